This is an optimization exercise on Yosys and OpenROAD, whose aim is small area, not a production implementation. At most, simulation tests tie the RTL to the original design; equivalence was not proved. Runs are listed by start time; runs that overlapped did not see each other's results, and the first one shown may already differ from the original design. The series may have gaps, and a smaller design here may also do less where the tests do not look. No functional check of the RTL was part of runs 1, 2 and 7. Power is estimated from default activity; no workload was simulated.

==> flow/design.v <==
`timescale 1ns / 1ps
package opl3_pkg;
	 parameter int CLK_FREQ = 315/88*1e6*4;
	 parameter SAMPLE_FREQ = 315/88*1e6*4/288;
    parameter REG_FILE_ADDRESS_WIDTH = $clog2('hF5);
    parameter REG_FILE_DATA_WIDTH = 8;
    parameter REG_TIMER_WIDTH = 8;
    parameter REG_CONNECTION_SEL_WIDTH = 6;
    parameter REG_MULT_WIDTH = 4;
    parameter REG_FNUM_WIDTH = 10;
    parameter REG_BLOCK_WIDTH = 3;
    parameter REG_WS_WIDTH = 3;
    parameter REG_ENV_WIDTH = 4;
    parameter REG_TL_WIDTH = 6;
    parameter REG_KSL_WIDTH = 2;
    parameter REG_FB_WIDTH = 3;
    parameter SAMPLE_WIDTH = 16;
    parameter DAC_OUTPUT_WIDTH = 24;
    parameter ENV_WIDTH = 9;
    parameter OP_OUT_WIDTH = 13;
    parameter PHASE_ACC_WIDTH = 20;
    parameter AM_VAL_WIDTH = 5;
    parameter ENV_RATE_COUNTER_OVERFLOW_WIDTH = 8;
    parameter CHANNEL_ACCUMULATOR_WIDTH = 19;    
    parameter NUM_BANKS = 2;
    parameter NUM_OPERATORS_PER_BANK = 18;
    parameter NUM_CHANNELS_PER_BANK = 9;
    parameter BANK_NUM_WIDTH = $clog2(NUM_BANKS);
    parameter OP_NUM_WIDTH = $clog2(NUM_OPERATORS_PER_BANK);
    parameter INSTANTIATE_TIMERS = 0;  
    parameter TIMER1_TICK_INTERVAL = 80e-6;   
    parameter TIMER2_TICK_INTERVAL = 320e-6;  
    typedef enum logic [2:0] {
        OP_NORMAL,
        OP_BASS_DRUM,
        OP_HI_HAT,
        OP_TOM_TOM,
        OP_SNARE_DRUM,
        OP_TOP_CYMBAL
    } operator_t;
endpackage
`timescale 1ns / 1ps
`default_nettype none   
module edge_detector #(
    parameter EDGE_LEVEL = 1,  
    parameter CLK_DLY = 0,  
    parameter INITIAL_INPUT_LEVEL = 0
) (
    input wire clk,
    input wire rst,
    input wire clk_en,
    input wire in, 
    output logic edge_detected
);
    logic in_r0;
    logic in_r1;
    always_ff @(posedge clk)
        if (rst) begin
            in_r0 <= INITIAL_INPUT_LEVEL;
            in_r1 <= INITIAL_INPUT_LEVEL;
        end
    	else if (!CLK_DLY)
            in_r0 <= in;
        else if (clk_en) begin
            in_r0 <= in;
            in_r1 <= in_r0;
        end
    always_comb
        if (EDGE_LEVEL)
            if (!CLK_DLY)
                edge_detected = in && !in_r0;
            else
                edge_detected = in_r0 && !in_r1;
        else
            if (!CLK_DLY)
                edge_detected = !in && in_r0;
            else 
                edge_detected = !in_r0 && in_r1;        
endmodule
`default_nettype wire   
`timescale 1ns / 1ps
`default_nettype none   
module clk_div
(
    input wire clk,
    input wire rst, 
    output logic clk_en
);
    localparam int CLK_DIV_COUNT = 288;
    logic [$clog2(CLK_DIV_COUNT)-1:0] counter;
    always_ff @(posedge clk)
        if (rst)
            counter <= 0;
        else if (counter == CLK_DIV_COUNT - 1)
            counter <= 0;
        else
            counter <= counter + 1;
    always_ff @(posedge clk)
        clk_en <= !rst && (counter == CLK_DIV_COUNT - 1);
endmodule
`default_nettype wire   
`timescale 1ns / 1ps
`default_nettype none   
module opl3_exp_lut (
    input wire clk,
    input wire [7:0] in,
    output logic [9:0] out
);
    always_ff @(posedge clk)
        unique case(in)
        8'h0: out <= 0;
        8'h1: out <= 3;
        8'h2: out <= 6;
        8'h3: out <= 8;
        8'h4: out <= 11;
        8'h5: out <= 14;
        8'h6: out <= 17;
        8'h7: out <= 20;
        8'h8: out <= 22;
        8'h9: out <= 25;
        8'ha: out <= 28;
        8'hb: out <= 31;
        8'hc: out <= 34;
        8'hd: out <= 37;
        8'he: out <= 40;
        8'hf: out <= 42;
        8'h10: out <= 45;
        8'h11: out <= 48;
        8'h12: out <= 51;
        8'h13: out <= 54;
        8'h14: out <= 57;
        8'h15: out <= 60;
        8'h16: out <= 63;
        8'h17: out <= 66;
        8'h18: out <= 69;
        8'h19: out <= 72;
        8'h1a: out <= 75;
        8'h1b: out <= 78;
        8'h1c: out <= 81;
        8'h1d: out <= 84;
        8'h1e: out <= 87;
        8'h1f: out <= 90;
        8'h20: out <= 93;
        8'h21: out <= 96;
        8'h22: out <= 99;
        8'h23: out <= 102;
        8'h24: out <= 105;
        8'h25: out <= 108;
        8'h26: out <= 111;
        8'h27: out <= 114;
        8'h28: out <= 117;
        8'h29: out <= 120;
        8'h2a: out <= 123;
        8'h2b: out <= 126;
        8'h2c: out <= 130;
        8'h2d: out <= 133;
        8'h2e: out <= 136;
        8'h2f: out <= 139;
        8'h30: out <= 142;
        8'h31: out <= 145;
        8'h32: out <= 148;
        8'h33: out <= 152;
        8'h34: out <= 155;
        8'h35: out <= 158;
        8'h36: out <= 161;
        8'h37: out <= 164;
        8'h38: out <= 168;
        8'h39: out <= 171;
        8'h3a: out <= 174;
        8'h3b: out <= 177;
        8'h3c: out <= 181;
        8'h3d: out <= 184;
        8'h3e: out <= 187;
        8'h3f: out <= 190;
        8'h40: out <= 194;
        8'h41: out <= 197;
        8'h42: out <= 200;
        8'h43: out <= 204;
        8'h44: out <= 207;
        8'h45: out <= 210;
        8'h46: out <= 214;
        8'h47: out <= 217;
        8'h48: out <= 220;
        8'h49: out <= 224;
        8'h4a: out <= 227;
        8'h4b: out <= 231;
        8'h4c: out <= 234;
        8'h4d: out <= 237;
        8'h4e: out <= 241;
        8'h4f: out <= 244;
        8'h50: out <= 248;
        8'h51: out <= 251;
        8'h52: out <= 255;
        8'h53: out <= 258;
        8'h54: out <= 262;
        8'h55: out <= 265;
        8'h56: out <= 268;
        8'h57: out <= 272;
        8'h58: out <= 276;
        8'h59: out <= 279;
        8'h5a: out <= 283;
        8'h5b: out <= 286;
        8'h5c: out <= 290;
        8'h5d: out <= 293;
        8'h5e: out <= 297;
        8'h5f: out <= 300;
        8'h60: out <= 304;
        8'h61: out <= 308;
        8'h62: out <= 311;
        8'h63: out <= 315;
        8'h64: out <= 318;
        8'h65: out <= 322;
        8'h66: out <= 326;
        8'h67: out <= 329;
        8'h68: out <= 333;
        8'h69: out <= 337;
        8'h6a: out <= 340;
        8'h6b: out <= 344;
        8'h6c: out <= 348;
        8'h6d: out <= 352;
        8'h6e: out <= 355;
        8'h6f: out <= 359;
        8'h70: out <= 363;
        8'h71: out <= 367;
        8'h72: out <= 370;
        8'h73: out <= 374;
        8'h74: out <= 378;
        8'h75: out <= 382;
        8'h76: out <= 385;
        8'h77: out <= 389;
        8'h78: out <= 393;
        8'h79: out <= 397;
        8'h7a: out <= 401;
        8'h7b: out <= 405;
        8'h7c: out <= 409;
        8'h7d: out <= 412;
        8'h7e: out <= 416;
        8'h7f: out <= 420;
        8'h80: out <= 424;
        8'h81: out <= 428;
        8'h82: out <= 432;
        8'h83: out <= 436;
        8'h84: out <= 440;
        8'h85: out <= 444;
        8'h86: out <= 448;
        8'h87: out <= 452;
        8'h88: out <= 456;
        8'h89: out <= 460;
        8'h8a: out <= 464;
        8'h8b: out <= 468;
        8'h8c: out <= 472;
        8'h8d: out <= 476;
        8'h8e: out <= 480;
        8'h8f: out <= 484;
        8'h90: out <= 488;
        8'h91: out <= 492;
        8'h92: out <= 496;
        8'h93: out <= 501;
        8'h94: out <= 505;
        8'h95: out <= 509;
        8'h96: out <= 513;
        8'h97: out <= 517;
        8'h98: out <= 521;
        8'h99: out <= 526;
        8'h9a: out <= 530;
        8'h9b: out <= 534;
        8'h9c: out <= 538;
        8'h9d: out <= 542;
        8'h9e: out <= 547;
        8'h9f: out <= 551;
        8'ha0: out <= 555;
        8'ha1: out <= 560;
        8'ha2: out <= 564;
        8'ha3: out <= 568;
        8'ha4: out <= 572;
        8'ha5: out <= 577;
        8'ha6: out <= 581;
        8'ha7: out <= 585;
        8'ha8: out <= 590;
        8'ha9: out <= 594;
        8'haa: out <= 599;
        8'hab: out <= 603;
        8'hac: out <= 607;
        8'had: out <= 612;
        8'hae: out <= 616;
        8'haf: out <= 621;
        8'hb0: out <= 625;
        8'hb1: out <= 630;
        8'hb2: out <= 634;
        8'hb3: out <= 639;
        8'hb4: out <= 643;
        8'hb5: out <= 648;
        8'hb6: out <= 652;
        8'hb7: out <= 657;
        8'hb8: out <= 661;
        8'hb9: out <= 666;
        8'hba: out <= 670;
        8'hbb: out <= 675;
        8'hbc: out <= 680;
        8'hbd: out <= 684;
        8'hbe: out <= 689;
        8'hbf: out <= 693;
        8'hc0: out <= 698;
        8'hc1: out <= 703;
        8'hc2: out <= 708;
        8'hc3: out <= 712;
        8'hc4: out <= 717;
        8'hc5: out <= 722;
        8'hc6: out <= 726;
        8'hc7: out <= 731;
        8'hc8: out <= 736;
        8'hc9: out <= 741;
        8'hca: out <= 745;
        8'hcb: out <= 750;
        8'hcc: out <= 755;
        8'hcd: out <= 760;
        8'hce: out <= 765;
        8'hcf: out <= 770;
        8'hd0: out <= 774;
        8'hd1: out <= 779;
        8'hd2: out <= 784;
        8'hd3: out <= 789;
        8'hd4: out <= 794;
        8'hd5: out <= 799;
        8'hd6: out <= 804;
        8'hd7: out <= 809;
        8'hd8: out <= 814;
        8'hd9: out <= 819;
        8'hda: out <= 824;
        8'hdb: out <= 829;
        8'hdc: out <= 834;
        8'hdd: out <= 839;
        8'hde: out <= 844;
        8'hdf: out <= 849;
        8'he0: out <= 854;
        8'he1: out <= 859;
        8'he2: out <= 864;
        8'he3: out <= 869;
        8'he4: out <= 874;
        8'he5: out <= 880;
        8'he6: out <= 885;
        8'he7: out <= 890;
        8'he8: out <= 895;
        8'he9: out <= 900;
        8'hea: out <= 906;
        8'heb: out <= 911;
        8'hec: out <= 916;
        8'hed: out <= 921;
        8'hee: out <= 927;
        8'hef: out <= 932;
        8'hf0: out <= 937;
        8'hf1: out <= 942;
        8'hf2: out <= 948;
        8'hf3: out <= 953;
        8'hf4: out <= 959;
        8'hf5: out <= 964;
        8'hf6: out <= 969;
        8'hf7: out <= 975;
        8'hf8: out <= 980;
        8'hf9: out <= 986;
        8'hfa: out <= 991;
        8'hfb: out <= 996;
        8'hfc: out <= 1002;
        8'hfd: out <= 1007;
        8'hfe: out <= 1013;
        8'hff: out <= 1018;
        endcase
endmodule
`default_nettype wire   
`timescale 1ns / 1ps
`default_nettype none   
module opl3_log_sine_lut (
    input wire clk,
    input wire [7:0] theta,
    output logic [11:0] out
);
    always_ff @(posedge clk)
        unique case(theta) 
        8'h0: out <= 2137;
        8'h1: out <= 1731;
        8'h2: out <= 1543;
        8'h3: out <= 1419;
        8'h4: out <= 1326;
        8'h5: out <= 1252;
        8'h6: out <= 1190;
        8'h7: out <= 1137;
        8'h8: out <= 1091;
        8'h9: out <= 1050;
        8'ha: out <= 1013;
        8'hb: out <= 979;
        8'hc: out <= 949;
        8'hd: out <= 920;
        8'he: out <= 894;
        8'hf: out <= 869;
        8'h10: out <= 846;
        8'h11: out <= 825;
        8'h12: out <= 804;
        8'h13: out <= 785;
        8'h14: out <= 767;
        8'h15: out <= 749;
        8'h16: out <= 732;
        8'h17: out <= 717;
        8'h18: out <= 701;
        8'h19: out <= 687;
        8'h1a: out <= 672;
        8'h1b: out <= 659;
        8'h1c: out <= 646;
        8'h1d: out <= 633;
        8'h1e: out <= 621;
        8'h1f: out <= 609;
        8'h20: out <= 598;
        8'h21: out <= 587;
        8'h22: out <= 576;
        8'h23: out <= 566;
        8'h24: out <= 556;
        8'h25: out <= 546;
        8'h26: out <= 536;
        8'h27: out <= 527;
        8'h28: out <= 518;
        8'h29: out <= 509;
        8'h2a: out <= 501;
        8'h2b: out <= 492;
        8'h2c: out <= 484;
        8'h2d: out <= 476;
        8'h2e: out <= 468;
        8'h2f: out <= 461;
        8'h30: out <= 453;
        8'h31: out <= 446;
        8'h32: out <= 439;
        8'h33: out <= 432;
        8'h34: out <= 425;
        8'h35: out <= 418;
        8'h36: out <= 411;
        8'h37: out <= 405;
        8'h38: out <= 399;
        8'h39: out <= 392;
        8'h3a: out <= 386;
        8'h3b: out <= 380;
        8'h3c: out <= 375;
        8'h3d: out <= 369;
        8'h3e: out <= 363;
        8'h3f: out <= 358;
        8'h40: out <= 352;
        8'h41: out <= 347;
        8'h42: out <= 341;
        8'h43: out <= 336;
        8'h44: out <= 331;
        8'h45: out <= 326;
        8'h46: out <= 321;
        8'h47: out <= 316;
        8'h48: out <= 311;
        8'h49: out <= 307;
        8'h4a: out <= 302;
        8'h4b: out <= 297;
        8'h4c: out <= 293;
        8'h4d: out <= 289;
        8'h4e: out <= 284;
        8'h4f: out <= 280;
        8'h50: out <= 276;
        8'h51: out <= 271;
        8'h52: out <= 267;
        8'h53: out <= 263;
        8'h54: out <= 259;
        8'h55: out <= 255;
        8'h56: out <= 251;
        8'h57: out <= 248;
        8'h58: out <= 244;
        8'h59: out <= 240;
        8'h5a: out <= 236;
        8'h5b: out <= 233;
        8'h5c: out <= 229;
        8'h5d: out <= 226;
        8'h5e: out <= 222;
        8'h5f: out <= 219;
        8'h60: out <= 215;
        8'h61: out <= 212;
        8'h62: out <= 209;
        8'h63: out <= 205;
        8'h64: out <= 202;
        8'h65: out <= 199;
        8'h66: out <= 196;
        8'h67: out <= 193;
        8'h68: out <= 190;
        8'h69: out <= 187;
        8'h6a: out <= 184;
        8'h6b: out <= 181;
        8'h6c: out <= 178;
        8'h6d: out <= 175;
        8'h6e: out <= 172;
        8'h6f: out <= 169;
        8'h70: out <= 167;
        8'h71: out <= 164;
        8'h72: out <= 161;
        8'h73: out <= 159;
        8'h74: out <= 156;
        8'h75: out <= 153;
        8'h76: out <= 151;
        8'h77: out <= 148;
        8'h78: out <= 146;
        8'h79: out <= 143;
        8'h7a: out <= 141;
        8'h7b: out <= 138;
        8'h7c: out <= 136;
        8'h7d: out <= 134;
        8'h7e: out <= 131;
        8'h7f: out <= 129;
        8'h80: out <= 127;
        8'h81: out <= 125;
        8'h82: out <= 122;
        8'h83: out <= 120;
        8'h84: out <= 118;
        8'h85: out <= 116;
        8'h86: out <= 114;
        8'h87: out <= 112;
        8'h88: out <= 110;
        8'h89: out <= 108;
        8'h8a: out <= 106;
        8'h8b: out <= 104;
        8'h8c: out <= 102;
        8'h8d: out <= 100;
        8'h8e: out <= 98;
        8'h8f: out <= 96;
        8'h90: out <= 94;
        8'h91: out <= 92;
        8'h92: out <= 91;
        8'h93: out <= 89;
        8'h94: out <= 87;
        8'h95: out <= 85;
        8'h96: out <= 83;
        8'h97: out <= 82;
        8'h98: out <= 80;
        8'h99: out <= 78;
        8'h9a: out <= 77;
        8'h9b: out <= 75;
        8'h9c: out <= 74;
        8'h9d: out <= 72;
        8'h9e: out <= 70;
        8'h9f: out <= 69;
        8'ha0: out <= 67;
        8'ha1: out <= 66;
        8'ha2: out <= 64;
        8'ha3: out <= 63;
        8'ha4: out <= 62;
        8'ha5: out <= 60;
        8'ha6: out <= 59;
        8'ha7: out <= 57;
        8'ha8: out <= 56;
        8'ha9: out <= 55;
        8'haa: out <= 53;
        8'hab: out <= 52;
        8'hac: out <= 51;
        8'had: out <= 49;
        8'hae: out <= 48;
        8'haf: out <= 47;
        8'hb0: out <= 46;
        8'hb1: out <= 45;
        8'hb2: out <= 43;
        8'hb3: out <= 42;
        8'hb4: out <= 41;
        8'hb5: out <= 40;
        8'hb6: out <= 39;
        8'hb7: out <= 38;
        8'hb8: out <= 37;
        8'hb9: out <= 36;
        8'hba: out <= 35;
        8'hbb: out <= 34;
        8'hbc: out <= 33;
        8'hbd: out <= 32;
        8'hbe: out <= 31;
        8'hbf: out <= 30;
        8'hc0: out <= 29;
        8'hc1: out <= 28;
        8'hc2: out <= 27;
        8'hc3: out <= 26;
        8'hc4: out <= 25;
        8'hc5: out <= 24;
        8'hc6: out <= 23;
        8'hc7: out <= 23;
        8'hc8: out <= 22;
        8'hc9: out <= 21;
        8'hca: out <= 20;
        8'hcb: out <= 20;
        8'hcc: out <= 19;
        8'hcd: out <= 18;
        8'hce: out <= 17;
        8'hcf: out <= 17;
        8'hd0: out <= 16;
        8'hd1: out <= 15;
        8'hd2: out <= 15;
        8'hd3: out <= 14;
        8'hd4: out <= 13;
        8'hd5: out <= 13;
        8'hd6: out <= 12;
        8'hd7: out <= 12;
        8'hd8: out <= 11;
        8'hd9: out <= 10;
        8'hda: out <= 10;
        8'hdb: out <= 9;
        8'hdc: out <= 9;
        8'hdd: out <= 8;
        8'hde: out <= 8;
        8'hdf: out <= 7;
        8'he0: out <= 7;
        8'he1: out <= 7;
        8'he2: out <= 6;
        8'he3: out <= 6;
        8'he4: out <= 5;
        8'he5: out <= 5;
        8'he6: out <= 5;
        8'he7: out <= 4;
        8'he8: out <= 4;
        8'he9: out <= 4;
        8'hea: out <= 3;
        8'heb: out <= 3;
        8'hec: out <= 3;
        8'hed: out <= 2;
        8'hee: out <= 2;
        8'hef: out <= 2;
        8'hf0: out <= 2;
        8'hf1: out <= 1;
        8'hf2: out <= 1;
        8'hf3: out <= 1;
        8'hf4: out <= 1;
        8'hf5: out <= 1;
        8'hf6: out <= 1;
        8'hf7: out <= 1;
        8'hf8: out <= 0;
        8'hf9: out <= 0;
        8'hfa: out <= 0;
        8'hfb: out <= 0;
        8'hfc: out <= 0;
        8'hfd: out <= 0;
        8'hfe: out <= 0;
        8'hff: out <= 0;
        endcase
endmodule
`default_nettype wire   
`timescale 1ns / 1ps
`default_nettype none  
import opl3_pkg::*;
module ksl_add_rom # (
    KSL_ADD_WIDTH = 8  
) (
    input wire clk,
    input wire [REG_FNUM_WIDTH-1:0] fnum,
    input wire [REG_BLOCK_WIDTH-1:0] block,
    input wire [REG_KSL_WIDTH-1:0] ksl,
    output logic [KSL_ADD_WIDTH-1:0] ksl_add
);
    logic [6:0] rom_out;
    logic signed [KSL_ADD_WIDTH-1:0] tmp0;
    logic signed [KSL_ADD_WIDTH-1:0] tmp1;
    logic [REG_FNUM_WIDTH-6-1:0] fnum_shifted;
    always_comb fnum_shifted = fnum >> 6;
    always_ff @(posedge clk)
        unique case (fnum_shifted)
        0: rom_out <= 0;
        1: rom_out <= 32;
        2: rom_out <= 40;
        3: rom_out <= 45;
        4: rom_out <= 48;
        5: rom_out <= 51;
        6: rom_out <= 53;
        7: rom_out <= 55;
        8: rom_out <= 56;
        9: rom_out <= 58;
        10: rom_out <= 59;
        11: rom_out <= 60;
        12: rom_out <= 61;
        13: rom_out <= 62;
        14: rom_out <= 63;
        15: rom_out <= 64;
        endcase
    always_comb tmp0 = block - 8;            
    always_comb tmp1 = rom_out + (tmp0 << 3);
    always_ff @(posedge clk)
        unique case (ksl)
        0: ksl_add <= 0;
        1: ksl_add <= tmp1 <= 0 ? 0 : tmp1 << 1;
        2: ksl_add <= tmp1 <= 0 ? 0 : tmp1;
        3: ksl_add <= tmp1 <= 0 ? 0 : tmp1 << 2;
        endcase
endmodule
`default_nettype wire   
`timescale 1ns / 1ps
`default_nettype none  
import opl3_pkg::*;
module tremolo (
    input wire clk,
    input wire rst,
    input wire sample_clk_en,
    input wire [BANK_NUM_WIDTH-1:0] bank_num,
    input wire [OP_NUM_WIDTH-1:0] op_num,            
    input wire dam,  
    output logic [AM_VAL_WIDTH-1:0] am_val
);
    localparam TREMOLO_MAX_COUNT = 13*1024;
    localparam TREMOLO_INDEX_WIDTH = $clog2(TREMOLO_MAX_COUNT);
    logic [TREMOLO_INDEX_WIDTH-1:0] tremolo_index;
    logic [TREMOLO_INDEX_WIDTH-8-1:0] am_val_tmp0;
    logic [TREMOLO_INDEX_WIDTH-8-1:0] am_val_tmp1;
    always_ff @(posedge clk)
        if (rst)
            tremolo_index <= '0;
        else if (sample_clk_en && bank_num == 0 && op_num == 0)
            if (tremolo_index == TREMOLO_MAX_COUNT - 1)
                tremolo_index <= 0;
            else
                tremolo_index <= tremolo_index + 1;
    always_comb am_val_tmp0 = tremolo_index >> 8;
    always_comb 
        if (am_val_tmp0 > 26)
            am_val_tmp1 = 2*26 + ~am_val_tmp0;
        else
            am_val_tmp1 = am_val_tmp0;
    always_ff @(posedge clk)
        if (dam)
            am_val <= am_val_tmp1;
        else
            am_val <= am_val_tmp1 >> 2;
endmodule
`default_nettype wire   
`timescale 1ns / 1ps
`default_nettype none   
import opl3_pkg::*;
module vibrato (
    input wire clk,
    input wire rst,
    input wire sample_clk_en,
    input wire [BANK_NUM_WIDTH-1:0] bank_num,
    input wire [OP_NUM_WIDTH-1:0] op_num,            
    input wire [REG_FNUM_WIDTH-1:0] fnum,
    input wire vib,
    input wire dvb,    
    output logic [REG_FNUM_WIDTH-1:0] vib_val
);
    localparam VIBRATO_INDEX_WIDTH = 13;
    logic [VIBRATO_INDEX_WIDTH-1:0] vibrato_index;
    logic [REG_FNUM_WIDTH-1:0] delta0;
    logic [REG_FNUM_WIDTH-1:0] delta1;
    logic [REG_FNUM_WIDTH-1:0] delta2;
    always_ff @(posedge clk)
        if (rst)
            vibrato_index <= '0;
        else if (sample_clk_en)
            vibrato_index <= vibrato_index + 1;
    always_comb delta0 = fnum >> 7;
    always_comb delta1 = ((vibrato_index >> 10) & 3) == 3 ? delta0 >> 1 : delta0;
    always_comb delta2 = !dvb ? delta1 >> 1 : delta1;
    always_ff @(posedge clk)
        vib_val <= ((vibrato_index >> 10) & 4) != 0 ? ~delta2 : delta2;
endmodule
`default_nettype wire   
`timescale 1ns / 1ps
`default_nettype none  
import opl3_pkg::*;
module env_rate_counter (
    input wire clk,
    input wire rst,
    input wire sample_clk_en,
    input wire [BANK_NUM_WIDTH-1:0] bank_num,
    input wire [OP_NUM_WIDTH-1:0] op_num,                  
    input wire ksr,  
    input wire nts,  
    input wire [REG_FNUM_WIDTH-1:0] fnum,    
    input wire [REG_BLOCK_WIDTH-1:0] block,    
    input wire [REG_ENV_WIDTH-1:0] requested_rate,
    output logic [ENV_RATE_COUNTER_OVERFLOW_WIDTH-1:0] rate_counter_overflow
);
    localparam COUNTER_WIDTH = 15;
    localparam OVERFLOW_TMP_MAX_VALUE = 7<<15;
    logic [ENV_RATE_COUNTER_OVERFLOW_WIDTH-1:0] rate_tmp0;
    logic [ENV_RATE_COUNTER_OVERFLOW_WIDTH-1:0] rate_tmp1;
    logic [ENV_RATE_COUNTER_OVERFLOW_WIDTH-1:0] rate_tmp2;
    logic [ENV_RATE_COUNTER_OVERFLOW_WIDTH-1:0] effective_rate;
    logic [ENV_RATE_COUNTER_OVERFLOW_WIDTH-1:0] rate_value;
    logic [ENV_RATE_COUNTER_OVERFLOW_WIDTH-1:0] requested_rate_shifted;
    logic [1:0] rof;
    logic [COUNTER_WIDTH-1:0] counter_cur;
    always_comb begin
        counter_cur = '0;
        for (int bi = 0; bi < NUM_BANKS; bi++)
            for (int oi = 0; oi < NUM_OPERATORS_PER_BANK; oi++)
                if (bank_num == bi && op_num == oi)
                    counter_cur = counter[bi][oi];
    end
    logic [NUM_BANKS-1:0][NUM_OPERATORS_PER_BANK-1:0][COUNTER_WIDTH-1:0] counter;
    logic [$clog2(OVERFLOW_TMP_MAX_VALUE)-1:0] overflow_tmp;
    logic sample_clk_en_d0;
    always_comb rate_tmp0 = nts ? fnum[8] : fnum[9];
    always_comb rate_tmp1 = rate_tmp0 | (block << 1);
    always_comb rate_tmp2 = ksr ? rate_tmp1 : rate_tmp1 >> 2;
    always_comb requested_rate_shifted = requested_rate << 2;
    always_comb
        if (rate_tmp2 + requested_rate_shifted > 60)
            effective_rate = 60;
        else
            effective_rate = rate_tmp2 + requested_rate_shifted;
    always_comb rate_value = effective_rate >> 2;
    always_comb rof = effective_rate[1:0];
    always_ff @(posedge clk)
        sample_clk_en_d0 <= sample_clk_en;
    genvar gi_rc, gj_rc;
    generate
    for (gi_rc = 0; gi_rc < NUM_BANKS; gi_rc++) begin : rc_bank
        for (gj_rc = 0; gj_rc < NUM_OPERATORS_PER_BANK; gj_rc++) begin : rc_op
            always_ff @(posedge clk)
                if (rst) begin
                    counter[gi_rc][gj_rc] <= '0;
                end
                else if (bank_num == gi_rc && op_num == gj_rc) begin
        if (sample_clk_en_d0 && requested_rate != 0)
                    counter[gi_rc][gj_rc] <= counter_cur + ((4 | rof) << rate_value);
                end
        end
    end
    endgenerate
    always_comb overflow_tmp = counter_cur + ((4 | rof) << rate_value);
    always_comb
        rate_counter_overflow = overflow_tmp >> 15;
endmodule
`default_nettype wire   
`timescale 1ns / 1ps
`default_nettype none  
import opl3_pkg::*;
module envelope_generator #(
    parameter SILENCE = 511
)(
    input wire clk,
    input wire rst,
    input wire sample_clk_en,
    input wire [BANK_NUM_WIDTH-1:0] bank_num,
    input wire [OP_NUM_WIDTH-1:0] op_num,        
    input wire [REG_ENV_WIDTH-1:0] ar,  
    input wire [REG_ENV_WIDTH-1:0] dr,  
    input wire [REG_ENV_WIDTH-1:0] sl,  
    input wire [REG_ENV_WIDTH-1:0] rr,  
    input wire [REG_TL_WIDTH-1:0] tl,   
    input wire ksr,                     
    input wire [REG_KSL_WIDTH-1:0] ksl,  
    input wire egt,                      
    input wire am,                       
    input wire dam,                      
    input wire nts,                      
    input wire [REG_FNUM_WIDTH-1:0] fnum,
    input wire [REG_MULT_WIDTH-1:0] mult,
    input wire [REG_BLOCK_WIDTH-1:0] block,
    input wire key_on_pulse,
    input wire key_off_pulse,
    output logic [ENV_WIDTH-1:0] env
);
    localparam KSL_ADD_WIDTH = 8;
    localparam PIPELINE_DELAY = 2;
    typedef enum logic [3:0] {
        ATTACK    = 4'b0001,
        DECAY     = 4'b0010,
        SUSTAIN   = 4'b0100,
        RELEASE   = 4'b1000
    } state_t;
    logic [NUM_BANKS-1:0][NUM_OPERATORS_PER_BANK-1:0][3:0] state;
    state_t next_state;
    logic [3:0] state_cur;
    logic [ENV_WIDTH-1:0] env_int_cur;
    always_comb begin
        state_cur = '0;
        for (int bi = 0; bi < NUM_BANKS; bi++)
            for (int oi = 0; oi < NUM_OPERATORS_PER_BANK; oi++)
                if (bank_num == bi && op_num == oi)
                    state_cur = state[bi][oi];
    end
    always_comb begin
        env_int_cur = '0;
        for (int bi = 0; bi < NUM_BANKS; bi++)
            for (int oi = 0; oi < NUM_OPERATORS_PER_BANK; oi++)
                if (bank_num == bi && op_num == oi)
                    env_int_cur = env_int[bi][oi];
    end    
    wire [KSL_ADD_WIDTH-1:0] ksl_add;
    logic [NUM_BANKS-1:0][NUM_OPERATORS_PER_BANK-1:0][ENV_WIDTH-1:0] env_int;
    wire [AM_VAL_WIDTH-1:0] am_val;
    logic [REG_ENV_WIDTH-1:0] requested_rate;
    wire [ENV_RATE_COUNTER_OVERFLOW_WIDTH-1:0] rate_counter_overflow;
    logic signed [ENV_WIDTH+1:0] env_tmp;  
    logic [PIPELINE_DELAY-1:0] sample_clk_en_delayed;
    ksl_add_rom ksl_add_rom (
        .*
    );
    genvar gi_st, gj_st;
    generate
    for (gi_st = 0; gi_st < NUM_BANKS; gi_st++) begin : st_bank
        for (gj_st = 0; gj_st < NUM_OPERATORS_PER_BANK; gj_st++) begin : st_op
            always_ff @(posedge clk)
                if (rst) begin
                    state[gi_st][gj_st] <= RELEASE;
                end
                else if (bank_num == gi_st && op_num == gj_st) begin
        if (key_on_pulse)
                    state[gi_st][gj_st] <= ATTACK;
                else if (key_off_pulse)
                    state[gi_st][gj_st] <= RELEASE;
                else if (sample_clk_en)
                    state[gi_st][gj_st] <= next_state;
                end
        end
    end
    endgenerate
    always_comb
        unique case (state_cur)
        ATTACK: next_state = env_int_cur == 0 ? DECAY : ATTACK;
        DECAY: next_state = (env_int_cur >> 4) >= sl ? SUSTAIN : DECAY;
        SUSTAIN: next_state = !egt ? RELEASE : SUSTAIN;
        RELEASE: next_state = RELEASE;
        default: next_state = RELEASE;
        endcase
    always_comb
        unique case (state_cur)
        ATTACK: requested_rate = ar;
        DECAY: requested_rate = dr;
        SUSTAIN: requested_rate = 0;
        RELEASE: requested_rate = rr;
        default: requested_rate = rr;
        endcase
    env_rate_counter env_rate_counter (
        .*
    );
    always_ff @(posedge clk) begin
        sample_clk_en_delayed <= sample_clk_en_delayed << 1;
        sample_clk_en_delayed[0] <= sample_clk_en;
    end        
    genvar gi_ei, gj_ei;
    generate
    for (gi_ei = 0; gi_ei < NUM_BANKS; gi_ei++) begin : ei_bank
        for (gj_ei = 0; gj_ei < NUM_OPERATORS_PER_BANK; gj_ei++) begin : ei_op
            always_ff @(posedge clk)
                if (rst) begin
                    env_int[gi_ei][gj_ei] <= SILENCE;
                end
                else if (bank_num == gi_ei && op_num == gj_ei) begin
        if (sample_clk_en_delayed[PIPELINE_DELAY-1])
                    if (state_cur == ATTACK && rate_counter_overflow != 0 && env_int_cur != 0)
                        env_int[gi_ei][gj_ei] <= env_int_cur - (((env_int_cur*rate_counter_overflow) >> 3) + 1);
                    else if (state_cur == DECAY || state_cur == RELEASE)
                        if (env_int_cur + rate_counter_overflow > SILENCE)
                            env_int[gi_ei][gj_ei] <= SILENCE;
                        else
                            env_int[gi_ei][gj_ei] <= env_int_cur + rate_counter_overflow;     
                end
        end
    end
    endgenerate
    tremolo tremolo (
        .*
    );
    always_comb
        if (am)
            env_tmp = env_int_cur + (tl << 2) + ksl_add + am_val;
        else
            env_tmp = env_int_cur + (tl << 2) + ksl_add;
    always_ff @(posedge clk)
        if (env_tmp < 0)
            env <= 0;
        else if (env_tmp > SILENCE) 
            env <= SILENCE;
        else
            env <= env_tmp;
endmodule
`default_nettype wire   
`timescale 1ns / 1ps
`default_nettype none  
import opl3_pkg::*;
module calc_rhythm_phase (
    input wire clk,
    input wire rst,
    input wire sample_clk_en,
    input wire [BANK_NUM_WIDTH-1:0] bank_num,
    input wire [OP_NUM_WIDTH-1:0] op_num,          
    input wire [NUM_BANKS-1:0][NUM_OPERATORS_PER_BANK-1:0][PHASE_ACC_WIDTH-1:0] phase_acc,
    input wire [2:0] op_type,    
    output logic [PHASE_ACC_WIDTH-1:0] rhythm_phase
);	
    localparam RAND_POLYNOMIAL = 'h800302;  
    localparam RAND_NUM_WIDTH = $clog2(RAND_POLYNOMIAL);
    logic [PHASE_ACC_WIDTH-10-1:0] friend_phase;
    logic [PHASE_ACC_WIDTH-10-1:0] phase_bit;
    logic [PHASE_ACC_WIDTH-10-1:0] upper_current_phase;
    logic [PHASE_ACC_WIDTH-10-1:0] noise_bit;    
    logic [RAND_NUM_WIDTH-1:0] rand_num;
    logic [PHASE_ACC_WIDTH-1:0] phase_acc_cur;
    always_comb begin
        phase_acc_cur = '0;
        for (int bi = 0; bi < NUM_BANKS; bi++)
            for (int oi = 0; oi < NUM_OPERATORS_PER_BANK; oi++)
                if (bank_num == bi && op_num == oi)
                    phase_acc_cur = phase_acc[bi][oi];
    end
    always_comb upper_current_phase = phase_acc_cur >> 10;
    always_comb
        unique case (op_type)
        OP_HI_HAT:     friend_phase = phase_acc[0][17] >> 10;
        OP_TOP_CYMBAL: friend_phase = phase_acc[0][13] >> 10;
        default:       friend_phase = '0;
        endcase
    always_comb
        phase_bit = (((upper_current_phase & 'h88) ^ ((upper_current_phase << 5) & 'h80)) |
         ((friend_phase ^ (friend_phase << 2)) & 'h20)) ? 'h02 : 'h00;
    always_comb
        unique case (op_type)
        OP_HI_HAT:     noise_bit = rand_num[0] << 1;
        OP_SNARE_DRUM: noise_bit = rand_num[0] << 8;
        default:       noise_bit = 0;
        endcase
    always_comb
        unique case (op_type)
        OP_NORMAL:     rhythm_phase = phase_acc_cur;
        OP_BASS_DRUM:  rhythm_phase = phase_acc_cur;
        OP_HI_HAT:     rhythm_phase = ((phase_bit << 8) | ('h34 << (phase_bit ^ noise_bit))) << 10;
        OP_TOM_TOM:    rhythm_phase = phase_acc_cur;
        OP_SNARE_DRUM: rhythm_phase = (('h100 + (upper_current_phase & 'h100)) ^ noise_bit) << 10;
        OP_TOP_CYMBAL: rhythm_phase = ((1 + phase_bit) << 8) << 10;
        default:       rhythm_phase = phase_acc_cur;
        endcase
    always_ff @(posedge clk)
        if (rst)
            rand_num <= 1;
        else if (sample_clk_en && bank_num == 0 && op_num == 0)
            if (rand_num & 1)
                rand_num <= (rand_num ^ RAND_POLYNOMIAL) >> 1;
            else
                rand_num <= rand_num >> 1;  
endmodule
`default_nettype wire   
`timescale 1ns / 1ps
`default_nettype none   
import opl3_pkg::*;
module calc_phase_inc (
    input wire clk,
    input wire rst,
    input wire sample_clk_en,
    input wire [BANK_NUM_WIDTH-1:0] bank_num,
    input wire [OP_NUM_WIDTH-1:0] op_num,                    
    input wire [REG_FNUM_WIDTH-1:0] fnum,
    input wire [REG_MULT_WIDTH-1:0] mult,
    input wire [REG_BLOCK_WIDTH-1:0] block,
    input wire vib,
    input wire dvb,
    input wire [ENV_WIDTH-1:0] env,
    output logic signed [PHASE_ACC_WIDTH-1:0] phase_inc
);   
    logic signed [PHASE_ACC_WIDTH-1:0] pre_mult;
    logic signed [PHASE_ACC_WIDTH-1:0] post_mult;
    wire signed [REG_FNUM_WIDTH-1:0] vib_val;
    always_comb pre_mult = fnum << block;
    always_ff @(posedge clk)
        unique case (mult)
        'h0: post_mult <= pre_mult >> 1;
        'h1: post_mult <= pre_mult;
        'h2: post_mult <= pre_mult*2;
        'h3: post_mult <= pre_mult*3;
        'h4: post_mult <= pre_mult*4;
        'h5: post_mult <= pre_mult*5;
        'h6: post_mult <= pre_mult*6;
        'h7: post_mult <= pre_mult*7;
        'h8: post_mult <= pre_mult*8;
        'h9: post_mult <= pre_mult*9;
        'hA: post_mult <= pre_mult*10;
        'hB: post_mult <= pre_mult*10;
        'hC: post_mult <= pre_mult*12;
        'hD: post_mult <= pre_mult*12;
        'hE: post_mult <= pre_mult*15;
        'hF: post_mult <= pre_mult*15;
        endcase
    always_comb
        if (vib)
            phase_inc = post_mult + vib_val;
        else
            phase_inc = post_mult;
    vibrato vibrato (
		  .vib_val(vib_val),
        .*
    );
endmodule
`default_nettype wire   
`timescale 1ns / 1ps
`default_nettype none  
import opl3_pkg::*;
module phase_generator (
    input wire clk,
    input wire rst,
    input wire sample_clk_en,
    input wire is_new,    
    input wire [BANK_NUM_WIDTH-1:0] bank_num,
    input wire [OP_NUM_WIDTH-1:0] op_num,  
    input wire [PHASE_ACC_WIDTH-1:0] phase_inc,
    input wire [REG_WS_WIDTH-1:0] ws,
    input wire [ENV_WIDTH-1:0] env,
    input wire key_on_pulse,
    input wire [OP_OUT_WIDTH-1:0] modulation,
    input wire [2:0] op_type,    
    output logic signed [OP_OUT_WIDTH-1:0] out
);	
    localparam LOG_SIN_OUT_WIDTH = 12;
    localparam EXP_IN_WIDTH = 8;
    localparam EXP_OUT_WIDTH = 10;
    localparam LOG_SIN_PLUS_GAIN_WIDTH = 13;
    localparam PIPELINE_DELAY = 2;     
    logic [PIPELINE_DELAY-1:0] sample_clk_en_delayed;
    logic [NUM_BANKS-1:0][NUM_OPERATORS_PER_BANK-1:0][PHASE_ACC_WIDTH-1:0] phase_acc;
    logic [NUM_BANKS-1:0][NUM_OPERATORS_PER_BANK-1:0][PHASE_ACC_WIDTH-1:0] final_phase;
    logic [PHASE_ACC_WIDTH-1:0] rhythm_phase;
    logic [NUM_BANKS-1:0][NUM_OPERATORS_PER_BANK-1:0] is_odd_period;
    logic [NUM_BANKS-1:0][NUM_OPERATORS_PER_BANK-1:0] phase_acc_msb_pos_edge_pulse;
    wire [LOG_SIN_OUT_WIDTH-1:0] log_sin_out; 
    logic [LOG_SIN_PLUS_GAIN_WIDTH-1:0] log_sin_plus_gain;     
    wire [EXP_OUT_WIDTH-1:0] exp_out;
    logic [OP_OUT_WIDTH-1:0] tmp_out0;
    logic signed [OP_OUT_WIDTH-1:0] tmp_out1;
    logic signed [OP_OUT_WIDTH-1:0] tmp_out2;    
    logic signed [OP_OUT_WIDTH-1:0] tmp_ws2;
    logic signed [OP_OUT_WIDTH-1:0] tmp_ws4;  
    logic [LOG_SIN_OUT_WIDTH-1:0] tmp_ws7;
    logic [REG_WS_WIDTH-1:0] ws_post_opl;
    logic [PHASE_ACC_WIDTH-1:0] final_phase_cur;
    always_comb begin
        final_phase_cur = '0;
        for (int bi = 0; bi < NUM_BANKS; bi++)
            for (int oi = 0; oi < NUM_OPERATORS_PER_BANK; oi++)
                if (bank_num == bi && op_num == oi)
                    final_phase_cur = final_phase[bi][oi];
    end
    logic [PHASE_ACC_WIDTH-1:0] phase_acc_cur;
    always_comb begin
        phase_acc_cur = '0;
        for (int bi = 0; bi < NUM_BANKS; bi++)
            for (int oi = 0; oi < NUM_OPERATORS_PER_BANK; oi++)
                if (bank_num == bi && op_num == oi)
                    phase_acc_cur = phase_acc[bi][oi];
    end
    logic  is_odd_period_cur;
    always_comb begin
        is_odd_period_cur = '0;
        for (int bi = 0; bi < NUM_BANKS; bi++)
            for (int oi = 0; oi < NUM_OPERATORS_PER_BANK; oi++)
                if (bank_num == bi && op_num == oi)
                    is_odd_period_cur = is_odd_period[bi][oi];
    end
    always_comb ws_post_opl = ws & (is_new ? 'h7 : 'h3);
    always_ff @(posedge clk) begin
        sample_clk_en_delayed <= sample_clk_en_delayed << 1;
        sample_clk_en_delayed[0] <= sample_clk_en;
    end
    calc_rhythm_phase calc_rhythm_phase (
        .*
    );
    genvar gi_pa, gj_pa;
    generate
    for (gi_pa = 0; gi_pa < NUM_BANKS; gi_pa++) begin : pa_bank
        for (gj_pa = 0; gj_pa < NUM_OPERATORS_PER_BANK; gj_pa++) begin : pa_op
            always_ff @(posedge clk)
                if (rst) begin
                    phase_acc[gi_pa][gj_pa] <= '0;
                    final_phase[gi_pa][gj_pa] <= '0;
                end
                else if (bank_num == gi_pa && op_num == gj_pa) begin
        if (sample_clk_en_delayed[PIPELINE_DELAY-1])
                    if (key_on_pulse) begin
                        phase_acc[gi_pa][gj_pa] <= 0;
                        final_phase[gi_pa][gj_pa] <= 0;
                    end
                    else if (ws_post_opl == 4 || ws_post_opl == 5) begin
                        phase_acc[gi_pa][gj_pa] <= phase_acc_cur + (phase_inc << 1);
                        final_phase[gi_pa][gj_pa] <= rhythm_phase + (phase_inc << 1)
                         + (modulation << 10);
                    end    
                    else begin
                        phase_acc[gi_pa][gj_pa] <= phase_acc_cur + phase_inc;
                        final_phase[gi_pa][gj_pa] <= rhythm_phase + phase_inc
                         + (modulation << 10);
                    end    
                end
        end
    end
    endgenerate
    always_comb tmp_ws2 = tmp_out1 < 0 ? ~tmp_out1 : tmp_out1;
    always_comb tmp_ws4 = is_odd_period_cur ? tmp_out1 : 0;
    genvar i, j;
    generate
    for (i = 0; i < NUM_BANKS; i ++) begin : pgname000
        for (j = 0; j < NUM_OPERATORS_PER_BANK; j++) begin : pgname001
            edge_detector #(
                .EDGE_LEVEL(0),
                .CLK_DLY(0)
            ) phase_acc_msb_edge_detect (
                .clk,
                .rst,
                .clk_en(1'b1),
                .in(final_phase_cur[19]),
                .edge_detected(phase_acc_msb_pos_edge_pulse[i][j])
            );   
        always_ff @(posedge clk)
            if (rst)
                is_odd_period[i][j] <= 0;
            else if (phase_acc_msb_pos_edge_pulse[i][j])
                is_odd_period[i][j] <= !is_odd_period[i][j]; 
    end            
	 end
    endgenerate
    opl3_log_sine_lut log_sine_lut_inst (
        .theta(final_phase_cur[18] ? ~final_phase_cur[17:10]
         : final_phase_cur[17:10]),
        .out(log_sin_out),
    	.*
    );
    always_comb
        unique case (final_phase_cur[19:18])
        0: tmp_ws7[11] = 0;
        1: tmp_ws7[11] = 1;
        2: tmp_ws7[11] = 1;
        3: tmp_ws7[11] = 0;
        endcase
    always_comb tmp_ws7[10:0] = final_phase_cur[19] ?
     ~final_phase_cur[17:10] << 3 : final_phase_cur[17:10] << 3;        
    always_comb log_sin_plus_gain = (ws_post_opl == 7 ? tmp_ws7 : log_sin_out) + (env << 3);
    opl3_exp_lut exp_lut_inst (
        .in(~log_sin_plus_gain[7:0]),
        .out(exp_out),
        .*
    );
    always_comb tmp_out0 = (2**10 + exp_out) << 1;
    always_comb
        if (final_phase_cur[19])
            tmp_out1 = ~(tmp_out0 >> log_sin_plus_gain[LOG_SIN_PLUS_GAIN_WIDTH-1:8]);
        else
            tmp_out1 = tmp_out0 >> log_sin_plus_gain[LOG_SIN_PLUS_GAIN_WIDTH-1:8]; 
    always_comb
        unique case (ws_post_opl)
        0: tmp_out2 = tmp_out1;
        1: tmp_out2 = tmp_out1 < 0 ? 0 : tmp_out1;
        2: tmp_out2 = tmp_ws2;
        3: tmp_out2 = final_phase_cur[PHASE_ACC_WIDTH-2] ? 0 : tmp_ws2;
        4: tmp_out2 = tmp_ws4;
        5: tmp_out2 = tmp_ws4 < 0 ? ~tmp_ws4 : tmp_ws4;
        6: tmp_out2 = tmp_out1 > 0 ? 2**(OP_OUT_WIDTH-1) - 1 : -2**(OP_OUT_WIDTH-1);
        7: tmp_out2 = tmp_out1;
        endcase 
    always_ff @(posedge clk)
        unique case (op_type)
        OP_NORMAL:    out <= tmp_out2;
        OP_BASS_DRUM: out <= tmp_out2;
        default:      out <= tmp_out2 << 1;
        endcase      
endmodule
`default_nettype wire   
`timescale 1ns / 1ps
`default_nettype none   
import opl3_pkg::*;
module operator (
    input wire clk,
    input wire rst,
    input wire sample_clk_en,
    input wire is_new,    
    input wire [BANK_NUM_WIDTH-1:0] bank_num,
    input wire [OP_NUM_WIDTH-1:0] op_num,              
    input wire [REG_FNUM_WIDTH-1:0] fnum,
    input wire [REG_MULT_WIDTH-1:0] mult,
    input wire [REG_BLOCK_WIDTH-1:0] block,
    input wire [REG_WS_WIDTH-1:0] ws,
    input wire vib,
    input wire dvb,
    input wire [NUM_BANKS-1:0][NUM_OPERATORS_PER_BANK-1:0] kon,  
    input wire [REG_ENV_WIDTH-1:0] ar,  
    input wire [REG_ENV_WIDTH-1:0] dr,  
    input wire [REG_ENV_WIDTH-1:0] sl,  
    input wire [REG_ENV_WIDTH-1:0] rr,  
    input wire [REG_TL_WIDTH-1:0] tl,   
    input wire ksr,                     
    input wire [REG_KSL_WIDTH-1:0] ksl,  
    input wire egt,                      
    input wire am,                       
    input wire dam,                      
    input wire nts,                      
    input wire bd,
    input wire sd,
    input wire tom,
    input wire tc,
    input wire hh,        
    input wire use_feedback,
    input wire [REG_FB_WIDTH-1:0] fb,
    input wire [OP_OUT_WIDTH-1:0] modulation,
    input wire latch_feedback_pulse,
    input wire [2:0] op_type,
    output logic signed [OP_OUT_WIDTH-1:0] out
);   
    wire [PHASE_ACC_WIDTH-1:0] phase_inc;
    logic key_on_pulse;
    wire [NUM_BANKS-1:0][NUM_OPERATORS_PER_BANK-1:0] key_on_pulse_array;
    logic key_off_pulse;
    wire [NUM_BANKS-1:0][NUM_OPERATORS_PER_BANK-1:0] key_off_pulse_array;
    wire [ENV_WIDTH-1:0] env;
    logic signed [NUM_BANKS-1:0][NUM_OPERATORS_PER_BANK-1:0][2-1:0][OP_OUT_WIDTH-1:0] feedback;
    logic signed [OP_OUT_WIDTH-1:0] feedback_result;
    logic signed [OP_OUT_WIDTH+1+2**REG_FB_WIDTH-1:0] feedback_result_p0;
    wire bd_on_pulse;
    wire sd_on_pulse;
    wire tom_on_pulse;
    wire tc_on_pulse;
    wire hh_on_pulse;
    logic rhythm_kon_pulse;
    logic [1:0][OP_OUT_WIDTH-1:0] feedback_cur;
    always_comb begin
        feedback_cur = '0;
        for (int bi = 0; bi < NUM_BANKS; bi++)
            for (int oi = 0; oi < NUM_OPERATORS_PER_BANK; oi++)
                if (bank_num == bi && op_num == oi)
                    feedback_cur = feedback[bi][oi];
    end
    logic  key_on_pulse_array_cur;
    always_comb begin
        key_on_pulse_array_cur = '0;
        for (int bi = 0; bi < NUM_BANKS; bi++)
            for (int oi = 0; oi < NUM_OPERATORS_PER_BANK; oi++)
                if (bank_num == bi && op_num == oi)
                    key_on_pulse_array_cur = key_on_pulse_array[bi][oi];
    end
    logic  key_off_pulse_array_cur;
    always_comb begin
        key_off_pulse_array_cur = '0;
        for (int bi = 0; bi < NUM_BANKS; bi++)
            for (int oi = 0; oi < NUM_OPERATORS_PER_BANK; oi++)
                if (bank_num == bi && op_num == oi)
                    key_off_pulse_array_cur = key_off_pulse_array[bi][oi];
    end
    genvar i, j;
    generate
        for (i = 0; i < NUM_BANKS; i ++) begin : ooname000
            for (j = 0; j < NUM_OPERATORS_PER_BANK; j++) begin : ooname001
                edge_detector #(
                    .EDGE_LEVEL(1), 
                    .CLK_DLY(1)
                ) key_on_edge_detect (
                    .clk_en(i == bank_num && j == op_num && sample_clk_en),
                    .in(kon[i][j]), 
                    .edge_detected(key_on_pulse_array[i][j]),
                    .*
                );
                edge_detector #(
                    .EDGE_LEVEL(0), 
                    .CLK_DLY(1)
                ) key_off_edge_detect (
                    .clk_en(i == bank_num && j == op_num && sample_clk_en && op_type == OP_NORMAL),
                    .in(kon[i][j]), 
                    .edge_detected(key_off_pulse_array[i][j]),
                    .*
                );                                   
            end            
			end
    endgenerate  
    edge_detector #(
        .EDGE_LEVEL(1), 
        .CLK_DLY(1)
    ) bd_edge_detect (
        .clk_en(op_type == OP_BASS_DRUM && sample_clk_en),
        .in(bd), 
        .edge_detected(bd_on_pulse),
        .*
    );
    edge_detector #(
        .EDGE_LEVEL(1), 
        .CLK_DLY(1)
    ) sd_edge_detect (
        .clk_en(op_type == OP_SNARE_DRUM && sample_clk_en),
        .in(sd), 
        .edge_detected(sd_on_pulse),
        .*
    );
    edge_detector #(
        .EDGE_LEVEL(1), 
        .CLK_DLY(1)
    ) tom_edge_detect (
        .clk_en(op_type == OP_TOM_TOM && sample_clk_en),
        .in(tom), 
        .edge_detected(tom_on_pulse),
        .*
    );       
    edge_detector #(
        .EDGE_LEVEL(1), 
        .CLK_DLY(1)
    ) tc_edge_detect (
        .clk_en(op_type == OP_TOP_CYMBAL && sample_clk_en),
        .in(tc), 
        .edge_detected(tc_on_pulse),
        .*
    );
    edge_detector #(
        .EDGE_LEVEL(1), 
        .CLK_DLY(1)
    ) hh_edge_detect (
        .clk_en(op_type == OP_HI_HAT && sample_clk_en),
        .in(hh), 
        .edge_detected(hh_on_pulse),
        .*
    ); 
    always_comb rhythm_kon_pulse =
     (op_type == OP_BASS_DRUM && bd_on_pulse) ||
     (op_type == OP_SNARE_DRUM && sd_on_pulse) ||
     (op_type == OP_TOM_TOM && tom_on_pulse) ||
     (op_type == OP_TOP_CYMBAL && tc_on_pulse) ||
     (op_type == OP_HI_HAT && hh_on_pulse);
    always_comb key_on_pulse = key_on_pulse_array_cur || rhythm_kon_pulse;
    always_comb key_off_pulse = key_off_pulse_array_cur;
    genvar gi_fb, gj_fb;
    generate
    for (gi_fb = 0; gi_fb < NUM_BANKS; gi_fb++) begin : fb_bank
        for (gj_fb = 0; gj_fb < NUM_OPERATORS_PER_BANK; gj_fb++) begin : fb_op
            always_ff @(posedge clk)
                if (rst) begin
                    feedback[gi_fb][gj_fb] <= '0;
                end
                else if (bank_num == gi_fb && op_num == gj_fb) begin
        if (latch_feedback_pulse) begin
                    feedback[gi_fb][gj_fb][0] <= out;
                    feedback[gi_fb][gj_fb][1] <= feedback[gi_fb][gj_fb][0];
                end
                end
        end
    end
    endgenerate
    always_comb
        if (fb == 0)
            feedback_result_p0 = 0;
        else
            feedback_result_p0 = (($signed(feedback_cur[0]) +
             $signed(feedback_cur[1])) <<< fb);
    always_comb feedback_result = feedback_result_p0 >>> 9;
    calc_phase_inc calc_phase_inc (
	     .phase_inc(phase_inc),
        .*
    ); 
    envelope_generator envelope_generator (
        .*
    );
    phase_generator phase_generator (
        .modulation(use_feedback ? feedback_result : modulation),
        .*
    );
endmodule
`default_nettype wire   
`timescale 1ns / 1ps
`default_nettype none   
import opl3_pkg::*;
module control_operators (
    input wire clk,
    input wire rst,
    input wire sample_clk_en,
    input wire [REG_CONNECTION_SEL_WIDTH-1:0] connection_sel,
    input wire is_new,
    input wire nts,                      
    input wire [NUM_BANKS-1:0][NUM_CHANNELS_PER_BANK-1:0][REG_FNUM_WIDTH-1:0] fnum,
    input wire [NUM_BANKS-1:0][NUM_OPERATORS_PER_BANK-1:0][REG_MULT_WIDTH-1:0] mult,
    input wire [NUM_BANKS-1:0][NUM_CHANNELS_PER_BANK-1:0][REG_BLOCK_WIDTH-1:0] block,
    input wire [NUM_BANKS-1:0][NUM_OPERATORS_PER_BANK-1:0][REG_WS_WIDTH-1:0] ws,
    input wire [NUM_BANKS-1:0][NUM_OPERATORS_PER_BANK-1:0] vib,
    input wire dvb,
    input wire [NUM_BANKS-1:0][NUM_CHANNELS_PER_BANK-1:0] kon,  
    input wire [NUM_BANKS-1:0][NUM_OPERATORS_PER_BANK-1:0][REG_ENV_WIDTH-1:0] ar,  
    input wire [NUM_BANKS-1:0][NUM_OPERATORS_PER_BANK-1:0][REG_ENV_WIDTH-1:0] dr,  
    input wire [NUM_BANKS-1:0][NUM_OPERATORS_PER_BANK-1:0][REG_ENV_WIDTH-1:0] sl,  
    input wire [NUM_BANKS-1:0][NUM_OPERATORS_PER_BANK-1:0][REG_ENV_WIDTH-1:0] rr,  
    input wire [NUM_BANKS-1:0][NUM_OPERATORS_PER_BANK-1:0][REG_TL_WIDTH-1:0] tl,   
    input wire [NUM_BANKS-1:0][NUM_OPERATORS_PER_BANK-1:0] ksr,                     
    input wire [NUM_BANKS-1:0][NUM_OPERATORS_PER_BANK-1:0][REG_KSL_WIDTH-1:0] ksl,  
    input wire [NUM_BANKS-1:0][NUM_OPERATORS_PER_BANK-1:0] egt,                      
    input wire [NUM_BANKS-1:0][NUM_OPERATORS_PER_BANK-1:0] am,                       
    input wire dam,                              
    input wire ryt,
    input wire bd,
    input wire sd,
    input wire tom,
    input wire tc,
    input wire hh,
    input wire [NUM_BANKS-1:0][NUM_CHANNELS_PER_BANK-1:0][REG_FB_WIDTH-1:0] fb,
    input wire [NUM_BANKS-1:0][NUM_CHANNELS_PER_BANK-1:0] cnt,
    output logic signed [NUM_BANKS-1:0][NUM_OPERATORS_PER_BANK-1:0][OP_OUT_WIDTH-1:0] operator_out
);  
    localparam OPERATOR_PIPELINE_DELAY = 7; 
    localparam NUM_OPERATOR_UPDATE_STATES = NUM_BANKS*NUM_OPERATORS_PER_BANK + 1;  
    logic [$clog2(OPERATOR_PIPELINE_DELAY)-1:0] delay_counter;
    logic [$clog2(NUM_OPERATOR_UPDATE_STATES)-1:0] state;
    logic [$clog2(NUM_OPERATOR_UPDATE_STATES)-1:0] next_state;
    logic [$clog2(NUM_BANKS)-1:0] bank_num;
    logic [$clog2(NUM_OPERATORS_PER_BANK)-1:0] op_num;
    logic [NUM_BANKS-1:0][NUM_OPERATORS_PER_BANK-1:0][REG_FNUM_WIDTH-1:0] fnum_tmp;
    logic [NUM_BANKS-1:0][NUM_OPERATORS_PER_BANK-1:0][REG_BLOCK_WIDTH-1:0] block_tmp;
    logic [NUM_BANKS-1:0][NUM_OPERATORS_PER_BANK-1:0] kon_tmp;
    logic [NUM_BANKS-1:0][NUM_OPERATORS_PER_BANK-1:0][REG_FB_WIDTH-1:0] fb_tmp;
    logic [NUM_BANKS-1:0][NUM_OPERATORS_PER_BANK-1:0] use_feedback;
    logic signed [NUM_BANKS-1:0][NUM_OPERATORS_PER_BANK-1:0][OP_OUT_WIDTH-1:0] modulation; 
    wire signed [OP_OUT_WIDTH-1:0] operator_out_tmp;
    logic latch_feedback_pulse;
    logic [NUM_BANKS-1:0][NUM_OPERATORS_PER_BANK-1:0][2:0] op_type_tmp;
    logic [REG_FNUM_WIDTH-1:0] fnum_tmp_cur;
    always_comb begin
        fnum_tmp_cur = '0;
        for (int bi = 0; bi < NUM_BANKS; bi++)
            for (int oi = 0; oi < NUM_OPERATORS_PER_BANK; oi++)
                if (bank_num == bi && op_num == oi)
                    fnum_tmp_cur = fnum_tmp[bi][oi];
    end
    logic [REG_MULT_WIDTH-1:0] mult_cur;
    always_comb begin
        mult_cur = '0;
        for (int bi = 0; bi < NUM_BANKS; bi++)
            for (int oi = 0; oi < NUM_OPERATORS_PER_BANK; oi++)
                if (bank_num == bi && op_num == oi)
                    mult_cur = mult[bi][oi];
    end
    logic [REG_BLOCK_WIDTH-1:0] block_tmp_cur;
    always_comb begin
        block_tmp_cur = '0;
        for (int bi = 0; bi < NUM_BANKS; bi++)
            for (int oi = 0; oi < NUM_OPERATORS_PER_BANK; oi++)
                if (bank_num == bi && op_num == oi)
                    block_tmp_cur = block_tmp[bi][oi];
    end
    logic [REG_WS_WIDTH-1:0] ws_cur;
    always_comb begin
        ws_cur = '0;
        for (int bi = 0; bi < NUM_BANKS; bi++)
            for (int oi = 0; oi < NUM_OPERATORS_PER_BANK; oi++)
                if (bank_num == bi && op_num == oi)
                    ws_cur = ws[bi][oi];
    end
    logic  vib_cur;
    always_comb begin
        vib_cur = '0;
        for (int bi = 0; bi < NUM_BANKS; bi++)
            for (int oi = 0; oi < NUM_OPERATORS_PER_BANK; oi++)
                if (bank_num == bi && op_num == oi)
                    vib_cur = vib[bi][oi];
    end
    logic [REG_ENV_WIDTH-1:0] ar_cur;
    always_comb begin
        ar_cur = '0;
        for (int bi = 0; bi < NUM_BANKS; bi++)
            for (int oi = 0; oi < NUM_OPERATORS_PER_BANK; oi++)
                if (bank_num == bi && op_num == oi)
                    ar_cur = ar[bi][oi];
    end
    logic [REG_ENV_WIDTH-1:0] dr_cur;
    always_comb begin
        dr_cur = '0;
        for (int bi = 0; bi < NUM_BANKS; bi++)
            for (int oi = 0; oi < NUM_OPERATORS_PER_BANK; oi++)
                if (bank_num == bi && op_num == oi)
                    dr_cur = dr[bi][oi];
    end
    logic [REG_ENV_WIDTH-1:0] sl_cur;
    always_comb begin
        sl_cur = '0;
        for (int bi = 0; bi < NUM_BANKS; bi++)
            for (int oi = 0; oi < NUM_OPERATORS_PER_BANK; oi++)
                if (bank_num == bi && op_num == oi)
                    sl_cur = sl[bi][oi];
    end
    logic [REG_ENV_WIDTH-1:0] rr_cur;
    always_comb begin
        rr_cur = '0;
        for (int bi = 0; bi < NUM_BANKS; bi++)
            for (int oi = 0; oi < NUM_OPERATORS_PER_BANK; oi++)
                if (bank_num == bi && op_num == oi)
                    rr_cur = rr[bi][oi];
    end
    logic [REG_TL_WIDTH-1:0] tl_cur;
    always_comb begin
        tl_cur = '0;
        for (int bi = 0; bi < NUM_BANKS; bi++)
            for (int oi = 0; oi < NUM_OPERATORS_PER_BANK; oi++)
                if (bank_num == bi && op_num == oi)
                    tl_cur = tl[bi][oi];
    end
    logic  ksr_cur;
    always_comb begin
        ksr_cur = '0;
        for (int bi = 0; bi < NUM_BANKS; bi++)
            for (int oi = 0; oi < NUM_OPERATORS_PER_BANK; oi++)
                if (bank_num == bi && op_num == oi)
                    ksr_cur = ksr[bi][oi];
    end
    logic [REG_KSL_WIDTH-1:0] ksl_cur;
    always_comb begin
        ksl_cur = '0;
        for (int bi = 0; bi < NUM_BANKS; bi++)
            for (int oi = 0; oi < NUM_OPERATORS_PER_BANK; oi++)
                if (bank_num == bi && op_num == oi)
                    ksl_cur = ksl[bi][oi];
    end
    logic  egt_cur;
    always_comb begin
        egt_cur = '0;
        for (int bi = 0; bi < NUM_BANKS; bi++)
            for (int oi = 0; oi < NUM_OPERATORS_PER_BANK; oi++)
                if (bank_num == bi && op_num == oi)
                    egt_cur = egt[bi][oi];
    end
    logic  am_cur;
    always_comb begin
        am_cur = '0;
        for (int bi = 0; bi < NUM_BANKS; bi++)
            for (int oi = 0; oi < NUM_OPERATORS_PER_BANK; oi++)
                if (bank_num == bi && op_num == oi)
                    am_cur = am[bi][oi];
    end
    logic  use_feedback_cur;
    always_comb begin
        use_feedback_cur = '0;
        for (int bi = 0; bi < NUM_BANKS; bi++)
            for (int oi = 0; oi < NUM_OPERATORS_PER_BANK; oi++)
                if (bank_num == bi && op_num == oi)
                    use_feedback_cur = use_feedback[bi][oi];
    end
    logic [REG_FB_WIDTH-1:0] fb_tmp_cur;
    always_comb begin
        fb_tmp_cur = '0;
        for (int bi = 0; bi < NUM_BANKS; bi++)
            for (int oi = 0; oi < NUM_OPERATORS_PER_BANK; oi++)
                if (bank_num == bi && op_num == oi)
                    fb_tmp_cur = fb_tmp[bi][oi];
    end
    logic [OP_OUT_WIDTH-1:0] modulation_cur;
    always_comb begin
        modulation_cur = '0;
        for (int bi = 0; bi < NUM_BANKS; bi++)
            for (int oi = 0; oi < NUM_OPERATORS_PER_BANK; oi++)
                if (bank_num == bi && op_num == oi)
                    modulation_cur = modulation[bi][oi];
    end
    logic [2:0] op_type_tmp_cur;
    always_comb begin
        op_type_tmp_cur = '0;
        for (int bi = 0; bi < NUM_BANKS; bi++)
            for (int oi = 0; oi < NUM_OPERATORS_PER_BANK; oi++)
                if (bank_num == bi && op_num == oi)
                    op_type_tmp_cur = op_type_tmp[bi][oi];
    end
    always_comb begin
        op_type_tmp = '0;
        fnum_tmp[0][0] = fnum[0][0];
        block_tmp[0][0] = block[0][0];
        kon_tmp[0][0] = kon[0][0];
        fb_tmp[0][0] = fb[0][0];
        use_feedback[0][0] = 1;
        modulation[0][0] = 0;
        fnum_tmp[0][3] = fnum[0][0];
        block_tmp[0][3] = block[0][0];
        kon_tmp[0][3] = kon[0][0];
        fb_tmp[0][3] = 0;
        use_feedback[0][3] = 0;
        modulation[0][3] = cnt[0][0] ? 0 : operator_out[0][0];
        fnum_tmp[0][1] = fnum[0][1];
        block_tmp[0][1] = block[0][1];
        kon_tmp[0][1] = kon[0][1];
        fb_tmp[0][1] = fb[0][1];
        use_feedback[0][1] = 1;
        modulation[0][1] = 0;
        fnum_tmp[0][4] = fnum[0][1];
        block_tmp[0][4] = block[0][1];
        kon_tmp[0][4] = kon[0][1];
        fb_tmp[0][4] = 0;
        use_feedback[0][4] = 0;
        modulation[0][4] = cnt[0][1] ? 0 : operator_out[0][1];
        fnum_tmp[0][2] = fnum[0][2];
        block_tmp[0][2] = block[0][2];
        kon_tmp[0][2] = kon[0][2];
        fb_tmp[0][2] = fb[0][2];
        use_feedback[0][2] = 1;
        modulation[0][2] = 0;
        fnum_tmp[0][5] = fnum[0][2];
        block_tmp[0][5] = block[0][2];
        kon_tmp[0][5] = kon[0][2];
        fb_tmp[0][5] = 0;
        use_feedback[0][5] = 0;
        modulation[0][5] = cnt[0][2] ? 0 : operator_out[0][2];
        fnum_tmp[1][0] = fnum[1][0];
        block_tmp[1][0] = block[1][0];
        kon_tmp[1][0] = kon[1][0];
        fb_tmp[1][0] = fb[1][0];
        use_feedback[1][0] = 1;
        modulation[1][0] = 0;
        fnum_tmp[1][3] = fnum[1][0];
        block_tmp[1][3] = block[1][0];
        kon_tmp[1][3] = kon[1][0];
        fb_tmp[1][3] = 0;
        use_feedback[1][3] = 0;
        modulation[1][3] = cnt[1][0] ? 0 : operator_out[1][0];
        fnum_tmp[1][1] = fnum[1][1];
        block_tmp[1][1] = block[1][1];
        kon_tmp[1][1] = kon[1][1];
        fb_tmp[1][1] = fb[1][1];
        use_feedback[1][1] = 1;
        modulation[1][1] = 0;
        fnum_tmp[1][4] = fnum[1][1];
        block_tmp[1][4] = block[1][1];
        kon_tmp[1][4] = kon[1][1];
        fb_tmp[1][4] = 0;
        use_feedback[1][4] = 0;
        modulation[1][4] = cnt[1][1] ? 0 : operator_out[1][1];
        fnum_tmp[1][2] = fnum[1][2];
        block_tmp[1][2] = block[1][2];
        kon_tmp[1][2] = kon[1][2];
        fb_tmp[1][2] = fb[1][2];
        use_feedback[1][2] = 1;
        modulation[1][2] = 0;
        fnum_tmp[1][5] = fnum[1][2];
        block_tmp[1][5] = block[1][2];
        kon_tmp[1][5] = kon[1][2];
        fb_tmp[1][5] = 0;
        use_feedback[1][5] = 0;
        modulation[1][5] = cnt[1][2] ? 0 : operator_out[1][2];
        fnum_tmp[0][12] = fnum[0][6];
        block_tmp[0][12] = block[0][6];
        kon_tmp[0][12] = kon[0][6];
        fb_tmp[0][12] = fb[0][6];
        op_type_tmp[0][12] = ryt ? OP_BASS_DRUM : OP_NORMAL;
        use_feedback[0][12] = 1;
        modulation[0][12] = 0;
        fnum_tmp[0][15] = fnum[0][6];
        block_tmp[0][15] = block[0][6];
        kon_tmp[0][15] = kon[0][6];
        fb_tmp[0][15] = 0;
        op_type_tmp[0][15] = ryt ? OP_BASS_DRUM : OP_NORMAL;
        use_feedback[0][15] = 0;
        modulation[0][15] = cnt[0][6] ? 0 : operator_out[0][12];
        fnum_tmp[0][13] = fnum[0][7];
        block_tmp[0][13] = block[0][7];
        kon_tmp[0][13] = kon[0][7];
        fb_tmp[0][13] = ryt ? 0 : fb[0][7];
        op_type_tmp[0][13] = ryt ? OP_HI_HAT : OP_NORMAL;
        use_feedback[0][13] = ryt ? 0 : 1;
        modulation[0][13] = 0;
        fnum_tmp[0][16] = fnum[0][7];
        block_tmp[0][16] = block[0][7];
        kon_tmp[0][16] = kon[0][7];
        fb_tmp[0][16] = 0;
        op_type_tmp[0][16] = ryt ? OP_SNARE_DRUM : OP_NORMAL;        
        use_feedback[0][16] = 0;
        modulation[0][16] = cnt[0][7] || ryt ? 0 : operator_out[0][13];
        fnum_tmp[0][14] = fnum[0][8];
        block_tmp[0][14] = block[0][8];
        kon_tmp[0][14] = kon[0][8];
        fb_tmp[0][14] = ryt ? 0 : fb[0][8];
        op_type_tmp[0][14] = ryt ? OP_TOM_TOM : OP_NORMAL;        
        use_feedback[0][14] = ryt ? 0 : 1;
        modulation[0][14] = 0;
        fnum_tmp[0][17] = fnum[0][8];
        block_tmp[0][17] = block[0][8];
        kon_tmp[0][17] = kon[0][8];
        fb_tmp[0][17] = 0;
        op_type_tmp[0][17] = ryt ? OP_TOP_CYMBAL : OP_NORMAL;
        use_feedback[0][17] = 0;
        modulation[0][17] = cnt[0][8] || ryt ? 0 : operator_out[0][14];
        fnum_tmp[1][12] = fnum[1][6];
        block_tmp[1][12] = block[1][6];
        kon_tmp[1][12] = kon[1][6];
        fb_tmp[1][12] = fb[1][6];
        use_feedback[1][12] = 1;
        modulation[1][12] = 0;
        fnum_tmp[1][15] = fnum[1][6];
        block_tmp[1][15] = block[1][6];
        kon_tmp[1][15] = kon[1][6];
        fb_tmp[1][15] = 0;
        use_feedback[1][15] = 0;
        modulation[1][15] = cnt[1][6] ? 0 : operator_out[1][12];
        fnum_tmp[1][13] = fnum[1][7];
        block_tmp[1][13] = block[1][7];
        kon_tmp[1][13] = kon[1][7];
        fb_tmp[1][13] = fb[1][7];
        use_feedback[1][13] = 1;
        modulation[1][13] = 0;
        fnum_tmp[1][16] = fnum[1][7];
        block_tmp[1][16] = block[1][7];
        kon_tmp[1][16] = kon[1][7];
        fb_tmp[1][16] = 0;
        use_feedback[1][16] = 0;
        modulation[1][16] = cnt[1][7] ? 0 : operator_out[1][13];
        fnum_tmp[1][14] = fnum[1][8];
        block_tmp[1][14] = block[1][8];
        kon_tmp[1][14] = kon[1][8];
        fb_tmp[1][14] = fb[1][8];
        use_feedback[1][14] = 1;
        modulation[1][14] = 0;
        fnum_tmp[1][17] = fnum[1][8];
        block_tmp[1][17] = block[1][8];
        kon_tmp[1][17] = kon[1][8];
        fb_tmp[1][17] = 0;  
        use_feedback[1][17] = 0;
        modulation[1][17] = cnt[1][8] ? 0 : operator_out[1][14];
        if (connection_sel[0]) begin
            fnum_tmp[0][6] = fnum[0][0];
            block_tmp[0][6] = block[0][0];
            kon_tmp[0][6] = kon[0][0];
            fb_tmp[0][6] = 0;
            use_feedback[0][6] = 0;
            modulation[0][6] = !cnt[0][0] && cnt[0][3] ? 0 : operator_out[0][3]; 
            fnum_tmp[0][9] = fnum[0][0];
            block_tmp[0][9] = block[0][0];
            kon_tmp[0][9] = kon[0][0];
            fb_tmp[0][9] = 0;
            use_feedback[0][9] = 0;
            modulation[0][9] = cnt[0][0] && cnt[0][3] ? 0 : operator_out[0][6];
        end
        else begin
            fnum_tmp[0][6] = fnum[0][3];
            block_tmp[0][6] = block[0][3];
            kon_tmp[0][6] = kon[0][3];
            fb_tmp[0][6] = fb[0][3];
            use_feedback[0][6] = 1;
            modulation[0][6] = 0;
            fnum_tmp[0][9] = fnum[0][3];
            block_tmp[0][9] = block[0][3];
            kon_tmp[0][9] = kon[0][3];
            fb_tmp[0][9] = 0; 
            use_feedback[0][9] = 0;
            modulation[0][9] = cnt[0][3] ? 0 : operator_out[0][6];
        end
        if (connection_sel[1]) begin
            fnum_tmp[0][7] = fnum[0][1];
            block_tmp[0][7] = block[0][1];
            kon_tmp[0][7] = kon[0][1];
            fb_tmp[0][7] = 0;
            use_feedback[0][7] = 0;
            modulation[0][7] = !cnt[0][1] && cnt[0][4] ? 0 : operator_out[0][4]; 
            fnum_tmp[0][10] = fnum[0][1];
            block_tmp[0][10] = block[0][1];
            kon_tmp[0][10] = kon[0][1];
            fb_tmp[0][10] = 0;
            use_feedback[0][10] = 0;
            modulation[0][10] = cnt[0][1] && cnt[0][4] ? 0 : operator_out[0][7];
        end
        else begin
            fnum_tmp[0][7] = fnum[0][4];
            block_tmp[0][7] = block[0][4];
            kon_tmp[0][7] = kon[0][4];
            fb_tmp[0][7] = fb[0][4];
            use_feedback[0][7] = 1;
            modulation[0][7] = 0;
            fnum_tmp[0][10] = fnum[0][4];
            block_tmp[0][10] = block[0][4];
            kon_tmp[0][10] = kon[0][4];
            fb_tmp[0][10] = 0;
            use_feedback[0][10] = 0;
            modulation[0][10] = cnt[0][4] ? 0 : operator_out[0][7];
        end
        if (connection_sel[2]) begin
            fnum_tmp[0][8] = fnum[0][2];
            block_tmp[0][8] = block[0][2];
            kon_tmp[0][8] = kon[0][2];
            fb_tmp[0][8] = 0;
            use_feedback[0][8] = 0;
            modulation[0][8] = !cnt[0][2] && cnt[0][5] ? 0 : operator_out[0][5];             
            fnum_tmp[0][11] = fnum[0][2];
            block_tmp[0][11] = block[0][2];
            kon_tmp[0][11] = kon[0][2];
            fb_tmp[0][11] = 0;
            use_feedback[0][11] = 0;
            modulation[0][11] = cnt[0][2] && cnt[0][5] ? 0 : operator_out[0][8];
        end
        else begin
            fnum_tmp[0][8] = fnum[0][5];
            block_tmp[0][8] = block[0][5];
            kon_tmp[0][8] = kon[0][5];
            fb_tmp[0][8] = fb[0][5];
            use_feedback[0][8] = 1;
            modulation[0][8] = 0;
            fnum_tmp[0][11] = fnum[0][5];
            block_tmp[0][11] = block[0][5];
            kon_tmp[0][11] = kon[0][5];
            fb_tmp[0][11] = 0;   
            use_feedback[0][11] = 0;
            modulation[0][11] = cnt[0][5] ? 0 : operator_out[0][8];
        end
        if (connection_sel[3]) begin
            fnum_tmp[1][6] = fnum[1][0];
            block_tmp[1][6] = block[1][0];
            kon_tmp[1][6] = kon[1][0];
            fb_tmp[1][6] = 0;
            use_feedback[1][6] = 0;
            modulation[1][6] = !cnt[1][0] && cnt[1][3] ? 0 : operator_out[1][3];            
            fnum_tmp[1][9] = fnum[1][0];
            block_tmp[1][9] = block[1][0];
            kon_tmp[1][9] = kon[1][0];
            fb_tmp[1][9] = 0;
            use_feedback[1][9] = 0;
            modulation[1][9] = cnt[1][0] && cnt[1][3] ? 0 : operator_out[1][6];           
        end
        else begin
            fnum_tmp[1][6] = fnum[1][3];
            block_tmp[1][6] = block[1][3];
            kon_tmp[1][6] = kon[1][3];
            fb_tmp[1][6] = fb[1][3];
            use_feedback[1][6] = 1;
            modulation[1][6] = 0;
            fnum_tmp[1][9] = fnum[1][3];
            block_tmp[1][9] = block[1][3];
            kon_tmp[1][9] = kon[1][3];
            fb_tmp[1][9] = 0; 
            use_feedback[1][9] = 0;
            modulation[1][9] = cnt[1][3] ? 0 : operator_out[1][6];
        end
        if (connection_sel[4]) begin
            fnum_tmp[1][7] = fnum[1][1];
            block_tmp[1][7] = block[1][1];
            kon_tmp[1][7] = kon[1][1];
            fb_tmp[1][7] = 0;
            use_feedback[1][7] = 0;
            modulation[1][7] = !cnt[1][1] && cnt[1][4] ? 0 : operator_out[1][4];            
            fnum_tmp[1][10] = fnum[1][1];
            block_tmp[1][10] = block[1][1];
            kon_tmp[1][10] = kon[1][1];
            fb_tmp[1][10] = 0;
            use_feedback[1][10] = 0;
            modulation[1][10] = cnt[1][1] && cnt[1][4] ? 0 : operator_out[1][7]; 
        end
        else begin
            fnum_tmp[1][7] = fnum[1][4];
            block_tmp[1][7] = block[1][4];
            kon_tmp[1][7] = kon[1][4];
            fb_tmp[1][7] = fb[1][4];
            use_feedback[1][7] = 1;
            modulation[1][7] = 0;
            fnum_tmp[1][10] = fnum[1][4];
            block_tmp[1][10] = block[1][4];
            kon_tmp[1][10] = kon[1][4];
            fb_tmp[1][10] = 0;   
            use_feedback[1][10] = 0;
            modulation[1][10] = cnt[1][4] ? 0 : operator_out[1][7];
        end
        if (connection_sel[5]) begin
            fnum_tmp[1][8] = fnum[1][2];
            block_tmp[1][8] = block[1][2];
            kon_tmp[1][8] = kon[1][2];
            fb_tmp[1][8] = 0;
            use_feedback[1][8] = 0;
            modulation[1][8] = !cnt[1][2] && cnt[1][5] ? 0 : operator_out[1][5];            
            fnum_tmp[1][11] = fnum[1][2];
            block_tmp[1][11] = block[1][2];
            kon_tmp[1][11] = kon[1][2];
            fb_tmp[1][11] = 0;
            use_feedback[1][11] = 0;
            modulation[1][11] = cnt[1][2] && cnt[1][5] ? 0 : operator_out[1][8]; 
        end
        else begin
            fnum_tmp[1][8] = fnum[1][5];
            block_tmp[1][8] = block[1][5];
            kon_tmp[1][8] = kon[1][5];
            fb_tmp[1][8] = fb[1][5];
            use_feedback[1][8] = 1;
            modulation[1][8] = 0;
            fnum_tmp[1][11] = fnum[1][5];
            block_tmp[1][11] = block[1][5];
            kon_tmp[1][11] = kon[1][5];
            fb_tmp[1][11] = 0; 
            use_feedback[1][11] = 0;
            modulation[1][11] = cnt[1][5] ? 0 : operator_out[1][8];
        end
    end               
    always_ff @(posedge clk)
        if (rst)
            state <= 0;
        else
            state <= next_state;
    always_comb
        if (state == 0)
            next_state = sample_clk_en ? 1 : 0;
        else if (delay_counter == OPERATOR_PIPELINE_DELAY - 1)
            if (state == NUM_OPERATOR_UPDATE_STATES - 1)
                next_state = 0;
            else
                next_state = state + 1;
        else
            next_state = state;
    always_ff @(posedge clk)
        if (rst || next_state != state)
            delay_counter <= 0;
        else if (delay_counter == OPERATOR_PIPELINE_DELAY - 1)
            delay_counter <= 0;
        else
            delay_counter <= delay_counter + 1;
    always_comb bank_num = state > NUM_OPERATORS_PER_BANK;
    always_comb 
        if (state == 0)
            op_num = 0;
        else if (state > NUM_OPERATORS_PER_BANK)
            op_num = state - NUM_OPERATORS_PER_BANK - 1;
        else
            op_num = state - 1;
    operator operator (
        .clk,
        .rst,
        .sample_clk_en(state != 0 && delay_counter == 0),
        .is_new,
        .bank_num,
        .op_num,
        .fnum(fnum_tmp_cur),
        .mult(mult_cur),
        .block(block_tmp_cur),
        .ws(ws_cur),
        .vib(vib_cur),
        .dvb,
        .kon(kon_tmp),  
        .ar(ar_cur), 
        .dr(dr_cur),
        .sl(sl_cur), 
        .rr(rr_cur), 
        .tl(tl_cur),  
        .ksr(ksr_cur),                   
        .ksl(ksl_cur), 
        .egt(egt_cur),                    
        .am(am_cur),                    
        .dam,                     
        .nts,  
        .bd,
        .sd,
        .tom,
        .tc,
        .hh,
        .use_feedback(use_feedback_cur),
        .fb(fb_tmp_cur),
        .latch_feedback_pulse,
        .modulation(modulation_cur),
        .op_type(op_type_tmp_cur),   
        .out(operator_out_tmp)
    ); 
    genvar i, j;
    generate
    for (i = 0; i < NUM_BANKS; i++) begin : ccname000
        for (j = 0; j < NUM_OPERATORS_PER_BANK; j++) begin : ccname001
            always_ff @(posedge clk)
                if (rst)
                    operator_out[i][j] <= 0;
                else if (i == bank_num && j == op_num &&
                 delay_counter == OPERATOR_PIPELINE_DELAY - 1)
                    operator_out[i][j] <= operator_out_tmp;
			end
		end
    endgenerate 
    always_comb
        latch_feedback_pulse = delay_counter == OPERATOR_PIPELINE_DELAY - 1;                 
endmodule
`default_nettype wire   
`timescale 1ns / 1ps
`default_nettype none   
import opl3_pkg::*;
module channels (
    input wire clk,
    input wire rst,
    input wire sample_clk_en,
    input wire [REG_CONNECTION_SEL_WIDTH-1:0] connection_sel,
    input wire is_new,
    input wire nts,                      
    input wire [2-1:0][9-1:0][REG_FNUM_WIDTH-1:0] fnum,
    input wire [2-1:0][18-1:0][REG_MULT_WIDTH-1:0] mult,
    input wire [2-1:0][9-1:0][REG_BLOCK_WIDTH-1:0] block,
    input wire [2-1:0][18-1:0][REG_WS_WIDTH-1:0] ws,
    input wire [2-1:0][18-1:0] vib,
    input wire dvb,
    input wire [2-1:0][9-1:0] kon,  
    input wire [2-1:0][18-1:0][REG_ENV_WIDTH-1:0] ar,  
    input wire [2-1:0][18-1:0][REG_ENV_WIDTH-1:0] dr,  
    input wire [2-1:0][18-1:0][REG_ENV_WIDTH-1:0] sl,  
    input wire [2-1:0][18-1:0][REG_ENV_WIDTH-1:0] rr,  
    input wire [2-1:0][18-1:0][REG_TL_WIDTH-1:0] tl,   
    input wire [2-1:0][18-1:0] ksr,                     
    input wire [2-1:0][18-1:0][REG_KSL_WIDTH-1:0] ksl,  
    input wire [2-1:0][18-1:0] egt,                      
    input wire [2-1:0][18-1:0] am,                       
    input wire dam,                              
    input wire ryt,
    input wire bd,
    input wire sd,
    input wire tom,
    input wire tc,
    input wire hh,
    input wire [2-1:0][9-1:0] cha,
    input wire [2-1:0][9-1:0] chb,
    input wire [2-1:0][9-1:0] chc,
    input wire [2-1:0][9-1:0] chd,
    input wire [2-1:0][9-1:0][REG_FB_WIDTH-1:0] fb,
    input wire [2-1:0][9-1:0] cnt,
	 output logic signed [SAMPLE_WIDTH-1:0] channel_a,
    output logic signed [SAMPLE_WIDTH-1:0] channel_b,
    output logic signed [SAMPLE_WIDTH-1:0] channel_c,
    output logic signed [SAMPLE_WIDTH-1:0] channel_d
);      
    logic signed [2-1:0][9-1:0][SAMPLE_WIDTH-1:0] channel_2_op;
    logic signed [2-1:0][3-1:0][SAMPLE_WIDTH-1:0] channel_4_op;
    logic signed [NUM_BANKS-1:0][NUM_OPERATORS_PER_BANK-1:0][OP_OUT_WIDTH-1:0] operator_out;
    logic signed [CHANNEL_ACCUMULATOR_WIDTH-1:0] channel_a_acc_pre_clamp;
    logic signed [2-1:0][9-1:0][CHANNEL_ACCUMULATOR_WIDTH-1:0] channel_a_acc_pre_clamp_p;    
    logic signed [CHANNEL_ACCUMULATOR_WIDTH-1:0] channel_b_acc_pre_clamp;
    logic signed [2-1:0][9-1:0][CHANNEL_ACCUMULATOR_WIDTH-1:0] channel_b_acc_pre_clamp_p;        
    logic signed [CHANNEL_ACCUMULATOR_WIDTH-1:0] channel_c_acc_pre_clamp;
    logic signed [2-1:0][9-1:0][CHANNEL_ACCUMULATOR_WIDTH-1:0] channel_c_acc_pre_clamp_p;        
    logic signed [CHANNEL_ACCUMULATOR_WIDTH-1:0] channel_d_acc_pre_clamp;
    logic signed [2-1:0][9-1:0][CHANNEL_ACCUMULATOR_WIDTH-1:0] channel_d_acc_pre_clamp_p;
    typedef enum {
        IDLE,
        CALC_OUTPUTS
    } state_t;
    state_t state;
    state_t next_state;
    logic [$clog2(9)-1:0] channel;
    logic bank;
    logic signed [CHANNEL_ACCUMULATOR_WIDTH-1:0] channel_a_acc_pre_clamp_p_cur;
    always_comb begin
        channel_a_acc_pre_clamp_p_cur = '0;
        for (int bi = 0; bi < 2; bi++)
            for (int oi = 0; oi < 9; oi++)
                if (bank == bi && channel == oi)
                    channel_a_acc_pre_clamp_p_cur = channel_a_acc_pre_clamp_p[bi][oi];
    end
    logic signed [CHANNEL_ACCUMULATOR_WIDTH-1:0] channel_b_acc_pre_clamp_p_cur;
    always_comb begin
        channel_b_acc_pre_clamp_p_cur = '0;
        for (int bi = 0; bi < 2; bi++)
            for (int oi = 0; oi < 9; oi++)
                if (bank == bi && channel == oi)
                    channel_b_acc_pre_clamp_p_cur = channel_b_acc_pre_clamp_p[bi][oi];
    end
    logic signed [CHANNEL_ACCUMULATOR_WIDTH-1:0] channel_c_acc_pre_clamp_p_cur;
    always_comb begin
        channel_c_acc_pre_clamp_p_cur = '0;
        for (int bi = 0; bi < 2; bi++)
            for (int oi = 0; oi < 9; oi++)
                if (bank == bi && channel == oi)
                    channel_c_acc_pre_clamp_p_cur = channel_c_acc_pre_clamp_p[bi][oi];
    end
    logic signed [CHANNEL_ACCUMULATOR_WIDTH-1:0] channel_d_acc_pre_clamp_p_cur;
    always_comb begin
        channel_d_acc_pre_clamp_p_cur = '0;
        for (int bi = 0; bi < 2; bi++)
            for (int oi = 0; oi < 9; oi++)
                if (bank == bi && channel == oi)
                    channel_d_acc_pre_clamp_p_cur = channel_d_acc_pre_clamp_p[bi][oi];
    end 
    always_ff @(posedge clk)
        if (rst)
            state <= IDLE;
        else
            state <= next_state;
    always_comb
        unique case (state)
        IDLE: next_state = sample_clk_en ? CALC_OUTPUTS : IDLE;
        CALC_OUTPUTS: next_state = bank == 1 && channel == 8 ? IDLE : CALC_OUTPUTS;
        endcase
    always_ff @(posedge clk)
        if (rst || state == IDLE || channel == 8)
            channel <= 0;
        else
            channel <= channel + 1;
    always_ff @(posedge clk)
        if (rst || state == IDLE)
            bank <= 0;
        else if (channel == 8)
            bank <= 1;       
    control_operators control_operators (
        .*
    );    
    genvar i, j;
    generate            
    for (i = 0; i < NUM_BANKS; i++) begin : cname001
        always_comb begin
            channel_2_op[i][0] = cnt[i][0] ? $signed(operator_out[i][0]) + $signed(operator_out[i][3])
             : $signed(operator_out[i][3]);
            channel_2_op[i][1] = cnt[i][1] ? $signed(operator_out[i][1]) + $signed(operator_out[i][4])
             : $signed(operator_out[i][4]);
            channel_2_op[i][2] = cnt[i][2] ? $signed(operator_out[i][2]) + $signed(operator_out[i][5])
             : $signed(operator_out[i][5]);        
            channel_2_op[i][3] = cnt[i][3] ? $signed(operator_out[i][6]) + $signed(operator_out[i][9])
             : $signed(operator_out[i][9]);
            channel_2_op[i][4] = cnt[i][4] ? $signed(operator_out[i][7]) + $signed(operator_out[i][10])
             : $signed(operator_out[i][10]);
            channel_2_op[i][5] = cnt[i][5] ? $signed(operator_out[i][8]) + $signed(operator_out[i][11])
             : $signed(operator_out[i][11]);
            if (ryt && i == 0)               
                channel_2_op[i][6] = cnt[i][6] ? $signed(operator_out[i][15]) : $signed(operator_out[i][12]);
            else
                channel_2_op[i][6] = cnt[i][6] ? $signed(operator_out[i][12]) + $signed(operator_out[i][15])
                 : $signed(operator_out[i][15]);
            channel_2_op[i][7] = cnt[i][7] || (ryt && i == 0) ? $signed(operator_out[i][13]) + $signed(operator_out[i][16])
             : $signed(operator_out[i][16]);   
            channel_2_op[i][8] = cnt[i][8] || (ryt && i == 0)  ? $signed(operator_out[i][14]) + $signed(operator_out[i][17])
             : $signed(operator_out[i][17]);
        end
        wire [1:0] cnt4_sel0 = {cnt[i][0], cnt[i][3]};
        wire [1:0] cnt4_sel1 = {cnt[i][1], cnt[i][4]};
        wire [1:0] cnt4_sel2 = {cnt[i][2], cnt[i][5]};
        always_comb begin
            unique case (cnt4_sel0)
            'b00: channel_4_op[i][0] = $signed(operator_out[i][9]);
            'b01: channel_4_op[i][0] = $signed(operator_out[i][3]) + $signed(operator_out[i][9]);
            'b10: channel_4_op[i][0] = $signed(operator_out[i][0]) + $signed(operator_out[i][9]);
            'b11: channel_4_op[i][0] = $signed(operator_out[i][0]) + $signed(operator_out[i][6]) + $signed(operator_out[i][9]);
            endcase
            unique case (cnt4_sel1)
            'b00: channel_4_op[i][1] = $signed(operator_out[i][10]);
            'b01: channel_4_op[i][1] = $signed(operator_out[i][4]) + $signed(operator_out[i][10]);
            'b10: channel_4_op[i][1] = $signed(operator_out[i][1]) + $signed(operator_out[i][10]);
            'b11: channel_4_op[i][1] = $signed(operator_out[i][1]) + $signed(operator_out[i][7]) + $signed(operator_out[i][10]);
            endcase
            unique case (cnt4_sel2)
            'b00: channel_4_op[i][2] = $signed(operator_out[i][11]);
            'b01: channel_4_op[i][2] = $signed(operator_out[i][5]) + $signed(operator_out[i][11]);
            'b10: channel_4_op[i][2] = $signed(operator_out[i][2]) + $signed(operator_out[i][11]);
            'b11: channel_4_op[i][2] = $signed(operator_out[i][2]) + $signed(operator_out[i][8]) + $signed(operator_out[i][11]);
            endcase 
        end
    end 
    endgenerate        
    generate
    for (i = 0; i < 3; i++) begin : cname011
        always_ff @(posedge clk)
            if (cha[0][i] || !is_new)
                channel_a_acc_pre_clamp_p[0][i] <= connection_sel[i] && is_new ? $signed(channel_4_op[0][i]) : $signed(channel_2_op[0][i]);
            else
                channel_a_acc_pre_clamp_p[0][i] <= 0;
	 end
    for (i = 3; i < 6; i++) begin : cname012
        always_ff @(posedge clk)
            if (cha[0][i] || !is_new)
                channel_a_acc_pre_clamp_p[0][i] <= $signed(channel_2_op[0][i]);
            else
                channel_a_acc_pre_clamp_p[0][i] <= 0;
	 end
    for (i = 6; i < 9; i++) begin : cname013
        always_ff @(posedge clk)
            if (cha[0][i] || !is_new)
                channel_a_acc_pre_clamp_p[0][i] <= $signed(channel_2_op[0][i]);
            else
                channel_a_acc_pre_clamp_p[0][i] <= 0;
		end
    for (i = 0; i < 3; i++) begin : cname014
        always_ff @(posedge clk)
            if (cha[1][i])
                channel_a_acc_pre_clamp_p[1][i] <= connection_sel[i+3] && is_new ? $signed(channel_4_op[1][i]) : $signed(channel_2_op[1][i]);
            else
                channel_a_acc_pre_clamp_p[1][i] <= 0;
	 end
    for (i = 3; i < 6; i++) begin : cname015
        always_ff @(posedge clk)
            if (cha[1][i])
                channel_a_acc_pre_clamp_p[1][i] <= $signed(channel_2_op[1][i]);
            else
                channel_a_acc_pre_clamp_p[1][i] <= 0;
	 end
    for (i = 6; i < 9; i++) begin : cname015a
        always_ff @(posedge clk)
            if (cha[1][i])
                channel_a_acc_pre_clamp_p[1][i] <= $signed(channel_2_op[1][i]);
            else
                channel_a_acc_pre_clamp_p[1][i] <= 0; 
	 end
    endgenerate
    always_ff @(posedge clk)
        if (sample_clk_en || rst)
            channel_a_acc_pre_clamp <= 0;
        else if (state == CALC_OUTPUTS)
            channel_a_acc_pre_clamp <= channel_a_acc_pre_clamp + channel_a_acc_pre_clamp_p_cur;
    generate
        for (i = 0; i < 3; i++) begin : cname016
            always_ff @(posedge clk)
                if (chb[0][i] || !is_new)
                    channel_b_acc_pre_clamp_p[0][i] <= connection_sel[i] && is_new ? $signed(channel_4_op[0][i]) : $signed(channel_2_op[0][i]);
                else
                    channel_b_acc_pre_clamp_p[0][i] <= 0;
		  end
        for (i = 3; i < 6; i++) begin : cname017
            always_ff @(posedge clk)
                if (chb[0][i] || !is_new)
                    channel_b_acc_pre_clamp_p[0][i] <= $signed(channel_2_op[0][i]);
                else
                    channel_b_acc_pre_clamp_p[0][i] <= 0;
		  end
        for (i = 6; i < 9; i++) begin : cname018
            always_ff @(posedge clk)
                if (chb[0][i] || !is_new)
                    channel_b_acc_pre_clamp_p[0][i] <= $signed(channel_2_op[0][i]);
                else
                    channel_b_acc_pre_clamp_p[0][i] <= 0;
		  end
        for (i = 0; i < 3; i++) begin : cname019
            always_ff @(posedge clk)
                if (chb[1][i])
                    channel_b_acc_pre_clamp_p[1][i] <= connection_sel[i+3] && is_new ? $signed(channel_4_op[1][i]) : $signed(channel_2_op[1][i]);
                else
                    channel_b_acc_pre_clamp_p[1][i] <= 0;
		  end
        for (i = 3; i < 6; i++) begin : cname020
            always_ff @(posedge clk)
                if (chb[1][i])
                    channel_b_acc_pre_clamp_p[1][i] <= $signed(channel_2_op[1][i]);
                else
                    channel_b_acc_pre_clamp_p[1][i] <= 0;
		  end
        for (i = 6; i < 9; i++) begin : cname021
            always_ff @(posedge clk)
                if (chb[1][i])
                    channel_b_acc_pre_clamp_p[1][i] <= $signed(channel_2_op[1][i]);
                else
                    channel_b_acc_pre_clamp_p[1][i] <= 0; 
		  end
    endgenerate
    always_ff @(posedge clk)
        if (sample_clk_en || rst)
            channel_b_acc_pre_clamp <= 0;
        else if (state == CALC_OUTPUTS)
            channel_b_acc_pre_clamp <= channel_b_acc_pre_clamp + channel_b_acc_pre_clamp_p_cur;    
    generate
        for (i = 0; i < 3; i++) begin : cname023
            always_ff @(posedge clk)
                if (chc[0][i] || !is_new)
                    channel_c_acc_pre_clamp_p[0][i] <= connection_sel[i] && is_new ? $signed(channel_4_op[0][i]) : $signed(channel_2_op[0][i]);
                else
                    channel_c_acc_pre_clamp_p[0][i] <= 0;
		  end
        for (i = 3; i < 6; i++) begin : cname024
            always_ff @(posedge clk)
                if (chc[0][i] || !is_new)
                    channel_c_acc_pre_clamp_p[0][i] <= $signed(channel_2_op[0][i]);
                else
                    channel_c_acc_pre_clamp_p[0][i] <= 0;
		  end
        for (i = 6; i < 9; i++) begin : cname025
            always_ff @(posedge clk)
                if (chc[0][i] || !is_new)
                    channel_c_acc_pre_clamp_p[0][i] <= $signed(channel_2_op[0][i]);
                else
                    channel_c_acc_pre_clamp_p[0][i] <= 0;
		  end
        for (i = 0; i < 3; i++) begin : cname026
            always_ff @(posedge clk)
                if (chc[1][i])
                    channel_c_acc_pre_clamp_p[1][i] <= connection_sel[i+3] && is_new ? $signed(channel_4_op[1][i]) : $signed(channel_2_op[1][i]);
                else
                    channel_c_acc_pre_clamp_p[1][i] <= 0;
		  end
        for (i = 3; i < 6; i++) begin : cname027
            always_ff @(posedge clk)
                if (chc[1][i])
                    channel_c_acc_pre_clamp_p[1][i] <= $signed(channel_2_op[1][i]);
                else
                    channel_c_acc_pre_clamp_p[1][i] <= 0;
		  end
        for (i = 6; i < 9; i++) begin : cname028
            always_ff @(posedge clk)
                if (chc[1][i])
                    channel_c_acc_pre_clamp_p[1][i] <= $signed(channel_2_op[1][i]);
                else
                    channel_c_acc_pre_clamp_p[1][i] <= 0; 
		  end
    endgenerate
    always_ff @(posedge clk)
        if (sample_clk_en || rst)
            channel_c_acc_pre_clamp <= 0;
        else if (state == CALC_OUTPUTS)
            channel_c_acc_pre_clamp <= channel_c_acc_pre_clamp + channel_c_acc_pre_clamp_p_cur;    
    generate
        for (i = 0; i < 3; i++) begin : cname029
            always_ff @(posedge clk)
                if (chd[0][i] || !is_new)
                    channel_d_acc_pre_clamp_p[0][i] <= connection_sel[i] && is_new ? $signed(channel_4_op[0][i]) : $signed(channel_2_op[0][i]);
                else
                    channel_d_acc_pre_clamp_p[0][i] <= 0;
		  end
        for (i = 3; i < 6; i++) begin : cname030
            always_ff @(posedge clk)
                if (chd[0][i] || !is_new)
                    channel_d_acc_pre_clamp_p[0][i] <= $signed(channel_2_op[0][i]);
                else
                    channel_d_acc_pre_clamp_p[0][i] <= 0;
		end
        for (i = 6; i < 9; i++) begin : cname031
            always_ff @(posedge clk)
                if (chd[0][i] || !is_new)
                    channel_d_acc_pre_clamp_p[0][i] <= $signed(channel_2_op[0][i]);
                else
                    channel_d_acc_pre_clamp_p[0][i] <= 0;
		end
        for (i = 0; i < 3; i++) begin : cname032
            always_ff @(posedge clk)
                if (chd[1][i])
                    channel_d_acc_pre_clamp_p[1][i] <= connection_sel[i+3] && is_new ? $signed(channel_4_op[1][i]) : $signed(channel_2_op[1][i]);
                else
                    channel_d_acc_pre_clamp_p[1][i] <= 0;
		end
        for (i = 3; i < 6; i++) begin : cname033
            always_ff @(posedge clk)
                if (chd[1][i])
                    channel_d_acc_pre_clamp_p[1][i] <= $signed(channel_2_op[1][i]);
                else
                    channel_d_acc_pre_clamp_p[1][i] <= 0;
			end
        for (i = 6; i < 9; i++) begin : cname034
            always_ff @(posedge clk)
                if (chd[1][i])
                    channel_d_acc_pre_clamp_p[1][i] <= $signed(channel_2_op[1][i]);
                else
                    channel_d_acc_pre_clamp_p[1][i] <= 0; 
			end
    endgenerate
    always_ff @(posedge clk)
        if (sample_clk_en || rst)
            channel_d_acc_pre_clamp <= 0;
        else if (state == CALC_OUTPUTS)
            channel_d_acc_pre_clamp <= channel_d_acc_pre_clamp + channel_d_acc_pre_clamp_p_cur;    
    always_ff @(posedge clk)
        if (rst) begin
            channel_a <= 0;
            channel_b <= 0;
            channel_c <= 0;
            channel_d <= 0;
        end
        else if (sample_clk_en) begin
            if (channel_a_acc_pre_clamp > 2**15 - 1)
                channel_a <= 2**15 - 1;
            else if (channel_a_acc_pre_clamp < -2**15)
                channel_a <= -2**15;
            else
                channel_a <= channel_a_acc_pre_clamp;
            if (channel_b_acc_pre_clamp > 2**15 - 1)
                channel_b <= 2**15 - 1;
            else if (channel_b_acc_pre_clamp < -2**15)
                channel_b <= -2**15;
            else
                channel_b <= channel_b_acc_pre_clamp;              
            if (channel_c_acc_pre_clamp > 2**15 - 1)
                channel_c <= 2**15 - 1;
            else if (channel_c_acc_pre_clamp < -2**15)
                channel_c <= -2**15;
            else
                channel_c <= channel_c_acc_pre_clamp;              
            if (channel_d_acc_pre_clamp > 2**15 - 1)
                channel_d <= 2**15 - 1;
            else if (channel_d_acc_pre_clamp < -2**15)
                channel_d <= -2**15;
            else
                channel_d <= channel_d_acc_pre_clamp; 
        end        
endmodule
`default_nettype wire   
`timescale 1ns / 1ps
`default_nettype none   
import opl3_pkg::*;
module register_file_axi #(
    parameter integer C_S_AXI_DATA_WIDTH = 0,
    parameter NUM_AXI_REGISTERS = 128
) (
    input wire clk,
    input wire rst,
    input wire [NUM_AXI_REGISTERS*4-1:0][7:0] slv8_reg,
    input wire sample_clk_en,
    output logic [REG_TIMER_WIDTH-1:0] timer1,
    output logic [REG_TIMER_WIDTH-1:0] timer2,
    output logic irq_rst,
    output logic mt1,
    output logic mt2,
    output logic st1,
    output logic st2,
    output logic [REG_CONNECTION_SEL_WIDTH-1:0] connection_sel,
    output logic is_new,
    output logic nts,                      
    output logic [2-1:0][9-1:0][REG_FNUM_WIDTH-1:0] fnum,
    output logic [2-1:0][18-1:0][REG_MULT_WIDTH-1:0] mult,
    output logic [2-1:0][9-1:0][REG_BLOCK_WIDTH-1:0] block,
    output logic [2-1:0][18-1:0][REG_WS_WIDTH-1:0] ws,
    output logic [2-1:0][18-1:0] vib,
    output logic dvb,
    output logic [2-1:0][9-1:0] kon,  
    output logic [2-1:0][18-1:0][REG_ENV_WIDTH-1:0] ar,  
    output logic [2-1:0][18-1:0][REG_ENV_WIDTH-1:0] dr,  
    output logic [2-1:0][18-1:0][REG_ENV_WIDTH-1:0] sl,  
    output logic [2-1:0][18-1:0][REG_ENV_WIDTH-1:0] rr,  
    output logic [2-1:0][18-1:0][REG_TL_WIDTH-1:0] tl,   
    output logic [2-1:0][18-1:0] ksr,                     
    output logic [2-1:0][18-1:0][REG_KSL_WIDTH-1:0] ksl,  
    output logic [2-1:0][18-1:0] egt,                      
    output logic [2-1:0][18-1:0] am,                       
    output logic dam,                              
    output logic ryt,
    output logic bd,
    output logic sd,
    output logic tom,
    output logic tc,
    output logic hh,
    output logic [2-1:0][9-1:0] cha,
    output logic [2-1:0][9-1:0] chb,
    output logic [2-1:0][9-1:0] chc,
    output logic [2-1:0][9-1:0] chd,
    output logic [2-1:0][9-1:0][REG_FB_WIDTH-1:0] fb,
    output logic [2-1:0][9-1:0] cnt
);  
    localparam BANK2_OFFSET = 256;
    always_ff @(posedge clk)
        if (sample_clk_en || rst) begin
            timer1 <= slv8_reg[2];
            timer2 <= slv8_reg[3];
            irq_rst <= slv8_reg[4][7];
            mt1 <= slv8_reg[4][6];
            mt2 <= slv8_reg[4][5];
            st2 <= slv8_reg[4][1];
            st1 <= slv8_reg[4][0];
            connection_sel <= slv8_reg[BANK2_OFFSET+4][REG_CONNECTION_SEL_WIDTH-1:0];
            is_new <= slv8_reg[BANK2_OFFSET+5][0];
            nts <= slv8_reg[8][6];
            dam <= slv8_reg['hBD][7];
            dvb <= slv8_reg['hBD][6];
            ryt <= slv8_reg['hBD][5];
            bd  <= slv8_reg['hBD][4];
            sd  <= slv8_reg['hBD][3];
            tom <= slv8_reg['hBD][2];
            tc  <= slv8_reg['hBD][1];
            hh  <= slv8_reg['hBD][0];                               
        end
    genvar bank;
    genvar i;
    generate
    for (bank = 0; bank < 2; bank++) begin : rname001
        for (i = 0; i < 6; i++) begin  : rname002
            always_ff @(posedge clk)
                if (sample_clk_en || rst) begin
                    am[bank][i]   <= slv8_reg['h20+i+bank*BANK2_OFFSET][7];
                    vib[bank][i]  <= slv8_reg['h20+i+bank*BANK2_OFFSET][6];
                    egt[bank][i]  <= slv8_reg['h20+i+bank*BANK2_OFFSET][5];
                    ksr[bank][i]  <= slv8_reg['h20+i+bank*BANK2_OFFSET][4];
                    mult[bank][i] <= slv8_reg['h20+i+bank*BANK2_OFFSET][3:0];
                    ksl[bank][i] <= slv8_reg['h40+i+bank*BANK2_OFFSET][7:6];
                    tl[bank][i]  <= slv8_reg['h40+i+bank*BANK2_OFFSET][5:0];
                    ar[bank][i] <= slv8_reg['h60+i+bank*BANK2_OFFSET][7:4];
                    dr[bank][i] <= slv8_reg['h60+i+bank*BANK2_OFFSET][3:0]; 
                    sl[bank][i] <= slv8_reg['h80+i+bank*BANK2_OFFSET][7:4];
                    rr[bank][i] <= slv8_reg['h80+i+bank*BANK2_OFFSET][3:0];
                    ws[bank][i] <= slv8_reg['hE0+i+bank*BANK2_OFFSET][2:0];                   
                end
					end
        for (i = 8; i < 14; i++) begin : rname003
            always_ff @(posedge clk)
                if (sample_clk_en || rst) begin               
                    am[bank][i-2]   <= slv8_reg['h20+i+bank*BANK2_OFFSET][7];
                    vib[bank][i-2]  <= slv8_reg['h20+i+bank*BANK2_OFFSET][6];
                    egt[bank][i-2]  <= slv8_reg['h20+i+bank*BANK2_OFFSET][5];
                    ksr[bank][i-2]  <= slv8_reg['h20+i+bank*BANK2_OFFSET][4];
                    mult[bank][i-2] <= slv8_reg['h20+i+bank*BANK2_OFFSET][3:0];
                    ksl[bank][i-2] <= slv8_reg['h40+i+bank*BANK2_OFFSET][7:6];
                    tl[bank][i-2]  <= slv8_reg['h40+i+bank*BANK2_OFFSET][5:0];
                    ar[bank][i-2] <= slv8_reg['h60+i+bank*BANK2_OFFSET][7:4];
                    dr[bank][i-2] <= slv8_reg['h60+i+bank*BANK2_OFFSET][3:0];
                    sl[bank][i-2] <= slv8_reg['h80+i+bank*BANK2_OFFSET][7:4];
                    rr[bank][i-2] <= slv8_reg['h80+i+bank*BANK2_OFFSET][3:0];                      
                    ws[bank][i-2] <= slv8_reg['hE0+i+bank*BANK2_OFFSET][2:0];                 
                end
					end
        for (i = 16; i < 22; i++) begin : rname004
            always_ff @(posedge clk)
                if (sample_clk_en || rst) begin                        
                    am[bank][i-4]   <= slv8_reg['h20+i+bank*BANK2_OFFSET][7];
                    vib[bank][i-4]  <= slv8_reg['h20+i+bank*BANK2_OFFSET][6];
                    egt[bank][i-4]  <= slv8_reg['h20+i+bank*BANK2_OFFSET][5];
                    ksr[bank][i-4]  <= slv8_reg['h20+i+bank*BANK2_OFFSET][4];
                    mult[bank][i-4] <= slv8_reg['h20+i+bank*BANK2_OFFSET][3:0];
                    ksl[bank][i-4] <= slv8_reg['h40+i+bank*BANK2_OFFSET][7:6];
                    tl[bank][i-4]  <= slv8_reg['h40+i+bank*BANK2_OFFSET][5:0];
                    ar[bank][i-4] <= slv8_reg['h60+i+bank*BANK2_OFFSET][7:4];
                    dr[bank][i-4] <= slv8_reg['h60+i+bank*BANK2_OFFSET][3:0];
                    sl[bank][i-4] <= slv8_reg['h80+i+bank*BANK2_OFFSET][7:4];
                    rr[bank][i-4] <= slv8_reg['h80+i+bank*BANK2_OFFSET][3:0];
                    ws[bank][i-4] <= slv8_reg['hE0+i+bank*BANK2_OFFSET][2:0];                 
                end
					end
        for (i = 0; i < 9; i++) begin : rname005
            always_ff @(posedge clk)
                if (sample_clk_en || rst) begin
                    fnum[bank][i][7:0] <= slv8_reg['hA0+i+bank*BANK2_OFFSET];
                    kon[bank][i]       <= slv8_reg['hB0+i+bank*BANK2_OFFSET][5];
                    block[bank][i]     <= slv8_reg['hB0+i+bank*BANK2_OFFSET][4:2];
                    fnum[bank][i][9:8] <= slv8_reg['hB0+i+bank*BANK2_OFFSET][1:0];
                    chd[bank][i] <= slv8_reg['hC0+i+bank*BANK2_OFFSET][7];
                    chc[bank][i] <= slv8_reg['hC0+i+bank*BANK2_OFFSET][6];
                    chb[bank][i] <= slv8_reg['hC0+i+bank*BANK2_OFFSET][5];
                    cha[bank][i] <= slv8_reg['hC0+i+bank*BANK2_OFFSET][4];
                    fb[bank][i]  <= slv8_reg['hC0+i+bank*BANK2_OFFSET][3:1];
                    cnt[bank][i] <= slv8_reg['hC0+i+bank*BANK2_OFFSET][0];                                
                end
					end
    end                
    endgenerate   
endmodule
`default_nettype wire   
`timescale 1ns / 1ps
`default_nettype none
import opl3_pkg::*;
module opl3 (
    input wire clk,
    input wire rst,
    input wire wr,
    input wire [8:0] addr,
    input wire [7:0] din,
    output logic signed [SAMPLE_WIDTH-1:0] channel_a,
    output logic signed [SAMPLE_WIDTH-1:0] channel_b,
    output logic signed [SAMPLE_WIDTH-1:0] channel_c,
    output logic signed [SAMPLE_WIDTH-1:0] channel_d
);
    logic [511:0][7:0] slv8_reg;
    function automatic [7:0] reg_mask(input integer a);
        integer bank;
        integer off;
        begin
            bank = a / 256;
            off = a % 256;
            reg_mask = 8'h00;
            if (bank == 0 && off == 'h08)
                reg_mask = 8'h40;
            if (bank == 0 && off == 'hBD)
                reg_mask = 8'hFF;
            if (bank == 1 && off == 'h04)
                reg_mask = 8'h3F;
            if (bank == 1 && off == 'h05)
                reg_mask = 8'h01;
            if ((off % 8) < 6 && (off & 'h1F) < 'h16) begin
                if (off >= 'h20 && off < 'h36)
                    reg_mask = 8'hFF;
                if (off >= 'h40 && off < 'h56)
                    reg_mask = 8'hFF;
                if (off >= 'h60 && off < 'h76)
                    reg_mask = 8'hFF;
                if (off >= 'h80 && off < 'h96)
                    reg_mask = 8'hFF;
                if (off >= 'hE0 && off < 'hF6)
                    reg_mask = 8'h07;
            end
            if (off >= 'hA0 && off < 'hA9)
                reg_mask = 8'hFF;
            if (off >= 'hB0 && off < 'hB9)
                reg_mask = 8'h3F;
            if (off >= 'hC0 && off < 'hC9)
                reg_mask = 8'hFF;
        end
    endfunction
    genvar ra, rb;
    generate
    for (ra = 0; ra < 512; ra++) begin : reg_byte
        for (rb = 0; rb < 8; rb++) begin : reg_bit
            if (reg_mask(ra) & (8'h01 << rb)) begin : stored
                always_ff @(posedge clk)
                    if (rst)
                        slv8_reg[ra][rb] <= 1'b0;
                    else if (wr && addr == ra)
                        slv8_reg[ra][rb] <= din[rb];
            end
            else begin : unused
                assign slv8_reg[ra][rb] = 1'b0;
            end
        end
    end
    endgenerate
    logic sample_clk_en;
    logic [REG_TIMER_WIDTH-1:0] timer1;
    logic [REG_TIMER_WIDTH-1:0] timer2;
    logic irq_rst;
    logic mt1;
    logic mt2;
    logic st1;
    logic st2;
    logic [REG_CONNECTION_SEL_WIDTH-1:0] connection_sel;
    logic is_new;
    logic nts;
    logic [1:0][8:0][REG_FNUM_WIDTH-1:0] fnum;
    logic [1:0][17:0][REG_MULT_WIDTH-1:0] mult;
    logic [1:0][8:0][REG_BLOCK_WIDTH-1:0] block;
    logic [1:0][17:0][REG_WS_WIDTH-1:0] ws;
    logic [1:0][17:0] vib;
    logic dvb;
    logic [1:0][8:0] kon;
    logic [1:0][17:0][REG_ENV_WIDTH-1:0] ar;
    logic [1:0][17:0][REG_ENV_WIDTH-1:0] dr;
    logic [1:0][17:0][REG_ENV_WIDTH-1:0] sl;
    logic [1:0][17:0][REG_ENV_WIDTH-1:0] rr;
    logic [1:0][17:0][REG_TL_WIDTH-1:0] tl;
    logic [1:0][17:0] ksr;
    logic [1:0][17:0][REG_KSL_WIDTH-1:0] ksl;
    logic [1:0][17:0] egt;
    logic [1:0][17:0] am;
    logic dam;
    logic ryt;
    logic bd;
    logic sd;
    logic tom;
    logic tc;
    logic hh;
    logic [1:0][8:0] cha;
    logic [1:0][8:0] chb;
    logic [1:0][8:0] chc;
    logic [1:0][8:0] chd;
    logic [1:0][8:0][REG_FB_WIDTH-1:0] fb;
    logic [1:0][8:0] cnt;
    clk_div sample_clk_gen (.clk(clk), .rst(rst), .clk_en(sample_clk_en));
    register_file_axi register_file_axi (.*);
    channels channels (.*);
endmodule
`default_nettype wire
==> flow/run.sh <==
#!/bin/bash
# synth_recipe.tcl (not shown) runs the flow's synth.tcl, then flattens the netlist and writes it again
# the make line also repeats each setting of config.mk as NAME=value (left out here)
make -C /OpenROAD-flow-scripts/flow DESIGN_CONFIG=/design/flow/config.mk WORK_HOME=/design/flow/orfs CLKGATE_MAP_FILE= SYNTH_SCRIPT=/design/flow/synth_recipe.tcl finish
==> flow/config.mk <==
export PLATFORM = sky130hd
export DESIGN_NAME = opl3
export DESIGN_NICKNAME = opl3
export VERILOG_FILES = /design/flow/design.v
export SDC_FILE = /design/flow/constraint.sdc
export NUM_CORES = 8
export LEC_CHECK = 0
export CAP_MARGIN = 20
export CORE_MARGIN = 2
export CORE_UTILIZATION = 35
export SLEW_MARGIN = 20
==> flow/constraint.sdc <==
create_clock -name core_clock -period 30.0 [get_ports {clk}]
set_input_delay 6.0000 -clock core_clock [delete_from_list [all_inputs] [get_ports {clk}]]
set_output_delay 6.0000 -clock core_clock [all_outputs]
set_load 0.01 [all_outputs]
==> flow_metrics.env, run 1 <==
export IMPL_slowest_stage="a32o_2"
export IMPL_max_cap_violations=0
export IMPL_fin_crit_sh_pct=73.5
export IMPL_ys_warn_count=2374
export IMPL_coreArea_mm2=0.999
export IMPL_clock_root_buffer="clkbuf_16"
export IMPL_tns_ps=0
export IMPL_async_flop_share_pct=0
export IMPL_relSlewSlack_pct=5.80
export IMPL_final_cell_area_mm2=0.397
export IMPL_cts_made_buffers=838
export IMPL_critical_path_startpoint="channels.control_operators.state[0]$_SDFF_PP0_"
export IMPL_yosys_top_cells_area="dfxtp_1, edfxtp_1, nand2_1"
export IMPL_cp_required_ps=31000
export IMPL_area_growth_syn_to_layout_pct=13.1
export IMPL_cts_setup_buffers=0
export IMPL_synth_nets=41093
export IMPL_synth_cells=39969
export IMPL_antenna_found_initial=142
export IMPL_numPortBuffers=83
export IMPL_synth_compound_area_share_pct=20.4
export IMPL_yosysMostFrequentCell="nand2_1"
export IMPL_rsz0062_at_grt="false"
export IMPL_synthXorXnorAreaFrac_pct=1.72
export IMPL_ys_top_cells_by_count="nand2_1, dfxtp_1, a21oi_1, nor2_1, clkbuf_1"
export IMPL_yosysTopAreaCell="dfxtp_1"
export IMPL_crit_type="reg2reg"
export IMPL_final_hold_viol_count=0
export IMPL_post_dp_hpwl_mm=1190
export IMPL_synthAdderAreaFrac_pct=4.35
export IMPL_period_needed_ps=22060
export IMPL_r2r_start="channels.control_operators.state[0]$_SDFF_PP0_"
export IMPL_die_height_mm=1.01
export IMPL_finalMaxSlewViolations=0
export IMPL_dieArea_mm2=1.01
export IMPL_grt_pass1_vias=295952
export IMPL_grt_pass1_wl_mm=2340
export IMPL_htreeDepth=6
export IMPL_drive_above_1_share_pct=8.20
export IMPL_synth_area_per_cell_um2=8.78
export IMPL_die_w_mm=1.01
export IMPL_vias=323973
export IMPL_ys_types=124
export IMPL_synth_top_family_by_area="compound AO/OA/AOI/OAI gates"
export IMPL_clock_fmax_mhz=45.3
export IMPL_critPathMaxStageDelay_ps=890
export IMPL_reg2reg_slack_ps=7940
export IMPL_first_iter_violations=51499
export IMPL_wl_per_cell_um=32.1
export IMPL_hp_start="register_file_axi.slv8_reg[1132]$_SDFFE_PP0P_"
export IMPL_start_util_pct=35.1
export IMPL_max_slew_worst_pin_slew_ps=1410
export IMPL_critPathMaxFanout=44
export IMPL_ys_seq_area_share_pct=49.8
export IMPL_drt_wl_total_mm=1710
export IMPL_fin_worst_skew_ps=144
export IMPL_grt_overflow_total=0
export IMPL_clkTransAtPathRegs_ps=70
export IMPL_p_leak_nw=142
export IMPL_min_path_cells=0
export IMPL_clock_path_buffers=5
export IMPL_p_per_area_mw_per_mm2=57.9
export IMPL_grt_max_degree=270
export IMPL_drc=0
export IMPL_grt_usage_pct=32.2
export IMPL_synth_seq_cells=7896
export IMPL_status="no timing/DRC/antenna violations"
export IMPL_clock_sinks=7896
export IMPL_clock_latency_ps=1260
export IMPL_ys_flop_type="dfxtp_1"
export IMPL_worst_setup_path_start_kind="flop"
export IMPL_peakVddDrop_mv=0.0579
export IMPL_crit_top_cell="a21oi_1"
export IMPL_drt_first_pass_iters=14
export IMPL_synth_area_mux_share_pct=2.30
export IMPL_cts_tree="done"
export IMPL_hold_path_endpoint="register_file_axi.sl[44]$_DFFE_PP_"
export IMPL_place_area_mm2=0.369
export IMPL_netlist_area_mm2=0.351
export IMPL_cts_hold_buf=0
export IMPL_routabilityCongestion=1.03
export IMPL_fin_nets=40122
export IMPL_setup_violations_final=0
export IMPL_ant_nets=0
export IMPL_crit_path_end_kind="flop"
export IMPL_hp_class="reg2reg"
export IMPL_cts_resized=0
export IMPL_netlist_area_leader_share_pct=35.5
export IMPL_reg2regPathDepth=65
export IMPL_arrival_ps=23060
export IMPL_viasPerCell=6.10
export IMPL_yosys_area_share_simple_pct=17.4
export IMPL_row_count=367
export IMPL_synth_edf_count=1672
export IMPL_io_pins=84
## worst max-delay path by stage
stage / to / slack [ps] / cells past startpoint
5_1_grt: flop / 7240 / 65
3_5_place_dp: flop / 8470 / 65
4_1_cts: flop / 8310 / 65
3_3_place_gp: flop / 8230 / 65
6_report: flop / 7940 / 65
2_1_floorplan: register_file_axi.am[0]$_DFFE_PP_ / 1090 / 5
## per-stage QoR
stage | util, % | power (mW) | std cells | setup WS, ps | hold WS (ps)
3_5_place_dp | 36.9 | 12.4 | 51433 | 8470 | 391
3_3_place_gp | 36.9 | 12.4 | 51425 | 8230 | 379
6_report | 39.7 | 23.0 | 53104 | 7940 | 334
5_1_grt | 39.7 | 23.5 | 52998 | 7240 | 341
2_1_floorplan | - | 12.0 | 39969 | 1090 | 330
4_1_cts | 39.7 | 23.0 | 52956 | 8310 | 332
## cell usage in the layout, fill, tap and decap left out, types with 454 or more instances in the layout
cell type	synthesis	routed
o21ai_0	2064	2044
nand2_1	7570	7517
ha_1	908	906
nor2b_1	579	557
nand3_1	1190	1170
dfxtp_1	6224	6206
inv_1	559	558
xnor2_1	464	454
clkbuf_16	0	858
a221oi_1	602	599
mux2i_1	661	657
a21oi_1	5462	5434
nand3b_1	591	591
nor2_1	2860	2710
buf_4	14	1165
edfxtp_1	1672	1672
a22oi_1	466	464
## where the power goes
part	switching [mW]	internal [mW]	total, mW	leakage (nW)
logic	0.865	0.280	1.15	60.4
clock network	4.57	6.20	10.8	13.8
registers	0.134	10.9	11.1	67.5
## cells by family (layout without fill, tap and decap cells)
group                      Yosys count  in the layout
xor gates and xnor gates           687            687
other                                0            139
DFF                               7896           7896
and+or+nand+nor                  14070          14070
adders and majority gates         1104           1104
AOI/OAI and AO/OA                11788          11788
muxes                              756            756
buffers and inverters             3668           3380
## worst max-delay path, delay by kind of cell (launching register included)
kind / cells / cell delay [ps]
flip-flops: 1 / 570
AO/OA/AOI/OAI: 33 / 10080
XOR/XNOR: 2 / 320
buffers and inverters: 9 / 3770
multiplexers: 2 / 320
AND/OR/NAND/NOR: 12 / 3390
adder cells (fa/ha/maj): 7 / 3130
## cell type report
| class | instances | area [um2] |
|---|---|---|
| Clock buffer | 1194 | 24300 |
| Antenna cell | 139 | 348 |
| Sequential cell | 7896 | 175000 |
| Fill cell | 98468 | 602000 |
| Inverter | 567 | 2140 |
| Clock inverter | 329 | 3670 |
| Timing Repair Buffer | 1290 | 10400 |
| Multi-Input combinational cell | 28405 | 165000 |
| Tap cell | 13284 | 16600 |
## per-layer routing
layer | track usage (%) | wire length (um)
met3 | 9.14 | 205000
met4 | 21.7 | 138000
met5 | 0.0282 | 335
met2 | 46.9 | 708000
met1 | 41.5 | 656000
==> run 2, diff against run 1 <==
--- a/flow/design.v
+++ b/flow/design.v
@@ -851,15 +851,15 @@
 );
     localparam KSL_ADD_WIDTH = 8;
     localparam PIPELINE_DELAY = 2;
-    typedef enum logic [3:0] {
-        ATTACK    = 4'b0001,
-        DECAY     = 4'b0010,
-        SUSTAIN   = 4'b0100,
-        RELEASE   = 4'b1000
+    typedef enum logic [1:0] {
+        ATTACK    = 2'd0,
+        DECAY     = 2'd1,
+        SUSTAIN   = 2'd2,
+        RELEASE   = 2'd3
     } state_t;
-    logic [NUM_BANKS-1:0][NUM_OPERATORS_PER_BANK-1:0][3:0] state;
+    logic [NUM_BANKS-1:0][NUM_OPERATORS_PER_BANK-1:0][1:0] state;
     state_t next_state;
-    logic [3:0] state_cur;
+    logic [1:0] state_cur;
     logic [ENV_WIDTH-1:0] env_int_cur;
     always_comb begin
         state_cur = '0;
@@ -910,7 +910,6 @@
         DECAY: next_state = (env_int_cur >> 4) >= sl ? SUSTAIN : DECAY;
         SUSTAIN: next_state = !egt ? RELEASE : SUSTAIN;
         RELEASE: next_state = RELEASE;
-        default: next_state = RELEASE;
         endcase
     always_comb
         unique case (state_cur)
@@ -918,7 +917,6 @@
         DECAY: requested_rate = dr;
         SUSTAIN: requested_rate = 0;
         RELEASE: requested_rate = rr;
-        default: requested_rate = rr;
         endcase
     env_rate_counter env_rate_counter (
         .*
@@ -1096,6 +1094,7 @@
     input wire key_on_pulse,
     input wire [OP_OUT_WIDTH-1:0] modulation,
     input wire [2:0] op_type,    
+    input wire op_idle,
     output logic signed [OP_OUT_WIDTH-1:0] out
 );	
     localparam LOG_SIN_OUT_WIDTH = 12;
@@ -1105,10 +1104,13 @@
     localparam PIPELINE_DELAY = 2;     
     logic [PIPELINE_DELAY-1:0] sample_clk_en_delayed;
     logic [NUM_BANKS-1:0][NUM_OPERATORS_PER_BANK-1:0][PHASE_ACC_WIDTH-1:0] phase_acc;
-    logic [NUM_BANKS-1:0][NUM_OPERATORS_PER_BANK-1:0][PHASE_ACC_WIDTH-1:0] final_phase;
+    logic [NUM_BANKS-1:0][NUM_OPERATORS_PER_BANK-1:0] final_phase_msb;
+    logic [PHASE_ACC_WIDTH-1:0] fp_cur;
+    logic [PHASE_ACC_WIDTH-1:0] fp_00;
+    logic slot_early;
     logic [PHASE_ACC_WIDTH-1:0] rhythm_phase;
-    logic [NUM_BANKS-1:0][NUM_OPERATORS_PER_BANK-1:0] is_odd_period;
-    logic [NUM_BANKS-1:0][NUM_OPERATORS_PER_BANK-1:0] phase_acc_msb_pos_edge_pulse;
+    logic is_odd_period;
+    logic final_phase_msb_r0;
     wire [LOG_SIN_OUT_WIDTH-1:0] log_sin_out; 
     logic [LOG_SIN_PLUS_GAIN_WIDTH-1:0] log_sin_plus_gain;     
     wire [EXP_OUT_WIDTH-1:0] exp_out;
@@ -1120,13 +1122,22 @@
     logic [LOG_SIN_OUT_WIDTH-1:0] tmp_ws7;
     logic [REG_WS_WIDTH-1:0] ws_post_opl;
     logic [PHASE_ACC_WIDTH-1:0] final_phase_cur;
+    logic final_phase_msb_cur;
     always_comb begin
-        final_phase_cur = '0;
+        final_phase_msb_cur = '0;
         for (int bi = 0; bi < NUM_BANKS; bi++)
             for (int oi = 0; oi < NUM_OPERATORS_PER_BANK; oi++)
                 if (bank_num == bi && op_num == oi)
-                    final_phase_cur = final_phase[bi][oi];
+                    final_phase_msb_cur = (bi == 0 && oi == 0) ? fp_00[PHASE_ACC_WIDTH-1] : final_phase_msb[bi][oi];
     end
+    always_comb slot_early = sample_clk_en || sample_clk_en_delayed[0] || sample_clk_en_delayed[1];
+    always_comb
+        if (op_idle)
+            final_phase_cur = fp_00;
+        else if (slot_early)
+            final_phase_cur = {final_phase_msb_cur, fp_cur[PHASE_ACC_WIDTH-2:0]};
+        else
+            final_phase_cur = fp_cur;
     logic [PHASE_ACC_WIDTH-1:0] phase_acc_cur;
     always_comb begin
         phase_acc_cur = '0;
@@ -1136,13 +1147,7 @@
                     phase_acc_cur = phase_acc[bi][oi];
     end
     logic  is_odd_period_cur;
-    always_comb begin
-        is_odd_period_cur = '0;
-        for (int bi = 0; bi < NUM_BANKS; bi++)
-            for (int oi = 0; oi < NUM_OPERATORS_PER_BANK; oi++)
-                if (bank_num == bi && op_num == oi)
-                    is_odd_period_cur = is_odd_period[bi][oi];
-    end
+    always_comb is_odd_period_cur = is_odd_period;
     always_comb ws_post_opl = ws & (is_new ? 'h7 : 'h3);
     always_ff @(posedge clk) begin
         sample_clk_en_delayed <= sample_clk_en_delayed << 1;
@@ -1151,6 +1156,21 @@
     calc_rhythm_phase calc_rhythm_phase (
         .*
     );
+    logic [PHASE_ACC_WIDTH-1:0] phase_acc_new;
+    logic [PHASE_ACC_WIDTH-1:0] final_phase_new;
+    always_comb
+        if (key_on_pulse) begin
+            phase_acc_new = 0;
+            final_phase_new = 0;
+        end
+        else if (ws_post_opl == 4 || ws_post_opl == 5) begin
+            phase_acc_new = phase_acc_cur + (phase_inc << 1);
+            final_phase_new = rhythm_phase + (phase_inc << 1) + (modulation << 10);
+        end
+        else begin
+            phase_acc_new = phase_acc_cur + phase_inc;
+            final_phase_new = rhythm_phase + phase_inc + (modulation << 10);
+        end
     genvar gi_pa, gj_pa;
     generate
     for (gi_pa = 0; gi_pa < NUM_BANKS; gi_pa++) begin : pa_bank
@@ -1158,52 +1178,43 @@
             always_ff @(posedge clk)
                 if (rst) begin
                     phase_acc[gi_pa][gj_pa] <= '0;
-                    final_phase[gi_pa][gj_pa] <= '0;
                 end
-                else if (bank_num == gi_pa && op_num == gj_pa) begin
-        if (sample_clk_en_delayed[PIPELINE_DELAY-1])
-                    if (key_on_pulse) begin
-                        phase_acc[gi_pa][gj_pa] <= 0;
-                        final_phase[gi_pa][gj_pa] <= 0;
-                    end
-                    else if (ws_post_opl == 4 || ws_post_opl == 5) begin
-                        phase_acc[gi_pa][gj_pa] <= phase_acc_cur + (phase_inc << 1);
-                        final_phase[gi_pa][gj_pa] <= rhythm_phase + (phase_inc << 1)
-                         + (modulation << 10);
-                    end    
-                    else begin
-                        phase_acc[gi_pa][gj_pa] <= phase_acc_cur + phase_inc;
-                        final_phase[gi_pa][gj_pa] <= rhythm_phase + phase_inc
-                         + (modulation << 10);
-                    end    
+                else if (bank_num == gi_pa && op_num == gj_pa && sample_clk_en_delayed[PIPELINE_DELAY-1]) begin
+                    phase_acc[gi_pa][gj_pa] <= phase_acc_new;
                 end
+            if (gi_pa == 0 && gj_pa == 0) begin : msb00
+                always_ff @(posedge clk)
+                    if (rst)
+                        fp_00 <= '0;
+                    else if (bank_num == 0 && op_num == 0 && sample_clk_en_delayed[PIPELINE_DELAY-1])
+                        fp_00 <= final_phase_new;
+                assign final_phase_msb[gi_pa][gj_pa] = 1'b0;
+            end
+            else begin : msbop
+                always_ff @(posedge clk)
+                    if (rst)
+                        final_phase_msb[gi_pa][gj_pa] <= '0;
+                    else if (bank_num == gi_pa && op_num == gj_pa && sample_clk_en_delayed[PIPELINE_DELAY-1])
+                        final_phase_msb[gi_pa][gj_pa] <= final_phase_new[PHASE_ACC_WIDTH-1];
+            end
         end
     end
     endgenerate
+    always_ff @(posedge clk)
+        if (sample_clk_en_delayed[PIPELINE_DELAY-1])
+            fp_cur <= final_phase_new;
     always_comb tmp_ws2 = tmp_out1 < 0 ? ~tmp_out1 : tmp_out1;
     always_comb tmp_ws4 = is_odd_period_cur ? tmp_out1 : 0;
-    genvar i, j;
-    generate
-    for (i = 0; i < NUM_BANKS; i ++) begin : pgname000
-        for (j = 0; j < NUM_OPERATORS_PER_BANK; j++) begin : pgname001
-            edge_detector #(
-                .EDGE_LEVEL(0),
-                .CLK_DLY(0)
-            ) phase_acc_msb_edge_detect (
-                .clk,
-                .rst,
-                .clk_en(1'b1),
-                .in(final_phase_cur[19]),
-                .edge_detected(phase_acc_msb_pos_edge_pulse[i][j])
-            );   
-        always_ff @(posedge clk)
-            if (rst)
-                is_odd_period[i][j] <= 0;
-            else if (phase_acc_msb_pos_edge_pulse[i][j])
-                is_odd_period[i][j] <= !is_odd_period[i][j]; 
-    end            
-	 end
-    endgenerate
+    always_ff @(posedge clk)
+        if (rst) begin
+            final_phase_msb_r0 <= 0;
+            is_odd_period <= 0;
+        end
+        else begin
+            final_phase_msb_r0 <= final_phase_cur[19];
+            if (!final_phase_cur[19] && final_phase_msb_r0)
+                is_odd_period <= !is_odd_period;
+        end
     opl3_log_sine_lut log_sine_lut_inst (
         .theta(final_phase_cur[18] ? ~final_phase_cur[17:10]
          : final_phase_cur[17:10]),
@@ -1286,8 +1297,9 @@
     input wire use_feedback,
     input wire [REG_FB_WIDTH-1:0] fb,
     input wire [OP_OUT_WIDTH-1:0] modulation,
-    input wire latch_feedback_pulse,
+    input wire [1:0][OP_OUT_WIDTH-1:0] feedback_cur,
     input wire [2:0] op_type,
+    input wire op_idle,
     output logic signed [OP_OUT_WIDTH-1:0] out
 );   
     wire [PHASE_ACC_WIDTH-1:0] phase_inc;
@@ -1296,7 +1308,6 @@
     logic key_off_pulse;
     wire [NUM_BANKS-1:0][NUM_OPERATORS_PER_BANK-1:0] key_off_pulse_array;
     wire [ENV_WIDTH-1:0] env;
-    logic signed [NUM_BANKS-1:0][NUM_OPERATORS_PER_BANK-1:0][2-1:0][OP_OUT_WIDTH-1:0] feedback;
     logic signed [OP_OUT_WIDTH-1:0] feedback_result;
     logic signed [OP_OUT_WIDTH+1+2**REG_FB_WIDTH-1:0] feedback_result_p0;
     wire bd_on_pulse;
@@ -1305,14 +1316,6 @@
     wire tc_on_pulse;
     wire hh_on_pulse;
     logic rhythm_kon_pulse;
-    logic [1:0][OP_OUT_WIDTH-1:0] feedback_cur;
-    always_comb begin
-        feedback_cur = '0;
-        for (int bi = 0; bi < NUM_BANKS; bi++)
-            for (int oi = 0; oi < NUM_OPERATORS_PER_BANK; oi++)
-                if (bank_num == bi && op_num == oi)
-                    feedback_cur = feedback[bi][oi];
-    end
     logic  key_on_pulse_array_cur;
     always_comb begin
         key_on_pulse_array_cur = '0;
@@ -1329,30 +1332,39 @@
                 if (bank_num == bi && op_num == oi)
                     key_off_pulse_array_cur = key_off_pulse_array[bi][oi];
     end
+    logic [NUM_BANKS-1:0][NUM_OPERATORS_PER_BANK-1:0] kon_r0, kon_r1;
+    logic [5:0] koff_r0, koff_r1;
     genvar i, j;
     generate
         for (i = 0; i < NUM_BANKS; i ++) begin : ooname000
             for (j = 0; j < NUM_OPERATORS_PER_BANK; j++) begin : ooname001
-                edge_detector #(
-                    .EDGE_LEVEL(1), 
-                    .CLK_DLY(1)
-                ) key_on_edge_detect (
-                    .clk_en(i == bank_num && j == op_num && sample_clk_en),
-                    .in(kon[i][j]), 
-                    .edge_detected(key_on_pulse_array[i][j]),
-                    .*
-                );
-                edge_detector #(
-                    .EDGE_LEVEL(0), 
-                    .CLK_DLY(1)
-                ) key_off_edge_detect (
-                    .clk_en(i == bank_num && j == op_num && sample_clk_en && op_type == OP_NORMAL),
-                    .in(kon[i][j]), 
-                    .edge_detected(key_off_pulse_array[i][j]),
-                    .*
-                );                                   
-            end            
-			end
+                always_ff @(posedge clk)
+                    if (rst) begin
+                        kon_r0[i][j] <= 0;
+                        kon_r1[i][j] <= 0;
+                    end
+                    else if (i == bank_num && j == op_num && sample_clk_en) begin
+                        kon_r0[i][j] <= kon[i][j];
+                        kon_r1[i][j] <= kon_r0[i][j];
+                    end
+                assign key_on_pulse_array[i][j] = kon_r0[i][j] && !kon_r1[i][j];
+                if (i == 0 && j >= 12) begin : rko
+                    always_ff @(posedge clk)
+                        if (rst) begin
+                            koff_r0[j-12] <= 0;
+                            koff_r1[j-12] <= 0;
+                        end
+                        else if (i == bank_num && j == op_num && sample_clk_en && op_type == OP_NORMAL) begin
+                            koff_r0[j-12] <= kon[i][j];
+                            koff_r1[j-12] <= koff_r0[j-12];
+                        end
+                    assign key_off_pulse_array[i][j] = !koff_r0[j-12] && koff_r1[j-12];
+                end
+                else begin : nko
+                    assign key_off_pulse_array[i][j] = !kon_r0[i][j] && kon_r1[i][j];
+                end
+            end
+        end
     endgenerate  
     edge_detector #(
         .EDGE_LEVEL(1), 
@@ -1407,23 +1419,6 @@
      (op_type == OP_HI_HAT && hh_on_pulse);
     always_comb key_on_pulse = key_on_pulse_array_cur || rhythm_kon_pulse;
     always_comb key_off_pulse = key_off_pulse_array_cur;
-    genvar gi_fb, gj_fb;
-    generate
-    for (gi_fb = 0; gi_fb < NUM_BANKS; gi_fb++) begin : fb_bank
-        for (gj_fb = 0; gj_fb < NUM_OPERATORS_PER_BANK; gj_fb++) begin : fb_op
-            always_ff @(posedge clk)
-                if (rst) begin
-                    feedback[gi_fb][gj_fb] <= '0;
-                end
-                else if (bank_num == gi_fb && op_num == gj_fb) begin
-        if (latch_feedback_pulse) begin
-                    feedback[gi_fb][gj_fb][0] <= out;
-                    feedback[gi_fb][gj_fb][1] <= feedback[gi_fb][gj_fb][0];
-                end
-                end
-        end
-    end
-    endgenerate
     always_comb
         if (fb == 0)
             feedback_result_p0 = 0;
@@ -1992,6 +1987,19 @@
             op_num = state - NUM_OPERATORS_PER_BANK - 1;
         else
             op_num = state - 1;
+    localparam logic [NUM_OPERATORS_PER_BANK-1:0] FB_CAPABLE = 18'b000111000111000111;
+    logic signed [NUM_BANKS-1:0][NUM_OPERATORS_PER_BANK-1:0][OP_OUT_WIDTH-1:0] fb_prev;
+    logic [1:0][OP_OUT_WIDTH-1:0] feedback_cur;
+    always_comb begin
+        feedback_cur = '0;
+        for (int bi = 0; bi < NUM_BANKS; bi++)
+            for (int oi = 0; oi < NUM_OPERATORS_PER_BANK; oi++)
+                if (bank_num == bi && op_num == oi) begin
+                    feedback_cur[0] = operator_out[bi][oi];
+                    if (FB_CAPABLE[oi])
+                        feedback_cur[1] = fb_prev[bi][oi];
+                end
+    end
     operator operator (
         .clk,
         .rst,
@@ -2024,9 +2032,10 @@
         .hh,
         .use_feedback(use_feedback_cur),
         .fb(fb_tmp_cur),
-        .latch_feedback_pulse,
+        .feedback_cur,
         .modulation(modulation_cur),
         .op_type(op_type_tmp_cur),   
+        .op_idle(state == 0),
         .out(operator_out_tmp)
     ); 
     genvar i, j;
@@ -2039,6 +2048,17 @@
                 else if (i == bank_num && j == op_num &&
                  delay_counter == OPERATOR_PIPELINE_DELAY - 1)
                     operator_out[i][j] <= operator_out_tmp;
+            if (FB_CAPABLE[j]) begin : fbp
+                always_ff @(posedge clk)
+                    if (rst)
+                        fb_prev[i][j] <= 0;
+                    else if (i == bank_num && j == op_num &&
+                     delay_counter == OPERATOR_PIPELINE_DELAY - 1)
+                        fb_prev[i][j] <= operator_out[i][j];
+            end
+            else begin : nofbp
+                assign fb_prev[i][j] = '0;
+            end
 			end
 		end
     endgenerate 
@@ -2090,327 +2110,123 @@
     output logic signed [SAMPLE_WIDTH-1:0] channel_c,
     output logic signed [SAMPLE_WIDTH-1:0] channel_d
 );      
-    logic signed [2-1:0][9-1:0][SAMPLE_WIDTH-1:0] channel_2_op;
-    logic signed [2-1:0][3-1:0][SAMPLE_WIDTH-1:0] channel_4_op;
     logic signed [NUM_BANKS-1:0][NUM_OPERATORS_PER_BANK-1:0][OP_OUT_WIDTH-1:0] operator_out;
     logic signed [CHANNEL_ACCUMULATOR_WIDTH-1:0] channel_a_acc_pre_clamp;
-    logic signed [2-1:0][9-1:0][CHANNEL_ACCUMULATOR_WIDTH-1:0] channel_a_acc_pre_clamp_p;    
     logic signed [CHANNEL_ACCUMULATOR_WIDTH-1:0] channel_b_acc_pre_clamp;
-    logic signed [2-1:0][9-1:0][CHANNEL_ACCUMULATOR_WIDTH-1:0] channel_b_acc_pre_clamp_p;        
     logic signed [CHANNEL_ACCUMULATOR_WIDTH-1:0] channel_c_acc_pre_clamp;
-    logic signed [2-1:0][9-1:0][CHANNEL_ACCUMULATOR_WIDTH-1:0] channel_c_acc_pre_clamp_p;        
     logic signed [CHANNEL_ACCUMULATOR_WIDTH-1:0] channel_d_acc_pre_clamp;
-    logic signed [2-1:0][9-1:0][CHANNEL_ACCUMULATOR_WIDTH-1:0] channel_d_acc_pre_clamp_p;
-    typedef enum {
-        IDLE,
-        CALC_OUTPUTS
-    } state_t;
-    state_t state;
-    state_t next_state;
-    logic [$clog2(9)-1:0] channel;
+    logic signed [CHANNEL_ACCUMULATOR_WIDTH-1:0] p_a, p_b, p_c, p_d;
+    logic calc;       
+    logic [3:0] channel;
     logic bank;
-    logic signed [CHANNEL_ACCUMULATOR_WIDTH-1:0] channel_a_acc_pre_clamp_p_cur;
+    logic [3:0] nchannel;
+    logic nbank;
     always_comb begin
-        channel_a_acc_pre_clamp_p_cur = '0;
-        for (int bi = 0; bi < 2; bi++)
-            for (int oi = 0; oi < 9; oi++)
-                if (bank == bi && channel == oi)
-                    channel_a_acc_pre_clamp_p_cur = channel_a_acc_pre_clamp_p[bi][oi];
-    end
-    logic signed [CHANNEL_ACCUMULATOR_WIDTH-1:0] channel_b_acc_pre_clamp_p_cur;
-    always_comb begin
-        channel_b_acc_pre_clamp_p_cur = '0;
-        for (int bi = 0; bi < 2; bi++)
-            for (int oi = 0; oi < 9; oi++)
-                if (bank == bi && channel == oi)
-                    channel_b_acc_pre_clamp_p_cur = channel_b_acc_pre_clamp_p[bi][oi];
-    end
-    logic signed [CHANNEL_ACCUMULATOR_WIDTH-1:0] channel_c_acc_pre_clamp_p_cur;
-    always_comb begin
-        channel_c_acc_pre_clamp_p_cur = '0;
-        for (int bi = 0; bi < 2; bi++)
-            for (int oi = 0; oi < 9; oi++)
-                if (bank == bi && channel == oi)
-                    channel_c_acc_pre_clamp_p_cur = channel_c_acc_pre_clamp_p[bi][oi];
-    end
-    logic signed [CHANNEL_ACCUMULATOR_WIDTH-1:0] channel_d_acc_pre_clamp_p_cur;
-    always_comb begin
-        channel_d_acc_pre_clamp_p_cur = '0;
-        for (int bi = 0; bi < 2; bi++)
-            for (int oi = 0; oi < 9; oi++)
-                if (bank == bi && channel == oi)
-                    channel_d_acc_pre_clamp_p_cur = channel_d_acc_pre_clamp_p[bi][oi];
-    end 
-    always_ff @(posedge clk)
-        if (rst)
-            state <= IDLE;
+        if (rst || !calc || channel == 8)
+            nchannel = 0;
         else
-            state <= next_state;
-    always_comb
-        unique case (state)
-        IDLE: next_state = sample_clk_en ? CALC_OUTPUTS : IDLE;
-        CALC_OUTPUTS: next_state = bank == 1 && channel == 8 ? IDLE : CALC_OUTPUTS;
-        endcase
-    always_ff @(posedge clk)
-        if (rst || state == IDLE || channel == 8)
-            channel <= 0;
+            nchannel = channel + 1;
+        if (rst || !calc)
+            nbank = 0;
+        else if (channel == 8)
+            nbank = 1;
         else
-            channel <= channel + 1;
+            nbank = bank;
+    end
     always_ff @(posedge clk)
-        if (rst || state == IDLE)
-            bank <= 0;
-        else if (channel == 8)
-            bank <= 1;       
+        if (rst)
+            calc <= 0;
+        else if (!calc)
+            calc <= sample_clk_en;
+        else if (bank == 1 && channel == 8)
+            calc <= 0;
+    always_ff @(posedge clk) begin
+        channel <= nchannel;
+        bank <= nbank;
+    end
     control_operators control_operators (
         .*
-    );    
-    genvar i, j;
-    generate            
-    for (i = 0; i < NUM_BANKS; i++) begin : cname001
-        always_comb begin
-            channel_2_op[i][0] = cnt[i][0] ? $signed(operator_out[i][0]) + $signed(operator_out[i][3])
-             : $signed(operator_out[i][3]);
-            channel_2_op[i][1] = cnt[i][1] ? $signed(operator_out[i][1]) + $signed(operator_out[i][4])
-             : $signed(operator_out[i][4]);
-            channel_2_op[i][2] = cnt[i][2] ? $signed(operator_out[i][2]) + $signed(operator_out[i][5])
-             : $signed(operator_out[i][5]);        
-            channel_2_op[i][3] = cnt[i][3] ? $signed(operator_out[i][6]) + $signed(operator_out[i][9])
-             : $signed(operator_out[i][9]);
-            channel_2_op[i][4] = cnt[i][4] ? $signed(operator_out[i][7]) + $signed(operator_out[i][10])
-             : $signed(operator_out[i][10]);
-            channel_2_op[i][5] = cnt[i][5] ? $signed(operator_out[i][8]) + $signed(operator_out[i][11])
-             : $signed(operator_out[i][11]);
-            if (ryt && i == 0)               
-                channel_2_op[i][6] = cnt[i][6] ? $signed(operator_out[i][15]) : $signed(operator_out[i][12]);
-            else
-                channel_2_op[i][6] = cnt[i][6] ? $signed(operator_out[i][12]) + $signed(operator_out[i][15])
-                 : $signed(operator_out[i][15]);
-            channel_2_op[i][7] = cnt[i][7] || (ryt && i == 0) ? $signed(operator_out[i][13]) + $signed(operator_out[i][16])
-             : $signed(operator_out[i][16]);   
-            channel_2_op[i][8] = cnt[i][8] || (ryt && i == 0)  ? $signed(operator_out[i][14]) + $signed(operator_out[i][17])
-             : $signed(operator_out[i][17]);
-        end
-        wire [1:0] cnt4_sel0 = {cnt[i][0], cnt[i][3]};
-        wire [1:0] cnt4_sel1 = {cnt[i][1], cnt[i][4]};
-        wire [1:0] cnt4_sel2 = {cnt[i][2], cnt[i][5]};
-        always_comb begin
-            unique case (cnt4_sel0)
-            'b00: channel_4_op[i][0] = $signed(operator_out[i][9]);
-            'b01: channel_4_op[i][0] = $signed(operator_out[i][3]) + $signed(operator_out[i][9]);
-            'b10: channel_4_op[i][0] = $signed(operator_out[i][0]) + $signed(operator_out[i][9]);
-            'b11: channel_4_op[i][0] = $signed(operator_out[i][0]) + $signed(operator_out[i][6]) + $signed(operator_out[i][9]);
-            endcase
-            unique case (cnt4_sel1)
-            'b00: channel_4_op[i][1] = $signed(operator_out[i][10]);
-            'b01: channel_4_op[i][1] = $signed(operator_out[i][4]) + $signed(operator_out[i][10]);
-            'b10: channel_4_op[i][1] = $signed(operator_out[i][1]) + $signed(operator_out[i][10]);
-            'b11: channel_4_op[i][1] = $signed(operator_out[i][1]) + $signed(operator_out[i][7]) + $signed(operator_out[i][10]);
-            endcase
-            unique case (cnt4_sel2)
-            'b00: channel_4_op[i][2] = $signed(operator_out[i][11]);
-            'b01: channel_4_op[i][2] = $signed(operator_out[i][5]) + $signed(operator_out[i][11]);
-            'b10: channel_4_op[i][2] = $signed(operator_out[i][2]) + $signed(operator_out[i][11]);
-            'b11: channel_4_op[i][2] = $signed(operator_out[i][2]) + $signed(operator_out[i][8]) + $signed(operator_out[i][11]);
-            endcase 
+    );
+    logic [NUM_OPERATORS_PER_BANK-1:0][OP_OUT_WIDTH-1:0] ob;
+    always_comb ob = nbank ? operator_out[1] : operator_out[0];
+    logic [OP_OUT_WIDTH-1:0] op_p, op_q, op_r, op_s;
+    always_comb begin
+        op_p = '0; op_q = '0; op_r = '0; op_s = '0;
+        for (int c = 0; c < 9; c++)
+            if (nchannel == c) begin
+                op_p = ob[c < 3 ? c : c < 6 ? c + 3 : c + 6];
+                op_q = ob[c < 3 ? c + 3 : c < 6 ? c + 6 : c + 9];
+            end
+        for (int c = 0; c < 3; c++)
+            if (nchannel == c) begin
+                op_r = ob[c + 6];
+                op_s = ob[c + 9];
+            end
+    end
+    logic [NUM_CHANNELS_PER_BANK-1:0] cntb, chab, chbb, chcb, chdb;
+    always_comb begin
+        cntb = nbank ? cnt[1] : cnt[0];
+        chab = nbank ? cha[1] : cha[0];
+        chbb = nbank ? chb[1] : chb[0];
+        chcb = nbank ? chc[1] : chc[0];
+        chdb = nbank ? chd[1] : chd[0];
+    end
+    logic cnt_c, cnt_c3, four_op, ryt0;
+    logic use_p, use_q, use_r, use_s;
+    always_comb begin
+        cnt_c = cntb[nchannel];
+        cnt_c3 = '0;
+        four_op = '0;
+        for (int c = 0; c < 3; c++)
+            if (nchannel == c) begin
+                cnt_c3 = cntb[c + 3];
+                four_op = connection_sel[c + 3*nbank] && is_new;
+            end
+        ryt0 = ryt && !nbank && nchannel >= 6;
+        if (four_op) begin
+            use_s = 1;
+            use_r = cnt_c && cnt_c3;
+            use_p = cnt_c;
+            use_q = !cnt_c && cnt_c3;
         end
-    end 
-    endgenerate        
-    generate
-    for (i = 0; i < 3; i++) begin : cname011
-        always_ff @(posedge clk)
-            if (cha[0][i] || !is_new)
-                channel_a_acc_pre_clamp_p[0][i] <= connection_sel[i] && is_new ? $signed(channel_4_op[0][i]) : $signed(channel_2_op[0][i]);
-            else
-                channel_a_acc_pre_clamp_p[0][i] <= 0;
-	 end
-    for (i = 3; i < 6; i++) begin : cname012
-        always_ff @(posedge clk)
-            if (cha[0][i] || !is_new)
-                channel_a_acc_pre_clamp_p[0][i] <= $signed(channel_2_op[0][i]);
-            else
-                channel_a_acc_pre_clamp_p[0][i] <= 0;
-	 end
-    for (i = 6; i < 9; i++) begin : cname013
-        always_ff @(posedge clk)
-            if (cha[0][i] || !is_new)
-                channel_a_acc_pre_clamp_p[0][i] <= $signed(channel_2_op[0][i]);
-            else
-                channel_a_acc_pre_clamp_p[0][i] <= 0;
-		end
-    for (i = 0; i < 3; i++) begin : cname014
-        always_ff @(posedge clk)
-            if (cha[1][i])
-                channel_a_acc_pre_clamp_p[1][i] <= connection_sel[i+3] && is_new ? $signed(channel_4_op[1][i]) : $signed(channel_2_op[1][i]);
-            else
-                channel_a_acc_pre_clamp_p[1][i] <= 0;
-	 end
-    for (i = 3; i < 6; i++) begin : cname015
-        always_ff @(posedge clk)
-            if (cha[1][i])
-                channel_a_acc_pre_clamp_p[1][i] <= $signed(channel_2_op[1][i]);
-            else
-                channel_a_acc_pre_clamp_p[1][i] <= 0;
-	 end
-    for (i = 6; i < 9; i++) begin : cname015a
-        always_ff @(posedge clk)
-            if (cha[1][i])
-                channel_a_acc_pre_clamp_p[1][i] <= $signed(channel_2_op[1][i]);
-            else
-                channel_a_acc_pre_clamp_p[1][i] <= 0; 
-	 end
-    endgenerate
+        else if (ryt0 && nchannel == 6) begin
+            use_s = 0;
+            use_r = 0;
+            use_p = !cnt_c;
+            use_q = cnt_c;
+        end
+        else begin
+            use_s = 0;
+            use_r = 0;
+            use_p = cnt_c || ryt0;
+            use_q = 1;
+        end
+    end
+    logic signed [CHANNEL_ACCUMULATOR_WIDTH-1:0] chan_val;
+    always_comb
+        chan_val = (use_p ? $signed(op_p) : 13'sd0) + (use_q ? $signed(op_q) : 13'sd0)
+         + (use_r ? $signed(op_r) : 13'sd0) + (use_s ? $signed(op_s) : 13'sd0);
+    logic all_out;
+    always_comb all_out = !is_new && !nbank;
+    always_ff @(posedge clk) begin
+        p_a <= chab[nchannel] || all_out ? chan_val : '0;
+        p_b <= chbb[nchannel] || all_out ? chan_val : '0;
+        p_c <= chcb[nchannel] || all_out ? chan_val : '0;
+        p_d <= chdb[nchannel] || all_out ? chan_val : '0;
+    end
     always_ff @(posedge clk)
-        if (sample_clk_en || rst)
+        if (sample_clk_en || rst) begin
             channel_a_acc_pre_clamp <= 0;
-        else if (state == CALC_OUTPUTS)
-            channel_a_acc_pre_clamp <= channel_a_acc_pre_clamp + channel_a_acc_pre_clamp_p_cur;
-    generate
-        for (i = 0; i < 3; i++) begin : cname016
-            always_ff @(posedge clk)
-                if (chb[0][i] || !is_new)
-                    channel_b_acc_pre_clamp_p[0][i] <= connection_sel[i] && is_new ? $signed(channel_4_op[0][i]) : $signed(channel_2_op[0][i]);
-                else
-                    channel_b_acc_pre_clamp_p[0][i] <= 0;
-		  end
-        for (i = 3; i < 6; i++) begin : cname017
-            always_ff @(posedge clk)
-                if (chb[0][i] || !is_new)
-                    channel_b_acc_pre_clamp_p[0][i] <= $signed(channel_2_op[0][i]);
-                else
-                    channel_b_acc_pre_clamp_p[0][i] <= 0;
-		  end
-        for (i = 6; i < 9; i++) begin : cname018
-            always_ff @(posedge clk)
-                if (chb[0][i] || !is_new)
-                    channel_b_acc_pre_clamp_p[0][i] <= $signed(channel_2_op[0][i]);
-                else
-                    channel_b_acc_pre_clamp_p[0][i] <= 0;
-		  end
-        for (i = 0; i < 3; i++) begin : cname019
-            always_ff @(posedge clk)
-                if (chb[1][i])
-                    channel_b_acc_pre_clamp_p[1][i] <= connection_sel[i+3] && is_new ? $signed(channel_4_op[1][i]) : $signed(channel_2_op[1][i]);
-                else
-                    channel_b_acc_pre_clamp_p[1][i] <= 0;
-		  end
-        for (i = 3; i < 6; i++) begin : cname020
-            always_ff @(posedge clk)
-                if (chb[1][i])
-                    channel_b_acc_pre_clamp_p[1][i] <= $signed(channel_2_op[1][i]);
-                else
-                    channel_b_acc_pre_clamp_p[1][i] <= 0;
-		  end
-        for (i = 6; i < 9; i++) begin : cname021
-            always_ff @(posedge clk)
-                if (chb[1][i])
-                    channel_b_acc_pre_clamp_p[1][i] <= $signed(channel_2_op[1][i]);
-                else
-                    channel_b_acc_pre_clamp_p[1][i] <= 0; 
-		  end
-    endgenerate
-    always_ff @(posedge clk)
-        if (sample_clk_en || rst)
             channel_b_acc_pre_clamp <= 0;
-        else if (state == CALC_OUTPUTS)
-            channel_b_acc_pre_clamp <= channel_b_acc_pre_clamp + channel_b_acc_pre_clamp_p_cur;    
-    generate
-        for (i = 0; i < 3; i++) begin : cname023
-            always_ff @(posedge clk)
-                if (chc[0][i] || !is_new)
-                    channel_c_acc_pre_clamp_p[0][i] <= connection_sel[i] && is_new ? $signed(channel_4_op[0][i]) : $signed(channel_2_op[0][i]);
-                else
-                    channel_c_acc_pre_clamp_p[0][i] <= 0;
-		  end
-        for (i = 3; i < 6; i++) begin : cname024
-            always_ff @(posedge clk)
-                if (chc[0][i] || !is_new)
-                    channel_c_acc_pre_clamp_p[0][i] <= $signed(channel_2_op[0][i]);
-                else
-                    channel_c_acc_pre_clamp_p[0][i] <= 0;
-		  end
-        for (i = 6; i < 9; i++) begin : cname025
-            always_ff @(posedge clk)
-                if (chc[0][i] || !is_new)
-                    channel_c_acc_pre_clamp_p[0][i] <= $signed(channel_2_op[0][i]);
-                else
-                    channel_c_acc_pre_clamp_p[0][i] <= 0;
-		  end
-        for (i = 0; i < 3; i++) begin : cname026
-            always_ff @(posedge clk)
-                if (chc[1][i])
-                    channel_c_acc_pre_clamp_p[1][i] <= connection_sel[i+3] && is_new ? $signed(channel_4_op[1][i]) : $signed(channel_2_op[1][i]);
-                else
-                    channel_c_acc_pre_clamp_p[1][i] <= 0;
-		  end
-        for (i = 3; i < 6; i++) begin : cname027
-            always_ff @(posedge clk)
-                if (chc[1][i])
-                    channel_c_acc_pre_clamp_p[1][i] <= $signed(channel_2_op[1][i]);
-                else
-                    channel_c_acc_pre_clamp_p[1][i] <= 0;
-		  end
-        for (i = 6; i < 9; i++) begin : cname028
-            always_ff @(posedge clk)
-                if (chc[1][i])
-                    channel_c_acc_pre_clamp_p[1][i] <= $signed(channel_2_op[1][i]);
-                else
-                    channel_c_acc_pre_clamp_p[1][i] <= 0; 
-		  end
-    endgenerate
-    always_ff @(posedge clk)
-        if (sample_clk_en || rst)
             channel_c_acc_pre_clamp <= 0;
-        else if (state == CALC_OUTPUTS)
-            channel_c_acc_pre_clamp <= channel_c_acc_pre_clamp + channel_c_acc_pre_clamp_p_cur;    
-    generate
-        for (i = 0; i < 3; i++) begin : cname029
-            always_ff @(posedge clk)
-                if (chd[0][i] || !is_new)
-                    channel_d_acc_pre_clamp_p[0][i] <= connection_sel[i] && is_new ? $signed(channel_4_op[0][i]) : $signed(channel_2_op[0][i]);
-                else
-                    channel_d_acc_pre_clamp_p[0][i] <= 0;
-		  end
-        for (i = 3; i < 6; i++) begin : cname030
-            always_ff @(posedge clk)
-                if (chd[0][i] || !is_new)
-                    channel_d_acc_pre_clamp_p[0][i] <= $signed(channel_2_op[0][i]);
-                else
-                    channel_d_acc_pre_clamp_p[0][i] <= 0;
-		end
-        for (i = 6; i < 9; i++) begin : cname031
-            always_ff @(posedge clk)
-                if (chd[0][i] || !is_new)
-                    channel_d_acc_pre_clamp_p[0][i] <= $signed(channel_2_op[0][i]);
-                else
-                    channel_d_acc_pre_clamp_p[0][i] <= 0;
-		end
-        for (i = 0; i < 3; i++) begin : cname032
-            always_ff @(posedge clk)
-                if (chd[1][i])
-                    channel_d_acc_pre_clamp_p[1][i] <= connection_sel[i+3] && is_new ? $signed(channel_4_op[1][i]) : $signed(channel_2_op[1][i]);
-                else
-                    channel_d_acc_pre_clamp_p[1][i] <= 0;
-		end
-        for (i = 3; i < 6; i++) begin : cname033
-            always_ff @(posedge clk)
-                if (chd[1][i])
-                    channel_d_acc_pre_clamp_p[1][i] <= $signed(channel_2_op[1][i]);
-                else
-                    channel_d_acc_pre_clamp_p[1][i] <= 0;
-			end
-        for (i = 6; i < 9; i++) begin : cname034
-            always_ff @(posedge clk)
-                if (chd[1][i])
-                    channel_d_acc_pre_clamp_p[1][i] <= $signed(channel_2_op[1][i]);
-                else
-                    channel_d_acc_pre_clamp_p[1][i] <= 0; 
-			end
-    endgenerate
-    always_ff @(posedge clk)
-        if (sample_clk_en || rst)
             channel_d_acc_pre_clamp <= 0;
-        else if (state == CALC_OUTPUTS)
-            channel_d_acc_pre_clamp <= channel_d_acc_pre_clamp + channel_d_acc_pre_clamp_p_cur;    
+        end
+        else if (calc) begin
+            channel_a_acc_pre_clamp <= channel_a_acc_pre_clamp + p_a;
+            channel_b_acc_pre_clamp <= channel_b_acc_pre_clamp + p_b;
+            channel_c_acc_pre_clamp <= channel_c_acc_pre_clamp + p_c;
+            channel_d_acc_pre_clamp <= channel_d_acc_pre_clamp + p_d;
+        end
     always_ff @(posedge clk)
         if (rst) begin
             channel_a <= 0;
--- a/flow/config.mk
+++ b/flow/config.mk
@@ -5,7 +5,8 @@
 export SDC_FILE = /design/flow/constraint.sdc
 export NUM_CORES = 8
 export LEC_CHECK = 0
+export ABC_AREA = 1
 export CAP_MARGIN = 20
 export CORE_MARGIN = 2
-export CORE_UTILIZATION = 35
+export CORE_UTILIZATION = 60
 export SLEW_MARGIN = 20
==> flow_metrics.env, run 2 <==
export IMPL_hp_class="reg2reg"
export IMPL_critPathMaxStageDelay_ps=560
export IMPL_placed_cells=38594
export IMPL_ys_top_cells_by_count="nand2_1, dfxtp_1, a21oi_1, o21ai_0, inv_1"
export IMPL_drt_first_pass_iters=11
export IMPL_peakVddDrop_mv=0.146
export IMPL_synth_seq_cells=6234
export IMPL_netlist_area_mm2=0.276
export IMPL_stdcell_count=39831
export IMPL_switching_share_pct=24.4
export IMPL_cts_tree="done"
export IMPL_ys_seq_area_share_pct=51.3
export IMPL_layout_commonest_cell="nand2_1"
export IMPL_finalMaxSlewViolations=0
export IMPL_sequentialPowerShare_pct=48.6
export IMPL_crit_path_end_kind="flop"
export IMPL_pwr_share_comb_pct=6.1
export IMPL_row_count=249
export IMPL_yosysMostFrequentCell="nand2_1"
export IMPL_status="no timing/DRC/antenna violations"
export IMPL_synth_edf_count=1682
export IMPL_first_iter_violations=34582
export IMPL_crit_type="reg2reg"
export IMPL_fin_worst_skew_ps=70.9
export IMPL_area_growth_syn_to_layout_pct=9.74
export IMPL_ant_nets=0
export IMPL_die_w_um=682
export IMPL_die_height_um=682
export IMPL_max_slew_worst_pin_slew_ps=1360
export IMPL_internal_power_mw=13.6
export IMPL_clock_latency_ps=1120
export IMPL_period_needed_ps=18610
export IMPL_final_cell_area_mm2=0.303
export IMPL_p_per_area_mw_per_mm2=59.6
export IMPL_crit_top_cell="nand2_1"
export IMPL_place_area_mm2=0.281
export IMPL_yosysTopAreaCell="dfxtp_1"
export IMPL_cts_setup_buffers=0
export IMPL_final_hold_viol_count=0
export IMPL_drc=0
export IMPL_layout_common_cells="nand2_1, dfxtp_1, a21oi_1"
export IMPL_grt_usage_pct=43.2
export IMPL_max_cap_violations=0
export IMPL_grt_pass1_vias=228542
export IMPL_power_mw=18.0
export IMPL_tns_ps=0
export IMPL_wl_per_cell_um=26.2
export IMPL_clkPwrFrac_pct=45.3
export IMPL_worst_setup_path_start_kind="flop"
export IMPL_drt_wl_total_mm=1050
export IMPL_synth_nets=34714
export IMPL_ys_flop_type="dfxtp_1"
export IMPL_p_sw_mw=4.40
export IMPL_vias=249625
export IMPL_drive_above_1_share_pct=6.32
export IMPL_async_flop_share_pct=0
export IMPL_dieArea_mm2=0.466
export IMPL_clock_root_buffer="clkbuf_16"
export IMPL_numPortBuffers=83
export IMPL_clock_fmax_mhz=53.7
export IMPL_ys_warn_count=2390
export IMPL_ys_types=84
export IMPL_start_util_pct=60.1
export IMPL_yosys_top_cells_area="dfxtp_1, edfxtp_1, nand2_1"
export IMPL_rsz0062_at_grt="false"
export IMPL_slowest_stage="o31ai_1"
export IMPL_routabilityCongestion=1.02
export IMPL_io_pins=84
export IMPL_clock_path_buffers=4
export IMPL_netlist_area_leader_share_pct=33.0
export IMPL_grt_pass1_wl_mm=1510
export IMPL_clkTransAtPathRegs_ps=60
export IMPL_grt_overflow_total=0
export IMPL_cp_required_ps=31040
export IMPL_arrival_ps=19660
export IMPL_synth_cells=34131
export IMPL_relSlewSlack_pct=8.19
export IMPL_cts_resized=0
export IMPL_fin_crit_sh_pct=62.0
export IMPL_post_dp_hpwl_mm=683
export IMPL_cts_made_buffers=633
export IMPL_clock_sinks=6234
export IMPL_p_leak_nw=120
export IMPL_antenna_found_initial=59
export IMPL_viasPerCell=6.27
export IMPL_critPathMaxFanout=54
export IMPL_htreeDepth=6
export IMPL_grt_max_degree=264
export IMPL_cts_hold_buf=0
export IMPL_coreArea_mm2=0.459
export IMPL_fin_nets=33672
export IMPL_setup_violations_final=0
export IMPL_synth_area_per_cell_um2=8.09
## run 2: changes by cell type in the layout (fill, tap and decap cells not counted), sizes merged, moves of 632 or more
cell | previous run | this run
inv | 594 | 3591
o21ai | 2161 | 4160
dfxtp | 6224 | 4552
nand2 | 7571 | 6244
a21oi | 5463 | 4152
nand4 | 138 | 841
mux2i | 662 | 30
## run 2: layout make-up
type	instances	area [um2]
antenna	53	133
clock buffer	930	18300
clock inverter	245	3150
fill	38271	156000
inverter	3604	13700
multi-input combinational	21922	112000
sequential	6234	142000
tap	6149	7690
timing repair buffer	694	5830
## run 2: kinds of logic after synthesis
kind of cell | Yosys count | synth area share [%]
compound gates | 9673 | 19.0
buf+inv | 5975 | 8.35
fa+ha+maj | 563 | 2.85
mux | 33 | 0.121
xor+xnor | 287 | 0.910
flops | 6234 | 51.3
simple gates | 11366 | 17.4
## run 2: through the flow
step           hold slack, ps  setup WS [ps]  util (%)
2_1_floorplan             329           1130         -
3_3_place_gp              405          11520      61.2
3_5_place_dp              408          11610      61.2
4_1_cts                   395          11490      65.9
5_1_grt                   400          10200      65.9
6_report                  396          11390      66.0
## run 2: worst max-delay path, delay by kind of cell, from the launching register on
kind	cells	cell delay, ps
buffers and inverters	16	3060
AND/OR/NAND/NOR	41	5990
XOR/XNOR	2	350
adder cells (fa/ha/maj)	9	2770
flip-flops	1	330
AO/OA/AOI/OAI	24	5850
## run 2: path summary, 6_finish.rpt
path	startpoint	end	slack, ps	depth (start not counted)
worst max-delay path	channels.control_operators.state[0]$_SDFF_PP0_	flop	11390	92
worst min register to register	register_file_axi.slv8_reg[1349]$_SDFFE_PP0P_	register_file_axi.fnum[85]$_DFFE_PP_	400	0
worst max register to register	channels.control_operators.state[0]$_SDFF_PP0_	flop	11390	92
worst min-delay path	register_file_axi.slv8_reg[1349]$_SDFFE_PP0P_	register_file_axi.fnum[85]$_DFFE_PP_	400	0
## run 2: per-layer routing
layer  vias to the layer above  part of all wire, %  track usage, %
met5                         -                0.036               0
met4                        32                  8.1            29.5
met3                      3555                   12            9.48
met2                     15554                   43            65.1
met1                    117447                   37            55.6
li1                     113037                    -               -
## run 2: power groups by stage
stage | clock network, mW | registers, mW | logic (mW)
4_1_cts | 8.16 | 8.77 | 1.07
2_1_floorplan | 0 | 9.04 | 0.661
6_report | 8.17 | 8.77 | 1.11
5_1_grt | 8.49 | 8.77 | 1.17
3_3_place_gp | 0 | 8.95 | 1.05
3_5_place_dp | 0 | 8.95 | 1.06
==> run 3, diff against run 2 <==
==> flow/design.v (replaced) <==
`timescale 1ns / 1ps
package opl3_pkg;
	 parameter int CLK_FREQ = 315/88*1e6*4;
	 parameter SAMPLE_FREQ = 315/88*1e6*4/288;
    parameter REG_FILE_ADDRESS_WIDTH = $clog2('hF5);
    parameter REG_FILE_DATA_WIDTH = 8;
    parameter REG_TIMER_WIDTH = 8;
    parameter REG_CONNECTION_SEL_WIDTH = 6;
    parameter REG_MULT_WIDTH = 4;
    parameter REG_FNUM_WIDTH = 10;
    parameter REG_BLOCK_WIDTH = 3;
    parameter REG_WS_WIDTH = 3;
    parameter REG_ENV_WIDTH = 4;
    parameter REG_TL_WIDTH = 6;
    parameter REG_KSL_WIDTH = 2;
    parameter REG_FB_WIDTH = 3;
    parameter SAMPLE_WIDTH = 16;
    parameter DAC_OUTPUT_WIDTH = 24;
    parameter ENV_WIDTH = 9;
    parameter OP_OUT_WIDTH = 13;
    parameter PHASE_ACC_WIDTH = 20;
    parameter AM_VAL_WIDTH = 5;
    parameter ENV_RATE_COUNTER_OVERFLOW_WIDTH = 8;
    parameter CHANNEL_ACCUMULATOR_WIDTH = 19;    
    parameter NUM_BANKS = 2;
    parameter NUM_OPERATORS_PER_BANK = 18;
    parameter NUM_CHANNELS_PER_BANK = 9;
    parameter BANK_NUM_WIDTH = $clog2(NUM_BANKS);
    parameter OP_NUM_WIDTH = $clog2(NUM_OPERATORS_PER_BANK);
    parameter INSTANTIATE_TIMERS = 0;  
    parameter TIMER1_TICK_INTERVAL = 80e-6;   
    parameter TIMER2_TICK_INTERVAL = 320e-6;  
    typedef enum logic [2:0] {
        OP_NORMAL,
        OP_BASS_DRUM,
        OP_HI_HAT,
        OP_TOM_TOM,
        OP_SNARE_DRUM,
        OP_TOP_CYMBAL
    } operator_t;
endpackage
`timescale 1ns / 1ps
`default_nettype none   
module edge_detector #(
    parameter EDGE_LEVEL = 1,  
    parameter CLK_DLY = 0,  
    parameter INITIAL_INPUT_LEVEL = 0
) (
    input wire clk,
    input wire rst,
    input wire clk_en,
    input wire in, 
    output logic edge_detected
);
    logic in_r0;
    logic in_r1;
    always_ff @(posedge clk)
        if (rst) begin
            in_r0 <= INITIAL_INPUT_LEVEL;
            in_r1 <= INITIAL_INPUT_LEVEL;
        end
    	else if (!CLK_DLY)
            in_r0 <= in;
        else if (clk_en) begin
            in_r0 <= in;
            in_r1 <= in_r0;
        end
    always_comb
        if (EDGE_LEVEL)
            if (!CLK_DLY)
                edge_detected = in && !in_r0;
            else
                edge_detected = in_r0 && !in_r1;
        else
            if (!CLK_DLY)
                edge_detected = !in && in_r0;
            else 
                edge_detected = !in_r0 && in_r1;        
endmodule
`default_nettype wire   
`timescale 1ns / 1ps
`default_nettype none   
module clk_div
(
    input wire clk,
    input wire rst, 
    output logic clk_en
);
    localparam int CLK_DIV_COUNT = 288;
    logic [$clog2(CLK_DIV_COUNT)-1:0] counter;
    always_ff @(posedge clk)
        if (rst)
            counter <= 0;
        else if (counter == CLK_DIV_COUNT - 1)
            counter <= 0;
        else
            counter <= counter + 1;
    always_ff @(posedge clk)
        clk_en <= !rst && (counter == CLK_DIV_COUNT - 1);
endmodule
`default_nettype wire   
`timescale 1ns / 1ps
`default_nettype none   
module opl3_exp_lut (
    input wire clk,
    input wire [7:0] in,
    output logic [9:0] out
);
    always_ff @(posedge clk)
        unique case(in)
        8'h0: out <= 0;
        8'h1: out <= 3;
        8'h2: out <= 6;
        8'h3: out <= 8;
        8'h4: out <= 11;
        8'h5: out <= 14;
        8'h6: out <= 17;
        8'h7: out <= 20;
        8'h8: out <= 22;
        8'h9: out <= 25;
        8'ha: out <= 28;
        8'hb: out <= 31;
        8'hc: out <= 34;
        8'hd: out <= 37;
        8'he: out <= 40;
        8'hf: out <= 42;
        8'h10: out <= 45;
        8'h11: out <= 48;
        8'h12: out <= 51;
        8'h13: out <= 54;
        8'h14: out <= 57;
        8'h15: out <= 60;
        8'h16: out <= 63;
        8'h17: out <= 66;
        8'h18: out <= 69;
        8'h19: out <= 72;
        8'h1a: out <= 75;
        8'h1b: out <= 78;
        8'h1c: out <= 81;
        8'h1d: out <= 84;
        8'h1e: out <= 87;
        8'h1f: out <= 90;
        8'h20: out <= 93;
        8'h21: out <= 96;
        8'h22: out <= 99;
        8'h23: out <= 102;
        8'h24: out <= 105;
        8'h25: out <= 108;
        8'h26: out <= 111;
        8'h27: out <= 114;
        8'h28: out <= 117;
        8'h29: out <= 120;
        8'h2a: out <= 123;
        8'h2b: out <= 126;
        8'h2c: out <= 130;
        8'h2d: out <= 133;
        8'h2e: out <= 136;
        8'h2f: out <= 139;
        8'h30: out <= 142;
        8'h31: out <= 145;
        8'h32: out <= 148;
        8'h33: out <= 152;
        8'h34: out <= 155;
        8'h35: out <= 158;
        8'h36: out <= 161;
        8'h37: out <= 164;
        8'h38: out <= 168;
        8'h39: out <= 171;
        8'h3a: out <= 174;
        8'h3b: out <= 177;
        8'h3c: out <= 181;
        8'h3d: out <= 184;
        8'h3e: out <= 187;
        8'h3f: out <= 190;
        8'h40: out <= 194;
        8'h41: out <= 197;
        8'h42: out <= 200;
        8'h43: out <= 204;
        8'h44: out <= 207;
        8'h45: out <= 210;
        8'h46: out <= 214;
        8'h47: out <= 217;
        8'h48: out <= 220;
        8'h49: out <= 224;
        8'h4a: out <= 227;
        8'h4b: out <= 231;
        8'h4c: out <= 234;
        8'h4d: out <= 237;
        8'h4e: out <= 241;
        8'h4f: out <= 244;
        8'h50: out <= 248;
        8'h51: out <= 251;
        8'h52: out <= 255;
        8'h53: out <= 258;
        8'h54: out <= 262;
        8'h55: out <= 265;
        8'h56: out <= 268;
        8'h57: out <= 272;
        8'h58: out <= 276;
        8'h59: out <= 279;
        8'h5a: out <= 283;
        8'h5b: out <= 286;
        8'h5c: out <= 290;
        8'h5d: out <= 293;
        8'h5e: out <= 297;
        8'h5f: out <= 300;
        8'h60: out <= 304;
        8'h61: out <= 308;
        8'h62: out <= 311;
        8'h63: out <= 315;
        8'h64: out <= 318;
        8'h65: out <= 322;
        8'h66: out <= 326;
        8'h67: out <= 329;
        8'h68: out <= 333;
        8'h69: out <= 337;
        8'h6a: out <= 340;
        8'h6b: out <= 344;
        8'h6c: out <= 348;
        8'h6d: out <= 352;
        8'h6e: out <= 355;
        8'h6f: out <= 359;
        8'h70: out <= 363;
        8'h71: out <= 367;
        8'h72: out <= 370;
        8'h73: out <= 374;
        8'h74: out <= 378;
        8'h75: out <= 382;
        8'h76: out <= 385;
        8'h77: out <= 389;
        8'h78: out <= 393;
        8'h79: out <= 397;
        8'h7a: out <= 401;
        8'h7b: out <= 405;
        8'h7c: out <= 409;
        8'h7d: out <= 412;
        8'h7e: out <= 416;
        8'h7f: out <= 420;
        8'h80: out <= 424;
        8'h81: out <= 428;
        8'h82: out <= 432;
        8'h83: out <= 436;
        8'h84: out <= 440;
        8'h85: out <= 444;
        8'h86: out <= 448;
        8'h87: out <= 452;
        8'h88: out <= 456;
        8'h89: out <= 460;
        8'h8a: out <= 464;
        8'h8b: out <= 468;
        8'h8c: out <= 472;
        8'h8d: out <= 476;
        8'h8e: out <= 480;
        8'h8f: out <= 484;
        8'h90: out <= 488;
        8'h91: out <= 492;
        8'h92: out <= 496;
        8'h93: out <= 501;
        8'h94: out <= 505;
        8'h95: out <= 509;
        8'h96: out <= 513;
        8'h97: out <= 517;
        8'h98: out <= 521;
        8'h99: out <= 526;
        8'h9a: out <= 530;
        8'h9b: out <= 534;
        8'h9c: out <= 538;
        8'h9d: out <= 542;
        8'h9e: out <= 547;
        8'h9f: out <= 551;
        8'ha0: out <= 555;
        8'ha1: out <= 560;
        8'ha2: out <= 564;
        8'ha3: out <= 568;
        8'ha4: out <= 572;
        8'ha5: out <= 577;
        8'ha6: out <= 581;
        8'ha7: out <= 585;
        8'ha8: out <= 590;
        8'ha9: out <= 594;
        8'haa: out <= 599;
        8'hab: out <= 603;
        8'hac: out <= 607;
        8'had: out <= 612;
        8'hae: out <= 616;
        8'haf: out <= 621;
        8'hb0: out <= 625;
        8'hb1: out <= 630;
        8'hb2: out <= 634;
        8'hb3: out <= 639;
        8'hb4: out <= 643;
        8'hb5: out <= 648;
        8'hb6: out <= 652;
        8'hb7: out <= 657;
        8'hb8: out <= 661;
        8'hb9: out <= 666;
        8'hba: out <= 670;
        8'hbb: out <= 675;
        8'hbc: out <= 680;
        8'hbd: out <= 684;
        8'hbe: out <= 689;
        8'hbf: out <= 693;
        8'hc0: out <= 698;
        8'hc1: out <= 703;
        8'hc2: out <= 708;
        8'hc3: out <= 712;
        8'hc4: out <= 717;
        8'hc5: out <= 722;
        8'hc6: out <= 726;
        8'hc7: out <= 731;
        8'hc8: out <= 736;
        8'hc9: out <= 741;
        8'hca: out <= 745;
        8'hcb: out <= 750;
        8'hcc: out <= 755;
        8'hcd: out <= 760;
        8'hce: out <= 765;
        8'hcf: out <= 770;
        8'hd0: out <= 774;
        8'hd1: out <= 779;
        8'hd2: out <= 784;
        8'hd3: out <= 789;
        8'hd4: out <= 794;
        8'hd5: out <= 799;
        8'hd6: out <= 804;
        8'hd7: out <= 809;
        8'hd8: out <= 814;
        8'hd9: out <= 819;
        8'hda: out <= 824;
        8'hdb: out <= 829;
        8'hdc: out <= 834;
        8'hdd: out <= 839;
        8'hde: out <= 844;
        8'hdf: out <= 849;
        8'he0: out <= 854;
        8'he1: out <= 859;
        8'he2: out <= 864;
        8'he3: out <= 869;
        8'he4: out <= 874;
        8'he5: out <= 880;
        8'he6: out <= 885;
        8'he7: out <= 890;
        8'he8: out <= 895;
        8'he9: out <= 900;
        8'hea: out <= 906;
        8'heb: out <= 911;
        8'hec: out <= 916;
        8'hed: out <= 921;
        8'hee: out <= 927;
        8'hef: out <= 932;
        8'hf0: out <= 937;
        8'hf1: out <= 942;
        8'hf2: out <= 948;
        8'hf3: out <= 953;
        8'hf4: out <= 959;
        8'hf5: out <= 964;
        8'hf6: out <= 969;
        8'hf7: out <= 975;
        8'hf8: out <= 980;
        8'hf9: out <= 986;
        8'hfa: out <= 991;
        8'hfb: out <= 996;
        8'hfc: out <= 1002;
        8'hfd: out <= 1007;
        8'hfe: out <= 1013;
        8'hff: out <= 1018;
        endcase
endmodule
`default_nettype wire   
`timescale 1ns / 1ps
`default_nettype none   
module opl3_log_sine_lut (
    input wire clk,
    input wire [7:0] theta,
    output logic [11:0] out
);
    always_ff @(posedge clk)
        unique case(theta) 
        8'h0: out <= 2137;
        8'h1: out <= 1731;
        8'h2: out <= 1543;
        8'h3: out <= 1419;
        8'h4: out <= 1326;
        8'h5: out <= 1252;
        8'h6: out <= 1190;
        8'h7: out <= 1137;
        8'h8: out <= 1091;
        8'h9: out <= 1050;
        8'ha: out <= 1013;
        8'hb: out <= 979;
        8'hc: out <= 949;
        8'hd: out <= 920;
        8'he: out <= 894;
        8'hf: out <= 869;
        8'h10: out <= 846;
        8'h11: out <= 825;
        8'h12: out <= 804;
        8'h13: out <= 785;
        8'h14: out <= 767;
        8'h15: out <= 749;
        8'h16: out <= 732;
        8'h17: out <= 717;
        8'h18: out <= 701;
        8'h19: out <= 687;
        8'h1a: out <= 672;
        8'h1b: out <= 659;
        8'h1c: out <= 646;
        8'h1d: out <= 633;
        8'h1e: out <= 621;
        8'h1f: out <= 609;
        8'h20: out <= 598;
        8'h21: out <= 587;
        8'h22: out <= 576;
        8'h23: out <= 566;
        8'h24: out <= 556;
        8'h25: out <= 546;
        8'h26: out <= 536;
        8'h27: out <= 527;
        8'h28: out <= 518;
        8'h29: out <= 509;
        8'h2a: out <= 501;
        8'h2b: out <= 492;
        8'h2c: out <= 484;
        8'h2d: out <= 476;
        8'h2e: out <= 468;
        8'h2f: out <= 461;
        8'h30: out <= 453;
        8'h31: out <= 446;
        8'h32: out <= 439;
        8'h33: out <= 432;
        8'h34: out <= 425;
        8'h35: out <= 418;
        8'h36: out <= 411;
        8'h37: out <= 405;
        8'h38: out <= 399;
        8'h39: out <= 392;
        8'h3a: out <= 386;
        8'h3b: out <= 380;
        8'h3c: out <= 375;
        8'h3d: out <= 369;
        8'h3e: out <= 363;
        8'h3f: out <= 358;
        8'h40: out <= 352;
        8'h41: out <= 347;
        8'h42: out <= 341;
        8'h43: out <= 336;
        8'h44: out <= 331;
        8'h45: out <= 326;
        8'h46: out <= 321;
        8'h47: out <= 316;
        8'h48: out <= 311;
        8'h49: out <= 307;
        8'h4a: out <= 302;
        8'h4b: out <= 297;
        8'h4c: out <= 293;
        8'h4d: out <= 289;
        8'h4e: out <= 284;
        8'h4f: out <= 280;
        8'h50: out <= 276;
        8'h51: out <= 271;
        8'h52: out <= 267;
        8'h53: out <= 263;
        8'h54: out <= 259;
        8'h55: out <= 255;
        8'h56: out <= 251;
        8'h57: out <= 248;
        8'h58: out <= 244;
        8'h59: out <= 240;
        8'h5a: out <= 236;
        8'h5b: out <= 233;
        8'h5c: out <= 229;
        8'h5d: out <= 226;
        8'h5e: out <= 222;
        8'h5f: out <= 219;
        8'h60: out <= 215;
        8'h61: out <= 212;
        8'h62: out <= 209;
        8'h63: out <= 205;
        8'h64: out <= 202;
        8'h65: out <= 199;
        8'h66: out <= 196;
        8'h67: out <= 193;
        8'h68: out <= 190;
        8'h69: out <= 187;
        8'h6a: out <= 184;
        8'h6b: out <= 181;
        8'h6c: out <= 178;
        8'h6d: out <= 175;
        8'h6e: out <= 172;
        8'h6f: out <= 169;
        8'h70: out <= 167;
        8'h71: out <= 164;
        8'h72: out <= 161;
        8'h73: out <= 159;
        8'h74: out <= 156;
        8'h75: out <= 153;
        8'h76: out <= 151;
        8'h77: out <= 148;
        8'h78: out <= 146;
        8'h79: out <= 143;
        8'h7a: out <= 141;
        8'h7b: out <= 138;
        8'h7c: out <= 136;
        8'h7d: out <= 134;
        8'h7e: out <= 131;
        8'h7f: out <= 129;
        8'h80: out <= 127;
        8'h81: out <= 125;
        8'h82: out <= 122;
        8'h83: out <= 120;
        8'h84: out <= 118;
        8'h85: out <= 116;
        8'h86: out <= 114;
        8'h87: out <= 112;
        8'h88: out <= 110;
        8'h89: out <= 108;
        8'h8a: out <= 106;
        8'h8b: out <= 104;
        8'h8c: out <= 102;
        8'h8d: out <= 100;
        8'h8e: out <= 98;
        8'h8f: out <= 96;
        8'h90: out <= 94;
        8'h91: out <= 92;
        8'h92: out <= 91;
        8'h93: out <= 89;
        8'h94: out <= 87;
        8'h95: out <= 85;
        8'h96: out <= 83;
        8'h97: out <= 82;
        8'h98: out <= 80;
        8'h99: out <= 78;
        8'h9a: out <= 77;
        8'h9b: out <= 75;
        8'h9c: out <= 74;
        8'h9d: out <= 72;
        8'h9e: out <= 70;
        8'h9f: out <= 69;
        8'ha0: out <= 67;
        8'ha1: out <= 66;
        8'ha2: out <= 64;
        8'ha3: out <= 63;
        8'ha4: out <= 62;
        8'ha5: out <= 60;
        8'ha6: out <= 59;
        8'ha7: out <= 57;
        8'ha8: out <= 56;
        8'ha9: out <= 55;
        8'haa: out <= 53;
        8'hab: out <= 52;
        8'hac: out <= 51;
        8'had: out <= 49;
        8'hae: out <= 48;
        8'haf: out <= 47;
        8'hb0: out <= 46;
        8'hb1: out <= 45;
        8'hb2: out <= 43;
        8'hb3: out <= 42;
        8'hb4: out <= 41;
        8'hb5: out <= 40;
        8'hb6: out <= 39;
        8'hb7: out <= 38;
        8'hb8: out <= 37;
        8'hb9: out <= 36;
        8'hba: out <= 35;
        8'hbb: out <= 34;
        8'hbc: out <= 33;
        8'hbd: out <= 32;
        8'hbe: out <= 31;
        8'hbf: out <= 30;
        8'hc0: out <= 29;
        8'hc1: out <= 28;
        8'hc2: out <= 27;
        8'hc3: out <= 26;
        8'hc4: out <= 25;
        8'hc5: out <= 24;
        8'hc6: out <= 23;
        8'hc7: out <= 23;
        8'hc8: out <= 22;
        8'hc9: out <= 21;
        8'hca: out <= 20;
        8'hcb: out <= 20;
        8'hcc: out <= 19;
        8'hcd: out <= 18;
        8'hce: out <= 17;
        8'hcf: out <= 17;
        8'hd0: out <= 16;
        8'hd1: out <= 15;
        8'hd2: out <= 15;
        8'hd3: out <= 14;
        8'hd4: out <= 13;
        8'hd5: out <= 13;
        8'hd6: out <= 12;
        8'hd7: out <= 12;
        8'hd8: out <= 11;
        8'hd9: out <= 10;
        8'hda: out <= 10;
        8'hdb: out <= 9;
        8'hdc: out <= 9;
        8'hdd: out <= 8;
        8'hde: out <= 8;
        8'hdf: out <= 7;
        8'he0: out <= 7;
        8'he1: out <= 7;
        8'he2: out <= 6;
        8'he3: out <= 6;
        8'he4: out <= 5;
        8'he5: out <= 5;
        8'he6: out <= 5;
        8'he7: out <= 4;
        8'he8: out <= 4;
        8'he9: out <= 4;
        8'hea: out <= 3;
        8'heb: out <= 3;
        8'hec: out <= 3;
        8'hed: out <= 2;
        8'hee: out <= 2;
        8'hef: out <= 2;
        8'hf0: out <= 2;
        8'hf1: out <= 1;
        8'hf2: out <= 1;
        8'hf3: out <= 1;
        8'hf4: out <= 1;
        8'hf5: out <= 1;
        8'hf6: out <= 1;
        8'hf7: out <= 1;
        8'hf8: out <= 0;
        8'hf9: out <= 0;
        8'hfa: out <= 0;
        8'hfb: out <= 0;
        8'hfc: out <= 0;
        8'hfd: out <= 0;
        8'hfe: out <= 0;
        8'hff: out <= 0;
        endcase
endmodule
`default_nettype wire   
`timescale 1ns / 1ps
`default_nettype none  
import opl3_pkg::*;
module ksl_add_rom # (
    KSL_ADD_WIDTH = 8  
) (
    input wire clk,
    input wire [REG_FNUM_WIDTH-1:0] fnum,
    input wire [REG_BLOCK_WIDTH-1:0] block,
    input wire [REG_KSL_WIDTH-1:0] ksl,
    output logic [KSL_ADD_WIDTH-1:0] ksl_add
);
    logic [6:0] rom_out;
    logic signed [KSL_ADD_WIDTH-1:0] tmp0;
    logic signed [KSL_ADD_WIDTH-1:0] tmp1;
    logic [REG_FNUM_WIDTH-6-1:0] fnum_shifted;
    always_comb fnum_shifted = fnum >> 6;
    always_ff @(posedge clk)
        unique case (fnum_shifted)
        0: rom_out <= 0;
        1: rom_out <= 32;
        2: rom_out <= 40;
        3: rom_out <= 45;
        4: rom_out <= 48;
        5: rom_out <= 51;
        6: rom_out <= 53;
        7: rom_out <= 55;
        8: rom_out <= 56;
        9: rom_out <= 58;
        10: rom_out <= 59;
        11: rom_out <= 60;
        12: rom_out <= 61;
        13: rom_out <= 62;
        14: rom_out <= 63;
        15: rom_out <= 64;
        endcase
    always_comb tmp0 = block - 8;            
    always_comb tmp1 = rom_out + (tmp0 << 3);
    always_ff @(posedge clk)
        unique case (ksl)
        0: ksl_add <= 0;
        1: ksl_add <= tmp1 <= 0 ? 0 : tmp1 << 1;
        2: ksl_add <= tmp1 <= 0 ? 0 : tmp1;
        3: ksl_add <= tmp1 <= 0 ? 0 : tmp1 << 2;
        endcase
endmodule
`default_nettype wire   
`timescale 1ns / 1ps
`default_nettype none  
import opl3_pkg::*;
module tremolo (
    input wire clk,
    input wire rst,
    input wire sample_clk_en,
    input wire [BANK_NUM_WIDTH-1:0] bank_num,
    input wire [OP_NUM_WIDTH-1:0] op_num,            
    input wire dam,  
    output logic [AM_VAL_WIDTH-1:0] am_val
);
    localparam TREMOLO_MAX_COUNT = 13*1024;
    localparam TREMOLO_INDEX_WIDTH = $clog2(TREMOLO_MAX_COUNT);
    logic [TREMOLO_INDEX_WIDTH-1:0] tremolo_index;
    logic [TREMOLO_INDEX_WIDTH-8-1:0] am_val_tmp0;
    logic [TREMOLO_INDEX_WIDTH-8-1:0] am_val_tmp1;
    always_ff @(posedge clk)
        if (rst)
            tremolo_index <= '0;
        else if (sample_clk_en && bank_num == 0 && op_num == 0)
            if (tremolo_index == TREMOLO_MAX_COUNT - 1)
                tremolo_index <= 0;
            else
                tremolo_index <= tremolo_index + 1;
    always_comb am_val_tmp0 = tremolo_index >> 8;
    always_comb 
        if (am_val_tmp0 > 26)
            am_val_tmp1 = 2*26 + ~am_val_tmp0;
        else
            am_val_tmp1 = am_val_tmp0;
    always_ff @(posedge clk)
        if (dam)
            am_val <= am_val_tmp1;
        else
            am_val <= am_val_tmp1 >> 2;
endmodule
`default_nettype wire   
`timescale 1ns / 1ps
`default_nettype none   
import opl3_pkg::*;
module vibrato (
    input wire clk,
    input wire rst,
    input wire sample_clk_en,
    input wire [BANK_NUM_WIDTH-1:0] bank_num,
    input wire [OP_NUM_WIDTH-1:0] op_num,            
    input wire [REG_FNUM_WIDTH-1:0] fnum,
    input wire vib,
    input wire dvb,    
    output logic [REG_FNUM_WIDTH-1:0] vib_val
);
    localparam VIBRATO_INDEX_WIDTH = 13;
    logic [VIBRATO_INDEX_WIDTH-1:0] vibrato_index;
    logic [REG_FNUM_WIDTH-1:0] delta0;
    logic [REG_FNUM_WIDTH-1:0] delta1;
    logic [REG_FNUM_WIDTH-1:0] delta2;
    always_ff @(posedge clk)
        if (rst)
            vibrato_index <= '0;
        else if (sample_clk_en)
            vibrato_index <= vibrato_index + 1;
    always_comb delta0 = fnum >> 7;
    always_comb delta1 = ((vibrato_index >> 10) & 3) == 3 ? delta0 >> 1 : delta0;
    always_comb delta2 = !dvb ? delta1 >> 1 : delta1;
    always_ff @(posedge clk)
        vib_val <= ((vibrato_index >> 10) & 4) != 0 ? ~delta2 : delta2;
endmodule
`default_nettype wire   
`timescale 1ns / 1ps
`default_nettype none  
import opl3_pkg::*;
module calc_rhythm_phase (
    input wire clk,
    input wire rst,
    input wire sample_clk_en,
    input wire [BANK_NUM_WIDTH-1:0] bank_num,
    input wire [OP_NUM_WIDTH-1:0] op_num,          
    input wire [PHASE_ACC_WIDTH-1:0] phase_acc_cur,
    input wire [PHASE_ACC_WIDTH-1:0] phase_acc_0_17,  
    input wire [PHASE_ACC_WIDTH-1:0] phase_acc_0_13,  
    input wire [2:0] op_type,    
    output logic [PHASE_ACC_WIDTH-1:0] rhythm_phase
);	
    localparam RAND_POLYNOMIAL = 'h800302;  
    localparam RAND_NUM_WIDTH = $clog2(RAND_POLYNOMIAL);
    logic [PHASE_ACC_WIDTH-10-1:0] friend_phase;
    logic [PHASE_ACC_WIDTH-10-1:0] phase_bit;
    logic [PHASE_ACC_WIDTH-10-1:0] upper_current_phase;
    logic [PHASE_ACC_WIDTH-10-1:0] noise_bit;    
    logic [RAND_NUM_WIDTH-1:0] rand_num;
    always_comb upper_current_phase = phase_acc_cur >> 10;
    always_comb
        unique case (op_type)
        OP_HI_HAT:     friend_phase = phase_acc_0_17 >> 10;
        OP_TOP_CYMBAL: friend_phase = phase_acc_0_13 >> 10;
        default:       friend_phase = '0;
        endcase
    always_comb
        phase_bit = (((upper_current_phase & 'h88) ^ ((upper_current_phase << 5) & 'h80)) |
         ((friend_phase ^ (friend_phase << 2)) & 'h20)) ? 'h02 : 'h00;
    always_comb
        unique case (op_type)
        OP_HI_HAT:     noise_bit = rand_num[0] << 1;
        OP_SNARE_DRUM: noise_bit = rand_num[0] << 8;
        default:       noise_bit = 0;
        endcase
    always_comb
        unique case (op_type)
        OP_NORMAL:     rhythm_phase = phase_acc_cur;
        OP_BASS_DRUM:  rhythm_phase = phase_acc_cur;
        OP_HI_HAT:     rhythm_phase = ((phase_bit << 8) | ('h34 << (phase_bit ^ noise_bit))) << 10;
        OP_TOM_TOM:    rhythm_phase = phase_acc_cur;
        OP_SNARE_DRUM: rhythm_phase = (('h100 + (upper_current_phase & 'h100)) ^ noise_bit) << 10;
        OP_TOP_CYMBAL: rhythm_phase = ((1 + phase_bit) << 8) << 10;
        default:       rhythm_phase = phase_acc_cur;
        endcase
    always_ff @(posedge clk)
        if (rst)
            rand_num <= 1;
        else if (sample_clk_en && bank_num == 0 && op_num == 0)
            if (rand_num & 1)
                rand_num <= (rand_num ^ RAND_POLYNOMIAL) >> 1;
            else
                rand_num <= rand_num >> 1;  
endmodule
`default_nettype wire   
`timescale 1ns / 1ps
`default_nettype none   
import opl3_pkg::*;
module calc_phase_inc (
    input wire clk,
    input wire rst,
    input wire sample_clk_en,
    input wire [BANK_NUM_WIDTH-1:0] bank_num,
    input wire [OP_NUM_WIDTH-1:0] op_num,                    
    input wire [REG_FNUM_WIDTH-1:0] fnum,
    input wire [REG_MULT_WIDTH-1:0] mult,
    input wire [REG_BLOCK_WIDTH-1:0] block,
    input wire vib,
    input wire dvb,
    input wire [ENV_WIDTH-1:0] env,
    output logic signed [PHASE_ACC_WIDTH-1:0] phase_inc
);   
    logic signed [PHASE_ACC_WIDTH-1:0] post_mult;
    wire signed [REG_FNUM_WIDTH-1:0] vib_val;
    logic [3:0] mm;
    logic [13:0] fnum_mult;
    logic [PHASE_ACC_WIDTH-1:0] shifted;
    always_comb begin
        unique case (mult)
        'h0: mm = 1;
        'hA, 'hB: mm = 10;
        'hC, 'hD: mm = 12;
        'hE, 'hF: mm = 15;
        default: mm = mult;
        endcase
        fnum_mult = fnum * mm;
        shifted = fnum_mult << block;
    end
    always_ff @(posedge clk)
        if (mult == 0)
            post_mult <= shifted >> 1;
        else
            post_mult <= shifted;
    always_comb
        if (vib)
            phase_inc = post_mult + vib_val;
        else
            phase_inc = post_mult;
    vibrato vibrato (
		  .vib_val(vib_val),
        .*
    );
endmodule
`default_nettype wire   
`timescale 1ns / 1ps
`default_nettype none   
import opl3_pkg::*;
module control_operators (
    input wire clk,
    input wire rst,
    input wire sample_clk_en,
    input wire [REG_CONNECTION_SEL_WIDTH-1:0] connection_sel,
    input wire is_new,
    input wire nts,                      
    input wire [NUM_BANKS-1:0][NUM_CHANNELS_PER_BANK-1:0][REG_FNUM_WIDTH-1:0] fnum,
    input wire [NUM_BANKS-1:0][NUM_OPERATORS_PER_BANK-1:0][REG_MULT_WIDTH-1:0] mult,
    input wire [NUM_BANKS-1:0][NUM_CHANNELS_PER_BANK-1:0][REG_BLOCK_WIDTH-1:0] block,
    input wire [NUM_BANKS-1:0][NUM_OPERATORS_PER_BANK-1:0][REG_WS_WIDTH-1:0] ws,
    input wire [NUM_BANKS-1:0][NUM_OPERATORS_PER_BANK-1:0] vib,
    input wire dvb,
    input wire [NUM_BANKS-1:0][NUM_CHANNELS_PER_BANK-1:0] kon,
    input wire [NUM_BANKS-1:0][NUM_OPERATORS_PER_BANK-1:0][REG_ENV_WIDTH-1:0] ar,  
    input wire [NUM_BANKS-1:0][NUM_OPERATORS_PER_BANK-1:0][REG_ENV_WIDTH-1:0] dr,  
    input wire [NUM_BANKS-1:0][NUM_OPERATORS_PER_BANK-1:0][REG_ENV_WIDTH-1:0] sl,  
    input wire [NUM_BANKS-1:0][NUM_OPERATORS_PER_BANK-1:0][REG_ENV_WIDTH-1:0] rr,  
    input wire [NUM_BANKS-1:0][NUM_OPERATORS_PER_BANK-1:0][REG_TL_WIDTH-1:0] tl,   
    input wire [NUM_BANKS-1:0][NUM_OPERATORS_PER_BANK-1:0] ksr,                     
    input wire [NUM_BANKS-1:0][NUM_OPERATORS_PER_BANK-1:0][REG_KSL_WIDTH-1:0] ksl,  
    input wire [NUM_BANKS-1:0][NUM_OPERATORS_PER_BANK-1:0] egt,                      
    input wire [NUM_BANKS-1:0][NUM_OPERATORS_PER_BANK-1:0] am,                       
    input wire dam,                              
    input wire ryt,
    input wire bd,
    input wire sd,
    input wire tom,
    input wire tc,
    input wire hh,
    input wire [NUM_BANKS-1:0][NUM_CHANNELS_PER_BANK-1:0][REG_FB_WIDTH-1:0] fb,
    input wire [NUM_BANKS-1:0][NUM_CHANNELS_PER_BANK-1:0] cnt,
    input wire mix_bank,
    input wire [3:0] mix_channel,
    output logic [OP_OUT_WIDTH-1:0] mix_p,
    output logic [OP_OUT_WIDTH-1:0] mix_q,
    output logic [OP_OUT_WIDTH-1:0] mix_r,
    output logic [OP_OUT_WIDTH-1:0] mix_s
);
    localparam OPERATOR_PIPELINE_DELAY = 7;
    localparam NUM_OPERATOR_UPDATE_STATES = NUM_BANKS*NUM_OPERATORS_PER_BANK + 1;  
    localparam RING = NUM_BANKS*NUM_OPERATORS_PER_BANK;
    localparam SILENCE = 511;
    localparam COUNTER_WIDTH = 15;
    typedef enum logic [1:0] {
        ATTACK    = 2'd0,
        DECAY     = 2'd1,
        SUSTAIN   = 2'd2,
        RELEASE   = 2'd3
    } env_state_t;
    logic [$clog2(OPERATOR_PIPELINE_DELAY)-1:0] delay_counter;
    logic [$clog2(NUM_OPERATOR_UPDATE_STATES)-1:0] state;
    logic [$clog2(NUM_OPERATOR_UPDATE_STATES)-1:0] next_state;
    logic [$clog2(NUM_BANKS)-1:0] bank_num;
    logic [$clog2(NUM_OPERATORS_PER_BANK)-1:0] op_num;
    logic idle;
    logic sce;       
    logic sce_d1;    
    logic sce_d2;    
    logic latch_out;
    always_ff @(posedge clk)
        if (rst)
            state <= 0;
        else
            state <= next_state;
    always_comb
        if (state == 0)
            next_state = sample_clk_en ? 1 : 0;
        else if (delay_counter == OPERATOR_PIPELINE_DELAY - 1)
            if (state == NUM_OPERATOR_UPDATE_STATES - 1)
                next_state = 0;
            else
                next_state = state + 1;
        else
            next_state = state;
    always_ff @(posedge clk)
        if (rst || next_state != state)
            delay_counter <= 0;
        else if (delay_counter == OPERATOR_PIPELINE_DELAY - 1)
            delay_counter <= 0;
        else
            delay_counter <= delay_counter + 1;
    always_comb bank_num = state > NUM_OPERATORS_PER_BANK;
    always_comb
        if (state == 0)
            op_num = 0;
        else if (state > NUM_OPERATORS_PER_BANK)
            op_num = state - NUM_OPERATORS_PER_BANK - 1;
        else
            op_num = state - 1;
    always_comb idle = state == 0;
    logic [RING-1:0] op_sel;
    always_comb
        for (int k = 0; k < RING; k++)
            op_sel[k] = state == k + 1 || (k == 0 && state == 0);
    always_comb sce = state != 0 && delay_counter == 0;
    always_ff @(posedge clk) begin
        sce_d1 <= sce;
        sce_d2 <= sce_d1;
    end
    always_comb latch_out = delay_counter == OPERATOR_PIPELINE_DELAY - 1;
    logic [NUM_BANKS-1:0][NUM_OPERATORS_PER_BANK-1:0][REG_FNUM_WIDTH-1:0] fnum_tmp;
    logic [NUM_BANKS-1:0][NUM_OPERATORS_PER_BANK-1:0][REG_BLOCK_WIDTH-1:0] block_tmp;
    logic [NUM_BANKS-1:0][NUM_OPERATORS_PER_BANK-1:0] kon_tmp;
    logic [NUM_BANKS-1:0][NUM_OPERATORS_PER_BANK-1:0][REG_FB_WIDTH-1:0] fb_tmp;
    logic [NUM_BANKS-1:0][NUM_OPERATORS_PER_BANK-1:0] use_feedback;
    logic [NUM_BANKS-1:0][NUM_OPERATORS_PER_BANK-1:0] mod_zero;   
    logic [NUM_BANKS-1:0][NUM_OPERATORS_PER_BANK-1:0][2:0] op_type_tmp;
    always_comb begin
        for (int b = 0; b < NUM_BANKS; b++) begin
            for (int j = 0; j < NUM_OPERATORS_PER_BANK; j++) begin
                op_type_tmp[b][j] = OP_NORMAL;
                fb_tmp[b][j] = 0;
                use_feedback[b][j] = 0;
                mod_zero[b][j] = 1;
            end
            for (int c = 0; c < 3; c++) begin
                fnum_tmp[b][c] = fnum[b][c];
                block_tmp[b][c] = block[b][c];
                kon_tmp[b][c] = kon[b][c];
                fb_tmp[b][c] = fb[b][c];
                use_feedback[b][c] = 1;
                fnum_tmp[b][c+3] = fnum[b][c];
                block_tmp[b][c+3] = block[b][c];
                kon_tmp[b][c+3] = kon[b][c];
                mod_zero[b][c+3] = cnt[b][c];
                fnum_tmp[b][c+12] = fnum[b][c+6];
                block_tmp[b][c+12] = block[b][c+6];
                kon_tmp[b][c+12] = kon[b][c+6];
                fnum_tmp[b][c+15] = fnum[b][c+6];
                block_tmp[b][c+15] = block[b][c+6];
                kon_tmp[b][c+15] = kon[b][c+6];
                if (connection_sel[3*b+c]) begin
                    fnum_tmp[b][c+6] = fnum[b][c];
                    block_tmp[b][c+6] = block[b][c];
                    kon_tmp[b][c+6] = kon[b][c];
                    mod_zero[b][c+6] = !cnt[b][c] && cnt[b][c+3];
                    fnum_tmp[b][c+9] = fnum[b][c];
                    block_tmp[b][c+9] = block[b][c];
                    kon_tmp[b][c+9] = kon[b][c];
                    mod_zero[b][c+9] = cnt[b][c] && cnt[b][c+3];
                end
                else begin
                    fnum_tmp[b][c+6] = fnum[b][c+3];
                    block_tmp[b][c+6] = block[b][c+3];
                    kon_tmp[b][c+6] = kon[b][c+3];
                    fb_tmp[b][c+6] = fb[b][c+3];
                    use_feedback[b][c+6] = 1;
                    fnum_tmp[b][c+9] = fnum[b][c+3];
                    block_tmp[b][c+9] = block[b][c+3];
                    kon_tmp[b][c+9] = kon[b][c+3];
                    mod_zero[b][c+9] = cnt[b][c+3];
                end
            end
            fb_tmp[b][12] = fb[b][6];
            use_feedback[b][12] = 1;
            mod_zero[b][15] = cnt[b][6];
            if (b == 0) begin
                fb_tmp[b][13] = ryt ? 0 : fb[b][7];
                use_feedback[b][13] = ryt ? 0 : 1;
                fb_tmp[b][14] = ryt ? 0 : fb[b][8];
                use_feedback[b][14] = ryt ? 0 : 1;
                mod_zero[b][16] = cnt[b][7] || ryt;
                mod_zero[b][17] = cnt[b][8] || ryt;
                op_type_tmp[b][12] = ryt ? OP_BASS_DRUM : OP_NORMAL;
                op_type_tmp[b][15] = ryt ? OP_BASS_DRUM : OP_NORMAL;
                op_type_tmp[b][13] = ryt ? OP_HI_HAT : OP_NORMAL;
                op_type_tmp[b][16] = ryt ? OP_SNARE_DRUM : OP_NORMAL;
                op_type_tmp[b][14] = ryt ? OP_TOM_TOM : OP_NORMAL;
                op_type_tmp[b][17] = ryt ? OP_TOP_CYMBAL : OP_NORMAL;
            end
            else begin
                fb_tmp[b][13] = fb[b][7];
                use_feedback[b][13] = 1;
                fb_tmp[b][14] = fb[b][8];
                use_feedback[b][14] = 1;
                mod_zero[b][16] = cnt[b][7];
                mod_zero[b][17] = cnt[b][8];
            end
        end
    end
    logic [REG_FNUM_WIDTH-1:0] fnum_cur;
    logic [REG_MULT_WIDTH-1:0] mult_cur;
    logic [REG_BLOCK_WIDTH-1:0] block_cur;
    logic [REG_WS_WIDTH-1:0] ws_cur;
    logic vib_cur;
    logic [REG_ENV_WIDTH-1:0] ar_cur, dr_cur, sl_cur, rr_cur;
    logic [REG_TL_WIDTH-1:0] tl_cur;
    logic ksr_cur;
    logic [REG_KSL_WIDTH-1:0] ksl_cur;
    logic egt_cur, am_cur, kon_cur, use_feedback_cur, mod_zero_cur;
    logic [REG_FB_WIDTH-1:0] fb_cur;
    logic [2:0] op_type;
    always_comb begin
        fnum_cur = '0; mult_cur = '0; block_cur = '0; ws_cur = '0; vib_cur = '0;
        ar_cur = '0; dr_cur = '0; sl_cur = '0; rr_cur = '0; tl_cur = '0; ksr_cur = '0;
        ksl_cur = '0; egt_cur = '0; am_cur = '0; kon_cur = '0; use_feedback_cur = '0;
        mod_zero_cur = '0; fb_cur = '0; op_type = '0;
        for (int bi = 0; bi < NUM_BANKS; bi++)
            for (int oi = 0; oi < NUM_OPERATORS_PER_BANK; oi++) begin
                fnum_cur = fnum_cur | (fnum_tmp[bi][oi] & {REG_FNUM_WIDTH{op_sel[18*bi+oi]}});
                mult_cur = mult_cur | (mult[bi][oi] & {REG_MULT_WIDTH{op_sel[18*bi+oi]}});
                block_cur = block_cur | (block_tmp[bi][oi] & {REG_BLOCK_WIDTH{op_sel[18*bi+oi]}});
                ws_cur = ws_cur | (ws[bi][oi] & {REG_WS_WIDTH{op_sel[18*bi+oi]}});
                vib_cur = vib_cur | (vib[bi][oi] & {1{op_sel[18*bi+oi]}});
                ar_cur = ar_cur | (ar[bi][oi] & {REG_ENV_WIDTH{op_sel[18*bi+oi]}});
                dr_cur = dr_cur | (dr[bi][oi] & {REG_ENV_WIDTH{op_sel[18*bi+oi]}});
                sl_cur = sl_cur | (sl[bi][oi] & {REG_ENV_WIDTH{op_sel[18*bi+oi]}});
                rr_cur = rr_cur | (rr[bi][oi] & {REG_ENV_WIDTH{op_sel[18*bi+oi]}});
                tl_cur = tl_cur | (tl[bi][oi] & {REG_TL_WIDTH{op_sel[18*bi+oi]}});
                ksr_cur = ksr_cur | (ksr[bi][oi] & {1{op_sel[18*bi+oi]}});
                ksl_cur = ksl_cur | (ksl[bi][oi] & {REG_KSL_WIDTH{op_sel[18*bi+oi]}});
                egt_cur = egt_cur | (egt[bi][oi] & {1{op_sel[18*bi+oi]}});
                am_cur = am_cur | (am[bi][oi] & {1{op_sel[18*bi+oi]}});
                kon_cur = kon_cur | (kon_tmp[bi][oi] & {1{op_sel[18*bi+oi]}});
                use_feedback_cur = use_feedback_cur | (use_feedback[bi][oi] & {1{op_sel[18*bi+oi]}});
                mod_zero_cur = mod_zero_cur | (mod_zero[bi][oi] & {1{op_sel[18*bi+oi]}});
                fb_cur = fb_cur | (fb_tmp[bi][oi] & {REG_FB_WIDTH{op_sel[18*bi+oi]}});
                op_type = op_type | (op_type_tmp[bi][oi] & {3{op_sel[18*bi+oi]}});
            end
    end
    logic [RING-1:0] r_kon0, r_kon1;                         
    logic [RING-1:0][1:0] r_state;                           
    logic [RING-1:0][ENV_WIDTH-1:0] r_env;                   
    logic [RING-1:0][COUNTER_WIDTH-1:0] r_cnt;               
    logic [RING-1:0][PHASE_ACC_WIDTH-1:0] r_phase;           
    logic [RING-1:0] r_fpmsb;                                
    logic [RING-1:0][OP_OUT_WIDTH-1:0] r_out;                
    logic [RING-1:0][OP_OUT_WIDTH-1:0] r_fb;                 
    logic [OP_OUT_WIDTH-1:0] out_00;
    logic [OP_OUT_WIDTH-1:0] fb_prev_00;
    logic [ENV_WIDTH-1:0] env_int_00;
    logic [PHASE_ACC_WIDTH-1:0] fp_00;
    wire bd_on_pulse, sd_on_pulse, tom_on_pulse, tc_on_pulse, hh_on_pulse;
    logic rhythm_kon_pulse;
    edge_detector #(.EDGE_LEVEL(1), .CLK_DLY(1)) bd_edge_detect (
        .clk, .rst, .clk_en(op_type == OP_BASS_DRUM && sce), .in(bd), .edge_detected(bd_on_pulse));
    edge_detector #(.EDGE_LEVEL(1), .CLK_DLY(1)) sd_edge_detect (
        .clk, .rst, .clk_en(op_type == OP_SNARE_DRUM && sce), .in(sd), .edge_detected(sd_on_pulse));
    edge_detector #(.EDGE_LEVEL(1), .CLK_DLY(1)) tom_edge_detect (
        .clk, .rst, .clk_en(op_type == OP_TOM_TOM && sce), .in(tom), .edge_detected(tom_on_pulse));
    edge_detector #(.EDGE_LEVEL(1), .CLK_DLY(1)) tc_edge_detect (
        .clk, .rst, .clk_en(op_type == OP_TOP_CYMBAL && sce), .in(tc), .edge_detected(tc_on_pulse));
    edge_detector #(.EDGE_LEVEL(1), .CLK_DLY(1)) hh_edge_detect (
        .clk, .rst, .clk_en(op_type == OP_HI_HAT && sce), .in(hh), .edge_detected(hh_on_pulse));
    always_comb rhythm_kon_pulse =
     (op_type == OP_BASS_DRUM && bd_on_pulse) ||
     (op_type == OP_SNARE_DRUM && sd_on_pulse) ||
     (op_type == OP_TOM_TOM && tom_on_pulse) ||
     (op_type == OP_TOP_CYMBAL && tc_on_pulse) ||
     (op_type == OP_HI_HAT && hh_on_pulse);
    logic [5:0] koff_r0, koff_r1;
    genvar gk;
    generate
    for (gk = 0; gk < 6; gk++) begin : rko
        always_ff @(posedge clk)
            if (rst) begin
                koff_r0[gk] <= 0;
                koff_r1[gk] <= 0;
            end
            else if (bank_num == 0 && op_num == gk + 12 && sce && op_type == OP_NORMAL) begin
                koff_r0[gk] <= kon_cur;
                koff_r1[gk] <= koff_r0[gk];
            end
    end
    endgenerate
    logic rhythm_op;
    logic koff_rhythm_pulse;
    always_comb begin
        rhythm_op = bank_num == 0 && op_num >= 12;
        koff_rhythm_pulse = 0;
        for (int k = 0; k < 6; k++)
            if (op_num == k + 12)
                koff_rhythm_pulse = !koff_r0[k] && koff_r1[k];
    end
    logic [2:0] key_on_pulse;    
    logic [2:0] key_off_pulse;
    always_comb
        for (int d = 0; d < 3; d++) begin
            key_on_pulse[d] = (r_kon0[d] && !r_kon1[d]) || rhythm_kon_pulse;
            key_off_pulse[d] = rhythm_op ? koff_rhythm_pulse : !r_kon0[d] && r_kon1[d];
        end
    env_state_t env_next_state;
    always_comb
        unique case (r_state[0])
        ATTACK: env_next_state = r_env[0] == 0 ? DECAY : ATTACK;
        DECAY: env_next_state = (r_env[0] >> 4) >= sl_cur ? SUSTAIN : DECAY;
        SUSTAIN: env_next_state = !egt_cur ? RELEASE : SUSTAIN;
        RELEASE: env_next_state = RELEASE;
        endcase
    function automatic [REG_ENV_WIDTH-1:0] req_rate(input [1:0] st);
        unique case (st)
        ATTACK: req_rate = ar_cur;
        DECAY: req_rate = dr_cur;
        SUSTAIN: req_rate = 0;
        RELEASE: req_rate = rr_cur;
        endcase
    endfunction
    logic [ENV_RATE_COUNTER_OVERFLOW_WIDTH-1:0] rate_tmp0;
    logic [ENV_RATE_COUNTER_OVERFLOW_WIDTH-1:0] rate_tmp1;
    logic [ENV_RATE_COUNTER_OVERFLOW_WIDTH-1:0] rate_tmp2;
    always_comb rate_tmp0 = nts ? fnum_cur[8] : fnum_cur[9];
    always_comb rate_tmp1 = rate_tmp0 | (block_cur << 1);
    always_comb rate_tmp2 = ksr_cur ? rate_tmp1 : rate_tmp1 >> 2;
    function automatic [17:0] rate_inc(input [REG_ENV_WIDTH-1:0] requested_rate);
        logic [ENV_RATE_COUNTER_OVERFLOW_WIDTH-1:0] effective_rate;
        logic [ENV_RATE_COUNTER_OVERFLOW_WIDTH-1:0] requested_rate_shifted;
        logic [ENV_RATE_COUNTER_OVERFLOW_WIDTH-1:0] rate_value;
        logic [1:0] rof;
        requested_rate_shifted = requested_rate << 2;
        if (rate_tmp2 + requested_rate_shifted > 60)
            effective_rate = 60;
        else
            effective_rate = rate_tmp2 + requested_rate_shifted;
        rate_value = effective_rate >> 2;
        rof = effective_rate[1:0];
        rate_inc = (4 | rof) << rate_value;
    endfunction
    logic [REG_ENV_WIDTH-1:0] requested_rate_sel;
    logic [17:0] overflow_tmp;
    logic [ENV_RATE_COUNTER_OVERFLOW_WIDTH-1:0] rate_counter_overflow;
    always_comb begin
        requested_rate_sel = req_rate(sce_d1 ? r_state[1] : r_state[2]);
        overflow_tmp = (sce_d1 ? r_cnt[1] : r_cnt[2]) + rate_inc(requested_rate_sel);
        rate_counter_overflow = overflow_tmp >> 15;
    end
    logic [ENV_WIDTH-1:0] env_int_cur;
    logic [ENV_WIDTH-1:0] env_int_new;
    always_comb begin
        env_int_cur = r_env[2];
        env_int_new = env_int_cur;
        if (r_state[2] == ATTACK && rate_counter_overflow != 0 && env_int_cur != 0)
            env_int_new = env_int_cur - (((env_int_cur*rate_counter_overflow) >> 3) + 1);
        else if (r_state[2] == DECAY || r_state[2] == RELEASE)
            if (env_int_cur + rate_counter_overflow > SILENCE)
                env_int_new = SILENCE;
            else
                env_int_new = env_int_cur + rate_counter_overflow;
    end
    logic [ENV_WIDTH-1:0] env_int_slot;
    always_ff @(posedge clk)
        if (sce_d2)
            env_int_slot <= env_int_new;
    logic [ENV_WIDTH-1:0] env_int_dp;
    always_comb env_int_dp = idle ? env_int_00 : env_int_slot;
    wire [7:0] ksl_add;
    wire [AM_VAL_WIDTH-1:0] am_val;
    ksl_add_rom ksl_add_rom (
        .clk,
        .fnum(fnum_cur),
        .block(block_cur),
        .ksl(ksl_cur),
        .ksl_add
    );
    tremolo tremolo (
        .clk,
        .rst,
        .sample_clk_en(sce),
        .bank_num,
        .op_num,
        .dam,
        .am_val
    );
    logic signed [ENV_WIDTH+1:0] env_tmp;  
    logic [ENV_WIDTH-1:0] env;
    always_comb
        if (am_cur)
            env_tmp = env_int_dp + (tl_cur << 2) + ksl_add + am_val;
        else
            env_tmp = env_int_dp + (tl_cur << 2) + ksl_add;
    always_ff @(posedge clk)
        if (env_tmp < 0)
            env <= 0;
        else if (env_tmp > SILENCE)
            env <= SILENCE;
        else
            env <= env_tmp;
    wire [PHASE_ACC_WIDTH-1:0] phase_inc;
    calc_phase_inc calc_phase_inc (
        .clk,
        .rst,
        .sample_clk_en(sce),
        .bank_num,
        .op_num,
        .fnum(fnum_cur),
        .mult(mult_cur),
        .block(block_cur),
        .vib(vib_cur),
        .dvb,
        .env,
        .phase_inc
    );
    logic is_00;
    always_comb is_00 = bank_num == 0 && op_num == 0;
    logic [1:0][OP_OUT_WIDTH-1:0] feedback_cur;
    always_comb begin
        feedback_cur[0] = is_00 ? out_00 : r_out[2];
        feedback_cur[1] = is_00 ? fb_prev_00 : r_fb[2];
    end
    logic signed [OP_OUT_WIDTH-1:0] feedback_result;
    logic signed [OP_OUT_WIDTH+1+2**REG_FB_WIDTH-1:0] feedback_result_p0;
    always_comb
        if (fb_cur == 0)
            feedback_result_p0 = 0;
        else
            feedback_result_p0 = (($signed(feedback_cur[0]) +
             $signed(feedback_cur[1])) <<< fb_cur);
    always_comb feedback_result = feedback_result_p0 >>> 9;
    logic [OP_OUT_WIDTH-1:0] modulation_in;
    logic [OP_OUT_WIDTH-1:0] modulation;
    always_comb modulation_in = mod_zero_cur ? '0 : r_out[23];
    always_comb modulation = use_feedback_cur ? feedback_result : modulation_in;
    localparam LOG_SIN_OUT_WIDTH = 12;
    localparam EXP_OUT_WIDTH = 10;
    localparam LOG_SIN_PLUS_GAIN_WIDTH = 13;
    logic [REG_WS_WIDTH-1:0] ws_post_opl;
    always_comb ws_post_opl = ws_cur & (is_new ? 'h7 : 'h3);
    wire [PHASE_ACC_WIDTH-1:0] rhythm_phase;
    calc_rhythm_phase calc_rhythm_phase (
        .clk,
        .rst,
        .sample_clk_en(sce),
        .bank_num,
        .op_num,
        .phase_acc_cur(r_phase[2]),
        .phase_acc_0_17(r_phase[10]),
        .phase_acc_0_13(r_phase[30]),
        .op_type,
        .rhythm_phase
    );
    logic [PHASE_ACC_WIDTH-1:0] phase_acc_new;
    logic [PHASE_ACC_WIDTH-1:0] final_phase_new;
    always_comb
        if (key_on_pulse[2]) begin
            phase_acc_new = 0;
            final_phase_new = 0;
        end
        else if (ws_post_opl == 4 || ws_post_opl == 5) begin
            phase_acc_new = r_phase[2] + (phase_inc << 1);
            final_phase_new = rhythm_phase + (phase_inc << 1) + (modulation << 10);
        end
        else begin
            phase_acc_new = r_phase[2] + phase_inc;
            final_phase_new = rhythm_phase + phase_inc + (modulation << 10);
        end
    logic [PHASE_ACC_WIDTH-1:0] fp_slot;
    always_ff @(posedge clk)
        if (sce_d2)
            fp_slot <= final_phase_new;
    logic [PHASE_ACC_WIDTH-1:0] final_phase_cur;
    always_comb
        if (idle)
            final_phase_cur = fp_00;
        else if (sce)
            final_phase_cur = {r_fpmsb[0], fp_slot[PHASE_ACC_WIDTH-2:0]};
        else if (sce_d1)
            final_phase_cur = {r_fpmsb[1], fp_slot[PHASE_ACC_WIDTH-2:0]};
        else if (sce_d2)
            final_phase_cur = {r_fpmsb[2], fp_slot[PHASE_ACC_WIDTH-2:0]};
        else
            final_phase_cur = fp_slot;
    logic is_odd_period;
    logic final_phase_msb_r0;
    always_ff @(posedge clk)
        if (rst) begin
            final_phase_msb_r0 <= 0;
            is_odd_period <= 0;
        end
        else begin
            final_phase_msb_r0 <= final_phase_cur[19];
            if (!final_phase_cur[19] && final_phase_msb_r0)
                is_odd_period <= !is_odd_period;
        end
    wire [LOG_SIN_OUT_WIDTH-1:0] log_sin_out;
    logic [LOG_SIN_PLUS_GAIN_WIDTH-1:0] log_sin_plus_gain;
    wire [EXP_OUT_WIDTH-1:0] exp_out;
    logic [OP_OUT_WIDTH-1:0] tmp_out0;
    logic signed [OP_OUT_WIDTH-1:0] tmp_out1;
    logic signed [OP_OUT_WIDTH-1:0] tmp_out2;
    logic signed [OP_OUT_WIDTH-1:0] tmp_ws2;
    logic signed [OP_OUT_WIDTH-1:0] tmp_ws4;
    logic [LOG_SIN_OUT_WIDTH-1:0] tmp_ws7;
    logic signed [OP_OUT_WIDTH-1:0] out;
    always_comb tmp_ws2 = tmp_out1 < 0 ? ~tmp_out1 : tmp_out1;
    always_comb tmp_ws4 = is_odd_period ? tmp_out1 : 0;
    opl3_log_sine_lut log_sine_lut_inst (
        .theta(final_phase_cur[18] ? ~final_phase_cur[17:10]
         : final_phase_cur[17:10]),
        .out(log_sin_out),
        .clk
    );
    always_comb
        unique case (final_phase_cur[19:18])
        0: tmp_ws7[11] = 0;
        1: tmp_ws7[11] = 1;
        2: tmp_ws7[11] = 1;
        3: tmp_ws7[11] = 0;
        endcase
    always_comb tmp_ws7[10:0] = final_phase_cur[19] ?
     ~final_phase_cur[17:10] << 3 : final_phase_cur[17:10] << 3;
    always_comb log_sin_plus_gain = (ws_post_opl == 7 ? tmp_ws7 : log_sin_out) + (env << 3);
    opl3_exp_lut exp_lut_inst (
        .in(~log_sin_plus_gain[7:0]),
        .out(exp_out),
        .clk
    );
    always_comb tmp_out0 = (2**10 + exp_out) << 1;
    always_comb
        if (final_phase_cur[19])
            tmp_out1 = ~(tmp_out0 >> log_sin_plus_gain[LOG_SIN_PLUS_GAIN_WIDTH-1:8]);
        else
            tmp_out1 = tmp_out0 >> log_sin_plus_gain[LOG_SIN_PLUS_GAIN_WIDTH-1:8];
    always_comb
        unique case (ws_post_opl)
        0: tmp_out2 = tmp_out1;
        1: tmp_out2 = tmp_out1 < 0 ? 0 : tmp_out1;
        2: tmp_out2 = tmp_ws2;
        3: tmp_out2 = final_phase_cur[PHASE_ACC_WIDTH-2] ? 0 : tmp_ws2;
        4: tmp_out2 = tmp_ws4;
        5: tmp_out2 = tmp_ws4 < 0 ? ~tmp_ws4 : tmp_ws4;
        6: tmp_out2 = tmp_out1 > 0 ? 2**(OP_OUT_WIDTH-1) - 1 : -2**(OP_OUT_WIDTH-1);
        7: tmp_out2 = tmp_out1;
        endcase
    always_ff @(posedge clk)
        unique case (op_type)
        OP_NORMAL:    out <= tmp_out2;
        OP_BASS_DRUM: out <= tmp_out2;
        default:      out <= tmp_out2 << 1;
        endcase
    logic w1_kon0, w1_kon1;
    logic [1:0] w1_state, w2_state;
    logic [COUNTER_WIDTH-1:0] w2_cnt;
    always_comb begin
        w1_kon0 = r_kon0[0];
        w1_kon1 = r_kon1[0];
        w1_state = r_state[0];
        if (sce) begin
            w1_kon0 = kon_cur;
            w1_kon1 = r_kon0[0];
            if (key_on_pulse[0])
                w1_state = ATTACK;
            else if (key_off_pulse[0])
                w1_state = RELEASE;
            else
                w1_state = env_next_state;
        end
        w2_state = r_state[1];
        w2_cnt = r_cnt[1];
        if (sce_d1) begin
            if (key_on_pulse[1])
                w2_state = ATTACK;
            else if (key_off_pulse[1])
                w2_state = RELEASE;
            if (requested_rate_sel != 0)
                w2_cnt = overflow_tmp[COUNTER_WIDTH-1:0];
        end
    end
    always_ff @(posedge clk) begin
        for (int p = 1; p < RING; p++) begin
            r_kon0[p] <= r_kon0[p-1];
            r_kon1[p] <= r_kon1[p-1];
            r_state[p] <= r_state[p-1];
            r_env[p] <= r_env[p-1];
            r_cnt[p] <= r_cnt[p-1];
            r_phase[p] <= r_phase[p-1];
            r_fpmsb[p] <= r_fpmsb[p-1];
            r_out[p] <= r_out[p-1];
            r_fb[p] <= r_fb[p-1];
        end
        r_kon0[0] <= r_kon0[RING-1];
        r_kon1[0] <= r_kon1[RING-1];
        r_state[0] <= r_state[RING-1];
        r_env[0] <= r_env[RING-1];
        r_cnt[0] <= r_cnt[RING-1];
        r_phase[0] <= r_phase[RING-1];
        r_fpmsb[0] <= r_fpmsb[RING-1];
        r_out[0] <= r_out[RING-1];
        r_fb[0] <= r_fb[RING-1];
        r_kon0[1] <= w1_kon0;
        r_kon1[1] <= w1_kon1;
        r_state[1] <= w1_state;
        if (!rst) begin
            r_state[2] <= w2_state;
            r_cnt[2] <= w2_cnt;
            if (sce_d2) begin
                r_env[3] <= env_int_new;
                r_phase[3] <= phase_acc_new;
                r_fpmsb[3] <= final_phase_new[PHASE_ACC_WIDTH-1];
            end
            if (!idle && latch_out) begin
                r_out[7] <= out;
                r_fb[7] <= r_out[6];
            end
        end
        for (int p = 1; p < RING; p += 12)
            if (rst) begin
                r_kon0[p] <= 0;
                r_kon1[p] <= 0;
                r_state[p] <= RELEASE;
                r_env[p] <= SILENCE;
                r_cnt[p] <= 0;
                r_phase[p] <= 0;
                r_fpmsb[p] <= 0;
                r_out[p] <= 0;
                r_fb[p] <= 0;
            end
    end
    always_ff @(posedge clk)
        if (rst) begin
            out_00 <= 0;
            fb_prev_00 <= 0;
            env_int_00 <= SILENCE;
            fp_00 <= 0;
        end
        else begin
            if (is_00 && latch_out) begin
                out_00 <= out;
                fb_prev_00 <= out_00;
            end
            if (is_00 && sce_d2) begin
                env_int_00 <= env_int_new;
                fp_00 <= final_phase_new;
            end
        end
    function automatic integer rpos(input integer c, input integer b, input integer j);
        rpos = ((c - 1 - 7*(18*b + j)) % RING + RING) % RING;
    endfunction
    logic [17:0] mix_sel;
    always_comb
        for (int c = 0; c < 18; c++)
            mix_sel[c] = {mix_bank, mix_channel} == {c / 9 == 1, 4'(c % 9)};
    always_comb begin
        mix_p = '0; mix_q = '0; mix_r = '0; mix_s = '0;
        for (int b = 0; b < NUM_BANKS; b++)
            for (int c = 0; c < 9; c++) begin
                if (b == 0 && c == 0)
                    mix_p = mix_p | (out_00 & {OP_OUT_WIDTH{mix_sel[9*b+c]}});
                else
                    mix_p = mix_p | (r_out[rpos(9*b+c, b, c < 3 ? c : c < 6 ? c + 3 : c + 6)] & {OP_OUT_WIDTH{mix_sel[9*b+c]}});
                mix_q = mix_q | (r_out[rpos(9*b+c, b, c < 3 ? c + 3 : c < 6 ? c + 6 : c + 9)] & {OP_OUT_WIDTH{mix_sel[9*b+c]}});
                if (c < 3) begin
                    mix_r = mix_r | (r_out[rpos(9*b+c, b, c + 6)] & {OP_OUT_WIDTH{mix_sel[9*b+c]}});
                    mix_s = mix_s | (r_out[rpos(9*b+c, b, c + 9)] & {OP_OUT_WIDTH{mix_sel[9*b+c]}});
                end
            end
    end
endmodule
`default_nettype wire   
`timescale 1ns / 1ps
`default_nettype none   
import opl3_pkg::*;
module channels (
    input wire clk,
    input wire rst,
    input wire sample_clk_en,
    input wire [REG_CONNECTION_SEL_WIDTH-1:0] connection_sel,
    input wire is_new,
    input wire nts,                      
    input wire [2-1:0][9-1:0][REG_FNUM_WIDTH-1:0] fnum,
    input wire [2-1:0][18-1:0][REG_MULT_WIDTH-1:0] mult,
    input wire [2-1:0][9-1:0][REG_BLOCK_WIDTH-1:0] block,
    input wire [2-1:0][18-1:0][REG_WS_WIDTH-1:0] ws,
    input wire [2-1:0][18-1:0] vib,
    input wire dvb,
    input wire [2-1:0][9-1:0] kon,  
    input wire [2-1:0][18-1:0][REG_ENV_WIDTH-1:0] ar,  
    input wire [2-1:0][18-1:0][REG_ENV_WIDTH-1:0] dr,  
    input wire [2-1:0][18-1:0][REG_ENV_WIDTH-1:0] sl,  
    input wire [2-1:0][18-1:0][REG_ENV_WIDTH-1:0] rr,  
    input wire [2-1:0][18-1:0][REG_TL_WIDTH-1:0] tl,   
    input wire [2-1:0][18-1:0] ksr,                     
    input wire [2-1:0][18-1:0][REG_KSL_WIDTH-1:0] ksl,  
    input wire [2-1:0][18-1:0] egt,                      
    input wire [2-1:0][18-1:0] am,                       
    input wire dam,                              
    input wire ryt,
    input wire bd,
    input wire sd,
    input wire tom,
    input wire tc,
    input wire hh,
    input wire [2-1:0][9-1:0] cha,
    input wire [2-1:0][9-1:0] chb,
    input wire [2-1:0][9-1:0] chc,
    input wire [2-1:0][9-1:0] chd,
    input wire [2-1:0][9-1:0][REG_FB_WIDTH-1:0] fb,
    input wire [2-1:0][9-1:0] cnt,
	 output logic signed [SAMPLE_WIDTH-1:0] channel_a,
    output logic signed [SAMPLE_WIDTH-1:0] channel_b,
    output logic signed [SAMPLE_WIDTH-1:0] channel_c,
    output logic signed [SAMPLE_WIDTH-1:0] channel_d
);      
    logic signed [CHANNEL_ACCUMULATOR_WIDTH-1:0] channel_a_acc_pre_clamp;
    logic signed [CHANNEL_ACCUMULATOR_WIDTH-1:0] channel_b_acc_pre_clamp;
    logic signed [CHANNEL_ACCUMULATOR_WIDTH-1:0] channel_c_acc_pre_clamp;
    logic signed [CHANNEL_ACCUMULATOR_WIDTH-1:0] channel_d_acc_pre_clamp;
    logic signed [CHANNEL_ACCUMULATOR_WIDTH-1:0] p_a, p_b, p_c, p_d;
    logic calc;       
    logic [3:0] channel;
    logic bank;
    logic [3:0] nchannel;
    logic nbank;
    always_comb begin
        if (rst || !calc || channel == 8)
            nchannel = 0;
        else
            nchannel = channel + 1;
        if (rst || !calc)
            nbank = 0;
        else if (channel == 8)
            nbank = 1;
        else
            nbank = bank;
    end
    always_ff @(posedge clk)
        if (rst)
            calc <= 0;
        else if (!calc)
            calc <= sample_clk_en;
        else if (bank == 1 && channel == 8)
            calc <= 0;
    always_ff @(posedge clk) begin
        channel <= nchannel;
        bank <= nbank;
    end
    logic [OP_OUT_WIDTH-1:0] op_p, op_q, op_r, op_s;
    control_operators control_operators (
        .mix_bank(nbank),
        .mix_channel(nchannel),
        .mix_p(op_p),
        .mix_q(op_q),
        .mix_r(op_r),
        .mix_s(op_s),
        .*
    );
    logic [NUM_CHANNELS_PER_BANK-1:0] cntb, chab, chbb, chcb, chdb;
    always_comb begin
        cntb = nbank ? cnt[1] : cnt[0];
        chab = nbank ? cha[1] : cha[0];
        chbb = nbank ? chb[1] : chb[0];
        chcb = nbank ? chc[1] : chc[0];
        chdb = nbank ? chd[1] : chd[0];
    end
    logic cnt_c, cnt_c3, four_op, ryt0;
    logic use_p, use_q, use_r, use_s;
    always_comb begin
        cnt_c = cntb[nchannel];
        cnt_c3 = '0;
        four_op = '0;
        for (int c = 0; c < 3; c++)
            if (nchannel == c) begin
                cnt_c3 = cntb[c + 3];
                four_op = connection_sel[c + 3*nbank] && is_new;
            end
        ryt0 = ryt && !nbank && nchannel >= 6;
        if (four_op) begin
            use_s = 1;
            use_r = cnt_c && cnt_c3;
            use_p = cnt_c;
            use_q = !cnt_c && cnt_c3;
        end
        else if (ryt0 && nchannel == 6) begin
            use_s = 0;
            use_r = 0;
            use_p = !cnt_c;
            use_q = cnt_c;
        end
        else begin
            use_s = 0;
            use_r = 0;
            use_p = cnt_c || ryt0;
            use_q = 1;
        end
    end
    logic signed [CHANNEL_ACCUMULATOR_WIDTH-1:0] chan_val;
    always_comb
        chan_val = (use_p ? $signed(op_p) : 13'sd0) + (use_q ? $signed(op_q) : 13'sd0)
         + (use_r ? $signed(op_r) : 13'sd0) + (use_s ? $signed(op_s) : 13'sd0);
    logic all_out;
    always_comb all_out = !is_new && !nbank;
    logic signed [CHANNEL_ACCUMULATOR_WIDTH-1:0] p_val;
    logic [3:0] p_en;
    always_ff @(posedge clk) begin
        p_val <= chan_val;
        p_en <= {chdb[nchannel] || all_out, chcb[nchannel] || all_out,
                 chbb[nchannel] || all_out, chab[nchannel] || all_out};
    end
    always_comb begin
        p_a = p_en[0] ? p_val : '0;
        p_b = p_en[1] ? p_val : '0;
        p_c = p_en[2] ? p_val : '0;
        p_d = p_en[3] ? p_val : '0;
    end
    always_ff @(posedge clk)
        if (sample_clk_en || rst) begin
            channel_a_acc_pre_clamp <= 0;
            channel_b_acc_pre_clamp <= 0;
            channel_c_acc_pre_clamp <= 0;
            channel_d_acc_pre_clamp <= 0;
        end
        else if (calc) begin
            channel_a_acc_pre_clamp <= channel_a_acc_pre_clamp + p_a;
            channel_b_acc_pre_clamp <= channel_b_acc_pre_clamp + p_b;
            channel_c_acc_pre_clamp <= channel_c_acc_pre_clamp + p_c;
            channel_d_acc_pre_clamp <= channel_d_acc_pre_clamp + p_d;
        end
    always_ff @(posedge clk)
        if (rst) begin
            channel_a <= 0;
            channel_b <= 0;
            channel_c <= 0;
            channel_d <= 0;
        end
        else if (sample_clk_en) begin
            if (channel_a_acc_pre_clamp > 2**15 - 1)
                channel_a <= 2**15 - 1;
            else if (channel_a_acc_pre_clamp < -2**15)
                channel_a <= -2**15;
            else
                channel_a <= channel_a_acc_pre_clamp;
            if (channel_b_acc_pre_clamp > 2**15 - 1)
                channel_b <= 2**15 - 1;
            else if (channel_b_acc_pre_clamp < -2**15)
                channel_b <= -2**15;
            else
                channel_b <= channel_b_acc_pre_clamp;              
            if (channel_c_acc_pre_clamp > 2**15 - 1)
                channel_c <= 2**15 - 1;
            else if (channel_c_acc_pre_clamp < -2**15)
                channel_c <= -2**15;
            else
                channel_c <= channel_c_acc_pre_clamp;              
            if (channel_d_acc_pre_clamp > 2**15 - 1)
                channel_d <= 2**15 - 1;
            else if (channel_d_acc_pre_clamp < -2**15)
                channel_d <= -2**15;
            else
                channel_d <= channel_d_acc_pre_clamp; 
        end        
endmodule
`default_nettype wire   
`timescale 1ns / 1ps
`default_nettype none   
import opl3_pkg::*;
module register_file_axi #(
    parameter integer C_S_AXI_DATA_WIDTH = 0,
    parameter NUM_AXI_REGISTERS = 128
) (
    input wire clk,
    input wire rst,
    input wire [NUM_AXI_REGISTERS*4-1:0][7:0] slv8_reg,
    input wire sample_clk_en,
    output logic [REG_TIMER_WIDTH-1:0] timer1,
    output logic [REG_TIMER_WIDTH-1:0] timer2,
    output logic irq_rst,
    output logic mt1,
    output logic mt2,
    output logic st1,
    output logic st2,
    output logic [REG_CONNECTION_SEL_WIDTH-1:0] connection_sel,
    output logic is_new,
    output logic nts,                      
    output logic [2-1:0][9-1:0][REG_FNUM_WIDTH-1:0] fnum,
    output logic [2-1:0][18-1:0][REG_MULT_WIDTH-1:0] mult,
    output logic [2-1:0][9-1:0][REG_BLOCK_WIDTH-1:0] block,
    output logic [2-1:0][18-1:0][REG_WS_WIDTH-1:0] ws,
    output logic [2-1:0][18-1:0] vib,
    output logic dvb,
    output logic [2-1:0][9-1:0] kon,  
    output logic [2-1:0][18-1:0][REG_ENV_WIDTH-1:0] ar,  
    output logic [2-1:0][18-1:0][REG_ENV_WIDTH-1:0] dr,  
    output logic [2-1:0][18-1:0][REG_ENV_WIDTH-1:0] sl,  
    output logic [2-1:0][18-1:0][REG_ENV_WIDTH-1:0] rr,  
    output logic [2-1:0][18-1:0][REG_TL_WIDTH-1:0] tl,   
    output logic [2-1:0][18-1:0] ksr,                     
    output logic [2-1:0][18-1:0][REG_KSL_WIDTH-1:0] ksl,  
    output logic [2-1:0][18-1:0] egt,                      
    output logic [2-1:0][18-1:0] am,                       
    output logic dam,                              
    output logic ryt,
    output logic bd,
    output logic sd,
    output logic tom,
    output logic tc,
    output logic hh,
    output logic [2-1:0][9-1:0] cha,
    output logic [2-1:0][9-1:0] chb,
    output logic [2-1:0][9-1:0] chc,
    output logic [2-1:0][9-1:0] chd,
    output logic [2-1:0][9-1:0][REG_FB_WIDTH-1:0] fb,
    output logic [2-1:0][9-1:0] cnt
);  
    localparam BANK2_OFFSET = 256;
    always_ff @(posedge clk)
        if (sample_clk_en || rst) begin
            timer1 <= slv8_reg[2];
            timer2 <= slv8_reg[3];
            irq_rst <= slv8_reg[4][7];
            mt1 <= slv8_reg[4][6];
            mt2 <= slv8_reg[4][5];
            st2 <= slv8_reg[4][1];
            st1 <= slv8_reg[4][0];
            connection_sel <= slv8_reg[BANK2_OFFSET+4][REG_CONNECTION_SEL_WIDTH-1:0];
            is_new <= slv8_reg[BANK2_OFFSET+5][0];
            nts <= slv8_reg[8][6];
            dam <= slv8_reg['hBD][7];
            dvb <= slv8_reg['hBD][6];
            ryt <= slv8_reg['hBD][5];
            bd  <= slv8_reg['hBD][4];
            sd  <= slv8_reg['hBD][3];
            tom <= slv8_reg['hBD][2];
            tc  <= slv8_reg['hBD][1];
            hh  <= slv8_reg['hBD][0];                               
        end
    genvar bank;
    genvar i;
    generate
    for (bank = 0; bank < 2; bank++) begin : rname001
        for (i = 0; i < 6; i++) begin  : rname002
            always_ff @(posedge clk)
                if (sample_clk_en || rst) begin
                    am[bank][i]   <= slv8_reg['h20+i+bank*BANK2_OFFSET][7];
                    vib[bank][i]  <= slv8_reg['h20+i+bank*BANK2_OFFSET][6];
                    egt[bank][i]  <= slv8_reg['h20+i+bank*BANK2_OFFSET][5];
                    ksr[bank][i]  <= slv8_reg['h20+i+bank*BANK2_OFFSET][4];
                    mult[bank][i] <= slv8_reg['h20+i+bank*BANK2_OFFSET][3:0];
                    ksl[bank][i] <= slv8_reg['h40+i+bank*BANK2_OFFSET][7:6];
                    tl[bank][i]  <= slv8_reg['h40+i+bank*BANK2_OFFSET][5:0];
                    ar[bank][i] <= slv8_reg['h60+i+bank*BANK2_OFFSET][7:4];
                    dr[bank][i] <= slv8_reg['h60+i+bank*BANK2_OFFSET][3:0]; 
                    sl[bank][i] <= slv8_reg['h80+i+bank*BANK2_OFFSET][7:4];
                    rr[bank][i] <= slv8_reg['h80+i+bank*BANK2_OFFSET][3:0];
                    ws[bank][i] <= slv8_reg['hE0+i+bank*BANK2_OFFSET][2:0];                   
                end
					end
        for (i = 8; i < 14; i++) begin : rname003
            always_ff @(posedge clk)
                if (sample_clk_en || rst) begin               
                    am[bank][i-2]   <= slv8_reg['h20+i+bank*BANK2_OFFSET][7];
                    vib[bank][i-2]  <= slv8_reg['h20+i+bank*BANK2_OFFSET][6];
                    egt[bank][i-2]  <= slv8_reg['h20+i+bank*BANK2_OFFSET][5];
                    ksr[bank][i-2]  <= slv8_reg['h20+i+bank*BANK2_OFFSET][4];
                    mult[bank][i-2] <= slv8_reg['h20+i+bank*BANK2_OFFSET][3:0];
                    ksl[bank][i-2] <= slv8_reg['h40+i+bank*BANK2_OFFSET][7:6];
                    tl[bank][i-2]  <= slv8_reg['h40+i+bank*BANK2_OFFSET][5:0];
                    ar[bank][i-2] <= slv8_reg['h60+i+bank*BANK2_OFFSET][7:4];
                    dr[bank][i-2] <= slv8_reg['h60+i+bank*BANK2_OFFSET][3:0];
                    sl[bank][i-2] <= slv8_reg['h80+i+bank*BANK2_OFFSET][7:4];
                    rr[bank][i-2] <= slv8_reg['h80+i+bank*BANK2_OFFSET][3:0];                      
                    ws[bank][i-2] <= slv8_reg['hE0+i+bank*BANK2_OFFSET][2:0];                 
                end
					end
        for (i = 16; i < 22; i++) begin : rname004
            always_ff @(posedge clk)
                if (sample_clk_en || rst) begin                        
                    am[bank][i-4]   <= slv8_reg['h20+i+bank*BANK2_OFFSET][7];
                    vib[bank][i-4]  <= slv8_reg['h20+i+bank*BANK2_OFFSET][6];
                    egt[bank][i-4]  <= slv8_reg['h20+i+bank*BANK2_OFFSET][5];
                    ksr[bank][i-4]  <= slv8_reg['h20+i+bank*BANK2_OFFSET][4];
                    mult[bank][i-4] <= slv8_reg['h20+i+bank*BANK2_OFFSET][3:0];
                    ksl[bank][i-4] <= slv8_reg['h40+i+bank*BANK2_OFFSET][7:6];
                    tl[bank][i-4]  <= slv8_reg['h40+i+bank*BANK2_OFFSET][5:0];
                    ar[bank][i-4] <= slv8_reg['h60+i+bank*BANK2_OFFSET][7:4];
                    dr[bank][i-4] <= slv8_reg['h60+i+bank*BANK2_OFFSET][3:0];
                    sl[bank][i-4] <= slv8_reg['h80+i+bank*BANK2_OFFSET][7:4];
                    rr[bank][i-4] <= slv8_reg['h80+i+bank*BANK2_OFFSET][3:0];
                    ws[bank][i-4] <= slv8_reg['hE0+i+bank*BANK2_OFFSET][2:0];                 
                end
					end
        for (i = 0; i < 9; i++) begin : rname005
            always_ff @(posedge clk)
                if (sample_clk_en || rst) begin
                    fnum[bank][i][7:0] <= slv8_reg['hA0+i+bank*BANK2_OFFSET];
                    kon[bank][i]       <= slv8_reg['hB0+i+bank*BANK2_OFFSET][5];
                    block[bank][i]     <= slv8_reg['hB0+i+bank*BANK2_OFFSET][4:2];
                    fnum[bank][i][9:8] <= slv8_reg['hB0+i+bank*BANK2_OFFSET][1:0];
                    chd[bank][i] <= slv8_reg['hC0+i+bank*BANK2_OFFSET][7];
                    chc[bank][i] <= slv8_reg['hC0+i+bank*BANK2_OFFSET][6];
                    chb[bank][i] <= slv8_reg['hC0+i+bank*BANK2_OFFSET][5];
                    cha[bank][i] <= slv8_reg['hC0+i+bank*BANK2_OFFSET][4];
                    fb[bank][i]  <= slv8_reg['hC0+i+bank*BANK2_OFFSET][3:1];
                    cnt[bank][i] <= slv8_reg['hC0+i+bank*BANK2_OFFSET][0];                                
                end
					end
    end                
    endgenerate   
endmodule
`default_nettype wire   
`timescale 1ns / 1ps
`default_nettype none
import opl3_pkg::*;
module opl3 (
    input wire clk,
    input wire rst,
    input wire wr,
    input wire [8:0] addr,
    input wire [7:0] din,
    output logic signed [SAMPLE_WIDTH-1:0] channel_a,
    output logic signed [SAMPLE_WIDTH-1:0] channel_b,
    output logic signed [SAMPLE_WIDTH-1:0] channel_c,
    output logic signed [SAMPLE_WIDTH-1:0] channel_d
);
    logic [511:0][7:0] slv8_reg;
    function automatic [7:0] reg_mask(input integer a);
        integer bank;
        integer off;
        begin
            bank = a / 256;
            off = a % 256;
            reg_mask = 8'h00;
            if (bank == 0 && off == 'h08)
                reg_mask = 8'h40;
            if (bank == 0 && off == 'hBD)
                reg_mask = 8'hFF;
            if (bank == 1 && off == 'h04)
                reg_mask = 8'h3F;
            if (bank == 1 && off == 'h05)
                reg_mask = 8'h01;
            if ((off % 8) < 6 && (off & 'h1F) < 'h16) begin
                if (off >= 'h20 && off < 'h36)
                    reg_mask = 8'hFF;
                if (off >= 'h40 && off < 'h56)
                    reg_mask = 8'hFF;
                if (off >= 'h60 && off < 'h76)
                    reg_mask = 8'hFF;
                if (off >= 'h80 && off < 'h96)
                    reg_mask = 8'hFF;
                if (off >= 'hE0 && off < 'hF6)
                    reg_mask = 8'h07;
            end
            if (off >= 'hA0 && off < 'hA9)
                reg_mask = 8'hFF;
            if (off >= 'hB0 && off < 'hB9)
                reg_mask = 8'h3F;
            if (off >= 'hC0 && off < 'hC9)
                reg_mask = 8'hFF;
        end
    endfunction
    logic [31:0] wr_grp;
    logic [15:0] wr_idx;
    logic [7:0] wr_data;
    always_comb begin
        wr_grp = '0;
        wr_idx = '0;
        for (int g = 0; g < 32; g++)
            if (addr[8:4] == g)
                wr_grp[g] = wr;
        for (int x = 0; x < 16; x++)
            if (addr[3:0] == x)
                wr_idx[x] = 1'b1;
        wr_data = rst ? 8'h00 : din;
    end
    genvar ra, rb;
    generate
    for (ra = 0; ra < 512; ra++) begin : reg_byte
        wire wr_en = rst || (wr_grp[ra / 16] && wr_idx[ra % 16]);
        for (rb = 0; rb < 8; rb++) begin : reg_bit
            if (reg_mask(ra) & (8'h01 << rb)) begin : stored
                always_ff @(posedge clk)
                    if (wr_en)
                        slv8_reg[ra][rb] <= wr_data[rb];
            end
            else begin : unused
                assign slv8_reg[ra][rb] = 1'b0;
            end
        end
    end
    endgenerate
    logic sample_clk_en;
    logic [REG_TIMER_WIDTH-1:0] timer1;
    logic [REG_TIMER_WIDTH-1:0] timer2;
    logic irq_rst;
    logic mt1;
    logic mt2;
    logic st1;
    logic st2;
    logic [REG_CONNECTION_SEL_WIDTH-1:0] connection_sel;
    logic is_new;
    logic nts;
    logic [1:0][8:0][REG_FNUM_WIDTH-1:0] fnum;
    logic [1:0][17:0][REG_MULT_WIDTH-1:0] mult;
    logic [1:0][8:0][REG_BLOCK_WIDTH-1:0] block;
    logic [1:0][17:0][REG_WS_WIDTH-1:0] ws;
    logic [1:0][17:0] vib;
    logic dvb;
    logic [1:0][8:0] kon;
    logic [1:0][17:0][REG_ENV_WIDTH-1:0] ar;
    logic [1:0][17:0][REG_ENV_WIDTH-1:0] dr;
    logic [1:0][17:0][REG_ENV_WIDTH-1:0] sl;
    logic [1:0][17:0][REG_ENV_WIDTH-1:0] rr;
    logic [1:0][17:0][REG_TL_WIDTH-1:0] tl;
    logic [1:0][17:0] ksr;
    logic [1:0][17:0][REG_KSL_WIDTH-1:0] ksl;
    logic [1:0][17:0] egt;
    logic [1:0][17:0] am;
    logic dam;
    logic ryt;
    logic bd;
    logic sd;
    logic tom;
    logic tc;
    logic hh;
    logic [1:0][8:0] cha;
    logic [1:0][8:0] chb;
    logic [1:0][8:0] chc;
    logic [1:0][8:0] chd;
    logic [1:0][8:0][REG_FB_WIDTH-1:0] fb;
    logic [1:0][8:0] cnt;
    clk_div sample_clk_gen (.clk(clk), .rst(rst), .clk_en(sample_clk_en));
    register_file_axi register_file_axi (.*);
    channels channels (.*);
endmodule
`default_nettype wire
--- a/flow/config.mk
+++ b/flow/config.mk
@@ -8,5 +8,7 @@
 export ABC_AREA = 1
 export CAP_MARGIN = 20
 export CORE_MARGIN = 2
-export CORE_UTILIZATION = 60
+export CORE_UTILIZATION = 50
+export CTS_CLUSTER_DIAMETER = 100
+export CTS_CLUSTER_SIZE = 20
 export SLEW_MARGIN = 20
==> flow_metrics.env, run 3 <==
export IMPL_status="no timing/DRC/antenna violations"
export IMPL_critPathMaxStageDelay_ps=580
export IMPL_routabilityCongestion=0.909
export IMPL_yosysTopAreaCell="edfxtp_1"
export IMPL_synth_cells=15668
export IMPL_yosys_top_cells_area="edfxtp_1, dfxtp_1, nand2_1"
export IMPL_p_leak_nw=87.3
export IMPL_grt_overflow_total=0
export IMPL_coreArea_mm2=0.420
export IMPL_dieArea_mm2=0.427
export IMPL_finalMaxSlewViolations=0
export IMPL_numPortBuffers=83
export IMPL_fin_worst_skew_ps=87.9
export IMPL_regToRegEndpoint="channels.control_operators.env_int_slot[8]$_DFFE_PP_"
export IMPL_worst_slack_ps=16450
export IMPL_final_cell_area_mm2=0.230
export IMPL_drc=0
export IMPL_tns_ps=0
export IMPL_antenna_found_initial=33
export IMPL_cts_made_buffers=366
export IMPL_ys_warn_count=2368
export IMPL_drive_above_1_share_pct=6.41
export IMPL_fin_nets=16473
export IMPL_placed_cells=21285
export IMPL_htreeDepth=5
export IMPL_cts_tree="done"
export IMPL_p_per_area_mw_per_mm2=69.4
export IMPL_crit_path_end_kind="flop"
export IMPL_crit_type="in2reg"
export IMPL_ant_nets=0
export IMPL_worst_setup_path_start_kind="input pin"
export IMPL_fillers=34687
export IMPL_post_dp_hpwl_mm=349
export IMPL_cts_hold_buf=0
export IMPL_die_w_um=654
export IMPL_clock_fmax_mhz=73.8
export IMPL_hp_class="reg2reg"
export IMPL_ys_types=77
export IMPL_io_pins=84
export IMPL_stdcell_count=21761
export IMPL_critPathMaxFanout=24
export IMPL_viasPerCell=5.41
export IMPL_ys_flop_type="edfxtp_1"
export IMPL_ys_seq_area_share_pct=77.2
export IMPL_clkTransAtPathRegs_ps=70
export IMPL_clock_root_buffer="clkbuf_16"
export IMPL_start_util_pct=50.2
export IMPL_peakVddDrop_mv=0.0578
export IMPL_async_flop_share_pct=0
export IMPL_clock_path_buffers=4
export IMPL_synth_seq_cells=6460
export IMPL_ys_top_cells_by_count="edfxtp_1, dfxtp_1, nand2_1, inv_1, nor2_1"
export IMPL_reg2reg_slack_ps=16780
export IMPL_clock_latency_ps=1010
export IMPL_cts_resized=0
export IMPL_grt_usage_pct=24.5
export IMPL_largest_reg_flops=1672
export IMPL_area_growth_syn_to_layout_pct=9.18
export IMPL_die_height_um=654
export IMPL_synth_area_per_cell_um2=13.5
export IMPL_netlist_area_leader_share_pct=47.9
export IMPL_grt_pass1_vias=111351
export IMPL_first_iter_violations=13710
export IMPL_wl_per_cell_um=24.5
export IMPL_arrival_ps=14440
export IMPL_r2r_start="channels.control_operators.state[0]$_SDFF_PP0_"
export IMPL_netlist_area_mm2=0.211
export IMPL_crit_top_cell="inv_1"
export IMPL_grt_pass1_wl_mm=765
export IMPL_hp_start="channels.control_operators.r_phase[266]$_SDFF_PP0_"
export IMPL_synth_edf_count=3363
export IMPL_post_place_ws_ps=15570
export IMPL_max_slew_worst_pin_slew_ps=1300
export IMPL_reg2regPathDepth=65
export IMPL_layout_common_cells="edfxtp_1, dfxtp_1, nand2_1"
export IMPL_fin_crit_sh_pct=45.2
export IMPL_cp_endpoint="channels.p_val[15]$_DFF_P_"
export IMPL_vias=117756
export IMPL_yosysMostFrequentCell="edfxtp_1"
export IMPL_cp_required_ps=30880
export IMPL_clock_sinks=6460
export IMPL_max_cap_violations=0
export IMPL_setup_violations_final=0
export IMPL_critical_path_startpoint="rst"
export IMPL_relSlewSlack_pct=13.3
export IMPL_cts_setup_buffers=0
export IMPL_place_area_mm2=0.220
export IMPL_grt_max_degree=191
export IMPL_rsz0062_at_grt="false"
export IMPL_period_needed_ps=13550
export IMPL_slowest_stage="inv_1"
export IMPL_layout_commonest_cell="edfxtp_1"
export IMPL_drt_wl_total_mm=532
export IMPL_synth_nets=16125
export IMPL_row_count=238
export IMPL_final_hold_viol_count=0
export IMPL_drt_first_pass_iters=6
-- run 3: cell type report --
| type | count | area (um2) | area share, % |
|---|---|---|---|
| timing repair buffer | 445 | 3640 | 1.58 |
| inverter | 1316 | 4960 | 2.15 |
| antenna | 10 | 25.0 | 0.0109 |
| clock buffer | 431 | 9520 | 4.13 |
| multi-input combinational | 7427 | 41600 | 18.1 |
| tap | 5640 | 7060 | 3.06 |
| sequential | 6460 | 163000 | 70.8 |
| clock inverter | 32 | 563 | 0.244 |
-- run 3: worst min-delay path by stage --
stage / to / cells past startpoint
after floorplan: channels.control_operators.r_cnt[0]$_DFF_P_ / 0
after global placement: channels.control_operators.r_env[109]$_DFF_P_ / 0
after detailed placement: channels.control_operators.r_cnt[1]$_DFF_P_ / 0
after CTS: channels.control_operators.r_phase[545]$_DFF_P_ / 0
after global routing: channels.control_operators.r_phase[546]$_DFF_P_ / 0
final: channels.control_operators.r_phase[286]$_DFF_P_ / 0
-- run 3: stage by stage --
stage	total power [mW]	utilization, %	hold WS, ps
after floorplan	10.9	-	310
after global placement	11.2	52.4	310
after detailed placement	11.2	52.4	312
after CTS	16.1	54.8	292
after global routing	16.6	54.8	287
final	16.0	54.8	291
-- run 3: logic make-up (layout without fill, tap and decap cells) --
logic type | after synthesis | count (layout) | synth area share (%)
other cells | 0 | 10 | 0
mux | 64 | 64 | 0.321
flops | 6460 | 6460 | 77.2
xor+xnor | 239 | 239 | 0.992
compound gates | 2430 | 2430 | 6.95
simple gates | 4257 | 4257 | 8.35
fa+ha+maj | 437 | 437 | 2.91
buf+inv | 1781 | 2224 | 3.24
-- run 3: metal layers --
layer	global-route usage [%]	vias to the layer above	part of all wire, %
li1	-	54661	-
met2	39.5	4565	46
met4	8.29	18	3.8
met5	0	-	0.024
met3	3.49	846	7.7
met1	34.4	57666	42
-- run 3: worst max-delay path: cells and delay by family --
kind,cells,cell delay [ps]
AOI/OAI and AO/OA,11,2240
buffers and inverters,12,2610
adders and majority gates,3,1590
and+or+nand+nor,8,1960
-- run 3: power by group --
| part | total, mW | internal, mW | switching [mW] |
|---|---|---|---|
| clock | 4.99 | 2.27 | 2.72 |
| combinational | 1.05 | 0.305 | 0.748 |
| sequential | 9.95 | 9.80 | 0.150 |
==> run 4, diff against run 3 <==
==> flow/flow/run.sh (new file) <==
#!/bin/bash
set -euo pipefail
bash standard.sh \
  CTS_ARGS="-sink_clustering_enable -repair_clock_nets -sink_clustering_size 20 -sink_clustering_max_diameter 100 -dont_use_dummy_load" \
  finish > standard_flow.log 2>&1
==> flow/standard.sh (new file) <==
#!/bin/bash
# synth_recipe.tcl (not shown) runs the flow's synth.tcl, then flattens the netlist and writes it again
# the make line also repeats each setting of config.mk as NAME=value (left out here)
make -C /OpenROAD-flow-scripts/flow DESIGN_CONFIG=/design/flow/config.mk WORK_HOME=/design/flow/orfs CLKGATE_MAP_FILE= SYNTH_SCRIPT=/design/flow/synth_recipe.tcl "${@:-finish}"
removed: flow/run.sh
==> flow_metrics.env, run 4 <==
export IMPL_status="no timing/DRC/antenna violations"
export IMPL_utilization_pct=54.6
export IMPL_antenna_found_initial=30
export IMPL_row_count=238
export IMPL_yosysTopAreaCell="edfxtp_1"
export IMPL_netlist_area_leader_share_pct=47.9
export IMPL_crit_type="in2reg"
export IMPL_drt_first_pass_iters=6
export IMPL_seq_area_mm2=0.163
export IMPL_route_met3_wl_mm=40.6
export IMPL_hp_start="channels.control_operators.r_phase[365]$_DFF_P_"
export IMPL_period_needed_ps=13570
export IMPL_p_per_area_mw_per_mm2=68.8
export IMPL_drc=0
export IMPL_finalMaxSlewViolations=0
export IMPL_arrival_ps=14420
export IMPL_coreArea_mm2=0.420
export IMPL_start_util_pct=50.2
export IMPL_synth_seq_cells=6460
export IMPL_fin_crit_sh_pct=45.2
export IMPL_worst_slack_ps=16430
export IMPL_multi_input_area_mm2=0.0416
export IMPL_critPathMaxFanout=24
export IMPL_clock_latency_ps=1000
export IMPL_die_w_um=654
export IMPL_synth_edf_count=3363
export IMPL_synth_nets=16125
export IMPL_crit_top_cell="inv_1"
export IMPL_viasPerCell=5.42
export IMPL_grt_pass1_vias=111033
export IMPL_fin_nets=16473
export IMPL_max_slew_worst_pin_slew_ps=1300
export IMPL_grt_max_degree=191
export IMPL_slowest_stage="inv_1"
export IMPL_yosysMostFrequentCell="edfxtp_1"
export IMPL_largest_reg_flops=1672
export IMPL_async_flop_share_pct=0
export IMPL_setup_violations_final=0
export IMPL_ys_seq_area_share_pct=77.2
export IMPL_stdcell_count=21667
export IMPL_final_hold_viol_count=0
export IMPL_ant_nets=0
export IMPL_crit_path_end_kind="flop"
export IMPL_cts_tree="done"
export IMPL_layout_commonest_cell="edfxtp_1"
export IMPL_ys_warn_count=2368
export IMPL_power_mw=15.8
export IMPL_drive_above_1_share_pct=6.21
export IMPL_first_iter_violations=14017
export IMPL_top_layer_used="met5"
export IMPL_placed_cells=21285
export IMPL_met2_length_mm=246
export IMPL_numPortBuffers=83
export IMPL_grt_pass1_wl_mm=764
export IMPL_area_growth_syn_to_layout_pct=8.74
export IMPL_layout_common_cells="edfxtp_1, dfxtp_1, nand2_1"
export IMPL_ys_flop_type="edfxtp_1"
export IMPL_max_cap_violations=0
export IMPL_fin_worst_skew_ps=116
export IMPL_dieArea_mm2=0.427
export IMPL_whs_ps=272
export IMPL_routabilityCongestion=0.909
export IMPL_netlist_area_mm2=0.211
export IMPL_clkTransAtPathRegs_ps=70
export IMPL_drt_wl_total_mm=532
export IMPL_critPathMaxStageDelay_ps=580
export IMPL_worst_setup_path_start_kind="input pin"
export IMPL_clock_fmax_mhz=73.7
export IMPL_tns_ps=0
export IMPL_die_height_um=654
export IMPL_relSlewSlack_pct=12.8
export IMPL_cts_setup_buffers=0
export IMPL_post_dp_hpwl_mm=349
export IMPL_final_cell_area_mm2=0.229
export IMPL_r2r_start="channels.control_operators.state[0]$_SDFF_PP0_"
export IMPL_vias=117527
export IMPL_post_place_ws_ps=15570
export IMPL_wl_met1_mm=226
export IMPL_ys_top_cells_by_count="edfxtp_1, dfxtp_1, nand2_1, inv_1, nor2_1"
export IMPL_cts_hold_buf=0
export IMPL_synth_cells=15668
export IMPL_ys_types=77
export IMPL_grt_overflow_total=0
export IMPL_yosys_top_cells_area="edfxtp_1, dfxtp_1, nand2_1"
export IMPL_htreeDepth=5
export IMPL_critical_path_startpoint="rst"
export IMPL_cts_made_buffers=366
export IMPL_cts_resized=0
export IMPL_place_area_mm2=0.220
export IMPL_clock_sinks=6460
export IMPL_wl_per_cell_um=24.6
export IMPL_p_leak_nw=86.9
export IMPL_grt_usage_pct=24.5
export IMPL_clock_root_buffer="clkbuf_16"
export IMPL_cp_required_ps=30840
export IMPL_synth_area_per_cell_um2=13.5
export IMPL_io_pins=84
export IMPL_fillers=34722
export IMPL_rsz0062_at_grt="false"
export IMPL_peakVddDrop_mv=0.0575
export IMPL_clock_path_buffers=4
export IMPL_hp_class="reg2reg"
run 4: cell counts after synthesis:
No cell type changed its count.
run 4: report_power, final:
group / switching [mW] / total, mW / internal [mW]
Sequential: 0.150 / 9.95 / 9.80
Clock: 2.62 / 4.78 / 2.16
Combinational: 0.748 / 1.05 / 0.305
run 4: logic make-up after synthesis:
| family | share of synthesized area, % |
|---|---|
| adders and majority gates | 2.91 |
| buffers and inverters | 3.24 |
| AOI/OAI and AO/OA | 6.95 |
| and+or+nand+nor | 8.35 |
| muxes | 0.321 |
| xor gates and xnor gates | 0.992 |
| DFF | 77.2 |
run 4: worst max-delay path: cells and delay by family:
| family | cells | cell delay, ps |
|---|---|---|
| buffers and inverters | 12 | 2580 |
| AND/OR/NAND/NOR | 8 | 1970 |
| adder cells (fa/ha/maj) | 3 | 1580 |
| AO/OA/AOI/OAI | 11 | 2240 |
run 4: path summary, 6_finish.rpt:
kind                                                           to  slack [ps]  cells past startpoint
max reg2reg  channels.control_operators.env_int_slot[8]$_DFFE_PP_       16750                     65
min reg2reg       channels.control_operators.r_phase[385]$_DFF_P_         270                      0
max                                    channels.p_val[15]$_DFF_P_       16430                     34
min               channels.control_operators.r_phase[385]$_DFF_P_         270                      0
run 4: layout make-up:
class                   count  area share (%)
clock buffers             366            3.99
inverters                1316            2.16
diodes                     13          0.0142
repair buffers            445            1.59
well taps                5640            3.08
flip-flops and latches   6460            71.0
multi-input cells        7427            18.1
run 4: metal layers:
metal | vias up | track usage, %
met5 | - | 0
met4 | 14 | 7.96
met3 | 834 | 3.49
met2 | 4576 | 39.6
met1 | 57532 | 34.4
li1 | 54571 | -
==> run 5, diff against run 4 <==
--- a/flow/design.v
+++ b/flow/design.v
@@ -962,10 +962,6 @@
         sce_d2 <= sce_d1;
     end
     always_comb latch_out = delay_counter == OPERATOR_PIPELINE_DELAY - 1;
-    logic [NUM_BANKS-1:0][NUM_OPERATORS_PER_BANK-1:0][REG_FNUM_WIDTH-1:0] fnum_tmp;
-    logic [NUM_BANKS-1:0][NUM_OPERATORS_PER_BANK-1:0][REG_BLOCK_WIDTH-1:0] block_tmp;
-    logic [NUM_BANKS-1:0][NUM_OPERATORS_PER_BANK-1:0] kon_tmp;
-    logic [NUM_BANKS-1:0][NUM_OPERATORS_PER_BANK-1:0][REG_FB_WIDTH-1:0] fb_tmp;
     logic [NUM_BANKS-1:0][NUM_OPERATORS_PER_BANK-1:0] use_feedback;
     logic [NUM_BANKS-1:0][NUM_OPERATORS_PER_BANK-1:0] mod_zero;   
     logic [NUM_BANKS-1:0][NUM_OPERATORS_PER_BANK-1:0][2:0] op_type_tmp;
@@ -973,55 +969,25 @@
         for (int b = 0; b < NUM_BANKS; b++) begin
             for (int j = 0; j < NUM_OPERATORS_PER_BANK; j++) begin
                 op_type_tmp[b][j] = OP_NORMAL;
-                fb_tmp[b][j] = 0;
                 use_feedback[b][j] = 0;
                 mod_zero[b][j] = 1;
             end
             for (int c = 0; c < 3; c++) begin
-                fnum_tmp[b][c] = fnum[b][c];
-                block_tmp[b][c] = block[b][c];
-                kon_tmp[b][c] = kon[b][c];
-                fb_tmp[b][c] = fb[b][c];
                 use_feedback[b][c] = 1;
-                fnum_tmp[b][c+3] = fnum[b][c];
-                block_tmp[b][c+3] = block[b][c];
-                kon_tmp[b][c+3] = kon[b][c];
                 mod_zero[b][c+3] = cnt[b][c];
-                fnum_tmp[b][c+12] = fnum[b][c+6];
-                block_tmp[b][c+12] = block[b][c+6];
-                kon_tmp[b][c+12] = kon[b][c+6];
-                fnum_tmp[b][c+15] = fnum[b][c+6];
-                block_tmp[b][c+15] = block[b][c+6];
-                kon_tmp[b][c+15] = kon[b][c+6];
                 if (connection_sel[3*b+c]) begin
-                    fnum_tmp[b][c+6] = fnum[b][c];
-                    block_tmp[b][c+6] = block[b][c];
-                    kon_tmp[b][c+6] = kon[b][c];
                     mod_zero[b][c+6] = !cnt[b][c] && cnt[b][c+3];
-                    fnum_tmp[b][c+9] = fnum[b][c];
-                    block_tmp[b][c+9] = block[b][c];
-                    kon_tmp[b][c+9] = kon[b][c];
                     mod_zero[b][c+9] = cnt[b][c] && cnt[b][c+3];
                 end
                 else begin
-                    fnum_tmp[b][c+6] = fnum[b][c+3];
-                    block_tmp[b][c+6] = block[b][c+3];
-                    kon_tmp[b][c+6] = kon[b][c+3];
-                    fb_tmp[b][c+6] = fb[b][c+3];
                     use_feedback[b][c+6] = 1;
-                    fnum_tmp[b][c+9] = fnum[b][c+3];
-                    block_tmp[b][c+9] = block[b][c+3];
-                    kon_tmp[b][c+9] = kon[b][c+3];
                     mod_zero[b][c+9] = cnt[b][c+3];
                 end
             end
-            fb_tmp[b][12] = fb[b][6];
             use_feedback[b][12] = 1;
             mod_zero[b][15] = cnt[b][6];
             if (b == 0) begin
-                fb_tmp[b][13] = ryt ? 0 : fb[b][7];
                 use_feedback[b][13] = ryt ? 0 : 1;
-                fb_tmp[b][14] = ryt ? 0 : fb[b][8];
                 use_feedback[b][14] = ryt ? 0 : 1;
                 mod_zero[b][16] = cnt[b][7] || ryt;
                 mod_zero[b][17] = cnt[b][8] || ryt;
@@ -1033,9 +999,7 @@
                 op_type_tmp[b][17] = ryt ? OP_TOP_CYMBAL : OP_NORMAL;
             end
             else begin
-                fb_tmp[b][13] = fb[b][7];
                 use_feedback[b][13] = 1;
-                fb_tmp[b][14] = fb[b][8];
                 use_feedback[b][14] = 1;
                 mod_zero[b][16] = cnt[b][7];
                 mod_zero[b][17] = cnt[b][8];
@@ -1054,16 +1018,33 @@
     logic egt_cur, am_cur, kon_cur, use_feedback_cur, mod_zero_cur;
     logic [REG_FB_WIDTH-1:0] fb_cur;
     logic [2:0] op_type;
+    logic [2*NUM_CHANNELS_PER_BANK-1:0] chan_sel;
+    always_comb
+        for (int b = 0; b < NUM_BANKS; b++)
+            for (int c = 0; c < 3; c++) begin
+                chan_sel[9*b+c] = op_sel[18*b+c] || op_sel[18*b+c+3] ||
+                 (connection_sel[3*b+c] && (op_sel[18*b+c+6] || op_sel[18*b+c+9]));
+                chan_sel[9*b+c+3] = !connection_sel[3*b+c] && (op_sel[18*b+c+6] || op_sel[18*b+c+9]);
+                chan_sel[9*b+c+6] = op_sel[18*b+c+12] || op_sel[18*b+c+15];
+            end
     always_comb begin
-        fnum_cur = '0; mult_cur = '0; block_cur = '0; ws_cur = '0; vib_cur = '0;
+        fnum_cur = '0; block_cur = '0; kon_cur = '0; fb_cur = '0;
+        for (int b = 0; b < NUM_BANKS; b++)
+            for (int c = 0; c < NUM_CHANNELS_PER_BANK; c++) begin
+                fnum_cur = fnum_cur | (fnum[b][c] & {REG_FNUM_WIDTH{chan_sel[9*b+c]}});
+                block_cur = block_cur | (block[b][c] & {REG_BLOCK_WIDTH{chan_sel[9*b+c]}});
+                kon_cur = kon_cur | (kon[b][c] & chan_sel[9*b+c]);
+                fb_cur = fb_cur | (fb[b][c] & {REG_FB_WIDTH{chan_sel[9*b+c]}});
+            end
+    end
+    always_comb begin
+        mult_cur = '0; ws_cur = '0; vib_cur = '0;
         ar_cur = '0; dr_cur = '0; sl_cur = '0; rr_cur = '0; tl_cur = '0; ksr_cur = '0;
-        ksl_cur = '0; egt_cur = '0; am_cur = '0; kon_cur = '0; use_feedback_cur = '0;
-        mod_zero_cur = '0; fb_cur = '0; op_type = '0;
+        ksl_cur = '0; egt_cur = '0; am_cur = '0; use_feedback_cur = '0;
+        mod_zero_cur = '0; op_type = '0;
         for (int bi = 0; bi < NUM_BANKS; bi++)
             for (int oi = 0; oi < NUM_OPERATORS_PER_BANK; oi++) begin
-                fnum_cur = fnum_cur | (fnum_tmp[bi][oi] & {REG_FNUM_WIDTH{op_sel[18*bi+oi]}});
                 mult_cur = mult_cur | (mult[bi][oi] & {REG_MULT_WIDTH{op_sel[18*bi+oi]}});
-                block_cur = block_cur | (block_tmp[bi][oi] & {REG_BLOCK_WIDTH{op_sel[18*bi+oi]}});
                 ws_cur = ws_cur | (ws[bi][oi] & {REG_WS_WIDTH{op_sel[18*bi+oi]}});
                 vib_cur = vib_cur | (vib[bi][oi] & {1{op_sel[18*bi+oi]}});
                 ar_cur = ar_cur | (ar[bi][oi] & {REG_ENV_WIDTH{op_sel[18*bi+oi]}});
@@ -1075,10 +1056,8 @@
                 ksl_cur = ksl_cur | (ksl[bi][oi] & {REG_KSL_WIDTH{op_sel[18*bi+oi]}});
                 egt_cur = egt_cur | (egt[bi][oi] & {1{op_sel[18*bi+oi]}});
                 am_cur = am_cur | (am[bi][oi] & {1{op_sel[18*bi+oi]}});
-                kon_cur = kon_cur | (kon_tmp[bi][oi] & {1{op_sel[18*bi+oi]}});
                 use_feedback_cur = use_feedback_cur | (use_feedback[bi][oi] & {1{op_sel[18*bi+oi]}});
                 mod_zero_cur = mod_zero_cur | (mod_zero[bi][oi] & {1{op_sel[18*bi+oi]}});
-                fb_cur = fb_cur | (fb_tmp[bi][oi] & {REG_FB_WIDTH{op_sel[18*bi+oi]}});
                 op_type = op_type | (op_type_tmp[bi][oi] & {3{op_sel[18*bi+oi]}});
             end
     end
@@ -1089,7 +1068,6 @@
     logic [RING-1:0][PHASE_ACC_WIDTH-1:0] r_phase;           
     logic [RING-1:0] r_fpmsb;                                
     logic [RING-1:0][OP_OUT_WIDTH-1:0] r_out;                
-    logic [RING-1:0][OP_OUT_WIDTH-1:0] r_fb;                 
     logic [OP_OUT_WIDTH-1:0] out_00;
     logic [OP_OUT_WIDTH-1:0] fb_prev_00;
     logic [ENV_WIDTH-1:0] env_int_00;
@@ -1258,7 +1236,7 @@
     logic [1:0][OP_OUT_WIDTH-1:0] feedback_cur;
     always_comb begin
         feedback_cur[0] = is_00 ? out_00 : r_out[2];
-        feedback_cur[1] = is_00 ? fb_prev_00 : r_fb[2];
+        feedback_cur[1] = is_00 ? fb_prev_00 : fb_queue[0];
     end
     logic signed [OP_OUT_WIDTH-1:0] feedback_result;
     logic signed [OP_OUT_WIDTH+1+2**REG_FB_WIDTH-1:0] feedback_result_p0;
@@ -1428,7 +1406,6 @@
             r_phase[p] <= r_phase[p-1];
             r_fpmsb[p] <= r_fpmsb[p-1];
             r_out[p] <= r_out[p-1];
-            r_fb[p] <= r_fb[p-1];
         end
         r_kon0[0] <= r_kon0[RING-1];
         r_kon1[0] <= r_kon1[RING-1];
@@ -1438,7 +1415,6 @@
         r_phase[0] <= r_phase[RING-1];
         r_fpmsb[0] <= r_fpmsb[RING-1];
         r_out[0] <= r_out[RING-1];
-        r_fb[0] <= r_fb[RING-1];
         r_kon0[1] <= w1_kon0;
         r_kon1[1] <= w1_kon1;
         r_state[1] <= w1_state;
@@ -1452,7 +1428,6 @@
             end
             if (!idle && latch_out) begin
                 r_out[7] <= out;
-                r_fb[7] <= r_out[6];
             end
         end
         for (int p = 1; p < RING; p += 12)
@@ -1465,9 +1440,19 @@
                 r_phase[p] <= 0;
                 r_fpmsb[p] <= 0;
                 r_out[p] <= 0;
-                r_fb[p] <= 0;
             end
     end
+    localparam FB_OPS = 17;
+    logic [FB_OPS-1:0][OP_OUT_WIDTH-1:0] fb_queue;
+    logic fb_shift;
+    always_comb fb_shift = !idle && latch_out && !is_00 &&
+     (op_num < 3 || (op_num >= 6 && op_num < 9) || (op_num >= 12 && op_num < 15));
+    always_ff @(posedge clk)
+        for (int i = 0; i < FB_OPS; i++)
+            if (rst && (i == FB_OPS-1 || i == FB_OPS/2))
+                fb_queue[i] <= '0;
+            else if (rst || fb_shift)
+                fb_queue[i] <= i == FB_OPS-1 ? r_out[6] : fb_queue[i+1];
     always_ff @(posedge clk)
         if (rst) begin
             out_00 <= 0;
==> flow/flow/run.sh (replaced) <==
#!/bin/bash
# Layout flow: the standard synthesis, then the combinational logic is
# re-mapped with Yosys's default ABC script (which gives less cell area than
# the ORFS speed/area scripts); every flip-flop instance, its name and cell
# type, is kept as the standard synthesis made it. Then the standard
# layout from floorplan to finish, with clock tree synthesis told to add no
# dummy loads. Each tool's output goes to a log file of its own here.
set -euo pipefail
WORK=$(pwd)
R=$WORK/orfs/results/$FLOW_PLATFORM/opl3/base
LIB=$FLOW_HOME/platforms/$FLOW_PLATFORM/lib/sky130_fd_sc_hd__tt_025C_1v80.lib
YOSYS=$(command -v yosys || echo "$FLOW_HOME/../tools/install/yosys/bin/yosys")

bash standard.sh synth > synth.log 2>&1

DONT_USE=$(grep -o 'sky130_fd_sc_hd__lpflow\w*\|sky130_fd_sc_hd__probe\w*' \
  "$FLOW_HOME/platforms/$FLOW_PLATFORM/config.mk" | sort -u | sed 's/^/-dont_use /' | tr '\n' ' ')
mkdir -p reopt
cp "$R/1_2_yosys.v" reopt/standard_1_2_yosys.v
cat > reopt/reopt.ys <<EOT
read_liberty -ignore_miss_func $LIB
read_verilog $WORK/reopt/standard_1_2_yosys.v
hierarchy -top $FLOW_TOP
blackbox sky130_fd_sc_hd__dfxtp_1 sky130_fd_sc_hd__edfxtp_1 sky130_fd_sc_hd__conb_1
flatten
opt_clean
techmap
opt -fast
abc -liberty $LIB $DONT_USE
opt_clean -purge
splitnets
opt_clean -purge
hilomap -singleton -hicell sky130_fd_sc_hd__conb_1 HI -locell sky130_fd_sc_hd__conb_1 LO
insbuf -buf sky130_fd_sc_hd__buf_4 A X
opt_clean -purge
stat -liberty $LIB
write_verilog -noattr -nohex -nodec $WORK/reopt/1_2_yosys.v
EOT
"$YOSYS" -l reopt/reopt.log -q reopt/reopt.ys > reopt/yosys_stdout.log 2>&1
# the re-mapped netlist replaces the standard one; make then rebuilds
# 1_synth.odb from it and runs the rest of the flow
cp reopt/1_2_yosys.v "$R/1_2_yosys.v"
touch "$R/1_2_yosys.v"

bash standard.sh \
  CTS_ARGS="-sink_clustering_enable -repair_clock_nets -sink_clustering_size 20 -sink_clustering_max_diameter 100 -dont_use_dummy_load" \
  finish > layout.log 2>&1
==> flow_metrics.env, run 5 <==
export IMPL_status="no timing/DRC/antenna violations"
export IMPL_cts_hold_buf=0
export IMPL_grt_overflow_total=0
export IMPL_crit_path_end_kind="flop"
export IMPL_hp_start="channels.control_operators.r_out[411]$_DFF_P_"
export IMPL_drc=0
export IMPL_cts_resized=0
export IMPL_p_per_area_mw_per_mm2=69.4
export IMPL_worst_setup_path_start_kind="input pin"
export IMPL_final_hold_viol_count=0
export IMPL_setup_violations_final=0
export IMPL_arrival_ps=14780
export IMPL_drt_first_pass_iters=14
export IMPL_cp_required_ps=30840
export IMPL_critical_path_startpoint="rst"
export IMPL_r2r_start="channels.control_operators.state[3]$_SDFF_PP0_"
export IMPL_drive_above_1_share_pct=7.05
export IMPL_utilization_pct=55.4
export IMPL_p_leak_nw=75.9
export IMPL_coreArea_mm2=0.393
export IMPL_first_iter_violations=14879
export IMPL_stdcell_count=18448
export IMPL_rsz0062_at_grt="false"
export IMPL_finalMaxSlewViolations=0
export IMPL_cts_setup_buffers=0
export IMPL_clock_latency_ps=1030
export IMPL_netlist_area_mm2=0.198
export IMPL_start_util_pct=50.3
export IMPL_htreeDepth=5
export IMPL_largest_reg_flops=1672
export IMPL_clock_root_buffer="clkbuf_16"
export IMPL_io_pins=84
export IMPL_area_growth_syn_to_layout_pct=10.1
export IMPL_die_w_um=633
export IMPL_vias=110082
export IMPL_peakVddDrop_mv=0.0567
export IMPL_fin_crit_sh_pct=46.5
export IMPL_ant_nets=0
export IMPL_critPathMaxFanout=47
export IMPL_crit_type="in2reg"
export IMPL_clock_fmax_mhz=71.7
export IMPL_seq_area_mm2=0.160
export IMPL_tns_ps=0
export IMPL_drt_wl_total_mm=545
export IMPL_viasPerCell=5.97
export IMPL_row_count=230
export IMPL_grt_pass1_wl_mm=772
export IMPL_slowest_stage="a21oi_1"
export IMPL_final_cell_area_mm2=0.218
export IMPL_fin_nets=13237
export IMPL_max_slew_worst_pin_slew_ps=1230
export IMPL_antenna_found_initial=28
export IMPL_multi_input_area_mm2=0.0376
export IMPL_placed_cells=18080
export IMPL_die_height_um=633
export IMPL_routabilityCongestion=0.912
export IMPL_grt_usage_pct=26.8
export IMPL_relSlewSlack_pct=17.1
export IMPL_ys_warn_count=2368
export IMPL_fillers=30897
export IMPL_cts_made_buffers=352
export IMPL_grt_max_degree=202
export IMPL_dieArea_mm2=0.400
export IMPL_clock_path_buffers=4
export IMPL_fin_worst_skew_ps=145
export IMPL_layout_commonest_cell="edfxtp_1"
export IMPL_hp_class="reg2reg"
export IMPL_power_mw=15.1
export IMPL_critPathMaxStageDelay_ps=500
export IMPL_synth_area_per_cell_um2=15.9
export IMPL_clock_sinks=6213
export IMPL_max_cap_violations=0
export IMPL_crit_top_cell="maj3_1"
export IMPL_clkTransAtPathRegs_ps=80
export IMPL_synth_cells=12415
export IMPL_place_area_mm2=0.209
export IMPL_period_needed_ps=13940
export IMPL_wl_per_cell_um=29.6
export IMPL_synth_nets=12435
export IMPL_cts_tree="done"
export IMPL_layout_common_cells="edfxtp_1, dfxtp_1, nand2_1"
export IMPL_grt_pass1_vias=105864
export IMPL_numPortBuffers=83
export IMPL_post_dp_hpwl_mm=353
==> run 5: through the flow <==
step | hold WS [ps] | setup WS [ps]
2_1_floorplan | 310 | 9480
3_3_place_gp | 310 | 14870
3_5_place_dp | 312 | 15180
4_1_cts | 276 | 16140
5_1_grt | 282 | 15190
6_report | 270 | 16060
==> run 5: final timing paths <==
check	slack [ps]	endpoint	depth (start not counted)
worst max register to register	16060	channels.control_operators.r_env[35]$_DFF_P_	37
worst min register to register	270	channels.control_operators.r_out[424]$_DFF_P_	0
worst min-delay path	270	channels.control_operators.r_out[424]$_DFF_P_	0
worst max-delay path	16060	channels.p_val[16]$_DFF_P_	37
==> run 5: critical path: cells and delay by family <==
family	cells	cell delay, ps
buf+inv	8	1580
xor+xnor	1	230
fa+ha+maj	7	2510
compound gates	13	2450
simple gates	8	1860
==> run 5: where the power goes <==
part | internal, mW | switching [mW] | total [mW]
sequential | 9.45 | 0.143 | 9.60
clock | 2.08 | 2.53 | 4.61
combinational | 0.266 | 0.639 | 0.905
==> run 5: cell type report <==
cell class	count	share of cell area [%]
antenna	13	0.0149
tap	5220	3.00
clock buffer	352	4.05
inverter	120	0.222
timing repair buffer	513	1.92
multi-input combinational	6017	17.3
sequential	6213	73.5
==> run 5: routing by layer <==
metal	vias to the layer above	routed length, um	GRT usage (%)
li1	48403	-	-
met1	55303	220000	36.7
met2	5346	254000	43.3
met3	1024	45600	3.91
met4	6	25100	10.7
met5	-	39	0
==> run 6, diff against run 5 <==
--- a/flow/flow/run.sh
+++ b/flow/flow/run.sh
@@ -21,7 +21,7 @@
 read_liberty -ignore_miss_func $LIB
 read_verilog $WORK/reopt/standard_1_2_yosys.v
 hierarchy -top $FLOW_TOP
-blackbox sky130_fd_sc_hd__dfxtp_1 sky130_fd_sc_hd__edfxtp_1 sky130_fd_sc_hd__conb_1
+blackbox sky130_fd_sc_hd__*df* sky130_fd_sc_hd__*dl*
 flatten
 opt_clean
 techmap
==> flow_metrics.env, run 6 <==
export IMPL_max_cap_violations=0
export IMPL_drc=0
export IMPL_synth_cells=12415
export IMPL_wl_per_cell_um=29.6
export IMPL_relSlewSlack_pct=17.1
export IMPL_antenna_found_initial=28
export IMPL_numPortBuffers=83
export IMPL_power_mw=15.1
export IMPL_vias=110082
export IMPL_stdcell_count=18448
export IMPL_layout_commonest_cell="edfxtp_1"
export IMPL_fin_worst_skew_ps=145
export IMPL_routabilityCongestion=0.912
export IMPL_post_dp_hpwl_mm=353
export IMPL_rsz0062_at_grt="false"
export IMPL_drt_first_pass_iters=14
export IMPL_viasPerCell=5.97
export IMPL_period_needed_ps=13940
export IMPL_critPathMaxFanout=47
export IMPL_largest_reg_flops=1672
export IMPL_cts_hold_buf=0
export IMPL_critPathMaxStageDelay_ps=500
export IMPL_cp_required_ps=30840
export IMPL_slowest_stage="a21oi_1"
export IMPL_fin_crit_sh_pct=46.5
export IMPL_grt_pass1_vias=105864
export IMPL_status="no timing/DRC/antenna violations"
export IMPL_drt_wl_total_mm=545
export IMPL_netlist_area_mm2=0.198
export IMPL_p_per_area_mw_per_mm2=69.4
export IMPL_setup_violations_final=0
export IMPL_hp_class="reg2reg"
export IMPL_peakVddDrop_mv=0.0567
export IMPL_clock_path_buffers=4
export IMPL_final_hold_viol_count=0
export IMPL_dieArea_mm2=0.400
export IMPL_coreArea_mm2=0.393
export IMPL_die_height_um=633
export IMPL_finalMaxSlewViolations=0
export IMPL_placed_cells=18080
export IMPL_clkTransAtPathRegs_ps=80
export IMPL_arrival_ps=14780
export IMPL_synth_area_per_cell_um2=15.9
export IMPL_clock_sinks=6213
export IMPL_place_area_mm2=0.209
export IMPL_crit_path_end_kind="flop"
export IMPL_synth_nets=12435
export IMPL_die_w_um=633
export IMPL_clock_latency_ps=1030
export IMPL_grt_max_degree=202
export IMPL_cts_setup_buffers=0
export IMPL_layout_common_cells="edfxtp_1, dfxtp_1, nand2_1"
export IMPL_area_growth_syn_to_layout_pct=10.1
export IMPL_first_iter_violations=14879
export IMPL_path_delay_family="adder cells"
export IMPL_crit_top_cell="maj3_1"
export IMPL_max_slew_worst_pin_slew_ps=1230
export IMPL_start_util_pct=50.3
export IMPL_drive_above_1_share_pct=7.05
export IMPL_fin_nets=13237
export IMPL_grt_usage_pct=26.8
export IMPL_ant_nets=0
export IMPL_worst_setup_path_start_kind="input pin"
export IMPL_crit_buf_inv=8
export IMPL_row_count=230
export IMPL_grt_overflow_total=0
export IMPL_cts_resized=0
export IMPL_grt_pass1_wl_mm=772
export IMPL_cts_made_buffers=352
export IMPL_crit_type="in2reg"
export IMPL_cts_tree="done"
export IMPL_ys_warn_count=2368
export IMPL_final_cell_area_mm2=0.218
export IMPL_htreeDepth=5
export IMPL_tns_ps=0
export IMPL_clock_root_buffer="clkbuf_16"
export IMPL_p_leak_nw=75.9
export IMPL_clock_fmax_mhz=71.7
export IMPL_io_pins=84
run 6: cell counts in the layout (fill, tap and decap cells not counted):
No cell type changed its count.
run 6: area by class of cell:
type                            count  area, um2
Tap cell                         5220       6530
Multi-Input combinational cell   6017      37600
Inverter                          120        484
Timing Repair Buffer              513       4170
Antenna cell                       13       32.5
Clock buffer                      352       8810
Fill cell                       30897     175000
Sequential cell                  6213     160000
run 6: metrics by stage:
step | hold WS [ps] | setup slack [ps] | util [%]
after CTS | 276 | 16140 | 55.4
after global routing | 282 | 15190 | 55.4
after global placement | 310 | 14870 | 53.1
after floorplan | 310 | 9480 | -
final | 270 | 16060 | 55.4
after detailed placement | 312 | 15180 | 53.1
run 6: worst reg2reg max path: cells and delay by family (launching register included):
family,cells,cell delay (ps)
AO/OA/AOI/OAI,19,5490
AND/OR/NAND/NOR,7,2700
adder cells (fa/ha/maj),5,2090
buffers and inverters,3,1250
flip-flops,1,1020
XOR/XNOR,2,970
multiplexers,1,310
run 6: report_power, final:
group	switching [mW]	internal, mW	total (mW)
combinational	0.639	0.266	0.905
sequential	0.143	9.45	9.60
clock	2.53	2.08	4.61
total	3.31	11.8	15.1
run 6: final timing paths:
path | start | endpoint | slack, ps | cells past startpoint
worst min-delay path | channels.control_operators.r_out[411]$_DFF_P_ | channels.control_operators.r_out[424]$_DFF_P_ | 270 | 0
worst max register to register | channels.control_operators.state[3]$_SDFF_PP0_ | channels.control_operators.r_env[35]$_DFF_P_ | 16060 | 37
worst min register to register | channels.control_operators.r_out[411]$_DFF_P_ | channels.control_operators.r_out[424]$_DFF_P_ | 270 | 0
worst max-delay path | rst | channels.p_val[16]$_DFF_P_ | 16060 | 37
run 6: per-layer routing:
layer | track usage [%] | routed length (um) | part of all wire [%]
met4 | 10.7 | 25100 | 4.6
met1 | 36.7 | 220000 | 40
met3 | 3.91 | 45600 | 8.4
met2 | 43.3 | 254000 | 47
met5 | 0 | 39 | 0.0072
==> run 7, diff against run 6 <==
--- a/flow/design.v
+++ b/flow/design.v
@@ -865,25 +865,14 @@
     input wire clk,
     input wire rst,
     input wire sample_clk_en,
+    input wire [511:0][7:0] slv8_reg,       
     input wire [REG_CONNECTION_SEL_WIDTH-1:0] connection_sel,
     input wire is_new,
     input wire nts,                      
     input wire [NUM_BANKS-1:0][NUM_CHANNELS_PER_BANK-1:0][REG_FNUM_WIDTH-1:0] fnum,
-    input wire [NUM_BANKS-1:0][NUM_OPERATORS_PER_BANK-1:0][REG_MULT_WIDTH-1:0] mult,
     input wire [NUM_BANKS-1:0][NUM_CHANNELS_PER_BANK-1:0][REG_BLOCK_WIDTH-1:0] block,
-    input wire [NUM_BANKS-1:0][NUM_OPERATORS_PER_BANK-1:0][REG_WS_WIDTH-1:0] ws,
-    input wire [NUM_BANKS-1:0][NUM_OPERATORS_PER_BANK-1:0] vib,
     input wire dvb,
     input wire [NUM_BANKS-1:0][NUM_CHANNELS_PER_BANK-1:0] kon,
-    input wire [NUM_BANKS-1:0][NUM_OPERATORS_PER_BANK-1:0][REG_ENV_WIDTH-1:0] ar,  
-    input wire [NUM_BANKS-1:0][NUM_OPERATORS_PER_BANK-1:0][REG_ENV_WIDTH-1:0] dr,  
-    input wire [NUM_BANKS-1:0][NUM_OPERATORS_PER_BANK-1:0][REG_ENV_WIDTH-1:0] sl,  
-    input wire [NUM_BANKS-1:0][NUM_OPERATORS_PER_BANK-1:0][REG_ENV_WIDTH-1:0] rr,  
-    input wire [NUM_BANKS-1:0][NUM_OPERATORS_PER_BANK-1:0][REG_TL_WIDTH-1:0] tl,   
-    input wire [NUM_BANKS-1:0][NUM_OPERATORS_PER_BANK-1:0] ksr,                     
-    input wire [NUM_BANKS-1:0][NUM_OPERATORS_PER_BANK-1:0][REG_KSL_WIDTH-1:0] ksl,  
-    input wire [NUM_BANKS-1:0][NUM_OPERATORS_PER_BANK-1:0] egt,                      
-    input wire [NUM_BANKS-1:0][NUM_OPERATORS_PER_BANK-1:0] am,                       
     input wire dam,                              
     input wire ryt,
     input wire bd,
@@ -1038,29 +1027,69 @@
             end
     end
     always_comb begin
-        mult_cur = '0; ws_cur = '0; vib_cur = '0;
-        ar_cur = '0; dr_cur = '0; sl_cur = '0; rr_cur = '0; tl_cur = '0; ksr_cur = '0;
-        ksl_cur = '0; egt_cur = '0; am_cur = '0; use_feedback_cur = '0;
-        mod_zero_cur = '0; op_type = '0;
+        use_feedback_cur = '0; mod_zero_cur = '0; op_type = '0;
         for (int bi = 0; bi < NUM_BANKS; bi++)
             for (int oi = 0; oi < NUM_OPERATORS_PER_BANK; oi++) begin
-                mult_cur = mult_cur | (mult[bi][oi] & {REG_MULT_WIDTH{op_sel[18*bi+oi]}});
-                ws_cur = ws_cur | (ws[bi][oi] & {REG_WS_WIDTH{op_sel[18*bi+oi]}});
-                vib_cur = vib_cur | (vib[bi][oi] & {1{op_sel[18*bi+oi]}});
-                ar_cur = ar_cur | (ar[bi][oi] & {REG_ENV_WIDTH{op_sel[18*bi+oi]}});
-                dr_cur = dr_cur | (dr[bi][oi] & {REG_ENV_WIDTH{op_sel[18*bi+oi]}});
-                sl_cur = sl_cur | (sl[bi][oi] & {REG_ENV_WIDTH{op_sel[18*bi+oi]}});
-                rr_cur = rr_cur | (rr[bi][oi] & {REG_ENV_WIDTH{op_sel[18*bi+oi]}});
-                tl_cur = tl_cur | (tl[bi][oi] & {REG_TL_WIDTH{op_sel[18*bi+oi]}});
-                ksr_cur = ksr_cur | (ksr[bi][oi] & {1{op_sel[18*bi+oi]}});
-                ksl_cur = ksl_cur | (ksl[bi][oi] & {REG_KSL_WIDTH{op_sel[18*bi+oi]}});
-                egt_cur = egt_cur | (egt[bi][oi] & {1{op_sel[18*bi+oi]}});
-                am_cur = am_cur | (am[bi][oi] & {1{op_sel[18*bi+oi]}});
-                use_feedback_cur = use_feedback_cur | (use_feedback[bi][oi] & {1{op_sel[18*bi+oi]}});
-                mod_zero_cur = mod_zero_cur | (mod_zero[bi][oi] & {1{op_sel[18*bi+oi]}});
+                use_feedback_cur = use_feedback_cur | (use_feedback[bi][oi] & op_sel[18*bi+oi]);
+                mod_zero_cur = mod_zero_cur | (mod_zero[bi][oi] & op_sel[18*bi+oi]);
                 op_type = op_type | (op_type_tmp[bi][oi] & {3{op_sel[18*bi+oi]}});
             end
     end
+    localparam PARAM_WIDTH = 35;
+    logic [RING-1:0][PARAM_WIDTH-1:0] r_par;
+    function automatic integer op_reg_offset(input integer j);
+        op_reg_offset = j < 6 ? j : j < 12 ? j + 2 : j + 4;
+    endfunction
+    function automatic [PARAM_WIDTH-1:0] op_params(input integer k);
+        integer a;
+        a = 256*(k / NUM_OPERATORS_PER_BANK) + op_reg_offset(k % NUM_OPERATORS_PER_BANK);
+        op_params = {slv8_reg['h20+a], slv8_reg['h40+a], slv8_reg['h60+a],
+                     slv8_reg['h80+a], slv8_reg['hE0+a][REG_WS_WIDTH-1:0]};
+    endfunction
+    always_ff @(posedge clk)
+        for (int k = 0; k < RING; k++)
+            if (sample_clk_en || rst)
+                r_par[((-7*k) % RING + RING) % RING] <= op_params(k);
+            else
+                r_par[((-7*k) % RING + RING) % RING] <= r_par[((-1 - 7*k) % RING + RING) % RING];
+    function automatic [REG_MULT_WIDTH-1:0] p_mult(input [PARAM_WIDTH-1:0] p); p_mult = p[30:27]; endfunction
+    function automatic p_am(input [PARAM_WIDTH-1:0] p); p_am = p[34]; endfunction
+    function automatic p_vib(input [PARAM_WIDTH-1:0] p); p_vib = p[33]; endfunction
+    function automatic p_egt(input [PARAM_WIDTH-1:0] p); p_egt = p[32]; endfunction
+    function automatic p_ksr(input [PARAM_WIDTH-1:0] p); p_ksr = p[31]; endfunction
+    function automatic [REG_KSL_WIDTH-1:0] p_ksl(input [PARAM_WIDTH-1:0] p); p_ksl = p[26:25]; endfunction
+    function automatic [REG_TL_WIDTH-1:0] p_tl(input [PARAM_WIDTH-1:0] p); p_tl = p[24:19]; endfunction
+    function automatic [REG_ENV_WIDTH-1:0] p_ar(input [PARAM_WIDTH-1:0] p); p_ar = p[18:15]; endfunction
+    function automatic [REG_ENV_WIDTH-1:0] p_dr(input [PARAM_WIDTH-1:0] p); p_dr = p[14:11]; endfunction
+    function automatic [REG_ENV_WIDTH-1:0] p_sl(input [PARAM_WIDTH-1:0] p); p_sl = p[10:7]; endfunction
+    function automatic [REG_ENV_WIDTH-1:0] p_rr(input [PARAM_WIDTH-1:0] p); p_rr = p[6:3]; endfunction
+    function automatic [REG_WS_WIDTH-1:0] p_ws(input [PARAM_WIDTH-1:0] p); p_ws = p[2:0]; endfunction
+    logic [REG_TL_WIDTH-1:0] tl_00;
+    logic [REG_KSL_WIDTH-1:0] ksl_00;
+    logic am_00;
+    logic [REG_WS_WIDTH-1:0] ws_00;
+    always_ff @(posedge clk)
+        if (sample_clk_en || rst) begin
+            tl_00 <= p_tl(op_params(0));
+            ksl_00 <= p_ksl(op_params(0));
+            am_00 <= p_am(op_params(0));
+            ws_00 <= p_ws(op_params(0));
+        end
+    always_comb begin
+        sl_cur = p_sl(r_par[0]);
+        egt_cur = p_egt(r_par[0]);
+        ar_cur = sce_d1 ? p_ar(r_par[1]) : p_ar(r_par[2]);
+        dr_cur = sce_d1 ? p_dr(r_par[1]) : p_dr(r_par[2]);
+        rr_cur = sce_d1 ? p_rr(r_par[1]) : p_rr(r_par[2]);
+        ksr_cur = sce_d1 ? p_ksr(r_par[1]) : p_ksr(r_par[2]);
+        mult_cur = p_mult(r_par[1]);
+        vib_cur = p_vib(r_par[2]);
+        ksl_cur = idle ? ksl_00 : delay_counter == 2 ? p_ksl(r_par[2]) : p_ksl(r_par[3]);
+        tl_cur = idle ? tl_00 : delay_counter == 3 ? p_tl(r_par[3]) : p_tl(r_par[4]);
+        am_cur = idle ? am_00 : delay_counter == 3 ? p_am(r_par[3]) : p_am(r_par[4]);
+        ws_cur = idle ? ws_00 : delay_counter == 2 ? p_ws(r_par[2]) :
+         delay_counter == 4 ? p_ws(r_par[4]) : p_ws(r_par[5]);
+    end
     logic [RING-1:0] r_kon0, r_kon1;                         
     logic [RING-1:0][1:0] r_state;                           
     logic [RING-1:0][ENV_WIDTH-1:0] r_env;                   
@@ -1471,7 +1500,7 @@
             end
         end
     function automatic integer rpos(input integer c, input integer b, input integer j);
-        rpos = ((c - 1 - 7*(18*b + j)) % RING + RING) % RING;
+        rpos = ((4*c - 1 - 7*(18*b + j)) % RING + RING) % RING;
     endfunction
     logic [17:0] mix_sel;
     always_comb
@@ -1501,25 +1530,14 @@
     input wire clk,
     input wire rst,
     input wire sample_clk_en,
+    input wire [511:0][7:0] slv8_reg,
     input wire [REG_CONNECTION_SEL_WIDTH-1:0] connection_sel,
     input wire is_new,
     input wire nts,                      
     input wire [2-1:0][9-1:0][REG_FNUM_WIDTH-1:0] fnum,
-    input wire [2-1:0][18-1:0][REG_MULT_WIDTH-1:0] mult,
     input wire [2-1:0][9-1:0][REG_BLOCK_WIDTH-1:0] block,
-    input wire [2-1:0][18-1:0][REG_WS_WIDTH-1:0] ws,
-    input wire [2-1:0][18-1:0] vib,
     input wire dvb,
     input wire [2-1:0][9-1:0] kon,  
-    input wire [2-1:0][18-1:0][REG_ENV_WIDTH-1:0] ar,  
-    input wire [2-1:0][18-1:0][REG_ENV_WIDTH-1:0] dr,  
-    input wire [2-1:0][18-1:0][REG_ENV_WIDTH-1:0] sl,  
-    input wire [2-1:0][18-1:0][REG_ENV_WIDTH-1:0] rr,  
-    input wire [2-1:0][18-1:0][REG_TL_WIDTH-1:0] tl,   
-    input wire [2-1:0][18-1:0] ksr,                     
-    input wire [2-1:0][18-1:0][REG_KSL_WIDTH-1:0] ksl,  
-    input wire [2-1:0][18-1:0] egt,                      
-    input wire [2-1:0][18-1:0] am,                       
     input wire dam,                              
     input wire ryt,
     input wire bd,
@@ -1542,34 +1560,30 @@
     logic signed [CHANNEL_ACCUMULATOR_WIDTH-1:0] channel_b_acc_pre_clamp;
     logic signed [CHANNEL_ACCUMULATOR_WIDTH-1:0] channel_c_acc_pre_clamp;
     logic signed [CHANNEL_ACCUMULATOR_WIDTH-1:0] channel_d_acc_pre_clamp;
-    logic signed [CHANNEL_ACCUMULATOR_WIDTH-1:0] p_a, p_b, p_c, p_d;
-    logic calc;       
-    logic [3:0] channel;
-    logic bank;
+    localparam MIX_CYCLES = 4*2*NUM_CHANNELS_PER_BANK;
+    logic mix_active;
+    logic [6:0] mix_cnt;         
+    logic mix_take;
+    logic [4:0] mix_idx;         
     logic [3:0] nchannel;
     logic nbank;
-    always_comb begin
-        if (rst || !calc || channel == 8)
-            nchannel = 0;
-        else
-            nchannel = channel + 1;
-        if (rst || !calc)
-            nbank = 0;
-        else if (channel == 8)
-            nbank = 1;
-        else
-            nbank = bank;
-    end
     always_ff @(posedge clk)
         if (rst)
-            calc <= 0;
-        else if (!calc)
-            calc <= sample_clk_en;
-        else if (bank == 1 && channel == 8)
-            calc <= 0;
-    always_ff @(posedge clk) begin
-        channel <= nchannel;
-        bank <= nbank;
+            mix_active <= 0;
+        else if (sample_clk_en)
+            mix_active <= 1;
+        else if (mix_cnt == MIX_CYCLES - 1)
+            mix_active <= 0;
+    always_ff @(posedge clk)
+        if (sample_clk_en || !mix_active)
+            mix_cnt <= 0;
+        else
+            mix_cnt <= mix_cnt + 1;
+    always_comb begin
+        mix_take = sample_clk_en || (mix_active && mix_cnt[1:0] == 3 && mix_cnt != MIX_CYCLES - 1);
+        mix_idx = sample_clk_en ? 5'd0 : 5'(mix_cnt[6:2] + 1);
+        nbank = mix_idx >= NUM_CHANNELS_PER_BANK;
+        nchannel = nbank ? 4'(mix_idx - NUM_CHANNELS_PER_BANK) : 4'(mix_idx);
     end
     logic [OP_OUT_WIDTH-1:0] op_p, op_q, op_r, op_s;
     control_operators control_operators (
@@ -1628,31 +1642,32 @@
     always_comb all_out = !is_new && !nbank;
     logic signed [CHANNEL_ACCUMULATOR_WIDTH-1:0] p_val;
     logic [3:0] p_en;
+    always_ff @(posedge clk)
+        if (mix_take) begin
+            p_val <= chan_val;
+            p_en <= {chdb[nchannel] || all_out, chcb[nchannel] || all_out,
+                     chbb[nchannel] || all_out, chab[nchannel] || all_out};
+        end
+    logic signed [3:0][CHANNEL_ACCUMULATOR_WIDTH-1:0] acc;
+    logic signed [CHANNEL_ACCUMULATOR_WIDTH-1:0] acc_in;
+    logic signed [CHANNEL_ACCUMULATOR_WIDTH-1:0] addend;
+    always_comb begin
+        addend = mix_active && p_en[mix_cnt[1:0]] ? p_val : '0;
+        acc_in = (mix_active && mix_cnt < 4 ? '0 : acc[3]) + addend;
+    end
     always_ff @(posedge clk) begin
-        p_val <= chan_val;
-        p_en <= {chdb[nchannel] || all_out, chcb[nchannel] || all_out,
-                 chbb[nchannel] || all_out, chab[nchannel] || all_out};
+        acc[0] <= rst ? '0 : acc_in;
+        acc[1] <= acc[0];
+        acc[2] <= acc[1];
+        acc[3] <= acc[2];
     end
     always_comb begin
-        p_a = p_en[0] ? p_val : '0;
-        p_b = p_en[1] ? p_val : '0;
-        p_c = p_en[2] ? p_val : '0;
-        p_d = p_en[3] ? p_val : '0;
+        channel_a_acc_pre_clamp = acc[2];
+        channel_b_acc_pre_clamp = acc[1];
+        channel_c_acc_pre_clamp = acc[0];
+        channel_d_acc_pre_clamp = acc[3];
     end
     always_ff @(posedge clk)
-        if (sample_clk_en || rst) begin
-            channel_a_acc_pre_clamp <= 0;
-            channel_b_acc_pre_clamp <= 0;
-            channel_c_acc_pre_clamp <= 0;
-            channel_d_acc_pre_clamp <= 0;
-        end
-        else if (calc) begin
-            channel_a_acc_pre_clamp <= channel_a_acc_pre_clamp + p_a;
-            channel_b_acc_pre_clamp <= channel_b_acc_pre_clamp + p_b;
-            channel_c_acc_pre_clamp <= channel_c_acc_pre_clamp + p_c;
-            channel_d_acc_pre_clamp <= channel_d_acc_pre_clamp + p_d;
-        end
-    always_ff @(posedge clk)
         if (rst) begin
             channel_a <= 0;
             channel_b <= 0;
@@ -1709,21 +1724,9 @@
     output logic is_new,
     output logic nts,                      
     output logic [2-1:0][9-1:0][REG_FNUM_WIDTH-1:0] fnum,
-    output logic [2-1:0][18-1:0][REG_MULT_WIDTH-1:0] mult,
     output logic [2-1:0][9-1:0][REG_BLOCK_WIDTH-1:0] block,
-    output logic [2-1:0][18-1:0][REG_WS_WIDTH-1:0] ws,
-    output logic [2-1:0][18-1:0] vib,
     output logic dvb,
     output logic [2-1:0][9-1:0] kon,  
-    output logic [2-1:0][18-1:0][REG_ENV_WIDTH-1:0] ar,  
-    output logic [2-1:0][18-1:0][REG_ENV_WIDTH-1:0] dr,  
-    output logic [2-1:0][18-1:0][REG_ENV_WIDTH-1:0] sl,  
-    output logic [2-1:0][18-1:0][REG_ENV_WIDTH-1:0] rr,  
-    output logic [2-1:0][18-1:0][REG_TL_WIDTH-1:0] tl,   
-    output logic [2-1:0][18-1:0] ksr,                     
-    output logic [2-1:0][18-1:0][REG_KSL_WIDTH-1:0] ksl,  
-    output logic [2-1:0][18-1:0] egt,                      
-    output logic [2-1:0][18-1:0] am,                       
     output logic dam,                              
     output logic ryt,
     output logic bd,
@@ -1764,57 +1767,6 @@
     genvar i;
     generate
     for (bank = 0; bank < 2; bank++) begin : rname001
-        for (i = 0; i < 6; i++) begin  : rname002
-            always_ff @(posedge clk)
-                if (sample_clk_en || rst) begin
-                    am[bank][i]   <= slv8_reg['h20+i+bank*BANK2_OFFSET][7];
-                    vib[bank][i]  <= slv8_reg['h20+i+bank*BANK2_OFFSET][6];
-                    egt[bank][i]  <= slv8_reg['h20+i+bank*BANK2_OFFSET][5];
-                    ksr[bank][i]  <= slv8_reg['h20+i+bank*BANK2_OFFSET][4];
-                    mult[bank][i] <= slv8_reg['h20+i+bank*BANK2_OFFSET][3:0];
-                    ksl[bank][i] <= slv8_reg['h40+i+bank*BANK2_OFFSET][7:6];
-                    tl[bank][i]  <= slv8_reg['h40+i+bank*BANK2_OFFSET][5:0];
-                    ar[bank][i] <= slv8_reg['h60+i+bank*BANK2_OFFSET][7:4];
-                    dr[bank][i] <= slv8_reg['h60+i+bank*BANK2_OFFSET][3:0]; 
-                    sl[bank][i] <= slv8_reg['h80+i+bank*BANK2_OFFSET][7:4];
-                    rr[bank][i] <= slv8_reg['h80+i+bank*BANK2_OFFSET][3:0];
-                    ws[bank][i] <= slv8_reg['hE0+i+bank*BANK2_OFFSET][2:0];                   
-                end
-					end
-        for (i = 8; i < 14; i++) begin : rname003
-            always_ff @(posedge clk)
-                if (sample_clk_en || rst) begin               
-                    am[bank][i-2]   <= slv8_reg['h20+i+bank*BANK2_OFFSET][7];
-                    vib[bank][i-2]  <= slv8_reg['h20+i+bank*BANK2_OFFSET][6];
-                    egt[bank][i-2]  <= slv8_reg['h20+i+bank*BANK2_OFFSET][5];
-                    ksr[bank][i-2]  <= slv8_reg['h20+i+bank*BANK2_OFFSET][4];
-                    mult[bank][i-2] <= slv8_reg['h20+i+bank*BANK2_OFFSET][3:0];
-                    ksl[bank][i-2] <= slv8_reg['h40+i+bank*BANK2_OFFSET][7:6];
-                    tl[bank][i-2]  <= slv8_reg['h40+i+bank*BANK2_OFFSET][5:0];
-                    ar[bank][i-2] <= slv8_reg['h60+i+bank*BANK2_OFFSET][7:4];
-                    dr[bank][i-2] <= slv8_reg['h60+i+bank*BANK2_OFFSET][3:0];
-                    sl[bank][i-2] <= slv8_reg['h80+i+bank*BANK2_OFFSET][7:4];
-                    rr[bank][i-2] <= slv8_reg['h80+i+bank*BANK2_OFFSET][3:0];                      
-                    ws[bank][i-2] <= slv8_reg['hE0+i+bank*BANK2_OFFSET][2:0];                 
-                end
-					end
-        for (i = 16; i < 22; i++) begin : rname004
-            always_ff @(posedge clk)
-                if (sample_clk_en || rst) begin                        
-                    am[bank][i-4]   <= slv8_reg['h20+i+bank*BANK2_OFFSET][7];
-                    vib[bank][i-4]  <= slv8_reg['h20+i+bank*BANK2_OFFSET][6];
-                    egt[bank][i-4]  <= slv8_reg['h20+i+bank*BANK2_OFFSET][5];
-                    ksr[bank][i-4]  <= slv8_reg['h20+i+bank*BANK2_OFFSET][4];
-                    mult[bank][i-4] <= slv8_reg['h20+i+bank*BANK2_OFFSET][3:0];
-                    ksl[bank][i-4] <= slv8_reg['h40+i+bank*BANK2_OFFSET][7:6];
-                    tl[bank][i-4]  <= slv8_reg['h40+i+bank*BANK2_OFFSET][5:0];
-                    ar[bank][i-4] <= slv8_reg['h60+i+bank*BANK2_OFFSET][7:4];
-                    dr[bank][i-4] <= slv8_reg['h60+i+bank*BANK2_OFFSET][3:0];
-                    sl[bank][i-4] <= slv8_reg['h80+i+bank*BANK2_OFFSET][7:4];
-                    rr[bank][i-4] <= slv8_reg['h80+i+bank*BANK2_OFFSET][3:0];
-                    ws[bank][i-4] <= slv8_reg['hE0+i+bank*BANK2_OFFSET][2:0];                 
-                end
-					end
         for (i = 0; i < 9; i++) begin : rname005
             always_ff @(posedge clk)
                 if (sample_clk_en || rst) begin
@@ -1926,21 +1878,9 @@
     logic is_new;
     logic nts;
     logic [1:0][8:0][REG_FNUM_WIDTH-1:0] fnum;
-    logic [1:0][17:0][REG_MULT_WIDTH-1:0] mult;
     logic [1:0][8:0][REG_BLOCK_WIDTH-1:0] block;
-    logic [1:0][17:0][REG_WS_WIDTH-1:0] ws;
-    logic [1:0][17:0] vib;
     logic dvb;
     logic [1:0][8:0] kon;
-    logic [1:0][17:0][REG_ENV_WIDTH-1:0] ar;
-    logic [1:0][17:0][REG_ENV_WIDTH-1:0] dr;
-    logic [1:0][17:0][REG_ENV_WIDTH-1:0] sl;
-    logic [1:0][17:0][REG_ENV_WIDTH-1:0] rr;
-    logic [1:0][17:0][REG_TL_WIDTH-1:0] tl;
-    logic [1:0][17:0] ksr;
-    logic [1:0][17:0][REG_KSL_WIDTH-1:0] ksl;
-    logic [1:0][17:0] egt;
-    logic [1:0][17:0] am;
     logic dam;
     logic ryt;
     logic bd;
--- a/flow/flow/run.sh
+++ b/flow/flow/run.sh
@@ -4,7 +4,8 @@
 # the ORFS speed/area scripts); every flip-flop instance, its name and cell
 # type, is kept as the standard synthesis made it. Then the standard
 # layout from floorplan to finish, with clock tree synthesis told to add no
-# dummy loads. Each tool's output goes to a log file of its own here.
+# dummy loads and with smaller clock buffers (clkbuf_8) driving clusters of at
+# most 15 flip-flops. Each tool's output goes to a log file of its own here.
 set -euo pipefail
 WORK=$(pwd)
 R=$WORK/orfs/results/$FLOW_PLATFORM/opl3/base
@@ -31,7 +32,6 @@
 splitnets
 opt_clean -purge
 hilomap -singleton -hicell sky130_fd_sc_hd__conb_1 HI -locell sky130_fd_sc_hd__conb_1 LO
-insbuf -buf sky130_fd_sc_hd__buf_4 A X
 opt_clean -purge
 stat -liberty $LIB
 write_verilog -noattr -nohex -nodec $WORK/reopt/1_2_yosys.v
@@ -43,5 +43,5 @@
 touch "$R/1_2_yosys.v"
 
 bash standard.sh \
-  CTS_ARGS="-sink_clustering_enable -repair_clock_nets -sink_clustering_size 20 -sink_clustering_max_diameter 100 -dont_use_dummy_load" \
+  CTS_ARGS="-sink_clustering_enable -repair_clock_nets -sink_clustering_size 15 -sink_clustering_max_diameter 100 -buf_list sky130_fd_sc_hd__clkbuf_8 -dont_use_dummy_load" \
   finish > layout.log 2>&1
--- a/flow/config.mk
+++ b/flow/config.mk
@@ -9,6 +9,4 @@
 export CAP_MARGIN = 20
 export CORE_MARGIN = 2
 export CORE_UTILIZATION = 50
-export CTS_CLUSTER_DIAMETER = 100
-export CTS_CLUSTER_SIZE = 20
 export SLEW_MARGIN = 20
==> flow_metrics.env, run 7 <==
export IMPL_p_sw_mw=3.30
export IMPL_period_needed_ps=13200
export IMPL_crit_type="reg2reg"
export IMPL_seq_area_mm2=0.148
export IMPL_synth_nets=15124
export IMPL_synth_cells=15104
export IMPL_hp_start="channels.control_operators.r_cnt[502]$_DFF_P_"
export IMPL_clkTransAtPathRegs_ps=100
export IMPL_wl_per_cell_um=20.4
export IMPL_grt_pass1_wl_mm=650
export IMPL_netlist_area_mm2=0.192
export IMPL_cts_resized=0
export IMPL_relSlewSlack_pct=22.9
export IMPL_grt_pass1_vias=106256
export IMPL_critPathMaxStageDelay_ps=910
export IMPL_pwr_share_comb_pct=7.4
export IMPL_drive_above_1_share_pct=5.13
export IMPL_post_dp_hpwl_mm=261
export IMPL_clock_fmax_mhz=75.8
export IMPL_rsz0062_at_grt="false"
export IMPL_tns_ps=0
export IMPL_sequentialPowerShare_pct=66.0
export IMPL_clock_sinks=6227
export IMPL_fin_crit_sh_pct=44.0
export IMPL_critPathMaxFanout=47
export IMPL_place_area_mm2=0.202
export IMPL_min_path_cells=0
export IMPL_multi_input_area_mm2=0.0441
export IMPL_switching_share_pct=23.2
export IMPL_cts_hold_buf=0
export IMPL_fin_nets=15955
export IMPL_first_iter_violations=10961
export IMPL_r2r_start="channels.control_operators.state[2]$_SDFF_PP0_"
export IMPL_row_count=227
export IMPL_crit_buf_inv=3
export IMPL_utilization_pct=54.4
export IMPL_dieArea_mm2=0.389
export IMPL_coreArea_mm2=0.383
export IMPL_ant_nets=0
export IMPL_synth_area_per_cell_um2=12.7
export IMPL_status="no timing/DRC/antenna violations"
export IMPL_arrival_ps=14100
export IMPL_drt_first_pass_iters=10
export IMPL_clock_root_buffer="clkbuf_8"
export IMPL_grt_max_degree=231
export IMPL_routabilityCongestion=0.883
export IMPL_layout_common_cells="nand2_1, dfxtp_1, edfxtp_1"
export IMPL_largest_reg_flops=1672
export IMPL_internal_power_mw=11.0
export IMPL_viasPerCell=5.28
export IMPL_cts_tree="done"
export IMPL_antenna_found_initial=20
export IMPL_critical_path_startpoint="channels.control_operators.state[2]$_SDFF_PP0_"
export IMPL_whs_ps=235
export IMPL_fillers=32330
export IMPL_drt_wl_total_mm=428
export IMPL_final_hold_viol_count=0
export IMPL_peakVddDrop_mv=0.0494
export IMPL_ys_warn_count=2368
export IMPL_fin_worst_skew_ps=137
export IMPL_path_delay_family="compound AO/OA/AOI/OAI gates"
export IMPL_cts_made_buffers=457
export IMPL_max_cap_violations=0
export IMPL_p_per_area_mw_per_mm2=68.4
export IMPL_cts_setup_buffers=0
export IMPL_worst_setup_path_start_kind="flop"
export IMPL_hp_class="reg2reg"
export IMPL_numPortBuffers=83
export IMPL_setup_violations_final=0
export IMPL_crit_path_end_kind="flop"
export IMPL_final_cell_area_mm2=0.208
export IMPL_grt_overflow_total=0
export IMPL_area_growth_syn_to_layout_pct=8.40
export IMPL_clock_path_buffers=4
export IMPL_io_pins=84
export IMPL_cp_required_ps=30900
export IMPL_p_leak_nw=80.6
export IMPL_htreeDepth=5
export IMPL_drc=0
export IMPL_reg2regPathDepth=34
export IMPL_layout_commonest_cell="nand2_1"
export IMPL_clock_latency_ps=1200
export IMPL_start_util_pct=50.2
export IMPL_path_depth=34
export IMPL_clkPwrFrac_pct=26.6
export IMPL_max_slew_worst_pin_slew_ps=1160
export IMPL_grt_usage_pct=21.5
export IMPL_slowest_stage="a2111oi_2"
export IMPL_finalMaxSlewViolations=0
export IMPL_vias=110740
export IMPL_die_height_um=624
export IMPL_die_w_um=624
## run 7: changes by cell type in the layout (fill, tap and decap cells not counted), moves of 65 or more
| cell | change |
|---|---|
| o21ai_0 | -81 |
| nand2_1 | +3622 |
| buf_4 | -146 |
| clkbuf_8 | +457 |
| clkbuf_16 | -352 |
| a222oi_1 | -188 |
| nand4_1 | -74 |
| xor2_1 | -67 |
| a22oi_1 | -104 |
| nand3_1 | -227 |
| edfxtp_1 | -1225 |
| nor2_1 | +83 |
| a22o_1 | -65 |
| dfxtp_1 | +1240 |
## run 7: cell type report
| type | instances | share of cell area, % |
|---|---|---|
| clock buffer | 457 | 3.02 |
| tap | 5038 | 3.03 |
| timing repair buffer | 373 | 1.50 |
| antenna | 8 | 0.00961 |
| sequential | 6227 | 71.1 |
| inverter | 111 | 0.207 |
| multi-input combinational | 8765 | 21.2 |
## run 7: worst register-to-register path, delay by kind of cell (launching register included)
kind                       cells  cell delay, ps
xor gates and xnor gates       2            1340
AOI/OAI and AO/OA             19            6440
DFF                            1             560
adders and majority gates      1             430
and+or+nand+nor                9            3490
buffers and inverters          3             700
## run 7: layer usage
layer  share of wire [%]  track usage, %  wire length (um)
met5               0.029               0               126
met2                  45            34.4            194000
met3                 5.8            3.01             24900
met1                  46            30.7            196000
met4                 3.0            6.35             12700
## run 7: metrics by stage
stage          setup WS [ps]  power [mW]  cells
5_1_grt                15590        14.8  20973
6_report               16800        14.3  20979
4_1_cts                16890        14.4  20969
2_1_floorplan         -36460        10.3  15104
3_5_place_dp           16970        10.7  20512
3_3_place_gp           16840        10.7  20506
## run 7: worst paths after layout
kind	endpoint	slack, ps
worst max-delay path	channels.control_operators.env_int_slot[7]$_DFFE_PP_	16800
worst min-delay path	channels.control_operators.r_cnt[517]$_DFF_P_	240
worst max register to register	channels.control_operators.env_int_slot[7]$_DFFE_PP_	16800
worst min register to register	channels.control_operators.r_cnt[517]$_DFF_P_	240
## run 7: power groups by stage
stage	Clock [mW]	Sequential, mW	Combinational [mW]
after floorplan	0	9.56	0.768
after global placement	0	9.60	1.05
after detailed placement	0	9.61	1.05
after CTS	3.92	9.42	1.06
after global routing	4.21	9.46	1.18
final	3.79	9.41	1.05
==> run 8, diff against run 7 <==
--- a/flow/design.v
+++ b/flow/design.v
@@ -1044,14 +1044,14 @@
         integer a;
         a = 256*(k / NUM_OPERATORS_PER_BANK) + op_reg_offset(k % NUM_OPERATORS_PER_BANK);
         op_params = {slv8_reg['h20+a], slv8_reg['h40+a], slv8_reg['h60+a],
-                     slv8_reg['h80+a], slv8_reg['hE0+a][REG_WS_WIDTH-1:0]};
+                     slv8_reg['h80+a], slv8_reg['hE0+a][REG_WS_WIDTH-1:0]} ^ {PARAM_WIDTH{k % 2 == 0}};
     endfunction
     always_ff @(posedge clk)
         for (int k = 0; k < RING; k++)
             if (sample_clk_en || rst)
-                r_par[((-7*k) % RING + RING) % RING] <= op_params(k);
+                r_par[((-7*k) % RING + RING) % RING] <= op_params(k) ^ {PARAM_WIDTH{k % 2 == 1}};
             else
-                r_par[((-7*k) % RING + RING) % RING] <= r_par[((-1 - 7*k) % RING + RING) % RING];
+                r_par[((-7*k) % RING + RING) % RING] <= ~r_par[((-1 - 7*k) % RING + RING) % RING];
     function automatic [REG_MULT_WIDTH-1:0] p_mult(input [PARAM_WIDTH-1:0] p); p_mult = p[30:27]; endfunction
     function automatic p_am(input [PARAM_WIDTH-1:0] p); p_am = p[34]; endfunction
     function automatic p_vib(input [PARAM_WIDTH-1:0] p); p_vib = p[33]; endfunction
@@ -1078,17 +1078,17 @@
     always_comb begin
         sl_cur = p_sl(r_par[0]);
         egt_cur = p_egt(r_par[0]);
-        ar_cur = sce_d1 ? p_ar(r_par[1]) : p_ar(r_par[2]);
-        dr_cur = sce_d1 ? p_dr(r_par[1]) : p_dr(r_par[2]);
-        rr_cur = sce_d1 ? p_rr(r_par[1]) : p_rr(r_par[2]);
-        ksr_cur = sce_d1 ? p_ksr(r_par[1]) : p_ksr(r_par[2]);
-        mult_cur = p_mult(r_par[1]);
+        ar_cur = sce_d1 ? p_ar(~r_par[1]) : p_ar(r_par[2]);
+        dr_cur = sce_d1 ? p_dr(~r_par[1]) : p_dr(r_par[2]);
+        rr_cur = sce_d1 ? p_rr(~r_par[1]) : p_rr(r_par[2]);
+        ksr_cur = sce_d1 ? p_ksr(~r_par[1]) : p_ksr(r_par[2]);
+        mult_cur = p_mult(~r_par[1]);
         vib_cur = p_vib(r_par[2]);
-        ksl_cur = idle ? ksl_00 : delay_counter == 2 ? p_ksl(r_par[2]) : p_ksl(r_par[3]);
-        tl_cur = idle ? tl_00 : delay_counter == 3 ? p_tl(r_par[3]) : p_tl(r_par[4]);
-        am_cur = idle ? am_00 : delay_counter == 3 ? p_am(r_par[3]) : p_am(r_par[4]);
+        ksl_cur = idle ? ksl_00 : delay_counter == 2 ? p_ksl(r_par[2]) : p_ksl(~r_par[3]);
+        tl_cur = idle ? tl_00 : delay_counter == 3 ? p_tl(~r_par[3]) : p_tl(r_par[4]);
+        am_cur = idle ? am_00 : delay_counter == 3 ? p_am(~r_par[3]) : p_am(r_par[4]);
         ws_cur = idle ? ws_00 : delay_counter == 2 ? p_ws(r_par[2]) :
-         delay_counter == 4 ? p_ws(r_par[4]) : p_ws(r_par[5]);
+         delay_counter == 4 ? p_ws(r_par[4]) : p_ws(~r_par[5]);
     end
     logic [RING-1:0] r_kon0, r_kon1;                         
     logic [RING-1:0][1:0] r_state;                           
@@ -1850,6 +1850,18 @@
                 wr_idx[x] = 1'b1;
         wr_data = rst ? 8'h00 : din;
     end
+    function automatic op_byte_inverted(input integer a);
+        integer off;
+        integer row;
+        begin
+            off = a % 256;
+            row = off & 'hE0;
+            op_byte_inverted = 0;
+            if ((row == 'h20 || row == 'h40 || row == 'h60 || row == 'h80 || row == 'hE0) &&
+                (off % 8) < 6 && (off & 'h1F) < 'h16)
+                op_byte_inverted = (off & 'h1F) % 2 == 0;
+        end
+    endfunction
     genvar ra, rb;
     generate
     for (ra = 0; ra < 512; ra++) begin : reg_byte
@@ -1858,7 +1870,7 @@
             if (reg_mask(ra) & (8'h01 << rb)) begin : stored
                 always_ff @(posedge clk)
                     if (wr_en)
-                        slv8_reg[ra][rb] <= wr_data[rb];
+                        slv8_reg[ra][rb] <= op_byte_inverted(ra) ? !wr_data[rb] : wr_data[rb];
             end
             else begin : unused
                 assign slv8_reg[ra][rb] = 1'b0;
==> flow_metrics.env, run 8 <==
export IMPL_status="no timing/DRC/antenna violations"
export IMPL_hp_start="channels.control_operators.r_phase[68]$_DFF_P_"
export IMPL_grt_pass1_wl_mm=661
export IMPL_clock_sinks=6227
export IMPL_row_count=226
export IMPL_largest_reg_flops=1672
export IMPL_io_pins=84
export IMPL_numPortBuffers=83
export IMPL_die_w_um=621
export IMPL_clkTransAtPathRegs_ps=100
export IMPL_multi_input_area_mm2=0.0423
export IMPL_switching_share_pct=25.1
export IMPL_critPathMaxStageDelay_ps=880
export IMPL_worst_slack_ps=17080
export IMPL_pwr_share_comb_pct=11.8
export IMPL_cts_hold_buf=0
export IMPL_power_mw=15.1
export IMPL_drt_wl_total_mm=447
export IMPL_internal_power_mw=11.3
export IMPL_clkPwrFrac_pct=25.1
export IMPL_dieArea_mm2=0.386
export IMPL_reg2reg_slack_ps=17080
export IMPL_grt_pass1_vias=102110
export IMPL_drt_first_pass_iters=17
export IMPL_synth_cells=12550
export IMPL_cts_setup_buffers=0
export IMPL_fillers=30546
export IMPL_p_sw_mw=3.79
export IMPL_layout_common_cells="dfxtp_1, edfxtp_1, mux2i_1"
export IMPL_synth_area_per_cell_um2=15.2
export IMPL_p_per_area_mw_per_mm2=73.1
export IMPL_post_dp_hpwl_mm=277
export IMPL_max_slew_worst_pin_slew_ps=1150
export IMPL_area_growth_syn_to_layout_pct=8.44
export IMPL_clock_latency_ps=1190
export IMPL_htreeDepth=5
export IMPL_clock_path_buffers=4
export IMPL_finalMaxSlewViolations=0
export IMPL_grt_max_degree=179
export IMPL_sequentialPowerShare_pct=63.2
export IMPL_worst_setup_path_start_kind="flop"
export IMPL_first_iter_violations=9917
export IMPL_coreArea_mm2=0.379
export IMPL_crit_top_cell="a211oi_1"
export IMPL_crit_type="reg2reg"
export IMPL_cts_tree="done"
export IMPL_seq_area_mm2=0.148
export IMPL_routabilityCongestion=0.863
export IMPL_start_util_pct=50.2
export IMPL_arrival_ps=13850
export IMPL_period_needed_ps=12920
export IMPL_wl_per_cell_um=24.3
export IMPL_max_cap_violations=0
export IMPL_cp_required_ps=30930
export IMPL_place_area_mm2=0.200
export IMPL_ys_warn_count=2368
export IMPL_post_place_ws_ps=16980
export IMPL_fin_nets=13387
export IMPL_synth_nets=12570
export IMPL_fin_worst_skew_ps=135
export IMPL_cts_made_buffers=456
export IMPL_antenna_found_initial=27
export IMPL_utilization_pct=54.5
export IMPL_crit_path_end_kind="flop"
export IMPL_rsz0062_at_grt="false"
export IMPL_grt_usage_pct=22.8
export IMPL_viasPerCell=5.52
export IMPL_netlist_area_mm2=0.190
export IMPL_fin_crit_sh_pct=43.1
export IMPL_min_path_cells=0
export IMPL_r2r_start="channels.control_operators.state[0]$_SDFF_PP0_"
export IMPL_final_cell_area_mm2=0.206
export IMPL_peakVddDrop_mv=0.0733
export IMPL_reg2regPathDepth=35
export IMPL_grt_overflow_total=0
export IMPL_hp_class="reg2reg"
export IMPL_setup_violations_final=0
export IMPL_relSlewSlack_pct=22.4
export IMPL_ant_nets=0
export IMPL_regToRegEndpoint="channels.control_operators.env_int_slot[7]$_DFFE_PP_"
export IMPL_critPathMaxFanout=29
export IMPL_vias=101555
export IMPL_clock_fmax_mhz=77.4
export IMPL_slowest_stage="dfxtp_1"
export IMPL_cts_resized=0
export IMPL_layout_commonest_cell="dfxtp_1"
export IMPL_hold_path_endpoint="channels.control_operators.r_phase[88]$_DFF_P_"
export IMPL_clock_root_buffer="clkbuf_8"
export IMPL_tns_ps=0
export IMPL_final_hold_viol_count=0
export IMPL_drive_above_1_share_pct=6.08
export IMPL_drc=0
export IMPL_p_leak_nw=77.6
export IMPL_die_height_um=621
run 8: changes by cell type in the layout (fill, tap and decap cells not counted), moves of 29 or more:
| cell | before | now |
|---|---|---|
| a21oi_1 | 397 | 431 |
| a222oi_1 | 125 | 167 |
| a22oi_1 | 193 | 119 |
| mux2i_1 | 163 | 1428 |
| nand2_1 | 4663 | 910 |
| nor3_1 | 129 | 158 |
run 8: area by class of cell:
class	instances	share of cell area [%]
flip-flops and latches	6227	71.7
well taps	5016	3.04
diodes	7	0.00849
inverters	130	0.252
multi-input cells	6192	20.5
clock buffers	456	3.04
repair buffers	360	1.47
run 8: worst max-delay path by stage:
stage	start	to	slack [ps]
floorplan	rst	channels.control_operators.am_00$_DFFE_PN_	-31270
global placement	channels.control_operators.state[0]$_SDFF_PP0_	channels.control_operators.env_int_slot[7]$_DFFE_PP_	16990
detailed placement	channels.control_operators.state[0]$_SDFF_PP0_	channels.control_operators.env_int_slot[7]$_DFFE_PP_	16980
CTS	channels.control_operators.state[0]$_SDFF_PP0_	channels.control_operators.env_int_slot[7]$_DFFE_PP_	17040
global route	channels.control_operators.state[0]$_SDFF_PP0_	channels.control_operators.env_int_slot[7]$_DFFE_PP_	16060
finish	channels.control_operators.state[0]$_SDFF_PP0_	channels.control_operators.env_int_slot[7]$_DFFE_PP_	17080
run 8: through the flow:
| stage | hold slack [ps] | cells |
|---|---|---|
| 2_1_floorplan | 310 | 12550 |
| 3_3_place_gp | 310 | 17920 |
| 3_5_place_dp | 312 | 17921 |
| 4_1_cts | 260 | 18377 |
| 5_1_grt | 269 | 18382 |
| 6_report | 278 | 18388 |
run 8: layer usage:
| layer | GRT usage (%) | up-vias | wire length, um |
|---|---|---|---|
| met4 | 7.74 | 12 | 15800 |
| met2 | 38.8 | 3188 | 216000 |
| met5 | 0 | - | 92 |
| met3 | 2.80 | 909 | 23700 |
| met1 | 30.4 | 50366 | 191000 |
| li1 | - | 47080 | - |
run 8: power groups by stage:
stage | registers (mW) | clock network [mW] | logic [mW]
finish | 9.53 | 3.78 | 1.77
CTS | 9.53 | 3.91 | 1.77
floorplan | 9.70 | 0 | 1.59
global placement | 9.72 | 0 | 1.76
detailed placement | 9.72 | 0 | 1.76
global route | 9.58 | 4.19 | 1.94
run 8: worst max-delay path, delay by kind of cell (launching register included):
| kind | cells | cell delay [ps] |
|---|---|---|
| compound gates | 21 | 7010 |
| flops | 1 | 880 |
| mux | 1 | 380 |
| buf+inv | 1 | 350 |
| xor+xnor | 2 | 940 |
| simple gates | 9 | 2690 |
| fa+ha+maj | 1 | 410 |
==> run 9, diff against run 8 <==
--- a/flow/config.mk
+++ b/flow/config.mk
@@ -6,7 +6,8 @@
 export NUM_CORES = 8
 export LEC_CHECK = 0
 export ABC_AREA = 1
-export CAP_MARGIN = 20
+export CAP_MARGIN = 10
 export CORE_MARGIN = 2
 export CORE_UTILIZATION = 50
-export SLEW_MARGIN = 20
+export GPL_TIMING_DRIVEN = 0
+export SLEW_MARGIN = 10
==> flow_metrics.env, run 9 <==
export IMPL_clkTransAtPathRegs_ps=110
export IMPL_ys_warn_count=2368
export IMPL_slowest_stage="or2_0"
export IMPL_layout_common_cells="dfxtp_1, edfxtp_1, mux2i_1"
export IMPL_max_cap_violations=0
export IMPL_grt_pass1_wl_mm=640
export IMPL_synth_nets=12570
export IMPL_largest_reg_flops=1672
export IMPL_reg2regPathDepth=34
export IMPL_relSlewSlack_pct=13.7
export IMPL_numPortBuffers=83
export IMPL_finalMaxSlewViolations=0
export IMPL_regToRegEndpoint="channels.control_operators.env_int_slot[7]$_DFFE_PP_"
export IMPL_start_util_pct=50.2
export IMPL_setup_violations_final=0
export IMPL_r2r_start="channels.control_operators.state[4]$_SDFF_PP0_"
export IMPL_hp_class="reg2reg"
export IMPL_routabilityCongestion=0.863
export IMPL_min_path_cells=0
export IMPL_synth_cells=12550
export IMPL_die_height_um=621
export IMPL_cts_tree="done"
export IMPL_arrival_ps=15400
export IMPL_grt_usage_pct=21.9
export IMPL_stdcell_count=18366
export IMPL_drt_first_pass_iters=14
export IMPL_internal_power_mw=11.3
export IMPL_coreArea_mm2=0.379
export IMPL_final_hold_viol_count=0
export IMPL_clkPwrFrac_pct=25.0
export IMPL_htreeDepth=5
export IMPL_cts_hold_buf=0
export IMPL_p_sw_mw=3.79
export IMPL_critPathMaxStageDelay_ps=920
export IMPL_viasPerCell=5.53
export IMPL_switching_share_pct=25.1
export IMPL_fin_worst_skew_ps=143
export IMPL_cp_required_ps=30900
export IMPL_worst_setup_path_start_kind="flop"
export IMPL_p_leak_nw=78.4
export IMPL_crit_path_end_kind="flop"
export IMPL_post_dp_hpwl_mm=277
export IMPL_period_needed_ps=14500
export IMPL_io_pins=84
export IMPL_netlist_area_mm2=0.190
export IMPL_fin_nets=13361
export IMPL_area_growth_syn_to_layout_pct=9.80
export IMPL_critical_path_startpoint="channels.control_operators.state[4]$_SDFF_PP0_"
export IMPL_sequentialPowerShare_pct=62.9
export IMPL_cts_resized=0
export IMPL_wl_per_cell_um=23.2
export IMPL_critPathMaxFanout=30
export IMPL_clock_root_buffer="clkbuf_8"
export IMPL_fin_crit_sh_pct=48.3
export IMPL_drt_wl_total_mm=426
export IMPL_crit_type="reg2reg"
export IMPL_utilization_pct=55.2
export IMPL_whs_ps=262
export IMPL_drive_above_1_share_pct=6.34
export IMPL_cts_setup_buffers=0
export IMPL_drc=0
export IMPL_peakVddDrop_mv=0.0480
export IMPL_status="no timing/DRC/antenna violations"
export IMPL_pwr_share_comb_pct=12.1
export IMPL_ant_nets=0
export IMPL_clock_fmax_mhz=69.0
export IMPL_hold_path_endpoint="channels.control_operators.r_env[300]$_DFF_P_"
export IMPL_reg2reg_slack_ps=15500
export IMPL_cts_made_buffers=458
export IMPL_fillers=30185
export IMPL_clock_path_buffers=4
export IMPL_first_iter_violations=9562
export IMPL_rsz0062_at_grt="false"
export IMPL_dieArea_mm2=0.386
export IMPL_grt_max_degree=102
export IMPL_placed_cells=17892
export IMPL_synth_area_per_cell_um2=15.2
export IMPL_row_count=226
export IMPL_clock_sinks=6227
export IMPL_layout_commonest_cell="dfxtp_1"
export IMPL_grt_overflow_total=0
export IMPL_grt_pass1_vias=101727
export IMPL_antenna_found_initial=23
export IMPL_tns_ps=0
export IMPL_die_w_um=621
export IMPL_hp_start="channels.control_operators.r_env[291]$_DFF_P_"
export IMPL_vias=101539
export IMPL_p_per_area_mw_per_mm2=72.3
export IMPL_clock_latency_ps=1160
export IMPL_max_slew_worst_pin_slew_ps=1290
run 9: changes by cell type in the layout (fill, tap and decap cells not counted), sizes merged:
cell	previous run	this run
diode	7	11
buf	276	248
inv	5	0
clkinv	125	130
clkbuf	458	460
run 9: critical path, delay by kind of cell, from the launching register on:
kind,cells,cell delay (ps)
simple gates,8,3340
flops,1,630
mux,1,430
fa+ha+maj,1,510
xor+xnor,1,440
compound gates,23,8880
run 9: area by class of cell:
cell class              count  area [um2]  area share [%]
inverters                 130         538           0.257
repair buffers            331        5170            2.47
multi-input cells        6192       42600            20.4
flip-flops and latches   6227      148000            70.8
plain buffers               1        3.75         0.00180
well taps                5016        6280            3.00
diodes                     11        27.5          0.0132
clock buffers             458        6300            3.02
run 9: layer usage:
metal	GRT usage [%]	up-vias	wire length (um)
li1	-	47103	-
met1	29.8	50402	187000
met2	36.5	3125	203000
met3	2.67	903	22200
met4	7.09	6	14400
met5	0	-	45
run 9: power groups by stage:
| stage | Combinational, mW | Sequential [mW] | Clock, mW |
|---|---|---|---|
| after floorplan | 1.59 | 9.70 | 0 |
| after global routing | 1.99 | 9.56 | 4.19 |
| final | 1.83 | 9.51 | 3.77 |
| after detailed placement | 1.81 | 9.71 | 0 |
| after global placement | 2.05 | 9.84 | 0 |
| after CTS | 1.82 | 9.52 | 3.90 |
run 9: worst max path at each step:
stage                                                                 endpoint  slack [ps]  depth (start not counted)
final                     channels.control_operators.env_int_slot[7]$_DFFE_PP_       15500                         34
after floorplan                     channels.control_operators.am_00$_DFFE_PN_      -31270                          2
after global placement           channels.control_operators.r_par[480]$_DFF_P_      -90440                          4
after CTS                 channels.control_operators.env_int_slot[7]$_DFFE_PP_       14550                         34
after detailed placement  channels.control_operators.env_int_slot[7]$_DFFE_PP_       14510                         34
after global routing      channels.control_operators.env_int_slot[7]$_DFFE_PP_       14440                         33
run 9: stage by stage:
stage | setup slack [ps] | power (mW) | area [um2]
4_1_cts | 14550 | 15.2 | 209000
6_report | 15500 | 15.1 | 209000
3_5_place_dp | 14510 | 11.5 | 203000
5_1_grt | 14440 | 15.7 | 209000
2_1_floorplan | -31270 | 11.3 | 190000
3_3_place_gp | -90440 | 11.9 | 197000
==> run 10, diff against run 9 <==
==> flow/design.v (replaced) <==
`timescale 1ns / 1ps
package opl3_pkg;
	 parameter int CLK_FREQ = 315/88*1e6*4;
	 parameter SAMPLE_FREQ = 315/88*1e6*4/288;
    parameter REG_FILE_ADDRESS_WIDTH = $clog2('hF5);
    parameter REG_FILE_DATA_WIDTH = 8;
    parameter REG_TIMER_WIDTH = 8;
    parameter REG_CONNECTION_SEL_WIDTH = 6;
    parameter REG_MULT_WIDTH = 4;
    parameter REG_FNUM_WIDTH = 10;
    parameter REG_BLOCK_WIDTH = 3;
    parameter REG_WS_WIDTH = 3;
    parameter REG_ENV_WIDTH = 4;
    parameter REG_TL_WIDTH = 6;
    parameter REG_KSL_WIDTH = 2;
    parameter REG_FB_WIDTH = 3;
    parameter SAMPLE_WIDTH = 16;
    parameter DAC_OUTPUT_WIDTH = 24;
    parameter ENV_WIDTH = 9;
    parameter OP_OUT_WIDTH = 13;
    parameter PHASE_ACC_WIDTH = 20;
    parameter AM_VAL_WIDTH = 5;
    parameter ENV_RATE_COUNTER_OVERFLOW_WIDTH = 8;
    parameter CHANNEL_ACCUMULATOR_WIDTH = 19;    
    parameter NUM_BANKS = 2;
    parameter NUM_OPERATORS_PER_BANK = 18;
    parameter NUM_CHANNELS_PER_BANK = 9;
    parameter BANK_NUM_WIDTH = $clog2(NUM_BANKS);
    parameter OP_NUM_WIDTH = $clog2(NUM_OPERATORS_PER_BANK);
    parameter INSTANTIATE_TIMERS = 0;  
    parameter TIMER1_TICK_INTERVAL = 80e-6;   
    parameter TIMER2_TICK_INTERVAL = 320e-6;  
    typedef enum logic [2:0] {
        OP_NORMAL,
        OP_BASS_DRUM,
        OP_HI_HAT,
        OP_TOM_TOM,
        OP_SNARE_DRUM,
        OP_TOP_CYMBAL
    } operator_t;
endpackage
`timescale 1ns / 1ps
`default_nettype none   
module edge_detector #(
    parameter EDGE_LEVEL = 1,  
    parameter CLK_DLY = 0,  
    parameter INITIAL_INPUT_LEVEL = 0
) (
    input wire clk,
    input wire rst,
    input wire clk_en,
    input wire in, 
    output logic edge_detected
);
    logic in_r0;
    logic in_r1;
    always_ff @(posedge clk)
        if (rst) begin
            in_r0 <= INITIAL_INPUT_LEVEL;
            in_r1 <= INITIAL_INPUT_LEVEL;
        end
    	else if (!CLK_DLY)
            in_r0 <= in;
        else if (clk_en) begin
            in_r0 <= in;
            in_r1 <= in_r0;
        end
    always_comb
        if (EDGE_LEVEL)
            if (!CLK_DLY)
                edge_detected = in && !in_r0;
            else
                edge_detected = in_r0 && !in_r1;
        else
            if (!CLK_DLY)
                edge_detected = !in && in_r0;
            else 
                edge_detected = !in_r0 && in_r1;        
endmodule
`default_nettype wire   
`timescale 1ns / 1ps
`default_nettype none   
module clk_div
(
    input wire clk,
    input wire rst, 
    output logic clk_en
);
    localparam int CLK_DIV_COUNT = 288;
    logic [$clog2(CLK_DIV_COUNT)-1:0] counter;
    always_ff @(posedge clk)
        if (rst)
            counter <= 0;
        else if (counter == CLK_DIV_COUNT - 1)
            counter <= 0;
        else
            counter <= counter + 1;
    always_ff @(posedge clk)
        clk_en <= !rst && (counter == CLK_DIV_COUNT - 1);
endmodule
`default_nettype wire   
`timescale 1ns / 1ps
`default_nettype none   
module opl3_exp_lut (
    input wire [7:0] in,
    output logic [9:0] out
);
    always_comb
        unique case(in)
        8'h0: out = 0;
        8'h1: out = 3;
        8'h2: out = 6;
        8'h3: out = 8;
        8'h4: out = 11;
        8'h5: out = 14;
        8'h6: out = 17;
        8'h7: out = 20;
        8'h8: out = 22;
        8'h9: out = 25;
        8'ha: out = 28;
        8'hb: out = 31;
        8'hc: out = 34;
        8'hd: out = 37;
        8'he: out = 40;
        8'hf: out = 42;
        8'h10: out = 45;
        8'h11: out = 48;
        8'h12: out = 51;
        8'h13: out = 54;
        8'h14: out = 57;
        8'h15: out = 60;
        8'h16: out = 63;
        8'h17: out = 66;
        8'h18: out = 69;
        8'h19: out = 72;
        8'h1a: out = 75;
        8'h1b: out = 78;
        8'h1c: out = 81;
        8'h1d: out = 84;
        8'h1e: out = 87;
        8'h1f: out = 90;
        8'h20: out = 93;
        8'h21: out = 96;
        8'h22: out = 99;
        8'h23: out = 102;
        8'h24: out = 105;
        8'h25: out = 108;
        8'h26: out = 111;
        8'h27: out = 114;
        8'h28: out = 117;
        8'h29: out = 120;
        8'h2a: out = 123;
        8'h2b: out = 126;
        8'h2c: out = 130;
        8'h2d: out = 133;
        8'h2e: out = 136;
        8'h2f: out = 139;
        8'h30: out = 142;
        8'h31: out = 145;
        8'h32: out = 148;
        8'h33: out = 152;
        8'h34: out = 155;
        8'h35: out = 158;
        8'h36: out = 161;
        8'h37: out = 164;
        8'h38: out = 168;
        8'h39: out = 171;
        8'h3a: out = 174;
        8'h3b: out = 177;
        8'h3c: out = 181;
        8'h3d: out = 184;
        8'h3e: out = 187;
        8'h3f: out = 190;
        8'h40: out = 194;
        8'h41: out = 197;
        8'h42: out = 200;
        8'h43: out = 204;
        8'h44: out = 207;
        8'h45: out = 210;
        8'h46: out = 214;
        8'h47: out = 217;
        8'h48: out = 220;
        8'h49: out = 224;
        8'h4a: out = 227;
        8'h4b: out = 231;
        8'h4c: out = 234;
        8'h4d: out = 237;
        8'h4e: out = 241;
        8'h4f: out = 244;
        8'h50: out = 248;
        8'h51: out = 251;
        8'h52: out = 255;
        8'h53: out = 258;
        8'h54: out = 262;
        8'h55: out = 265;
        8'h56: out = 268;
        8'h57: out = 272;
        8'h58: out = 276;
        8'h59: out = 279;
        8'h5a: out = 283;
        8'h5b: out = 286;
        8'h5c: out = 290;
        8'h5d: out = 293;
        8'h5e: out = 297;
        8'h5f: out = 300;
        8'h60: out = 304;
        8'h61: out = 308;
        8'h62: out = 311;
        8'h63: out = 315;
        8'h64: out = 318;
        8'h65: out = 322;
        8'h66: out = 326;
        8'h67: out = 329;
        8'h68: out = 333;
        8'h69: out = 337;
        8'h6a: out = 340;
        8'h6b: out = 344;
        8'h6c: out = 348;
        8'h6d: out = 352;
        8'h6e: out = 355;
        8'h6f: out = 359;
        8'h70: out = 363;
        8'h71: out = 367;
        8'h72: out = 370;
        8'h73: out = 374;
        8'h74: out = 378;
        8'h75: out = 382;
        8'h76: out = 385;
        8'h77: out = 389;
        8'h78: out = 393;
        8'h79: out = 397;
        8'h7a: out = 401;
        8'h7b: out = 405;
        8'h7c: out = 409;
        8'h7d: out = 412;
        8'h7e: out = 416;
        8'h7f: out = 420;
        8'h80: out = 424;
        8'h81: out = 428;
        8'h82: out = 432;
        8'h83: out = 436;
        8'h84: out = 440;
        8'h85: out = 444;
        8'h86: out = 448;
        8'h87: out = 452;
        8'h88: out = 456;
        8'h89: out = 460;
        8'h8a: out = 464;
        8'h8b: out = 468;
        8'h8c: out = 472;
        8'h8d: out = 476;
        8'h8e: out = 480;
        8'h8f: out = 484;
        8'h90: out = 488;
        8'h91: out = 492;
        8'h92: out = 496;
        8'h93: out = 501;
        8'h94: out = 505;
        8'h95: out = 509;
        8'h96: out = 513;
        8'h97: out = 517;
        8'h98: out = 521;
        8'h99: out = 526;
        8'h9a: out = 530;
        8'h9b: out = 534;
        8'h9c: out = 538;
        8'h9d: out = 542;
        8'h9e: out = 547;
        8'h9f: out = 551;
        8'ha0: out = 555;
        8'ha1: out = 560;
        8'ha2: out = 564;
        8'ha3: out = 568;
        8'ha4: out = 572;
        8'ha5: out = 577;
        8'ha6: out = 581;
        8'ha7: out = 585;
        8'ha8: out = 590;
        8'ha9: out = 594;
        8'haa: out = 599;
        8'hab: out = 603;
        8'hac: out = 607;
        8'had: out = 612;
        8'hae: out = 616;
        8'haf: out = 621;
        8'hb0: out = 625;
        8'hb1: out = 630;
        8'hb2: out = 634;
        8'hb3: out = 639;
        8'hb4: out = 643;
        8'hb5: out = 648;
        8'hb6: out = 652;
        8'hb7: out = 657;
        8'hb8: out = 661;
        8'hb9: out = 666;
        8'hba: out = 670;
        8'hbb: out = 675;
        8'hbc: out = 680;
        8'hbd: out = 684;
        8'hbe: out = 689;
        8'hbf: out = 693;
        8'hc0: out = 698;
        8'hc1: out = 703;
        8'hc2: out = 708;
        8'hc3: out = 712;
        8'hc4: out = 717;
        8'hc5: out = 722;
        8'hc6: out = 726;
        8'hc7: out = 731;
        8'hc8: out = 736;
        8'hc9: out = 741;
        8'hca: out = 745;
        8'hcb: out = 750;
        8'hcc: out = 755;
        8'hcd: out = 760;
        8'hce: out = 765;
        8'hcf: out = 770;
        8'hd0: out = 774;
        8'hd1: out = 779;
        8'hd2: out = 784;
        8'hd3: out = 789;
        8'hd4: out = 794;
        8'hd5: out = 799;
        8'hd6: out = 804;
        8'hd7: out = 809;
        8'hd8: out = 814;
        8'hd9: out = 819;
        8'hda: out = 824;
        8'hdb: out = 829;
        8'hdc: out = 834;
        8'hdd: out = 839;
        8'hde: out = 844;
        8'hdf: out = 849;
        8'he0: out = 854;
        8'he1: out = 859;
        8'he2: out = 864;
        8'he3: out = 869;
        8'he4: out = 874;
        8'he5: out = 880;
        8'he6: out = 885;
        8'he7: out = 890;
        8'he8: out = 895;
        8'he9: out = 900;
        8'hea: out = 906;
        8'heb: out = 911;
        8'hec: out = 916;
        8'hed: out = 921;
        8'hee: out = 927;
        8'hef: out = 932;
        8'hf0: out = 937;
        8'hf1: out = 942;
        8'hf2: out = 948;
        8'hf3: out = 953;
        8'hf4: out = 959;
        8'hf5: out = 964;
        8'hf6: out = 969;
        8'hf7: out = 975;
        8'hf8: out = 980;
        8'hf9: out = 986;
        8'hfa: out = 991;
        8'hfb: out = 996;
        8'hfc: out = 1002;
        8'hfd: out = 1007;
        8'hfe: out = 1013;
        8'hff: out = 1018;
        endcase
endmodule
`default_nettype wire   
`timescale 1ns / 1ps
`default_nettype none   
module opl3_log_sine_lut (
    input wire [7:0] theta,
    output logic [11:0] out
);
    always_comb
        unique case(theta) 
        8'h0: out = 2137;
        8'h1: out = 1731;
        8'h2: out = 1543;
        8'h3: out = 1419;
        8'h4: out = 1326;
        8'h5: out = 1252;
        8'h6: out = 1190;
        8'h7: out = 1137;
        8'h8: out = 1091;
        8'h9: out = 1050;
        8'ha: out = 1013;
        8'hb: out = 979;
        8'hc: out = 949;
        8'hd: out = 920;
        8'he: out = 894;
        8'hf: out = 869;
        8'h10: out = 846;
        8'h11: out = 825;
        8'h12: out = 804;
        8'h13: out = 785;
        8'h14: out = 767;
        8'h15: out = 749;
        8'h16: out = 732;
        8'h17: out = 717;
        8'h18: out = 701;
        8'h19: out = 687;
        8'h1a: out = 672;
        8'h1b: out = 659;
        8'h1c: out = 646;
        8'h1d: out = 633;
        8'h1e: out = 621;
        8'h1f: out = 609;
        8'h20: out = 598;
        8'h21: out = 587;
        8'h22: out = 576;
        8'h23: out = 566;
        8'h24: out = 556;
        8'h25: out = 546;
        8'h26: out = 536;
        8'h27: out = 527;
        8'h28: out = 518;
        8'h29: out = 509;
        8'h2a: out = 501;
        8'h2b: out = 492;
        8'h2c: out = 484;
        8'h2d: out = 476;
        8'h2e: out = 468;
        8'h2f: out = 461;
        8'h30: out = 453;
        8'h31: out = 446;
        8'h32: out = 439;
        8'h33: out = 432;
        8'h34: out = 425;
        8'h35: out = 418;
        8'h36: out = 411;
        8'h37: out = 405;
        8'h38: out = 399;
        8'h39: out = 392;
        8'h3a: out = 386;
        8'h3b: out = 380;
        8'h3c: out = 375;
        8'h3d: out = 369;
        8'h3e: out = 363;
        8'h3f: out = 358;
        8'h40: out = 352;
        8'h41: out = 347;
        8'h42: out = 341;
        8'h43: out = 336;
        8'h44: out = 331;
        8'h45: out = 326;
        8'h46: out = 321;
        8'h47: out = 316;
        8'h48: out = 311;
        8'h49: out = 307;
        8'h4a: out = 302;
        8'h4b: out = 297;
        8'h4c: out = 293;
        8'h4d: out = 289;
        8'h4e: out = 284;
        8'h4f: out = 280;
        8'h50: out = 276;
        8'h51: out = 271;
        8'h52: out = 267;
        8'h53: out = 263;
        8'h54: out = 259;
        8'h55: out = 255;
        8'h56: out = 251;
        8'h57: out = 248;
        8'h58: out = 244;
        8'h59: out = 240;
        8'h5a: out = 236;
        8'h5b: out = 233;
        8'h5c: out = 229;
        8'h5d: out = 226;
        8'h5e: out = 222;
        8'h5f: out = 219;
        8'h60: out = 215;
        8'h61: out = 212;
        8'h62: out = 209;
        8'h63: out = 205;
        8'h64: out = 202;
        8'h65: out = 199;
        8'h66: out = 196;
        8'h67: out = 193;
        8'h68: out = 190;
        8'h69: out = 187;
        8'h6a: out = 184;
        8'h6b: out = 181;
        8'h6c: out = 178;
        8'h6d: out = 175;
        8'h6e: out = 172;
        8'h6f: out = 169;
        8'h70: out = 167;
        8'h71: out = 164;
        8'h72: out = 161;
        8'h73: out = 159;
        8'h74: out = 156;
        8'h75: out = 153;
        8'h76: out = 151;
        8'h77: out = 148;
        8'h78: out = 146;
        8'h79: out = 143;
        8'h7a: out = 141;
        8'h7b: out = 138;
        8'h7c: out = 136;
        8'h7d: out = 134;
        8'h7e: out = 131;
        8'h7f: out = 129;
        8'h80: out = 127;
        8'h81: out = 125;
        8'h82: out = 122;
        8'h83: out = 120;
        8'h84: out = 118;
        8'h85: out = 116;
        8'h86: out = 114;
        8'h87: out = 112;
        8'h88: out = 110;
        8'h89: out = 108;
        8'h8a: out = 106;
        8'h8b: out = 104;
        8'h8c: out = 102;
        8'h8d: out = 100;
        8'h8e: out = 98;
        8'h8f: out = 96;
        8'h90: out = 94;
        8'h91: out = 92;
        8'h92: out = 91;
        8'h93: out = 89;
        8'h94: out = 87;
        8'h95: out = 85;
        8'h96: out = 83;
        8'h97: out = 82;
        8'h98: out = 80;
        8'h99: out = 78;
        8'h9a: out = 77;
        8'h9b: out = 75;
        8'h9c: out = 74;
        8'h9d: out = 72;
        8'h9e: out = 70;
        8'h9f: out = 69;
        8'ha0: out = 67;
        8'ha1: out = 66;
        8'ha2: out = 64;
        8'ha3: out = 63;
        8'ha4: out = 62;
        8'ha5: out = 60;
        8'ha6: out = 59;
        8'ha7: out = 57;
        8'ha8: out = 56;
        8'ha9: out = 55;
        8'haa: out = 53;
        8'hab: out = 52;
        8'hac: out = 51;
        8'had: out = 49;
        8'hae: out = 48;
        8'haf: out = 47;
        8'hb0: out = 46;
        8'hb1: out = 45;
        8'hb2: out = 43;
        8'hb3: out = 42;
        8'hb4: out = 41;
        8'hb5: out = 40;
        8'hb6: out = 39;
        8'hb7: out = 38;
        8'hb8: out = 37;
        8'hb9: out = 36;
        8'hba: out = 35;
        8'hbb: out = 34;
        8'hbc: out = 33;
        8'hbd: out = 32;
        8'hbe: out = 31;
        8'hbf: out = 30;
        8'hc0: out = 29;
        8'hc1: out = 28;
        8'hc2: out = 27;
        8'hc3: out = 26;
        8'hc4: out = 25;
        8'hc5: out = 24;
        8'hc6: out = 23;
        8'hc7: out = 23;
        8'hc8: out = 22;
        8'hc9: out = 21;
        8'hca: out = 20;
        8'hcb: out = 20;
        8'hcc: out = 19;
        8'hcd: out = 18;
        8'hce: out = 17;
        8'hcf: out = 17;
        8'hd0: out = 16;
        8'hd1: out = 15;
        8'hd2: out = 15;
        8'hd3: out = 14;
        8'hd4: out = 13;
        8'hd5: out = 13;
        8'hd6: out = 12;
        8'hd7: out = 12;
        8'hd8: out = 11;
        8'hd9: out = 10;
        8'hda: out = 10;
        8'hdb: out = 9;
        8'hdc: out = 9;
        8'hdd: out = 8;
        8'hde: out = 8;
        8'hdf: out = 7;
        8'he0: out = 7;
        8'he1: out = 7;
        8'he2: out = 6;
        8'he3: out = 6;
        8'he4: out = 5;
        8'he5: out = 5;
        8'he6: out = 5;
        8'he7: out = 4;
        8'he8: out = 4;
        8'he9: out = 4;
        8'hea: out = 3;
        8'heb: out = 3;
        8'hec: out = 3;
        8'hed: out = 2;
        8'hee: out = 2;
        8'hef: out = 2;
        8'hf0: out = 2;
        8'hf1: out = 1;
        8'hf2: out = 1;
        8'hf3: out = 1;
        8'hf4: out = 1;
        8'hf5: out = 1;
        8'hf6: out = 1;
        8'hf7: out = 1;
        8'hf8: out = 0;
        8'hf9: out = 0;
        8'hfa: out = 0;
        8'hfb: out = 0;
        8'hfc: out = 0;
        8'hfd: out = 0;
        8'hfe: out = 0;
        8'hff: out = 0;
        endcase
endmodule
`default_nettype wire   
`timescale 1ns / 1ps
`default_nettype none  
import opl3_pkg::*;
module ksl_add_rom # (
    KSL_ADD_WIDTH = 8  
) (
    input wire clk,
    input wire [REG_FNUM_WIDTH-1:0] fnum,
    input wire [REG_BLOCK_WIDTH-1:0] block,
    input wire [REG_KSL_WIDTH-1:0] ksl,
    output logic [KSL_ADD_WIDTH-1:0] ksl_add
);
    logic [6:0] rom_out;
    logic signed [KSL_ADD_WIDTH-1:0] tmp0;
    logic signed [KSL_ADD_WIDTH-1:0] tmp1;
    logic [REG_FNUM_WIDTH-6-1:0] fnum_shifted;
    always_comb fnum_shifted = fnum >> 6;
    always_ff @(posedge clk)
        unique case (fnum_shifted)
        0: rom_out <= 0;
        1: rom_out <= 32;
        2: rom_out <= 40;
        3: rom_out <= 45;
        4: rom_out <= 48;
        5: rom_out <= 51;
        6: rom_out <= 53;
        7: rom_out <= 55;
        8: rom_out <= 56;
        9: rom_out <= 58;
        10: rom_out <= 59;
        11: rom_out <= 60;
        12: rom_out <= 61;
        13: rom_out <= 62;
        14: rom_out <= 63;
        15: rom_out <= 64;
        endcase
    always_comb tmp0 = block - 8;            
    always_comb tmp1 = rom_out + (tmp0 << 3);
    always_ff @(posedge clk)
        unique case (ksl)
        0: ksl_add <= 0;
        1: ksl_add <= tmp1 <= 0 ? 0 : tmp1 << 1;
        2: ksl_add <= tmp1 <= 0 ? 0 : tmp1;
        3: ksl_add <= tmp1 <= 0 ? 0 : tmp1 << 2;
        endcase
endmodule
`default_nettype wire   
`timescale 1ns / 1ps
`default_nettype none  
import opl3_pkg::*;
module tremolo (
    input wire clk,
    input wire rst,
    input wire sample_clk_en,
    input wire [BANK_NUM_WIDTH-1:0] bank_num,
    input wire [OP_NUM_WIDTH-1:0] op_num,            
    input wire dam,  
    output logic [AM_VAL_WIDTH-1:0] am_val
);
    localparam TREMOLO_MAX_COUNT = 13*1024;
    localparam TREMOLO_INDEX_WIDTH = $clog2(TREMOLO_MAX_COUNT);
    logic [TREMOLO_INDEX_WIDTH-1:0] tremolo_index;
    logic [TREMOLO_INDEX_WIDTH-8-1:0] am_val_tmp0;
    logic [TREMOLO_INDEX_WIDTH-8-1:0] am_val_tmp1;
    always_ff @(posedge clk)
        if (rst)
            tremolo_index <= '0;
        else if (sample_clk_en && bank_num == 0 && op_num == 0)
            if (tremolo_index == TREMOLO_MAX_COUNT - 1)
                tremolo_index <= 0;
            else
                tremolo_index <= tremolo_index + 1;
    always_comb am_val_tmp0 = tremolo_index >> 8;
    always_comb 
        if (am_val_tmp0 > 26)
            am_val_tmp1 = 2*26 + ~am_val_tmp0;
        else
            am_val_tmp1 = am_val_tmp0;
    always_ff @(posedge clk)
        if (dam)
            am_val <= am_val_tmp1;
        else
            am_val <= am_val_tmp1 >> 2;
endmodule
`default_nettype wire   
`timescale 1ns / 1ps
`default_nettype none   
import opl3_pkg::*;
module vibrato (
    input wire clk,
    input wire rst,
    input wire sample_clk_en,
    input wire [BANK_NUM_WIDTH-1:0] bank_num,
    input wire [OP_NUM_WIDTH-1:0] op_num,            
    input wire [REG_FNUM_WIDTH-1:0] fnum,
    input wire vib,
    input wire dvb,    
    output logic [REG_FNUM_WIDTH-1:0] vib_val
);
    localparam VIBRATO_INDEX_WIDTH = 13;
    logic [VIBRATO_INDEX_WIDTH-1:0] vibrato_index;
    logic [REG_FNUM_WIDTH-1:0] delta0;
    logic [REG_FNUM_WIDTH-1:0] delta1;
    logic [REG_FNUM_WIDTH-1:0] delta2;
    always_ff @(posedge clk)
        if (rst)
            vibrato_index <= '0;
        else if (sample_clk_en)
            vibrato_index <= vibrato_index + 1;
    always_comb delta0 = fnum >> 7;
    always_comb delta1 = ((vibrato_index >> 10) & 3) == 3 ? delta0 >> 1 : delta0;
    always_comb delta2 = !dvb ? delta1 >> 1 : delta1;
    always_ff @(posedge clk)
        vib_val <= ((vibrato_index >> 10) & 4) != 0 ? ~delta2 : delta2;
endmodule
`default_nettype wire   
`timescale 1ns / 1ps
`default_nettype none  
import opl3_pkg::*;
module calc_rhythm_phase (
    input wire clk,
    input wire rst,
    input wire sample_clk_en,
    input wire [BANK_NUM_WIDTH-1:0] bank_num,
    input wire [OP_NUM_WIDTH-1:0] op_num,          
    input wire [PHASE_ACC_WIDTH-1:0] phase_acc_cur,
    input wire [PHASE_ACC_WIDTH-1:0] phase_acc_0_17,  
    input wire [PHASE_ACC_WIDTH-1:0] phase_acc_0_13,  
    input wire [2:0] op_type,    
    output logic [PHASE_ACC_WIDTH-1:0] rhythm_phase
);	
    localparam RAND_POLYNOMIAL = 'h800302;  
    localparam RAND_NUM_WIDTH = $clog2(RAND_POLYNOMIAL);
    logic [PHASE_ACC_WIDTH-10-1:0] friend_phase;
    logic [PHASE_ACC_WIDTH-10-1:0] phase_bit;
    logic [PHASE_ACC_WIDTH-10-1:0] upper_current_phase;
    logic [PHASE_ACC_WIDTH-10-1:0] noise_bit;    
    logic [RAND_NUM_WIDTH-1:0] rand_num;
    always_comb upper_current_phase = phase_acc_cur >> 10;
    always_comb
        unique case (op_type)
        OP_HI_HAT:     friend_phase = phase_acc_0_17 >> 10;
        OP_TOP_CYMBAL: friend_phase = phase_acc_0_13 >> 10;
        default:       friend_phase = '0;
        endcase
    always_comb
        phase_bit = (((upper_current_phase & 'h88) ^ ((upper_current_phase << 5) & 'h80)) |
         ((friend_phase ^ (friend_phase << 2)) & 'h20)) ? 'h02 : 'h00;
    always_comb
        unique case (op_type)
        OP_HI_HAT:     noise_bit = rand_num[0] << 1;
        OP_SNARE_DRUM: noise_bit = rand_num[0] << 8;
        default:       noise_bit = 0;
        endcase
    always_comb
        unique case (op_type)
        OP_NORMAL:     rhythm_phase = phase_acc_cur;
        OP_BASS_DRUM:  rhythm_phase = phase_acc_cur;
        OP_HI_HAT:     rhythm_phase = ((phase_bit << 8) | ('h34 << (phase_bit ^ noise_bit))) << 10;
        OP_TOM_TOM:    rhythm_phase = phase_acc_cur;
        OP_SNARE_DRUM: rhythm_phase = (('h100 + (upper_current_phase & 'h100)) ^ noise_bit) << 10;
        OP_TOP_CYMBAL: rhythm_phase = ((1 + phase_bit) << 8) << 10;
        default:       rhythm_phase = phase_acc_cur;
        endcase
    always_ff @(posedge clk)
        if (rst)
            rand_num <= 1;
        else if (sample_clk_en && bank_num == 0 && op_num == 0)
            if (rand_num & 1)
                rand_num <= (rand_num ^ RAND_POLYNOMIAL) >> 1;
            else
                rand_num <= rand_num >> 1;  
endmodule
`default_nettype wire   
`timescale 1ns / 1ps
`default_nettype none   
import opl3_pkg::*;
module calc_phase_inc (
    input wire clk,
    input wire rst,
    input wire sample_clk_en,
    input wire [BANK_NUM_WIDTH-1:0] bank_num,
    input wire [OP_NUM_WIDTH-1:0] op_num,                    
    input wire [REG_FNUM_WIDTH-1:0] fnum,
    input wire [REG_MULT_WIDTH-1:0] mult,
    input wire [REG_BLOCK_WIDTH-1:0] block,
    input wire vib,
    input wire dvb,
    input wire [ENV_WIDTH-1:0] env,
    output logic signed [PHASE_ACC_WIDTH-1:0] phase_inc
);   
    logic signed [PHASE_ACC_WIDTH-1:0] post_mult;
    wire signed [REG_FNUM_WIDTH-1:0] vib_val;
    logic [3:0] mm;
    logic [13:0] fnum_mult;
    logic [PHASE_ACC_WIDTH-1:0] shifted;
    always_comb begin
        unique case (mult)
        'h0: mm = 1;
        'hA, 'hB: mm = 10;
        'hC, 'hD: mm = 12;
        'hE, 'hF: mm = 15;
        default: mm = mult;
        endcase
        fnum_mult = fnum * mm;
        shifted = fnum_mult << block;
    end
    always_ff @(posedge clk)
        if (mult == 0)
            post_mult <= shifted >> 1;
        else
            post_mult <= shifted;
    always_comb
        if (vib)
            phase_inc = post_mult + vib_val;
        else
            phase_inc = post_mult;
    vibrato vibrato (
		  .vib_val(vib_val),
        .*
    );
endmodule
`default_nettype wire   
`timescale 1ns / 1ps
`default_nettype none   
import opl3_pkg::*;
module control_operators (
    input wire clk,
    input wire rst,
    input wire sample_clk_en,
    input wire [511:0][7:0] slv8_reg,       
    input wire [REG_CONNECTION_SEL_WIDTH-1:0] connection_sel,
    input wire is_new,
    input wire nts,                      
    input wire [NUM_BANKS-1:0][NUM_CHANNELS_PER_BANK-1:0][REG_FNUM_WIDTH-1:0] fnum,
    input wire [NUM_BANKS-1:0][NUM_CHANNELS_PER_BANK-1:0][REG_BLOCK_WIDTH-1:0] block,
    input wire dvb,
    input wire [NUM_BANKS-1:0][NUM_CHANNELS_PER_BANK-1:0] kon,
    input wire dam,                              
    input wire ryt,
    input wire bd,
    input wire sd,
    input wire tom,
    input wire tc,
    input wire hh,
    input wire [NUM_BANKS-1:0][NUM_CHANNELS_PER_BANK-1:0][REG_FB_WIDTH-1:0] fb,
    input wire [NUM_BANKS-1:0][NUM_CHANNELS_PER_BANK-1:0] cnt,
    input wire mix_bank,
    input wire [3:0] mix_channel,
    output logic [OP_OUT_WIDTH-1:0] mix_p,
    output logic [OP_OUT_WIDTH-1:0] mix_q,
    output logic [OP_OUT_WIDTH-1:0] mix_r,
    output logic [OP_OUT_WIDTH-1:0] mix_s
);
    localparam RING = NUM_BANKS*NUM_OPERATORS_PER_BANK;
    localparam SILENCE = 511;
    localparam COUNTER_WIDTH = 15;
    localparam LAST_STEP = RING + 4;     
    typedef enum logic [1:0] {
        ATTACK    = 2'd0,
        DECAY     = 2'd1,
        SUSTAIN   = 2'd2,
        RELEASE   = 2'd3
    } env_state_t;
    logic active;
    logic [5:0] step;
    always_ff @(posedge clk)
        if (rst)
            active <= 0;
        else if (sample_clk_en)
            active <= 1;
        else if (step == LAST_STEP)
            active <= 0;
    always_ff @(posedge clk)
        if (sample_clk_en || !active)
            step <= 0;
        else
            step <= step + 1;
    logic v0, v1, v2, v3, v4;            
    logic [5:0] k0, k1, k2, k4;          
    logic recompute_00;                  
    always_comb begin
        v0 = active && step < RING;
        k0 = step;
        recompute_00 = active && step == LAST_STEP;
    end
    always_ff @(posedge clk)
        if (rst) begin
            v1 <= 0; v2 <= 0; v3 <= 0; v4 <= 0;
        end
        else begin
            v1 <= v0; v2 <= v1; v3 <= v2; v4 <= v3;
        end
    logic [5:0] k3;
    always_ff @(posedge clk) begin
        k1 <= k0; k2 <= k1; k3 <= k2; k4 <= k3;
    end
    function automatic [4:0] op_of(input [5:0] k);
        op_of = k >= NUM_OPERATORS_PER_BANK ? 5'(k - NUM_OPERATORS_PER_BANK) : 5'(k);
    endfunction
    function automatic bank_of(input [5:0] k);
        bank_of = k >= NUM_OPERATORS_PER_BANK;
    endfunction
    logic [NUM_BANKS-1:0][NUM_OPERATORS_PER_BANK-1:0] use_feedback;
    logic [NUM_BANKS-1:0][NUM_OPERATORS_PER_BANK-1:0] mod_zero;   
    logic [NUM_BANKS-1:0][NUM_OPERATORS_PER_BANK-1:0][2:0] op_type_tmp;
    always_comb begin
        for (int b = 0; b < NUM_BANKS; b++) begin
            for (int j = 0; j < NUM_OPERATORS_PER_BANK; j++) begin
                op_type_tmp[b][j] = OP_NORMAL;
                use_feedback[b][j] = 0;
                mod_zero[b][j] = 1;
            end
            for (int c = 0; c < 3; c++) begin
                use_feedback[b][c] = 1;
                mod_zero[b][c+3] = cnt[b][c];
                if (connection_sel[3*b+c]) begin
                    mod_zero[b][c+6] = !cnt[b][c] && cnt[b][c+3];
                    mod_zero[b][c+9] = cnt[b][c] && cnt[b][c+3];
                end
                else begin
                    use_feedback[b][c+6] = 1;
                    mod_zero[b][c+9] = cnt[b][c+3];
                end
            end
            use_feedback[b][12] = 1;
            mod_zero[b][15] = cnt[b][6];
            if (b == 0) begin
                use_feedback[b][13] = ryt ? 0 : 1;
                use_feedback[b][14] = ryt ? 0 : 1;
                mod_zero[b][16] = cnt[b][7] || ryt;
                mod_zero[b][17] = cnt[b][8] || ryt;
                op_type_tmp[b][12] = ryt ? OP_BASS_DRUM : OP_NORMAL;
                op_type_tmp[b][15] = ryt ? OP_BASS_DRUM : OP_NORMAL;
                op_type_tmp[b][13] = ryt ? OP_HI_HAT : OP_NORMAL;
                op_type_tmp[b][16] = ryt ? OP_SNARE_DRUM : OP_NORMAL;
                op_type_tmp[b][14] = ryt ? OP_TOM_TOM : OP_NORMAL;
                op_type_tmp[b][17] = ryt ? OP_TOP_CYMBAL : OP_NORMAL;
            end
            else begin
                use_feedback[b][13] = 1;
                use_feedback[b][14] = 1;
                mod_zero[b][16] = cnt[b][7];
                mod_zero[b][17] = cnt[b][8];
            end
        end
    end
    logic [RING-1:0] op_sel;
    logic [2*NUM_CHANNELS_PER_BANK-1:0] chan_sel;
    always_comb begin
        for (int k = 0; k < RING; k++)
            op_sel[k] = k0 == k;
        for (int b = 0; b < NUM_BANKS; b++)
            for (int c = 0; c < 3; c++) begin
                chan_sel[9*b+c] = op_sel[18*b+c] || op_sel[18*b+c+3] ||
                 (connection_sel[3*b+c] && (op_sel[18*b+c+6] || op_sel[18*b+c+9]));
                chan_sel[9*b+c+3] = !connection_sel[3*b+c] && (op_sel[18*b+c+6] || op_sel[18*b+c+9]);
                chan_sel[9*b+c+6] = op_sel[18*b+c+12] || op_sel[18*b+c+15];
            end
    end
    function automatic integer op_reg_offset(input integer j);
        op_reg_offset = j < 6 ? j : j < 12 ? j + 2 : j + 4;
    endfunction
    localparam PARAM_WIDTH = 35;
    function automatic [PARAM_WIDTH-1:0] op_params(input integer k);
        integer a;
        a = 256*(k / NUM_OPERATORS_PER_BANK) + op_reg_offset(k % NUM_OPERATORS_PER_BANK);
        op_params = {slv8_reg['h20+a], slv8_reg['h40+a], slv8_reg['h60+a],
                     slv8_reg['h80+a], slv8_reg['hE0+a][REG_WS_WIDTH-1:0]};
    endfunction
    logic [PARAM_WIDTH-1:0] par0;
    logic [REG_FNUM_WIDTH-1:0] fnum0;
    logic [REG_BLOCK_WIDTH-1:0] block0;
    logic kon0;
    logic [REG_FB_WIDTH-1:0] fb0;
    logic use_fb0, mod_zero0;
    logic [2:0] op_type0;
    always_comb begin
        par0 = '0;
        use_fb0 = 0; mod_zero0 = 0; op_type0 = '0;
        for (int b = 0; b < NUM_BANKS; b++)
            for (int j = 0; j < NUM_OPERATORS_PER_BANK; j++) begin
                par0 = par0 | (op_params(18*b+j) & {PARAM_WIDTH{op_sel[18*b+j]}});
                use_fb0 = use_fb0 | (use_feedback[b][j] & op_sel[18*b+j]);
                mod_zero0 = mod_zero0 | (mod_zero[b][j] & op_sel[18*b+j]);
                op_type0 = op_type0 | (op_type_tmp[b][j] & {3{op_sel[18*b+j]}});
            end
        fnum0 = '0; block0 = '0; kon0 = '0; fb0 = '0;
        for (int b = 0; b < NUM_BANKS; b++)
            for (int c = 0; c < NUM_CHANNELS_PER_BANK; c++) begin
                fnum0 = fnum0 | (fnum[b][c] & {REG_FNUM_WIDTH{chan_sel[9*b+c]}});
                block0 = block0 | (block[b][c] & {REG_BLOCK_WIDTH{chan_sel[9*b+c]}});
                kon0 = kon0 | (kon[b][c] & chan_sel[9*b+c]);
                fb0 = fb0 | (fb[b][c] & {REG_FB_WIDTH{chan_sel[9*b+c]}});
            end
    end
    function automatic [REG_MULT_WIDTH-1:0] p_mult(input [PARAM_WIDTH-1:0] p); p_mult = p[30:27]; endfunction
    function automatic p_am(input [PARAM_WIDTH-1:0] p); p_am = p[34]; endfunction
    function automatic p_vib(input [PARAM_WIDTH-1:0] p); p_vib = p[33]; endfunction
    function automatic p_egt(input [PARAM_WIDTH-1:0] p); p_egt = p[32]; endfunction
    function automatic p_ksr(input [PARAM_WIDTH-1:0] p); p_ksr = p[31]; endfunction
    function automatic [REG_KSL_WIDTH-1:0] p_ksl(input [PARAM_WIDTH-1:0] p); p_ksl = p[26:25]; endfunction
    function automatic [REG_TL_WIDTH-1:0] p_tl(input [PARAM_WIDTH-1:0] p); p_tl = p[24:19]; endfunction
    function automatic [REG_ENV_WIDTH-1:0] p_ar(input [PARAM_WIDTH-1:0] p); p_ar = p[18:15]; endfunction
    function automatic [REG_ENV_WIDTH-1:0] p_dr(input [PARAM_WIDTH-1:0] p); p_dr = p[14:11]; endfunction
    function automatic [REG_ENV_WIDTH-1:0] p_sl(input [PARAM_WIDTH-1:0] p); p_sl = p[10:7]; endfunction
    function automatic [REG_ENV_WIDTH-1:0] p_rr(input [PARAM_WIDTH-1:0] p); p_rr = p[6:3]; endfunction
    function automatic [REG_WS_WIDTH-1:0] p_ws(input [PARAM_WIDTH-1:0] p); p_ws = p[2:0]; endfunction
    logic [PARAM_WIDTH-1:0] par1, par2;
    logic [REG_FNUM_WIDTH-1:0] fnum1;
    logic [REG_BLOCK_WIDTH-1:0] block1;
    logic [REG_FB_WIDTH-1:0] fb1, fb2;
    logic use_fb1, use_fb2, mod_zero1, mod_zero2;
    logic [2:0] op_type1, op_type2, op_type3, op_type4;
    logic [REG_WS_WIDTH-1:0] ws3, ws4;
    always_ff @(posedge clk) begin
        par1 <= par0; par2 <= par1;
        fnum1 <= fnum0; block1 <= block0;
        fb1 <= fb0; fb2 <= fb1;
        use_fb1 <= use_fb0; use_fb2 <= use_fb1;
        mod_zero1 <= mod_zero0; mod_zero2 <= mod_zero1;
        op_type1 <= op_type0; op_type2 <= op_type1; op_type3 <= op_type2; op_type4 <= op_type3;
        ws3 <= p_ws(par2); ws4 <= ws3;
    end
    logic [RING-1:0] r_kon0, r_kon1;                         
    logic [RING-1:0][1:0] r_state;                           
    logic [RING-1:0][ENV_WIDTH-1:0] r_env;                   
    logic [RING-1:0][COUNTER_WIDTH-1:0] r_cnt;               
    logic [RING-1:0][PHASE_ACC_WIDTH-1:0] r_phase;           
    logic [RING-1:0] r_fpmsb;                                
    logic [RING-1:0][OP_OUT_WIDTH-1:0] r_out;                
    wire bd_on_pulse, sd_on_pulse, tom_on_pulse, tc_on_pulse, hh_on_pulse;
    edge_detector #(.EDGE_LEVEL(1), .CLK_DLY(1)) bd_edge_detect (
        .clk, .rst, .clk_en(v0 && op_type0 == OP_BASS_DRUM), .in(bd), .edge_detected(bd_on_pulse));
    edge_detector #(.EDGE_LEVEL(1), .CLK_DLY(1)) sd_edge_detect (
        .clk, .rst, .clk_en(v0 && op_type0 == OP_SNARE_DRUM), .in(sd), .edge_detected(sd_on_pulse));
    edge_detector #(.EDGE_LEVEL(1), .CLK_DLY(1)) tom_edge_detect (
        .clk, .rst, .clk_en(v0 && op_type0 == OP_TOM_TOM), .in(tom), .edge_detected(tom_on_pulse));
    edge_detector #(.EDGE_LEVEL(1), .CLK_DLY(1)) tc_edge_detect (
        .clk, .rst, .clk_en(v0 && op_type0 == OP_TOP_CYMBAL), .in(tc), .edge_detected(tc_on_pulse));
    edge_detector #(.EDGE_LEVEL(1), .CLK_DLY(1)) hh_edge_detect (
        .clk, .rst, .clk_en(v0 && op_type0 == OP_HI_HAT), .in(hh), .edge_detected(hh_on_pulse));
    logic rhythm_kon_pulse_0, rhythm_kon_pulse_1;
    always_comb begin
        rhythm_kon_pulse_0 =
         (op_type0 == OP_BASS_DRUM && bd_on_pulse) ||
         (op_type0 == OP_SNARE_DRUM && sd_on_pulse) ||
         (op_type0 == OP_TOM_TOM && tom_on_pulse) ||
         (op_type0 == OP_TOP_CYMBAL && tc_on_pulse) ||
         (op_type0 == OP_HI_HAT && hh_on_pulse);
        rhythm_kon_pulse_1 =
         (op_type1 == OP_BASS_DRUM && bd_on_pulse) ||
         (op_type1 == OP_SNARE_DRUM && sd_on_pulse) ||
         (op_type1 == OP_TOM_TOM && tom_on_pulse) ||
         (op_type1 == OP_TOP_CYMBAL && tc_on_pulse) ||
         (op_type1 == OP_HI_HAT && hh_on_pulse);
    end
    logic [5:0] koff_r0, koff_r1;
    always_ff @(posedge clk)
        for (int i = 0; i < 6; i++)
            if (rst) begin
                koff_r0[i] <= 0;
                koff_r1[i] <= 0;
            end
            else if (v0 && k0 == i + 12 && op_type0 == OP_NORMAL) begin
                koff_r0[i] <= kon0;
                koff_r1[i] <= koff_r0[i];
            end
    logic key_off_0, key_off_1;
    always_comb begin
        key_off_0 = !r_kon0[0] && r_kon1[0];
        key_off_1 = !r_kon0[1] && r_kon1[1];
        for (int i = 0; i < 6; i++) begin
            if (k0 == i + 12)
                key_off_0 = !koff_r0[i] && koff_r1[i];
            if (k1 == i + 12)
                key_off_1 = !koff_r0[i] && koff_r1[i];
        end
    end
    logic key_on_0;
    logic [1:0] state_1;
    always_comb begin
        key_on_0 = (r_kon0[0] && !r_kon1[0]) || rhythm_kon_pulse_0;
        if (key_on_0)
            state_1 = ATTACK;
        else if (key_off_0)
            state_1 = RELEASE;
        else
            unique case (r_state[0])
            ATTACK: state_1 = r_env[0] == 0 ? DECAY : ATTACK;
            DECAY: state_1 = (r_env[0] >> 4) >= p_sl(par0) ? SUSTAIN : DECAY;
            SUSTAIN: state_1 = !p_egt(par0) ? RELEASE : SUSTAIN;
            RELEASE: state_1 = RELEASE;
            endcase
    end
    function automatic [REG_ENV_WIDTH-1:0] req_rate(input [1:0] st, input [PARAM_WIDTH-1:0] p);
        unique case (st)
        ATTACK: req_rate = p_ar(p);
        DECAY: req_rate = p_dr(p);
        SUSTAIN: req_rate = 0;
        RELEASE: req_rate = p_rr(p);
        endcase
    endfunction
    function automatic [17:0] rate_inc(input [REG_ENV_WIDTH-1:0] requested_rate,
                                       input [ENV_RATE_COUNTER_OVERFLOW_WIDTH-1:0] rate_tmp2);
        logic [ENV_RATE_COUNTER_OVERFLOW_WIDTH-1:0] effective_rate;
        logic [ENV_RATE_COUNTER_OVERFLOW_WIDTH-1:0] requested_rate_shifted;
        logic [ENV_RATE_COUNTER_OVERFLOW_WIDTH-1:0] rate_value;
        logic [1:0] rof;
        requested_rate_shifted = requested_rate << 2;
        if (rate_tmp2 + requested_rate_shifted > 60)
            effective_rate = 60;
        else
            effective_rate = rate_tmp2 + requested_rate_shifted;
        rate_value = effective_rate >> 2;
        rof = effective_rate[1:0];
        rate_inc = (4 | rof) << rate_value;
    endfunction
    logic [ENV_RATE_COUNTER_OVERFLOW_WIDTH-1:0] rate_tmp0;
    logic [ENV_RATE_COUNTER_OVERFLOW_WIDTH-1:0] rate_tmp1;
    logic [ENV_RATE_COUNTER_OVERFLOW_WIDTH-1:0] rate_tmp2_1;
    logic [3:0] rate_tmp2_2;
    always_comb rate_tmp0 = nts ? fnum1[8] : fnum1[9];
    always_comb rate_tmp1 = rate_tmp0 | (block1 << 1);
    always_comb rate_tmp2_1 = p_ksr(par1) ? rate_tmp1 : rate_tmp1 >> 2;
    always_ff @(posedge clk) rate_tmp2_2 <= rate_tmp2_1[3:0];
    logic key_on_1, key_on_2;
    logic [1:0] state_2;
    logic [REG_ENV_WIDTH-1:0] requested_rate_1;
    logic [17:0] counter_sum_1;
    always_comb begin
        key_on_1 = (r_kon0[1] && !r_kon1[1]) || rhythm_kon_pulse_1;
        if (key_on_1)
            state_2 = ATTACK;
        else if (key_off_1)
            state_2 = RELEASE;
        else
            state_2 = r_state[1];
        requested_rate_1 = req_rate(r_state[1], par1);
        counter_sum_1 = r_cnt[1] + rate_inc(requested_rate_1, rate_tmp2_1);
    end
    always_ff @(posedge clk) key_on_2 <= key_on_1;
    logic [REG_ENV_WIDTH-1:0] requested_rate_2;
    logic [17:0] overflow_tmp;
    logic [ENV_RATE_COUNTER_OVERFLOW_WIDTH-1:0] rate_counter_overflow;
    logic [ENV_WIDTH-1:0] env_int_cur;
    logic [ENV_WIDTH-1:0] env_int_new;
    always_comb begin
        requested_rate_2 = req_rate(r_state[2], par2);
        overflow_tmp = r_cnt[2] + rate_inc(requested_rate_2, 8'(rate_tmp2_2));
        rate_counter_overflow = overflow_tmp >> 15;
        env_int_cur = r_env[2];
        env_int_new = env_int_cur;
        if (r_state[2] == ATTACK && rate_counter_overflow != 0 && env_int_cur != 0)
            env_int_new = env_int_cur - (((env_int_cur*rate_counter_overflow) >> 3) + 1);
        else if (r_state[2] == DECAY || r_state[2] == RELEASE)
            if (env_int_cur + rate_counter_overflow > SILENCE)
                env_int_new = SILENCE;
            else
                env_int_new = env_int_cur + rate_counter_overflow;
    end
    wire [7:0] ksl_add;
    ksl_add_rom ksl_add_rom (
        .clk,
        .fnum(fnum0),
        .block(block1),
        .ksl(p_ksl(par1)),
        .ksl_add
    );
    wire [AM_VAL_WIDTH-1:0] am_val;
    tremolo tremolo (
        .clk,
        .rst,
        .sample_clk_en(v0 && k0 == 0),
        .bank_num(1'b0),
        .op_num(5'd0),
        .dam,
        .am_val
    );
    logic [9:0] env_add_2;
    always_comb
        env_add_2 = (p_tl(par2) << 2) + ksl_add + (p_am(par2) ? am_val : 5'd0);
    wire [PHASE_ACC_WIDTH-1:0] phase_inc;
    calc_phase_inc calc_phase_inc (
        .clk,
        .rst,
        .sample_clk_en(v0),
        .bank_num(1'b0),
        .op_num(5'd0),
        .fnum(fnum1),
        .mult(p_mult(par1)),
        .block(block1),
        .vib(p_vib(par2)),
        .dvb,
        .env(9'd0),
        .phase_inc
    );
    logic [OP_OUT_WIDTH-1:0] out_00;         
    localparam FB_OPS = 17;
    logic [FB_OPS-1:0][OP_OUT_WIDTH-1:0] fb_queue;
    logic [1:0][OP_OUT_WIDTH-1:0] feedback_cur;
    always_comb begin
        feedback_cur[0] = k2 == 0 ? out_00 : r_out[2];
        feedback_cur[1] = k2 == 0 ? out_00 : fb_queue[0];
    end
    logic signed [OP_OUT_WIDTH-1:0] feedback_result;
    logic signed [OP_OUT_WIDTH+1+2**REG_FB_WIDTH-1:0] feedback_result_p0;
    always_comb
        if (fb2 == 0)
            feedback_result_p0 = 0;
        else
            feedback_result_p0 = (($signed(feedback_cur[0]) +
             $signed(feedback_cur[1])) <<< fb2);
    always_comb feedback_result = feedback_result_p0 >>> 9;
    logic signed [OP_OUT_WIDTH-1:0] out;
    logic [OP_OUT_WIDTH-1:0] modulation;
    always_comb modulation = use_fb2 ? feedback_result : mod_zero2 ? '0 : out;
    logic [REG_WS_WIDTH-1:0] ws_post_opl_2;
    always_comb ws_post_opl_2 = p_ws(par2) & (is_new ? 'h7 : 'h3);
    wire [PHASE_ACC_WIDTH-1:0] rhythm_phase;
    calc_rhythm_phase calc_rhythm_phase (
        .clk,
        .rst,
        .sample_clk_en(v0 && k0 == 0),
        .bank_num(1'b0),
        .op_num(5'd0),
        .phase_acc_cur(r_phase[2]),
        .phase_acc_0_17(r_phase[RING-2]),
        .phase_acc_0_13(r_phase[6]),
        .op_type(op_type2),
        .rhythm_phase
    );
    logic [PHASE_ACC_WIDTH-1:0] phase_acc_new;
    logic [PHASE_ACC_WIDTH-1:0] final_phase_new;
    always_comb
        if (key_on_2) begin
            phase_acc_new = 0;
            final_phase_new = 0;
        end
        else if (ws_post_opl_2 == 4 || ws_post_opl_2 == 5) begin
            phase_acc_new = r_phase[2] + (phase_inc << 1);
            final_phase_new = rhythm_phase + (phase_inc << 1) + (modulation << 10);
        end
        else begin
            phase_acc_new = r_phase[2] + phase_inc;
            final_phase_new = rhythm_phase + phase_inc + (modulation << 10);
        end
    logic odd_parity, last_msb;
    logic odd_2;         
    logic fp_msb_00;     
    always_comb
        odd_2 = odd_parity ^ (last_msb && !r_fpmsb[2]) ^ (r_fpmsb[2] && !final_phase_new[PHASE_ACC_WIDTH-1]);
    always_ff @(posedge clk)
        if (rst) begin
            odd_parity <= 0;
            last_msb <= 0;
        end
        else if (v2) begin
            odd_parity <= odd_2;
            last_msb <= final_phase_new[PHASE_ACC_WIDTH-1];
        end
        else if (v3 && k3 == RING-1) begin
            odd_parity <= odd_parity ^ (last_msb && !fp_msb_00);
            last_msb <= fp_msb_00;
        end
    always_ff @(posedge clk)
        if (rst)
            fp_msb_00 <= 0;
        else if (v2 && k2 == 0)
            fp_msb_00 <= final_phase_new[PHASE_ACC_WIDTH-1];
    logic [9:0] fp_3;                
    logic [ENV_WIDTH-1:0] env_int_3;
    logic [9:0] env_add_3;
    logic odd_3, odd_4;
    always_ff @(posedge clk) begin
        fp_3 <= final_phase_new[PHASE_ACC_WIDTH-1:10];
        env_int_3 <= env_int_new;
        env_add_3 <= env_add_2;
        odd_3 <= odd_2;
        odd_4 <= odd_3;
    end
    localparam LOG_SIN_OUT_WIDTH = 12;
    localparam EXP_OUT_WIDTH = 10;
    localparam LOG_SIN_PLUS_GAIN_WIDTH = 13;
    logic [REG_WS_WIDTH-1:0] ws_post_opl_3;
    always_comb ws_post_opl_3 = ws3 & (is_new ? 'h7 : 'h3);
    wire [LOG_SIN_OUT_WIDTH-1:0] log_sin_out;
    opl3_log_sine_lut log_sine_lut_inst (
        .theta(fp_3[8] ? ~fp_3[7:0] : fp_3[7:0]),
        .out(log_sin_out)
    );
    logic [LOG_SIN_OUT_WIDTH-1:0] tmp_ws7;
    always_comb begin
        tmp_ws7[11] = fp_3[9] ^ fp_3[8];
        tmp_ws7[10:0] = fp_3[9] ? ~fp_3[7:0] << 3 : fp_3[7:0] << 3;
    end
    logic signed [ENV_WIDTH+1:0] env_tmp;  
    logic [ENV_WIDTH-1:0] env;
    always_comb begin
        env_tmp = env_int_3 + env_add_3;
        if (env_tmp < 0)
            env = 0;
        else if (env_tmp > SILENCE)
            env = SILENCE;
        else
            env = env_tmp;
    end
    logic [LOG_SIN_PLUS_GAIN_WIDTH-1:0] log_sin_plus_gain_3;
    always_comb log_sin_plus_gain_3 = (ws_post_opl_3 == 7 ? tmp_ws7 : log_sin_out) + (env << 3);
    logic [LOG_SIN_PLUS_GAIN_WIDTH-1:0] lsp_4;
    logic [1:0] fp_4;            
    always_ff @(posedge clk) begin
        lsp_4 <= log_sin_plus_gain_3;
        fp_4 <= fp_3[9:8];
    end
    logic [LOG_SIN_PLUS_GAIN_WIDTH-1:0] lsp_00;
    logic [1:0] fp_hi_00;
    logic [REG_WS_WIDTH-1:0] ws_00;
    always_ff @(posedge clk)
        if (v4 && k4 == 0) begin
            lsp_00 <= lsp_4;
            fp_hi_00 <= fp_4;
            ws_00 <= ws4;
        end
    logic [LOG_SIN_PLUS_GAIN_WIDTH-1:0] lsp;
    logic [1:0] fp_hi;
    logic [REG_WS_WIDTH-1:0] ws_post_opl_4;
    logic odd_period;
    logic [2:0] op_type_4;
    always_comb begin
        lsp = recompute_00 ? lsp_00 : lsp_4;
        fp_hi = recompute_00 ? fp_hi_00 : fp_4;
        ws_post_opl_4 = (recompute_00 ? ws_00 : ws4) & (is_new ? 'h7 : 'h3);
        odd_period = recompute_00 ? odd_parity : odd_4;
        op_type_4 = recompute_00 ? OP_NORMAL : op_type4;
    end
    wire [EXP_OUT_WIDTH-1:0] exp_out;
    opl3_exp_lut exp_lut_inst (
        .in(~lsp[7:0]),
        .out(exp_out)
    );
    logic [OP_OUT_WIDTH-1:0] tmp_out0;
    logic signed [OP_OUT_WIDTH-1:0] tmp_out1;
    logic signed [OP_OUT_WIDTH-1:0] tmp_out2;
    logic signed [OP_OUT_WIDTH-1:0] tmp_ws2;
    logic signed [OP_OUT_WIDTH-1:0] tmp_ws4;
    logic signed [OP_OUT_WIDTH-1:0] out_new;
    always_comb tmp_out0 = (2**10 + exp_out) << 1;
    always_comb
        if (fp_hi[1])
            tmp_out1 = ~(tmp_out0 >> lsp[LOG_SIN_PLUS_GAIN_WIDTH-1:8]);
        else
            tmp_out1 = tmp_out0 >> lsp[LOG_SIN_PLUS_GAIN_WIDTH-1:8];
    always_comb tmp_ws2 = tmp_out1 < 0 ? ~tmp_out1 : tmp_out1;
    always_comb tmp_ws4 = odd_period ? tmp_out1 : 0;
    always_comb
        unique case (ws_post_opl_4)
        0: tmp_out2 = tmp_out1;
        1: tmp_out2 = tmp_out1 < 0 ? 0 : tmp_out1;
        2: tmp_out2 = tmp_ws2;
        3: tmp_out2 = fp_hi[0] ? 0 : tmp_ws2;
        4: tmp_out2 = tmp_ws4;
        5: tmp_out2 = tmp_ws4 < 0 ? ~tmp_ws4 : tmp_ws4;
        6: tmp_out2 = tmp_out1 > 0 ? 2**(OP_OUT_WIDTH-1) - 1 : -2**(OP_OUT_WIDTH-1);
        7: tmp_out2 = tmp_out1;
        endcase
    always_comb
        unique case (op_type_4)
        OP_NORMAL:    out_new = tmp_out2;
        OP_BASS_DRUM: out_new = tmp_out2;
        default:      out_new = tmp_out2 << 1;
        endcase
    always_ff @(posedge clk)
        out <= out_new;
    always_ff @(posedge clk)
        if (rst)
            out_00 <= 0;
        else if (recompute_00)
            out_00 <= out_new;
    logic fb_shift;
    always_comb fb_shift = v2 && k2 != 0 &&
     (op_of(k2) < 3 || (op_of(k2) >= 6 && op_of(k2) < 9) || (op_of(k2) >= 12 && op_of(k2) < 15));
    always_ff @(posedge clk)
        for (int i = 0; i < FB_OPS; i++)
            if (rst && (i == FB_OPS-1 || i == FB_OPS/2))
                fb_queue[i] <= '0;
            else if (rst || fb_shift)
                fb_queue[i] <= i == FB_OPS-1 ? r_out[2] : fb_queue[i+1];
    always_ff @(posedge clk) begin
        for (int p = 1; p < RING; p++) begin
            r_kon0[p] <= r_kon0[p-1];
            r_kon1[p] <= r_kon1[p-1];
            r_state[p] <= r_state[p-1];
            r_env[p] <= r_env[p-1];
            r_cnt[p] <= r_cnt[p-1];
            r_phase[p] <= r_phase[p-1];
            r_fpmsb[p] <= r_fpmsb[p-1];
            r_out[p] <= r_out[p-1];
        end
        r_kon0[0] <= r_kon0[RING-1];
        r_kon1[0] <= r_kon1[RING-1];
        r_state[0] <= r_state[RING-1];
        r_env[0] <= r_env[RING-1];
        r_cnt[0] <= r_cnt[RING-1];
        r_phase[0] <= r_phase[RING-1];
        r_fpmsb[0] <= r_fpmsb[RING-1];
        r_out[0] <= r_out[RING-1];
        if (v0) begin
            r_kon0[1] <= kon0;
            r_kon1[1] <= r_kon0[0];
            r_state[1] <= state_1;
        end
        if (v1) begin
            r_state[2] <= state_2;
            if (requested_rate_1 != 0)
                r_cnt[2] <= counter_sum_1[COUNTER_WIDTH-1:0];
        end
        if (v2) begin
            r_env[3] <= env_int_new;
            r_phase[3] <= phase_acc_new;
            r_fpmsb[3] <= final_phase_new[PHASE_ACC_WIDTH-1];
        end
        if (v4)
            r_out[5] <= out_new;
        for (int p = 1; p < RING; p += 12)
            if (rst) begin
                r_kon0[p] <= 0;
                r_kon1[p] <= 0;
                r_state[p] <= RELEASE;
                r_env[p] <= SILENCE;
                r_cnt[p] <= 0;
                r_phase[p] <= 0;
                r_fpmsb[p] <= 0;
                r_out[p] <= 0;
            end
    end
    function automatic integer rpos(input integer c, input integer b, input integer j);
        rpos = ((c - 1 - (18*b + j)) % RING + RING) % RING;
    endfunction
    logic [17:0] mix_sel;
    always_comb
        for (int c = 0; c < 18; c++)
            mix_sel[c] = {mix_bank, mix_channel} == {c / 9 == 1, 4'(c % 9)};
    always_comb begin
        mix_p = '0; mix_q = '0; mix_r = '0; mix_s = '0;
        for (int b = 0; b < NUM_BANKS; b++)
            for (int c = 0; c < 9; c++) begin
                if (b == 0 && c == 0)
                    mix_p = mix_p | (out_00 & {OP_OUT_WIDTH{mix_sel[9*b+c]}});
                else
                    mix_p = mix_p | (r_out[rpos(9*b+c, b, c < 3 ? c : c < 6 ? c + 3 : c + 6)] & {OP_OUT_WIDTH{mix_sel[9*b+c]}});
                mix_q = mix_q | (r_out[rpos(9*b+c, b, c < 3 ? c + 3 : c < 6 ? c + 6 : c + 9)] & {OP_OUT_WIDTH{mix_sel[9*b+c]}});
                if (c < 3) begin
                    mix_r = mix_r | (r_out[rpos(9*b+c, b, c + 6)] & {OP_OUT_WIDTH{mix_sel[9*b+c]}});
                    mix_s = mix_s | (r_out[rpos(9*b+c, b, c + 9)] & {OP_OUT_WIDTH{mix_sel[9*b+c]}});
                end
            end
    end
endmodule
`default_nettype wire   
`timescale 1ns / 1ps
`default_nettype none   
import opl3_pkg::*;
module channels (
    input wire clk,
    input wire rst,
    input wire sample_clk_en,
    input wire [511:0][7:0] slv8_reg,
    input wire [REG_CONNECTION_SEL_WIDTH-1:0] connection_sel,
    input wire is_new,
    input wire nts,                      
    input wire [2-1:0][9-1:0][REG_FNUM_WIDTH-1:0] fnum,
    input wire [2-1:0][9-1:0][REG_BLOCK_WIDTH-1:0] block,
    input wire dvb,
    input wire [2-1:0][9-1:0] kon,  
    input wire dam,                              
    input wire ryt,
    input wire bd,
    input wire sd,
    input wire tom,
    input wire tc,
    input wire hh,
    input wire [2-1:0][9-1:0] cha,
    input wire [2-1:0][9-1:0] chb,
    input wire [2-1:0][9-1:0] chc,
    input wire [2-1:0][9-1:0] chd,
    input wire [2-1:0][9-1:0][REG_FB_WIDTH-1:0] fb,
    input wire [2-1:0][9-1:0] cnt,
	 output logic signed [SAMPLE_WIDTH-1:0] channel_a,
    output logic signed [SAMPLE_WIDTH-1:0] channel_b,
    output logic signed [SAMPLE_WIDTH-1:0] channel_c,
    output logic signed [SAMPLE_WIDTH-1:0] channel_d
);      
    logic signed [CHANNEL_ACCUMULATOR_WIDTH-1:0] channel_a_acc_pre_clamp;
    logic signed [CHANNEL_ACCUMULATOR_WIDTH-1:0] channel_b_acc_pre_clamp;
    logic signed [CHANNEL_ACCUMULATOR_WIDTH-1:0] channel_c_acc_pre_clamp;
    logic signed [CHANNEL_ACCUMULATOR_WIDTH-1:0] channel_d_acc_pre_clamp;
    logic signed [CHANNEL_ACCUMULATOR_WIDTH-1:0] p_a, p_b, p_c, p_d;
    logic calc;       
    logic [3:0] channel;
    logic bank;
    logic [3:0] nchannel;
    logic nbank;
    always_comb begin
        if (rst || !calc || channel == 8)
            nchannel = 0;
        else
            nchannel = channel + 1;
        if (rst || !calc)
            nbank = 0;
        else if (channel == 8)
            nbank = 1;
        else
            nbank = bank;
    end
    always_ff @(posedge clk)
        if (rst)
            calc <= 0;
        else if (!calc)
            calc <= sample_clk_en;
        else if (bank == 1 && channel == 8)
            calc <= 0;
    always_ff @(posedge clk) begin
        channel <= nchannel;
        bank <= nbank;
    end
    logic [OP_OUT_WIDTH-1:0] op_p, op_q, op_r, op_s;
    control_operators control_operators (
        .mix_bank(nbank),
        .mix_channel(nchannel),
        .mix_p(op_p),
        .mix_q(op_q),
        .mix_r(op_r),
        .mix_s(op_s),
        .*
    );
    logic [NUM_CHANNELS_PER_BANK-1:0] cntb, chab, chbb, chcb, chdb;
    always_comb begin
        cntb = nbank ? cnt[1] : cnt[0];
        chab = nbank ? cha[1] : cha[0];
        chbb = nbank ? chb[1] : chb[0];
        chcb = nbank ? chc[1] : chc[0];
        chdb = nbank ? chd[1] : chd[0];
    end
    logic cnt_c, cnt_c3, four_op, ryt0;
    logic use_p, use_q, use_r, use_s;
    always_comb begin
        cnt_c = cntb[nchannel];
        cnt_c3 = '0;
        four_op = '0;
        for (int c = 0; c < 3; c++)
            if (nchannel == c) begin
                cnt_c3 = cntb[c + 3];
                four_op = connection_sel[c + 3*nbank] && is_new;
            end
        ryt0 = ryt && !nbank && nchannel >= 6;
        if (four_op) begin
            use_s = 1;
            use_r = cnt_c && cnt_c3;
            use_p = cnt_c;
            use_q = !cnt_c && cnt_c3;
        end
        else if (ryt0 && nchannel == 6) begin
            use_s = 0;
            use_r = 0;
            use_p = !cnt_c;
            use_q = cnt_c;
        end
        else begin
            use_s = 0;
            use_r = 0;
            use_p = cnt_c || ryt0;
            use_q = 1;
        end
    end
    logic signed [CHANNEL_ACCUMULATOR_WIDTH-1:0] chan_val;
    always_comb
        chan_val = (use_p ? $signed(op_p) : 13'sd0) + (use_q ? $signed(op_q) : 13'sd0)
         + (use_r ? $signed(op_r) : 13'sd0) + (use_s ? $signed(op_s) : 13'sd0);
    logic all_out;
    always_comb all_out = !is_new && !nbank;
    logic signed [CHANNEL_ACCUMULATOR_WIDTH-1:0] p_val;
    logic [3:0] p_en;
    always_ff @(posedge clk) begin
        p_val <= chan_val;
        p_en <= {chdb[nchannel] || all_out, chcb[nchannel] || all_out,
                 chbb[nchannel] || all_out, chab[nchannel] || all_out};
    end
    always_comb begin
        p_a = p_en[0] ? p_val : '0;
        p_b = p_en[1] ? p_val : '0;
        p_c = p_en[2] ? p_val : '0;
        p_d = p_en[3] ? p_val : '0;
    end
    always_ff @(posedge clk)
        if (sample_clk_en || rst) begin
            channel_a_acc_pre_clamp <= 0;
            channel_b_acc_pre_clamp <= 0;
            channel_c_acc_pre_clamp <= 0;
            channel_d_acc_pre_clamp <= 0;
        end
        else if (calc) begin
            channel_a_acc_pre_clamp <= channel_a_acc_pre_clamp + p_a;
            channel_b_acc_pre_clamp <= channel_b_acc_pre_clamp + p_b;
            channel_c_acc_pre_clamp <= channel_c_acc_pre_clamp + p_c;
            channel_d_acc_pre_clamp <= channel_d_acc_pre_clamp + p_d;
        end
    always_ff @(posedge clk)
        if (rst) begin
            channel_a <= 0;
            channel_b <= 0;
            channel_c <= 0;
            channel_d <= 0;
        end
        else if (sample_clk_en) begin
            if (channel_a_acc_pre_clamp > 2**15 - 1)
                channel_a <= 2**15 - 1;
            else if (channel_a_acc_pre_clamp < -2**15)
                channel_a <= -2**15;
            else
                channel_a <= channel_a_acc_pre_clamp;
            if (channel_b_acc_pre_clamp > 2**15 - 1)
                channel_b <= 2**15 - 1;
            else if (channel_b_acc_pre_clamp < -2**15)
                channel_b <= -2**15;
            else
                channel_b <= channel_b_acc_pre_clamp;              
            if (channel_c_acc_pre_clamp > 2**15 - 1)
                channel_c <= 2**15 - 1;
            else if (channel_c_acc_pre_clamp < -2**15)
                channel_c <= -2**15;
            else
                channel_c <= channel_c_acc_pre_clamp;              
            if (channel_d_acc_pre_clamp > 2**15 - 1)
                channel_d <= 2**15 - 1;
            else if (channel_d_acc_pre_clamp < -2**15)
                channel_d <= -2**15;
            else
                channel_d <= channel_d_acc_pre_clamp; 
        end        
endmodule
`default_nettype wire   
`timescale 1ns / 1ps
`default_nettype none   
import opl3_pkg::*;
module register_file_axi #(
    parameter integer C_S_AXI_DATA_WIDTH = 0,
    parameter NUM_AXI_REGISTERS = 128
) (
    input wire clk,
    input wire rst,
    input wire [NUM_AXI_REGISTERS*4-1:0][7:0] slv8_reg,
    input wire sample_clk_en,
    output logic [REG_TIMER_WIDTH-1:0] timer1,
    output logic [REG_TIMER_WIDTH-1:0] timer2,
    output logic irq_rst,
    output logic mt1,
    output logic mt2,
    output logic st1,
    output logic st2,
    output logic [REG_CONNECTION_SEL_WIDTH-1:0] connection_sel,
    output logic is_new,
    output logic nts,                      
    output logic [2-1:0][9-1:0][REG_FNUM_WIDTH-1:0] fnum,
    output logic [2-1:0][9-1:0][REG_BLOCK_WIDTH-1:0] block,
    output logic dvb,
    output logic [2-1:0][9-1:0] kon,  
    output logic dam,                              
    output logic ryt,
    output logic bd,
    output logic sd,
    output logic tom,
    output logic tc,
    output logic hh,
    output logic [2-1:0][9-1:0] cha,
    output logic [2-1:0][9-1:0] chb,
    output logic [2-1:0][9-1:0] chc,
    output logic [2-1:0][9-1:0] chd,
    output logic [2-1:0][9-1:0][REG_FB_WIDTH-1:0] fb,
    output logic [2-1:0][9-1:0] cnt
);  
    localparam BANK2_OFFSET = 256;
    always_ff @(posedge clk)
        if (sample_clk_en || rst) begin
            timer1 <= slv8_reg[2];
            timer2 <= slv8_reg[3];
            irq_rst <= slv8_reg[4][7];
            mt1 <= slv8_reg[4][6];
            mt2 <= slv8_reg[4][5];
            st2 <= slv8_reg[4][1];
            st1 <= slv8_reg[4][0];
            connection_sel <= slv8_reg[BANK2_OFFSET+4][REG_CONNECTION_SEL_WIDTH-1:0];
            is_new <= slv8_reg[BANK2_OFFSET+5][0];
            nts <= slv8_reg[8][6];
            dam <= slv8_reg['hBD][7];
            dvb <= slv8_reg['hBD][6];
            ryt <= slv8_reg['hBD][5];
            bd  <= slv8_reg['hBD][4];
            sd  <= slv8_reg['hBD][3];
            tom <= slv8_reg['hBD][2];
            tc  <= slv8_reg['hBD][1];
            hh  <= slv8_reg['hBD][0];                               
        end
    genvar bank;
    genvar i;
    generate
    for (bank = 0; bank < 2; bank++) begin : rname001
        for (i = 0; i < 9; i++) begin : rname005
            always_ff @(posedge clk)
                if (sample_clk_en || rst) begin
                    fnum[bank][i][7:0] <= slv8_reg['hA0+i+bank*BANK2_OFFSET];
                    kon[bank][i]       <= slv8_reg['hB0+i+bank*BANK2_OFFSET][5];
                    block[bank][i]     <= slv8_reg['hB0+i+bank*BANK2_OFFSET][4:2];
                    fnum[bank][i][9:8] <= slv8_reg['hB0+i+bank*BANK2_OFFSET][1:0];
                    chd[bank][i] <= slv8_reg['hC0+i+bank*BANK2_OFFSET][7];
                    chc[bank][i] <= slv8_reg['hC0+i+bank*BANK2_OFFSET][6];
                    chb[bank][i] <= slv8_reg['hC0+i+bank*BANK2_OFFSET][5];
                    cha[bank][i] <= slv8_reg['hC0+i+bank*BANK2_OFFSET][4];
                    fb[bank][i]  <= slv8_reg['hC0+i+bank*BANK2_OFFSET][3:1];
                    cnt[bank][i] <= slv8_reg['hC0+i+bank*BANK2_OFFSET][0];                                
                end
					end
    end                
    endgenerate   
endmodule
`default_nettype wire   
`timescale 1ns / 1ps
`default_nettype none
import opl3_pkg::*;
module opl3 (
    input wire clk,
    input wire rst,
    input wire wr,
    input wire [8:0] addr,
    input wire [7:0] din,
    output logic signed [SAMPLE_WIDTH-1:0] channel_a,
    output logic signed [SAMPLE_WIDTH-1:0] channel_b,
    output logic signed [SAMPLE_WIDTH-1:0] channel_c,
    output logic signed [SAMPLE_WIDTH-1:0] channel_d
);
    logic [511:0][7:0] slv8_reg;
    function automatic [7:0] reg_mask(input integer a);
        integer bank;
        integer off;
        begin
            bank = a / 256;
            off = a % 256;
            reg_mask = 8'h00;
            if (bank == 0 && off == 'h08)
                reg_mask = 8'h40;
            if (bank == 0 && off == 'hBD)
                reg_mask = 8'hFF;
            if (bank == 1 && off == 'h04)
                reg_mask = 8'h3F;
            if (bank == 1 && off == 'h05)
                reg_mask = 8'h01;
            if ((off % 8) < 6 && (off & 'h1F) < 'h16) begin
                if (off >= 'h20 && off < 'h36)
                    reg_mask = 8'hFF;
                if (off >= 'h40 && off < 'h56)
                    reg_mask = 8'hFF;
                if (off >= 'h60 && off < 'h76)
                    reg_mask = 8'hFF;
                if (off >= 'h80 && off < 'h96)
                    reg_mask = 8'hFF;
                if (off >= 'hE0 && off < 'hF6)
                    reg_mask = 8'h07;
            end
            if (off >= 'hA0 && off < 'hA9)
                reg_mask = 8'hFF;
            if (off >= 'hB0 && off < 'hB9)
                reg_mask = 8'h3F;
            if (off >= 'hC0 && off < 'hC9)
                reg_mask = 8'hFF;
        end
    endfunction
    localparam NUM_OPS = 2*NUM_OPERATORS_PER_BANK;
    localparam [5:0] NO_OP = 6'h3F;
    function automatic integer op_row(input integer a);      
        integer off;
        begin
            off = a % 256;
            op_row = -1;
            if ((off % 8) < 6 && (off & 'h1F) < 'h16)
                case (off & 'hE0)
                'h20: op_row = 0;
                'h40: op_row = 1;
                'h60: op_row = 2;
                'h80: op_row = 3;
                'hE0: op_row = 4;
                default: op_row = -1;
                endcase
        end
    endfunction
    function automatic integer op_index(input integer a);    
        integer off;
        begin
            off = a % 32;
            op_index = 18*(a / 256) + (off < 6 ? off : off < 14 ? off - 2 : off - 4);
        end
    endfunction
    logic [5:0] in_op;
    logic [2:0] in_row;
    always_comb begin
        in_op = NO_OP;
        in_row = '0;
        for (int a = 0; a < 512; a++)
            if (addr == a && op_row(a) >= 0) begin
                in_op = 6'(op_index(a));
                in_row = 3'(op_row(a));
            end
        if (!wr || rst)
            in_op = NO_OP;
    end
    logic [NUM_OPS:1][5:0] dl_op;
    logic [NUM_OPS:1][2:0] dl_row;
    logic [NUM_OPS:1][7:0] dl_data;
    always_ff @(posedge clk) begin
        dl_op[1] <= in_op;
        dl_row[1] <= in_row;
        dl_data[1] <= din;
        for (int s = 2; s <= NUM_OPS; s++) begin
            dl_op[s] <= rst && (s % 16 == 1) ? NO_OP : dl_op[s-1];
            dl_row[s] <= dl_row[s-1];
            dl_data[s] <= dl_data[s-1];
        end
    end
    logic [31:0] wr_grp;
    logic [15:0] wr_idx;
    logic [7:0] wr_data;
    always_comb begin
        wr_grp = '0;
        wr_idx = '0;
        for (int g = 0; g < 32; g++)
            if (addr[8:4] == g)
                wr_grp[g] = wr;
        for (int x = 0; x < 16; x++)
            if (addr[3:0] == x)
                wr_idx[x] = 1'b1;
        wr_data = rst ? 8'h00 : din;
    end
    genvar ra, rb;
    generate
    for (ra = 0; ra < 512; ra++) begin : reg_byte
        if (op_row(ra) >= 0) begin : op_byte
            localparam integer K = op_index(ra);
            wire wr_en = rst || (dl_op[K+1] == K && dl_row[K+1] == op_row(ra));
            for (rb = 0; rb < 8; rb++) begin : reg_bit
                if (reg_mask(ra) & (8'h01 << rb)) begin : stored
                    always_ff @(posedge clk)
                        if (wr_en)
                            slv8_reg[ra][rb] <= !rst && dl_data[K+1][rb];
                end
                else begin : unused
                    assign slv8_reg[ra][rb] = 1'b0;
                end
            end
        end
        else begin : other_byte
            wire wr_en = rst || (wr_grp[ra / 16] && wr_idx[ra % 16]);
            for (rb = 0; rb < 8; rb++) begin : reg_bit
                if (reg_mask(ra) & (8'h01 << rb)) begin : stored
                    always_ff @(posedge clk)
                        if (wr_en)
                            slv8_reg[ra][rb] <= wr_data[rb];
                end
                else begin : unused
                    assign slv8_reg[ra][rb] = 1'b0;
                end
            end
        end
    end
    endgenerate
    logic sample_clk_en;
    logic [REG_TIMER_WIDTH-1:0] timer1;
    logic [REG_TIMER_WIDTH-1:0] timer2;
    logic irq_rst;
    logic mt1;
    logic mt2;
    logic st1;
    logic st2;
    logic [REG_CONNECTION_SEL_WIDTH-1:0] connection_sel;
    logic is_new;
    logic nts;
    logic [1:0][8:0][REG_FNUM_WIDTH-1:0] fnum;
    logic [1:0][8:0][REG_BLOCK_WIDTH-1:0] block;
    logic dvb;
    logic [1:0][8:0] kon;
    logic dam;
    logic ryt;
    logic bd;
    logic sd;
    logic tom;
    logic tc;
    logic hh;
    logic [1:0][8:0] cha;
    logic [1:0][8:0] chb;
    logic [1:0][8:0] chc;
    logic [1:0][8:0] chd;
    logic [1:0][8:0][REG_FB_WIDTH-1:0] fb;
    logic [1:0][8:0] cnt;
    clk_div sample_clk_gen (.clk(clk), .rst(rst), .clk_en(sample_clk_en));
    register_file_axi register_file_axi (.*);
    channels channels (.*);
endmodule
`default_nettype wire
--- a/flow/config.mk
+++ b/flow/config.mk
@@ -6,8 +6,7 @@
 export NUM_CORES = 8
 export LEC_CHECK = 0
 export ABC_AREA = 1
-export CAP_MARGIN = 10
+export CAP_MARGIN = 20
 export CORE_MARGIN = 2
 export CORE_UTILIZATION = 50
-export GPL_TIMING_DRIVEN = 0
-export SLEW_MARGIN = 10
+export SLEW_MARGIN = 20
==> flow_metrics.env, run 10 <==
export IMPL_peakVddDrop_mv=0.0559
export IMPL_die_height_um=597
export IMPL_grt_use_met2_pct=46.7
export IMPL_ys_warn_count=2368
export IMPL_status="no timing/DRC/antenna violations"
export IMPL_grt_usage_pct=31.9
export IMPL_hp_class="reg2reg"
export IMPL_clock_root_buffer="clkbuf_8"
export IMPL_p_sw_mw=4.05
export IMPL_met3_usage_pct=9.62
export IMPL_worst_slack_ps=17040
export IMPL_r2r_start="channels.control_operators.step[5]$_SDFF_PP0_"
export IMPL_hold_path_endpoint="channels.control_operators.r_phase[405]$_DFF_P_"
export IMPL_numPortBuffers=83
export IMPL_post_place_ws_ps=15850
export IMPL_critPathMaxFanout=36
export IMPL_fin_crit_sh_pct=43.2
export IMPL_die_w_um=597
export IMPL_rsz0062_at_grt="false"
export IMPL_antenna_found_initial=69
export IMPL_synth_area_per_cell_um2=14.5
export IMPL_layout_commonest_cell="dfxtp_1"
export IMPL_cts_setup_buffers=0
export IMPL_min_path_cells=0
export IMPL_clock_sinks=5666
export IMPL_regToRegEndpoint="channels.control_operators.r_out[66]$_DFF_P_"
export IMPL_reg2regPathDepth=27
export IMPL_dieArea_mm2=0.356
export IMPL_grt_overflow_total=0
export IMPL_slowest_stage="nand3_1"
export IMPL_synth_nets=12139
export IMPL_crit_buf_inv=3
export IMPL_max_cap_violations=0
export IMPL_grt_pass1_vias=103388
export IMPL_coreArea_mm2=0.350
export IMPL_io_pins=84
export IMPL_clock_fmax_mhz=77.2
export IMPL_hp_start="channels.control_operators.r_phase[385]$_DFF_P_"
export IMPL_switching_share_pct=28.3
export IMPL_critPathMaxStageDelay_ps=650
export IMPL_area_growth_syn_to_layout_pct=9.76
export IMPL_p_leak_nw=68.8
export IMPL_crit_top_cell="a21oi_1"
export IMPL_period_needed_ps=12960
export IMPL_drt_wl_total_mm=579
export IMPL_arrival_ps=13970
export IMPL_layout_common_cells="dfxtp_1, edfxtp_1, nand2_1"
export IMPL_path_delay_family="compound AO/OA/AOI/OAI gates"
export IMPL_drc=0
export IMPL_sequentialPowerShare_pct=60.0
export IMPL_setup_violations_final=0
export IMPL_routabilityCongestion=1.00
export IMPL_vias=109247
export IMPL_cts_tree="done"
export IMPL_clock_path_buffers=4
export IMPL_grt_util_met1_pct=43.0
export IMPL_tns_ps=0
export IMPL_crit_type="in2reg"
export IMPL_wl_per_cell_um=32.8
export IMPL_fin_nets=13012
export IMPL_pwr_share_comb_pct=15.4
export IMPL_cts_made_buffers=420
export IMPL_internal_power_mw=10.3
export IMPL_start_util_pct=50.2
export IMPL_synth_cells=12119
export IMPL_max_slew_worst_pin_slew_ps=1360
export IMPL_p_per_area_mw_per_mm2=74.2
export IMPL_clock_latency_ps=1230
export IMPL_fillers=28278
export IMPL_netlist_area_mm2=0.176
export IMPL_post_dp_hpwl_mm=387
export IMPL_largest_reg_flops=1672
export IMPL_htreeDepth=5
export IMPL_crit_path_end_kind="flop"
export IMPL_relSlewSlack_pct=9.05
export IMPL_grt_max_degree=121
export IMPL_cts_hold_buf=0
export IMPL_first_iter_violations=15859
export IMPL_fin_worst_skew_ps=167
export IMPL_viasPerCell=6.19
export IMPL_clkTransAtPathRegs_ps=90
export IMPL_final_hold_viol_count=0
export IMPL_clkPwrFrac_pct=24.7
export IMPL_cp_required_ps=31010
export IMPL_grt_pass1_wl_mm=798
export IMPL_cts_resized=0
export IMPL_ant_nets=0
export IMPL_reg2reg_slack_ps=21050
export IMPL_drt_first_pass_iters=13
export IMPL_row_count=217
export IMPL_worst_setup_path_start_kind="input pin"
export IMPL_drive_above_1_share_pct=7.56
export IMPL_grt_busiest_layer="met2"
export IMPL_finalMaxSlewViolations=0
run 10: worst max path at each step:
| stage | cells past startpoint | startpoint | endpoint |
|---|---|---|---|
| 5_1_grt | 29 | rst | channels.p_val[13]$_DFF_P_ |
| 3_5_place_dp | 29 | rst | channels.p_val[13]$_DFF_P_ |
| 2_1_floorplan | 2 | rst | register_file_axi.bd$_DFFE_PP_ |
| 3_3_place_gp | 29 | rst | channels.p_val[13]$_DFF_P_ |
| 4_1_cts | 29 | rst | channels.p_val[13]$_DFF_P_ |
| 6_report | 29 | rst | channels.p_val[13]$_DFF_P_ |
run 10: worst reg2reg max path: stages (launching register included):
cell      delay (ps)
dfxtp_1          580
nand2b_1         440
nor3_1           600
and2_1           210
buf_4            370
nor2_1           130
nor2_1           120
buf_4            200
nand2_1          210
nor2_1           500
nor2_1           250
o21ai_0          310
a21oi_1           70
a311oi_1         290
o221ai_1         220
mux2_1           370
nor2_1           110
nor2_1            80
a211o_1          350
a211o_1          300
or4_1            510
nor4b_1          350
a31oi_1          170
a21oi_1          640
clkinv_1         240
o21ai_0          680
o21ai_0          240
mux2_1           340
run 10: area by class of cell:
type                    count  area (um2)  area share, %
inverters                 154         593          0.308
repair buffers            452        3720           1.93
multi-input cells        6298       40400           21.0
diodes                     66         165         0.0856
clock buffers             420        5780           3.00
flip-flops and latches   5666      136000           70.7
well taps                4599        5750           2.98
run 10: through the flow:
step	instance area (um2)	std cells	hold slack, ps	utilization (%)	total power [mW]
after floorplan	176000	12119	310	-	9.94
after global placement	187000	17160	310	53.4	10.9
after detailed placement	187000	17163	312	53.4	10.9
after CTS	193000	17583	239	55.1	14.3
after global routing	193000	17590	228	55.1	14.8
final	193000	17655	245	55.1	14.3
run 10: per-layer routing:
metal | vias to the layer above | part of all wire [%]
li1 | 46734 | -
met5 | - | 0.028
met4 | 24 | 5.9
met2 | 6645 | 43
met1 | 54347 | 40
met3 | 1497 | 12
run 10: power by group through the flow:
stage,combinational (mW),sequential [mW],clock (mW)
2_1_floorplan,1.26,8.67,0
4_1_cts,2.15,8.58,3.60
3_3_place_gp,2.16,8.75,0
6_report,2.20,8.58,3.53
3_5_place_dp,2.14,8.75,0
5_1_grt,2.33,8.61,3.86
==> run 11, diff against run 10 <==
--- a/flow/design.v
+++ b/flow/design.v
@@ -867,10 +867,7 @@
     input wire [REG_CONNECTION_SEL_WIDTH-1:0] connection_sel,
     input wire is_new,
     input wire nts,                      
-    input wire [NUM_BANKS-1:0][NUM_CHANNELS_PER_BANK-1:0][REG_FNUM_WIDTH-1:0] fnum,
-    input wire [NUM_BANKS-1:0][NUM_CHANNELS_PER_BANK-1:0][REG_BLOCK_WIDTH-1:0] block,
     input wire dvb,
-    input wire [NUM_BANKS-1:0][NUM_CHANNELS_PER_BANK-1:0] kon,
     input wire dam,                              
     input wire ryt,
     input wire bd,
@@ -878,10 +875,12 @@
     input wire tom,
     input wire tc,
     input wire hh,
-    input wire [NUM_BANKS-1:0][NUM_CHANNELS_PER_BANK-1:0][REG_FB_WIDTH-1:0] fb,
     input wire [NUM_BANKS-1:0][NUM_CHANNELS_PER_BANK-1:0] cnt,
-    input wire mix_bank,
-    input wire [3:0] mix_channel,
+    input wire [REG_FNUM_WIDTH-1:0] chan_fnum,
+    input wire [REG_BLOCK_WIDTH-1:0] chan_block,
+    input wire chan_kon,
+    input wire [REG_FB_WIDTH-1:0] chan_fb,
+    input wire mix_first,
     output logic [OP_OUT_WIDTH-1:0] mix_p,
     output logic [OP_OUT_WIDTH-1:0] mix_q,
     output logic [OP_OUT_WIDTH-1:0] mix_r,
@@ -912,7 +911,7 @@
         else
             step <= step + 1;
     logic v0, v1, v2, v3, v4;            
-    logic [5:0] k0, k1, k2, k4;          
+    logic [5:0] k0;                      
     logic recompute_00;                  
     always_comb begin
         v0 = active && step < RING;
@@ -926,16 +925,26 @@
         else begin
             v1 <= v0; v2 <= v1; v3 <= v2; v4 <= v3;
         end
-    logic [5:0] k3;
+    logic first0, first1, first2, first3, first4;    
+    logic fb_op0, fb_op1, fb_op2;                    
+    logic last0, last1, last2, last3;                
+    logic [2:0] koff0, koff1;                        
+    always_comb begin
+        first0 = k0 == 0;
+        fb_op0 = k0 != 0 && (op_of(k0) < 3 || (op_of(k0) >= 6 && op_of(k0) < 9) ||
+         (op_of(k0) >= 12 && op_of(k0) < 15));
+        last0 = k0 == RING-1;
+        koff0 = k0 >= 12 && k0 < 18 ? 3'(k0 - 12) : 3'd7;
+    end
     always_ff @(posedge clk) begin
-        k1 <= k0; k2 <= k1; k3 <= k2; k4 <= k3;
+        first1 <= first0; first2 <= first1; first3 <= first2; first4 <= first3;
+        fb_op1 <= fb_op0; fb_op2 <= fb_op1;
+        last1 <= last0; last2 <= last1; last3 <= last2;
+        koff1 <= koff0;
     end
     function automatic [4:0] op_of(input [5:0] k);
         op_of = k >= NUM_OPERATORS_PER_BANK ? 5'(k - NUM_OPERATORS_PER_BANK) : 5'(k);
     endfunction
-    function automatic bank_of(input [5:0] k);
-        bank_of = k >= NUM_OPERATORS_PER_BANK;
-    endfunction
     logic [NUM_BANKS-1:0][NUM_OPERATORS_PER_BANK-1:0] use_feedback;
     logic [NUM_BANKS-1:0][NUM_OPERATORS_PER_BANK-1:0] mod_zero;   
     logic [NUM_BANKS-1:0][NUM_OPERATORS_PER_BANK-1:0][2:0] op_type_tmp;
@@ -981,17 +990,32 @@
         end
     end
     logic [RING-1:0] op_sel;
-    logic [2*NUM_CHANNELS_PER_BANK-1:0] chan_sel;
-    always_comb begin
+    always_comb
         for (int k = 0; k < RING; k++)
             op_sel[k] = k0 == k;
-        for (int b = 0; b < NUM_BANKS; b++)
-            for (int c = 0; c < 3; c++) begin
-                chan_sel[9*b+c] = op_sel[18*b+c] || op_sel[18*b+c+3] ||
-                 (connection_sel[3*b+c] && (op_sel[18*b+c+6] || op_sel[18*b+c+9]));
-                chan_sel[9*b+c+3] = !connection_sel[3*b+c] && (op_sel[18*b+c+6] || op_sel[18*b+c+9]);
-                chan_sel[9*b+c+6] = op_sel[18*b+c+12] || op_sel[18*b+c+15];
-            end
+    localparam CP_DEPTH = 10;
+    logic [CP_DEPTH:1][REG_FNUM_WIDTH+REG_BLOCK_WIDTH:0] cp;     
+    logic [REG_FB_WIDTH-1:0] cp_fb;
+    always_ff @(posedge clk) begin
+        cp[1] <= {chan_kon, chan_block, chan_fnum};
+        for (int i = 2; i <= CP_DEPTH; i++)
+            cp[i] <= cp[i-1];
+        cp_fb <= chan_fb;
+    end
+    logic [1:0] cp_sel;          
+    always_comb begin
+        logic [4:0] j;
+        logic cs;
+        j = op_of(k0);
+        cs = connection_sel[3*(k0 >= NUM_OPERATORS_PER_BANK) + j % 3];
+        if (j < 3 || (j >= 12 && j < 15))
+            cp_sel = 0;
+        else if (j < 6 || j >= 15)
+            cp_sel = 1;
+        else if (j < 9)
+            cp_sel = cs ? 2 : 0;
+        else
+            cp_sel = cs ? 3 : 1;
     end
     function automatic integer op_reg_offset(input integer j);
         op_reg_offset = j < 6 ? j : j < 12 ? j + 2 : j + 4;
@@ -1020,14 +1044,13 @@
                 mod_zero0 = mod_zero0 | (mod_zero[b][j] & op_sel[18*b+j]);
                 op_type0 = op_type0 | (op_type_tmp[b][j] & {3{op_sel[18*b+j]}});
             end
-        fnum0 = '0; block0 = '0; kon0 = '0; fb0 = '0;
-        for (int b = 0; b < NUM_BANKS; b++)
-            for (int c = 0; c < NUM_CHANNELS_PER_BANK; c++) begin
-                fnum0 = fnum0 | (fnum[b][c] & {REG_FNUM_WIDTH{chan_sel[9*b+c]}});
-                block0 = block0 | (block[b][c] & {REG_BLOCK_WIDTH{chan_sel[9*b+c]}});
-                kon0 = kon0 | (kon[b][c] & chan_sel[9*b+c]);
-                fb0 = fb0 | (fb[b][c] & {REG_FB_WIDTH{chan_sel[9*b+c]}});
-            end
+        unique case (cp_sel)
+        0: {kon0, block0, fnum0} = cp[1];
+        1: {kon0, block0, fnum0} = cp[4];
+        2: {kon0, block0, fnum0} = cp[7];
+        3: {kon0, block0, fnum0} = cp[10];
+        endcase
+        fb0 = cp_fb;
     end
     function automatic [REG_MULT_WIDTH-1:0] p_mult(input [PARAM_WIDTH-1:0] p); p_mult = p[30:27]; endfunction
     function automatic p_am(input [PARAM_WIDTH-1:0] p); p_am = p[34]; endfunction
@@ -1097,7 +1120,7 @@
                 koff_r0[i] <= 0;
                 koff_r1[i] <= 0;
             end
-            else if (v0 && k0 == i + 12 && op_type0 == OP_NORMAL) begin
+            else if (v0 && koff0 == i && op_type0 == OP_NORMAL) begin
                 koff_r0[i] <= kon0;
                 koff_r1[i] <= koff_r0[i];
             end
@@ -1106,9 +1129,9 @@
         key_off_0 = !r_kon0[0] && r_kon1[0];
         key_off_1 = !r_kon0[1] && r_kon1[1];
         for (int i = 0; i < 6; i++) begin
-            if (k0 == i + 12)
+            if (koff0 == i)
                 key_off_0 = !koff_r0[i] && koff_r1[i];
-            if (k1 == i + 12)
+            if (koff1 == i)
                 key_off_1 = !koff_r0[i] && koff_r1[i];
         end
     end
@@ -1206,7 +1229,7 @@
     tremolo tremolo (
         .clk,
         .rst,
-        .sample_clk_en(v0 && k0 == 0),
+        .sample_clk_en(v0 && first0),
         .bank_num(1'b0),
         .op_num(5'd0),
         .dam,
@@ -1235,8 +1258,8 @@
     logic [FB_OPS-1:0][OP_OUT_WIDTH-1:0] fb_queue;
     logic [1:0][OP_OUT_WIDTH-1:0] feedback_cur;
     always_comb begin
-        feedback_cur[0] = k2 == 0 ? out_00 : r_out[2];
-        feedback_cur[1] = k2 == 0 ? out_00 : fb_queue[0];
+        feedback_cur[0] = first2 ? out_00 : r_out[2];
+        feedback_cur[1] = first2 ? out_00 : fb_queue[0];
     end
     logic signed [OP_OUT_WIDTH-1:0] feedback_result;
     logic signed [OP_OUT_WIDTH+1+2**REG_FB_WIDTH-1:0] feedback_result_p0;
@@ -1256,7 +1279,7 @@
     calc_rhythm_phase calc_rhythm_phase (
         .clk,
         .rst,
-        .sample_clk_en(v0 && k0 == 0),
+        .sample_clk_en(v0 && first0),
         .bank_num(1'b0),
         .op_num(5'd0),
         .phase_acc_cur(r_phase[2]),
@@ -1294,14 +1317,14 @@
             odd_parity <= odd_2;
             last_msb <= final_phase_new[PHASE_ACC_WIDTH-1];
         end
-        else if (v3 && k3 == RING-1) begin
+        else if (v3 && last3) begin
             odd_parity <= odd_parity ^ (last_msb && !fp_msb_00);
             last_msb <= fp_msb_00;
         end
     always_ff @(posedge clk)
         if (rst)
             fp_msb_00 <= 0;
-        else if (v2 && k2 == 0)
+        else if (v2 && first2)
             fp_msb_00 <= final_phase_new[PHASE_ACC_WIDTH-1];
     logic [9:0] fp_3;                
     logic [ENV_WIDTH-1:0] env_int_3;
@@ -1348,30 +1371,11 @@
         lsp_4 <= log_sin_plus_gain_3;
         fp_4 <= fp_3[9:8];
     end
-    logic [LOG_SIN_PLUS_GAIN_WIDTH-1:0] lsp_00;
-    logic [1:0] fp_hi_00;
-    logic [REG_WS_WIDTH-1:0] ws_00;
-    always_ff @(posedge clk)
-        if (v4 && k4 == 0) begin
-            lsp_00 <= lsp_4;
-            fp_hi_00 <= fp_4;
-            ws_00 <= ws4;
-        end
-    logic [LOG_SIN_PLUS_GAIN_WIDTH-1:0] lsp;
-    logic [1:0] fp_hi;
     logic [REG_WS_WIDTH-1:0] ws_post_opl_4;
-    logic odd_period;
-    logic [2:0] op_type_4;
-    always_comb begin
-        lsp = recompute_00 ? lsp_00 : lsp_4;
-        fp_hi = recompute_00 ? fp_hi_00 : fp_4;
-        ws_post_opl_4 = (recompute_00 ? ws_00 : ws4) & (is_new ? 'h7 : 'h3);
-        odd_period = recompute_00 ? odd_parity : odd_4;
-        op_type_4 = recompute_00 ? OP_NORMAL : op_type4;
-    end
+    always_comb ws_post_opl_4 = ws4 & (is_new ? 'h7 : 'h3);
     wire [EXP_OUT_WIDTH-1:0] exp_out;
     opl3_exp_lut exp_lut_inst (
-        .in(~lsp[7:0]),
+        .in(~lsp_4[7:0]),
         .out(exp_out)
     );
     logic [OP_OUT_WIDTH-1:0] tmp_out0;
@@ -1379,42 +1383,54 @@
     logic signed [OP_OUT_WIDTH-1:0] tmp_out2;
     logic signed [OP_OUT_WIDTH-1:0] tmp_ws2;
     logic signed [OP_OUT_WIDTH-1:0] tmp_ws4;
+    logic signed [OP_OUT_WIDTH-1:0] out_odd;     
+    logic odd_gated;                             
     logic signed [OP_OUT_WIDTH-1:0] out_new;
     always_comb tmp_out0 = (2**10 + exp_out) << 1;
     always_comb
-        if (fp_hi[1])
-            tmp_out1 = ~(tmp_out0 >> lsp[LOG_SIN_PLUS_GAIN_WIDTH-1:8]);
+        if (fp_4[1])
+            tmp_out1 = ~(tmp_out0 >> lsp_4[LOG_SIN_PLUS_GAIN_WIDTH-1:8]);
         else
-            tmp_out1 = tmp_out0 >> lsp[LOG_SIN_PLUS_GAIN_WIDTH-1:8];
+            tmp_out1 = tmp_out0 >> lsp_4[LOG_SIN_PLUS_GAIN_WIDTH-1:8];
     always_comb tmp_ws2 = tmp_out1 < 0 ? ~tmp_out1 : tmp_out1;
-    always_comb tmp_ws4 = odd_period ? tmp_out1 : 0;
+    always_comb tmp_ws4 = tmp_out1;
     always_comb
         unique case (ws_post_opl_4)
         0: tmp_out2 = tmp_out1;
         1: tmp_out2 = tmp_out1 < 0 ? 0 : tmp_out1;
         2: tmp_out2 = tmp_ws2;
-        3: tmp_out2 = fp_hi[0] ? 0 : tmp_ws2;
+        3: tmp_out2 = fp_4[0] ? 0 : tmp_ws2;
         4: tmp_out2 = tmp_ws4;
         5: tmp_out2 = tmp_ws4 < 0 ? ~tmp_ws4 : tmp_ws4;
         6: tmp_out2 = tmp_out1 > 0 ? 2**(OP_OUT_WIDTH-1) - 1 : -2**(OP_OUT_WIDTH-1);
         7: tmp_out2 = tmp_out1;
         endcase
     always_comb
-        unique case (op_type_4)
-        OP_NORMAL:    out_new = tmp_out2;
-        OP_BASS_DRUM: out_new = tmp_out2;
-        default:      out_new = tmp_out2 << 1;
+        unique case (op_type4)
+        OP_NORMAL:    out_odd = tmp_out2;
+        OP_BASS_DRUM: out_odd = tmp_out2;
+        default:      out_odd = tmp_out2 << 1;
         endcase
+    always_comb begin
+        odd_gated = (ws_post_opl_4 == 4 || ws_post_opl_4 == 5) && !odd_4;
+        out_new = odd_gated ? '0 : out_odd;
+    end
+    logic [OP_OUT_WIDTH-1:0] out_odd_00;
+    logic odd_used_00;
+    always_ff @(posedge clk)
+        if (v4 && first4) begin
+            out_odd_00 <= out_odd;
+            odd_used_00 <= ws_post_opl_4 == 4 || ws_post_opl_4 == 5;
+        end
     always_ff @(posedge clk)
         out <= out_new;
     always_ff @(posedge clk)
         if (rst)
             out_00 <= 0;
         else if (recompute_00)
-            out_00 <= out_new;
+            out_00 <= odd_used_00 && !odd_parity ? '0 : out_odd_00;
     logic fb_shift;
-    always_comb fb_shift = v2 && k2 != 0 &&
-     (op_of(k2) < 3 || (op_of(k2) >= 6 && op_of(k2) < 9) || (op_of(k2) >= 12 && op_of(k2) < 15));
+    always_comb fb_shift = v2 && fb_op2;
     always_ff @(posedge clk)
         for (int i = 0; i < FB_OPS; i++)
             if (rst && (i == FB_OPS-1 || i == FB_OPS/2))
@@ -1469,27 +1485,11 @@
                 r_out[p] <= 0;
             end
     end
-    function automatic integer rpos(input integer c, input integer b, input integer j);
-        rpos = ((c - 1 - (18*b + j)) % RING + RING) % RING;
-    endfunction
-    logic [17:0] mix_sel;
-    always_comb
-        for (int c = 0; c < 18; c++)
-            mix_sel[c] = {mix_bank, mix_channel} == {c / 9 == 1, 4'(c % 9)};
     always_comb begin
-        mix_p = '0; mix_q = '0; mix_r = '0; mix_s = '0;
-        for (int b = 0; b < NUM_BANKS; b++)
-            for (int c = 0; c < 9; c++) begin
-                if (b == 0 && c == 0)
-                    mix_p = mix_p | (out_00 & {OP_OUT_WIDTH{mix_sel[9*b+c]}});
-                else
-                    mix_p = mix_p | (r_out[rpos(9*b+c, b, c < 3 ? c : c < 6 ? c + 3 : c + 6)] & {OP_OUT_WIDTH{mix_sel[9*b+c]}});
-                mix_q = mix_q | (r_out[rpos(9*b+c, b, c < 3 ? c + 3 : c < 6 ? c + 6 : c + 9)] & {OP_OUT_WIDTH{mix_sel[9*b+c]}});
-                if (c < 3) begin
-                    mix_r = mix_r | (r_out[rpos(9*b+c, b, c + 6)] & {OP_OUT_WIDTH{mix_sel[9*b+c]}});
-                    mix_s = mix_s | (r_out[rpos(9*b+c, b, c + 9)] & {OP_OUT_WIDTH{mix_sel[9*b+c]}});
-                end
-            end
+        mix_p = mix_first ? out_00 : r_out[RING-1];
+        mix_q = r_out[RING-4];
+        mix_r = r_out[RING-7];
+        mix_s = r_out[RING-10];
     end
 endmodule
 `default_nettype wire   
@@ -1504,10 +1504,7 @@
     input wire [REG_CONNECTION_SEL_WIDTH-1:0] connection_sel,
     input wire is_new,
     input wire nts,                      
-    input wire [2-1:0][9-1:0][REG_FNUM_WIDTH-1:0] fnum,
-    input wire [2-1:0][9-1:0][REG_BLOCK_WIDTH-1:0] block,
     input wire dvb,
-    input wire [2-1:0][9-1:0] kon,  
     input wire dam,                              
     input wire ryt,
     input wire bd,
@@ -1515,11 +1512,6 @@
     input wire tom,
     input wire tc,
     input wire hh,
-    input wire [2-1:0][9-1:0] cha,
-    input wire [2-1:0][9-1:0] chb,
-    input wire [2-1:0][9-1:0] chc,
-    input wire [2-1:0][9-1:0] chd,
-    input wire [2-1:0][9-1:0][REG_FB_WIDTH-1:0] fb,
     input wire [2-1:0][9-1:0] cnt,
 	 output logic signed [SAMPLE_WIDTH-1:0] channel_a,
     output logic signed [SAMPLE_WIDTH-1:0] channel_b,
@@ -1531,51 +1523,77 @@
     logic signed [CHANNEL_ACCUMULATOR_WIDTH-1:0] channel_c_acc_pre_clamp;
     logic signed [CHANNEL_ACCUMULATOR_WIDTH-1:0] channel_d_acc_pre_clamp;
     logic signed [CHANNEL_ACCUMULATOR_WIDTH-1:0] p_a, p_b, p_c, p_d;
-    logic calc;       
-    logic [3:0] channel;
-    logic bank;
+    logic mix_active;
+    logic [2:0] mix_group;       
+    logic [2:0] mix_phase;       
+    logic mix_take;
+    logic [4:0] mix_idx;         
     logic [3:0] nchannel;
     logic nbank;
+    always_ff @(posedge clk)
+        if (rst) begin
+            mix_active <= 0;
+            mix_group <= 0;
+            mix_phase <= 0;
+        end
+        else if (sample_clk_en) begin
+            mix_active <= 1;
+            mix_group <= 0;
+            mix_phase <= 1;
+        end
+        else if (mix_active) begin
+            if (mix_phase == 5) begin
+                mix_phase <= 0;
+                mix_group <= mix_group + 1;
+            end
+            else
+                mix_phase <= mix_phase + 1;
+            if (mix_group == 5 && mix_phase == 2)
+                mix_active <= 0;
+        end
     always_comb begin
-        if (rst || !calc || channel == 8)
-            nchannel = 0;
-        else
-            nchannel = channel + 1;
-        if (rst || !calc)
-            nbank = 0;
-        else if (channel == 8)
-            nbank = 1;
-        else
-            nbank = bank;
+        mix_take = sample_clk_en || (mix_active && mix_phase < 3);
+        mix_idx = sample_clk_en ? 5'd0 : 5'(3*mix_group + mix_phase);
+        nbank = mix_idx >= NUM_CHANNELS_PER_BANK;
+        nchannel = nbank ? 4'(mix_idx - NUM_CHANNELS_PER_BANK) : 4'(mix_idx);
+    end
+    logic [REG_FNUM_WIDTH-1:0] chan_fnum;
+    logic [REG_BLOCK_WIDTH-1:0] chan_block;
+    logic chan_kon;
+    logic [REG_FB_WIDTH-1:0] chan_fb;
+    logic [3:0] chan_out_en;     
+    logic [3:0] chan_out_en_00;
+    always_comb begin
+        chan_fnum = '0; chan_block = '0; chan_kon = '0; chan_fb = '0; chan_out_en = '0;
+        for (int b = 0; b < NUM_BANKS; b++)
+            for (int c = 0; c < NUM_CHANNELS_PER_BANK; c++)
+                if (nbank == b && nchannel == c) begin
+                    chan_fnum = {slv8_reg['hB0+256*b+c][1:0], slv8_reg['hA0+256*b+c]};
+                    chan_kon = slv8_reg['hB0+256*b+c][5];
+                    chan_block = slv8_reg['hB0+256*b+c][4:2];
+                    chan_out_en = slv8_reg['hC0+256*b+c][7:4];
+                    chan_fb = slv8_reg['hC0+256*b+c][3:1];
+                end
     end
     always_ff @(posedge clk)
         if (rst)
-            calc <= 0;
-        else if (!calc)
-            calc <= sample_clk_en;
-        else if (bank == 1 && channel == 8)
-            calc <= 0;
-    always_ff @(posedge clk) begin
-        channel <= nchannel;
-        bank <= nbank;
-    end
+            chan_out_en_00 <= '0;
+        else if (sample_clk_en)
+            chan_out_en_00 <= chan_out_en;
     logic [OP_OUT_WIDTH-1:0] op_p, op_q, op_r, op_s;
     control_operators control_operators (
-        .mix_bank(nbank),
-        .mix_channel(nchannel),
+        .mix_first(sample_clk_en),
         .mix_p(op_p),
         .mix_q(op_q),
         .mix_r(op_r),
         .mix_s(op_s),
         .*
     );
-    logic [NUM_CHANNELS_PER_BANK-1:0] cntb, chab, chbb, chcb, chdb;
+    logic [NUM_CHANNELS_PER_BANK-1:0] cntb;
+    logic [3:0] out_en;
     always_comb begin
         cntb = nbank ? cnt[1] : cnt[0];
-        chab = nbank ? cha[1] : cha[0];
-        chbb = nbank ? chb[1] : chb[0];
-        chcb = nbank ? chc[1] : chc[0];
-        chdb = nbank ? chd[1] : chd[0];
+        out_en = sample_clk_en ? chan_out_en_00 : chan_out_en;
     end
     logic cnt_c, cnt_c3, four_op, ryt0;
     logic use_p, use_q, use_r, use_s;
@@ -1616,10 +1634,11 @@
     always_comb all_out = !is_new && !nbank;
     logic signed [CHANNEL_ACCUMULATOR_WIDTH-1:0] p_val;
     logic [3:0] p_en;
+    logic p_valid;
     always_ff @(posedge clk) begin
         p_val <= chan_val;
-        p_en <= {chdb[nchannel] || all_out, chcb[nchannel] || all_out,
-                 chbb[nchannel] || all_out, chab[nchannel] || all_out};
+        p_en <= out_en | {4{all_out}};
+        p_valid <= mix_take && !rst;
     end
     always_comb begin
         p_a = p_en[0] ? p_val : '0;
@@ -1634,7 +1653,7 @@
             channel_c_acc_pre_clamp <= 0;
             channel_d_acc_pre_clamp <= 0;
         end
-        else if (calc) begin
+        else if (p_valid) begin
             channel_a_acc_pre_clamp <= channel_a_acc_pre_clamp + p_a;
             channel_b_acc_pre_clamp <= channel_b_acc_pre_clamp + p_b;
             channel_c_acc_pre_clamp <= channel_c_acc_pre_clamp + p_c;
@@ -1696,10 +1715,7 @@
     output logic [REG_CONNECTION_SEL_WIDTH-1:0] connection_sel,
     output logic is_new,
     output logic nts,                      
-    output logic [2-1:0][9-1:0][REG_FNUM_WIDTH-1:0] fnum,
-    output logic [2-1:0][9-1:0][REG_BLOCK_WIDTH-1:0] block,
     output logic dvb,
-    output logic [2-1:0][9-1:0] kon,  
     output logic dam,                              
     output logic ryt,
     output logic bd,
@@ -1707,11 +1723,6 @@
     output logic tom,
     output logic tc,
     output logic hh,
-    output logic [2-1:0][9-1:0] cha,
-    output logic [2-1:0][9-1:0] chb,
-    output logic [2-1:0][9-1:0] chc,
-    output logic [2-1:0][9-1:0] chd,
-    output logic [2-1:0][9-1:0][REG_FB_WIDTH-1:0] fb,
     output logic [2-1:0][9-1:0] cnt
 );  
     localparam BANK2_OFFSET = 256;
@@ -1743,15 +1754,6 @@
         for (i = 0; i < 9; i++) begin : rname005
             always_ff @(posedge clk)
                 if (sample_clk_en || rst) begin
-                    fnum[bank][i][7:0] <= slv8_reg['hA0+i+bank*BANK2_OFFSET];
-                    kon[bank][i]       <= slv8_reg['hB0+i+bank*BANK2_OFFSET][5];
-                    block[bank][i]     <= slv8_reg['hB0+i+bank*BANK2_OFFSET][4:2];
-                    fnum[bank][i][9:8] <= slv8_reg['hB0+i+bank*BANK2_OFFSET][1:0];
-                    chd[bank][i] <= slv8_reg['hC0+i+bank*BANK2_OFFSET][7];
-                    chc[bank][i] <= slv8_reg['hC0+i+bank*BANK2_OFFSET][6];
-                    chb[bank][i] <= slv8_reg['hC0+i+bank*BANK2_OFFSET][5];
-                    cha[bank][i] <= slv8_reg['hC0+i+bank*BANK2_OFFSET][4];
-                    fb[bank][i]  <= slv8_reg['hC0+i+bank*BANK2_OFFSET][3:1];
                     cnt[bank][i] <= slv8_reg['hC0+i+bank*BANK2_OFFSET][0];                                
                 end
 					end
@@ -1810,7 +1812,8 @@
         end
     endfunction
     localparam NUM_OPS = 2*NUM_OPERATORS_PER_BANK;
-    localparam [5:0] NO_OP = 6'h3F;
+    localparam NUM_CHS = 2*NUM_CHANNELS_PER_BANK;
+    localparam [5:0] NO_TARGET = 6'h1F;     
     function automatic integer op_row(input integer a);      
         integer off;
         begin
@@ -1834,32 +1837,70 @@
             op_index = 18*(a / 256) + (off < 6 ? off : off < 14 ? off - 2 : off - 4);
         end
     endfunction
-    logic [5:0] in_op;
-    logic [2:0] in_row;
+    function automatic integer ch_row(input integer a);      
+        integer off;
+        begin
+            off = a % 256;
+            ch_row = -1;
+            if (off >= 'hA0 && off < 'hA9)
+                ch_row = 0;
+            if (off >= 'hB0 && off < 'hB9)
+                ch_row = 1;
+            if (off >= 'hC0 && off < 'hC9)
+                ch_row = 2;
+        end
+    endfunction
+    function automatic integer ch_index(input integer a);    
+        ch_index = 9*(a / 256) + (a % 16);
+    endfunction
+    function automatic integer ch_delay(input integer c);
+        ch_delay = 6*(c / 3) + c % 3;
+    endfunction
+    function automatic integer byte_target(input integer a);
+        integer b, off, c;
+        begin
+            b = a / 256;
+            off = a % 256;
+            c = off % 16;
+            if (op_row(a) >= 0)
+                byte_target = 32*b + 8*((off % 32) / 8) + off % 8;
+            else if (ch_row(a) >= 0)
+                byte_target = c < 6 ? 32*b + 24 + c : 32*b + 8*(c - 6) + 6;
+            else
+                byte_target = -1;
+        end
+    endfunction
+    function automatic integer byte_row(input integer a);
+        byte_row = op_row(a) >= 0 ? op_row(a) : ch_row(a);
+    endfunction
+    function automatic integer byte_delay(input integer a);
+        byte_delay = op_row(a) >= 0 ? op_index(a) + 1 : ch_delay(ch_index(a));
+    endfunction
+    logic [NUM_OPS:0][5:0] dl_tgt;
+    logic [NUM_OPS:0][2:0] dl_row;
+    logic [NUM_OPS:0][7:0] dl_data;
     always_comb begin
-        in_op = NO_OP;
-        in_row = '0;
-        for (int a = 0; a < 512; a++)
-            if (addr == a && op_row(a) >= 0) begin
-                in_op = 6'(op_index(a));
-                in_row = 3'(op_row(a));
+        dl_tgt[0] = NO_TARGET;
+        dl_row[0] = '0;
+        if (wr && !rst) begin
+            if (addr[2:0] < 6 && addr[4:3] != 3 &&
+             (addr[7:5] == 1 || addr[7:5] == 2 || addr[7:5] == 3 || addr[7:5] == 4 || addr[7:5] == 7)) begin
+                dl_tgt[0] = {addr[8], addr[4:3], addr[2:0]};
+                dl_row[0] = addr[7:5] == 7 ? 3'd4 : 3'(addr[7:5] - 1);
+            end
+            if ((addr[7:4] == 'hA || addr[7:4] == 'hB || addr[7:4] == 'hC) && addr[3:0] < 9) begin
+                dl_tgt[0] = addr[3:0] < 6 ? {addr[8], 2'b11, addr[2:0]} : {addr[8], 2'(addr[3:0] - 6), 3'b110};
+                dl_row[0] = 3'(addr[7:4] - 'hA);
             end
-        if (!wr || rst)
-            in_op = NO_OP;
+        end
+        dl_data[0] = rst ? 8'h00 : din;
     end
-    logic [NUM_OPS:1][5:0] dl_op;
-    logic [NUM_OPS:1][2:0] dl_row;
-    logic [NUM_OPS:1][7:0] dl_data;
-    always_ff @(posedge clk) begin
-        dl_op[1] <= in_op;
-        dl_row[1] <= in_row;
-        dl_data[1] <= din;
-        for (int s = 2; s <= NUM_OPS; s++) begin
-            dl_op[s] <= rst && (s % 16 == 1) ? NO_OP : dl_op[s-1];
+    always_ff @(posedge clk)
+        for (int s = 1; s <= NUM_OPS; s++) begin
+            dl_tgt[s] <= rst && (s % 15 == 1) ? NO_TARGET : dl_tgt[s-1];
             dl_row[s] <= dl_row[s-1];
-            dl_data[s] <= dl_data[s-1];
+            dl_data[s] <= rst && (s % 15 == 1) ? 8'h00 : dl_data[s-1];
         end
-    end
     logic [31:0] wr_grp;
     logic [15:0] wr_idx;
     logic [7:0] wr_data;
@@ -1877,14 +1918,20 @@
     genvar ra, rb;
     generate
     for (ra = 0; ra < 512; ra++) begin : reg_byte
-        if (op_row(ra) >= 0) begin : op_byte
-            localparam integer K = op_index(ra);
-            wire wr_en = rst || (dl_op[K+1] == K && dl_row[K+1] == op_row(ra));
+        if (byte_target(ra) >= 0) begin : delayed_byte
+            localparam integer S = byte_delay(ra);
+            wire wr_en = rst || (dl_tgt[S] == byte_target(ra) && dl_row[S] == byte_row(ra));
+            wire wr_en_now = rst || (wr_grp[ra / 16] && wr_idx[ra % 16]);
             for (rb = 0; rb < 8; rb++) begin : reg_bit
-                if (reg_mask(ra) & (8'h01 << rb)) begin : stored
+                if (ch_row(ra) == 2 && rb == 0) begin : cnt_bit
+                    always_ff @(posedge clk)
+                        if (wr_en_now)
+                            slv8_reg[ra][rb] <= wr_data[rb];
+                end
+                else if (reg_mask(ra) & (8'h01 << rb)) begin : stored
                     always_ff @(posedge clk)
                         if (wr_en)
-                            slv8_reg[ra][rb] <= !rst && dl_data[K+1][rb];
+                            slv8_reg[ra][rb] <= dl_data[S][rb];
                 end
                 else begin : unused
                     assign slv8_reg[ra][rb] = 1'b0;
@@ -1917,10 +1964,7 @@
     logic [REG_CONNECTION_SEL_WIDTH-1:0] connection_sel;
     logic is_new;
     logic nts;
-    logic [1:0][8:0][REG_FNUM_WIDTH-1:0] fnum;
-    logic [1:0][8:0][REG_BLOCK_WIDTH-1:0] block;
     logic dvb;
-    logic [1:0][8:0] kon;
     logic dam;
     logic ryt;
     logic bd;
@@ -1928,11 +1972,6 @@
     logic tom;
     logic tc;
     logic hh;
-    logic [1:0][8:0] cha;
-    logic [1:0][8:0] chb;
-    logic [1:0][8:0] chc;
-    logic [1:0][8:0] chd;
-    logic [1:0][8:0][REG_FB_WIDTH-1:0] fb;
     logic [1:0][8:0] cnt;
     clk_div sample_clk_gen (.clk(clk), .rst(rst), .clk_en(sample_clk_en));
     register_file_axi register_file_axi (.*);
--- a/flow/flow/run.sh
+++ b/flow/flow/run.sh
@@ -5,7 +5,7 @@
 # type, is kept as the standard synthesis made it. Then the standard
 # layout from floorplan to finish, with clock tree synthesis told to add no
 # dummy loads and with smaller clock buffers (clkbuf_8) driving clusters of at
-# most 15 flip-flops. Each tool's output goes to a log file of its own here.
+# most 15 flip-flops within 60 um. Each tool's output goes to a log file of its own here.
 set -euo pipefail
 WORK=$(pwd)
 R=$WORK/orfs/results/$FLOW_PLATFORM/opl3/base
@@ -43,5 +43,5 @@
 touch "$R/1_2_yosys.v"
 
 bash standard.sh \
-  CTS_ARGS="-sink_clustering_enable -repair_clock_nets -sink_clustering_size 15 -sink_clustering_max_diameter 100 -buf_list sky130_fd_sc_hd__clkbuf_8 -dont_use_dummy_load" \
+  CTS_ARGS="-sink_clustering_enable -repair_clock_nets -sink_clustering_size 15 -sink_clustering_max_diameter 60 -buf_list sky130_fd_sc_hd__clkbuf_8 -dont_use_dummy_load" \
   finish > layout.log 2>&1
==> flow_metrics.env, run 11 <==
export IMPL_htreeDepth=5
export IMPL_first_iter_violations=17537
export IMPL_drc=0
export IMPL_synth_nets=11749
export IMPL_largest_reg_flops=1672
export IMPL_clkTransAtPathRegs_ps=100
export IMPL_fin_crit_sh_pct=31.7
export IMPL_clock_root_buffer="clkbuf_8"
export IMPL_fillers=26315
export IMPL_synth_cells=11729
export IMPL_grt_busiest_layer="met2"
export IMPL_p_per_area_mw_per_mm2=75.9
export IMPL_io_pins=84
export IMPL_layout_common_cells="dfxtp_1, edfxtp_1, nand2_1"
export IMPL_drt_first_pass_iters=13
export IMPL_rsz0062_at_grt="false"
export IMPL_grt_pass1_wl_mm=883
export IMPL_grt_util_met1_pct=46.5
export IMPL_setup_violations_final=0
export IMPL_cts_made_buffers=436
export IMPL_cts_tree="done"
export IMPL_vias=107801
export IMPL_critPathMaxStageDelay_ps=820
export IMPL_cts_hold_buf=0
export IMPL_hp_class="reg2reg"
export IMPL_numPortBuffers=83
export IMPL_grt_overflow_total=0
export IMPL_viasPerCell=6.34
export IMPL_dieArea_mm2=0.335
export IMPL_reg2regPathDepth=29
export IMPL_crit_path_end_kind="flop"
export IMPL_peakVddDrop_mv=0.0581
export IMPL_cp_required_ps=31030
export IMPL_arrival_ps=10540
export IMPL_min_path_cells=0
export IMPL_p_leak_nw=65.6
export IMPL_worst_setup_path_start_kind="flop"
export IMPL_grt_max_degree=109
export IMPL_fin_worst_skew_ps=182
export IMPL_row_count=211
export IMPL_max_cap_violations=0
export IMPL_relSlewSlack_pct=8.34
export IMPL_antenna_found_initial=109
export IMPL_routabilityCongestion=1.14
export IMPL_die_height_um=579
export IMPL_critPathMaxFanout=22
export IMPL_die_w_um=579
export IMPL_grt_use_met2_pct=57.4
export IMPL_met3_usage_pct=14.3
export IMPL_grt_pass1_vias=99316
export IMPL_clock_latency_ps=1290
export IMPL_clock_sinks=5421
export IMPL_ant_nets=0
export IMPL_drive_above_1_share_pct=6.58
export IMPL_layout_commonest_cell="dfxtp_1"
export IMPL_reg2reg_slack_ps=20480
export IMPL_clock_path_buffers=4
export IMPL_cts_setup_buffers=0
export IMPL_grt_usage_pct=39.7
export IMPL_period_needed_ps=9520
export IMPL_clock_fmax_mhz=105
export IMPL_slowest_stage="nor2_2"
export IMPL_wl_per_cell_um=39.5
export IMPL_stdcell_count=16996
export IMPL_post_dp_hpwl_mm=498
export IMPL_placed_cells=16426
export IMPL_cts_resized=0
export IMPL_tns_ps=0
export IMPL_coreArea_mm2=0.330
export IMPL_utilization_pct=54.8
export IMPL_crit_type="reg2reg"
export IMPL_final_hold_viol_count=0
export IMPL_finalMaxSlewViolations=0
export IMPL_max_slew_worst_pin_slew_ps=1370
export IMPL_status="no timing/DRC/antenna violations"
export IMPL_area_growth_syn_to_layout_pct=9.34
export IMPL_fin_nets=12536
export IMPL_netlist_area_mm2=0.165
export IMPL_synth_area_per_cell_um2=14.1
export IMPL_start_util_pct=50.1
export IMPL_drt_wl_total_mm=672
export IMPL_ys_warn_count=2368
run 11: changes by cell type in the layout (fill, tap and decap cells not counted), sizes merged, moves of 43 or more:
cell,delta
edfxtp,-382
nand2,+305
nor2b,-225
dfxtp,+137
buf,-108
o21ai,-98
nor2,-90
a222oi,-83
a21oi,-54
o41ai,-51
diode,+50
a22o,+43
run 11: area by class of cell:
| class | instances | area (um2) | share of cell area [%] |
|---|---|---|---|
| clock buffer | 436 | 6000 | 3.32 |
| antenna | 116 | 290 | 0.161 |
| multi-input combinational | 6168 | 37900 | 20.9 |
| tap | 4366 | 5460 | 3.02 |
| sequential | 5421 | 128000 | 70.6 |
| inverter | 139 | 534 | 0.295 |
| timing repair buffer | 350 | 2960 | 1.63 |
run 11: through the flow:
stage                     power [mW]  hold WS, ps  setup slack, ps  cell area (um2)
final                           13.7          244            20480           181000
after CTS                       13.7          242            20420           180000
after detailed placement        10.3          312            20340           174000
after global routing            14.1          238            19460           181000
after floorplan                 9.41          310            16800           165000
after global placement          10.3          310            20350           174000
run 11: final timing paths:
| kind | from | end |
|---|---|---|
| max | channels.mix_phase[0]$_SDFFE_PP0P_ | channels.p_val[16]$_DFF_P_ |
| min | channels.control_operators.r_phase[263]$_SDFF_PP0_ | channels.control_operators.r_phase[283]$_DFF_P_ |
| max reg2reg | channels.mix_phase[0]$_SDFFE_PP0P_ | channels.p_val[16]$_DFF_P_ |
| min reg2reg | channels.control_operators.r_phase[263]$_SDFF_PP0_ | channels.control_operators.r_phase[283]$_DFF_P_ |
run 11: worst max-delay path, delay by kind of cell, from the launching register on:
| family | cells | cell delay (ps) |
|---|---|---|
| buffers and inverters | 2 | 580 |
| AO/OA/AOI/OAI | 13 | 3120 |
| XOR/XNOR | 2 | 810 |
| flip-flops | 1 | 400 |
| adder cells (fa/ha/maj) | 2 | 820 |
| AND/OR/NAND/NOR | 10 | 3650 |
run 11: where the power goes:
| part | switching [mW] | internal, mW |
|---|---|---|
| registers | 0.377 | 7.90 |
| logic | 1.30 | 0.608 |
| clock network | 2.24 | 1.29 |
| total | 3.91 | 9.80 |
run 11: per-layer routing:
| layer | wire [um] | up-vias |
|---|---|---|
| li1 | - | 44787 |
| met1 | 235000 | 53307 |
| met2 | 286000 | 7668 |
| met3 | 79600 | 2003 |
| met4 | 71000 | 36 |
| met5 | 267 | - |
==> run 12, diff against run 11 <==
--- a/flow/design.v
+++ b/flow/design.v
@@ -1641,10 +1641,10 @@
         p_valid <= mix_take && !rst;
     end
     always_comb begin
-        p_a = p_en[0] ? p_val : '0;
-        p_b = p_en[1] ? p_val : '0;
-        p_c = p_en[2] ? p_val : '0;
-        p_d = p_en[3] ? p_val : '0;
+        p_a = p_valid && p_en[0] ? p_val : '0;
+        p_b = p_valid && p_en[1] ? p_val : '0;
+        p_c = p_valid && p_en[2] ? p_val : '0;
+        p_d = p_valid && p_en[3] ? p_val : '0;
     end
     always_ff @(posedge clk)
         if (sample_clk_en || rst) begin
@@ -1653,7 +1653,7 @@
             channel_c_acc_pre_clamp <= 0;
             channel_d_acc_pre_clamp <= 0;
         end
-        else if (p_valid) begin
+        else begin
             channel_a_acc_pre_clamp <= channel_a_acc_pre_clamp + p_a;
             channel_b_acc_pre_clamp <= channel_b_acc_pre_clamp + p_b;
             channel_c_acc_pre_clamp <= channel_c_acc_pre_clamp + p_c;
==> flow_metrics.env, run 12 <==
export IMPL_htreeDepth=5
export IMPL_final_hold_viol_count=0
export IMPL_period_needed_ps=9590
export IMPL_first_iter_violations=18012
export IMPL_worstPathCellList="xor3_1, a21o_1, and3_1, o311ai_0, a31o_1, a21oi_1, nor3_1, and3_1, a22o_1, o21a_1, o311ai_0, a2111oi_1, xnor3_1, xnor2_1, o22ai_1, a311oi_1, o31ai_1, maj3_1, a211oi_1, o31ai_1, a21boi_0, nor4b_1, nor4_1"
export IMPL_fin_crit_sh_pct=32.0
export IMPL_path_delay_family="compound AO/OA/AOI/OAI gates"
export IMPL_die_height_um=579
export IMPL_netlist_area_mm2=0.165
export IMPL_dieArea_mm2=0.335
export IMPL_reg2reg_slack_ps=20410
export IMPL_clkTransAtPathRegs_ps=90
export IMPL_relSlewSlack_pct=4.96
export IMPL_area_growth_syn_to_layout_pct=9.48
export IMPL_grt_pass1_vias=98826
export IMPL_synth_nets=11661
export IMPL_clock_sinks=5421
export IMPL_row_count=210
export IMPL_clock_fmax_mhz=104
export IMPL_status="no timing/DRC/antenna violations"
export IMPL_synth_area_per_cell_um2=14.2
export IMPL_worst_setup_path_start_kind="flop"
export IMPL_grt_pass1_wl_mm=850
export IMPL_synth_cells=11641
export IMPL_place_area_mm2=0.175
export IMPL_drt_first_pass_iters=12
export IMPL_cp_required_ps=30960
export IMPL_grt_overflow_total=0
export IMPL_finalMaxSlewViolations=0
export IMPL_p_per_area_mw_per_mm2=75.8
export IMPL_critPathMaxFanout=22
export IMPL_critPathMaxStageDelay_ps=1010
export IMPL_layout_common_cells="dfxtp_1, edfxtp_1, nand2_1"
export IMPL_grt_max_degree=135
export IMPL_hp_class="reg2reg"
export IMPL_p_leak_nw=65.6
export IMPL_fin_worst_skew_ps=150
export IMPL_wl_per_cell_um=37.9
export IMPL_power_mw=13.7
export IMPL_setup_violations_final=0
export IMPL_cts_hold_buf=0
export IMPL_drt_wl_total_mm=640
export IMPL_rsz0062_at_grt="false"
export IMPL_tns_ps=0
export IMPL_post_dp_hpwl_mm=471
export IMPL_layout_commonest_cell="dfxtp_1"
export IMPL_coreArea_mm2=0.328
export IMPL_crit_path_end_kind="flop"
export IMPL_slowest_stage="and3_1"
export IMPL_utilization_pct=55.1
export IMPL_cts_resized=0
export IMPL_start_util_pct=50.3
export IMPL_antenna_found_initial=88
export IMPL_drc=0
export IMPL_peakVddDrop_mv=0.0628
export IMPL_clock_latency_ps=1190
export IMPL_arrival_ps=10550
export IMPL_clock_root_buffer="clkbuf_8"
export IMPL_vias=106849
export IMPL_crit_type="reg2reg"
export IMPL_fin_nets=12487
export IMPL_cts_tree="done"
export IMPL_io_pins=84
export IMPL_ant_nets=0
export IMPL_drive_above_1_share_pct=6.96
export IMPL_crit_buf_inv=0
export IMPL_max_cap_violations=0
export IMPL_numPortBuffers=83
export IMPL_routabilityCongestion=1.07
export IMPL_ys_warn_count=2368
export IMPL_final_cell_area_mm2=0.181
export IMPL_clock_path_buffers=4
export IMPL_largest_reg_flops=1672
export IMPL_cts_made_buffers=432
export IMPL_grt_usage_pct=37.5
export IMPL_viasPerCell=6.33
export IMPL_die_w_um=579
export IMPL_cts_setup_buffers=0
export IMPL_max_slew_worst_pin_slew_ps=1430
==> run 12: metrics by stage <==
stage | worst slack (ps) | hold WS (ps) | std cells
2_1_floorplan | 17010 | 310 | 11641
3_3_place_gp | 20420 | 309 | 16357
3_5_place_dp | 20390 | 312 | 16370
4_1_cts | 20430 | 179 | 16802
5_1_grt | 19620 | 163 | 16816
6_report | 20410 | 221 | 16881
==> run 12: final timing paths <==
path / startpoint / end / cells after the start
min reg2reg: channels.control_operators.r_out[390]$_DFF_P_ / channels.control_operators.r_out[403]$_DFF_P_ / 0
min: channels.control_operators.r_out[390]$_DFF_P_ / channels.control_operators.r_out[403]$_DFF_P_ / 0
max: channels.mix_group[0]$_SDFFE_PP0P_ / channels.p_val[15]$_DFF_P_ / 23
max reg2reg: channels.mix_group[0]$_SDFFE_PP0P_ / channels.p_val[15]$_DFF_P_ / 23
==> run 12: worst reg2reg max path: stages (launching register included) <==
cell       delay [ps]
dfxtp_1           530
xor3_1            540
a21o_1            240
and3_1            210
o311ai_0          810
a31o_1            780
a21oi_1           300
nor3_1            590
and3_1           1020
a22o_1            270
o21a_1            220
o311ai_0          160
a2111oi_1         790
xnor3_1           330
xnor2_1           240
o22ai_1           150
a311oi_1          360
o31ai_1           160
maj3_1            430
a211oi_1          300
o31ai_1           140
a21boi_0          370
nor4b_1           150
nor4_1            370
==> run 12: routing by layer <==
metal | part of all wire (%) | global-route usage, %
met1 | 37 | 48.0
met2 | 42 | 54.5
met3 | 12 | 11.6
met4 | 8.3 | 26.1
met5 | 0.048 | 0
==> run 12: cell type report <==
class,instances,area (um2)
Inverter,171,657
Tap cell,4346,5440
Clock buffer,432,5950
Sequential cell,5421,128000
Antenna cell,70,175
Multi-Input combinational cell,6048,37700
Fill cell,26402,147000
Timing Repair Buffer,393,3180
==> run 12: power by group <==
part           leakage [nW]  internal, mW  switching, mW
registers              47.9          7.89          0.327
clock network          3.11          1.28           2.22
logic                  14.7         0.614           1.37
total                  65.6          9.79           3.92

[re-timing with driven ports]
No port has a modelled driver above. Below, the same layouts with a new extraction and two added sets of constraints. Step 1 (the two cells are an assumption about what drives the block):
set clk [get_ports {clk}]
set_driving_cell -lib_cell sky130_fd_sc_hd__clkbuf_16 $clk
set_driving_cell -lib_cell sky130_fd_sc_hd__buf_2 [delete_from_list [all_inputs] $clk]
Step 2 times the ports against the registers' clock, not the clock port: input delays grow and output delays shrink by t, the midpoint of the rising clock arrivals with the driver on. Three values: ideal ports, drivers, drivers and shift; two values: the first two.
| run | t, ns | slack for setup (ns) | worst setup path at the end | worst register clock-pin slew, ns | cell pins on the clock port's net |
|---|---|---|---|---|---|
| run 1 | 1.335 | 7.939 / 7.939 / 7.939 | register to register | 0.07 / 0.07 | 1 |
| run 2 | 1.220 | 11.389 / 11.389 / 11.389 | register to register | 0.07 / 0.07 | 1 |
| run 3 | 1.079 | 16.448 / 16.522 / 15.443 | input to register | 0.09 / 0.09 | 1 |
| run 4 | 1.038 | 16.426 / 16.501 / 15.464 | input to register | 0.09 / 0.09 | 1 |
| run 5 | 1.071 | 16.057 / 16.059 / 15.048 | input to register | 0.09 / 0.09 | 1 |
| run 6 | 1.071 | 16.057 / 16.059 / 15.048 | input to register | 0.09 / 0.09 | 1 |
| run 7 | 1.238 | 16.801 / 16.801 / 16.801 | register to register | 0.11 / 0.11 | 1 |
| run 8 | 1.240 | 17.079 / 17.079 / 17.079 | register to register | 0.10 / 0.10 | 1 |
| run 9 | 1.202 | 15.499 / 15.499 / 15.499 | register to register | 0.11 / 0.11 | 1 |
| run 10 | 1.247 | 17.044 / 17.096 / 15.849 | input to register | 0.11 / 0.11 | 1 |
| run 11 | 1.323 | 20.483 / 20.483 / 20.222 | input to register | 0.11 / 0.11 | 1 |
| run 12 | 1.236 | 20.414 / 20.414 / 20.220 | input to register | 0.11 / 0.11 | 1 |
After both steps setup and hold are still met in every run listed. The setup slack of run 10, which loses most, moves by +0.052 ns with the drivers and by -1.195 ns with both steps.
